From an optimization exercise on the open Yosys and OpenROAD flow, aimed at small area and a short achievable clock period; shortcuts taken in it are not production practice.
RTL that was checked went through simulation tests only; none was proved equivalent to the original.
The runs stand in the order in which they began. Some may have run side by side, so a run need not build on the results above it, and the first need not be the original design.
The series may have gaps, and a smaller design here may also do less where the tests do not look.
The RTL of runs 5 to 11, 14, 16 to 19, 21, 22, 24, 25, 27, 28 and 31 to 34 was laid out without a check of its function.
The clock cells of runs 15 to 35 come from the design's own scripts or RTL, not from TritonCTS.
The clock port is modelled as an ideal driver, which makes a skipped or thinned clock tree look cheaper than it is; a real chip needs a root buffer or a tree.

$ cat flow/run.sh
#!/bin/bash
# synth_recipe.tcl (not shown) runs the flow's synth.tcl, then flattens the netlist and writes it again
# the make line also repeats each setting of config.mk as NAME=value (left out here)
make -C /OpenROAD-flow-scripts/flow DESIGN_CONFIG=/design/flow/config.mk WORK_HOME=/design/flow/orfs CLKGATE_MAP_FILE= SYNTH_SCRIPT=/design/flow/synth_recipe.tcl finish
$ cat flow/design.v
module contador (iCLK, iRST_n, iENABLE, iUP_DOWN, oCOUNT, oTC, oTCMedios);
	parameter fin_cuenta = 20;  
	parameter n = $clog2(fin_cuenta-1);  
	input iCLK, iRST_n, iENABLE, iUP_DOWN;
	output reg [n-1:0] oCOUNT;
	output oTC,oTCMedios;
	always @(posedge iCLK)
	begin
		if (!iRST_n)			 
			oCOUNT <= 0;
		else if (iENABLE)		 
			begin
			if (iUP_DOWN)		 
				begin
				if(oCOUNT == fin_cuenta-1)  
					oCOUNT <= 0;
				else
					oCOUNT <= oCOUNT + 1;  
				end
			else						 
				begin
				if(oCOUNT == 0)	 
					oCOUNT <= fin_cuenta-1;
				else					 
					oCOUNT <= oCOUNT -1;
				end
			end
	end
	assign oTC = (iUP_DOWN)? ((oCOUNT == (fin_cuenta-1))? iENABLE :0) : ((oCOUNT == 0)? iENABLE : 0);
	assign oTCMedios = (iUP_DOWN)? ((oCOUNT == (fin_cuenta/2))? iENABLE :0) : ((oCOUNT == 0)? iENABLE : 0);
endmodule 
module ram_dp #(parameter mem_depth=32, parameter size=8)
(
input [size-1:0] data_in,
input wren,clock,rden,
input [$clog2(mem_depth-1)-1:0] wraddress, 
input [$clog2(mem_depth-1)-1:0] rdaddress,
output logic [size-1:0] data_out
);
logic [size-1:0] mem [mem_depth-1 :0];
always_ff @(posedge clock)
begin
  if (wren==1'b1)
        mem[wraddress]<=data_in;
  if (rden==1'b1)
        data_out<=mem[rdaddress];   
end     
endmodule 
module DataPath_FIFO (
    input  CLK, RST_n, 
    input  e_countr, e_countw, e_USE_DW, UD_USE_DW, control,
    input WREN, RDEN,
    input [7:0] data_in,
    output [4:0] USE_DW,
    output reg [7:0] data_out
);
wire [$clog2(31)-1:0] wraddress; 
wire [$clog2(31)-1:0] rdaddress;
wire [7:0] DATA;
contador Countw
(
	.iCLK(CLK) ,	 
	.iRST_n(RST_n) ,	 
	.iENABLE(e_countw) ,	 
	.oCOUNT(wraddress) ,	 
	.iUP_DOWN(1'b1)
);
defparam Countw.fin_cuenta = 32; 
contador Countr
(
	.iCLK(CLK) ,	 
	.iRST_n(RST_n) ,	 
	.iENABLE(e_countr) ,	 
	.oCOUNT(rdaddress) ,	 
	.iUP_DOWN(1'b1)
);
defparam Countr.fin_cuenta = 32; 
contador Use_DW
(
	.iCLK(CLK) ,	 
	.iRST_n(RST_n) ,	 
	.iENABLE(e_USE_DW) ,	 
	.oCOUNT(USE_DW) ,	 
	.iUP_DOWN(UD_USE_DW)
);
defparam Use_DW.fin_cuenta = 32;  
ram_dp  Ram_dp (
    .clock(CLK),
    .rden(RDEN),
    .wren(WREN),
    .data_in(data_in), 
    .wraddress(wraddress), 
    .rdaddress(rdaddress),
    .data_out(DATA)
);
always@(posedge CLK)
begin
	if(control)
		data_out <= data_in;
	else
		data_out <= DATA;
end
endmodule
module FSM_FIFO (
	input CLK, RESET_N,
	input CLEAR_N, READ, WRITE, 
	input [4:0] USE_DW,
	output reg F_FULL_N, F_EMPTY_N, UD_USE_DW,
	output reg e_countw,e_countr, e_USE_DW, WREN, RDEN, control
);
reg [1:0] state, next_state;
localparam [1:0] vacio = 2'b00, otros = 2'b01, lleno = 2'b10;
always @(posedge CLK)
	begin
		if(!RESET_N)
			state <= vacio;
		else if (!CLEAR_N)
			state <= vacio;
		else
			state <= next_state;
	end
always @(WRITE, READ, USE_DW, state)
begin
		case (state)
			vacio:
				begin
					if(WRITE == 1 && READ == 0)
						next_state = otros;
					else
						next_state = vacio;
				end
			otros:
				begin
					if (WRITE)
						if(READ)
							next_state = otros;
						else
							begin
								if(USE_DW == 31)
									next_state = lleno;
								else
									next_state = otros;
							end
					else
						if(!READ)
							next_state = otros;
						else
							begin
								if(USE_DW == 1)
									next_state = vacio;
								else
									next_state = otros;
							end
				end
			lleno:
				begin
					if (WRITE)
						next_state = lleno; 
					else
						if (READ)
							next_state = otros;
						else
							next_state = lleno;
				end
			default: next_state = vacio;
		endcase 
	end
always @(state, READ, WRITE)
	begin
		case (state)
			vacio:
				begin
					F_EMPTY_N = 0;
					F_FULL_N = 1;
					if (WRITE && READ)
						begin
							WREN = 1;
							RDEN = 1;
							e_countw = 0;
							e_countr = 0;
							e_USE_DW = 0;
							UD_USE_DW = 1;
							control = 1;
						end
					else if (WRITE == 1 && READ == 0)
						begin
							WREN = 1;
							RDEN = 0;
							e_countw = 1;
							e_countr = 0;
							e_USE_DW = 1;
							UD_USE_DW = 1;
							control = 0;
						end
					else
						begin
							WREN = 0;
							RDEN = 0;
							e_countw = 0;
							e_countr = 0;
							e_USE_DW = 0;
							UD_USE_DW = 1;
							control = 0;
						end
				end
			otros:
				begin
					F_EMPTY_N = 1;
					F_FULL_N = 1;
					control = 0;
					if (WRITE)
						if (READ)
							begin
								WREN = 1;  
								RDEN = 1;  
								e_countw = 1;
								e_countr = 1;
								e_USE_DW = 0;
								UD_USE_DW = 1;
							end
						else
							begin
								WREN = 1;  
								RDEN = 0;  
								e_countw = 1;
								e_countr = 0;
								e_USE_DW = 1;
								UD_USE_DW = 1;
							end
					else if (!WRITE && READ)
						begin
							WREN = 0;  
							RDEN = 1;  
							e_countw = 0;
							e_countr = 1;
							e_USE_DW = 1;
							UD_USE_DW = 0;
						end
					else
						begin
							WREN = 0;  
							RDEN = 0;  
							e_countw = 0;
							e_countr = 0;
							e_USE_DW = 0;
							UD_USE_DW = 1;
						end
				end
			lleno:
				begin
					F_EMPTY_N = 1;
					F_FULL_N = 0;
					control = 0;
					if (WRITE && READ)
						begin
							WREN = 1;  
							RDEN = 1;  
							e_countw = 1;
							e_countr = 1;
							e_USE_DW = 0;
							UD_USE_DW = 1;
						end
					else if (!WRITE && READ)
						begin
							WREN = 0;  
							RDEN = 1;  
							e_countw = 0;
							e_countr = 1;
							e_USE_DW = 1;
							UD_USE_DW = 0;
						end
					else
						begin
							WREN = 0;  
							RDEN = 0;  
							e_countw = 0;
							e_countr = 0;
							e_USE_DW = 0;
							UD_USE_DW = 1;
						end
				end
			default:
				begin
					F_EMPTY_N = 1;
					F_FULL_N = 1;
					control = 0;
					WREN = 0;  
					RDEN = 0;  
					e_countw = 0;
					e_countr = 0;
					e_USE_DW = 0;
					UD_USE_DW = 1;
				end
		endcase
	end
endmodule 
module FIFO(
	input [7:0] DATA_IN,
	input READ, WRITE, CLEAR_N, RESET_N, CLOCK,
	output[7:0] DATA_OUT,
	output [4:0] USE_DW,
	output F_FULL_N, F_EMPTY_N
);
wire e_countr, e_countw,e_USE_DW, UD_USE_DW;
wire WREN, RDEN, control;
wire RESET;
and(RESET, RESET_N, CLEAR_N);
DataPath_FIFO DataPath_FIFO
(
	.CLK(CLOCK) ,	
	.RST_n(RESET) ,	
	.e_countr(e_countr) ,	
	.e_countw(e_countw) ,
	.e_USE_DW(e_USE_DW) ,
	.UD_USE_DW(UD_USE_DW) ,
	.WREN(WREN) ,
	.RDEN(RDEN) ,
	.data_in(DATA_IN) ,
	.USE_DW(USE_DW) ,
	.control(control),
	.data_out(DATA_OUT) 
);
FSM_FIFO FSM_FIFO
(
	.CLK(CLOCK) ,	
	.RESET_N(RESET) ,
	.CLEAR_N(RESET) ,
	.READ(READ) ,	
	.control(control),
	.WRITE(WRITE) ,	
	.USE_DW(USE_DW) ,
	.F_FULL_N(F_FULL_N) ,
	.F_EMPTY_N(F_EMPTY_N) ,
	.UD_USE_DW(UD_USE_DW) ,	
	.e_countw(e_countw) ,	
	.e_countr(e_countr) ,	
	.e_USE_DW(e_USE_DW) ,	
	.WREN(WREN) ,	
	.RDEN(RDEN) 	
);
endmodule 
$ cat flow/constraint.sdc
create_clock -name core_clock -period 2.5 [get_ports {CLOCK}]
set_input_delay 0.5000 -clock core_clock [delete_from_list [all_inputs] [get_ports {CLOCK}]]
set_output_delay 0.5000 -clock core_clock [all_outputs]
set_load 0.01 [all_outputs]
$ cat flow/config.mk
export PLATFORM = sky130hd
export DESIGN_NAME = FIFO
export DESIGN_NICKNAME = FIFO
export VERILOG_FILES = /design/flow/design.v
export SDC_FILE = /design/flow/constraint.sdc
export NUM_CORES = 4
export LEC_CHECK = 0
export CAP_MARGIN = 20
export CORE_MARGIN = 2
export CORE_UTILIZATION = 40
export SLEW_MARGIN = 20
==> results of run 1 <==
worst paths after layout:
check	startpoint	end	slack [ns]	cells after the start
max	FSM_FIFO.state[0]	F_FULL_N	0.15	4
min	DataPath_FIFO.Ram_dp.data_out[3]	DataPath_FIFO.data_out[3]	0.48	1
max reg2reg	DataPath_FIFO.Countr.oCOUNT[1]	DataPath_FIFO.Ram_dp.data_out[5]	0.16	6
min reg2reg	DataPath_FIFO.Ram_dp.data_out[3]	DataPath_FIFO.data_out[3]	0.48	1
synth_stat cells (3+ instances only):
library cell,instances
sky130_fd_sc_hd__mux2i_1,36
sky130_fd_sc_hd__nor2b_1,4
sky130_fd_sc_hd__a22o_1,7
sky130_fd_sc_hd__and2_1,3
sky130_fd_sc_hd__nand2_1,18
sky130_fd_sc_hd__edfxtp_1,264
sky130_fd_sc_hd__nand3b_1,8
sky130_fd_sc_hd__buf_4,4
sky130_fd_sc_hd__mux4_2,45
sky130_fd_sc_hd__clkbuf_1,17
sky130_fd_sc_hd__nand3_1,7
sky130_fd_sc_hd__nor4_1,3
sky130_fd_sc_hd__o221ai_1,9
sky130_fd_sc_hd__a2111oi_1,3
sky130_fd_sc_hd__o21ai_0,6
sky130_fd_sc_hd__buf_6,4
sky130_fd_sc_hd__dfxtp_1,25
sky130_fd_sc_hd__inv_1,11
sky130_fd_sc_hd__ha_1,21
sky130_fd_sc_hd__mux2_2,8
sky130_fd_sc_hd__o22ai_1,7
sky130_fd_sc_hd__nor2_1,44
sky130_fd_sc_hd__nor3_1,3
sky130_fd_sc_hd__a21oi_1,28
sky130_fd_sc_hd__a22oi_1,10
sky130_fd_sc_hd__buf_2,8
sky130_fd_sc_hd__and3_1,3
sky130_fd_sc_hd__a31oi_1,6
sky130_fd_sc_hd__or3b_1,3
sky130_fd_sc_hd__o21ai_1,8
flip-flops by register name, summed over array words and instances, names as in the netlist:
name / count
DataPath_FIFO.Countr.oCOUNT: 5
DataPath_FIFO.Countw.oCOUNT: 5
DataPath_FIFO.Ram_dp.data_out: 8
DataPath_FIFO.Ram_dp.mem: 256
DataPath_FIFO.Use_DW.oCOUNT: 5
DataPath_FIFO.data_out: 8
FSM_FIFO.state: 2
layer usage:
layer	routed length, µm	global-route usage (%)
met1	11300	23.9
met2	12000	27.2
met3	1500	2.72
met4	466	3.99
met5	0	0
placed cells by master (no fill, tap or decap), types with 7 or more instances in the layout:
master and count:
sky130_fd_sc_hd__dfxtp_1 23, sky130_fd_sc_hd__nor2_1 44, sky130_fd_sc_hd__mux2_2 8, sky130_fd_sc_hd__nand3_1 7, sky130_fd_sc_hd__clkdlybuf4s50_1 27, sky130_fd_sc_hd__a22o_1 7
sky130_fd_sc_hd__a21oi_1 28, sky130_fd_sc_hd__nand3b_1 8, sky130_fd_sc_hd__clkinv_2 9, sky130_fd_sc_hd__edfxtp_1 264, sky130_fd_sc_hd__o22ai_1 7, sky130_fd_sc_hd__ha_1 21
sky130_fd_sc_hd__o221ai_1 9, sky130_fd_sc_hd__nand2_1 18, sky130_fd_sc_hd__o21ai_1 8, sky130_fd_sc_hd__a22oi_1 10, sky130_fd_sc_hd__buf_4 83, sky130_fd_sc_hd__mux2i_1 36
sky130_fd_sc_hd__inv_1 11, sky130_fd_sc_hd__clkbuf_16 31, sky130_fd_sc_hd__mux4_2 45
layout make-up:
type                    instances  area [µm²]  area share (%)
flip-flops and latches        289        8430            60.6
multi-input cells             323        3030            21.8
repair buffers                112         933            6.70
clock buffers                  36         795            5.71
well taps                     384         480            3.45
clock inverters                20         208            1.49
inverters                      11        41.3           0.297
what timing repair did:
item	4_1_cts	5_1_grt
hold buffers	0	0
setup endpoints to repair	0	3
resized for setup	0	1
setup buffers	0	7
worst register-to-register path, cell delays in order (launching register included):
cell and delay (ns):
sky130_fd_sc_hd__dfxtp_1 0.77, sky130_fd_sc_hd__buf_4 0.27, sky130_fd_sc_hd__nor2b_1 0.43, sky130_fd_sc_hd__buf_4 0.27, sky130_fd_sc_hd__a22o_1 0.17, sky130_fd_sc_hd__a2111oi_2 0.07
sky130_fd_sc_hd__a21oi_1 0.21
per-stage QoR:
step	worst slack [ns]	cell area [µm²]	utilization [%]	setup TNS (ns)
floorplan	0.452	11700	-	0
global placement	-0.101	12900	44.7	-17.16
detailed placement	-0.198	12900	44.7	-30.59
CTS	0.0590	13900	48.2	0
global route	0.0158	13900	48.4	0
finish	0.152	13900	48.4	0
logic make-up after synthesis:
family / share of synthesized area (%)
and+or+nand+nor: 4.74
buffers and inverters: 2.09
DFF: 72.0
adders and majority gates: 2.25
muxes: 13.0
xor gates and xnor gates: 0.0749
AOI/OAI and AO/OA: 5.87
==> impl_metrics.env, run 1 <==
export IMPL_outcome="timing/DRC/antenna clean"
export IMPL_synth_lib_cells_used_distinct=56
export IMPL_h_tree_depth=1
export IMPL_route_detailed_drc=0
export IMPL_cell_chosen_for_the_clock_root="sky130_fd_sc_hd__clkbuf_16"
export IMPL_final_hold_violation_count=0
export IMPL_placement_io_buffers=27
export IMPL_placement_rows=62
export IMPL_hpwl_um=16600
export IMPL_report_final_slew_viol_count=0
export IMPL_die_area_mm2=0.0306
export IMPL_clock_skew_final_ns=0.00804
export IMPL_critPathArrivalTime_ns=1.85
export IMPL_area_of_the_core_region_mm2=0.0288
export IMPL_first_pass_grt_wire_length_um=39200
export IMPL_antenna_diode_count=0
export IMPL_worst_slew_margin_rel_pct=46.9
export IMPL_hold_class="register to register"
export IMPL_max_cap_violations=0
export IMPL_post_synth_instance_area_mm2=0.0117
export IMPL_post_place_cells=1112
export IMPL_globalRoute_totalOverflow=0
export IMPL_crit_path_max_fanout=6
export IMPL_synth_largest_area_cell="sky130_fd_sc_hd__edfxtp_1"
export IMPL_wl_per_cell_um=21.5
export IMPL_floorplan_initialDensity_pct=40.7
export IMPL_number_of_buffers_on_the_longest_clock_path=3
export IMPL_instances_no_fill=1175
export IMPL_synth_edff_count=264
export IMPL_totalWireLength_um=25300
export IMPL_critical_path_required_ns=2.00
export IMPL_gp_routability_congestion=0.850
export IMPL_synth_ff_type="sky130_fd_sc_hd__edfxtp_1"
export IMPL_worst_path_top_cell_family_by_delay="buffers and inverters"
export IMPL_first_global_vias=6630
export IMPL_fraction_of_final_layout_cells_with_drive_strength_greater_than_1_pct=24.1
export IMPL_layout_worst_path_cycle_share_pct=93.9
export IMPL_numCtsBuffers=30
export IMPL_syn_nets=692
export IMPL_layout_min_cycle_time_ns=2.35
export IMPL_synth_top_cell_area_share_pct=67.8
export IMPL_maxClockFrequency_mhz=426
export IMPL_unrepaired_setup_endpoints_after_global_routing="false"
export IMPL_signed_area_change_from_the_synthesized_netlist_to_the_final_layout_pct=19.0
export IMPL_cp_common_cell="sky130_fd_sc_hd__inv_1"
export IMPL_synth_async_reset_ratio_pct=0
export IMPL_vias_per_cell=5.38
export IMPL_finish_net_count=801
export IMPL_layout_filler_cells=2383
export IMPL_slew_of_the_pin_with_the_lowest_slew_margin_ns=0.795
export IMPL_nature_of_the_critical_path_startpoint="register"
export IMPL_number_of_cells_produced_by_synthesis=658
export IMPL_tritoncts_num_sinks=289
export IMPL_timing_critical_path_slowest_cell_delay_ns=0.53
export IMPL_critical_path_slowest_cell="sky130_fd_sc_hd__clkdlybuf4s50_1"
export IMPL_grt_max_degree=34
export IMPL_groute_usage_overall_pct=16.8
export IMPL_clkTransAtPathRegs_ns=0.06
export IMPL_drt_pass1_iter_count=5
export IMPL_grt_antenna_before_repair=0
export IMPL_end_kind="primary output"
export IMPL_path_buf_inv=3
export IMPL_synth_seq_area_share_pct=72.0
export IMPL_hold_ws_ns=0.483
export IMPL_path_cells="inv_1 -> ha_1 -> inv_1 -> clkdlybuf4s50_1"
export IMPL_height_of_the_chip_um=175
export IMPL_detail_route_antenna_nets=0
export IMPL_tritoncts="yes"
export IMPL_setup_worst_path_class="register to primary output"
export IMPL_synth_seq_cells=289
export IMPL_drt_iter0_drc=578
export IMPL_yosys_warnings=4
export IMPL_finalSetupViolCount=0
export IMPL_die_width_um=175
export IMPL_clkLatencyLatePin_ns=0.54
export IMPL_boundaryPins=28
export IMPL_num_vias=6325
export IMPL_post_synth_cell_area_avg_um2=17.8
export IMPL_synth_top_cells_by_area="sky130_fd_sc_hd__edfxtp_1, sky130_fd_sc_hd__mux4_2, sky130_fd_sc_hd__dfxtp_1, sky130_fd_sc_hd__mux2i_1, sky130_fd_sc_hd__ha_1"
Power of run 1 is not shown: the default activity estimate is doubtful for this run.
==> run 2, diff against run 1 <==
==> flow/design.v (replaced) <==
module FIFO(
	input [7:0] DATA_IN,
	input READ, WRITE, CLEAR_N, RESET_N, CLOCK,
	output reg [7:0] DATA_OUT,
	output reg [4:0] USE_DW,
	output reg F_FULL_N, F_EMPTY_N
);
reg [255:0] sr;       
reg [7:0]   rd;       
wire rst = ~(RESET_N & CLEAR_N);
wire shift = WRITE & (READ | F_FULL_N);
always @(posedge CLOCK)
	if (shift)
		sr <= {sr[247:0], DATA_IN};
wire [7:0] oldest [0:31];
genvar s;
generate
	for (s = 0; s < 32; s = s + 1) begin : g_rot
		assign oldest[s] = sr[8*((s+31)%32) +: 8];
	end
endgenerate
always @(posedge CLOCK)
	rd <= oldest[USE_DW];
always @(posedge CLOCK)
	if (~F_EMPTY_N & WRITE & READ)
		DATA_OUT <= DATA_IN;
	else
		DATA_OUT <= rd;
wire inc = WRITE & ~READ & F_FULL_N;
wire dec = READ & ~WRITE & F_EMPTY_N;
always @(posedge CLOCK)
	if (rst) begin
		USE_DW    <= 5'd0;
		F_FULL_N  <= 1'b1;
		F_EMPTY_N <= 1'b0;
	end else if (inc) begin
		USE_DW    <= USE_DW + 5'd1;
		F_FULL_N  <= ~(USE_DW == 5'd31);
		F_EMPTY_N <= 1'b1;
	end else if (dec) begin
		USE_DW    <= USE_DW - 5'd1;
		F_FULL_N  <= 1'b1;
		F_EMPTY_N <= ~(USE_DW == 5'd1 && F_FULL_N);
	end
endmodule
==> run 2 against run 1 <==
Synthesized area fell by 6.0%; register-to-register slack lost 0.05 ns; critical endpoint is now USE_DW[4]; sequential share of layout area rose by 2.2 points; setup slack got worse by 0.10 ns; highest routed layer unchanged; critical path type unchanged; global-route usage rose by 3.3 points; utilization shrank 0.13 points.
==> impl_metrics.env, run 2 <==
export IMPL_nature_of_the_critical_path_startpoint="register"
export IMPL_layout_top_registers="sr: 256 flops, DATA_OUT: 8 flops, rd: 8 flops"
export IMPL_area_of_the_core_region_mm2=0.0270
export IMPL_syn_nets=709
export IMPL_antenna_diode_count=0
export IMPL_finish_net_count=787
export IMPL_synth_largest_area_cell="sky130_fd_sc_hd__edfxtp_1"
export IMPL_die_width_um=170
export IMPL_crit_path_max_fanout=18
export IMPL_hold_ws_ns=0.442
export IMPL_finalSetupViolCount=0
export IMPL_largest_register_ff_count=256
export IMPL_synth_edff_count=256
export IMPL_layout_worst_path_cycle_share_pct=98.1
export IMPL_critical_path_required_ns=2.00
export IMPL_maxClockFrequency_mhz=408
export IMPL_placement_rows=60
export IMPL_critPathArrivalTime_ns=1.95
export IMPL_grt_max_degree=41
export IMPL_worst_slew_margin_rel_pct=24.4
export IMPL_post_synth_cell_area_avg_um2=16.0
export IMPL_grt_antenna_before_repair=0
export IMPL_first_global_vias=6834
export IMPL_groute_usage_overall_pct=20.1
export IMPL_synth_ff_type="sky130_fd_sc_hd__edfxtp_1"
export IMPL_cell_chosen_for_the_clock_root="sky130_fd_sc_hd__clkbuf_16"
export IMPL_post_place_cells=1078
export IMPL_layout_min_cycle_time_ns=2.45
export IMPL_totalWireLength_um=29100
export IMPL_post_cts_buffers=0
export IMPL_floorplan_initialDensity_pct=40.8
export IMPL_synth_top_cell_area_share_pct=69.9
export IMPL_number_of_buffers_on_the_longest_clock_path=3
export IMPL_post_synth_instance_area_mm2=0.0110
export IMPL_end_kind="primary output"
export IMPL_largest_register="sr"
export IMPL_yosys_cell_count_top_type="sky130_fd_sc_hd__edfxtp_1"
export IMPL_first_pass_grt_wire_length_um=43100
export IMPL_most_common_layout_cells="sky130_fd_sc_hd__edfxtp_1, sky130_fd_sc_hd__buf_4, sky130_fd_sc_hd__nand3_1, sky130_fd_sc_hd__a22oi_1, sky130_fd_sc_hd__nand2_1"
export IMPL_signed_area_change_from_the_synthesized_netlist_to_the_final_layout_pct=18.2
export IMPL_drt_iter0_drc=1018
export IMPL_clkLatencyLatePin_ns=0.55
export IMPL_boundaryPins=28
export IMPL_route_detailed_drc=0
export IMPL_unrepaired_setup_endpoints_after_global_routing="false"
export IMPL_instances_no_fill=1130
export IMPL_synth_seq_cells=279
export IMPL_utilization_of_the_core_after_routing_pct=48.2
export IMPL_outcome="timing/DRC/antenna clean"
export IMPL_synth_async_reset_ratio_pct=0
export IMPL_detail_route_antenna_nets=0
export IMPL_height_of_the_chip_um=170
export IMPL_globalRoute_totalOverflow=0
export IMPL_slew_of_the_pin_with_the_lowest_slew_margin_ns=1.13
export IMPL_tritoncts_num_sinks=279
export IMPL_gp_routability_congestion=0.937
export IMPL_wl_per_cell_um=25.8
export IMPL_max_cap_violations=0
export IMPL_h_tree_depth=1
export IMPL_synth_top_cells_by_area="sky130_fd_sc_hd__edfxtp_1, sky130_fd_sc_hd__dfxtp_1, sky130_fd_sc_hd__a22oi_1, sky130_fd_sc_hd__mux2_2, sky130_fd_sc_hd__nand3_1"
export IMPL_layout_cells_most_common="sky130_fd_sc_hd__edfxtp_1"
export IMPL_final_hold_violation_count=0
export IMPL_placement_io_buffers=27
export IMPL_synth_top_cells_by_count="sky130_fd_sc_hd__edfxtp_1, sky130_fd_sc_hd__nand3_1, sky130_fd_sc_hd__a22oi_1"
export IMPL_number_of_cells_produced_by_synthesis=689
export IMPL_num_vias=6915
export IMPL_hpwl_um=19700
export IMPL_clkTransAtPathRegs_ns=0.06
export IMPL_setup_worst_path_class="register to primary output"
export IMPL_fraction_of_final_layout_cells_with_drive_strength_greater_than_1_pct=19.8
export IMPL_yosys_warnings=1
export IMPL_hold_class="register to register"
export IMPL_vias_per_cell=6.12
export IMPL_tritoncts="yes"
export IMPL_numCtsBuffers=28
export IMPL_synth_lib_cells_used_distinct=65
export IMPL_synth_seq_area_share_pct=74.1
export IMPL_report_final_slew_viol_count=0
export IMPL_die_area_mm2=0.0288
export IMPL_clock_skew_final_ns=0.0177
export IMPL_drt_pass1_iter_count=6
## run 2: changes by cell type after synthesis, sizes merged, moves of 16 or more
| cell | change |
|---|---|
| mux4 | -42 |
| mux2 | +16 |
| a22oi | +28 |
| nor2 | -30 |
| nand3 | +40 |
| a21oi | -21 |
| mux2i | -18 |
## run 2: worst max-delay path, stage by stage, from the launching register on
cell	delay, ns
sky130_fd_sc_hd__dfxtp_2	0.46
sky130_fd_sc_hd__buf_4	0.34
sky130_fd_sc_hd__clkdlybuf4s50_1	0.60
## run 2: cell families (layout without fill, tap and decap cells)
group / after synthesis / after routing / share of synthesized area [%]
adders and majority gates: 7 / 7 / 0.796
and+or+nand+nor: 157 / 157 / 7.48
AOI/OAI and AO/OA: 142 / 142 / 9.96
xor gates and xnor gates: 3 / 3 / 0.239
muxes: 47 / 47 / 5.12
buffers and inverters: 54 / 154 / 2.32
DFF: 279 / 279 / 74.1
## run 2: metal layers
metal | track usage [%] | up-vias | share of wire (%)
met4 | 6.69 | 0 | 3.1
met2 | 29.9 | 442 | 44
met1 | 29.5 | 3468 | 44
met3 | 4.13 | 66 | 9.2
met5 | 0 | - | 0
li1 | - | 2939 | -
## run 2: per-stage QoR
step	area, µm²	setup slack (ns)	TNS, ns
finish	13000	0.0484	0
detailed placement	12100	0.101	0
global route	13000	0.0128	0
CTS	13000	0.0531	0
floorplan	11100	-0.311	-79.56
global placement	12100	0.178	0
## run 2: path summary, 6_finish.rpt
kind / from / end / slack (ns) / depth (start not counted)
setup / recovery: USE_DW[4] / USE_DW[4] / 0.05 / 2
hold / removal: sr[68] / sr[76] / 0.44 / 0
setup reg to reg: USE_DW[0] / rd[0] / 0.11 / 8
hold reg to reg: sr[68] / sr[76] / 0.44 / 0
## run 2: layout make-up
cell class              instances  area [µm²]
clock inverters                18         111
inverters                       8        30.0
clock buffers                  34         764
flip-flops and latches        279        8160
well taps                     341         427
multi-input cells             356        2640
fillers                      2257       13900
repair buffers                 94         873
## run 2: repair_timing
| item | 4_1_cts | 5_1_grt |
|---|---|---|
| gates resized for setup | 0 | 4 |
| hold buffers | 0 | 0 |
| endpoints found under the setup margin | 0 | 8 |
Power of run 2 is not shown: the default activity estimate is doubtful for this run.
==> run 3, diff against run 2 <==
--- a/flow/config.mk
+++ b/flow/config.mk
@@ -9,3 +9,4 @@
 export CORE_MARGIN = 2
 export CORE_UTILIZATION = 40
+export SETUP_SLACK_MARGIN = 0.8
 export SLEW_MARGIN = 20
==> run 3 against run 2 <==
Final area up 4.3%; utilization increased by 2.1 points; fmax rose by 15%; die area unchanged; wire length increased by 2.6%; register-to-register slack better by 0.25 ns; highest routed layer unchanged.
==> impl_metrics.env, run 3 <==
export IMPL_number_of_buffers_on_the_longest_clock_path=3
export IMPL_largest_register_ff_count=256
export IMPL_groute_layer_met3_usage_pct=5.20
export IMPL_end_point_of_the_critical_path="rd[6]"
export IMPL_clkLatencyLatePin_ns=0.56
export IMPL_slew_of_the_pin_with_the_lowest_slew_margin_ns=0.615
export IMPL_tritoncts="yes"
export IMPL_utilization_of_the_core_after_routing_pct=50.3
export IMPL_syn_nets=709
export IMPL_crit_path_start="USE_DW[3]"
export IMPL_launch_instance_of_the_worst_register_to_register_path="USE_DW[3]"
export IMPL_drt_iter0_drc=959
export IMPL_outcome="timing/DRC/antenna clean"
export IMPL_final_area_mm2=0.0136
export IMPL_crit_path_max_fanout=12
export IMPL_synth_seq_area_share_pct=74.1
export IMPL_layout_min_cycle_time_ns=2.14
export IMPL_unrepaired_setup_endpoints_after_global_routing="true"
export IMPL_holdCritStartpoint="sr[186]"
export IMPL_hpwl_um=19800
export IMPL_groute_layer_met2_usage_pct=31.7
export IMPL_rr_worst_depth=8
export IMPL_post_synth_instance_area_mm2=0.0110
export IMPL_fraction_of_final_layout_cells_with_drive_strength_greater_than_1_pct=25.9
export IMPL_critPathArrivalTime_ns=2.61
export IMPL_max_cap_violations=0
export IMPL_yosys_cell_count_top_type="sky130_fd_sc_hd__edfxtp_1"
export IMPL_worst_slew_margin_rel_pct=58.8
export IMPL_clkTransAtPathRegs_ns=0.07
export IMPL_maxClockFrequency_mhz=468
export IMPL_synth_top_cell_area_share_pct=69.9
export IMPL_synth_largest_area_cell="sky130_fd_sc_hd__edfxtp_1"
export IMPL_globalRouteMet1Util_pct=29.5
export IMPL_end_kind="register"
export IMPL_clock_skew_final_ns=0.0178
export IMPL_placement_rows=60
export IMPL_pre_cts_slack_ns=0.120
export IMPL_detail_route_antenna_nets=0
export IMPL_grt_max_degree=62
export IMPL_synth_top_cells_by_count="sky130_fd_sc_hd__edfxtp_1, sky130_fd_sc_hd__nand3_1, sky130_fd_sc_hd__a22oi_1"
export IMPL_synth_async_reset_ratio_pct=0
export IMPL_setup_worst_path_class="register to register"
export IMPL_layout_worst_path_cycle_share_pct=85.5
export IMPL_synth_ff_type="sky130_fd_sc_hd__edfxtp_1"
export IMPL_grt_antenna_before_repair=0
export IMPL_report_final_slew_viol_count=0
export IMPL_numCtsBuffers=29
export IMPL_synth_seq_cells=279
export IMPL_groute_usage_overall_pct=20.8
export IMPL_cell_chosen_for_the_clock_root="sky130_fd_sc_hd__clkbuf_16"
export IMPL_grt_most_used_layer="met2"
export IMPL_gp_routability_congestion=0.924
export IMPL_setup_total_negative_slack_ns=0
export IMPL_tritoncts_num_sinks=279
export IMPL_wl_per_cell_um=26.0
export IMPL_height_of_the_chip_um=170
export IMPL_worst_slack_ns=0.363
export IMPL_totalWireLength_um=29900
export IMPL_placement_io_buffers=27
export IMPL_number_of_cells_produced_by_synthesis=689
export IMPL_boundaryPins=28
export IMPL_drt_pass1_iter_count=8
export IMPL_layout_cells_most_common="sky130_fd_sc_hd__edfxtp_1"
export IMPL_most_common_layout_cells="sky130_fd_sc_hd__edfxtp_1, sky130_fd_sc_hd__buf_4, sky130_fd_sc_hd__nand3_1, sky130_fd_sc_hd__a22oi_1, sky130_fd_sc_hd__nand2_1"
export IMPL_nature_of_the_critical_path_startpoint="register"
export IMPL_die_width_um=170
export IMPL_largest_register="sr"
export IMPL_signed_area_change_from_the_synthesized_netlist_to_the_final_layout_pct=23.3
export IMPL_cts_hold_repair_buffers=0
export IMPL_regToRegEndpoint="rd[6]"
export IMPL_antenna_diode_count=0
export IMPL_die_area_mm2=0.0288
export IMPL_num_vias=7088
export IMPL_finish_net_count=807
export IMPL_post_synth_cell_area_avg_um2=16.0
export IMPL_synth_lib_cells_used_distinct=65
export IMPL_final_hold_violation_count=0
export IMPL_synth_edff_count=256
export IMPL_hold_class="register to register"
export IMPL_globalRoute_totalOverflow=0
export IMPL_floorplan_initialDensity_pct=40.8
export IMPL_finalSetupViolCount=0
export IMPL_layout_top_registers="sr: 256 flops, DATA_OUT: 8 flops, rd: 8 flops"
export IMPL_h_tree_depth=1
export IMPL_area_of_the_core_region_mm2=0.0270
export IMPL_dpl_instance_area_mm2=0.0121
export IMPL_layout_filler_cells=2208
export IMPL_vias_per_cell=6.16
export IMPL_reg2reg_slack_ns=0.36
export IMPL_critical_path_required_ns=2.97
export IMPL_route_detailed_drc=0
export IMPL_synth_top_cells_by_area="sky130_fd_sc_hd__edfxtp_1, sky130_fd_sc_hd__dfxtp_1, sky130_fd_sc_hd__a22oi_1, sky130_fd_sc_hd__mux2_2, sky130_fd_sc_hd__nand3_1"
export IMPL_first_pass_grt_wire_length_um=44700
export IMPL_yosys_warnings=1
export IMPL_first_global_vias=6976
[run 3: kinds of logic (layout without fill, tap and decap cells)]
group | Yosys count | in the layout | synth area share [%]
AOI/OAI and AO/OA | 142 | 142 | 9.96
DFF | 279 | 279 | 74.1
buffers and inverters | 54 | 175 | 2.32
adders and majority gates | 7 | 7 | 0.796
and+or+nand+nor | 157 | 157 | 7.48
xor gates and xnor gates | 3 | 3 | 0.239
muxes | 47 | 47 | 5.12
[run 3: repair_timing]
item / in CTS / in global routing
gates resized for setup: 79 / 18
setup endpoints to repair: 24 / 14
pin swaps: 8 / 7
buffers inserted: 16 / 6
cloned: 1 / 1
endpoints found under the hold margin: 0 / 0
[run 3: routing by layer]
layer	share of wire, %	vias to the layer above
met2	46	475
met1	40	3548
met5	0	-
met4	2.9	0
met3	11	73
li1	-	2992
[run 3: final cells by class]
class,count,area [µm²],share of cell area [%]
sequential,279,8170,60.2
multi-input combinational,356,2790,20.6
clock inverter,16,223,1.64
tap,341,427,3.15
inverter,8,32.5,0.240
timing repair buffer,113,1120,8.23
clock buffer,38,800,5.90
[run 3: worst min path at each step]
stage | slack [ns] | endpoint | depth (start not counted)
final | 0.43 | sr[194] | 0
after global routing | 0.45 | sr[60] | 0
after CTS | 0.43 | sr[194] | 0
after detailed placement | 0.43 | sr[239] | 0
after global placement | 0.42 | sr[74] | 0
after floorplan | 0.42 | sr[144] | 0
[run 3: critical path: stages, from the launching register on]
cell and delay (ns):
sky130_fd_sc_hd__dfxtp_4 0.34, sky130_fd_sc_hd__buf_4 0.18, sky130_fd_sc_hd__buf_6 0.17, sky130_fd_sc_hd__nor2_2 0.34, sky130_fd_sc_hd__buf_4 0.24, sky130_fd_sc_hd__a21oi_1 0.09, sky130_fd_sc_hd__o32ai_1 0.45, sky130_fd_sc_hd__nor4_4 0.07
sky130_fd_sc_hd__a41oi_2 0.18
[run 3: through the flow]
step | hold WS [ns] | instances
floorplan | 0.418 | 689
global placement | 0.424 | 1073
detailed placement | 0.428 | 1073
CTS | 0.434 | 1144
global route | 0.454 | 1151
finish | 0.432 | 1151
Power of run 3 is not shown: the default activity estimate is doubtful for this run.
==> run 4, diff against run 3 <==
--- a/flow/config.mk
+++ b/flow/config.mk
@@ -9,4 +9,4 @@
 export CORE_MARGIN = 2
 export CORE_UTILIZATION = 40
-export SETUP_SLACK_MARGIN = 0.8
+export SETUP_SLACK_MARGIN = 1.2
 export SLEW_MARGIN = 20
==> run 4 against run 3 <==
Sequential share of layout area is 6.7 points lower; count of clock-buffer cells in the layout rose by 2; cell count increased by 7.7%; die area stayed put; first-iteration DRC count rose by 16%; largest cell class unchanged.
==> impl_metrics.env, run 4 <==
export IMPL_end_kind="register"
export IMPL_hold_end="sr[195]"
export IMPL_globalRoute_totalOverflow=0
export IMPL_height_of_the_chip_um=170
export IMPL_clkLatencyLatePin_ns=0.55
export IMPL_finalSetupViolCount=0
export IMPL_nature_of_the_critical_path_startpoint="register"
export IMPL_finish_net_count=898
export IMPL_yosys_warnings=1
export IMPL_placement_rows=60
export IMPL_crit_path_max_fanout=8
export IMPL_drt_pass1_iter_count=8
export IMPL_die_area_mm2=0.0288
export IMPL_layout_cells_most_common="sky130_fd_sc_hd__edfxtp_1"
export IMPL_post_synth_cell_area_avg_um2=16.0
export IMPL_synth_top_cell_area_share_pct=69.9
export IMPL_number_of_buffers_on_the_longest_clock_path=3
export IMPL_synth_lib_cells_used_distinct=65
export IMPL_slew_of_the_pin_with_the_lowest_slew_margin_ns=0.787
export IMPL_final_hold_violation_count=0
export IMPL_rr_worst_depth=7
export IMPL_worst_hold_path_num_cells=0
export IMPL_max_cap_violations=0
export IMPL_number_of_cells_produced_by_synthesis=689
export IMPL_synth_edff_count=256
export IMPL_worst_slew_margin_rel_pct=47.3
export IMPL_launch_instance_of_the_worst_register_to_register_path="USE_DW[2]"
export IMPL_post_synth_instance_area_mm2=0.0110
export IMPL_reg2reg_slack_ns=0.31
export IMPL_setup_worst_path_class="register to register"
export IMPL_num_vias=7665
export IMPL_antenna_diode_count=0
export IMPL_synth_seq_cells=279
export IMPL_tritoncts="yes"
export IMPL_syn_nets=709
export IMPL_yosys_cell_count_top_type="sky130_fd_sc_hd__edfxtp_1"
export IMPL_detail_route_antenna_nets=0
export IMPL_setup_total_negative_slack_ns=0
export IMPL_floorplan_initialDensity_pct=40.8
export IMPL_synth_largest_area_cell="sky130_fd_sc_hd__edfxtp_1"
export IMPL_first_pass_grt_wire_length_um=47800
export IMPL_unrepaired_setup_endpoints_after_global_routing="true"
export IMPL_hpwl_um=20000
export IMPL_first_global_vias=7475
export IMPL_layout_worst_path_cycle_share_pct=87.7
export IMPL_vias_per_cell=6.18
export IMPL_hold_ws_ns=0.448
export IMPL_signed_area_change_from_the_synthesized_netlist_to_the_final_layout_pct=38.8
export IMPL_synth_async_reset_ratio_pct=0
export IMPL_outcome="timing/DRC/antenna clean"
export IMPL_area_of_the_core_region_mm2=0.0270
export IMPL_dpl_instance_area_mm2=0.0122
export IMPL_hold_class="register to register"
export IMPL_die_width_um=170
export IMPL_placement_io_buffers=27
export IMPL_pre_cts_slack_ns=0.0849
export IMPL_tritoncts_num_sinks=279
export IMPL_wl_per_cell_um=26.4
export IMPL_numCtsBuffers=28
export IMPL_most_common_layout_cells="sky130_fd_sc_hd__edfxtp_1, sky130_fd_sc_hd__buf_4, sky130_fd_sc_hd__buf_6, sky130_fd_sc_hd__nand3_1, sky130_fd_sc_hd__a22oi_1"
export IMPL_clock_skew_final_ns=0.0118
export IMPL_largest_register="sr"
export IMPL_drt_iter0_drc=1114
export IMPL_boundaryPins=28
export IMPL_route_detailed_drc=0
export IMPL_totalWireLength_um=32700
export IMPL_clkTransAtPathRegs_ns=0.06
export IMPL_grt_antenna_before_repair=1
export IMPL_synth_ff_type="sky130_fd_sc_hd__edfxtp_1"
export IMPL_holdCritStartpoint="sr[187]"
export IMPL_cell_chosen_for_the_clock_root="sky130_fd_sc_hd__clkbuf_16"
export IMPL_gp_routability_congestion=0.949
export IMPL_worst_slack_ns=0.308
export IMPL_synth_top_cells_by_count="sky130_fd_sc_hd__edfxtp_1, sky130_fd_sc_hd__nand3_1, sky130_fd_sc_hd__a22oi_1"
export IMPL_layout_min_cycle_time_ns=2.19
export IMPL_grt_max_degree=16
export IMPL_critical_path_required_ns=2.96
export IMPL_synth_seq_area_share_pct=74.1
export IMPL_groute_usage_overall_pct=22.4
export IMPL_layout_top_registers="sr: 256 flops, DATA_OUT: 8 flops, rd: 8 flops"
export IMPL_largest_register_ff_count=256
export IMPL_fraction_of_final_layout_cells_with_drive_strength_greater_than_1_pct=36.9
export IMPL_final_area_mm2=0.0153
export IMPL_maxClockFrequency_mhz=456
export IMPL_regToRegEndpoint="rd[4]"
export IMPL_cts_hold_repair_buffers=0
export IMPL_h_tree_depth=1
export IMPL_critPathArrivalTime_ns=2.65
export IMPL_synth_top_cells_by_area="sky130_fd_sc_hd__edfxtp_1, sky130_fd_sc_hd__dfxtp_1, sky130_fd_sc_hd__a22oi_1, sky130_fd_sc_hd__mux2_2, sky130_fd_sc_hd__nand3_1"
export IMPL_report_final_slew_viol_count=0
run 4: through the flow:
stage	cells	util [%]
after global routing	1240	56.6
after global placement	1075	45.2
after detailed placement	1075	45.2
final	1240	56.6
after CTS	1218	54.6
after floorplan	689	-
run 4: metal layers:
metal / vias up / part of all wire (%) / global-route usage, %
met5: - / 0.040 / 0
met4: 2 / 4.0 / 7.95
met3: 118 / 11 / 5.55
met2: 569 / 45 / 34.1
met1: 3794 / 40 / 31.4
li1: 3182 / - / -
run 4: area by class of cell:
| cell class | count | area, µm² |
|---|---|---|
| flip-flops and latches | 279 | 8170 |
| clock inverters | 11 | 104 |
| inverters | 8 | 37.5 |
| clock buffers | 40 | 787 |
| multi-input cells | 356 | 2970 |
| repair buffers | 205 | 2770 |
| well taps | 341 | 427 |
| fillers | 2003 | 11700 |
run 4: timing repair:
item / CTS / global route
endpoints found under the setup margin: 284 / 289
gates resized for setup: 173 / 77
gates cloned: 23 / 5
setup buffers: 69 / 17
pin swaps: 11 / 36
run 4: cells by family after synthesis:
kind of cell    count (synthesis)  synth area share (%)
compound gates                142                  9.96
xor+xnor                        3                 0.239
fa+ha+maj                       7                 0.796
buf+inv                        54                  2.32
flops                         279                  74.1
mux                            47                  5.12
simple gates                  157                  7.48
run 4: worst max path at each step:
stage	start	to	slack [ns]	depth (start not counted)
3_5_place_dp	USE_DW[0]	rd[1]	0.08	7
5_1_grt	USE_DW[0]	rd[3]	0.25	10
6_report	USE_DW[2]	rd[4]	0.31	7
4_1_cts	USE_DW[0]	rd[4]	0.33	7
2_1_floorplan	READ	sr[0]	-0.31	1
3_3_place_gp	USE_DW[0]	rd[2]	0.22	7
run 4: critical path, cell delays in order, from the launching register on:
cell and delay (ns):
sky130_fd_sc_hd__dfxtp_4 0.37, sky130_fd_sc_hd__buf_6 0.14, sky130_fd_sc_hd__and3_4 0.20, sky130_fd_sc_hd__ha_4 0.17, sky130_fd_sc_hd__buf_6 0.13, sky130_fd_sc_hd__or4_4 0.54, sky130_fd_sc_hd__or2_4 0.33, sky130_fd_sc_hd__a41oi_2 0.23
Power of run 4 is not shown: the default activity estimate is doubtful for this run.
==> run 5, diff against run 4 <==
==> flow/design.v (replaced) <==
module FIFO(
	input [7:0] DATA_IN,
	input READ, WRITE, CLEAR_N, RESET_N, CLOCK,
	output reg [7:0] DATA_OUT,
	output reg [4:0] USE_DW,
	output reg F_FULL_N, F_EMPTY_N
);
reg [255:0] sr;       
reg [7:0]   rd;       
reg [3:0]   lo;       
reg [7:0]   hi;       
wire rst = ~(RESET_N & CLEAR_N);
wire shift = WRITE & (READ | F_FULL_N);
always @(posedge CLOCK)
	if (shift)
		sr <= {sr[247:0], DATA_IN};
reg [7:0] oldest;
integer s;
always @* begin
	oldest = 8'd0;
	for (s = 0; s < 32; s = s + 1)
		oldest = oldest | ({8{lo[s%4] & hi[s/4]}} & sr[8*((s+31)%32) +: 8]);
end
always @(posedge CLOCK)
	rd <= oldest;
always @(posedge CLOCK)
	if (~F_EMPTY_N & WRITE & READ)
		DATA_OUT <= DATA_IN;
	else
		DATA_OUT <= rd;
wire inc = WRITE & ~READ & F_FULL_N;
wire dec = READ & ~WRITE & F_EMPTY_N;
reg [4:0] cnt_n;
reg       full_n_n, empty_n_n;
always @* begin
	cnt_n     = USE_DW;
	full_n_n  = F_FULL_N;
	empty_n_n = F_EMPTY_N;
	if (rst) begin
		cnt_n     = 5'd0;
		full_n_n  = 1'b1;
		empty_n_n = 1'b0;
	end else if (inc) begin
		cnt_n     = USE_DW + 5'd1;
		full_n_n  = ~(USE_DW == 5'd31);
		empty_n_n = 1'b1;
	end else if (dec) begin
		cnt_n     = USE_DW - 5'd1;
		full_n_n  = 1'b1;
		empty_n_n = ~(USE_DW == 5'd1 && F_FULL_N);
	end
end
always @(posedge CLOCK) begin
	USE_DW    <= cnt_n;
	F_FULL_N  <= full_n_n;
	F_EMPTY_N <= empty_n_n;
	lo        <= 4'd1 << cnt_n[1:0];
	hi        <= 8'd1 << cnt_n[4:2];
end
endmodule
--- a/flow/config.mk
+++ b/flow/config.mk
@@ -9,4 +9,3 @@
 export CORE_MARGIN = 2
 export CORE_UTILIZATION = 40
-export SETUP_SLACK_MARGIN = 1.2
 export SLEW_MARGIN = 20
==> run 5 against run 4 <==
Global-route usage shrank 6.5 points; utilization down 8.6 points; synthesized cell count decreased by 12%; first-iteration DRC count down 22%; still clean on timing, DRC and antenna; sequential share of layout area rose by 14 points; flip-flop and latch count rose by 12; setup slack improved by 0.075 ns; critical path type is now register to primary output; clock skew increased by 0.0060 ns; wire length is 31% lower; count of clock-buffer cells in the layout fell by 7.
==> impl_metrics.env, run 5 <==
export IMPL_outcome="timing/DRC/antenna clean"
export IMPL_slew_of_the_pin_with_the_lowest_slew_margin_ns=1.09
export IMPL_placement_io_buffers=27
export IMPL_height_of_the_chip_um=166
export IMPL_clkLatencyLatePin_ns=0.55
export IMPL_synth_lib_cells_used_distinct=45
export IMPL_post_cts_resized_instances=0
export IMPL_placement_rows=59
export IMPL_number_of_cells_produced_by_synthesis=608
export IMPL_dpl_instance_area_mm2=0.0114
export IMPL_detail_route_antenna_nets=0
export IMPL_fraction_of_final_layout_cells_with_drive_strength_greater_than_1_pct=13.5
export IMPL_final_hold_violation_count=0
export IMPL_gp_routability_congestion=0.862
export IMPL_groute_usage_overall_pct=15.9
export IMPL_numCtsBuffers=30
export IMPL_wl_per_cell_um=22.2
export IMPL_clock_skew_final_ns=0.0178
export IMPL_synth_async_reset_ratio_pct=0
export IMPL_worst_slack_ns=0.383
export IMPL_largest_register="sr"
export IMPL_setup_total_negative_slack_ns=0
export IMPL_cell_chosen_for_the_clock_root="sky130_fd_sc_hd__clkbuf_16"
export IMPL_totalWireLength_um=22400
export IMPL_report_final_slew_viol_count=0
export IMPL_die_area_mm2=0.0277
export IMPL_route_detailed_drc=0
export IMPL_synth_edff_count=256
export IMPL_die_width_um=166
export IMPL_area_of_the_core_region_mm2=0.0260
export IMPL_h_tree_depth=1
export IMPL_boundaryPins=28
export IMPL_antenna_diode_count=0
export IMPL_most_common_layout_cells="sky130_fd_sc_hd__edfxtp_1, sky130_fd_sc_hd__a22oi_1, sky130_fd_sc_hd__a22o_1, sky130_fd_sc_hd__clkbuf_16"
export IMPL_timing_critical_path_slowest_cell_delay_ns=0.60
export IMPL_hold_class="register to register"
export IMPL_maxClockFrequency_mhz=472
export IMPL_synth_top_cells_by_count="sky130_fd_sc_hd__edfxtp_1, sky130_fd_sc_hd__a22oi_1, sky130_fd_sc_hd__a22o_1"
export IMPL_post_cts_buffers=0
export IMPL_seqCellArea_mm2=0.00839
export IMPL_synth_seq_area_share_pct=79.4
export IMPL_layout_min_cycle_time_ns=2.12
export IMPL_max_cap_violations=0
export IMPL_critPathArrivalTime_ns=1.62
export IMPL_synth_top_cells_by_area="sky130_fd_sc_hd__edfxtp_1, sky130_fd_sc_hd__dfxtp_1, sky130_fd_sc_hd__a22oi_1, sky130_fd_sc_hd__a22o_1, sky130_fd_sc_hd__a222oi_1"
export IMPL_finalSetupViolCount=0
export IMPL_num_vias=5980
export IMPL_first_global_vias=6131
export IMPL_vias_per_cell=5.91
export IMPL_syn_nets=625
export IMPL_tritoncts="yes"
export IMPL_drt_iter0_drc=870
export IMPL_yosys_cell_count_top_type="sky130_fd_sc_hd__edfxtp_1"
export IMPL_path_buf_inv=1
export IMPL_multi_input_area_mm2=0.00201
export IMPL_setup_worst_path_class="register to primary output"
export IMPL_number_of_buffers_on_the_longest_clock_path=3
export IMPL_layout_cells_most_common="sky130_fd_sc_hd__edfxtp_1"
export IMPL_crit_path_max_fanout=7
export IMPL_worst_path_top_cell_family_by_delay="buffers and inverters"
export IMPL_critical_path_slowest_cell="sky130_fd_sc_hd__clkdlybuf4s50_1"
export IMPL_layout_filler_cells=2154
export IMPL_clkTransAtPathRegs_ns=0.06
export IMPL_post_synth_cell_area_avg_um2=17.4
export IMPL_finish_net_count=670
export IMPL_largest_register_ff_count=256
export IMPL_floorplan_initialDensity_pct=40.6
export IMPL_layout_worst_path_cycle_share_pct=84.7
export IMPL_drt_pass1_iter_count=5
export IMPL_hold_ws_ns=0.448
export IMPL_synth_largest_area_cell="sky130_fd_sc_hd__edfxtp_1"
export IMPL_first_pass_grt_wire_length_um=35200
export IMPL_synth_ff_type="sky130_fd_sc_hd__edfxtp_1"
export IMPL_worst_slew_margin_rel_pct=27.1
export IMPL_nature_of_the_critical_path_startpoint="register"
export IMPL_post_synth_instance_area_mm2=0.0106
export IMPL_synth_seq_cells=291
export IMPL_yosys_warnings=1
export IMPL_path_cells="clkdlybuf4s50_1"
export IMPL_final_area_mm2=0.0125
export IMPL_grt_max_degree=66
export IMPL_synth_top_cell_area_share_pct=72.8
export IMPL_tritoncts_num_sinks=291
export IMPL_hpwl_um=13000
export IMPL_pre_cts_slack_ns=0.116
export IMPL_critical_path_required_ns=2.00
export IMPL_grt_antenna_before_repair=0
export IMPL_end_kind="primary output"
export IMPL_cts_hold_repair_buffers=0
export IMPL_globalRoute_totalOverflow=0
export IMPL_signed_area_change_from_the_synthesized_netlist_to_the_final_layout_pct=18.1
export IMPL_unrepaired_setup_endpoints_after_global_routing="false"
[run 5: cell count changes in the layout (fill, tap and decap cells not counted), moves of 21 or more]
cell / change
sky130_fd_sc_hd__buf_4: -51
sky130_fd_sc_hd__buf_6: -47
sky130_fd_sc_hd__a22oi_1: +35
sky130_fd_sc_hd__a22o_1: +32
sky130_fd_sc_hd__buf_16: -25
sky130_fd_sc_hd__nand3_1: -21
[run 5: worst paths after layout]
path / startpoint / to / slack [ns] / cells after the start
worst min register to register: sr[117] / sr[125] / 0.45 / 0
worst max register to register: USE_DW[0] / hi[2] / 0.66 / 6
worst max-delay path: USE_DW[2] / USE_DW[2] / 0.38 / 1
worst min-delay path: sr[117] / sr[125] / 0.45 / 0
[run 5: layout make-up]
class                           count  share of cell area [%]
Timing Repair Buffer               51                    4.31
Clock inverter                     22                    2.47
Sequential cell                   291                    67.3
Inverter                            8                   0.241
Multi-Input combinational cell    271                    16.1
Tap cell                          335                    3.36
Clock buffer                       33                    6.28
[run 5: kinds of logic after synthesis]
logic type	synth area share [%]
buf+inv	1.66
flops	79.4
fa+ha+maj	0.474
simple gates	4.63
compound gates	12.7
mux	1.16
[run 5: per-stage QoR]
step	cells	util, %
after global routing	1011	48.0
after CTS	1011	48.0
final	1011	48.0
after floorplan	608	-
after global placement	956	43.8
after detailed placement	956	43.8
[run 5: routing by layer]
metal	GRT usage [%]	vias up	part of all wire (%)
li1	-	2613	-
met1	23.5	3039	44
met5	0	-	0
met2	24.2	289	45
met3	2.59	39	8.1
met4	5.43	0	2.5
[run 5: worst register-to-register path, cell delays in order (launching register included)]
cell	delay, ns
sky130_fd_sc_hd__dfxtp_1	0.37
sky130_fd_sc_hd__ha_1	0.24
sky130_fd_sc_hd__and3_1	0.19
sky130_fd_sc_hd__ha_1	0.28
sky130_fd_sc_hd__nand2b_1	0.18
sky130_fd_sc_hd__o31a_1	0.17
sky130_fd_sc_hd__a211oi_1	0.30
Power of run 5 is not shown: the default activity estimate is doubtful for this run.
==> run 6, diff against run 5 <==
--- a/flow/config.mk
+++ b/flow/config.mk
@@ -9,3 +9,4 @@
 export CORE_MARGIN = 2
 export CORE_UTILIZATION = 40
+export SETUP_SLACK_MARGIN = 1.0
 export SLEW_MARGIN = 20
==> run 6 against run 5 <==
Via count is 5.3% higher; die area did not move; fmax up 31%; flip-flop and latch count unchanged; hold slack lost 0.0014 ns; setup slack improved by 0.50 ns; global-route usage up 0.52 points; wire length grew 7.9%; critical path depth up 6; first-iteration DRC count decreased by 20%; critical path type is now register to register; critical endpoint is now hi[4].
==> impl_metrics.env, run 6 <==
export IMPL_setup_worst_path_class="register to register"
export IMPL_yosys_cell_count_top_type="sky130_fd_sc_hd__edfxtp_1"
export IMPL_nature_of_the_critical_path_startpoint="register"
export IMPL_hold_class="register to register"
export IMPL_final_area_mm2=0.0134
export IMPL_clock_skew_final_ns=0.00952
export IMPL_synth_top_cells_by_count="sky130_fd_sc_hd__edfxtp_1, sky130_fd_sc_hd__a22oi_1, sky130_fd_sc_hd__a22o_1"
export IMPL_critical_path_required_ns=2.94
export IMPL_globalRoute_totalOverflow=0
export IMPL_largest_register="sr"
export IMPL_report_final_slew_viol_count=0
export IMPL_boundaryPins=28
export IMPL_layout_cells_most_common="sky130_fd_sc_hd__edfxtp_1"
export IMPL_groute_layer_met2_usage_pct=25.3
export IMPL_dpl_instance_area_mm2=0.0116
export IMPL_area_of_the_core_region_mm2=0.0260
export IMPL_worst_slew_margin_rel_pct=74.0
export IMPL_seqCellArea_mm2=0.00846
export IMPL_drt_iter0_drc=697
export IMPL_synth_largest_area_cell="sky130_fd_sc_hd__edfxtp_1"
export IMPL_number_of_buffers_on_the_longest_clock_path=3
export IMPL_post_place_cells=966
export IMPL_cts_hold_repair_buffers=0
export IMPL_antenna_diode_count=0
export IMPL_crit_path_max_fanout=5
export IMPL_hpwl_um=13600
export IMPL_max_cap_violations=0
export IMPL_multi_input_area_mm2=0.00226
export IMPL_fraction_of_final_layout_cells_with_drive_strength_greater_than_1_pct=29.7
export IMPL_wl_per_cell_um=22.7
export IMPL_clkLatencyLatePin_ns=0.54
export IMPL_yosys_warnings=1
export IMPL_largest_register_ff_count=256
export IMPL_syn_nets=625
export IMPL_synth_ff_type="sky130_fd_sc_hd__edfxtp_1"
export IMPL_vias_per_cell=5.91
export IMPL_layout_min_cycle_time_ns=1.62
export IMPL_drt_pass1_iter_count=5
export IMPL_groute_layer_met3_usage_pct=3.16
export IMPL_grt_antenna_before_repair=0
export IMPL_numCtsBuffers=29
export IMPL_synth_top_cell_area_share_pct=72.8
export IMPL_globalRouteMet1Util_pct=24.2
export IMPL_height_of_the_chip_um=166
export IMPL_die_area_mm2=0.0277
export IMPL_route_detailed_drc=0
export IMPL_synth_edff_count=256
export IMPL_first_global_vias=6208
export IMPL_h_tree_depth=1
export IMPL_grt_most_used_layer="met2"
export IMPL_number_of_cells_produced_by_synthesis=608
export IMPL_post_synth_instance_area_mm2=0.0106
export IMPL_finalSetupViolCount=0
export IMPL_end_kind="register"
export IMPL_layout_filler_cells=2103
export IMPL_post_synth_cell_area_avg_um2=17.4
export IMPL_groute_usage_overall_pct=16.5
export IMPL_synth_lib_cells_used_distinct=45
export IMPL_gp_routability_congestion=0.860
export IMPL_maxClockFrequency_mhz=618
export IMPL_synth_top_cells_by_area="sky130_fd_sc_hd__edfxtp_1, sky130_fd_sc_hd__dfxtp_1, sky130_fd_sc_hd__a22oi_1, sky130_fd_sc_hd__a22o_1, sky130_fd_sc_hd__a222oi_1"
export IMPL_totalWireLength_um=24200
export IMPL_cell_chosen_for_the_clock_root="sky130_fd_sc_hd__clkbuf_16"
export IMPL_placement_io_buffers=27
export IMPL_grt_max_degree=28
export IMPL_clkTransAtPathRegs_ns=0.06
export IMPL_tritoncts="yes"
export IMPL_tritoncts_num_sinks=291
export IMPL_slew_of_the_pin_with_the_lowest_slew_margin_ns=0.387
export IMPL_detail_route_antenna_nets=0
export IMPL_placement_rows=59
export IMPL_synth_seq_area_share_pct=79.4
export IMPL_finish_net_count=725
export IMPL_first_pass_grt_wire_length_um=36000
export IMPL_outcome="timing/DRC/antenna clean"
export IMPL_most_common_layout_cells="sky130_fd_sc_hd__edfxtp_1, sky130_fd_sc_hd__a22oi_1, sky130_fd_sc_hd__buf_4, sky130_fd_sc_hd__a22o_1, sky130_fd_sc_hd__clkbuf_16"
export IMPL_reg2reg_slack_ns=0.88
export IMPL_floorplan_initialDensity_pct=40.6
export IMPL_layout_worst_path_cycle_share_pct=64.8
export IMPL_utilization_of_the_core_after_routing_pct=51.7
export IMPL_signed_area_change_from_the_synthesized_netlist_to_the_final_layout_pct=27.1
export IMPL_instances_no_fill=1066
export IMPL_die_width_um=166
export IMPL_final_hold_violation_count=0
export IMPL_synth_async_reset_ratio_pct=0
export IMPL_critPathArrivalTime_ns=2.06
export IMPL_synth_seq_cells=291
export IMPL_num_vias=6297
export IMPL_unrepaired_setup_endpoints_after_global_routing="true"
[run 6: cell counts after synthesis]
Identical to the previous run, type by type.
[run 6: final cells by class]
cell class	count	area share (%)
clock buffers	38	5.96
well taps	335	3.12
repair buffers	107	8.94
inverters	8	0.242
clock inverters	16	1.90
flip-flops and latches	291	63.0
multi-input cells	271	16.8
[run 6: worst max-delay path: stages (launching register included)]
cell                       delay (ns)
sky130_fd_sc_hd__dfxtp_4         0.38
sky130_fd_sc_hd__inv_4           0.07
sky130_fd_sc_hd__ha_4            0.14
sky130_fd_sc_hd__nand4b_1        0.16
sky130_fd_sc_hd__and4_1          0.23
sky130_fd_sc_hd__nor2_4          0.18
sky130_fd_sc_hd__inv_2           0.10
sky130_fd_sc_hd__nor4_1          0.25
[run 6: final timing paths]
path             to  depth (start not counted)       from
min reg2reg  sr[37]                          0     sr[29]
min          sr[37]                          0     sr[29]
max reg2reg   hi[4]                          7  USE_DW[1]
max           hi[4]                          7  USE_DW[1]
[run 6: metrics by stage]
step	hold WS, ns	TNS (ns)	setup slack (ns)
finish	0.447	0	0.881
global route	0.456	0	0.834
CTS	0.448	0	0.876
detailed placement	0.435	0	0.185
global placement	0.429	0	0.217
floorplan	0.426	-79.56	-0.311
[run 6: logic make-up (layout without fill, tap and decap cells)]
family                   after synthesis  count (layout)  share of synthesized area [%]
flip-flops                           291             291                           79.4
AO/OA/AOI/OAI                        163             163                           12.7
AND/OR/NAND/NOR                       94              94                           4.63
buffers and inverters                 46             169                           1.66
multiplexers                          10              10                           1.16
adder cells (fa/ha/maj)                4               4                          0.474
[run 6: timing repair]
item / in CTS / in global routing
endpoints found under the setup margin: 235 / 164
pin swaps: 21 / 24
gates resized for setup: 131 / 28
cloned: 0 / 2
setup buffers: 28 / 16
hold endpoints to repair: 0 / 0
[run 6: metal layers]
layer	wire length (µm)	share of wire (%)
met1	11000	45
met2	11000	45
met3	1780	7.4
met4	455	1.9
met5	0	0
Power of run 6 is not shown: the default activity estimate is doubtful for this run.
==> run 7, diff against run 6 <==
--- a/flow/config.mk
+++ b/flow/config.mk
@@ -9,4 +9,6 @@
 export CORE_MARGIN = 2
 export CORE_UTILIZATION = 40
-export SETUP_SLACK_MARGIN = 1.0
+export CTS_BUF_LIST = sky130_fd_sc_hd__clkbuf_8
+export CTS_CLUSTER_DIAMETER = 60
+export CTS_CLUSTER_SIZE = 18
 export SLEW_MARGIN = 20
==> run 7 against run 6 <==
Flip-flop and latch count unchanged; hold slack better by 0.0043 ns; count of clock-buffer cells in the layout down 15; via count down 5.9%; critical path depth down 6; die area unchanged; fmax down 23%; global-route usage down 0.80 points; utilization down 6.3 points; critical path type is now register to primary output; critical endpoint is now USE_DW[0].
==> impl_metrics.env, run 7 <==
export IMPL_yosys_cell_count_top_type="sky130_fd_sc_hd__edfxtp_1"
export IMPL_instances_no_fill=993
export IMPL_numCtsBuffers=21
export IMPL_tritoncts_num_sinks=291
export IMPL_drt_iter0_drc=760
export IMPL_timing_critical_path_slowest_cell_delay_ns=0.60
export IMPL_gp_routability_congestion=0.862
export IMPL_height_of_the_chip_um=166
export IMPL_final_hold_violation_count=0
export IMPL_groute_usage_overall_pct=15.7
export IMPL_post_place_cells=956
export IMPL_yosys_warnings=1
export IMPL_hold_ws_ns=0.451
export IMPL_first_pass_grt_wire_length_um=34600
export IMPL_layout_worst_path_cycle_share_pct=84.5
export IMPL_path_cells="clkdlybuf4s50_1"
export IMPL_largest_register="sr"
export IMPL_finalSetupViolCount=0
export IMPL_report_final_slew_viol_count=0
export IMPL_hold_class="register to register"
export IMPL_end_kind="primary output"
export IMPL_detail_route_antenna_nets=0
export IMPL_h_tree_depth=1
export IMPL_grt_antenna_before_repair=0
export IMPL_worst_path_top_cell_family_by_delay="buffers and inverters"
export IMPL_synth_top_cells_by_count="sky130_fd_sc_hd__edfxtp_1, sky130_fd_sc_hd__a22oi_1, sky130_fd_sc_hd__a22o_1"
export IMPL_critPathArrivalTime_ns=1.61
export IMPL_hold_end="sr[131]"
export IMPL_floorplan_initialDensity_pct=40.6
export IMPL_layout_filler_cells=2232
export IMPL_number_of_cells_produced_by_synthesis=608
export IMPL_fraction_of_final_layout_cells_with_drive_strength_greater_than_1_pct=10.6
export IMPL_placement_io_buffers=27
export IMPL_pre_cts_slack_ns=0.116
export IMPL_cell_chosen_for_the_clock_root="sky130_fd_sc_hd__clkbuf_8"
export IMPL_finish_net_count=661
export IMPL_wl_per_cell_um=22.2
export IMPL_synth_top_cell_area_share_pct=72.8
export IMPL_slew_of_the_pin_with_the_lowest_slew_margin_ns=1.10
export IMPL_post_synth_cell_area_avg_um2=17.4
export IMPL_path_buf_inv=1
export IMPL_area_of_the_core_region_mm2=0.0260
export IMPL_globalRoute_totalOverflow=0
export IMPL_post_cts_buffers=0
export IMPL_rr_worst_depth=5
export IMPL_worst_slack_ns=0.388
export IMPL_layout_min_cycle_time_ns=2.11
export IMPL_first_global_vias=6006
export IMPL_synth_seq_cells=291
export IMPL_worst_hold_path_num_cells=0
export IMPL_boundaryPins=28
export IMPL_most_common_layout_cells="sky130_fd_sc_hd__edfxtp_1, sky130_fd_sc_hd__a22oi_1, sky130_fd_sc_hd__a22o_1, sky130_fd_sc_hd__dfxtp_1, sky130_fd_sc_hd__nand2_1"
export IMPL_synth_top_cells_by_area="sky130_fd_sc_hd__edfxtp_1, sky130_fd_sc_hd__dfxtp_1, sky130_fd_sc_hd__a22oi_1, sky130_fd_sc_hd__a22o_1, sky130_fd_sc_hd__a222oi_1"
export IMPL_reg2reg_slack_ns=0.64
export IMPL_die_width_um=166
export IMPL_largest_register_ff_count=256
export IMPL_clock_skew_final_ns=0.0317
export IMPL_maxClockFrequency_mhz=474
export IMPL_route_detailed_drc=0
export IMPL_synth_largest_area_cell="sky130_fd_sc_hd__edfxtp_1"
export IMPL_nature_of_the_critical_path_startpoint="register"
export IMPL_grt_max_degree=66
export IMPL_post_synth_instance_area_mm2=0.0106
export IMPL_clkLatencyLatePin_ns=0.54
export IMPL_outcome="timing/DRC/antenna clean"
export IMPL_launch_instance_of_the_worst_register_to_register_path="hi[0]"
export IMPL_die_area_mm2=0.0277
export IMPL_tritoncts="yes"
export IMPL_num_vias=5924
export IMPL_crit_path_max_fanout=7
export IMPL_vias_per_cell=5.97
export IMPL_max_cap_violations=0
export IMPL_holdCritStartpoint="sr[123]"
export IMPL_synth_async_reset_ratio_pct=0
export IMPL_setup_worst_path_class="register to primary output"
export IMPL_totalWireLength_um=22000
export IMPL_layout_cells_most_common="sky130_fd_sc_hd__edfxtp_1"
export IMPL_critical_path_slowest_cell="sky130_fd_sc_hd__clkdlybuf4s50_1"
export IMPL_cts_hold_repair_buffers=0
export IMPL_critical_path_required_ns=2.00
export IMPL_syn_nets=625
export IMPL_antenna_diode_count=0
export IMPL_post_cts_resized_instances=0
export IMPL_worst_slew_margin_rel_pct=26.4
export IMPL_synth_seq_area_share_pct=79.4
export IMPL_unrepaired_setup_endpoints_after_global_routing="false"
export IMPL_drt_pass1_iter_count=8
export IMPL_synth_edff_count=256
export IMPL_placement_rows=59
export IMPL_signed_area_change_from_the_synthesized_netlist_to_the_final_layout_pct=11.5
export IMPL_number_of_buffers_on_the_longest_clock_path=3
export IMPL_regToRegEndpoint="rd[1]"
export IMPL_synth_lib_cells_used_distinct=45
export IMPL_hpwl_um=13000
export IMPL_synth_ff_type="sky130_fd_sc_hd__edfxtp_1"
export IMPL_clkTransAtPathRegs_ns=0.11
[run 7: worst register-to-register path, cell delays in order, from the launching register on]
cell                       delay, ns
sky130_fd_sc_hd__dfxtp_1        0.69
sky130_fd_sc_hd__buf_4          0.35
sky130_fd_sc_hd__a22oi_1        0.19
sky130_fd_sc_hd__nand2_1        0.08
sky130_fd_sc_hd__a221oi_1       0.29
sky130_fd_sc_hd__nand4_1        0.13
[run 7: metal layers]
layer | GRT usage (%) | part of all wire, %
met5 | 0 | 0
met4 | 4.31 | 2.2
met3 | 2.71 | 8.1
met2 | 24.1 | 45
met1 | 23.2 | 45
[run 7: logic make-up after synthesis]
logic type,synth area share [%]
buffers and inverters,1.66
AO/OA/AOI/OAI,12.7
multiplexers,1.16
AND/OR/NAND/NOR,4.63
adder cells (fa/ha/maj),0.474
flip-flops,79.4
[run 7: metrics by stage]
| stage | util (%) | cell area [µm²] | TNS [ns] |
|---|---|---|---|
| after floorplan | - | 10600 | -79.56 |
| after global placement | 43.8 | 11400 | 0 |
| after detailed placement | 43.8 | 11400 | 0 |
| after CTS | 45.3 | 11800 | 0 |
| after global routing | 45.3 | 11800 | 0 |
| final | 45.3 | 11800 | 0 |
[run 7: area by class of cell]
| class | instances | area [µm²] | area share, % |
|---|---|---|---|
| inverter | 8 | 30.0 | 0.255 |
| timing repair buffer | 51 | 538 | 4.57 |
| clock inverter | 14 | 75.1 | 0.637 |
| sequential | 291 | 8390 | 71.3 |
| tap | 335 | 419 | 3.56 |
| clock buffer | 23 | 317 | 2.69 |
| multi-input combinational | 271 | 2010 | 17.0 |
[run 7: worst max-delay path by stage]
stage / start / to / slack, ns / cells past startpoint
final: USE_DW[0] / USE_DW[0] / 0.39 / 1
after global routing: USE_DW[2] / USE_DW[2] / 0.25 / 1
after CTS: USE_DW[2] / USE_DW[2] / 0.35 / 1
after detailed placement: WRITE / hi[4] / 0.12 / 6
after global placement: WRITE / hi[4] / 0.24 / 6
after floorplan: READ / sr[0] / -0.31 / 1
Power of run 7 is not shown: the default activity estimate is doubtful for this run.
==> run 8, diff against run 7 <==
--- a/flow/design.v
+++ b/flow/design.v
@@ -55,6 +55,17 @@
 	F_FULL_N  <= full_n_n;
 	F_EMPTY_N <= empty_n_n;
-	lo        <= 4'd1 << cnt_n[1:0];
-	hi        <= 8'd1 << cnt_n[4:2];
 end
+always @(posedge CLOCK)
+	if (rst) begin
+		lo <= 4'b0001;
+		hi <= 8'b00000001;
+	end else if (inc) begin
+		lo <= {lo[2:0], lo[3]};
+		if (lo[3])
+			hi <= {hi[6:0], hi[7]};
+	end else if (dec) begin
+		lo <= {lo[0], lo[3:1]};
+		if (lo[0])
+			hi <= {hi[0], hi[7:1]};
+	end
 endmodule
--- a/flow/config.mk
+++ b/flow/config.mk
@@ -12,3 +12,4 @@
 export CTS_CLUSTER_DIAMETER = 60
 export CTS_CLUSTER_SIZE = 18
+export SETUP_SLACK_MARGIN = 1.0
 export SLEW_MARGIN = 20
==> run 8 against run 7 <==
Still clean; synthesized area up 2.0%; first-iteration DRC count down 3.0%; fmax up 27%; register-to-register slack better by 0.20 ns; critical endpoint is now rd[2].
==> impl_metrics.env, run 8 <==
export IMPL_vias_per_cell=5.96
export IMPL_hpwl_um=13100
export IMPL_synth_top_cell_area_share_pct=71.4
export IMPL_post_synth_and_or_nand_nor_area_fraction_pct=4.51
export IMPL_drt_pass1_iter_count=5
export IMPL_height_of_the_chip_um=168
export IMPL_slew_of_the_pin_with_the_lowest_slew_margin_ns=0.408
export IMPL_number_of_cells_produced_by_synthesis=640
export IMPL_route_detailed_drc=0
export IMPL_layout_cells_most_common="sky130_fd_sc_hd__edfxtp_1"
export IMPL_totalWireLength_um=26000
export IMPL_wl_per_cell_um=24.0
export IMPL_tritoncts_num_sinks=291
export IMPL_numCtsBuffers=22
export IMPL_crit_path_max_fanout=2
export IMPL_finalSetupViolCount=0
export IMPL_nature_of_the_critical_path_startpoint="register"
export IMPL_unrepaired_setup_endpoints_after_global_routing="true"
export IMPL_gp_routability_congestion=0.830
export IMPL_yosys_area_share_xor_xnor_pct=0.244
export IMPL_synth_top_cells_by_count="sky130_fd_sc_hd__edfxtp_1, sky130_fd_sc_hd__a22oi_1, sky130_fd_sc_hd__nand2_1"
export IMPL_max_cap_violations=0
export IMPL_critPathArrivalTime_ns=2.07
export IMPL_maxClockFrequency_mhz=603
export IMPL_layout_min_cycle_time_ns=1.66
export IMPL_outcome="timing/DRC/antenna clean"
export IMPL_pre_cts_slack_ns=0.204
export IMPL_layout_worst_path_cycle_share_pct=66.3
export IMPL_largest_register="sr"
export IMPL_floorplan_initialDensity_pct=40.3
export IMPL_cts_hold_repair_buffers=0
export IMPL_rr_worst_depth=4
export IMPL_num_vias=6438
export IMPL_globalRoute_totalOverflow=0
export IMPL_holdCritStartpoint="sr[18]"
export IMPL_critical_path_slowest_cell="sky130_fd_sc_hd__edfxtp_1"
export IMPL_yosys_cell_count_top_type="sky130_fd_sc_hd__edfxtp_1"
export IMPL_timing_critical_path_slowest_cell_delay_ns=0.45
export IMPL_clkLatencyLatePin_ns=0.56
export IMPL_setup_total_negative_slack_ns=0
export IMPL_detail_route_antenna_nets=0
export IMPL_clock_skew_final_ns=0.0259
export IMPL_clkTransAtPathRegs_ns=0.12
export IMPL_setup_worst_path_class="register to register"
export IMPL_synth_async_reset_ratio_pct=0
export IMPL_die_area_mm2=0.0283
export IMPL_tritoncts="yes"
export IMPL_launch_instance_of_the_worst_register_to_register_path="sr[90]"
export IMPL_placement_rows=60
export IMPL_synth_ff_type="sky130_fd_sc_hd__edfxtp_1"
export IMPL_end_kind="register"
export IMPL_hold_end="sr[26]"
export IMPL_final_area_mm2=0.0128
export IMPL_worst_hold_path_num_cells=0
export IMPL_post_synth_mux_area_share_pct=1.23
export IMPL_fraction_of_final_layout_cells_with_drive_strength_greater_than_1_pct=25.2
export IMPL_synthAdderAreaFrac_pct=0.465
export IMPL_antenna_diode_count=0
export IMPL_final_hold_violation_count=0
export IMPL_placement_io_buffers=27
export IMPL_first_global_vias=6429
export IMPL_path_cells="a222oi_1 -> nand3_1 -> a222oi_1 -> nand3_1"
export IMPL_synth_compound_area_share_pct=13.6
export IMPL_drt_iter0_drc=737
export IMPL_critical_path_required_ns=2.91
export IMPL_synth_lib_cells_used_distinct=41
export IMPL_synth_edff_count=256
export IMPL_signed_area_change_from_the_synthesized_netlist_to_the_final_layout_pct=19.3
export IMPL_grt_max_degree=97
export IMPL_worst_slack_ns=0.842
export IMPL_number_of_buffers_on_the_longest_clock_path=3
export IMPL_post_synth_cell_area_avg_um2=16.8
export IMPL_largest_register_ff_count=256
export IMPL_first_pass_grt_wire_length_um=38400
export IMPL_synth_top_cells_by_area="sky130_fd_sc_hd__edfxtp_1, sky130_fd_sc_hd__dfxtp_1, sky130_fd_sc_hd__a22oi_1, sky130_fd_sc_hd__a22o_1, sky130_fd_sc_hd__a222oi_1"
export IMPL_most_common_layout_cells="sky130_fd_sc_hd__edfxtp_1, sky130_fd_sc_hd__a22oi_1, sky130_fd_sc_hd__nand2_1, sky130_fd_sc_hd__buf_4, sky130_fd_sc_hd__a22o_1"
export IMPL_hold_class="register to register"
export IMPL_grt_antenna_before_repair=0
export IMPL_post_synth_instance_area_mm2=0.0108
export IMPL_synth_largest_area_cell="sky130_fd_sc_hd__edfxtp_1"
export IMPL_groute_usage_overall_pct=17.7
export IMPL_report_final_slew_viol_count=0
export IMPL_yosys_warnings=1
export IMPL_h_tree_depth=1
export IMPL_area_of_the_core_region_mm2=0.0267
export IMPL_synth_seq_cells=291
export IMPL_reg2reg_slack_ns=0.84
export IMPL_dpl_instance_area_mm2=0.0116
export IMPL_syn_nets=657
export IMPL_cell_chosen_for_the_clock_root="sky130_fd_sc_hd__clkbuf_8"
export IMPL_finish_net_count=740
export IMPL_main_combinational_cell_family_by_area_after_synthesis="compound AO/OA/AOI/OAI gates"
export IMPL_synth_seq_area_share_pct=77.9
export IMPL_worst_slew_margin_rel_pct=72.8
export IMPL_regToRegEndpoint="rd[2]"
export IMPL_boundaryPins=28
export IMPL_die_width_um=168
-- run 8: changes by cell type in the layout (fill, tap and decap cells not counted), sizes merged, moves of 3 or more --
| cell | previous run | this run |
|---|---|---|
| buf | 24 | 85 |
| nand3 | 25 | 20 |
| clkdlybuf4s50 | 27 | 10 |
| a21boi | 5 | 2 |
| bufbuf | 0 | 3 |
| nor2 | 5 | 18 |
| nor4 | 8 | 0 |
| a22oi | 72 | 76 |
| a311oi | 0 | 10 |
| nand2 | 30 | 49 |
| a211oi | 5 | 2 |
| inv | 21 | 18 |
-- run 8: how the worst max path moves through the flow --
stage | start | end | slack, ns
after global routing | sr[90] | rd[2] | 0.73
after CTS | F_EMPTY_N | F_EMPTY_N | 0.93
after global placement | READ | hi[0] | 0.32
final | sr[90] | rd[2] | 0.84
after floorplan | READ | sr[0] | -0.31
after detailed placement | WRITE | hi[2] | 0.20
-- run 8: logic make-up (layout without fill, tap and decap cells) --
kind of cell	Yosys count	count (layout)
flip-flops	291	291
AO/OA/AOI/OAI	173	174
AND/OR/NAND/NOR	107	108
buffers and inverters	50	147
multiplexers	12	12
adder cells (fa/ha/maj)	4	4
XOR/XNOR	3	3
-- run 8: per-stage QoR --
step	hold WS, ns	util (%)	std cells
floorplan	0.426	-	640
global placement	0.434	43.2	989
CTS	0.438	46.9	1069
detailed placement	0.433	43.2	989
finish	0.447	48.1	1080
global route	0.442	48.1	1080
-- run 8: critical path, delay by kind of cell (launching register included) --
kind	cells	cell delay, ns
AOI/OAI and AO/OA	2	0.80
DFF	1	0.45
and+or+nand+nor	2	0.27
-- run 8: timing repair --
| item | in CTS | in global routing |
|---|---|---|
| endpoints found under the setup margin | 226 | 125 |
| pin swaps | 20 | 28 |
| gates resized for setup | 110 | 39 |
| gates cloned | 4 | 2 |
| buffers inserted | 36 | 9 |
-- run 8: area by class of cell --
class | instances | area [µm²]
Clock buffer | 23 | 317
Clock inverter | 17 | 125
Fill cell | 2293 | 13900
Inverter | 6 | 22.5
Multi-Input combinational cell | 301 | 2340
Sequential cell | 291 | 8450
Tap cell | 341 | 427
Timing Repair Buffer | 101 | 1170
-- run 8: routing by layer --
layer  track usage [%]  part of all wire, %
met1              25.5                   45
met2              26.9                   45
met3              3.29                  7.0
met4              6.45                  2.7
met5                 0                    0
Power of run 8 is not shown: the default activity estimate is doubtful for this run.
==> run 9, diff against run 8 <==
--- a/flow/config.mk
+++ b/flow/config.mk
@@ -8,5 +8,5 @@
 export CAP_MARGIN = 20
 export CORE_MARGIN = 2
-export CORE_UTILIZATION = 40
+export CORE_UTILIZATION = 60
 export CTS_BUF_LIST = sky130_fd_sc_hd__clkbuf_8
 export CTS_CLUSTER_DIAMETER = 60
==> run 9 against run 8 <==
Final area decreased by 3.6%; critical path depth unchanged; sequential share of layout area increased by 2.4 points; setup slack improved by 0.043 ns.
==> impl_metrics.env, run 9 <==
export IMPL_layout_min_cycle_time_ns=1.62
export IMPL_critPathArrivalTime_ns=2.03
export IMPL_crit_path_start="sr[86]"
export IMPL_synth_seq_area_share_pct=77.9
export IMPL_max_cap_violations=0
export IMPL_critical_path_required_ns=2.91
export IMPL_grt_antenna_before_repair=0
export IMPL_worst_slack_ns=0.885
export IMPL_instances_no_fill=952
export IMPL_hold_class="register to register"
export IMPL_pre_cts_slack_ns=0.253
export IMPL_synth_edff_count=256
export IMPL_tritoncts="yes"
export IMPL_clkTransAtPathRegs_ns=0.11
export IMPL_synth_ff_type="sky130_fd_sc_hd__edfxtp_1"
export IMPL_wl_per_cell_um=24.8
export IMPL_layout_worst_path_cycle_share_pct=64.6
export IMPL_gp_routability_congestion=0.786
export IMPL_outcome="timing/DRC/antenna clean"
export IMPL_rr_worst_depth=4
export IMPL_number_of_buffers_on_the_longest_clock_path=3
export IMPL_drt_pass1_iter_count=7
export IMPL_synth_async_reset_ratio_pct=0
export IMPL_post_synth_instance_area_mm2=0.0108
export IMPL_post_synth_mux_area_share_pct=1.23
export IMPL_first_pass_grt_wire_length_um=36400
export IMPL_post_synth_and_or_nand_nor_area_fraction_pct=4.51
export IMPL_placement_io_buffers=27
export IMPL_layout_cells_most_common="sky130_fd_sc_hd__edfxtp_1"
export IMPL_synth_compound_area_share_pct=13.6
export IMPL_tritoncts_num_sinks=291
export IMPL_hpwl_um=13200
export IMPL_signed_area_change_from_the_synthesized_netlist_to_the_final_layout_pct=15.0
export IMPL_height_of_the_chip_um=138
export IMPL_slew_of_the_pin_with_the_lowest_slew_margin_ns=0.456
export IMPL_detail_route_antenna_nets=0
export IMPL_finalSetupViolCount=0
export IMPL_area_of_the_core_region_mm2=0.0174
export IMPL_drt_iter0_drc=842
export IMPL_final_hold_violation_count=0
export IMPL_synth_largest_area_cell="sky130_fd_sc_hd__edfxtp_1"
export IMPL_end_kind="register"
export IMPL_nature_of_the_critical_path_startpoint="register"
export IMPL_yosys_warnings=1
export IMPL_worst_slew_margin_rel_pct=69.5
export IMPL_synth_seq_cells=291
export IMPL_setup_worst_path_class="register to register"
export IMPL_synth_lib_cells_used_distinct=41
export IMPL_main_combinational_cell_family_by_area_after_synthesis="compound AO/OA/AOI/OAI gates"
export IMPL_antenna_diode_count=0
export IMPL_finish_net_count=730
export IMPL_vias_per_cell=6.74
export IMPL_syn_nets=657
export IMPL_yosys_cell_count_top_type="sky130_fd_sc_hd__edfxtp_1"
export IMPL_post_place_cells=880
export IMPL_holdCritStartpoint="sr[245]"
export IMPL_synth_top_cells_by_count="sky130_fd_sc_hd__edfxtp_1, sky130_fd_sc_hd__a22oi_1, sky130_fd_sc_hd__nand2_1"
export IMPL_fraction_of_final_layout_cells_with_drive_strength_greater_than_1_pct=22.8
export IMPL_largest_register="sr"
export IMPL_totalWireLength_um=23600
export IMPL_synth_top_cells_by_area="sky130_fd_sc_hd__edfxtp_1, sky130_fd_sc_hd__dfxtp_1, sky130_fd_sc_hd__a22oi_1, sky130_fd_sc_hd__a22o_1, sky130_fd_sc_hd__a222oi_1"
export IMPL_unrepaired_setup_endpoints_after_global_routing="true"
export IMPL_floorplan_initialDensity_pct=61.9
export IMPL_cell_chosen_for_the_clock_root="sky130_fd_sc_hd__clkbuf_8"
export IMPL_synth_top_cell_area_share_pct=71.4
export IMPL_largest_register_ff_count=256
export IMPL_route_detailed_drc=0
export IMPL_groute_usage_overall_pct=25.6
export IMPL_globalRoute_totalOverflow=0
export IMPL_die_area_mm2=0.0190
export IMPL_post_synth_cell_area_avg_um2=16.8
export IMPL_numCtsBuffers=20
export IMPL_launch_instance_of_the_worst_register_to_register_path="sr[86]"
export IMPL_first_global_vias=6314
export IMPL_clkLatencyLatePin_ns=0.54
export IMPL_setup_total_negative_slack_ns=0
export IMPL_num_vias=6414
export IMPL_crit_path_max_fanout=2
export IMPL_maxClockFrequency_mhz=619
export IMPL_most_common_layout_cells="sky130_fd_sc_hd__edfxtp_1, sky130_fd_sc_hd__a22oi_1, sky130_fd_sc_hd__nand2_1, sky130_fd_sc_hd__buf_4, sky130_fd_sc_hd__a22o_1"
export IMPL_yosys_area_share_xor_xnor_pct=0.244
export IMPL_die_width_um=138
export IMPL_clock_skew_final_ns=0.0157
export IMPL_worst_hold_path_num_cells=0
export IMPL_synthAdderAreaFrac_pct=0.465
export IMPL_report_final_slew_viol_count=0
export IMPL_placement_rows=48
export IMPL_boundaryPins=28
export IMPL_h_tree_depth=1
export IMPL_grt_max_degree=63
export IMPL_number_of_cells_produced_by_synthesis=640
-- run 9: cell types whose count changed in the layout (fill, tap and decap cells not counted), sizes merged --
| cell | previous run | this run |
|---|---|---|
| clkinvlp | 1 | 0 |
| bufinv | 1 | 0 |
| clkinv | 3 | 1 |
| clkbuf | 24 | 21 |
| buf | 85 | 82 |
| and3b | 3 | 2 |
| inv | 18 | 20 |
| bufbuf | 3 | 0 |
-- run 9: logic make-up after synthesis --
logic type	count (synthesis)
xor gates and xnor gates	3
buffers and inverters	50
AOI/OAI and AO/OA	173
DFF	291
and+or+nand+nor	107
muxes	12
adders and majority gates	4
-- run 9: area by class of cell --
cell class | count | area [µm²]
Multi-Input combinational cell | 300 | 2300
Inverter | 6 | 22.5
Tap cell | 225 | 282
Sequential cell | 291 | 8440
Clock buffer | 21 | 289
Fill cell | 1159 | 5030
Timing Repair Buffer | 94 | 991
Clock inverter | 15 | 65.1
-- run 9: repair_timing --
item                                   in CTS  in global routing
setup endpoints to repair                 207                 27
pin swaps                                  16                 16
hold buffers                                0                  0
gates cloned                                1                  0
setup buffers                              33                  2
gates resized for setup                   109                 22
endpoints found under the hold margin       0                  0
-- run 9: metrics by stage --
| stage | hold slack [ns] | area, µm² | util (%) |
|---|---|---|---|
| after global routing | 0.458 | 12400 | 71.1 |
| after detailed placement | 0.435 | 11500 | 66.0 |
| final | 0.453 | 12400 | 71.1 |
| after global placement | 0.429 | 11500 | 66.0 |
| after floorplan | 0.426 | 10800 | - |
| after CTS | 0.454 | 12300 | 70.4 |
-- run 9: final timing paths --
kind                                end  slack (ns)
worst max-delay path              rd[6]        0.88
worst min-delay path            sr[253]        0.45
worst max register to register    rd[6]        0.88
worst min register to register  sr[253]        0.45
-- run 9: per-layer routing --
layer / share of wire, % / up-vias / routed length [µm] / global-route usage (%)
met5: 0 / - / 0 / 0
met1: 43 / 3298 / 10100 / 37.3
met3: 8.1 / 30 / 1900 / 4.13
li1: - / 2762 / - / -
met2: 48 / 324 / 11200 / 40.6
met4: 1.5 / 0 / 355 / 7.31
-- run 9: worst max-delay path, stage by stage (launching register included) --
cell,delay [ns]
sky130_fd_sc_hd__edfxtp_1,0.42
sky130_fd_sc_hd__a222oi_1,0.42
sky130_fd_sc_hd__nand3_1,0.13
sky130_fd_sc_hd__a222oi_1,0.39
sky130_fd_sc_hd__nand3_1,0.14
Power of run 9 is not shown: the default activity estimate is doubtful for this run.
==> run 10, diff against run 9 <==
--- a/flow/config.mk
+++ b/flow/config.mk
@@ -6,7 +6,8 @@
 export NUM_CORES = 4
 export LEC_CHECK = 0
+export ABC_CLOCK_PERIOD_IN_PS = 1000
 export CAP_MARGIN = 20
 export CORE_MARGIN = 2
-export CORE_UTILIZATION = 60
+export CORE_UTILIZATION = 40
 export CTS_BUF_LIST = sky130_fd_sc_hd__clkbuf_8
 export CTS_CLUSTER_DIAMETER = 60
==> run 10 against run 9 <==
Critical endpoint is now rd[2]; clock skew up 0.010 ns; wire length grew 10%; die area rose by 48%.
==> impl_metrics.env, run 10 <==
export IMPL_outcome="timing/DRC/antenna clean"
export IMPL_post_synth_mux_area_share_pct=1.23
export IMPL_regToRegEndpoint="rd[2]"
export IMPL_synth_largest_area_cell="sky130_fd_sc_hd__edfxtp_1"
export IMPL_worst_hold_path_num_cells=0
export IMPL_die_area_mm2=0.0283
export IMPL_h_tree_depth=1
export IMPL_maxClockFrequency_mhz=603
export IMPL_clock_skew_final_ns=0.0259
export IMPL_globalRoute_totalOverflow=0
export IMPL_reg2reg_slack_ns=0.84
export IMPL_main_combinational_cell_family_by_area_after_synthesis="compound AO/OA/AOI/OAI gates"
export IMPL_rr_worst_depth=4
export IMPL_boundaryPins=28
export IMPL_post_synth_cell_area_avg_um2=16.8
export IMPL_end_kind="register"
export IMPL_yosys_warnings=1
export IMPL_clkLatencyLatePin_ns=0.56
export IMPL_layout_min_cycle_time_ns=1.66
export IMPL_synth_edff_count=256
export IMPL_worst_slack_ns=0.842
export IMPL_max_cap_violations=0
export IMPL_vias_per_cell=5.96
export IMPL_hpwl_um=13100
export IMPL_post_synth_instance_area_mm2=0.0108
export IMPL_cts_hold_repair_buffers=0
export IMPL_pre_cts_slack_ns=0.204
export IMPL_synth_ff_type="sky130_fd_sc_hd__edfxtp_1"
export IMPL_finish_net_count=740
export IMPL_most_common_layout_cells="sky130_fd_sc_hd__edfxtp_1, sky130_fd_sc_hd__a22oi_1, sky130_fd_sc_hd__nand2_1, sky130_fd_sc_hd__buf_4, sky130_fd_sc_hd__a22o_1"
export IMPL_worst_slew_margin_rel_pct=72.8
export IMPL_holdCritStartpoint="sr[18]"
export IMPL_groute_usage_overall_pct=17.7
export IMPL_height_of_the_chip_um=168
export IMPL_totalWireLength_um=26000
export IMPL_finalSetupViolCount=0
export IMPL_unrepaired_setup_endpoints_after_global_routing="true"
export IMPL_dpl_instance_area_mm2=0.0116
export IMPL_layout_worst_path_cycle_share_pct=66.3
export IMPL_floorplan_initialDensity_pct=40.3
export IMPL_synth_async_reset_ratio_pct=0
export IMPL_clkTransAtPathRegs_ns=0.12
export IMPL_drt_iter0_drc=737
export IMPL_tritoncts="yes"
export IMPL_die_width_um=168
export IMPL_hold_end="sr[26]"
export IMPL_drt_pass1_iter_count=5
export IMPL_fraction_of_final_layout_cells_with_drive_strength_greater_than_1_pct=25.2
export IMPL_gp_routability_congestion=0.830
export IMPL_slew_of_the_pin_with_the_lowest_slew_margin_ns=0.408
export IMPL_launch_instance_of_the_worst_register_to_register_path="sr[90]"
export IMPL_crit_path_max_fanout=2
export IMPL_synth_lib_cells_used_distinct=41
export IMPL_number_of_cells_produced_by_synthesis=640
export IMPL_first_pass_grt_wire_length_um=38400
export IMPL_wl_per_cell_um=24.0
export IMPL_signed_area_change_from_the_synthesized_netlist_to_the_final_layout_pct=19.3
export IMPL_num_vias=6438
export IMPL_largest_register="sr"
export IMPL_synth_seq_cells=291
export IMPL_hold_class="register to register"
export IMPL_post_synth_and_or_nand_nor_area_fraction_pct=4.51
export IMPL_grt_antenna_before_repair=0
export IMPL_nature_of_the_critical_path_startpoint="register"
export IMPL_synthAdderAreaFrac_pct=0.465
export IMPL_grt_max_degree=97
export IMPL_syn_nets=657
export IMPL_final_area_mm2=0.0128
export IMPL_synth_compound_area_share_pct=13.6
export IMPL_synth_top_cell_area_share_pct=71.4
export IMPL_synth_top_cells_by_count="sky130_fd_sc_hd__edfxtp_1, sky130_fd_sc_hd__a22oi_1, sky130_fd_sc_hd__nand2_1"
export IMPL_yosys_cell_count_top_type="sky130_fd_sc_hd__edfxtp_1"
export IMPL_critical_path_required_ns=2.91
export IMPL_largest_register_ff_count=256
export IMPL_report_final_slew_viol_count=0
export IMPL_placement_io_buffers=27
export IMPL_cell_chosen_for_the_clock_root="sky130_fd_sc_hd__clkbuf_8"
export IMPL_setup_worst_path_class="register to register"
export IMPL_critPathArrivalTime_ns=2.07
export IMPL_antenna_diode_count=0
export IMPL_placement_rows=60
export IMPL_number_of_buffers_on_the_longest_clock_path=3
export IMPL_layout_cells_most_common="sky130_fd_sc_hd__edfxtp_1"
export IMPL_tritoncts_num_sinks=291
export IMPL_synth_seq_area_share_pct=77.9
export IMPL_detail_route_antenna_nets=0
export IMPL_area_of_the_core_region_mm2=0.0267
export IMPL_numCtsBuffers=22
export IMPL_yosys_area_share_xor_xnor_pct=0.244
export IMPL_route_detailed_drc=0
export IMPL_first_global_vias=6429
export IMPL_final_hold_violation_count=0
export IMPL_synth_top_cells_by_area="sky130_fd_sc_hd__edfxtp_1, sky130_fd_sc_hd__dfxtp_1, sky130_fd_sc_hd__a22oi_1, sky130_fd_sc_hd__a22o_1, sky130_fd_sc_hd__a222oi_1"
[run 10: per-stage QoR]
| stage | setup TNS, ns | std cells | util, % | hold WS, ns |
|---|---|---|---|---|
| 6_report | 0 | 1080 | 48.1 | 0.447 |
| 5_1_grt | 0 | 1080 | 48.1 | 0.442 |
| 4_1_cts | 0 | 1069 | 46.9 | 0.438 |
| 3_5_place_dp | 0 | 989 | 43.2 | 0.433 |
| 3_3_place_gp | 0 | 989 | 43.2 | 0.434 |
| 2_1_floorplan | -79.56 | 640 | - | 0.426 |
[run 10: area by class of cell]
| cell class | count | area (µm²) |
|---|---|---|
| inverter | 6 | 22.5 |
| tap | 341 | 427 |
| sequential | 291 | 8450 |
| fill | 2293 | 13900 |
| clock buffer | 23 | 317 |
| clock inverter | 17 | 125 |
| timing repair buffer | 101 | 1170 |
| multi-input combinational | 301 | 2340 |
[run 10: worst max-delay path by stage]
stage / to / from
detailed placement: hi[2] / WRITE
CTS: F_EMPTY_N / F_EMPTY_N
global route: rd[2] / sr[90]
floorplan: sr[0] / READ
finish: rd[2] / sr[90]
global placement: hi[0] / READ
[run 10: critical path, stage by stage, from the launching register on]
cell and delay [ns]:
sky130_fd_sc_hd__edfxtp_1 0.45, sky130_fd_sc_hd__a222oi_1 0.45, sky130_fd_sc_hd__nand3_1 0.14, sky130_fd_sc_hd__a222oi_1 0.35, sky130_fd_sc_hd__nand3_1 0.13
[run 10: cells by family after synthesis]
family | after synthesis
xor gates and xnor gates | 3
muxes | 12
buffers and inverters | 50
DFF | 291
AOI/OAI and AO/OA | 173
adders and majority gates | 4
and+or+nand+nor | 107
[run 10: what timing repair did]
item,CTS,global route
resized for setup,110,39
pin swaps,20,28
setup buffers,36,9
endpoints found under the setup margin,226,125
gates cloned,4,2
[run 10: per-layer routing]
metal / routed length [µm] / GRT usage, % / vias up
met2: 11700 / 26.9 / 299
met5: 0 / 0 / -
met3: 1810 / 3.29 / 45
met4: 712 / 6.45 / 0
li1: - / - / 2793
met1: 11700 / 25.5 / 3301
Power of run 10 is not shown: the default activity estimate is doubtful for this run.
==> run 11, diff against run 10 <==
--- a/flow/config.mk
+++ b/flow/config.mk
@@ -9,5 +9,5 @@
 export CAP_MARGIN = 20
 export CORE_MARGIN = 2
-export CORE_UTILIZATION = 40
+export CORE_UTILIZATION = 70
 export CTS_BUF_LIST = sky130_fd_sc_hd__clkbuf_8
 export CTS_CLUSTER_DIAMETER = 60
==> run 11 against run 10 <==
Fmax is 1.3% higher; die area down 42%; non-clock buffer count up 2; count of clock-buffer cells in the layout fell by 1; critical path depth stayed put; synthesized area unchanged; global-route usage up 11 points; register-to-register slack improved by 0.02 ns; wire length decreased by 4.6%; final area fell by 3.0%; highest routed layer unchanged.
==> impl_metrics.env, run 11 <==
export IMPL_synth_lib_cells_used_distinct=41
export IMPL_detail_route_antenna_nets=0
export IMPL_cell_chosen_for_the_clock_root="sky130_fd_sc_hd__clkbuf_8"
export IMPL_numCtsBuffers=20
export IMPL_post_place_cells=842
export IMPL_grt_max_degree=59
export IMPL_number_of_cells_produced_by_synthesis=640
export IMPL_synth_edff_count=256
export IMPL_cts_hold_repair_buffers=0
export IMPL_drt_iter0_drc=926
export IMPL_synth_largest_area_cell="sky130_fd_sc_hd__edfxtp_1"
export IMPL_rr_worst_depth=4
export IMPL_finish_net_count=740
export IMPL_clock_skew_final_ns=0.0284
export IMPL_finalSetupViolCount=0
export IMPL_hold_class="register to register"
export IMPL_synth_top_cell_area_share_pct=71.4
export IMPL_instances_no_fill=925
export IMPL_clkLatencyLatePin_ns=0.55
export IMPL_outcome="timing/DRC/antenna clean"
export IMPL_reg2reg_slack_ns=0.86
export IMPL_first_global_vias=6214
export IMPL_placement_io_buffers=27
export IMPL_floorplan_initialDensity_pct=71.1
export IMPL_die_area_mm2=0.0164
export IMPL_slew_of_the_pin_with_the_lowest_slew_margin_ns=0.473
export IMPL_largest_register_ff_count=256
export IMPL_synth_top_cells_by_count="sky130_fd_sc_hd__edfxtp_1, sky130_fd_sc_hd__a22oi_1, sky130_fd_sc_hd__nand2_1"
export IMPL_hold_end="sr[50]"
export IMPL_groute_layer_met2_usage_pct=44.1
export IMPL_pre_cts_slack_ns=0.285
export IMPL_area_of_the_core_region_mm2=0.0151
export IMPL_layout_cells_most_common="sky130_fd_sc_hd__edfxtp_1"
export IMPL_wl_per_cell_um=26.8
export IMPL_number_of_buffers_on_the_longest_clock_path=3
export IMPL_first_pass_grt_wire_length_um=35200
export IMPL_gp_routability_congestion=0.826
export IMPL_route_detailed_drc=0
export IMPL_critPathArrivalTime_ns=2.04
export IMPL_report_final_slew_viol_count=0
export IMPL_globalRouteMet1Util_pct=42.7
export IMPL_holdCritStartpoint="sr[42]"
export IMPL_regToRegEndpoint="rd[5]"
export IMPL_max_cap_violations=0
export IMPL_maxClockFrequency_mhz=611
export IMPL_globalRoute_totalOverflow=0
export IMPL_h_tree_depth=1
export IMPL_clkTransAtPathRegs_ns=0.11
export IMPL_post_synth_cell_area_avg_um2=16.8
export IMPL_launch_instance_of_the_worst_register_to_register_path="sr[117]"
export IMPL_setup_worst_path_class="register to register"
export IMPL_end_kind="register"
export IMPL_placement_rows=45
export IMPL_most_common_layout_cells="sky130_fd_sc_hd__edfxtp_1, sky130_fd_sc_hd__a22oi_1, sky130_fd_sc_hd__nand2_1, sky130_fd_sc_hd__buf_4, sky130_fd_sc_hd__a22o_1"
export IMPL_tritoncts="yes"
export IMPL_unrepaired_setup_endpoints_after_global_routing="true"
export IMPL_num_vias=6628
export IMPL_layout_min_cycle_time_ns=1.64
export IMPL_fraction_of_final_layout_cells_with_drive_strength_greater_than_1_pct=23.6
export IMPL_groute_layer_met3_usage_pct=4.63
export IMPL_layout_worst_path_cycle_share_pct=65.5
export IMPL_drt_pass1_iter_count=6
export IMPL_worst_slack_ns=0.863
export IMPL_yosys_warnings=1
export IMPL_final_hold_violation_count=0
export IMPL_syn_nets=657
export IMPL_largest_register="sr"
export IMPL_tritoncts_num_sinks=291
export IMPL_nature_of_the_critical_path_startpoint="register"
export IMPL_synth_async_reset_ratio_pct=0
export IMPL_grt_most_used_layer="met2"
export IMPL_grt_antenna_before_repair=0
export IMPL_synth_seq_area_share_pct=77.9
export IMPL_crit_path_max_fanout=2
export IMPL_critical_path_required_ns=2.90
export IMPL_totalWireLength_um=24800
export IMPL_post_synth_instance_area_mm2=0.0108
export IMPL_die_width_um=128
export IMPL_worst_hold_path_num_cells=0
export IMPL_signed_area_change_from_the_synthesized_netlist_to_the_final_layout_pct=15.7
export IMPL_synth_ff_type="sky130_fd_sc_hd__edfxtp_1"
export IMPL_groute_usage_overall_pct=28.7
export IMPL_synth_seq_cells=291
export IMPL_boundaryPins=28
export IMPL_height_of_the_chip_um=128
export IMPL_yosys_cell_count_top_type="sky130_fd_sc_hd__edfxtp_1"
export IMPL_hpwl_um=13100
export IMPL_antenna_diode_count=0
export IMPL_worst_slew_margin_rel_pct=68.4
export IMPL_vias_per_cell=7.17
export IMPL_synth_top_cells_by_area="sky130_fd_sc_hd__edfxtp_1, sky130_fd_sc_hd__dfxtp_1, sky130_fd_sc_hd__a22oi_1, sky130_fd_sc_hd__a22o_1, sky130_fd_sc_hd__a222oi_1"
## run 11: cell counts after synthesis
No cell type changed its count.
## run 11: critical path: stages, from the launching register on
cell                       delay [ns]
sky130_fd_sc_hd__edfxtp_1        0.44
sky130_fd_sc_hd__a222oi_1        0.39
sky130_fd_sc_hd__inv_1           0.09
sky130_fd_sc_hd__a222oi_1        0.37
sky130_fd_sc_hd__nand4b_1        0.20
## run 11: cell type report
cell class | count | area (µm²)
clock buffers | 22 | 303
clock inverters | 14 | 65.1
fillers | 774 | 2690
inverters | 6 | 22.5
multi-input cells | 301 | 2300
flip-flops and latches | 291 | 8450
well taps | 188 | 235
repair buffers | 103 | 1080
## run 11: through the flow
| step | util (%) | setup TNS (ns) | hold WS [ns] | cell area [µm²] |
|---|---|---|---|---|
| floorplan | - | -79.56 | 0.426 | 10800 |
| global placement | 75.5 | 0 | 0.431 | 11400 |
| detailed placement | 75.5 | 0 | 0.435 | 11400 |
| CTS | 79.9 | 0 | 0.433 | 12100 |
| global route | 82.3 | 0 | 0.435 | 12500 |
| finish | 82.3 | 0 | 0.442 | 12500 |
## run 11: how the worst max path moves through the flow
stage / from / to / slack, ns / depth (start not counted)
5_1_grt: sr[117] / rd[5] / 0.80 / 4
3_3_place_gp: READ / hi[0] / 0.35 / 5
2_1_floorplan: READ / sr[0] / -0.31 / 1
6_report: sr[117] / rd[5] / 0.86 / 4
4_1_cts: sr[117] / rd[5] / 0.89 / 4
3_5_place_dp: WRITE / hi[7] / 0.28 / 5
## run 11: cells by family (layout without fill, tap and decap cells)
group / count (synthesis) / count (layout) / synth area share (%)
simple gates: 107 / 108 / 4.51
mux: 12 / 12 / 1.23
xor+xnor: 3 / 3 / 0.244
fa+ha+maj: 4 / 4 / 0.465
buf+inv: 50 / 145 / 2.09
compound gates: 173 / 174 / 13.6
flops: 291 / 291 / 77.9
## run 11: timing repair
item                                    in CTS  in global routing
endpoints found under the setup margin      32                166
setup buffers                               26                 17
resized for setup                          108                 39
gates cloned                                 2                  2
pin swaps                                   16                 27
endpoints found under the hold margin        0                  0
## run 11: layer usage
metal	wire length (µm)	vias to the layer above
met1	9870	3314
met5	0	-
met3	2540	64
met2	11600	466
li1	-	2784
met4	723	0
Power of run 11 is not shown: the default activity estimate is doubtful for this run.
==> run 12, diff against run 11 <==
--- a/flow/design.v
+++ b/flow/design.v
@@ -7,5 +7,7 @@
 );
 reg [255:0] sr;       
-reg [7:0]   rd;       
+reg [7:0]   rd0;      
+reg [7:0]   rd1;      
+reg         rdh;      
 reg [3:0]   lo;       
 reg [7:0]   hi;       
@@ -15,18 +17,24 @@
 	if (shift)
 		sr <= {sr[247:0], DATA_IN};
-reg [7:0] oldest;
+reg [7:0] oldest0, oldest1;
 integer s;
 always @* begin
-	oldest = 8'd0;
-	for (s = 0; s < 32; s = s + 1)
-		oldest = oldest | ({8{lo[s%4] & hi[s/4]}} & sr[8*((s+31)%32) +: 8]);
+	oldest0 = 8'd0;
+	oldest1 = 8'd0;
+	for (s = 0; s < 16; s = s + 1)
+		oldest0 = oldest0 | ({8{lo[s%4] & hi[s/4]}} & sr[8*((s+31)%32) +: 8]);
+	for (s = 16; s < 32; s = s + 1)
+		oldest1 = oldest1 | ({8{lo[s%4] & hi[s/4]}} & sr[8*((s+31)%32) +: 8]);
 end
-always @(posedge CLOCK)
-	rd <= oldest;
+always @(posedge CLOCK) begin
+	rd0 <= oldest0;
+	rd1 <= oldest1;
+	rdh <= |hi[7:4];
+end
 always @(posedge CLOCK)
 	if (~F_EMPTY_N & WRITE & READ)
 		DATA_OUT <= DATA_IN;
 	else
-		DATA_OUT <= rd;
+		DATA_OUT <= rdh ? rd1 : rd0;
 wire inc = WRITE & ~READ & F_FULL_N;
 wire dec = READ & ~WRITE & F_EMPTY_N;
--- a/flow/config.mk
+++ b/flow/config.mk
@@ -6,8 +6,8 @@
 export NUM_CORES = 4
 export LEC_CHECK = 0
-export ABC_CLOCK_PERIOD_IN_PS = 1000
+export ABC_AREA = 1
 export CAP_MARGIN = 20
 export CORE_MARGIN = 2
-export CORE_UTILIZATION = 70
+export CORE_UTILIZATION = 60
 export CTS_BUF_LIST = sky130_fd_sc_hd__clkbuf_8
 export CTS_CLUSTER_DIAMETER = 60
==> run 12 against run 11 <==
Setup slack improved by 0.091 ns; register-to-register slack improved by 0.097 ns; cell count up 46%; critical path type is now register to primary output; global-route usage down 3.5 points; die area up 24%; critical path depth fell by 3; hold slack better by 0.0022 ns; first-iteration DRC count decreased by 24%; non-clock buffer count down 34.
==> impl_metrics.env, run 12 <==
export IMPL_instances_no_fill=1355
export IMPL_cts_hold_repair_buffers=0
export IMPL_num_vias=7325
export IMPL_finalSetupViolCount=0
export IMPL_clkTransAtPathRegs_ns=0.11
export IMPL_synth_seq_cells=300
export IMPL_layout_worst_path_cycle_share_pct=61.8
export IMPL_end_point_of_the_critical_path="F_FULL_N"
export IMPL_first_global_vias=6816
export IMPL_end_kind="primary output"
export IMPL_synth_lib_cells_used_distinct=20
export IMPL_pre_cts_slack_ns=0.247
export IMPL_worst_slew_margin_rel_pct=51.0
export IMPL_gp_routability_congestion=0.810
export IMPL_launch_instance_of_the_worst_register_to_register_path="F_FULL_N"
export IMPL_largest_register_ff_count=256
export IMPL_synth_async_reset_ratio_pct=0
export IMPL_reg2reg_slack_ns=0.96
export IMPL_post_synth_cell_area_avg_um2=11.3
export IMPL_vias_per_cell=5.41
export IMPL_hold_class="register to register"
export IMPL_final_hold_violation_count=0
export IMPL_groute_usage_overall_pct=25.2
export IMPL_drt_iter0_drc=708
export IMPL_worst_path_top_cell_family_by_delay="flip-flops"
export IMPL_most_common_layout_cells="sky130_fd_sc_hd__nand2_1, sky130_fd_sc_hd__edfxtp_1, sky130_fd_sc_hd__inv_1, sky130_fd_sc_hd__nor2_1, sky130_fd_sc_hd__nand4_1"
export IMPL_clkLatencyLatePin_ns=0.56
export IMPL_post_place_cells=1286
export IMPL_globalRoute_totalOverflow=0
export IMPL_hold_ws_ns=0.445
export IMPL_crit_path_start="F_FULL_N"
export IMPL_die_width_um=143
export IMPL_area_of_the_core_region_mm2=0.0188
export IMPL_placement_io_buffers=27
export IMPL_worst_path_stages=1
export IMPL_critPathArrivalTime_ns=1.05
export IMPL_outcome="timing/DRC/antenna clean"
export IMPL_signed_area_change_from_the_synthesized_netlist_to_the_final_layout_pct=14.3
export IMPL_route_detailed_drc=0
export IMPL_hpwl_um=16100
export IMPL_worst_hold_path_num_cells=0
export IMPL_synth_largest_area_cell="sky130_fd_sc_hd__edfxtp_1"
export IMPL_worst_slack_ns=0.955
export IMPL_setup_worst_path_class="register to primary output"
export IMPL_critical_path_slowest_cell="sky130_fd_sc_hd__dfxtp_4"
export IMPL_largest_register="sr"
export IMPL_layout_min_cycle_time_ns=1.55
export IMPL_number_of_cells_produced_by_synthesis=1021
export IMPL_synth_seq_area_share_pct=74.2
export IMPL_yosys_warnings=1
export IMPL_boundaryPins=28
export IMPL_layout_filler_cells=1361
export IMPL_height_of_the_chip_um=143
export IMPL_slew_of_the_pin_with_the_lowest_slew_margin_ns=0.733
export IMPL_fraction_of_final_layout_cells_with_drive_strength_greater_than_1_pct=10.6
export IMPL_synth_top_cell_area_share_pct=66.6
export IMPL_die_area_mm2=0.0204
export IMPL_regToRegEndpoint="sr[193]"
export IMPL_grt_antenna_before_repair=0
export IMPL_crit_path_max_fanout=2
export IMPL_number_of_buffers_on_the_longest_clock_path=3
export IMPL_yosys_cell_count_top_type="sky130_fd_sc_hd__nand2_1"
export IMPL_drt_pass1_iter_count=5
export IMPL_layout_cells_most_common="sky130_fd_sc_hd__nand2_1"
export IMPL_report_final_slew_viol_count=0
export IMPL_syn_nets=1038
export IMPL_numCtsBuffers=22
export IMPL_totalWireLength_um=25800
export IMPL_first_pass_grt_wire_length_um=38100
export IMPL_timing_critical_path_slowest_cell_delay_ns=0.37
export IMPL_maxClockFrequency_mhz=647
export IMPL_synth_top_cells_by_area="sky130_fd_sc_hd__edfxtp_1, sky130_fd_sc_hd__nand2_1, sky130_fd_sc_hd__dfxtp_1, sky130_fd_sc_hd__inv_1, sky130_fd_sc_hd__nor2_1"
export IMPL_synth_top_cells_by_count="sky130_fd_sc_hd__nand2_1, sky130_fd_sc_hd__edfxtp_1, sky130_fd_sc_hd__inv_1"
export IMPL_tritoncts_num_sinks=300
export IMPL_h_tree_depth=1
export IMPL_path_cells="buf_6"
export IMPL_wl_per_cell_um=19.0
export IMPL_synth_ff_type="sky130_fd_sc_hd__edfxtp_1"
export IMPL_cell_chosen_for_the_clock_root="sky130_fd_sc_hd__clkbuf_8"
export IMPL_unrepaired_setup_endpoints_after_global_routing="true"
export IMPL_nature_of_the_critical_path_startpoint="register"
export IMPL_critical_path_required_ns=2.00
export IMPL_synth_edff_count=256
export IMPL_finish_net_count=1121
export IMPL_floorplan_initialDensity_pct=61.5
export IMPL_detail_route_antenna_nets=0
export IMPL_grt_max_degree=67
export IMPL_post_synth_instance_area_mm2=0.0115
export IMPL_clock_skew_final_ns=0.0290
export IMPL_path_buf_inv=1
export IMPL_rr_worst_depth=7
export IMPL_tritoncts="yes"
export IMPL_placement_rows=50
export IMPL_max_cap_violations=0
## run 12: cell types whose count changed after synthesis, sizes merged, moves of 13 or more
cell / before / now
o21ai: 2 / 15
inv: 6 / 109
a21oi: 6 / 19
nand4: 6 / 35
clkbuf: 20 / 2
a222oi: 22 / 0
a22oi: 76 / 0
a22o: 41 / 0
nor2: 18 / 60
buf: 24 / 8
nand2: 49 / 441
## run 12: stage by stage
| step | instance area [µm²] | utilization, % | setup TNS [ns] |
|---|---|---|---|
| floorplan | 11600 | - | -692.02 |
| global placement | 12300 | 65.4 | 0 |
| detailed placement | 12300 | 65.4 | 0 |
| CTS | 12900 | 68.9 | 0 |
| global route | 13200 | 70.3 | 0 |
| finish | 13200 | 70.3 | 0 |
## run 12: cells by family (layout without fill, tap and decap cells)
group,Yosys count,count (layout),synth area share [%]
AO/OA/AOI/OAI,34,34,1.47
adder cells (fa/ha/maj),4,4,0.433
buffers and inverters,119,218,4.00
flip-flops,300,300,74.2
multiplexers,8,8,0.694
other,0,1,0
AND/OR/NAND/NOR,556,556,19.2
## run 12: worst reg2reg max path, cell delays in order (launching register included)
cell and delay (ns):
sky130_fd_sc_hd__dfxtp_4 0.38, sky130_fd_sc_hd__buf_4 0.16, sky130_fd_sc_hd__nand2_4 0.08, sky130_fd_sc_hd__o21ai_4 0.09, sky130_fd_sc_hd__buf_12 0.15, sky130_fd_sc_hd__buf_12 0.14
sky130_fd_sc_hd__buf_12 0.12, sky130_fd_sc_hd__buf_16 0.13
## run 12: what timing repair did
action	CTS	global route
gates cloned	3	4
pin swaps	1	1
buffers inserted	13	8
setup endpoints to repair	262	201
gates resized for setup	97	21
## run 12: layout make-up
class	instances	area [µm²]	share of cell area, %
clock buffer	24	330	2.50
antenna	1	2.50	0.0190
inverter	109	444	3.36
multi-input combinational	602	2550	19.3
timing repair buffer	69	888	6.73
clock inverter	16	91.3	0.692
sequential	300	8610	65.2
tap	234	293	2.22
## run 12: per-layer routing
metal / vias up / wire (µm) / global-route usage (%)
li1: 3538 / - / -
met1: 3516 / 11900 / 37.7
met2: 229 / 11800 / 39.2
met3: 42 / 1510 / 3.86
met4: 0 / 610 / 6.83
met5: - / 0 / 0
## run 12: how the worst min path moves through the flow
stage               endpoint     from  slack (ns)
floorplan            sr[100]   sr[92]        0.43
global placement     sr[150]  sr[142]        0.43
detailed placement    sr[85]   sr[77]        0.43
CTS                  sr[172]  sr[164]        0.44
global route         sr[188]  sr[180]        0.44
finish               sr[188]  sr[180]        0.44
Power of run 12 is not shown: the default activity estimate is doubtful for this run.
==> run 13, diff against run 12 <==
--- a/flow/config.mk
+++ b/flow/config.mk
@@ -6,5 +6,4 @@
 export NUM_CORES = 4
 export LEC_CHECK = 0
-export ABC_AREA = 1
 export CAP_MARGIN = 20
 export CORE_MARGIN = 2
==> run 13 against run 12 <==
Synthesized area is 4.5% lower; via count is 9.4% lower; utilization is 0.17 points higher; global-route usage is 1.2 points lower; die area is 4.4% lower; setup slack better by 0.011 ns; sequential share of layout area is 2.7 points higher; critical path depth stayed put; synthesized cell count is 33% lower; highest routed layer unchanged; non-clock buffer count is 27 higher; wire length is 3.2% lower; critical endpoint is now USE_DW[1].
==> impl_metrics.env, run 13 <==
export IMPL_synth_edff_count=256
export IMPL_post_synth_instance_area_mm2=0.0110
export IMPL_signed_area_change_from_the_synthesized_netlist_to_the_final_layout_pct=15.3
export IMPL_vias_per_cell=6.66
export IMPL_floorplan_initialDensity_pct=61.2
export IMPL_layout_filler_cells=1198
export IMPL_detail_route_antenna_nets=0
export IMPL_largest_register_ff_count=256
export IMPL_area_of_the_core_region_mm2=0.0180
export IMPL_synth_lib_cells_used_distinct=38
export IMPL_synth_ff_type="sky130_fd_sc_hd__edfxtp_1"
export IMPL_nature_of_the_critical_path_startpoint="register"
export IMPL_synth_async_reset_ratio_pct=0
export IMPL_route_detailed_drc=0
export IMPL_cell_chosen_for_the_clock_root="sky130_fd_sc_hd__clkbuf_8"
export IMPL_h_tree_depth=1
export IMPL_seqCellArea_mm2=0.00863
export IMPL_globalRoute_totalOverflow=0
export IMPL_yosys_cell_count_top_type="sky130_fd_sc_hd__edfxtp_1"
export IMPL_syn_nets=697
export IMPL_post_synth_cell_area_avg_um2=16.2
export IMPL_drt_pass1_iter_count=7
export IMPL_max_cap_violations=0
export IMPL_grt_antenna_before_repair=0
export IMPL_setup_total_negative_slack_ns=0
export IMPL_layout_worst_path_cycle_share_pct=61.4
export IMPL_groute_usage_overall_pct=24.0
export IMPL_clock_skew_final_ns=0.0232
export IMPL_wl_per_cell_um=25.1
export IMPL_number_of_cells_produced_by_synthesis=680
export IMPL_tritoncts="yes"
export IMPL_synth_top_cells_by_area="sky130_fd_sc_hd__edfxtp_1, sky130_fd_sc_hd__dfxtp_1, sky130_fd_sc_hd__a222oi_1, sky130_fd_sc_hd__a22oi_1, sky130_fd_sc_hd__a22o_1"
export IMPL_largest_register="sr"
export IMPL_routedLengthMet1_um=10300
export IMPL_critPathArrivalTime_ns=1.03
export IMPL_finish_net_count=768
export IMPL_fraction_of_final_layout_cells_with_drive_strength_greater_than_1_pct=19.8
export IMPL_hold_class="register to register"
export IMPL_synth_largest_area_cell="sky130_fd_sc_hd__edfxtp_1"
export IMPL_worst_path_top_cell_family_by_delay="flip-flops"
export IMPL_grt_max_degree=80
export IMPL_path_buf_inv=1
export IMPL_first_global_vias=6326
export IMPL_clkLatencyLatePin_ns=0.57
export IMPL_unrepaired_setup_endpoints_after_global_routing="true"
export IMPL_critical_path_required_ns=2.00
export IMPL_final_hold_violation_count=0
export IMPL_setup_worst_path_class="register to primary output"
export IMPL_tritoncts_num_sinks=300
export IMPL_most_common_layout_cells="sky130_fd_sc_hd__edfxtp_1, sky130_fd_sc_hd__nand2_1, sky130_fd_sc_hd__a22oi_1, sky130_fd_sc_hd__a222oi_1, sky130_fd_sc_hd__buf_4"
export IMPL_num_vias=6634
export IMPL_first_pass_grt_wire_length_um=36400
export IMPL_wl_met2_um=12400
export IMPL_slew_of_the_pin_with_the_lowest_slew_margin_ns=0.747
export IMPL_synth_top_cell_area_share_pct=69.7
export IMPL_synth_seq_cells=300
export IMPL_placement_io_buffers=27
export IMPL_hpwl_um=12500
export IMPL_maxClockFrequency_mhz=652
export IMPL_layout_min_cycle_time_ns=1.53
export IMPL_gp_routability_congestion=0.783
export IMPL_clkTransAtPathRegs_ns=0.11
export IMPL_totalWireLength_um=25000
export IMPL_crit_path_max_fanout=2
export IMPL_finalSetupViolCount=0
export IMPL_timing_critical_path_slowest_cell_delay_ns=0.37
export IMPL_multi_input_area_mm2=0.00224
export IMPL_number_of_buffers_on_the_longest_clock_path=3
export IMPL_cts_hold_repair_buffers=0
export IMPL_worst_slew_margin_rel_pct=50.1
export IMPL_outcome="timing/DRC/antenna clean"
export IMPL_numCtsBuffers=22
export IMPL_highest_signal_layer="met4"
export IMPL_boundaryPins=28
export IMPL_placement_rows=49
export IMPL_path_cells="buf_6"
export IMPL_end_kind="primary output"
export IMPL_die_area_mm2=0.0195
export IMPL_met3RoutedLength_um=1910
export IMPL_synth_seq_area_share_pct=77.7
export IMPL_yosys_warnings=1
export IMPL_height_of_the_chip_um=140
export IMPL_die_width_um=140
export IMPL_critical_path_slowest_cell="sky130_fd_sc_hd__dfxtp_4"
export IMPL_antenna_diode_count=0
export IMPL_drt_iter0_drc=1036
export IMPL_synth_top_cells_by_count="sky130_fd_sc_hd__edfxtp_1, sky130_fd_sc_hd__a22oi_1, sky130_fd_sc_hd__nand2_1"
export IMPL_report_final_slew_viol_count=0
export IMPL_layout_cells_most_common="sky130_fd_sc_hd__edfxtp_1"
run 13: worst paths after layout:
kind / endpoint / depth (start not counted) / from / slack (ns)
setup reg to reg: rd0[3] / 5 / lo[0] / 0.98
setup / recovery: USE_DW[1] / 1 / USE_DW[1] / 0.97
hold reg to reg: sr[67] / 0 / sr[59] / 0.45
hold / removal: sr[67] / 0 / sr[59] / 0.45
run 13: what timing repair did:
item	in CTS	in global routing
resized for setup	108	24
pin swaps	14	18
gates cloned	1	3
endpoints found under the setup margin	243	246
setup buffers	23	20
run 13: cells by family after synthesis:
kind of cell	count (synthesis)	synth area share [%]
flip-flops	300	77.7
XOR/XNOR	3	0.238
AO/OA/AOI/OAI	171	12.9
multiplexers	14	1.29
AND/OR/NAND/NOR	114	4.56
buffers and inverters	74	2.81
adder cells (fa/ha/maj)	4	0.454
run 13: area by class of cell:
cell class	instances	area share, %
flip-flops and latches	300	67.9
multi-input cells	307	17.6
repair buffers	96	8.23
clock buffers	23	2.49
well taps	229	2.25
clock inverters	17	0.807
inverters	24	0.709
run 13: through the flow:
step	setup slack, ns	hold WS (ns)	utilization, %	area (µm²)	instances
2_1_floorplan	-0.311	0.419	-	11000	680
3_3_place_gp	0.353	0.427	64.6	11600	909
3_5_place_dp	0.284	0.434	64.6	11600	909
4_1_cts	0.938	0.453	68.7	12400	973
5_1_grt	0.874	0.461	70.5	12700	996
6_report	0.966	0.446	70.5	12700	996
run 13: metal layers:
| metal | global-route usage, % | vias up |
|---|---|---|
| li1 | - | 2884 |
| met1 | 34.8 | 3360 |
| met2 | 39.6 | 360 |
| met3 | 3.34 | 30 |
| met4 | 5.58 | 0 |
| met5 | 0 | - |
Power of run 13 is not shown: the default activity estimate is doubtful for this run.
==> run 14, diff against run 13 <==
==> flow/design.v (replaced) <==
module FIFO(
	input [7:0] DATA_IN,
	input READ, WRITE, CLEAR_N, RESET_N, CLOCK,
	output reg [7:0] DATA_OUT,
	output reg [4:0] USE_DW,
	output reg F_FULL_N, F_EMPTY_N
);
reg [255:0] sr;       
reg [7:0]   pd;       
reg         pv;       
reg [3:0]   lo;       
reg [7:0]   hi;       
reg [7:0]   rd0;      
reg [7:0]   rd1;      
reg         rdh;      
reg         rdp;      
wire rst = ~(RESET_N & CLEAR_N);
wire wa = WRITE & (READ ? F_EMPTY_N : F_FULL_N);
wire rr = READ & F_EMPTY_N;
always @(posedge CLOCK) begin
	pd <= DATA_IN;
	pv <= wa & ~rst;
end
always @(posedge CLOCK)
	if (pv)
		sr <= {sr[247:0], pd};
always @(posedge CLOCK)
	if (rst) begin
		lo <= 4'b1000;
		hi <= 8'b10000000;
	end else if (pv & ~rr) begin
		lo <= {lo[2:0], lo[3]};
		if (lo[3])
			hi <= {hi[6:0], hi[7]};
	end else if (~pv & rr) begin
		lo <= {lo[0], lo[3:1]};
		if (lo[0])
			hi <= {hi[0], hi[7:1]};
	end
reg [7:0] oldest0, oldest1;
integer s;
always @* begin
	oldest0 = 8'd0;
	oldest1 = 8'd0;
	for (s = 0; s < 16; s = s + 1)
		oldest0 = oldest0 | ({8{lo[s%4] & hi[s/4]}} & sr[8*s +: 8]);
	for (s = 16; s < 32; s = s + 1)
		oldest1 = oldest1 | ({8{lo[s%4] & hi[s/4]}} & sr[8*s +: 8]);
end
always @(posedge CLOCK) begin
	rd0 <= oldest0;
	rd1 <= oldest1;
	rdh <= |hi[7:4];
	rdp <= pv & lo[3] & hi[7];
end
always @(posedge CLOCK)
	if (~F_EMPTY_N & WRITE & READ)
		DATA_OUT <= DATA_IN;
	else if (rdp)
		DATA_OUT <= sr[7:0];
	else
		DATA_OUT <= rdh ? rd1 : rd0;
wire inc = WRITE & ~READ & F_FULL_N;
wire dec = READ & ~WRITE & F_EMPTY_N;
always @(posedge CLOCK)
	if (rst) begin
		USE_DW    <= 5'd0;
		F_FULL_N  <= 1'b1;
		F_EMPTY_N <= 1'b0;
	end else if (inc) begin
		USE_DW    <= USE_DW + 5'd1;
		F_FULL_N  <= ~(USE_DW == 5'd31);
		F_EMPTY_N <= 1'b1;
	end else if (dec) begin
		USE_DW    <= USE_DW - 5'd1;
		F_FULL_N  <= 1'b1;
		F_EMPTY_N <= ~(USE_DW == 5'd1 && F_FULL_N);
	end
endmodule
==> run 14 against run 13 <==
Hold slack lost 0.040 ns; utilization grew 0.45 points; register-to-register slack worse by 0.18 ns; die area up 1.6%; final area is 1.3% higher; critical path depth rose by 3; non-clock buffer count did not move; fmax is 9.6% lower.
==> impl_metrics.env, run 14 <==
export IMPL_report_final_slew_viol_count=0
export IMPL_layout_cells_most_common="sky130_fd_sc_hd__edfxtp_1"
export IMPL_hold_class="input port to register"
export IMPL_finalSetupViolCount=0
export IMPL_path_cells="buf_12 -> a222oi_1 -> o22ai_1 -> or4_1"
export IMPL_num_vias=6731
export IMPL_timing_critical_path_slowest_cell_delay_ns=0.46
export IMPL_unrepaired_setup_endpoints_after_global_routing="true"
export IMPL_numCtsBuffers=22
export IMPL_critical_path_required_ns=2.95
export IMPL_worst_slew_margin_rel_pct=54.6
export IMPL_reg2reg_slack_ns=0.80
export IMPL_drt_pass1_iter_count=8
export IMPL_first_pass_grt_wire_length_um=37600
export IMPL_syn_nets=689
export IMPL_synth_seq_area_share_pct=78.2
export IMPL_placement_io_buffers=27
export IMPL_synthAdderAreaFrac_pct=0.670
export IMPL_area_of_the_core_region_mm2=0.0181
export IMPL_max_cap_violations=0
export IMPL_die_width_um=141
export IMPL_setup_worst_path_class="register to register"
export IMPL_clock_skew_final_ns=0.0253
export IMPL_wl_per_cell_um=25.1
export IMPL_placement_rows=49
export IMPL_drt_iter0_drc=1179
export IMPL_dpl_instance_area_mm2=0.0118
export IMPL_final_hold_violation_count=0
export IMPL_floorplan_initialDensity_pct=61.8
export IMPL_h_tree_depth=1
export IMPL_synth_async_reset_ratio_pct=0
export IMPL_die_area_mm2=0.0198
export IMPL_synth_top_cell_area_share_pct=68.6
export IMPL_synth_lib_cells_used_distinct=43
export IMPL_layout_filler_cells=1198
export IMPL_post_synth_mux_area_share_pct=2.41
export IMPL_grt_max_degree=116
export IMPL_final_area_mm2=0.0129
export IMPL_slew_of_the_pin_with_the_lowest_slew_margin_ns=0.679
export IMPL_synth_largest_area_cell="sky130_fd_sc_hd__edfxtp_1"
export IMPL_utilization_of_the_core_after_routing_pct=71.0
export IMPL_height_of_the_chip_um=141
export IMPL_nature_of_the_critical_path_startpoint="register"
export IMPL_post_synth_and_or_nand_nor_area_fraction_pct=3.44
export IMPL_most_common_layout_cells="sky130_fd_sc_hd__edfxtp_1, sky130_fd_sc_hd__buf_4, sky130_fd_sc_hd__a222oi_1, sky130_fd_sc_hd__a22oi_1, sky130_fd_sc_hd__dfxtp_1"
export IMPL_first_global_vias=6292
export IMPL_gp_routability_congestion=0.820
export IMPL_grt_antenna_before_repair=0
export IMPL_boundaryPins=28
export IMPL_detail_route_antenna_nets=0
export IMPL_globalRoute_totalOverflow=0
export IMPL_largest_register_ff_count=256
export IMPL_yosys_area_share_xor_xnor_pct=0.234
export IMPL_post_synth_cell_area_avg_um2=16.7
export IMPL_synth_seq_cells=310
export IMPL_antenna_diode_count=0
export IMPL_layout_worst_path_cycle_share_pct=67.9
export IMPL_synth_top_cells_by_area="sky130_fd_sc_hd__edfxtp_1, sky130_fd_sc_hd__dfxtp_1, sky130_fd_sc_hd__a222oi_1, sky130_fd_sc_hd__a22oi_1, sky130_fd_sc_hd__mux2i_1"
export IMPL_layout_min_cycle_time_ns=1.70
export IMPL_tritoncts="yes"
export IMPL_synth_top_cells_by_count="sky130_fd_sc_hd__edfxtp_1, sky130_fd_sc_hd__dfxtp_1, sky130_fd_sc_hd__a22oi_1"
export IMPL_tritoncts_num_sinks=310
export IMPL_cell_chosen_for_the_clock_root="sky130_fd_sc_hd__clkbuf_8"
export IMPL_hpwl_um=14000
export IMPL_cts_hold_repair_buffers=0
export IMPL_yosys_cell_count_top_type="sky130_fd_sc_hd__edfxtp_1"
export IMPL_end_kind="register"
export IMPL_outcome="timing/DRC/antenna clean"
export IMPL_post_synth_instance_area_mm2=0.0112
export IMPL_groute_usage_overall_pct=24.9
export IMPL_synth_ff_type="sky130_fd_sc_hd__edfxtp_1"
export IMPL_finish_net_count=768
export IMPL_main_combinational_cell_family_by_area_after_synthesis="compound AO/OA/AOI/OAI gates"
export IMPL_synth_compound_area_share_pct=12.6
export IMPL_yosys_warnings=1
export IMPL_critPathArrivalTime_ns=2.14
export IMPL_totalWireLength_um=25000
export IMPL_clkLatencyLatePin_ns=0.56
export IMPL_crit_path_max_fanout=24
export IMPL_largest_register="sr"
export IMPL_fraction_of_final_layout_cells_with_drive_strength_greater_than_1_pct=22.6
export IMPL_number_of_cells_produced_by_synthesis=670
export IMPL_critical_path_slowest_cell="sky130_fd_sc_hd__a222oi_1"
export IMPL_number_of_buffers_on_the_longest_clock_path=3
export IMPL_maxClockFrequency_mhz=589
export IMPL_signed_area_change_from_the_synthesized_netlist_to_the_final_layout_pct=14.9
export IMPL_vias_per_cell=6.77
export IMPL_route_detailed_drc=0
export IMPL_synth_edff_count=256
export IMPL_clkTransAtPathRegs_ns=0.12
## run 14: changes by cell type after synthesis, moves of 8 or more
cell	before	now
sky130_fd_sc_hd__a211oi_1	3	14
sky130_fd_sc_hd__a21oi_1	12	21
sky130_fd_sc_hd__a22o_1	34	4
sky130_fd_sc_hd__dfxtp_1	44	54
sky130_fd_sc_hd__inv_1	24	16
sky130_fd_sc_hd__nand2_1	57	16
sky130_fd_sc_hd__o21ai_0	2	16
sky130_fd_sc_hd__o22ai_1	1	26
## run 14: worst max-delay path, delay by kind of cell (launching register included)
family	cells	cell delay [ns]
buffers and inverters	1	0.17
and+or+nand+nor	1	0.40
AOI/OAI and AO/OA	2	0.58
DFF	1	0.41
## run 14: metrics by stage
stage                     setup TNS [ns]  setup WS [ns]  hold WS (ns)  instances
after CTS                              0          0.849         0.382        982
after floorplan                    -8.21         -0.769         0.386        670
after global routing                   0          0.779         0.392        994
final                                  0          0.802         0.406        994
after global placement                 0          0.362         0.387        910
after detailed placement               0          0.267         0.390        910
## run 14: layout make-up
class,count,area (µm²),share of cell area (%)
timing repair buffer,96,923,7.17
clock inverter,17,114,0.884
tap,229,287,2.22
inverter,18,77.6,0.602
sequential,310,8830,68.6
multi-input combinational,301,2330,18.1
clock buffer,23,317,2.46
## run 14: what timing repair did
| action | 4_1_cts | 5_1_grt |
|---|---|---|
| setup buffers | 32 | 11 |
| setup endpoints to repair | 212 | 48 |
| cloned | 0 | 1 |
| resized for setup | 117 | 36 |
| pin swaps | 23 | 19 |
## run 14: final timing paths
check	startpoint	to	depth (start not counted)
setup / recovery	lo[2]	rd0[6]	4
hold / removal	READ	pv	3
setup reg to reg	lo[2]	rd0[6]	4
hold reg to reg	pd[6]	sr[6]	0
## run 14: metal layers
layer	share of wire (%)	vias up	track usage [%]	wire length [µm]
li1	-	2902	-	-
met5	0	-	0	0
met2	46	380	38.2	11500
met3	8.6	46	3.77	2160
met4	2.7	0	7.37	686
met1	43	3403	37.8	10600
## run 14: cell families (layout without fill, tap and decap cells)
group                    count (synthesis)  after routing
buffers and inverters                   60            154
AND/OR/NAND/NOR                         77             77
AO/OA/AOI/OAI                          188            189
adder cells (fa/ha/maj)                  6              6
flip-flops                             310            310
XOR/XNOR                                 3              3
multiplexers                            26             26
Power of run 14 is not shown: the default activity estimate is doubtful for this run.
==> run 15, diff against run 14 <==
--- a/flow/design.v
+++ b/flow/design.v
@@ -11,7 +11,6 @@
 reg [3:0]   lo;       
 reg [7:0]   hi;       
-reg [7:0]   rd0;      
-reg [7:0]   rd1;      
-reg         rdh;      
+reg [31:0]  rd;        
+reg [3:0]   rdq;       
 reg         rdp;      
 wire rst = ~(RESET_N & CLEAR_N);
@@ -38,19 +37,22 @@
 			hi <= {hi[0], hi[7:1]};
 	end
-reg [7:0] oldest0, oldest1;
-integer s;
+reg [31:0] oldest;
+integer s, q;
 always @* begin
-	oldest0 = 8'd0;
-	oldest1 = 8'd0;
-	for (s = 0; s < 16; s = s + 1)
-		oldest0 = oldest0 | ({8{lo[s%4] & hi[s/4]}} & sr[8*s +: 8]);
-	for (s = 16; s < 32; s = s + 1)
-		oldest1 = oldest1 | ({8{lo[s%4] & hi[s/4]}} & sr[8*s +: 8]);
+	oldest = 32'd0;
+	for (s = 0; s < 32; s = s + 1)
+		oldest[8*(s/8) +: 8] = oldest[8*(s/8) +: 8] | ({8{lo[s%4] & hi[s/4]}} & sr[8*s +: 8]);
 end
 always @(posedge CLOCK) begin
-	rd0 <= oldest0;
-	rd1 <= oldest1;
-	rdh <= |hi[7:4];
+	rd <= oldest;
+	for (q = 0; q < 4; q = q + 1)
+		rdq[q] <= hi[2*q] | hi[2*q+1];
 	rdp <= pv & lo[3] & hi[7];
+end
+reg [7:0] rdsel;
+always @* begin
+	rdsel = 8'd0;
+	for (q = 0; q < 4; q = q + 1)
+		rdsel = rdsel | ({8{rdq[q]}} & rd[8*q +: 8]);
 end
 always @(posedge CLOCK)
@@ -60,5 +62,5 @@
 		DATA_OUT <= sr[7:0];
 	else
-		DATA_OUT <= rdh ? rd1 : rd0;
+		DATA_OUT <= rdsel;
 wire inc = WRITE & ~READ & F_FULL_N;
 wire dec = READ & ~WRITE & F_EMPTY_N;
==> flow/flow/run.sh (new file) <==
#!/bin/bash
# Standard ORFS layout, except that the clock tree is built by manual_cts.tcl:
# a two-level inverter tree (one root inverter, one leaf inverter per cluster
# of flip-flops) in place of TritonCTS's buffer tree.
set -euo pipefail
here=$(cd "$(dirname "$0")" && pwd)
export PRE_CTS_TCL="$here/manual_cts.tcl"
bash standard.sh > standard.log 2>&1
==> flow/flow/manual_cts.tcl (new file) <==
# Sourced by ORFS's cts.tcl (PRE_CTS_TCL hook). Replaces clock_tree_synthesis
# with a two-level inverter tree: the clock port drives a few root inverters,
# which drive one leaf inverter per k-means cluster of flip-flops.

proc mcts_outpin {inst} {
  foreach it [$inst getITerms] {
    if {[$it isOutputSignal]} { return $it }
  }
}

# k-means of points (xs, ys) into K clusters of at most capf * n / K points,
# seeded along x. Returns {assign cx cy cnt}.
proc mcts_kmeans {xs ys K capf} {
  set n [llength $xs]
  set order [lsort -real -indices $xs]
  set cx {}
  set cy {}
  for {set k 0} {$k < $K} {incr k} {
    set i [lindex $order [expr {int(($k + 0.5) * $n / $K)}]]
    lappend cx [lindex $xs $i]
    lappend cy [lindex $ys $i]
  }
  set cap [expr {int(ceil($capf * $n / $K))}]
  for {set iter 0} {$iter < 40} {incr iter} {
    set pairs {}
    for {set i 0} {$i < $n} {incr i} {
      for {set k 0} {$k < $K} {incr k} {
        set d [expr {abs([lindex $xs $i] - [lindex $cx $k]) + abs([lindex $ys $i] - [lindex $cy $k])}]
        lappend pairs [list $d $i $k]
      }
    }
    set pairs [lsort -real -index 0 $pairs]
    set assign [lrepeat $n -1]
    set cnt [lrepeat $K 0]
    foreach p $pairs {
      lassign $p d i k
      if {[lindex $assign $i] >= 0} continue
      if {[lindex $cnt $k] >= $cap} continue
      lset assign $i $k
      lset cnt $k [expr {[lindex $cnt $k] + 1}]
    }
    set sx [lrepeat $K 0.0]
    set sy [lrepeat $K 0.0]
    for {set i 0} {$i < $n} {incr i} {
      set k [lindex $assign $i]
      lset sx $k [expr {[lindex $sx $k] + [lindex $xs $i]}]
      lset sy $k [expr {[lindex $sy $k] + [lindex $ys $i]}]
    }
    for {set k 0} {$k < $K} {incr k} {
      if {[lindex $cnt $k] > 0} {
        lset cx $k [expr {[lindex $sx $k] / [lindex $cnt $k]}]
        lset cy $k [expr {[lindex $sy $k] / [lindex $cnt $k]}]
      }
    }
  }
  return [list $assign $cx $cy $cnt]
}

# The clock port drives R root inverters; each drives a group of leaf
# inverters; each leaf inverter drives one cluster of about S flip-flops.
proc mcts_build {S R root_cell leaf_cell} {
  set block [ord::get_db_block]
  set db [ord::get_db]
  set clk_net [$block findNet CLOCK]
  set sinks {}
  set xs {}
  set ys {}
  foreach it [$clk_net getITerms] {
    set inst [$it getInst]
    set bb [$inst getBBox]
    lappend sinks $it
    lappend xs [expr {([$bb xMin] + [$bb xMax]) / 2.0}]
    lappend ys [expr {([$bb yMin] + [$bb yMax]) / 2.0}]
  }
  set n [llength $sinks]
  set K [expr {max($R, int(round(double($n) / $S)))}]
  lassign [mcts_kmeans $xs $ys $K 1.1] assign cx cy cnt
  puts "manual CTS: $n sinks in $K clusters of $cnt"
  lassign [mcts_kmeans $cx $cy $R 1.0] rassign rx ry rcnt
  puts "manual CTS: $R roots driving $rcnt leaves"
  set rootm [$db findMaster $root_cell]
  set leafm [$db findMaster $leaf_cell]
  set rnets {}
  for {set r 0} {$r < $R} {incr r} {
    set root [odb::dbInst_create $block $rootm clkinv_root_$r]
    $root setLocation [expr {int([lindex $rx $r])}] [expr {int([lindex $ry $r])}]
    $root setPlacementStatus PLACED
    set rnet [odb::dbNet_create $block clknet_root_$r]
    $rnet setSigType CLOCK
    [$root findITerm A] connect $clk_net
    [mcts_outpin $root] connect $rnet
    lappend rnets $rnet
  }
  for {set k 0} {$k < $K} {incr k} {
    set b [odb::dbInst_create $block $leafm clkinv_leaf_$k]
    $b setLocation [expr {int([lindex $cx $k])}] [expr {int([lindex $cy $k])}]
    $b setPlacementStatus PLACED
    set net [odb::dbNet_create $block clknet_leaf_$k]
    $net setSigType CLOCK
    [$b findITerm A] connect [lindex $rnets [lindex $rassign $k]]
    [mcts_outpin $b] connect $net
    for {set i 0} {$i < $n} {incr i} {
      if {[lindex $assign $i] == $k} {
        set it [lindex $sinks $i]
        $it disconnect
        $it connect $net
      }
    }
  }
  global_connect
}

set ::mcts_S 20
set ::mcts_R 3
set ::mcts_root sky130_fd_sc_hd__inv_16
set ::mcts_leaf sky130_fd_sc_hd__clkinv_8

# cts.tcl calls repair_clock_inverters and then clock_tree_synthesis after
# this hook; build the tree in place of the latter.
proc clock_tree_synthesis {args} {
  mcts_build $::mcts_S $::mcts_R $::mcts_root $::mcts_leaf
  set_propagated_clock [all_clocks]
}
==> flow/standard.sh (new file) <==
#!/bin/bash
# synth_recipe.tcl (not shown) runs the flow's synth.tcl, then flattens the netlist and writes it again
# the make line also repeats each setting of config.mk as NAME=value (left out here)
make -C /OpenROAD-flow-scripts/flow DESIGN_CONFIG=/design/flow/config.mk WORK_HOME=/design/flow/orfs CLKGATE_MAP_FILE= SYNTH_SCRIPT=/design/flow/synth_recipe.tcl "${@:-finish}"
--- a/flow/config.mk
+++ b/flow/config.mk
@@ -12,4 +12,4 @@
 export CTS_CLUSTER_DIAMETER = 60
 export CTS_CLUSTER_SIZE = 18
-export SETUP_SLACK_MARGIN = 1.0
+export SETUP_SLACK_MARGIN = 1.3
 export SLEW_MARGIN = 20
removed: flow/run.sh
==> run 15 against run 14 <==
Flip-flop and latch count increased by 19; fmax up 11%; wire length is 14% higher; critical path depth grew 3; global-route usage increased by 1.3 points; final area rose by 12%.
==> impl_metrics.env, run 15 <==
export IMPL_clkTransAtPathRegs_ns=0.07
export IMPL_post_synth_cell_area_avg_um2=16.6
export IMPL_num_vias=7201
export IMPL_hold_class="register to register"
export IMPL_synth_lib_cells_used_distinct=48
export IMPL_first_global_vias=6926
export IMPL_critical_path_slowest_cell="sky130_fd_sc_hd__mux2_4"
export IMPL_detail_route_antenna_nets=0
export IMPL_groute_layer_met2_usage_pct=43.6
export IMPL_synth_largest_area_cell="sky130_fd_sc_hd__edfxtp_1"
export IMPL_finalSetupViolCount=0
export IMPL_final_hold_violation_count=0
export IMPL_synth_seq_cells=329
export IMPL_clkLatencyLatePin_ns=0.14
export IMPL_die_width_um=145
export IMPL_critical_path_required_ns=2.52
export IMPL_cts_hold_repair_buffers=0
export IMPL_clock_skew_final_ns=0.0247
export IMPL_worst_slew_margin_rel_pct=56.0
export IMPL_first_pass_grt_wire_length_um=41100
export IMPL_nature_of_the_critical_path_startpoint="input port"
export IMPL_end_kind="register"
export IMPL_setup_worst_path_class="input port to register"
export IMPL_grt_max_degree=69
export IMPL_grt_most_used_layer="met2"
export IMPL_synth_seq_area_share_pct=76.9
export IMPL_unrepaired_setup_endpoints_after_global_routing="true"
export IMPL_wl_per_cell_um=26.4
export IMPL_hpwl_um=14000
export IMPL_timing_critical_path_slowest_cell_delay_ns=0.31
export IMPL_crit_path_max_fanout=6
export IMPL_outcome="timing/DRC/antenna clean"
export IMPL_largest_register_ff_count=256
export IMPL_post_synth_instance_area_mm2=0.0119
export IMPL_fraction_of_final_layout_cells_with_drive_strength_greater_than_1_pct=29.8
export IMPL_drt_pass1_iter_count=7
export IMPL_number_of_cells_produced_by_synthesis=718
export IMPL_largest_register="sr"
export IMPL_instances_no_fill=1074
export IMPL_route_detailed_drc=0
export IMPL_grt_antenna_before_repair=1
export IMPL_finish_net_count=829
export IMPL_synth_top_cell_area_share_pct=64.6
export IMPL_layout_cells_most_common="sky130_fd_sc_hd__edfxtp_1"
export IMPL_report_final_slew_viol_count=0
export IMPL_synth_async_reset_ratio_pct=0
export IMPL_yosys_warnings=1
export IMPL_synth_ff_type="sky130_fd_sc_hd__edfxtp_1"
export IMPL_placement_rows=51
export IMPL_layout_worst_path_cycle_share_pct=61.0
export IMPL_placement_io_buffers=27
export IMPL_synth_top_cells_by_area="sky130_fd_sc_hd__edfxtp_1, sky130_fd_sc_hd__dfxtp_1, sky130_fd_sc_hd__a22o_1, sky130_fd_sc_hd__a22oi_1, sky130_fd_sc_hd__a222oi_1"
export IMPL_height_of_the_chip_um=145
export IMPL_layout_top_registers="sr: 256 flops, rd: 32 flops"
export IMPL_die_area_mm2=0.0210
export IMPL_boundaryPins=28
export IMPL_most_common_layout_cells="sky130_fd_sc_hd__edfxtp_1, sky130_fd_sc_hd__dfxtp_1, sky130_fd_sc_hd__a22o_1, sky130_fd_sc_hd__a22oi_1, sky130_fd_sc_hd__buf_4"
export IMPL_totalWireLength_um=28400
export IMPL_slew_of_the_pin_with_the_lowest_slew_margin_ns=0.659
export IMPL_post_place_cells=976
export IMPL_max_cap_violations=0
export IMPL_globalRouteMet1Util_pct=36.5
export IMPL_gp_routability_congestion=0.804
export IMPL_drt_iter0_drc=841
export IMPL_syn_nets=737
export IMPL_synth_edff_count=256
export IMPL_layout_min_cycle_time_ns=1.53
export IMPL_signed_area_change_from_the_synthesized_netlist_to_the_final_layout_pct=21.2
export IMPL_path_cells="buf_8 -> nand2_8 -> ha_4 -> buf_6 -> mux2_4 -> mux2i_2 -> nand2_1"
export IMPL_floorplan_initialDensity_pct=61.1
export IMPL_area_of_the_core_region_mm2=0.0195
export IMPL_vias_per_cell=6.70
export IMPL_groute_usage_overall_pct=26.2
export IMPL_globalRoute_totalOverflow=0
export IMPL_critPathArrivalTime_ns=1.54
export IMPL_synth_top_cells_by_count="sky130_fd_sc_hd__edfxtp_1, sky130_fd_sc_hd__dfxtp_1, sky130_fd_sc_hd__a22oi_1"
export IMPL_groute_layer_met3_usage_pct=4.54
export IMPL_maxClockFrequency_mhz=656
export IMPL_yosys_cell_count_top_type="sky130_fd_sc_hd__edfxtp_1"
-- run 15: cell count changes after synthesis, moves of 16 or more --
cell / change
sky130_fd_sc_hd__a21oi_1: -18
sky130_fd_sc_hd__a222oi_1: -20
sky130_fd_sc_hd__nor2_1: -17
sky130_fd_sc_hd__dfxtp_1: +19
sky130_fd_sc_hd__a22o_1: +48
sky130_fd_sc_hd__o22ai_1: -19
sky130_fd_sc_hd__nand2_1: +16
-- run 15: repair_timing --
| action | in CTS | in global routing |
|---|---|---|
| pin swaps | 51 | 29 |
| buffers inserted | 44 | 11 |
| gates resized for setup | 187 | 69 |
| gates cloned | 16 | 7 |
| setup endpoints to repair | 322 | 283 |
-- run 15: final timing paths --
| kind | start | to | slack, ns | depth (start not counted) |
|---|---|---|---|---|
| max | READ | lo[3] | 0.97 | 7 |
| min | pd[5] | sr[5] | 0.41 | 0 |
| min reg2reg | pd[5] | sr[5] | 0.41 | 0 |
| max reg2reg | F_EMPTY_N | lo[3] | 1.03 | 6 |
-- run 15: routing by layer --
metal	vias to the layer above	share of wire [%]
li1	3117	-
met1	3700	41
met2	335	49
met3	49	8.1
met4	0	2.7
met5	-	0
-- run 15: cell families after synthesis --
family,Yosys count,synth area share [%]
DFF,329,76.9
AOI/OAI and AO/OA,216,15.0
and+or+nand+nor,82,3.59
buffers and inverters,69,2.47
muxes,16,1.38
adders and majority gates,6,0.631
-- run 15: critical path, delay by kind of cell --
kind                     cells  cell delay [ns]
adder cells (fa/ha/maj)      1             0.14
buffers and inverters        2             0.25
AND/OR/NAND/NOR              2             0.17
multiplexers                 2             0.49
-- run 15: final cells by class --
type                       count  area (µm²)
inverter                      34         395
tap                          265         332
timing repair buffer         124        1620
fill                        1190        5040
antenna                        1        2.50
sequential                   329        9210
multi-input combinational    321        2870
-- run 15: metrics by stage --
step	cell area, µm²	hold slack (ns)	util (%)	setup TNS (ns)	worst slack [ns]
floorplan	11900	0.386	-	-9.42	-0.893
global placement	12500	0.387	64.3	0	0.254
detailed placement	12500	0.389	64.3	0	0.189
CTS	14000	0.407	71.9	0	1.00
global route	14400	0.416	74.1	0	0.945
finish	14400	0.406	74.1	0	0.975
Power of run 15 is not shown: the default activity estimate is doubtful for this run.
==> run 16, diff against run 15 <==
--- a/flow/design.v
+++ b/flow/design.v
@@ -24,16 +24,15 @@
 	if (pv)
 		sr <= {sr[247:0], pd};
+wire [3:0] lo_r0 = pv ? {lo[2:0], lo[3]} : lo;           
+wire [3:0] lo_r1 = pv ? lo : {lo[0], lo[3:1]};           
+wire [7:0] hi_r0 = (pv & lo[3]) ? {hi[6:0], hi[7]} : hi;
+wire [7:0] hi_r1 = (~pv & lo[0]) ? {hi[0], hi[7:1]} : hi;
 always @(posedge CLOCK)
 	if (rst) begin
 		lo <= 4'b1000;
 		hi <= 8'b10000000;
-	end else if (pv & ~rr) begin
-		lo <= {lo[2:0], lo[3]};
-		if (lo[3])
-			hi <= {hi[6:0], hi[7]};
-	end else if (~pv & rr) begin
-		lo <= {lo[0], lo[3:1]};
-		if (lo[0])
-			hi <= {hi[0], hi[7:1]};
+	end else begin
+		lo <= rr ? lo_r1 : lo_r0;
+		hi <= rr ? hi_r1 : hi_r0;
 	end
 reg [31:0] oldest;
@@ -56,26 +55,27 @@
 		rdsel = rdsel | ({8{rdq[q]}} & rd[8*q +: 8]);
 end
+wire [7:0] rdout = rdp ? sr[7:0] : rdsel;
 always @(posedge CLOCK)
 	if (~F_EMPTY_N & WRITE & READ)
 		DATA_OUT <= DATA_IN;
-	else if (rdp)
-		DATA_OUT <= sr[7:0];
 	else
-		DATA_OUT <= rdsel;
-wire inc = WRITE & ~READ & F_FULL_N;
-wire dec = READ & ~WRITE & F_EMPTY_N;
-always @(posedge CLOCK)
-	if (rst) begin
-		USE_DW    <= 5'd0;
-		F_FULL_N  <= 1'b1;
-		F_EMPTY_N <= 1'b0;
-	end else if (inc) begin
-		USE_DW    <= USE_DW + 5'd1;
-		F_FULL_N  <= ~(USE_DW == 5'd31);
-		F_EMPTY_N <= 1'b1;
-	end else if (dec) begin
-		USE_DW    <= USE_DW - 5'd1;
-		F_FULL_N  <= 1'b1;
-		F_EMPTY_N <= ~(USE_DW == 5'd1 && F_FULL_N);
-	end
+		DATA_OUT <= rdout;
+wire [4:0] cnt_up = F_FULL_N  ? USE_DW + 5'd1 : USE_DW;    
+wire [4:0] cnt_dn = F_EMPTY_N ? USE_DW - 5'd1 : USE_DW;    
+wire       full_up  = ~F_FULL_N | (USE_DW == 5'd31);      
+wire       empty_dn = ~F_EMPTY_N | (USE_DW == 5'd1 && F_FULL_N);  
+reg [4:0] cnt_n;
+reg       full_n, empty_n;
+always @* begin
+	case ({WRITE, READ})
+		2'b10: begin cnt_n = cnt_up; full_n = full_up;   empty_n = 1'b0;       end
+		2'b01: begin cnt_n = cnt_dn; full_n = 1'b0;      empty_n = empty_dn;   end
+		default: begin cnt_n = USE_DW; full_n = ~F_FULL_N; empty_n = ~F_EMPTY_N; end
+	endcase
+end
+always @(posedge CLOCK) begin
+	USE_DW    <= rst ? 5'd0 : cnt_n;
+	F_FULL_N  <= rst | ~full_n;
+	F_EMPTY_N <= ~rst & ~empty_n;
+end
 endmodule
--- a/flow/config.mk
+++ b/flow/config.mk
@@ -12,4 +12,4 @@
 export CTS_CLUSTER_DIAMETER = 60
 export CTS_CLUSTER_SIZE = 18
-export SETUP_SLACK_MARGIN = 1.3
+export SETUP_SLACK_MARGIN = 1.0
 export SLEW_MARGIN = 20
==> run 16 against run 15 <==
Still clean on timing, DRC and antenna; final area shrank 9.7%; die area shrank 0.47%; clock skew shrank 0.0072 ns.
==> impl_metrics.env, run 16 <==
export IMPL_unrepaired_setup_endpoints_after_global_routing="true"
export IMPL_largest_register_ff_count=256
export IMPL_layout_min_cycle_time_ns=1.63
export IMPL_vias_per_cell=6.61
export IMPL_finalSetupViolCount=0
export IMPL_floorplan_initialDensity_pct=61.0
export IMPL_layout_filler_cells=1395
export IMPL_clkLatencyLatePin_ns=0.14
export IMPL_outcome="timing/DRC/antenna clean"
export IMPL_critPathArrivalTime_ns=1.66
export IMPL_cts_hold_repair_buffers=0
export IMPL_worst_slew_margin_rel_pct=62.0
export IMPL_clock_skew_final_ns=0.0176
export IMPL_critical_path_required_ns=2.53
export IMPL_die_width_um=144
export IMPL_synth_seq_area_share_pct=77.3
export IMPL_wl_per_cell_um=23.4
export IMPL_path_buf_inv=2
export IMPL_worst_hold_path_num_cells=0
export IMPL_grt_antenna_before_repair=0
export IMPL_highest_signal_layer="met4"
export IMPL_first_pass_grt_wire_length_um=36700
export IMPL_timing_critical_path_slowest_cell_delay_ns=0.46
export IMPL_report_final_slew_viol_count=0
export IMPL_boundaryPins=28
export IMPL_layout_worst_path_cycle_share_pct=65.2
export IMPL_yosys_cell_count_top_type="sky130_fd_sc_hd__edfxtp_1"
export IMPL_layout_cells_most_common="sky130_fd_sc_hd__edfxtp_1"
export IMPL_layout_top_registers="sr: 256 flops, rd: 32 flops"
export IMPL_post_synth_cell_area_avg_um2=16.0
export IMPL_synth_top_cells_by_count="sky130_fd_sc_hd__edfxtp_1, sky130_fd_sc_hd__dfxtp_1, sky130_fd_sc_hd__a22o_1"
export IMPL_synth_seq_cells=329
export IMPL_met3RoutedLength_um=1530
export IMPL_synth_lib_cells_used_distinct=43
export IMPL_post_place_cells=996
export IMPL_placement_io_buffers=27
export IMPL_globalRoute_totalOverflow=0
export IMPL_synth_async_reset_ratio_pct=0
export IMPL_multi_input_area_mm2=0.00256
export IMPL_synth_largest_area_cell="sky130_fd_sc_hd__edfxtp_1"
export IMPL_fraction_of_final_layout_cells_with_drive_strength_greater_than_1_pct=12.2
export IMPL_number_of_cells_produced_by_synthesis=738
export IMPL_crit_path_max_fanout=3
export IMPL_die_area_mm2=0.0209
export IMPL_totalWireLength_um=24000
export IMPL_hold_class="register to register"
export IMPL_most_common_layout_cells="sky130_fd_sc_hd__edfxtp_1, sky130_fd_sc_hd__a22o_1, sky130_fd_sc_hd__dfxtp_1, sky130_fd_sc_hd__a22oi_1, sky130_fd_sc_hd__nand2_1"
export IMPL_gp_routability_congestion=0.831
export IMPL_routedLengthMet1_um=10400
export IMPL_dpl_instance_area_mm2=0.0124
export IMPL_antenna_diode_count=0
export IMPL_drt_iter0_drc=818
export IMPL_finish_net_count=781
export IMPL_worst_path_stages=7
export IMPL_area_of_the_core_region_mm2=0.0194
export IMPL_signed_area_change_from_the_synthesized_netlist_to_the_final_layout_pct=10.0
export IMPL_worst_path_top_cell_family_by_delay="simple AND/OR/NAND/NOR gates"
export IMPL_route_detailed_drc=0
export IMPL_instances_no_fill=1025
export IMPL_grt_max_degree=105
export IMPL_post_synth_instance_area_mm2=0.0118
export IMPL_placement_rows=51
export IMPL_detail_route_antenna_nets=0
export IMPL_wl_met2_um=11500
export IMPL_path_cells="buf_12 -> inv_12 -> ha_4 -> or4b_4 -> a211oi_2 -> xnor2_1 -> nor2_1"
export IMPL_final_hold_violation_count=0
export IMPL_end_kind="register"
export IMPL_syn_nets=757
export IMPL_nature_of_the_critical_path_startpoint="input port"
export IMPL_height_of_the_chip_um=144
export IMPL_synth_edff_count=256
export IMPL_setup_worst_path_class="input port to register"
export IMPL_critical_path_slowest_cell="sky130_fd_sc_hd__or4b_4"
export IMPL_seqCellArea_mm2=0.00919
export IMPL_synth_ff_type="sky130_fd_sc_hd__edfxtp_1"
export IMPL_largest_register="sr"
export IMPL_maxClockFrequency_mhz=613
export IMPL_num_vias=6774
export IMPL_drt_pass1_iter_count=5
export IMPL_final_area_mm2=0.0130
export IMPL_synth_top_cells_by_area="sky130_fd_sc_hd__edfxtp_1, sky130_fd_sc_hd__dfxtp_1, sky130_fd_sc_hd__a22o_1, sky130_fd_sc_hd__a22oi_1, sky130_fd_sc_hd__a222oi_1"
export IMPL_first_global_vias=6626
export IMPL_hpwl_um=14400
export IMPL_slew_of_the_pin_with_the_lowest_slew_margin_ns=0.571
export IMPL_rr_worst_depth=6
export IMPL_yosys_warnings=1
export IMPL_max_cap_violations=0
export IMPL_clkTransAtPathRegs_ns=0.08
export IMPL_synth_top_cell_area_share_pct=64.9
export IMPL_groute_usage_overall_pct=22.6
==> run 16: cell types whose count changed in the layout (fill, tap and decap cells not counted), moves of 9 or more <==
cell	change
sky130_fd_sc_hd__mux2i_1	-11
sky130_fd_sc_hd__buf_2	-14
sky130_fd_sc_hd__a22o_1	+9
sky130_fd_sc_hd__buf_6	-20
sky130_fd_sc_hd__nand3_1	+16
sky130_fd_sc_hd__nor2_1	+22
sky130_fd_sc_hd__buf_4	-17
sky130_fd_sc_hd__buf_16	-16
sky130_fd_sc_hd__nand2_1	+10
sky130_fd_sc_hd__a21oi_1	+16
sky130_fd_sc_hd__a22oi_1	+12
sky130_fd_sc_hd__a22oi_2	-19
sky130_fd_sc_hd__o21ai_0	+12
==> run 16: metrics by stage <==
stage,hold WS [ns],setup slack (ns),utilization (%),TNS (ns)
6_report,0.403,0.869,67.2,0
5_1_grt,0.418,0.813,67.2,0
4_1_cts,0.404,0.807,66.7,0
3_5_place_dp,0.391,0.159,64.2,0
3_3_place_gp,0.387,0.200,64.2,0
2_1_floorplan,0.386,-0.639,-,-6.50
==> run 16: path summary, 6_finish.rpt <==
path                            slack (ns)      start   endpoint
worst max register to register        0.97  USE_DW[0]  USE_DW[4]
worst min register to register        0.40      pd[0]      sr[0]
worst max-delay path                  0.87      WRITE  USE_DW[3]
worst min-delay path                  0.40      pd[0]      sr[0]
==> run 16: kinds of logic after synthesis <==
kind of cell | after synthesis | synth area share, %
DFF | 329 | 77.3
AOI/OAI and AO/OA | 222 | 15.0
and+or+nand+nor | 108 | 4.19
buffers and inverters | 67 | 2.39
adders and majority gates | 6 | 0.634
xor gates and xnor gates | 4 | 0.296
muxes | 2 | 0.169
==> run 16: repair_timing <==
| action | 4_1_cts | 5_1_grt |
|---|---|---|
| gates cloned | 1 | 0 |
| gates resized for setup | 53 | 19 |
| endpoints found under the hold margin | 0 | 0 |
| pin swaps | 11 | 10 |
| setup endpoints to repair | 107 | 31 |
| setup buffers | 7 | 2 |
==> run 16: cell type report <==
| type | count | area share, % |
|---|---|---|
| flip-flops and latches | 329 | 70.5 |
| multi-input cells | 343 | 19.7 |
| repair buffers | 55 | 4.28 |
| inverters | 33 | 2.98 |
| well taps | 265 | 2.55 |
==> run 16: layer usage <==
metal / up-vias / GRT usage [%]
met2: 251 / 36.9
met5: - / 0
met3: 47 / 1.92
met4: 0 / 4.96
met1: 3456 / 33.8
li1: 3020 / -
Power of run 16 is not shown: the default activity estimate is doubtful for this run.
==> run 17, diff against run 16 <==
--- a/flow/config.mk
+++ b/flow/config.mk
@@ -12,4 +12,4 @@
 export CTS_CLUSTER_DIAMETER = 60
 export CTS_CLUSTER_SIZE = 18
-export SETUP_SLACK_MARGIN = 1.0
+export SETUP_SLACK_MARGIN = 1.2
 export SLEW_MARGIN = 20
==> run 17 against run 16 <==
Clock skew rose by 0.026 ns; cell count rose by 4.4%; sequential share of layout area fell by 4.1 points; setup slack barely moved; flip-flop and latch count did not move; via count rose by 3.3%; largest cell class unchanged; hold slack improved by 0.0063 ns; die area did not move; first-iteration DRC count fell by 7.3%; critical path type unchanged.
==> impl_metrics.env, run 17 <==
export IMPL_antenna_diode_count=0
export IMPL_placement_io_buffers=27
export IMPL_num_vias=6995
export IMPL_synth_async_reset_ratio_pct=0
export IMPL_globalRoute_totalOverflow=0
export IMPL_vias_per_cell=6.54
export IMPL_synth_edff_count=256
export IMPL_max_cap_violations=0
export IMPL_synth_top_cell_area_share_pct=64.9
export IMPL_post_synth_cell_area_avg_um2=16.0
export IMPL_detail_route_antenna_nets=0
export IMPL_layout_min_cycle_time_ns=1.63
export IMPL_number_of_cells_produced_by_synthesis=738
export IMPL_boundaryPins=28
export IMPL_setup_worst_path_class="input port to register"
export IMPL_crit_path_max_fanout=2
export IMPL_synth_largest_area_cell="sky130_fd_sc_hd__edfxtp_1"
export IMPL_outcome="timing/DRC/antenna clean"
export IMPL_slew_of_the_pin_with_the_lowest_slew_margin_ns=0.513
export IMPL_yosys_warnings=1
export IMPL_first_pass_grt_wire_length_um=38800
export IMPL_report_final_slew_viol_count=0
export IMPL_synth_top_cells_by_count="sky130_fd_sc_hd__edfxtp_1, sky130_fd_sc_hd__dfxtp_1, sky130_fd_sc_hd__a22o_1"
export IMPL_signed_area_change_from_the_synthesized_netlist_to_the_final_layout_pct=16.9
export IMPL_synth_top_cells_by_area="sky130_fd_sc_hd__edfxtp_1, sky130_fd_sc_hd__dfxtp_1, sky130_fd_sc_hd__a22o_1, sky130_fd_sc_hd__a22oi_1, sky130_fd_sc_hd__a222oi_1"
export IMPL_synth_lib_cells_used_distinct=43
export IMPL_hpwl_um=14300
export IMPL_clkTransAtPathRegs_ns=0.08
export IMPL_clock_skew_final_ns=0.0440
export IMPL_fraction_of_final_layout_cells_with_drive_strength_greater_than_1_pct=23.2
export IMPL_post_synth_instance_area_mm2=0.0118
export IMPL_most_common_layout_cells="sky130_fd_sc_hd__edfxtp_1, sky130_fd_sc_hd__a22o_1, sky130_fd_sc_hd__dfxtp_1, sky130_fd_sc_hd__a22oi_1"
export IMPL_critical_path_required_ns=2.54
export IMPL_layout_top_registers="sr: 256 flops, rd: 32 flops"
export IMPL_layout_filler_cells=1278
export IMPL_groute_layer_met3_usage_pct=1.72
export IMPL_height_of_the_chip_um=144
export IMPL_synth_seq_cells=329
export IMPL_nature_of_the_critical_path_startpoint="input port"
export IMPL_hold_class="register to register"
export IMPL_globalRouteMet1Util_pct=35.4
export IMPL_multi_input_area_mm2=0.00277
export IMPL_area_of_the_core_region_mm2=0.0194
export IMPL_final_hold_violation_count=0
export IMPL_layout_worst_path_cycle_share_pct=65.2
export IMPL_totalWireLength_um=26300
export IMPL_end_kind="register"
export IMPL_die_width_um=144
export IMPL_seqCellArea_mm2=0.00920
export IMPL_hold_ws_ns=0.410
export IMPL_yosys_cell_count_top_type="sky130_fd_sc_hd__edfxtp_1"
export IMPL_drt_iter0_drc=758
export IMPL_route_detailed_drc=0
export IMPL_groute_usage_overall_pct=24.2
export IMPL_finalSetupViolCount=0
export IMPL_clkLatencyLatePin_ns=0.15
export IMPL_grt_most_used_layer="met2"
export IMPL_gp_routability_congestion=0.844
export IMPL_unrepaired_setup_endpoints_after_global_routing="true"
export IMPL_syn_nets=757
export IMPL_drt_pass1_iter_count=6
export IMPL_groute_layer_met2_usage_pct=40.9
export IMPL_critPathArrivalTime_ns=1.67
export IMPL_layout_cells_most_common="sky130_fd_sc_hd__edfxtp_1"
export IMPL_grt_antenna_before_repair=0
export IMPL_placement_rows=51
export IMPL_cts_hold_repair_buffers=0
export IMPL_finish_net_count=826
export IMPL_synth_ff_type="sky130_fd_sc_hd__edfxtp_1"
export IMPL_wl_per_cell_um=24.6
export IMPL_synth_seq_area_share_pct=77.3
export IMPL_largest_register_ff_count=256
export IMPL_largest_register="sr"
export IMPL_floorplan_initialDensity_pct=61.0
export IMPL_worst_slew_margin_rel_pct=65.8
export IMPL_die_area_mm2=0.0209
export IMPL_maxClockFrequency_mhz=613
export IMPL_grt_max_degree=88
export IMPL_first_global_vias=6752
run 17: cell types whose count changed in the layout (fill, tap and decap cells not counted), moves of 4 or more:
cell and change:
sky130_fd_sc_hd__buf_16 +6, sky130_fd_sc_hd__a311oi_1 -5, sky130_fd_sc_hd__nor2_1 -10, sky130_fd_sc_hd__a22oi_1 -11, sky130_fd_sc_hd__clkdlybuf4s50_1 -6, sky130_fd_sc_hd__dfxtp_1 -4
sky130_fd_sc_hd__a22oi_2 +11, sky130_fd_sc_hd__a311oi_2 +5, sky130_fd_sc_hd__buf_4 +18, sky130_fd_sc_hd__nor2_2 +10, sky130_fd_sc_hd__buf_8 +8, sky130_fd_sc_hd__buf_6 +8
run 17: area by class of cell:
class | instances | share of cell area, %
Tap cell | 265 | 2.40
Multi-Input combinational cell | 345 | 20.0
Timing Repair Buffer | 98 | 8.25
Inverter | 33 | 2.87
Sequential cell | 329 | 66.4
run 17: per-stage QoR:
| step | std cells | instance area (µm²) | TNS [ns] | setup slack (ns) | util (%) |
|---|---|---|---|---|---|
| final | 1070 | 13800 | 0 | 0.869 | 71.3 |
| after global routing | 1070 | 13800 | 0 | 0.837 | 71.3 |
| after CTS | 1052 | 13400 | 0 | 0.842 | 69.3 |
| after detailed placement | 997 | 12500 | 0 | 0.0646 | 64.5 |
| after global placement | 997 | 12500 | 0 | 0.127 | 64.5 |
| after floorplan | 738 | 12000 | -6.50 | -0.639 | - |
run 17: layer usage:
layer  part of all wire (%)  vias up  routed length [µm]
li1                       -     3120                   -
met2                     50      284               13100
met1                     43     3556               11200
met3                    5.4       35                1430
met5                      0        -                   0
met4                    2.0        0                 524
run 17: logic make-up (layout without fill, tap and decap cells):
group | after synthesis | after routing | share of synthesized area (%)
buffers and inverters | 67 | 131 | 2.39
flip-flops | 329 | 329 | 77.3
AND/OR/NAND/NOR | 108 | 110 | 4.19
AO/OA/AOI/OAI | 222 | 223 | 15.0
multiplexers | 2 | 2 | 0.169
adder cells (fa/ha/maj) | 6 | 6 | 0.634
XOR/XNOR | 4 | 4 | 0.296
run 17: worst paths after layout:
check                           cells past startpoint  slack (ns)      start        end
worst max register to register                      6        1.04  USE_DW[1]  USE_DW[4]
worst max-delay path                                7        0.87      WRITE  USE_DW[3]
worst min register to register                      0        0.41      pd[0]      sr[0]
worst min-delay path                                0        0.41      pd[0]      sr[0]
run 17: critical path, stage by stage:
cell	delay, ns
sky130_fd_sc_hd__buf_8	0.11
sky130_fd_sc_hd__inv_12	0.04
sky130_fd_sc_hd__ha_4	0.12
sky130_fd_sc_hd__or4b_4	0.46
sky130_fd_sc_hd__a211oi_2	0.24
sky130_fd_sc_hd__xnor2_1	0.15
sky130_fd_sc_hd__nor2_1	0.05
run 17: timing repair:
| action | in CTS | in global routing |
|---|---|---|
| endpoints found under the hold margin | 0 | 0 |
| setup buffers | 30 | 15 |
| pin swaps | 30 | 46 |
| gates resized for setup | 107 | 62 |
| cloned | 6 | 3 |
| setup endpoints to repair | 334 | 77 |
Power of run 17 is not shown: the default activity estimate is doubtful for this run.
==> run 18, diff against run 17 <==
--- a/flow/design.v
+++ b/flow/design.v
@@ -61,18 +61,48 @@
 	else
 		DATA_OUT <= rdout;
-wire [4:0] cnt_up = F_FULL_N  ? USE_DW + 5'd1 : USE_DW;    
-wire [4:0] cnt_dn = F_EMPTY_N ? USE_DW - 5'd1 : USE_DW;    
-wire       full_up  = ~F_FULL_N | (USE_DW == 5'd31);      
-wire       empty_dn = ~F_EMPTY_N | (USE_DW == 5'd1 && F_FULL_N);  
+reg [3:0] nlo;
+reg [7:0] nhi;
+function [4:0] enc;
+	input [3:0] l;
+	input [7:0] h;
+	begin
+		enc[0] = l[1] | l[3];
+		enc[1] = l[2] | l[3];
+		enc[2] = h[1] | h[3] | h[5] | h[7];
+		enc[3] = h[2] | h[3] | h[6] | h[7];
+		enc[4] = h[4] | h[5] | h[6] | h[7];
+	end
+endfunction
+wire [3:0] nlo_up = F_FULL_N ? {nlo[2:0], nlo[3]} : nlo;
+wire [7:0] nhi_up = (F_FULL_N & nlo[3]) ? {nhi[6:0], nhi[7]} : nhi;
+wire [3:0] nlo_dn = F_EMPTY_N ? {nlo[0], nlo[3:1]} : nlo;
+wire [7:0] nhi_dn = (F_EMPTY_N & nlo[0]) ? {nhi[0], nhi[7:1]} : nhi;
+wire [4:0] cnt_up = enc(nlo_up, nhi_up);
+wire [4:0] cnt_dn = enc(nlo_dn, nhi_dn);
+wire       full_up  = ~F_FULL_N | (nlo[3] & nhi[7]);             
+wire       empty_dn = ~F_EMPTY_N | (nlo[1] & nhi[0] & F_FULL_N);  
+reg [3:0] nlo_n;
+reg [7:0] nhi_n;
 reg [4:0] cnt_n;
 reg       full_n, empty_n;
 always @* begin
 	case ({WRITE, READ})
-		2'b10: begin cnt_n = cnt_up; full_n = full_up;   empty_n = 1'b0;       end
-		2'b01: begin cnt_n = cnt_dn; full_n = 1'b0;      empty_n = empty_dn;   end
-		default: begin cnt_n = USE_DW; full_n = ~F_FULL_N; empty_n = ~F_EMPTY_N; end
+		2'b10: begin
+			nlo_n = nlo_up; nhi_n = nhi_up; cnt_n = cnt_up;
+			full_n = full_up; empty_n = 1'b0;
+		end
+		2'b01: begin
+			nlo_n = nlo_dn; nhi_n = nhi_dn; cnt_n = cnt_dn;
+			full_n = 1'b0; empty_n = empty_dn;
+		end
+		default: begin
+			nlo_n = nlo; nhi_n = nhi; cnt_n = USE_DW;
+			full_n = ~F_FULL_N; empty_n = ~F_EMPTY_N;
+		end
 	endcase
 end
 always @(posedge CLOCK) begin
+	nlo       <= rst ? 4'b0001 : nlo_n;
+	nhi       <= rst ? 8'b00000001 : nhi_n;
 	USE_DW    <= rst ? 5'd0 : cnt_n;
 	F_FULL_N  <= rst | ~full_n;
--- a/flow/flow/run.sh
+++ b/flow/flow/run.sh
@@ -6,3 +6,4 @@
 here=$(cd "$(dirname "$0")" && pwd)
 export PRE_CTS_TCL="$here/manual_cts.tcl"
+export BUFFER_PORTS_ARGS="-buffer_cell sky130_fd_sc_hd__buf_2"
 bash standard.sh > standard.log 2>&1
==> run 18 against run 17 <==
Synthesized area grew 6.6%; critical path depth grew 1; wire length grew 13%; largest cell class unchanged; cell count grew 10%; final area grew 5.4%; sequential share of layout area shrank 1.8 points; hold slack lost 0.0036 ns; flip-flop and latch count grew 12; still clean; first-iteration DRC count grew 30%; via count grew 15%; synthesized cell count grew 13%.
==> impl_metrics.env, run 18 <==
export IMPL_route_detailed_drc=0
export IMPL_height_of_the_chip_um=149
export IMPL_pre_cts_slack_ns=0.562
export IMPL_first_global_vias=7587
export IMPL_area_of_the_core_region_mm2=0.0208
export IMPL_fraction_of_final_layout_cells_with_drive_strength_greater_than_1_pct=25.6
export IMPL_worst_slew_margin_rel_pct=58.6
export IMPL_post_synth_cell_area_avg_um2=15.1
export IMPL_end_kind="register"
export IMPL_finish_net_count=923
export IMPL_critPathArrivalTime_ns=1.60
export IMPL_detail_route_antenna_nets=0
export IMPL_hold_class="register to register"
export IMPL_grt_max_degree=90
export IMPL_post_synth_instance_area_mm2=0.0126
export IMPL_num_vias=8039
export IMPL_synth_lib_cells_used_distinct=59
export IMPL_wl_per_cell_um=25.2
export IMPL_setup_total_negative_slack_ns=0
export IMPL_unrepaired_setup_endpoints_after_global_routing="true"
export IMPL_clock_skew_final_ns=0.0313
export IMPL_clkLatencyLatePin_ns=0.15
export IMPL_critical_path_slowest_cell="sky130_fd_sc_hd__a222oi_1"
export IMPL_synth_largest_area_cell="sky130_fd_sc_hd__edfxtp_1"
export IMPL_first_pass_grt_wire_length_um=44400
export IMPL_maxClockFrequency_mhz=632
export IMPL_cts_hold_repair_buffers=0
export IMPL_layout_worst_path_cycle_share_pct=63.3
export IMPL_slew_of_the_pin_with_the_lowest_slew_margin_ns=0.621
export IMPL_layout_cells_most_common="sky130_fd_sc_hd__edfxtp_1"
export IMPL_synth_seq_cells=341
export IMPL_syn_nets=851
export IMPL_signed_area_change_from_the_synthesized_netlist_to_the_final_layout_pct=15.6
export IMPL_drt_iter0_drc=983
export IMPL_placement_rows=53
export IMPL_yosys_warnings=1
export IMPL_layout_min_cycle_time_ns=1.58
export IMPL_gp_routability_congestion=0.827
export IMPL_regToRegEndpoint="nhi[2]"
export IMPL_final_hold_violation_count=0
export IMPL_hpwl_um=17000
export IMPL_synth_top_cell_area_share_pct=60.9
export IMPL_synth_edff_count=256
export IMPL_path_buf_inv=3
export IMPL_report_final_slew_viol_count=0
export IMPL_drt_pass1_iter_count=5
export IMPL_finalSetupViolCount=0
export IMPL_synth_top_cells_by_count="sky130_fd_sc_hd__edfxtp_1, sky130_fd_sc_hd__dfxtp_1, sky130_fd_sc_hd__clkbuf_1"
export IMPL_antenna_diode_count=0
export IMPL_hold_end="sr[3]"
export IMPL_holdCritStartpoint="pd[3]"
export IMPL_largest_register="sr"
export IMPL_max_cap_violations=0
export IMPL_cp_common_cell="sky130_fd_sc_hd__nor2b_4"
export IMPL_nature_of_the_critical_path_startpoint="input port"
export IMPL_synth_top_cells_by_area="sky130_fd_sc_hd__edfxtp_1, sky130_fd_sc_hd__dfxtp_1, sky130_fd_sc_hd__a22o_1, sky130_fd_sc_hd__a22oi_1, sky130_fd_sc_hd__a32oi_1"
export IMPL_synth_async_reset_ratio_pct=0
export IMPL_worst_path_top_cell_family_by_delay="simple AND/OR/NAND/NOR gates"
export IMPL_yosys_cell_count_top_type="sky130_fd_sc_hd__edfxtp_1"
export IMPL_floorplan_initialDensity_pct=60.6
export IMPL_layout_top_registers="sr: 256 flops, rd: 32 flops"
export IMPL_clkTransAtPathRegs_ns=0.07
export IMPL_outcome="timing/DRC/antenna clean"
export IMPL_placement_io_buffers=27
export IMPL_timing_critical_path_slowest_cell_delay_ns=0.33
export IMPL_vias_per_cell=6.81
export IMPL_number_of_cells_produced_by_synthesis=836
export IMPL_worst_hold_path_num_cells=0
export IMPL_most_common_layout_cells="sky130_fd_sc_hd__edfxtp_1, sky130_fd_sc_hd__dfxtp_1, sky130_fd_sc_hd__buf_4, sky130_fd_sc_hd__nand3_1, sky130_fd_sc_hd__nand2_1"
export IMPL_totalWireLength_um=29800
export IMPL_path_cells="buf_12 -> inv_12 -> ha_4 -> buf_6 -> nor2b_4 -> nor2b_4 -> a222oi_1 -> nor2_1"
export IMPL_worst_slack_ns=0.918
export IMPL_crit_path_max_fanout=6
export IMPL_setup_worst_path_class="input port to register"
export IMPL_reg2reg_slack_ns=0.95
export IMPL_rr_worst_depth=5
export IMPL_globalRoute_totalOverflow=0
export IMPL_die_area_mm2=0.0222
export IMPL_die_width_um=149
export IMPL_grt_antenna_before_repair=0
export IMPL_launch_instance_of_the_worst_register_to_register_path="nlo[3]"
export IMPL_groute_usage_overall_pct=25.5
export IMPL_synth_seq_area_share_pct=74.4
export IMPL_largest_register_ff_count=256
export IMPL_critical_path_required_ns=2.52
export IMPL_boundaryPins=28
export IMPL_synth_ff_type="sky130_fd_sc_hd__edfxtp_1"
-- run 18: cell types whose count changed after synthesis, moves of 9 or more --
cell	previous run	this run
sky130_fd_sc_hd__nand3_1	21	42
sky130_fd_sc_hd__a22oi_1	53	38
sky130_fd_sc_hd__a311oi_1	9	0
sky130_fd_sc_hd__and2_1	1	11
sky130_fd_sc_hd__dfxtp_1	73	85
sky130_fd_sc_hd__clkbuf_1	36	46
sky130_fd_sc_hd__a22o_1	61	33
sky130_fd_sc_hd__nand4_1	0	10
sky130_fd_sc_hd__a32oi_1	0	30
-- run 18: cells by family after synthesis --
| group | Yosys count | synth area share [%] |
|---|---|---|
| AO/OA/AOI/OAI | 239 | 15.4 |
| flip-flops | 341 | 74.4 |
| adder cells (fa/ha/maj) | 2 | 0.198 |
| AND/OR/NAND/NOR | 164 | 6.40 |
| buffers and inverters | 81 | 2.84 |
| multiplexers | 9 | 0.734 |
-- run 18: routing by layer --
metal  global-route usage (%)  share of wire, %  vias up
li1                         -                 -     3504
met1                     38.8                42     4073
met2                     39.5                47      399
met3                     2.87               7.7       63
met4                     7.38               2.9        0
met5                        0                 0        -
-- run 18: area by class of cell --
| cell class | instances | area [µm²] |
|---|---|---|
| inverter | 35 | 410 |
| fill | 1398 | 6240 |
| tap | 275 | 344 |
| multi-input combinational | 415 | 3240 |
| timing repair buffer | 115 | 1160 |
| sequential | 341 | 9430 |
-- run 18: what timing repair did --
| action | in CTS | in global routing |
|---|---|---|
| gates resized for setup | 85 | 57 |
| setup buffers | 40 | 23 |
| gates cloned | 3 | 2 |
| pin swaps | 31 | 38 |
| endpoints found under the setup margin | 331 | 143 |
| hold endpoints to repair | 0 | 0 |
-- run 18: worst reg2reg max path, cell delays in order, from the launching register on --
cell                       delay, ns
sky130_fd_sc_hd__dfxtp_1        0.30
sky130_fd_sc_hd__buf_4          0.17
sky130_fd_sc_hd__nand2_2        0.23
sky130_fd_sc_hd__mux2_2         0.37
sky130_fd_sc_hd__a222oi_1       0.29
sky130_fd_sc_hd__nor2_1         0.07
-- run 18: worst max-delay path by stage --
stage / startpoint / to / slack (ns) / depth (start not counted)
CTS: WRITE / nhi[2] / 0.95 / 8
global route: WRITE / USE_DW[4] / 0.88 / 8
global placement: READ / nhi[2] / 0.61 / 7
floorplan: pv / hi[7] / -0.61 / 6
detailed placement: READ / nhi[2] / 0.56 / 7
finish: WRITE / nhi[2] / 0.92 / 8
-- run 18: per-stage QoR --
| step | area, µm² | instances | utilization [%] | hold slack, ns |
|---|---|---|---|---|
| after global placement | 13100 | 1093 | 63.1 | 0.386 |
| after CTS | 14200 | 1156 | 68.0 | 0.408 |
| after floorplan | 12900 | 836 | - | 0.386 |
| after global routing | 14600 | 1181 | 70.1 | 0.420 |
| final | 14600 | 1181 | 70.1 | 0.406 |
| after detailed placement | 13100 | 1093 | 63.1 | 0.389 |
Power of run 18 is not shown: the default activity estimate is doubtful for this run.
==> run 19, diff against run 18 <==
--- a/flow/config.mk
+++ b/flow/config.mk
@@ -12,4 +12,4 @@
 export CTS_CLUSTER_DIAMETER = 60
 export CTS_CLUSTER_SIZE = 18
-export SETUP_SLACK_MARGIN = 1.2
+export SETUP_SLACK_MARGIN = 1.0
 export SLEW_MARGIN = 20
==> run 19 against run 18 <==
First-iteration DRC count decreased by 13%; highest routed layer unchanged; via count down 5.1%; wire length decreased by 6.6%; synthesized area unchanged; final area shrank 5.5%; register-to-register slack better by 0.04 ns; flip-flop and latch count unchanged; sequential share of layout area up 3.7 points; fmax rose by 0.62%; critical path type unchanged; critical path depth stayed put; synthesized cell count is the same; global-route usage down 1.2 points.
==> impl_metrics.env, run 19 <==
export IMPL_outcome="timing/DRC/antenna clean"
export IMPL_synth_seq_cells=341
export IMPL_path_cells="buf_12 -> inv_12 -> ha_4 -> buf_4 -> nor2_1 -> o21a_1 -> a21oi_1 -> a31oi_1"
export IMPL_yosys_area_share_xor_xnor_pct=0
export IMPL_drt_iter0_drc=853
export IMPL_final_area_mm2=0.0138
export IMPL_totalWireLength_um=27800
export IMPL_slew_of_the_pin_with_the_lowest_slew_margin_ns=0.798
export IMPL_main_combinational_cell_family_by_area_after_synthesis="compound AO/OA/AOI/OAI gates"
export IMPL_post_synth_mux_area_share_pct=0.734
export IMPL_layout_min_cycle_time_ns=1.57
export IMPL_largest_register_ff_count=256
export IMPL_gp_routability_congestion=0.885
export IMPL_report_final_slew_viol_count=0
export IMPL_regToRegEndpoint="nhi[2]"
export IMPL_antenna_diode_count=0
export IMPL_clkTransAtPathRegs_ns=0.07
export IMPL_post_synth_cell_area_avg_um2=15.1
export IMPL_synth_largest_area_cell="sky130_fd_sc_hd__edfxtp_1"
export IMPL_number_of_cells_produced_by_synthesis=836
export IMPL_floorplan_initialDensity_pct=60.6
export IMPL_synth_lib_cells_used_distinct=59
export IMPL_globalRoute_totalOverflow=0
export IMPL_die_width_um=149
export IMPL_critical_path_required_ns=2.55
export IMPL_rr_worst_depth=4
export IMPL_final_hold_violation_count=0
export IMPL_num_vias=7627
export IMPL_height_of_the_chip_um=149
export IMPL_grt_max_degree=160
export IMPL_syn_nets=851
export IMPL_placement_rows=53
export IMPL_yosys_cell_count_top_type="sky130_fd_sc_hd__edfxtp_1"
export IMPL_hold_class="register to register"
export IMPL_synth_edff_count=256
export IMPL_critPathArrivalTime_ns=1.62
export IMPL_detail_route_antenna_nets=0
export IMPL_placement_io_buffers=27
export IMPL_clock_skew_final_ns=0.0262
export IMPL_wl_per_cell_um=24.5
export IMPL_layout_filler_cells=1512
export IMPL_unrepaired_setup_endpoints_after_global_routing="true"
export IMPL_instances_no_fill=1137
export IMPL_vias_per_cell=6.71
export IMPL_first_pass_grt_wire_length_um=42600
export IMPL_post_place_cells=1096
export IMPL_critical_path_slowest_cell="sky130_fd_sc_hd__nor2_1"
export IMPL_clkLatencyLatePin_ns=0.15
export IMPL_reg2reg_slack_ns=0.99
export IMPL_grt_antenna_before_repair=0
export IMPL_setup_worst_path_class="input port to register"
export IMPL_largest_register="sr"
export IMPL_layout_cells_most_common="sky130_fd_sc_hd__edfxtp_1"
export IMPL_cts_hold_repair_buffers=0
export IMPL_finalSetupViolCount=0
export IMPL_synthAdderAreaFrac_pct=0.198
export IMPL_most_common_layout_cells="sky130_fd_sc_hd__edfxtp_1, sky130_fd_sc_hd__dfxtp_1, sky130_fd_sc_hd__nand3_1, sky130_fd_sc_hd__nand2_1, sky130_fd_sc_hd__a22oi_1"
export IMPL_end_point_of_the_critical_path="USE_DW[2]"
export IMPL_area_of_the_core_region_mm2=0.0208
export IMPL_finish_net_count=879
export IMPL_fraction_of_final_layout_cells_with_drive_strength_greater_than_1_pct=16.8
export IMPL_drt_pass1_iter_count=8
export IMPL_path_buf_inv=3
export IMPL_end_kind="register"
export IMPL_dpl_instance_area_mm2=0.0131
export IMPL_synth_compound_area_share_pct=15.4
export IMPL_layout_worst_path_cycle_share_pct=62.9
export IMPL_synth_top_cells_by_area="sky130_fd_sc_hd__edfxtp_1, sky130_fd_sc_hd__dfxtp_1, sky130_fd_sc_hd__a22o_1, sky130_fd_sc_hd__a22oi_1, sky130_fd_sc_hd__a32oi_1"
export IMPL_groute_usage_overall_pct=24.4
export IMPL_worst_path_top_cell_family_by_delay="compound AO/OA/AOI/OAI gates"
export IMPL_synth_ff_type="sky130_fd_sc_hd__edfxtp_1"
export IMPL_synth_seq_area_share_pct=74.4
export IMPL_signed_area_change_from_the_synthesized_netlist_to_the_final_layout_pct=9.17
export IMPL_launch_instance_of_the_worst_register_to_register_path="nlo[3]"
export IMPL_route_detailed_drc=0
export IMPL_max_cap_violations=0
export IMPL_synth_top_cells_by_count="sky130_fd_sc_hd__edfxtp_1, sky130_fd_sc_hd__dfxtp_1, sky130_fd_sc_hd__clkbuf_1"
export IMPL_hpwl_um=16900
export IMPL_worst_slew_margin_rel_pct=46.8
export IMPL_synth_async_reset_ratio_pct=0
export IMPL_crit_path_start="WRITE"
export IMPL_layout_top_registers="sr: 256 flops, rd: 32 flops"
export IMPL_boundaryPins=28
export IMPL_post_synth_and_or_nand_nor_area_fraction_pct=6.40
export IMPL_die_area_mm2=0.0222
export IMPL_crit_path_max_fanout=6
export IMPL_worst_path_stages=8
export IMPL_post_synth_instance_area_mm2=0.0126
export IMPL_timing_critical_path_slowest_cell_delay_ns=0.25
export IMPL_synth_top_cell_area_share_pct=60.9
export IMPL_maxClockFrequency_mhz=636
export IMPL_nature_of_the_critical_path_startpoint="input port"
export IMPL_first_global_vias=7419
export IMPL_yosys_warnings=1
==> run 19: cell count changes in the layout (fill, tap and decap cells not counted), sizes merged <==
cell    before  now
buf        113   71
clkbuf       2    0
==> run 19: what timing repair did <==
action / 4_1_cts / 5_1_grt
buffers inserted: 13 / 7
endpoints found under the setup margin: 69 / 76
pin swaps: 9 / 8
resized for setup: 40 / 16
cloned: 1 / 0
==> run 19: layout make-up <==
| class | count | area [µm²] | share of cell area (%) |
|---|---|---|---|
| inverters | 35 | 410 | 2.98 |
| multi-input cells | 415 | 3010 | 21.9 |
| flip-flops and latches | 341 | 9420 | 68.4 |
| well taps | 275 | 344 | 2.50 |
| repair buffers | 71 | 588 | 4.27 |
==> run 19: per-layer routing <==
layer,global-route usage (%),vias to the layer above,routed length (µm)
met5,0,-,0
met4,6.14,0,794
met3,1.77,51,1590
met2,39.1,332,13100
met1,36.9,3841,12300
li1,-,3403,-
==> run 19: stage by stage <==
step	util (%)	hold WS, ns	TNS, ns	worst slack, ns
2_1_floorplan	-	0.386	-6.28	-0.611
3_5_place_dp	62.9	0.393	0	0.419
4_1_cts	65.6	0.397	0	0.935
6_report	66.2	0.396	0	0.928
5_1_grt	66.2	0.392	0	0.878
3_3_place_gp	62.9	0.389	0	0.475
==> run 19: logic make-up (layout without fill, tap and decap cells) <==
logic type               Yosys count  count (layout)
AO/OA/AOI/OAI                    239             240
adder cells (fa/ha/maj)            2               2
AND/OR/NAND/NOR                  164             164
flip-flops                       341             341
multiplexers                       9               9
buffers and inverters             81             106
==> run 19: worst min path at each step <==
| stage | start | endpoint | slack, ns | cells after the start |
|---|---|---|---|---|
| 2_1_floorplan | pd[0] | sr[0] | 0.39 | 0 |
| 3_3_place_gp | pd[7] | sr[7] | 0.39 | 0 |
| 3_5_place_dp | pd[7] | sr[7] | 0.39 | 0 |
| 4_1_cts | pd[1] | sr[1] | 0.40 | 0 |
| 5_1_grt | pd[1] | sr[1] | 0.39 | 0 |
| 6_report | pd[1] | sr[1] | 0.40 | 0 |
Power of run 19 is not shown: the default activity estimate is doubtful for this run.
==> run 20, diff against run 19 <==
==> flow/design.v (replaced) <==
module FIFO(
	input [7:0] DATA_IN,
	input READ, WRITE, CLEAR_N, RESET_N, CLOCK,
	output reg [7:0] DATA_OUT,
	output reg [4:0] USE_DW,
	output reg F_FULL_N, F_EMPTY_N
);
reg [255:0] sr;       
reg [7:0]   pd;       
reg         pv;       
reg [3:0]   lo;       
reg [7:0]   hi;       
reg [31:0]  rd;        
reg [3:0]   rdq;       
reg         rdp;      
wire rst = ~(RESET_N & CLEAR_N);
wire wa = WRITE & (READ ? F_EMPTY_N : F_FULL_N);
wire rr = READ & F_EMPTY_N;
always @(posedge CLOCK) begin
	pd <= DATA_IN;
	pv <= wa & ~rst;
end
always @(posedge CLOCK)
	if (pv)
		sr <= {sr[247:0], pd};
always @(posedge CLOCK)
	if (rst) begin
		lo <= 4'b1000;
		hi <= 8'b10000000;
	end else if (pv & ~rr) begin
		lo <= {lo[2:0], lo[3]};
		if (lo[3])
			hi <= {hi[6:0], hi[7]};
	end else if (~pv & rr) begin
		lo <= {lo[0], lo[3:1]};
		if (lo[0])
			hi <= {hi[0], hi[7:1]};
	end
reg [31:0] oldest;
integer s, q;
always @* begin
	oldest = 32'd0;
	for (s = 0; s < 32; s = s + 1)
		oldest[8*(s/8) +: 8] = oldest[8*(s/8) +: 8] | ({8{lo[s%4] & hi[s/4]}} & sr[8*s +: 8]);
end
always @(posedge CLOCK) begin
	rd <= oldest;
	for (q = 0; q < 4; q = q + 1)
		rdq[q] <= hi[2*q] | hi[2*q+1];
	rdp <= pv & lo[3] & hi[7];
end
reg [7:0] rdsel;
always @* begin
	rdsel = 8'd0;
	for (q = 0; q < 4; q = q + 1)
		rdsel = rdsel | ({8{rdq[q]}} & rd[8*q +: 8]);
end
always @(posedge CLOCK)
	if (~F_EMPTY_N & WRITE & READ)
		DATA_OUT <= DATA_IN;
	else if (rdp)
		DATA_OUT <= sr[7:0];
	else
		DATA_OUT <= rdsel;
wire inc = WRITE & ~READ & F_FULL_N;
wire dec = READ & ~WRITE & F_EMPTY_N;
always @(posedge CLOCK)
	if (rst) begin
		USE_DW    <= 5'd0;
		F_FULL_N  <= 1'b1;
		F_EMPTY_N <= 1'b0;
	end else if (inc) begin
		USE_DW    <= USE_DW + 5'd1;
		F_FULL_N  <= ~(USE_DW == 5'd31);
		F_EMPTY_N <= 1'b1;
	end else if (dec) begin
		USE_DW    <= USE_DW - 5'd1;
		F_FULL_N  <= 1'b1;
		F_EMPTY_N <= ~(USE_DW == 5'd1 && F_FULL_N);
	end
endmodule
--- a/flow/flow/run.sh
+++ b/flow/flow/run.sh
@@ -6,4 +6,3 @@
 here=$(cd "$(dirname "$0")" && pwd)
 export PRE_CTS_TCL="$here/manual_cts.tcl"
-export BUFFER_PORTS_ARGS="-buffer_cell sky130_fd_sc_hd__buf_2"
 bash standard.sh > standard.log 2>&1
==> run 20 against run 19 <==
Cell count shrank 12%; synthesized area shrank 5.7%; global-route usage shrank 2.3 points; largest cell class unchanged; setup slack gained 0.10 ns; still clean on timing, DRC and antenna; critical path depth grew 2; via count shrank 14%; register-to-register slack gained 0.08 ns; final area shrank 6.0%; wire length shrank 16%.
==> impl_metrics.env, run 20 <==
export IMPL_finish_net_count=757
export IMPL_layout_worst_path_cycle_share_pct=58.7
export IMPL_floorplan_initialDensity_pct=61.1
export IMPL_totalWireLength_um=23200
export IMPL_globalRouteMet1Util_pct=33.7
export IMPL_most_common_layout_cells="sky130_fd_sc_hd__edfxtp_1, sky130_fd_sc_hd__a22oi_1, sky130_fd_sc_hd__dfxtp_1, sky130_fd_sc_hd__a22o_1, sky130_fd_sc_hd__nand2_1"
export IMPL_layout_min_cycle_time_ns=1.47
export IMPL_unrepaired_setup_endpoints_after_global_routing="true"
export IMPL_number_of_cells_produced_by_synthesis=718
export IMPL_grt_max_degree=141
export IMPL_largest_register="sr"
export IMPL_groute_layer_met2_usage_pct=35.9
export IMPL_groute_layer_met3_usage_pct=1.55
export IMPL_fraction_of_final_layout_cells_with_drive_strength_greater_than_1_pct=11.5
export IMPL_utilization_of_the_core_after_routing_pct=66.5
export IMPL_clkTransAtPathRegs_ns=0.06
export IMPL_setup_worst_path_class="input port to register"
export IMPL_cts_hold_repair_buffers=0
export IMPL_crit_path_max_fanout=9
export IMPL_synth_top_cell_area_share_pct=64.6
export IMPL_synth_seq_area_share_pct=76.9
export IMPL_wl_per_cell_um=23.2
export IMPL_area_of_the_core_region_mm2=0.0195
export IMPL_synth_ff_type="sky130_fd_sc_hd__edfxtp_1"
export IMPL_end_kind="register"
export IMPL_layout_cells_most_common="sky130_fd_sc_hd__edfxtp_1"
export IMPL_clkLatencyLatePin_ns=0.15
export IMPL_clock_skew_final_ns=0.0278
export IMPL_post_synth_cell_area_avg_um2=16.6
export IMPL_groute_usage_overall_pct=22.0
export IMPL_synth_lib_cells_used_distinct=48
export IMPL_max_cap_violations=0
export IMPL_synth_largest_area_cell="sky130_fd_sc_hd__edfxtp_1"
export IMPL_globalRoute_totalOverflow=0
export IMPL_grt_antenna_before_repair=0
export IMPL_final_hold_violation_count=0
export IMPL_yosys_cell_count_top_type="sky130_fd_sc_hd__edfxtp_1"
export IMPL_critPathArrivalTime_ns=1.47
export IMPL_dpl_instance_area_mm2=0.0125
export IMPL_first_global_vias=6360
export IMPL_die_area_mm2=0.0210
export IMPL_signed_area_change_from_the_synthesized_netlist_to_the_final_layout_pct=8.81
export IMPL_gp_routability_congestion=0.791
export IMPL_detail_route_antenna_nets=0
export IMPL_placement_io_buffers=27
export IMPL_num_vias=6559
export IMPL_finalSetupViolCount=0
export IMPL_layout_top_registers="sr: 256 flops, rd: 32 flops"
export IMPL_outcome="timing/DRC/antenna clean"
export IMPL_drt_pass1_iter_count=5
export IMPL_critical_path_required_ns=2.50
export IMPL_final_area_mm2=0.0129
export IMPL_route_detailed_drc=0
export IMPL_slew_of_the_pin_with_the_lowest_slew_margin_ns=0.724
export IMPL_first_pass_grt_wire_length_um=36100
export IMPL_post_synth_instance_area_mm2=0.0119
export IMPL_height_of_the_chip_um=145
export IMPL_worst_slew_margin_rel_pct=51.7
export IMPL_vias_per_cell=6.55
export IMPL_antenna_diode_count=0
export IMPL_setup_total_negative_slack_ns=0
export IMPL_largest_register_ff_count=256
export IMPL_synth_top_cells_by_count="sky130_fd_sc_hd__edfxtp_1, sky130_fd_sc_hd__dfxtp_1, sky130_fd_sc_hd__a22oi_1"
export IMPL_nature_of_the_critical_path_startpoint="input port"
export IMPL_die_width_um=145
export IMPL_hpwl_um=13900
export IMPL_synth_seq_cells=329
export IMPL_yosys_warnings=1
export IMPL_grt_most_used_layer="met2"
export IMPL_synth_edff_count=256
export IMPL_reg2reg_slack_ns=1.07
export IMPL_layout_filler_cells=1383
export IMPL_report_final_slew_viol_count=0
export IMPL_placement_rows=51
export IMPL_drt_iter0_drc=843
export IMPL_synth_top_cells_by_area="sky130_fd_sc_hd__edfxtp_1, sky130_fd_sc_hd__dfxtp_1, sky130_fd_sc_hd__a22o_1, sky130_fd_sc_hd__a22oi_1, sky130_fd_sc_hd__a222oi_1"
export IMPL_boundaryPins=28
export IMPL_maxClockFrequency_mhz=681
export IMPL_synth_async_reset_ratio_pct=0
export IMPL_syn_nets=737
export IMPL_hold_class="register to register"
-- run 20: kinds of logic (layout without fill, tap and decap cells) --
logic type / count (synthesis) / count (layout) / synth area share, %
DFF: 329 / 329 / 76.9
AOI/OAI and AO/OA: 216 / 216 / 15.0
and+or+nand+nor: 82 / 82 / 3.59
buffers and inverters: 69 / 87 / 2.47
muxes: 16 / 16 / 1.38
adders and majority gates: 6 / 6 / 0.631
-- run 20: worst paths after layout --
kind,startpoint,end,cells past startpoint
worst min-delay path,pd[2],sr[2],0
worst max-delay path,READ,pv,10
worst min register to register,pd[2],sr[2],0
worst max register to register,F_EMPTY_N,hi[1],6
-- run 20: critical path, cell delays in order --
cell	delay, ns
sky130_fd_sc_hd__buf_12	0.11
sky130_fd_sc_hd__nand2_4	0.07
sky130_fd_sc_hd__inv_2	0.05
sky130_fd_sc_hd__buf_4	0.13
sky130_fd_sc_hd__buf_4	0.12
sky130_fd_sc_hd__buf_4	0.12
sky130_fd_sc_hd__buf_4	0.12
sky130_fd_sc_hd__buf_4	0.12
sky130_fd_sc_hd__nand2_1	0.06
sky130_fd_sc_hd__a21oi_1	0.06
-- run 20: per-layer routing --
layer	wire length [µm]	part of all wire [%]	vias to the layer above
met5	0	0	-
met4	392	1.7	0
met3	1330	5.7	26
met2	11100	48	225
met1	10400	45	3354
li1	-	-	2954
-- run 20: layout make-up --
class                   count  area, µm²  area share [%]
repair buffers             53        544            4.20
flip-flops and latches    329       9180            70.9
well taps                 265        332            2.56
multi-input cells         320       2520            19.4
inverters                  34        377            2.91
-- run 20: repair_timing --
action	in CTS	in global routing
resized for setup	42	14
gates cloned	0	0
pin swaps	3	3
buffers inserted	5	4
setup endpoints to repair	62	33
-- run 20: through the flow --
stage               setup slack (ns)  hold slack (ns)  cells
finish                          1.03            0.404   1001
global route                   0.963            0.416   1001
detailed placement           -0.0289            0.390    973
floorplan                     -0.893            0.386    718
CTS                            0.889            0.405    997
global placement              0.0740            0.387    973
Power of run 20 is not shown: the default activity estimate is doubtful for this run.
==> run 21, diff against run 20 <==
--- a/flow/design.v
+++ b/flow/design.v
@@ -24,16 +24,15 @@
 	if (pv)
 		sr <= {sr[247:0], pd};
+wire [3:0] lo_r0 = pv ? {lo[2:0], lo[3]} : lo;           
+wire [3:0] lo_r1 = pv ? lo : {lo[0], lo[3:1]};           
+wire [7:0] hi_r0 = (pv & lo[3]) ? {hi[6:0], hi[7]} : hi;
+wire [7:0] hi_r1 = (~pv & lo[0]) ? {hi[0], hi[7:1]} : hi;
 always @(posedge CLOCK)
 	if (rst) begin
 		lo <= 4'b1000;
 		hi <= 8'b10000000;
-	end else if (pv & ~rr) begin
-		lo <= {lo[2:0], lo[3]};
-		if (lo[3])
-			hi <= {hi[6:0], hi[7]};
-	end else if (~pv & rr) begin
-		lo <= {lo[0], lo[3:1]};
-		if (lo[0])
-			hi <= {hi[0], hi[7:1]};
+	end else begin
+		lo <= rr ? lo_r1 : lo_r0;
+		hi <= rr ? hi_r1 : hi_r0;
 	end
 reg [31:0] oldest;
@@ -56,26 +55,55 @@
 		rdsel = rdsel | ({8{rdq[q]}} & rd[8*q +: 8]);
 end
+wire [7:0] rdout = rdp ? sr[7:0] : rdsel;
 always @(posedge CLOCK)
 	if (~F_EMPTY_N & WRITE & READ)
 		DATA_OUT <= DATA_IN;
-	else if (rdp)
-		DATA_OUT <= sr[7:0];
 	else
-		DATA_OUT <= rdsel;
-wire inc = WRITE & ~READ & F_FULL_N;
-wire dec = READ & ~WRITE & F_EMPTY_N;
-always @(posedge CLOCK)
-	if (rst) begin
-		USE_DW    <= 5'd0;
-		F_FULL_N  <= 1'b1;
-		F_EMPTY_N <= 1'b0;
-	end else if (inc) begin
-		USE_DW    <= USE_DW + 5'd1;
-		F_FULL_N  <= ~(USE_DW == 5'd31);
-		F_EMPTY_N <= 1'b1;
-	end else if (dec) begin
-		USE_DW    <= USE_DW - 5'd1;
-		F_FULL_N  <= 1'b1;
-		F_EMPTY_N <= ~(USE_DW == 5'd1 && F_FULL_N);
+		DATA_OUT <= rdout;
+reg [3:0] nlo;
+reg [7:0] nhi;
+function [4:0] enc;
+	input [3:0] l;
+	input [7:0] h;
+	begin
+		enc[0] = l[1] | l[3];
+		enc[1] = l[2] | l[3];
+		enc[2] = h[1] | h[3] | h[5] | h[7];
+		enc[3] = h[2] | h[3] | h[6] | h[7];
+		enc[4] = h[4] | h[5] | h[6] | h[7];
 	end
+endfunction
+wire [3:0] nlo_up = F_FULL_N ? {nlo[2:0], nlo[3]} : nlo;
+wire [7:0] nhi_up = (F_FULL_N & nlo[3]) ? {nhi[6:0], nhi[7]} : nhi;
+wire [3:0] nlo_dn = F_EMPTY_N ? {nlo[0], nlo[3:1]} : nlo;
+wire [7:0] nhi_dn = (F_EMPTY_N & nlo[0]) ? {nhi[0], nhi[7:1]} : nhi;
+wire [4:0] cnt_up = enc(nlo_up, nhi_up);
+wire [4:0] cnt_dn = enc(nlo_dn, nhi_dn);
+wire       full_up  = ~F_FULL_N | (nlo[3] & nhi[7]);             
+wire       empty_dn = ~F_EMPTY_N | (nlo[1] & nhi[0] & F_FULL_N);  
+reg [3:0] nlo_n;
+reg [7:0] nhi_n;
+reg [4:0] cnt_n;
+reg       full_n, empty_n;
+wire wr_only = WRITE & ~READ;
+wire rd_only = READ & ~WRITE;
+always @* begin
+	nlo_n = nlo; nhi_n = nhi; cnt_n = USE_DW;
+	full_n = ~F_FULL_N; empty_n = ~F_EMPTY_N;
+	if (rd_only) begin
+		nlo_n = nlo_dn; nhi_n = nhi_dn; cnt_n = cnt_dn;
+		full_n = 1'b0; empty_n = empty_dn;
+	end
+	if (wr_only) begin
+		nlo_n = nlo_up; nhi_n = nhi_up; cnt_n = cnt_up;
+		full_n = full_up; empty_n = 1'b0;
+	end
+end
+always @(posedge CLOCK) begin
+	nlo       <= rst ? 4'b0001 : nlo_n;
+	nhi       <= rst ? 8'b00000001 : nhi_n;
+	USE_DW    <= rst ? 5'd0 : cnt_n;
+	F_FULL_N  <= rst | ~full_n;
+	F_EMPTY_N <= ~rst & ~empty_n;
+end
 endmodule
--- a/flow/flow/run.sh
+++ b/flow/flow/run.sh
@@ -6,3 +6,4 @@
 here=$(cd "$(dirname "$0")" && pwd)
 export PRE_CTS_TCL="$here/manual_cts.tcl"
+export BUFFER_PORTS_ARGS="-buffer_cell sky130_fd_sc_hd__buf_2"
 bash standard.sh > standard.log 2>&1
==> run 21 against run 20 <==
Critical path depth is 2 lower; fmax is 9.4% lower; global-route usage is 1.7 points higher; hold slack better by 0.0046 ns; setup slack worse by 0.15 ns; highest routed layer unchanged; via count is 15% higher; synthesized cell count is 15% higher; still clean on timing, DRC and antenna; synthesized area is 5.9% higher; utilization is 0.97 points lower; register-to-register slack worse by 0.13 ns; critical path type unchanged; first-iteration DRC count is 14% higher.
==> impl_metrics.env, run 21 <==
export IMPL_finish_net_count=863
export IMPL_utilization_of_the_core_after_routing_pct=65.5
export IMPL_clkLatencyLatePin_ns=0.15
export IMPL_wl_per_cell_um=23.9
export IMPL_layout_top_registers="sr: 256 flops, rd: 32 flops"
export IMPL_setup_worst_path_class="input port to register"
export IMPL_critPathArrivalTime_ns=1.62
export IMPL_nature_of_the_critical_path_startpoint="input port"
export IMPL_synth_edff_count=256
export IMPL_route_detailed_drc=0
export IMPL_antenna_diode_count=0
export IMPL_yosys_area_share_xor_xnor_pct=0
export IMPL_critical_path_required_ns=2.50
export IMPL_unrepaired_setup_endpoints_after_global_routing="true"
export IMPL_largest_register_ff_count=256
export IMPL_synth_top_cells_by_count="sky130_fd_sc_hd__edfxtp_1, sky130_fd_sc_hd__dfxtp_1, sky130_fd_sc_hd__a22oi_1"
export IMPL_die_width_um=149
export IMPL_yosys_warnings=1
export IMPL_drt_pass1_iter_count=8
export IMPL_synth_compound_area_share_pct=16.0
export IMPL_groute_usage_overall_pct=23.7
export IMPL_cts_hold_repair_buffers=0
export IMPL_synth_seq_area_share_pct=74.5
export IMPL_final_hold_violation_count=0
export IMPL_worst_slew_margin_rel_pct=52.1
export IMPL_post_synth_mux_area_share_pct=0
export IMPL_max_cap_violations=0
export IMPL_slew_of_the_pin_with_the_lowest_slew_margin_ns=0.718
export IMPL_num_vias=7519
export IMPL_end_kind="register"
export IMPL_synth_largest_area_cell="sky130_fd_sc_hd__edfxtp_1"
export IMPL_pre_cts_slack_ns=0.404
export IMPL_post_synth_and_or_nand_nor_area_fraction_pct=5.84
export IMPL_fraction_of_final_layout_cells_with_drive_strength_greater_than_1_pct=16.5
export IMPL_placement_io_buffers=27
export IMPL_maxClockFrequency_mhz=617
export IMPL_clock_skew_final_ns=0.0263
export IMPL_largest_register="sr"
export IMPL_number_of_cells_produced_by_synthesis=829
export IMPL_first_global_vias=7298
export IMPL_grt_antenna_before_repair=0
export IMPL_grt_max_degree=131
export IMPL_detail_route_antenna_nets=0
export IMPL_outcome="timing/DRC/antenna clean"
export IMPL_signed_area_change_from_the_synthesized_netlist_to_the_final_layout_pct=8.34
export IMPL_placement_rows=53
export IMPL_finalSetupViolCount=0
export IMPL_floorplan_initialDensity_pct=60.5
export IMPL_hold_class="register to register"
export IMPL_synth_top_cells_by_area="sky130_fd_sc_hd__edfxtp_1, sky130_fd_sc_hd__dfxtp_1, sky130_fd_sc_hd__a22oi_1, sky130_fd_sc_hd__a22o_1, sky130_fd_sc_hd__nand3_1"
export IMPL_height_of_the_chip_um=149
export IMPL_synth_async_reset_ratio_pct=0
export IMPL_synth_top_cell_area_share_pct=61.0
export IMPL_area_of_the_core_region_mm2=0.0208
export IMPL_boundaryPins=28
export IMPL_most_common_layout_cells="sky130_fd_sc_hd__edfxtp_1, sky130_fd_sc_hd__dfxtp_1, sky130_fd_sc_hd__a22oi_1, sky130_fd_sc_hd__a22o_1, sky130_fd_sc_hd__nand2_1"
export IMPL_globalRoute_totalOverflow=0
export IMPL_vias_per_cell=6.71
export IMPL_synth_ff_type="sky130_fd_sc_hd__edfxtp_1"
export IMPL_layout_worst_path_cycle_share_pct=64.8
export IMPL_post_synth_instance_area_mm2=0.0126
export IMPL_drt_iter0_drc=962
export IMPL_layout_min_cycle_time_ns=1.62
export IMPL_main_combinational_cell_family_by_area_after_synthesis="compound AO/OA/AOI/OAI gates"
export IMPL_crit_path_max_fanout=7
export IMPL_first_pass_grt_wire_length_um=41600
export IMPL_clkTransAtPathRegs_ns=0.08
export IMPL_syn_nets=844
export IMPL_yosys_cell_count_top_type="sky130_fd_sc_hd__edfxtp_1"
export IMPL_setup_total_negative_slack_ns=0
export IMPL_worst_slack_ns=0.880
export IMPL_totalWireLength_um=26800
export IMPL_die_area_mm2=0.0222
export IMPL_synthAdderAreaFrac_pct=0.199
export IMPL_report_final_slew_viol_count=0
export IMPL_gp_routability_congestion=0.801
export IMPL_synth_seq_cells=341
export IMPL_post_synth_cell_area_avg_um2=15.2
export IMPL_hpwl_um=16300
export IMPL_synth_lib_cells_used_distinct=60
export IMPL_layout_cells_most_common="sky130_fd_sc_hd__edfxtp_1"
-- run 21: worst max-delay path: stages --
cell and delay, ns:
sky130_fd_sc_hd__buf_12 0.09, sky130_fd_sc_hd__inv_12 0.03, sky130_fd_sc_hd__ha_4 0.17, sky130_fd_sc_hd__buf_6 0.13, sky130_fd_sc_hd__buf_4 0.14, sky130_fd_sc_hd__a2111oi_4 0.31, sky130_fd_sc_hd__a221o_1 0.19, sky130_fd_sc_hd__a21oi_1 0.06
-- run 21: cell families after synthesis --
logic type	after synthesis
AOI/OAI and AO/OA	253
adders and majority gates	2
buffers and inverters	84
DFF	341
and+or+nand+nor	149
-- run 21: final timing paths --
check / from / endpoint / slack (ns) / cells past startpoint
worst max-delay path: READ / USE_DW[4] / 0.88 / 8
worst min-delay path: pd[1] / sr[1] / 0.41 / 0
worst max register to register: lo[3] / rd[5] / 0.94 / 4
worst min register to register: pd[1] / sr[1] / 0.41 / 0
-- run 21: metal layers --
layer  part of all wire [%]  vias to the layer above  GRT usage, %
met5                      0                        -             0
met4                    1.9                        0          5.00
met3                    5.7                       33          2.32
met2                     47                      278          37.7
met1                     45                     3859          36.3
li1                       -                     3349             -
-- run 21: repair_timing --
action / in CTS / in global routing
gates cloned: 1 / 0
endpoints found under the setup margin: 58 / 49
pin swaps: 6 / 7
gates resized for setup: 37 / 22
setup buffers: 16 / 6
-- run 21: cell type report --
class / instances / area (µm²)
Tap cell: 275 / 344
Sequential cell: 341 / 9420
Timing Repair Buffer: 65 / 514
Inverter: 35 / 408
Multi-Input combinational cell: 405 / 2970
Fill cell: 1542 / 7170
-- run 21: through the flow --
stage | cell area, µm² | hold slack (ns) | instances
floorplan | 12700 | 0.386 | 829
global placement | 12900 | 0.388 | 1078
detailed placement | 12900 | 0.390 | 1078
CTS | 13500 | 0.405 | 1115
global route | 13600 | 0.419 | 1121
finish | 13600 | 0.408 | 1121
Power of run 21 is not shown: the default activity estimate is doubtful for this run.
==> run 22, diff against run 21 <==
==> flow/design.v (replaced) <==
module FIFO(
	input [7:0] DATA_IN,
	input READ, WRITE, CLEAR_N, RESET_N, CLOCK,
	output reg [7:0] DATA_OUT,
	output reg [4:0] USE_DW,
	output reg F_FULL_N, F_EMPTY_N
);
reg [255:0] sr;       
reg [7:0]   pd;       
reg         pv;       
reg [3:0]   lo;       
reg [7:0]   hi;       
reg [31:0]  rd;        
reg [3:0]   rdq;       
reg         rdp;      
wire rst_n = RESET_N & CLEAR_N;
wire rst   = ~rst_n;
wire rr = READ & F_EMPTY_N;
always @(posedge CLOCK) begin
	pd <= DATA_IN;
	pv <= rst_n & WRITE & ((READ & F_EMPTY_N) | (~READ & F_FULL_N));
end
always @(posedge CLOCK)
	if (pv)
		sr <= {sr[247:0], pd};
wire [3:0] lo_r0, lo_r1;    
wire [7:0] hi_r0, hi_r1;
wire       hi_up = pv & lo[3];
wire       hi_dn = ~pv & lo[0];
genvar g;
generate
	for (g = 0; g < 4; g = g + 1) begin : g_lo
		assign lo_r0[g] = (pv & lo[(g+3)%4]) | (~pv & lo[g]);
		assign lo_r1[g] = (pv & lo[g]) | (~pv & lo[(g+1)%4]);
	end
	for (g = 0; g < 8; g = g + 1) begin : g_hi
		assign hi_r0[g] = (hi_up & hi[(g+7)%8]) | (~hi_up & hi[g]);
		assign hi_r1[g] = (hi_dn & hi[(g+1)%8]) | (~hi_dn & hi[g]);
	end
endgenerate
always @(posedge CLOCK) begin
	lo <= {4{rst_n}} & ((lo_r1 & {4{rr}}) | (lo_r0 & {4{~rr}})) | {rst, 3'b000};
	hi <= {8{rst_n}} & ((hi_r1 & {8{rr}}) | (hi_r0 & {8{~rr}})) | {rst, 7'b0};
end
reg [31:0] oldest;
integer s, q;
always @* begin
	oldest = 32'd0;
	for (s = 0; s < 32; s = s + 1)
		oldest[8*(s/8) +: 8] = oldest[8*(s/8) +: 8] | ({8{lo[s%4] & hi[s/4]}} & sr[8*s +: 8]);
end
always @(posedge CLOCK) begin
	rd <= oldest;
	for (q = 0; q < 4; q = q + 1)
		rdq[q] <= hi[2*q] | hi[2*q+1];
	rdp <= pv & lo[3] & hi[7];
end
reg [7:0] rdsel;
always @* begin
	rdsel = 8'd0;
	for (q = 0; q < 4; q = q + 1)
		rdsel = rdsel | ({8{rdq[q]}} & rd[8*q +: 8]);
end
wire [7:0] rdout = rdp ? sr[7:0] : rdsel;
always @(posedge CLOCK)
	if (~F_EMPTY_N & WRITE & READ)
		DATA_OUT <= DATA_IN;
	else
		DATA_OUT <= rdout;
reg [3:0] nlo;
reg [7:0] nhi;
function [4:0] enc;
	input [3:0] l;
	input [7:0] h;
	begin
		enc[0] = l[1] | l[3];
		enc[1] = l[2] | l[3];
		enc[2] = h[1] | h[3] | h[5] | h[7];
		enc[3] = h[2] | h[3] | h[6] | h[7];
		enc[4] = h[4] | h[5] | h[6] | h[7];
	end
endfunction
wire inc  = WRITE & ~READ & F_FULL_N;
wire dec  = READ & ~WRITE & F_EMPTY_N;
wire hold = ~inc & ~dec;
wire [3:0] nlo_up = {nlo[2:0], nlo[3]};
wire [7:0] nhi_up = nlo[3] ? {nhi[6:0], nhi[7]} : nhi;
wire [3:0] nlo_dn = {nlo[0], nlo[3:1]};
wire [7:0] nhi_dn = nlo[0] ? {nhi[0], nhi[7:1]} : nhi;
wire [4:0] cnt_up = enc(nlo_up, nhi_up);
wire [4:0] cnt_dn = enc(nlo_dn, nhi_dn);
wire       c31 = nlo[3] & nhi[7];    
wire       c1  = nlo[1] & nhi[0];    
always @(posedge CLOCK) begin
	nlo       <= {3'b000, rst} | ({4{rst_n}} & (({4{inc}} & nlo_up) | ({4{dec}} & nlo_dn) | ({4{hold}} & nlo)));
	nhi       <= {7'b0, rst} | ({8{rst_n}} & (({8{inc}} & nhi_up) | ({8{dec}} & nhi_dn) | ({8{hold}} & nhi)));
	USE_DW    <= {5{rst_n}} & (({5{inc}} & cnt_up) | ({5{dec}} & cnt_dn) | ({5{hold}} & USE_DW));
	F_FULL_N  <= ~(rst_n & ((inc & c31) | (hold & ~F_FULL_N)));
	F_EMPTY_N <= rst_n & ~((dec & c1) | (hold & ~F_EMPTY_N));
end
endmodule
==> run 22 against run 21 <==
Sequential share of layout area is 2.0 points higher; utilization is 0.16 points higher; cell count is 4.4% lower; die area is 2.2% lower; synthesized cell count is 4.9% lower; synthesized area is 2.2% lower; critical path type is now register to register; clock skew is 0.0083 ns higher; first-iteration DRC count is 15% lower; register-to-register slack better by 0.08 ns; critical endpoint is now USE_DW[4]; hold slack worse by 0.0044 ns.
==> impl_metrics.env, run 22 <==
export IMPL_synth_async_reset_ratio_pct=0
export IMPL_final_area_mm2=0.0133
export IMPL_hpwl_um=16200
export IMPL_final_hold_violation_count=0
export IMPL_layout_min_cycle_time_ns=1.48
export IMPL_groute_usage_overall_pct=23.3
export IMPL_unrepaired_setup_endpoints_after_global_routing="true"
export IMPL_setup_total_negative_slack_ns=0
export IMPL_synth_top_cell_area_share_pct=62.4
export IMPL_crit_path_max_fanout=11
export IMPL_clkLatencyLatePin_ns=0.15
export IMPL_max_cap_violations=0
export IMPL_synth_seq_cells=341
export IMPL_grt_max_degree=87
export IMPL_holdCritStartpoint="pd[3]"
export IMPL_area_of_the_core_region_mm2=0.0202
export IMPL_nature_of_the_critical_path_startpoint="register"
export IMPL_report_final_slew_viol_count=0
export IMPL_layout_top_registers="sr: 256 flops, rd: 32 flops"
export IMPL_finalSetupViolCount=0
export IMPL_largest_register="sr"
export IMPL_clkTransAtPathRegs_ns=0.07
export IMPL_regToRegEndpoint="USE_DW[4]"
export IMPL_totalWireLength_um=25900
export IMPL_critical_path_slowest_cell="sky130_fd_sc_hd__dfxtp_1"
export IMPL_launch_instance_of_the_worst_register_to_register_path="nlo[3]"
export IMPL_route_detailed_drc=0
export IMPL_drt_iter0_drc=815
export IMPL_die_width_um=147
export IMPL_grt_antenna_before_repair=0
export IMPL_boundaryPins=28
export IMPL_yosys_cell_count_top_type="sky130_fd_sc_hd__edfxtp_1"
export IMPL_post_synth_cell_area_avg_um2=15.6
export IMPL_synth_largest_area_cell="sky130_fd_sc_hd__edfxtp_1"
export IMPL_utilization_of_the_core_after_routing_pct=65.7
export IMPL_worst_hold_path_num_cells=0
export IMPL_maxClockFrequency_mhz=674
export IMPL_slew_of_the_pin_with_the_lowest_slew_margin_ns=0.710
export IMPL_syn_nets=801
export IMPL_end_kind="register"
export IMPL_synth_seq_area_share_pct=76.2
export IMPL_placement_io_buffers=27
export IMPL_antenna_diode_count=0
export IMPL_synth_lib_cells_used_distinct=53
export IMPL_setup_worst_path_class="register to register"
export IMPL_outcome="timing/DRC/antenna clean"
export IMPL_drt_pass1_iter_count=5
export IMPL_floorplan_initialDensity_pct=61.1
export IMPL_path_cells="mux2_2 -> o41ai_1 -> a21oi_1"
export IMPL_layout_worst_path_cycle_share_pct=59.3
export IMPL_dpl_instance_area_mm2=0.0127
export IMPL_globalRoute_totalOverflow=0
export IMPL_rr_worst_depth=3
export IMPL_synth_top_cells_by_area="sky130_fd_sc_hd__edfxtp_1, sky130_fd_sc_hd__dfxtp_1, sky130_fd_sc_hd__a22oi_1, sky130_fd_sc_hd__a22o_1, sky130_fd_sc_hd__a222oi_1"
export IMPL_gp_routability_congestion=0.840
export IMPL_synth_ff_type="sky130_fd_sc_hd__edfxtp_1"
export IMPL_most_common_layout_cells="sky130_fd_sc_hd__edfxtp_1, sky130_fd_sc_hd__dfxtp_1, sky130_fd_sc_hd__a22oi_1, sky130_fd_sc_hd__nand2_1, sky130_fd_sc_hd__a21oi_1"
export IMPL_height_of_the_chip_um=147
export IMPL_clock_skew_final_ns=0.0346
export IMPL_largest_register_ff_count=256
export IMPL_yosys_warnings=1
export IMPL_wl_per_cell_um=24.2
export IMPL_layout_cells_most_common="sky130_fd_sc_hd__edfxtp_1"
export IMPL_reg2reg_slack_ns=1.02
export IMPL_die_area_mm2=0.0217
export IMPL_first_pass_grt_wire_length_um=39900
export IMPL_first_global_vias=6804
export IMPL_critical_path_required_ns=2.48
export IMPL_finish_net_count=817
export IMPL_vias_per_cell=6.76
export IMPL_fraction_of_final_layout_cells_with_drive_strength_greater_than_1_pct=14.7
export IMPL_number_of_cells_produced_by_synthesis=788
export IMPL_detail_route_antenna_nets=0
export IMPL_worst_slew_margin_rel_pct=52.5
export IMPL_hold_class="register to register"
export IMPL_signed_area_change_from_the_synthesized_netlist_to_the_final_layout_pct=7.60
export IMPL_num_vias=7243
export IMPL_synth_edff_count=256
export IMPL_timing_critical_path_slowest_cell_delay_ns=0.56
export IMPL_placement_rows=52
export IMPL_synth_top_cells_by_count="sky130_fd_sc_hd__edfxtp_1, sky130_fd_sc_hd__dfxtp_1, sky130_fd_sc_hd__a22oi_1"
export IMPL_critPathArrivalTime_ns=1.46
export IMPL_post_synth_instance_area_mm2=0.0123
export IMPL_hold_end="sr[3]"
run 22: cell type report:
class                      count  area (µm²)
tap                          270         338
inverter                      31         392
multi-input combinational    377        2720
fill                        1476        6920
sequential                   341        9410
timing repair buffer          53         398
run 22: worst max path at each step:
stage	start	endpoint	slack, ns	depth (start not counted)
floorplan	pv	hi[6]	-0.54	5
global placement	READ	nlo[0]	0.59	5
detailed placement	READ	nhi[3]	0.50	5
CTS	READ	USE_DW[1]	1.00	5
global route	lo[0]	rd[31]	0.96	4
finish	nlo[3]	USE_DW[4]	1.02	3
run 22: per-stage QoR:
| stage | setup slack (ns) | instances | hold WS (ns) |
|---|---|---|---|
| 6_report | 1.02 | 1072 | 0.404 |
| 3_5_place_dp | 0.504 | 1042 | 0.389 |
| 5_1_grt | 0.962 | 1072 | 0.419 |
| 4_1_cts | 1.00 | 1068 | 0.406 |
| 2_1_floorplan | -0.542 | 788 | 0.386 |
| 3_3_place_gp | 0.593 | 1042 | 0.389 |
run 22: repair_timing:
| action | CTS | global route |
|---|---|---|
| hold buffers | 0 | 0 |
| pin swaps | 2 | 4 |
| resized for setup | 14 | 25 |
| buffers inserted | 6 | 4 |
| endpoints found under the setup margin | 156 | 28 |
run 22: logic make-up (layout without fill, tap and decap cells):
| family | Yosys count | after routing | share of synthesized area, % |
|---|---|---|---|
| compound gates | 241 | 241 | 15.1 |
| simple gates | 127 | 127 | 5.28 |
| buf+inv | 70 | 84 | 2.64 |
| mux | 9 | 9 | 0.762 |
| flops | 341 | 341 | 76.2 |
run 22: layer usage:
layer	up-vias	global-route usage (%)	part of all wire [%]
met4	0	3.80	2.1
met2	310	37.4	47
met5	-	0	0
met1	3677	36.1	45
li1	3220	-	-
met3	36	2.08	6.4
run 22: critical path, delay by kind of cell (launching register included):
kind / cells / cell delay (ns)
muxes: 1 / 0.38
DFF: 1 / 0.56
AOI/OAI and AO/OA: 2 / 0.40
Power of run 22 is not shown: the default activity estimate is doubtful for this run.
==> run 23, diff against run 22 <==
==> flow/design.v (replaced) <==
module FIFO(
	input [7:0] DATA_IN,
	input READ, WRITE, CLEAR_N, RESET_N, CLOCK,
	output reg [7:0] DATA_OUT,
	output reg [4:0] USE_DW,
	output reg F_FULL_N, F_EMPTY_N
);
reg [255:0] sr;       
reg [7:0]   pd;       
reg         pv;       
reg [3:0]   lo;       
reg [7:0]   hi;       
reg [31:0]  rd;        
reg [3:0]   rdq;       
reg         rdp;      
wire rst = ~(RESET_N & CLEAR_N);
wire wa = WRITE & (READ ? F_EMPTY_N : F_FULL_N);
wire rr = READ & F_EMPTY_N;
always @(posedge CLOCK) begin
	pd <= DATA_IN;
	pv <= wa & ~rst;
end
always @(posedge CLOCK)
	if (pv)
		sr <= {sr[247:0], pd};
always @(posedge CLOCK)
	if (rst) begin
		lo <= 4'b1000;
		hi <= 8'b10000000;
	end else if (pv & ~rr) begin
		lo <= {lo[2:0], lo[3]};
		if (lo[3])
			hi <= {hi[6:0], hi[7]};
	end else if (~pv & rr) begin
		lo <= {lo[0], lo[3:1]};
		if (lo[0])
			hi <= {hi[0], hi[7:1]};
	end
reg [31:0] oldest;
integer s, q;
always @* begin
	oldest = 32'd0;
	for (s = 0; s < 32; s = s + 1)
		oldest[8*(s/8) +: 8] = oldest[8*(s/8) +: 8] | ({8{lo[s%4] & hi[s/4]}} & sr[8*s +: 8]);
end
always @(posedge CLOCK) begin
	rd <= oldest;
	for (q = 0; q < 4; q = q + 1)
		rdq[q] <= hi[2*q] | hi[2*q+1];
	rdp <= pv & lo[3] & hi[7];
end
reg [7:0] rdsel;
always @* begin
	rdsel = 8'd0;
	for (q = 0; q < 4; q = q + 1)
		rdsel = rdsel | ({8{rdq[q]}} & rd[8*q +: 8]);
end
always @(posedge CLOCK)
	if (~F_EMPTY_N & WRITE & READ)
		DATA_OUT <= DATA_IN;
	else if (rdp)
		DATA_OUT <= sr[7:0];
	else
		DATA_OUT <= rdsel;
wire inc = WRITE & ~READ & F_FULL_N;
wire dec = READ & ~WRITE & F_EMPTY_N;
always @(posedge CLOCK)
	if (rst) begin
		USE_DW    <= 5'd0;
		F_FULL_N  <= 1'b1;
		F_EMPTY_N <= 1'b0;
	end else if (inc) begin
		USE_DW    <= USE_DW + 5'd1;
		F_FULL_N  <= ~(USE_DW == 5'd31);
		F_EMPTY_N <= 1'b1;
	end else if (dec) begin
		USE_DW    <= USE_DW - 5'd1;
		F_FULL_N  <= 1'b1;
		F_EMPTY_N <= ~(USE_DW == 5'd1 && F_FULL_N);
	end
endmodule
==> run 23 against run 22 <==
Setup slack lost 0.067 ns; clock skew shrank 0.0013 ns; first-iteration DRC count shrank 17%; synthesized cell count shrank 8.9%; still clean; fmax shrank 4.3%; global-route usage shrank 1.1 points; final area shrank 3.3%; wire length shrank 9.1%; register-to-register slack lost 0.02 ns; via count shrank 9.6%; sequential share of layout area grew 0.54 points.
==> impl_metrics.env, run 23 <==
export IMPL_first_global_vias=6346
export IMPL_synth_seq_cells=329
export IMPL_final_hold_violation_count=0
export IMPL_timing_critical_path_slowest_cell_delay_ns=0.30
export IMPL_report_final_slew_viol_count=0
export IMPL_nature_of_the_critical_path_startpoint="input port"
export IMPL_outcome="timing/DRC/antenna clean"
export IMPL_number_of_cells_produced_by_synthesis=718
export IMPL_synth_async_reset_ratio_pct=0
export IMPL_max_cap_violations=0
export IMPL_vias_per_cell=6.53
export IMPL_worst_path_top_cell_family_by_delay="simple AND/OR/NAND/NOR gates"
export IMPL_num_vias=6547
export IMPL_worst_slew_margin_rel_pct=56.0
export IMPL_layout_worst_path_cycle_share_pct=62.0
export IMPL_synth_lib_cells_used_distinct=48
export IMPL_synth_top_cells_by_area="sky130_fd_sc_hd__edfxtp_1, sky130_fd_sc_hd__dfxtp_1, sky130_fd_sc_hd__a22o_1, sky130_fd_sc_hd__a22oi_1, sky130_fd_sc_hd__a222oi_1"
export IMPL_path_buf_inv=2
export IMPL_hold_ws_ns=0.406
export IMPL_gp_routability_congestion=0.786
export IMPL_groute_usage_overall_pct=22.2
export IMPL_layout_min_cycle_time_ns=1.55
export IMPL_placement_rows=51
export IMPL_end_kind="register"
export IMPL_first_pass_grt_wire_length_um=35900
export IMPL_maxClockFrequency_mhz=645
export IMPL_totalWireLength_um=23600
export IMPL_synth_top_cell_area_share_pct=64.6
export IMPL_syn_nets=737
export IMPL_fraction_of_final_layout_cells_with_drive_strength_greater_than_1_pct=14.7
export IMPL_largest_register="sr"
export IMPL_placement_io_buffers=27
export IMPL_finalSetupViolCount=0
export IMPL_critPathArrivalTime_ns=1.59
export IMPL_slew_of_the_pin_with_the_lowest_slew_margin_ns=0.660
export IMPL_grt_max_degree=106
export IMPL_wl_per_cell_um=23.5
export IMPL_synth_largest_area_cell="sky130_fd_sc_hd__edfxtp_1"
export IMPL_area_of_the_core_region_mm2=0.0195
export IMPL_most_common_layout_cells="sky130_fd_sc_hd__edfxtp_1, sky130_fd_sc_hd__dfxtp_1, sky130_fd_sc_hd__a22oi_1, sky130_fd_sc_hd__a22o_1, sky130_fd_sc_hd__nand2_1"
export IMPL_height_of_the_chip_um=145
export IMPL_clock_skew_final_ns=0.0333
export IMPL_drt_pass1_iter_count=5
export IMPL_synth_ff_type="sky130_fd_sc_hd__edfxtp_1"
export IMPL_layout_filler_cells=1394
export IMPL_signed_area_change_from_the_synthesized_netlist_to_the_final_layout_pct=7.74
export IMPL_floorplan_initialDensity_pct=61.1
export IMPL_finish_net_count=758
export IMPL_critical_path_slowest_cell="sky130_fd_sc_hd__or2_4"
export IMPL_layout_cells_most_common="sky130_fd_sc_hd__edfxtp_1"
export IMPL_largest_register_ff_count=256
export IMPL_synth_top_cells_by_count="sky130_fd_sc_hd__edfxtp_1, sky130_fd_sc_hd__dfxtp_1, sky130_fd_sc_hd__a22oi_1"
export IMPL_antenna_diode_count=0
export IMPL_die_width_um=145
export IMPL_post_synth_cell_area_avg_um2=16.6
export IMPL_detail_route_antenna_nets=0
export IMPL_clkLatencyLatePin_ns=0.15
export IMPL_layout_top_registers="sr: 256 flops, rd: 32 flops"
export IMPL_synth_seq_area_share_pct=76.9
export IMPL_path_cells="buf_8 -> nand2_8 -> inv_4 -> ha_4 -> and3b_2 -> or2_4 -> a211oi_2"
export IMPL_unrepaired_setup_endpoints_after_global_routing="true"
export IMPL_hold_class="register to register"
export IMPL_crit_path_max_fanout=7
export IMPL_globalRoute_totalOverflow=0
export IMPL_post_synth_instance_area_mm2=0.0119
export IMPL_clkTransAtPathRegs_ns=0.08
export IMPL_yosys_cell_count_top_type="sky130_fd_sc_hd__edfxtp_1"
export IMPL_route_detailed_drc=0
export IMPL_drt_iter0_drc=679
export IMPL_die_area_mm2=0.0210
export IMPL_boundaryPins=28
export IMPL_synth_edff_count=256
export IMPL_critical_path_required_ns=2.54
export IMPL_hpwl_um=13900
export IMPL_yosys_warnings=1
export IMPL_grt_antenna_before_repair=0
export IMPL_setup_worst_path_class="input port to register"
-- run 23: cell types whose count changed after synthesis, moves of 8 or more --
cell / change
sky130_fd_sc_hd__dfxtp_1: -12
sky130_fd_sc_hd__a31oi_1: -10
sky130_fd_sc_hd__a22oi_1: +14
sky130_fd_sc_hd__a22o_1: +24
sky130_fd_sc_hd__o2bb2ai_1: +8
sky130_fd_sc_hd__a21oi_1: -32
sky130_fd_sc_hd__a32oi_1: -19
sky130_fd_sc_hd__nand3_1: -19
sky130_fd_sc_hd__a221oi_1: -14
sky130_fd_sc_hd__and3_1: +8
sky130_fd_sc_hd__nor2_1: -17
-- run 23: final cells by class --
type	instances	area, µm²	share of cell area (%)
Sequential cell	329	9170	71.5
Multi-Input combinational cell	320	2520	19.7
Timing Repair Buffer	54	417	3.25
Inverter	34	379	2.96
Tap cell	265	332	2.59
-- run 23: metrics by stage --
stage,instance area (µm²),setup WS [ns],cells,TNS (ns),util (%)
2_1_floorplan,11900,-0.893,718,-9.42,-
3_3_place_gp,12300,0.436,971,0,63.1
3_5_place_dp,12300,0.330,971,0,63.1
4_1_cts,12800,0.909,1001,0,65.6
5_1_grt,12800,0.910,1002,0,65.9
6_report,12800,0.950,1002,0,65.9
-- run 23: kinds of logic (layout without fill, tap and decap cells) --
logic type	count (synthesis)	count (layout)	synth area share (%)
buf+inv	69	88	2.47
fa+ha+maj	6	6	0.631
mux	16	16	1.38
compound gates	216	216	15.0
simple gates	82	82	3.59
flops	329	329	76.9
-- run 23: worst reg2reg max path, cell delays in order, from the launching register on --
cell	delay, ns
sky130_fd_sc_hd__dfxtp_2	0.45
sky130_fd_sc_hd__nand2_8	0.08
sky130_fd_sc_hd__ha_4	0.18
sky130_fd_sc_hd__and3b_2	0.30
sky130_fd_sc_hd__buf_4	0.15
sky130_fd_sc_hd__nor3_1	0.05
sky130_fd_sc_hd__a211oi_2	0.22
-- run 23: final timing paths --
check        startpoint     to  slack (ns)  cells after the start
max                READ  hi[4]        0.95                      7
min               pd[7]  sr[7]        0.41                      0
min reg2reg       pd[7]  sr[7]        0.41                      0
max reg2reg   F_EMPTY_N  hi[4]        1.00                      6
-- run 23: what timing repair did --
action | CTS | global route
hold buffers | 0 | 0
gates resized for setup | 19 | 13
buffers inserted | 10 | 1
gates cloned | 1 | 0
setup endpoints to repair | 254 | 60
pin swaps | 4 | 9
-- run 23: layer usage --
layer  track usage (%)  vias up  wire length, µm  share of wire (%)
met5                 0        -                0                  0
met4              5.11        0              442                1.9
met3              2.24       39             1400                5.9
met2              35.8      230            11300                 48
met1              33.2     3326            10500                 44
li1                  -     2952                -                  -
Power of run 23 is not shown: the default activity estimate is doubtful for this run.
==> run 24, diff against run 23 <==
==> flow/design.v (replaced) <==
module FIFO(
	input [7:0] DATA_IN,
	input READ, WRITE, CLEAR_N, RESET_N, CLOCK,
	output reg [7:0] DATA_OUT,
	output reg [4:0] USE_DW,
	output reg F_FULL_N, F_EMPTY_N
);
reg [255:0] sr;       
reg [31:0]  rd;       
reg [3:0]   rdq;      
reg [3:0]   lo;       
reg [7:0]   hi;       
wire rst = ~(RESET_N & CLEAR_N);
wire shift = WRITE & (READ | F_FULL_N);
always @(posedge CLOCK)
	if (shift)
		sr <= {sr[247:0], DATA_IN};
reg [31:0] oldest;
integer s, q;
always @* begin
	oldest = 32'd0;
	for (s = 0; s < 32; s = s + 1)
		oldest[8*(s/8) +: 8] = oldest[8*(s/8) +: 8] | ({8{lo[s%4] & hi[s/4]}} & sr[8*((s+31)%32) +: 8]);
end
always @(posedge CLOCK) begin
	rd <= oldest;
	for (q = 0; q < 4; q = q + 1)
		rdq[q] <= hi[2*q] | hi[2*q+1];
end
reg [7:0] rdsel;
always @* begin
	rdsel = 8'd0;
	for (q = 0; q < 4; q = q + 1)
		rdsel = rdsel | ({8{rdq[q]}} & rd[8*q +: 8]);
end
always @(posedge CLOCK)
	if (~F_EMPTY_N & WRITE & READ)
		DATA_OUT <= DATA_IN;
	else
		DATA_OUT <= rdsel;
wire inc = WRITE & ~READ & F_FULL_N;
wire dec = READ & ~WRITE & F_EMPTY_N;
reg [4:0] cnt_n;
reg       full_n_n, empty_n_n;
always @* begin
	cnt_n     = USE_DW;
	full_n_n  = F_FULL_N;
	empty_n_n = F_EMPTY_N;
	if (rst) begin
		cnt_n     = 5'd0;
		full_n_n  = 1'b1;
		empty_n_n = 1'b0;
	end else if (inc) begin
		cnt_n     = USE_DW + 5'd1;
		full_n_n  = ~(USE_DW == 5'd31);
		empty_n_n = 1'b1;
	end else if (dec) begin
		cnt_n     = USE_DW - 5'd1;
		full_n_n  = 1'b1;
		empty_n_n = ~(USE_DW == 5'd1 && F_FULL_N);
	end
end
always @(posedge CLOCK) begin
	USE_DW    <= cnt_n;
	F_FULL_N  <= full_n_n;
	F_EMPTY_N <= empty_n_n;
end
always @(posedge CLOCK)
	if (rst) begin
		lo <= 4'b0001;
		hi <= 8'b00000001;
	end else if (inc) begin
		lo <= {lo[2:0], lo[3]};
		if (lo[3])
			hi <= {hi[6:0], hi[7]};
	end else if (dec) begin
		lo <= {lo[0], lo[3:1]};
		if (lo[0])
			hi <= {hi[0], hi[7:1]};
	end
endmodule
==> run 24 against run 23 <==
Wire length grew 7.1%; setup slack lost 0.077 ns; critical path depth shrank 4; fmax shrank 4.7%; flip-flop and latch count shrank 10; utilization grew 0.22 points; register-to-register slack lost 0.06 ns; global-route usage grew 2.5 points; critical path type unchanged; largest cell class unchanged.
==> impl_metrics.env, run 24 <==
export IMPL_outcome="timing/DRC/antenna clean"
export IMPL_cts_hold_repair_buffers=0
export IMPL_finalSetupViolCount=0
export IMPL_crit_path_max_fanout=120
export IMPL_layout_min_cycle_time_ns=1.63
export IMPL_globalRoute_totalOverflow=0
export IMPL_post_synth_instance_area_mm2=0.0115
export IMPL_die_width_um=142
export IMPL_floorplan_initialDensity_pct=61.2
export IMPL_hold_ws_ns=0.434
export IMPL_critical_path_required_ns=2.29
export IMPL_unrepaired_setup_endpoints_after_global_routing="true"
export IMPL_nature_of_the_critical_path_startpoint="input port"
export IMPL_clock_skew_final_ns=0.0322
export IMPL_syn_nets=715
export IMPL_first_global_vias=6434
export IMPL_largest_register="sr"
export IMPL_detail_route_antenna_nets=0
export IMPL_number_of_cells_produced_by_synthesis=698
export IMPL_end_kind="register"
export IMPL_largest_register_ff_count=256
export IMPL_synth_top_cells_by_area="sky130_fd_sc_hd__edfxtp_1, sky130_fd_sc_hd__dfxtp_1, sky130_fd_sc_hd__a22o_1, sky130_fd_sc_hd__a22oi_1, sky130_fd_sc_hd__a222oi_1"
export IMPL_first_pass_grt_wire_length_um=38500
export IMPL_layout_top_registers="sr: 256 flops, rd: 32 flops"
export IMPL_hold_end="sr[165]"
export IMPL_holdCritStartpoint="sr[157]"
export IMPL_placement_rows=50
export IMPL_rr_worst_depth=2
export IMPL_yosys_cell_count_top_type="sky130_fd_sc_hd__edfxtp_1"
export IMPL_launch_instance_of_the_worst_register_to_register_path="F_FULL_N"
export IMPL_vias_per_cell=6.95
export IMPL_synth_largest_area_cell="sky130_fd_sc_hd__edfxtp_1"
export IMPL_fraction_of_final_layout_cells_with_drive_strength_greater_than_1_pct=14.0
export IMPL_maxClockFrequency_mhz=615
export IMPL_route_detailed_drc=0
export IMPL_drt_iter0_drc=807
export IMPL_clkTransAtPathRegs_ns=0.08
export IMPL_layout_worst_path_cycle_share_pct=65.1
export IMPL_grt_antenna_before_repair=1
export IMPL_clkLatencyLatePin_ns=0.15
export IMPL_post_synth_cell_area_avg_um2=16.5
export IMPL_die_area_mm2=0.0203
export IMPL_reg2reg_slack_ns=0.94
export IMPL_gp_routability_congestion=0.813
export IMPL_layout_filler_cells=1310
export IMPL_area_of_the_core_region_mm2=0.0188
export IMPL_synth_lib_cells_used_distinct=49
export IMPL_placement_io_buffers=27
export IMPL_regToRegEndpoint="sr[154]"
export IMPL_synth_edff_count=256
export IMPL_hold_class="register to register"
export IMPL_yosys_warnings=1
export IMPL_height_of_the_chip_um=142
export IMPL_worst_hold_path_num_cells=0
export IMPL_totalWireLength_um=25300
export IMPL_worst_slew_margin_rel_pct=59.8
export IMPL_synth_seq_cells=319
export IMPL_max_cap_violations=0
export IMPL_critPathArrivalTime_ns=1.42
export IMPL_groute_usage_overall_pct=24.7
export IMPL_utilization_of_the_core_after_routing_pct=66.1
export IMPL_slew_of_the_pin_with_the_lowest_slew_margin_ns=0.602
export IMPL_final_hold_violation_count=0
export IMPL_boundaryPins=28
export IMPL_num_vias=6663
export IMPL_layout_cells_most_common="sky130_fd_sc_hd__edfxtp_1"
export IMPL_synth_seq_area_share_pct=77.9
export IMPL_synth_async_reset_ratio_pct=0
export IMPL_synth_top_cell_area_share_pct=66.9
export IMPL_grt_max_degree=121
export IMPL_most_common_layout_cells="sky130_fd_sc_hd__edfxtp_1, sky130_fd_sc_hd__dfxtp_1, sky130_fd_sc_hd__a22o_1, sky130_fd_sc_hd__nand2_1, sky130_fd_sc_hd__a22oi_1"
export IMPL_wl_per_cell_um=26.3
export IMPL_setup_worst_path_class="input port to register"
export IMPL_finish_net_count=743
export IMPL_signed_area_change_from_the_synthesized_netlist_to_the_final_layout_pct=7.94
export IMPL_synth_ff_type="sky130_fd_sc_hd__edfxtp_1"
export IMPL_synth_top_cells_by_count="sky130_fd_sc_hd__edfxtp_1, sky130_fd_sc_hd__dfxtp_1, sky130_fd_sc_hd__a22o_1, sky130_fd_sc_hd__nand2_1, sky130_fd_sc_hd__a22oi_1"
export IMPL_drt_pass1_iter_count=5
export IMPL_hpwl_um=15600
export IMPL_report_final_slew_viol_count=0
[run 24: what timing repair did]
| action | 4_1_cts | 5_1_grt |
|---|---|---|
| endpoints found under the hold margin | 0 | 0 |
| buffers inserted | 2 | 6 |
| setup endpoints to repair | 238 | 239 |
| cloned | 0 | 0 |
| pin swaps | 0 | 2 |
| resized for setup | 15 | 13 |
[run 24: how the worst max path moves through the flow]
stage           from       to  slack, ns  depth (start not counted)
4_1_cts        WRITE  sr[157]       0.89                          3
3_3_place_gp    READ    lo[3]       0.74                          5
5_1_grt        WRITE  sr[178]       0.82                          3
6_report       WRITE  sr[154]       0.87                          3
2_1_floorplan   READ    sr[0]      -0.40                          2
3_5_place_dp   WRITE   sr[82]       0.68                          4
[run 24: final cells by class]
cell class / count / area (µm²) / area share [%]
Antenna cell: 1 / 2.50 / 0.0202
Inverter: 29 / 358 / 2.89
Multi-Input combinational cell: 317 / 2290 / 18.5
Sequential cell: 319 / 8970 / 72.3
Tap cell: 234 / 293 / 2.36
Timing Repair Buffer: 59 / 488 / 3.94
[run 24: per-stage QoR]
step | instances | setup WS [ns] | TNS, ns | area [µm²]
floorplan | 698 | -0.402 | -102.94 | 11500
global placement | 931 | 0.740 | 0 | 11900
detailed placement | 931 | 0.682 | 0 | 11900
CTS | 952 | 0.890 | 0 | 12300
global route | 958 | 0.821 | 0 | 12400
finish | 959 | 0.873 | 0 | 12400
[run 24: routing by layer]
layer | vias up | wire length (µm) | GRT usage [%]
met5 | - | 0 | 0
met4 | 0 | 635 | 6.04
met3 | 44 | 1540 | 1.88
met2 | 276 | 12200 | 39.9
met1 | 3434 | 10900 | 37.3
li1 | 2909 | - | -
[run 24: cell families (layout without fill, tap and decap cells)]
family,count (synthesis),count (layout),synth area share [%]
flops,319,319,77.9
compound gates,200,200,13.9
simple gates,110,110,4.94
buf+inv,62,88,2.53
fa+ha+maj,4,4,0.436
mux,3,3,0.261
other cells,0,1,0
[run 24: critical path, cell delays in order]
cell	delay [ns]
sky130_fd_sc_hd__buf_2	0.18
sky130_fd_sc_hd__o21a_4	0.20
sky130_fd_sc_hd__buf_16	0.43
Power of run 24 is not shown: the default activity estimate is doubtful for this run.
==> run 25, diff against run 24 <==
--- a/flow/flow/run.sh
+++ b/flow/flow/run.sh
@@ -6,4 +6,5 @@
 here=$(cd "$(dirname "$0")" && pwd)
 export PRE_CTS_TCL="$here/manual_cts.tcl"
+export PRE_RESIZE_TCL="$here/max_fanout.tcl"
 export BUFFER_PORTS_ARGS="-buffer_cell sky130_fd_sc_hd__buf_2"
 bash standard.sh > standard.log 2>&1
==> flow/flow/max_fanout.tcl (new file) <==
# Sourced by ORFS's resize.tcl (PRE_RESIZE_TCL hook) before repair_design:
# a fanout limit makes repair_design build buffer trees for the wide nets
# (the shift enable of the storage, the read selects).
set_max_fanout 20 [current_design]
==> run 25 against run 24 <==
Fmax up 9.4%; first-iteration DRC count up 11%; via count up 2.5%; global-route usage up 1.3 points; synthesized area unchanged; clock skew up 0.0029 ns; final area up 4.7%; register-to-register slack better by 0.11 ns; largest cell class unchanged; highest routed layer unchanged.
==> impl_metrics.env, run 25 <==
export IMPL_outcome="timing/DRC/antenna clean"
export IMPL_yosys_warnings=1
export IMPL_unrepaired_setup_endpoints_after_global_routing="false"
export IMPL_seqCellArea_mm2=0.00897
export IMPL_slew_of_the_pin_with_the_lowest_slew_margin_ns=0.753
export IMPL_dpl_instance_area_mm2=0.0121
export IMPL_detail_route_antenna_nets=0
export IMPL_worst_path_top_cell_family_by_delay="buffers and inverters"
export IMPL_finalSetupViolCount=0
export IMPL_groute_layer_met3_usage_pct=2.83
export IMPL_largest_register="sr"
export IMPL_floorplan_initialDensity_pct=61.2
export IMPL_timing_critical_path_slowest_cell_delay_ns=0.21
export IMPL_area_of_the_core_region_mm2=0.0188
export IMPL_signed_area_change_from_the_synthesized_netlist_to_the_final_layout_pct=13.0
export IMPL_vias_per_cell=6.89
export IMPL_critPathArrivalTime_ns=1.38
export IMPL_clkLatencyLatePin_ns=0.15
export IMPL_synth_edff_count=256
export IMPL_synth_ff_type="sky130_fd_sc_hd__edfxtp_1"
export IMPL_setup_worst_path_class="input port to register"
export IMPL_final_hold_violation_count=0
export IMPL_max_cap_violations=0
export IMPL_report_final_slew_viol_count=0
export IMPL_synth_lib_cells_used_distinct=49
export IMPL_first_pass_grt_wire_length_um=40100
export IMPL_multi_input_area_mm2=0.00233
export IMPL_synth_largest_area_cell="sky130_fd_sc_hd__edfxtp_1"
export IMPL_syn_nets=715
export IMPL_end_kind="register"
export IMPL_synth_top_cells_by_count="sky130_fd_sc_hd__edfxtp_1, sky130_fd_sc_hd__dfxtp_1, sky130_fd_sc_hd__a22o_1, sky130_fd_sc_hd__nand2_1, sky130_fd_sc_hd__a22oi_1"
export IMPL_first_global_vias=6647
export IMPL_globalRoute_totalOverflow=0
export IMPL_grt_max_degree=23
export IMPL_layout_filler_cells=1261
export IMPL_route_detailed_drc=0
export IMPL_globalRouteMet1Util_pct=38.6
export IMPL_path_cells="buf_12 -> o21a_4 -> buf_12 -> buf_16 -> buf_12 -> clkbuf_16"
export IMPL_hold_class="register to register"
export IMPL_synth_async_reset_ratio_pct=0
export IMPL_layout_top_registers="sr: 256 flops, rd: 32 flops"
export IMPL_cp_common_cell="sky130_fd_sc_hd__buf_12"
export IMPL_fraction_of_final_layout_cells_with_drive_strength_greater_than_1_pct=18.4
export IMPL_drt_pass1_iter_count=7
export IMPL_worst_slew_margin_rel_pct=49.7
export IMPL_yosys_cell_count_top_type="sky130_fd_sc_hd__edfxtp_1"
export IMPL_number_of_cells_produced_by_synthesis=698
export IMPL_layout_worst_path_cycle_share_pct=59.5
export IMPL_post_synth_instance_area_mm2=0.0115
export IMPL_finish_net_count=775
export IMPL_final_area_mm2=0.0130
export IMPL_post_synth_cell_area_avg_um2=16.5
export IMPL_cts_hold_repair_buffers=0
export IMPL_synth_top_cell_area_share_pct=66.9
export IMPL_grt_most_used_layer="met2"
export IMPL_layout_cells_most_common="sky130_fd_sc_hd__edfxtp_1"
export IMPL_height_of_the_chip_um=142
export IMPL_crit_path_max_fanout=7
export IMPL_layout_min_cycle_time_ns=1.49
export IMPL_nature_of_the_critical_path_startpoint="input port"
export IMPL_num_vias=6832
export IMPL_largest_register_ff_count=256
export IMPL_hpwl_um=17000
export IMPL_grt_antenna_before_repair=1
export IMPL_wl_per_cell_um=26.7
export IMPL_synth_seq_area_share_pct=77.9
export IMPL_most_common_layout_cells="sky130_fd_sc_hd__edfxtp_1, sky130_fd_sc_hd__dfxtp_1, sky130_fd_sc_hd__a22o_1, sky130_fd_sc_hd__nand2_1, sky130_fd_sc_hd__a22oi_1"
export IMPL_path_buf_inv=5
export IMPL_utilization_of_the_core_after_routing_pct=69.2
export IMPL_critical_path_required_ns=2.39
export IMPL_gp_routability_congestion=0.813
export IMPL_clkTransAtPathRegs_ns=0.08
export IMPL_totalWireLength_um=26500
export IMPL_placement_rows=50
export IMPL_groute_usage_overall_pct=26.0
export IMPL_synth_seq_cells=319
export IMPL_clock_skew_final_ns=0.0351
export IMPL_critical_path_slowest_cell="sky130_fd_sc_hd__o21a_4"
export IMPL_die_width_um=142
export IMPL_drt_iter0_drc=899
export IMPL_hold_ws_ns=0.425
export IMPL_groute_layer_met2_usage_pct=42.1
export IMPL_boundaryPins=28
export IMPL_die_area_mm2=0.0203
export IMPL_placement_io_buffers=27
export IMPL_synth_top_cells_by_area="sky130_fd_sc_hd__edfxtp_1, sky130_fd_sc_hd__dfxtp_1, sky130_fd_sc_hd__a22o_1, sky130_fd_sc_hd__a22oi_1, sky130_fd_sc_hd__a222oi_1"
export IMPL_maxClockFrequency_mhz=673
==> run 25: final timing paths <==
kind	slack [ns]	to	from	cells after the start
worst max-delay path	1.01	sr[36]	READ	6
worst min-delay path	0.43	sr[39]	sr[31]	0
worst max register to register	1.05	rd[6]	lo[0]	5
worst min register to register	0.43	sr[39]	sr[31]	0
==> run 25: through the flow <==
step	setup TNS (ns)	worst slack, ns	cells
floorplan	-102.94	-0.402	698
global placement	0	0.740	931
detailed placement	-115.75	-1.44	949
CTS	0	0.912	982
global route	0	1.00	990
finish	0	1.01	991
==> run 25: final cells by class <==
cell class                 count  share of cell area, %
tap                          234                   2.26
multi-input combinational    317                   18.0
timing repair buffer          91                   7.91
inverter                      29                   2.76
sequential                   319                   69.1
antenna                        1                 0.0193
==> run 25: layer usage <==
layer / vias to the layer above / part of all wire (%)
li1: 2984 / -
met1: 3501 / 44
met2: 305 / 48
met3: 42 / 6.4
met4: 0 / 2.1
met5: - / 0
==> run 25: logic make-up (layout without fill, tap and decap cells) <==
| family | count (synthesis) | count (layout) | share of synthesized area, % |
|---|---|---|---|
| mux | 3 | 3 | 0.261 |
| other cells | 0 | 1 | 0 |
| compound gates | 200 | 200 | 13.9 |
| buf+inv | 62 | 120 | 2.53 |
| flops | 319 | 319 | 77.9 |
| fa+ha+maj | 4 | 4 | 0.436 |
| simple gates | 110 | 110 | 4.94 |
==> run 25: what timing repair did <==
item | 4_1_cts | 5_1_grt
gates cloned | 3 | 3
pin swaps | 3 | 7
setup endpoints to repair | 249 | 93
hold endpoints to repair | 0 | 0
buffers inserted | 11 | 5
gates resized for setup | 156 | 26
Power of run 25 is not shown: the default activity estimate is doubtful for this run.
==> run 26, diff against run 25 <==
==> flow/design.v (replaced) <==
module FIFO(
	input [7:0] DATA_IN,
	input READ, WRITE, CLEAR_N, RESET_N, CLOCK,
	output reg [7:0] DATA_OUT,
	output reg [4:0] USE_DW,
	output reg F_FULL_N, F_EMPTY_N
);
reg [255:0] sr;       
reg [7:0]   pd;       
reg         pv;       
reg [3:0]   lo;       
reg [7:0]   hi;       
reg [31:0]  rd;        
reg [3:0]   rdq;       
reg         rdp;      
wire rst = ~(RESET_N & CLEAR_N);
wire wa = WRITE & (READ ? F_EMPTY_N : F_FULL_N);
wire rr = READ & F_EMPTY_N;
always @(posedge CLOCK) begin
	pd <= DATA_IN;
	pv <= wa & ~rst;
end
always @(posedge CLOCK)
	if (pv)
		sr <= {sr[247:0], pd};
always @(posedge CLOCK)
	if (rst) begin
		lo <= 4'b1000;
		hi <= 8'b10000000;
	end else if (pv & ~rr) begin
		lo <= {lo[2:0], lo[3]};
		if (lo[3])
			hi <= {hi[6:0], hi[7]};
	end else if (~pv & rr) begin
		lo <= {lo[0], lo[3:1]};
		if (lo[0])
			hi <= {hi[0], hi[7:1]};
	end
reg [31:0] oldest;
integer s, q;
always @* begin
	oldest = 32'd0;
	for (s = 0; s < 32; s = s + 1)
		oldest[8*(s/8) +: 8] = oldest[8*(s/8) +: 8] | ({8{lo[s%4] & hi[s/4]}} & sr[8*s +: 8]);
end
always @(posedge CLOCK) begin
	rd <= oldest;
	for (q = 0; q < 4; q = q + 1)
		rdq[q] <= hi[2*q] | hi[2*q+1];
	rdp <= pv & lo[3] & hi[7];
end
reg [7:0] rdsel;
always @* begin
	rdsel = 8'd0;
	for (q = 0; q < 4; q = q + 1)
		rdsel = rdsel | ({8{rdq[q]}} & rd[8*q +: 8]);
end
always @(posedge CLOCK)
	if (~F_EMPTY_N & WRITE & READ)
		DATA_OUT <= DATA_IN;
	else if (rdp)
		DATA_OUT <= sr[7:0];
	else
		DATA_OUT <= rdsel;
wire inc = WRITE & ~READ & F_FULL_N;
wire dec = READ & ~WRITE & F_EMPTY_N;
always @(posedge CLOCK)
	if (rst) begin
		USE_DW    <= 5'd0;
		F_FULL_N  <= 1'b1;
		F_EMPTY_N <= 1'b0;
	end else if (inc) begin
		USE_DW    <= USE_DW + 5'd1;
		F_FULL_N  <= ~(USE_DW == 5'd31);
		F_EMPTY_N <= 1'b1;
	end else if (dec) begin
		USE_DW    <= USE_DW - 5'd1;
		F_FULL_N  <= 1'b1;
		F_EMPTY_N <= ~(USE_DW == 5'd1 && F_FULL_N);
	end
endmodule
==> run 26 against run 25 <==
Hold slack worse by 0.017 ns; critical path type unchanged; sequential share of layout area grew 1.4 points; cell count is 2.9% higher; setup slack got worse by 0.047 ns; critical path depth increased by 1; clock skew down 0.017 ns.
==> impl_metrics.env, run 26 <==
export IMPL_outcome="timing/DRC/antenna clean"
export IMPL_hold_end="sr[6]"
export IMPL_post_synth_instance_area_mm2=0.0119
export IMPL_post_synth_mux_area_share_pct=1.38
export IMPL_grt_antenna_before_repair=0
export IMPL_most_common_layout_cells="sky130_fd_sc_hd__edfxtp_1, sky130_fd_sc_hd__dfxtp_1, sky130_fd_sc_hd__a22oi_1, sky130_fd_sc_hd__a22o_1, sky130_fd_sc_hd__nand2_1"
export IMPL_critPathArrivalTime_ns=1.58
export IMPL_fraction_of_final_layout_cells_with_drive_strength_greater_than_1_pct=17.0
export IMPL_worst_slew_margin_rel_pct=55.0
export IMPL_placement_io_buffers=27
export IMPL_antenna_diode_count=0
export IMPL_height_of_the_chip_um=145
export IMPL_synth_top_cells_by_count="sky130_fd_sc_hd__edfxtp_1, sky130_fd_sc_hd__dfxtp_1, sky130_fd_sc_hd__a22oi_1"
export IMPL_synth_top_cell_area_share_pct=64.6
export IMPL_hpwl_um=15800
export IMPL_number_of_cells_produced_by_synthesis=718
export IMPL_synth_compound_area_share_pct=15.0
export IMPL_layout_cells_most_common="sky130_fd_sc_hd__edfxtp_1"
export IMPL_finish_net_count=776
export IMPL_critical_path_required_ns=2.54
export IMPL_detail_route_antenna_nets=0
export IMPL_synth_ff_type="sky130_fd_sc_hd__edfxtp_1"
export IMPL_groute_usage_overall_pct=23.4
export IMPL_final_hold_violation_count=0
export IMPL_hold_class="register to register"
export IMPL_setup_worst_path_class="input port to register"
export IMPL_dpl_instance_area_mm2=0.0125
export IMPL_slew_of_the_pin_with_the_lowest_slew_margin_ns=0.674
export IMPL_layout_top_registers="sr: 256 flops, rd: 32 flops"
export IMPL_largest_register_ff_count=256
export IMPL_synth_edff_count=256
export IMPL_syn_nets=737
export IMPL_crit_path_max_fanout=7
export IMPL_yosys_warnings=1
export IMPL_synthAdderAreaFrac_pct=0.631
export IMPL_synth_largest_area_cell="sky130_fd_sc_hd__edfxtp_1"
export IMPL_die_area_mm2=0.0210
export IMPL_worst_hold_path_num_cells=0
export IMPL_launch_instance_of_the_worst_register_to_register_path="pv"
export IMPL_first_pass_grt_wire_length_um=37600
export IMPL_signed_area_change_from_the_synthesized_netlist_to_the_final_layout_pct=9.27
export IMPL_final_area_mm2=0.0130
export IMPL_grt_max_degree=24
export IMPL_finalSetupViolCount=0
export IMPL_holdCritStartpoint="pd[6]"
export IMPL_num_vias=6691
export IMPL_utilization_of_the_core_after_routing_pct=66.8
export IMPL_die_width_um=145
export IMPL_post_synth_and_or_nand_nor_area_fraction_pct=3.59
export IMPL_vias_per_cell=6.56
export IMPL_synth_seq_area_share_pct=76.9
export IMPL_post_synth_cell_area_avg_um2=16.6
export IMPL_globalRoute_totalOverflow=0
export IMPL_reg2reg_slack_ns=1.01
export IMPL_gp_routability_congestion=0.786
export IMPL_maxClockFrequency_mhz=652
export IMPL_boundaryPins=28
export IMPL_synth_seq_cells=329
export IMPL_yosys_area_share_xor_xnor_pct=0
export IMPL_drt_pass1_iter_count=7
export IMPL_synth_top_cells_by_area="sky130_fd_sc_hd__edfxtp_1, sky130_fd_sc_hd__dfxtp_1, sky130_fd_sc_hd__a22o_1, sky130_fd_sc_hd__a22oi_1, sky130_fd_sc_hd__a222oi_1"
export IMPL_placement_rows=51
export IMPL_layout_min_cycle_time_ns=1.53
export IMPL_report_final_slew_viol_count=0
export IMPL_synth_lib_cells_used_distinct=48
export IMPL_wl_per_cell_um=24.1
export IMPL_clkLatencyLatePin_ns=0.15
export IMPL_yosys_cell_count_top_type="sky130_fd_sc_hd__edfxtp_1"
export IMPL_totalWireLength_um=24600
export IMPL_end_kind="register"
export IMPL_max_cap_violations=0
export IMPL_clkTransAtPathRegs_ns=0.08
export IMPL_unrepaired_setup_endpoints_after_global_routing="true"
export IMPL_route_detailed_drc=0
export IMPL_nature_of_the_critical_path_startpoint="input port"
export IMPL_main_combinational_cell_family_by_area_after_synthesis="compound AO/OA/AOI/OAI gates"
export IMPL_rr_worst_depth=5
export IMPL_first_global_vias=6527
export IMPL_regToRegEndpoint="hi[4]"
export IMPL_clock_skew_final_ns=0.0178
export IMPL_cts_hold_repair_buffers=0
export IMPL_drt_iter0_drc=564
export IMPL_synth_async_reset_ratio_pct=0
export IMPL_area_of_the_core_region_mm2=0.0195
export IMPL_layout_worst_path_cycle_share_pct=61.3
export IMPL_floorplan_initialDensity_pct=61.1
export IMPL_largest_register="sr"
## run 26: layout make-up
class	count	area, µm²
sequential	329	9170
timing repair buffer	72	572
fill	1383	6460
multi-input combinational	320	2550
tap	265	332
inverter	34	382
## run 26: stage by stage
stage               cells  hold WS (ns)  setup TNS [ns]  setup slack (ns)
floorplan             718         0.386           -9.42            -0.893
global placement      971         0.388               0             0.436
detailed placement    995         0.389         -118.37             -1.12
CTS                  1018         0.408               0             0.929
global route         1020         0.415               0             0.937
finish               1020         0.408               0             0.967
## run 26: layer usage
layer	share of wire, %	wire length (µm)	vias up	GRT usage (%)
li1	-	-	2994	-
met1	43	10500	3411	33.7
met2	49	12000	256	38.7
met3	6.6	1610	30	3.03
met4	1.9	470	0	5.01
met5	0	0	-	0
## run 26: logic make-up (layout without fill, tap and decap cells)
kind of cell             count (synthesis)  count (layout)
flip-flops                             329             329
AO/OA/AOI/OAI                          216             216
AND/OR/NAND/NOR                         82              82
buffers and inverters                   69             106
multiplexers                            16              16
adder cells (fa/ha/maj)                  6               6
## run 26: timing repair
| item | in CTS | in global routing |
|---|---|---|
| resized for setup | 144 | 20 |
| gates cloned | 0 | 0 |
| setup endpoints to repair | 293 | 50 |
| setup buffers | 7 | 2 |
| pin swaps | 4 | 8 |
## run 26: worst max-delay path by stage
stage          startpoint  endpoint  slack (ns)  depth (start not counted)
6_report             READ     hi[4]        0.97                          7
2_1_floorplan          pv     hi[2]       -0.89                          6
5_1_grt              READ     hi[4]        0.94                          7
3_5_place_dp        lo[1]     rd[9]       -1.12                          6
4_1_cts              READ     hi[4]        0.93                          7
3_3_place_gp         READ     hi[6]        0.44                          6
## run 26: critical path, cell delays in order
cell and delay [ns]:
sky130_fd_sc_hd__buf_8 0.11, sky130_fd_sc_hd__nand2_8 0.08, sky130_fd_sc_hd__inv_6 0.04, sky130_fd_sc_hd__ha_4 0.14
sky130_fd_sc_hd__and3b_2 0.22, sky130_fd_sc_hd__or2_4 0.29, sky130_fd_sc_hd__a211oi_2 0.21
Power of run 26 is not shown: the default activity estimate is doubtful for this run.
==> run 27, diff against run 26 <==
==> flow/design.v (replaced) <==
module FIFO(
	input [7:0] DATA_IN,
	input READ, WRITE, CLEAR_N, RESET_N, CLOCK,
	output reg [7:0] DATA_OUT,
	output reg [4:0] USE_DW,
	output reg F_FULL_N, F_EMPTY_N
);
reg [255:0] sr;       
reg [31:0]  rd;       
reg [3:0]   rdq;      
reg [3:0]   lo;       
reg [7:0]   hi;       
wire rst = ~(RESET_N & CLEAR_N);
wire shift = WRITE & (READ | F_FULL_N);
always @(posedge CLOCK)
	if (shift)
		sr <= {sr[247:0], DATA_IN};
reg [31:0] oldest;
integer s, q;
always @* begin
	oldest = 32'd0;
	for (s = 0; s < 32; s = s + 1)
		oldest[8*(s/8) +: 8] = oldest[8*(s/8) +: 8] | ({8{lo[s%4] & hi[s/4]}} & sr[8*((s+31)%32) +: 8]);
end
always @(posedge CLOCK) begin
	rd <= oldest;
	for (q = 0; q < 4; q = q + 1)
		rdq[q] <= hi[2*q] | hi[2*q+1];
end
reg [7:0] rdsel;
always @* begin
	rdsel = 8'd0;
	for (q = 0; q < 4; q = q + 1)
		rdsel = rdsel | ({8{rdq[q]}} & rd[8*q +: 8]);
end
always @(posedge CLOCK)
	if (~F_EMPTY_N & WRITE & READ)
		DATA_OUT <= DATA_IN;
	else
		DATA_OUT <= rdsel;
wire inc = WRITE & ~READ & F_FULL_N;
wire dec = READ & ~WRITE & F_EMPTY_N;
reg [4:0] cnt_n;
reg       full_n_n, empty_n_n;
always @* begin
	cnt_n     = USE_DW;
	full_n_n  = F_FULL_N;
	empty_n_n = F_EMPTY_N;
	if (rst) begin
		cnt_n     = 5'd0;
		full_n_n  = 1'b1;
		empty_n_n = 1'b0;
	end else if (inc) begin
		cnt_n     = USE_DW + 5'd1;
		full_n_n  = ~(USE_DW == 5'd31);
		empty_n_n = 1'b1;
	end else if (dec) begin
		cnt_n     = USE_DW - 5'd1;
		full_n_n  = 1'b1;
		empty_n_n = ~(USE_DW == 5'd1 && F_FULL_N);
	end
end
always @(posedge CLOCK) begin
	USE_DW    <= cnt_n;
	F_FULL_N  <= full_n_n;
	F_EMPTY_N <= empty_n_n;
end
always @(posedge CLOCK)
	if (rst) begin
		lo <= 4'b0001;
		hi <= 8'b00000001;
	end else if (inc) begin
		lo <= {lo[2:0], lo[3]};
		if (lo[3])
			hi <= {hi[6:0], hi[7]};
	end else if (dec) begin
		lo <= {lo[0], lo[3:1]};
		if (lo[0])
			hi <= {hi[0], hi[7:1]};
	end
endmodule
--- a/flow/config.mk
+++ b/flow/config.mk
@@ -12,4 +12,4 @@
 export CTS_CLUSTER_DIAMETER = 60
 export CTS_CLUSTER_SIZE = 18
-export SETUP_SLACK_MARGIN = 1.0
+export SETUP_SLACK_MARGIN = 1.1
 export SLEW_MARGIN = 20
==> run 27 against run 26 <==
Largest cell class unchanged; synthesized cell count is 2.8% lower; die area is 3.3% lower; cell count is 3.1% higher; sequential share of layout area is 8.2 points lower; register-to-register slack worse by 0.03 ns; global-route usage is 3.7 points higher; wire length is 19% higher; first-iteration DRC count is 65% higher; hold slack better by 0.041 ns; utilization is 10 points higher.
==> impl_metrics.env, run 27 <==
export IMPL_outcome="timing/DRC/antenna clean"
export IMPL_maxClockFrequency_mhz=654
export IMPL_highest_signal_layer="met4"
export IMPL_post_synth_and_or_nand_nor_area_fraction_pct=4.94
export IMPL_post_synth_mux_area_share_pct=0.261
export IMPL_met3RoutedLength_um=2390
export IMPL_layout_worst_path_cycle_share_pct=61.1
export IMPL_hold_class="register to register"
export IMPL_synth_compound_area_share_pct=13.9
export IMPL_syn_nets=715
export IMPL_placement_io_buffers=27
export IMPL_synth_seq_cells=319
export IMPL_fraction_of_final_layout_cells_with_drive_strength_greater_than_1_pct=29.2
export IMPL_hpwl_um=16500
export IMPL_boundaryPins=28
export IMPL_regToRegEndpoint="rd[19]"
export IMPL_worst_slew_margin_rel_pct=65.8
export IMPL_grt_antenna_before_repair=0
export IMPL_largest_register="sr"
export IMPL_synth_edff_count=256
export IMPL_synth_ff_type="sky130_fd_sc_hd__edfxtp_1"
export IMPL_layout_cells_most_common="sky130_fd_sc_hd__edfxtp_1"
export IMPL_synth_top_cell_area_share_pct=66.9
export IMPL_synth_seq_area_share_pct=77.9
export IMPL_first_pass_grt_wire_length_um=41600
export IMPL_groute_usage_overall_pct=27.1
export IMPL_layout_min_cycle_time_ns=1.53
export IMPL_synth_async_reset_ratio_pct=0
export IMPL_rr_worst_depth=4
export IMPL_globalRoute_totalOverflow=0
export IMPL_detail_route_antenna_nets=0
export IMPL_signed_area_change_from_the_synthesized_netlist_to_the_final_layout_pct=25.4
export IMPL_height_of_the_chip_um=142
export IMPL_launch_instance_of_the_worst_register_to_register_path="lo[1]"
export IMPL_placement_rows=50
export IMPL_utilization_of_the_core_after_routing_pct=76.8
export IMPL_setup_worst_path_class="input port to register"
export IMPL_die_width_um=142
export IMPL_first_global_vias=6846
export IMPL_num_vias=7398
export IMPL_worst_slack_ns=0.971
export IMPL_clkLatencyLatePin_ns=0.14
export IMPL_hold_end="sr[134]"
export IMPL_finalSetupViolCount=0
export IMPL_worst_hold_path_num_cells=0
export IMPL_unrepaired_setup_endpoints_after_global_routing="true"
export IMPL_area_of_the_core_region_mm2=0.0188
export IMPL_nature_of_the_critical_path_startpoint="input port"
export IMPL_most_common_layout_cells="sky130_fd_sc_hd__edfxtp_1, sky130_fd_sc_hd__dfxtp_1, sky130_fd_sc_hd__buf_4, sky130_fd_sc_hd__a22o_1, sky130_fd_sc_hd__nand2_1"
export IMPL_drt_pass1_iter_count=7
export IMPL_totalWireLength_um=29300
export IMPL_wl_per_cell_um=27.9
export IMPL_synth_top_cells_by_area="sky130_fd_sc_hd__edfxtp_1, sky130_fd_sc_hd__dfxtp_1, sky130_fd_sc_hd__a22o_1, sky130_fd_sc_hd__a22oi_1, sky130_fd_sc_hd__a222oi_1"
export IMPL_antenna_diode_count=0
export IMPL_yosys_warnings=1
export IMPL_floorplan_initialDensity_pct=61.2
export IMPL_max_cap_violations=0
export IMPL_synth_lib_cells_used_distinct=49
export IMPL_post_synth_instance_area_mm2=0.0115
export IMPL_reg2reg_slack_ns=0.98
export IMPL_number_of_cells_produced_by_synthesis=698
export IMPL_routedLengthMet1_um=12300
export IMPL_grt_max_degree=23
export IMPL_main_combinational_cell_family_by_area_after_synthesis="compound AO/OA/AOI/OAI gates"
export IMPL_yosys_area_share_xor_xnor_pct=0
export IMPL_clkTransAtPathRegs_ns=0.07
export IMPL_wl_met2_um=14000
export IMPL_finish_net_count=837
export IMPL_yosys_cell_count_top_type="sky130_fd_sc_hd__edfxtp_1"
export IMPL_final_hold_violation_count=0
export IMPL_hold_ws_ns=0.450
export IMPL_critPathArrivalTime_ns=1.42
export IMPL_critical_path_required_ns=2.40
export IMPL_report_final_slew_viol_count=0
export IMPL_pre_cts_slack_ns=-2.14
export IMPL_die_area_mm2=0.0203
export IMPL_synthAdderAreaFrac_pct=0.436
export IMPL_layout_top_registers="sr: 256 flops, rd: 32 flops"
export IMPL_slew_of_the_pin_with_the_lowest_slew_margin_ns=0.512
export IMPL_route_detailed_drc=0
export IMPL_vias_per_cell=7.03
export IMPL_layout_filler_cells=1061
export IMPL_gp_routability_congestion=0.807
export IMPL_crit_path_max_fanout=5
export IMPL_largest_register_ff_count=256
export IMPL_clock_skew_final_ns=0.0236
export IMPL_synth_largest_area_cell="sky130_fd_sc_hd__edfxtp_1"
export IMPL_end_kind="register"
export IMPL_drt_iter0_drc=933
export IMPL_post_synth_cell_area_avg_um2=16.5
export IMPL_holdCritStartpoint="sr[126]"
export IMPL_synth_top_cells_by_count="sky130_fd_sc_hd__edfxtp_1, sky130_fd_sc_hd__dfxtp_1, sky130_fd_sc_hd__a22o_1, sky130_fd_sc_hd__nand2_1, sky130_fd_sc_hd__a22oi_1"
-- run 27: worst max-delay path by stage --
stage,startpoint,end,slack (ns),cells past startpoint
CTS,WRITE,sr[224],0.94,6
finish,READ,sr[247],0.97,6
floorplan,READ,sr[0],-0.40,2
global placement,lo[0],hi[0],0.70,3
detailed placement,WRITE,sr[109],-2.14,6
global route,lo[1],rd[19],0.94,5
-- run 27: logic make-up after synthesis --
kind of cell	after synthesis
buf+inv	62
flops	319
mux	3
simple gates	110
fa+ha+maj	4
compound gates	200
-- run 27: metal layers --
layer,track usage (%),up-vias
met1,42.2,3808
li1,-,3121
met3,1.95,52
met2,43.7,417
met4,4.43,0
met5,0,-
-- run 27: metrics by stage --
step                      area [µm²]  std cells  setup TNS [ns]
after floorplan                11500        698         -102.94
after global placement         11900        928               0
after detailed placement       12100        948         -213.67
after CTS                      13700       1023               0
after global routing           14400       1052               0
final                          14400       1052               0
-- run 27: layout make-up --
cell class / count / area, µm² / share of cell area [%]
Inverter: 29 / 363 / 2.52
Sequential cell: 319 / 8980 / 62.3
Multi-Input combinational cell: 319 / 2580 / 17.9
Tap cell: 234 / 293 / 2.03
Timing Repair Buffer: 151 / 2200 / 15.3
-- run 27: critical path: stages --
cell,delay (ns)
sky130_fd_sc_hd__buf_12,0.10
sky130_fd_sc_hd__o21a_4,0.24
sky130_fd_sc_hd__buf_12,0.14
sky130_fd_sc_hd__buf_12,0.13
sky130_fd_sc_hd__buf_16,0.15
sky130_fd_sc_hd__clkbuf_16,0.16
-- run 27: what timing repair did --
action / CTS / global route
cloned: 19 / 15
hold buffers: 0 / 0
endpoints found under the setup margin: 295 / 228
pin swaps: 17 / 27
gates resized for setup: 256 / 57
buffers inserted: 37 / 14
Power of run 27 is not shown: the default activity estimate is doubtful for this run.
==> run 28, diff against run 27 <==
--- a/flow/config.mk
+++ b/flow/config.mk
@@ -12,4 +12,4 @@
 export CTS_CLUSTER_DIAMETER = 60
 export CTS_CLUSTER_SIZE = 18
-export SETUP_SLACK_MARGIN = 1.1
+export SETUP_SLACK_MARGIN = 1.2
 export SLEW_MARGIN = 20
==> run 28 against run 27 <==
Fmax is 1.6% lower; utilization is 2.4 points higher; register-to-register slack worse by 0.03 ns; hold slack better by 0.0014 ns; clock skew increased by 0.0034 ns; sequential share of layout area is 1.9 points lower; wire length grew 4.5%; still clean on timing, DRC and antenna; critical path depth unchanged.
==> impl_metrics.env, run 28 <==
export IMPL_largest_register_ff_count=256
export IMPL_hpwl_um=16300
export IMPL_area_of_the_core_region_mm2=0.0188
export IMPL_end_kind="register"
export IMPL_rr_worst_depth=6
export IMPL_groute_usage_overall_pct=26.9
export IMPL_grt_antenna_before_repair=0
export IMPL_first_pass_grt_wire_length_um=41300
export IMPL_final_hold_violation_count=0
export IMPL_holdCritStartpoint="sr[124]"
export IMPL_layout_min_cycle_time_ns=1.55
export IMPL_synth_edff_count=256
export IMPL_layout_top_registers="sr: 256 flops, rd: 32 flops"
export IMPL_signed_area_change_from_the_synthesized_netlist_to_the_final_layout_pct=29.4
export IMPL_post_synth_cell_area_avg_um2=16.5
export IMPL_synth_async_reset_ratio_pct=0
export IMPL_gp_routability_congestion=0.834
export IMPL_syn_nets=715
export IMPL_hold_class="register to register"
export IMPL_yosys_cell_count_top_type="sky130_fd_sc_hd__edfxtp_1"
export IMPL_route_detailed_drc=0
export IMPL_worst_slack_ns=0.946
export IMPL_wl_per_cell_um=28.6
export IMPL_critPathArrivalTime_ns=1.56
export IMPL_report_final_slew_viol_count=0
export IMPL_globalRoute_totalOverflow=0
export IMPL_setup_total_negative_slack_ns=0
export IMPL_pre_cts_slack_ns=-1.92
export IMPL_detail_route_antenna_nets=0
export IMPL_antenna_diode_count=0
export IMPL_vias_per_cell=6.98
export IMPL_hold_end="sr[132]"
export IMPL_clock_skew_final_ns=0.0270
export IMPL_reg2reg_slack_ns=0.95
export IMPL_slew_of_the_pin_with_the_lowest_slew_margin_ns=0.533
export IMPL_layout_cells_most_common="sky130_fd_sc_hd__edfxtp_1"
export IMPL_cts_hold_repair_buffers=0
export IMPL_finish_net_count=858
export IMPL_crit_path_max_fanout=5
export IMPL_worst_hold_path_num_cells=0
export IMPL_synth_lib_cells_used_distinct=49
export IMPL_first_global_vias=6894
export IMPL_maxClockFrequency_mhz=644
export IMPL_clkTransAtPathRegs_ns=0.08
export IMPL_boundaryPins=28
export IMPL_num_vias=7488
export IMPL_nature_of_the_critical_path_startpoint="register"
export IMPL_clkLatencyLatePin_ns=0.15
export IMPL_synth_top_cell_area_share_pct=66.9
export IMPL_critical_path_required_ns=2.51
export IMPL_drt_iter0_drc=1016
export IMPL_yosys_warnings=1
export IMPL_synth_largest_area_cell="sky130_fd_sc_hd__edfxtp_1"
export IMPL_drt_pass1_iter_count=6
export IMPL_placement_io_buffers=27
export IMPL_max_cap_violations=0
export IMPL_unrepaired_setup_endpoints_after_global_routing="true"
export IMPL_placement_rows=50
export IMPL_die_width_um=142
export IMPL_fraction_of_final_layout_cells_with_drive_strength_greater_than_1_pct=33.4
export IMPL_totalWireLength_um=30700
export IMPL_layout_worst_path_cycle_share_pct=62.1
export IMPL_regToRegEndpoint="rd[5]"
export IMPL_post_synth_instance_area_mm2=0.0115
export IMPL_largest_register="sr"
export IMPL_die_area_mm2=0.0203
export IMPL_synth_top_cells_by_area="sky130_fd_sc_hd__edfxtp_1, sky130_fd_sc_hd__dfxtp_1, sky130_fd_sc_hd__a22o_1, sky130_fd_sc_hd__a22oi_1, sky130_fd_sc_hd__a222oi_1"
export IMPL_synth_top_cells_by_count="sky130_fd_sc_hd__edfxtp_1, sky130_fd_sc_hd__dfxtp_1, sky130_fd_sc_hd__a22o_1, sky130_fd_sc_hd__nand2_1, sky130_fd_sc_hd__a22oi_1"
export IMPL_synth_ff_type="sky130_fd_sc_hd__edfxtp_1"
export IMPL_launch_instance_of_the_worst_register_to_register_path="lo[0]"
export IMPL_synth_seq_area_share_pct=77.9
export IMPL_worst_slew_margin_rel_pct=64.4
export IMPL_finalSetupViolCount=0
export IMPL_synth_seq_cells=319
export IMPL_outcome="timing/DRC/antenna clean"
export IMPL_grt_max_degree=23
export IMPL_floorplan_initialDensity_pct=61.2
export IMPL_number_of_cells_produced_by_synthesis=698
export IMPL_most_common_layout_cells="sky130_fd_sc_hd__edfxtp_1, sky130_fd_sc_hd__dfxtp_1, sky130_fd_sc_hd__a22o_1, sky130_fd_sc_hd__nand2_1, sky130_fd_sc_hd__buf_4"
export IMPL_height_of_the_chip_um=142
export IMPL_setup_worst_path_class="register to register"
## run 28: cell counts after synthesis
No cell type changed its count.
## run 28: area by class of cell
cell class | instances | area, µm²
Sequential cell | 319 | 8980
Timing Repair Buffer | 171 | 2530
Inverter | 29 | 378
Multi-Input combinational cell | 320 | 2690
Fill cell | 982 | 3900
Tap cell | 234 | 293
## run 28: layer usage
metal  vias to the layer above  global-route usage (%)  wire length, µm
met3                        61                    2.96             2430
li1                       3173                       -                -
met2                       424                    42.0            14700
met5                         -                       0                0
met4                         0                    7.66              758
met1                      3830                    41.0            12700
## run 28: metrics by stage
step | cell area (µm²) | hold WS [ns] | instances | utilization (%)
after detailed placement | 12100 | 0.432 | 948 | 64.6
final | 14900 | 0.451 | 1073 | 79.2
after global routing | 14900 | 0.461 | 1073 | 79.2
after floorplan | 11500 | 0.419 | 698 | -
after global placement | 12000 | 0.423 | 932 | 63.8
after CTS | 13600 | 0.448 | 1018 | 72.2
## run 28: how the worst max path moves through the flow
stage	start	end	cells past startpoint
after floorplan	READ	sr[0]	2
after global placement	READ	lo[2]	5
after detailed placement	WRITE	sr[26]	6
after CTS	lo[0]	rd[3]	5
after global routing	lo[0]	rd[5]	6
final	lo[0]	rd[5]	6
## run 28: cells by family after synthesis
kind of cell / Yosys count / share of synthesized area [%]
compound gates: 200 / 13.9
mux: 3 / 0.261
simple gates: 110 / 4.94
buf+inv: 62 / 2.53
flops: 319 / 77.9
fa+ha+maj: 4 / 0.436
## run 28: critical path, stage by stage, from the launching register on
cell and delay (ns):
sky130_fd_sc_hd__dfxtp_4 0.36, sky130_fd_sc_hd__buf_12 0.12, sky130_fd_sc_hd__buf_12 0.14, sky130_fd_sc_hd__buf_12 0.14, sky130_fd_sc_hd__a22o_1 0.23, sky130_fd_sc_hd__a221oi_2 0.25, sky130_fd_sc_hd__o22ai_1 0.15
## run 28: timing repair
action                     4_1_cts  5_1_grt
pin swaps                       10       40
setup buffers                   31       34
setup endpoints to repair      307      307
gates resized for setup        190      135
gates cloned                    20       21
Power of run 28 is not shown: the default activity estimate is doubtful for this run.
==> run 29, diff against run 28 <==
==> flow/design.v (replaced) <==
module FIFO(
	input [7:0] DATA_IN,
	input READ, WRITE, CLEAR_N, RESET_N, CLOCK,
	output reg [7:0] DATA_OUT,
	output reg [4:0] USE_DW,
	output reg F_FULL_N, F_EMPTY_N
);
reg [255:0] sr;       
reg [7:0]   pd;       
reg         pv;       
reg [31:0]  sel;      
reg [31:0]  rd;        
reg [3:0]   rdq;       
reg         rdp;      
wire rst_n = RESET_N & CLEAR_N;
wire rst   = ~rst_n;
wire wa = WRITE & (READ ? F_EMPTY_N : F_FULL_N);
wire rr = READ & F_EMPTY_N;
always @(posedge CLOCK) begin
	pd <= DATA_IN;
	pv <= wa & ~rst;
end
always @(posedge CLOCK)
	if (pv)
		sr <= {sr[247:0], pd};
wire [31:0] sel_r1 = ({32{pv}} & sel) | ({32{~pv}} & {sel[0], sel[31:1]});    
wire [31:0] sel_r0 = ({32{pv}} & {sel[30:0], sel[31]}) | ({32{~pv}} & sel);   
always @(posedge CLOCK)
	sel <= ({32{rst_n}} & (({32{rr}} & sel_r1) | ({32{~rr}} & sel_r0))) | {rst, 31'd0};
reg [31:0] oldest;
integer s, q;
always @* begin
	oldest = 32'd0;
	for (s = 0; s < 32; s = s + 1)
		oldest[8*(s/8) +: 8] = oldest[8*(s/8) +: 8] | ({8{sel[s]}} & sr[8*s +: 8]);
end
always @(posedge CLOCK) begin
	rd <= oldest;
	for (q = 0; q < 4; q = q + 1)
		rdq[q] <= |sel[8*q +: 8];
	rdp <= pv & sel[31];
end
reg [7:0] rdsel;
always @* begin
	rdsel = 8'd0;
	for (q = 0; q < 4; q = q + 1)
		rdsel = rdsel | ({8{rdq[q]}} & rd[8*q +: 8]);
end
always @(posedge CLOCK)
	if (~F_EMPTY_N & WRITE & READ)
		DATA_OUT <= DATA_IN;
	else if (rdp)
		DATA_OUT <= sr[7:0];
	else
		DATA_OUT <= rdsel;
wire inc = WRITE & ~READ & F_FULL_N;
wire dec = READ & ~WRITE & F_EMPTY_N;
always @(posedge CLOCK)
	if (rst) begin
		USE_DW    <= 5'd0;
		F_FULL_N  <= 1'b1;
		F_EMPTY_N <= 1'b0;
	end else if (inc) begin
		USE_DW    <= USE_DW + 5'd1;
		F_FULL_N  <= ~(USE_DW == 5'd31);
		F_EMPTY_N <= 1'b1;
	end else if (dec) begin
		USE_DW    <= USE_DW - 5'd1;
		F_FULL_N  <= 1'b1;
		F_EMPTY_N <= ~(USE_DW == 5'd1 && F_FULL_N);
	end
endmodule
--- a/flow/config.mk
+++ b/flow/config.mk
@@ -12,4 +12,4 @@
 export CTS_CLUSTER_DIAMETER = 60
 export CTS_CLUSTER_SIZE = 18
-export SETUP_SLACK_MARGIN = 1.2
+export SETUP_SLACK_MARGIN = 1.0
 export SLEW_MARGIN = 20
==> run 29 against run 28 <==
Critical path type is now input port to register; flip-flop and latch count up 30; die area up 6.7%; wire length down 16%; setup slack better by 0.094 ns; register-to-register slack better by 0.10 ns; utilization down 14 points; fmax up 6.4%; clock skew down 0.014 ns.
==> impl_metrics.env, run 29 <==
export IMPL_setup_worst_path_class="input port to register"
export IMPL_synth_top_cell_area_share_pct=62.6
export IMPL_route_detailed_drc=0
export IMPL_yosys_cell_count_top_type="sky130_fd_sc_hd__edfxtp_1"
export IMPL_max_cap_violations=0
export IMPL_layout_cells_most_common="sky130_fd_sc_hd__edfxtp_1"
export IMPL_globalRoute_totalOverflow=0
export IMPL_final_hold_violation_count=0
export IMPL_synth_async_reset_ratio_pct=0
export IMPL_grt_max_degree=24
export IMPL_largest_register_ff_count=256
export IMPL_hold_ws_ns=0.407
export IMPL_synth_seq_cells=349
export IMPL_outcome="timing/DRC/antenna clean"
export IMPL_largest_register="sr"
export IMPL_floorplan_initialDensity_pct=60.9
export IMPL_critical_path_required_ns=2.55
export IMPL_num_vias=6966
export IMPL_synth_edff_count=256
export IMPL_boundaryPins=28
export IMPL_number_of_cells_produced_by_synthesis=779
export IMPL_clkTransAtPathRegs_ns=0.07
export IMPL_synth_top_cells_by_count="sky130_fd_sc_hd__edfxtp_1, sky130_fd_sc_hd__a22oi_1, sky130_fd_sc_hd__dfxtp_1"
export IMPL_pre_cts_slack_ns=-2.67
export IMPL_rr_worst_depth=4
export IMPL_first_pass_grt_wire_length_um=40300
export IMPL_synth_top_cells_by_area="sky130_fd_sc_hd__edfxtp_1, sky130_fd_sc_hd__dfxtp_1, sky130_fd_sc_hd__a22oi_1, sky130_fd_sc_hd__nand4_1, sky130_fd_sc_hd__buf_2"
export IMPL_layout_top_registers="sr: 256 flops, rd: 32 flops, sel: 32 flops"
export IMPL_syn_nets=796
export IMPL_layout_filler_cells=1407
export IMPL_grt_antenna_before_repair=0
export IMPL_crit_path_max_fanout=13
export IMPL_first_global_vias=6890
export IMPL_signed_area_change_from_the_synthesized_netlist_to_the_final_layout_pct=7.16
export IMPL_critPathArrivalTime_ns=1.51
export IMPL_yosys_warnings=1
export IMPL_detail_route_antenna_nets=0
export IMPL_placement_io_buffers=27
export IMPL_layout_min_cycle_time_ns=1.46
export IMPL_post_synth_cell_area_avg_um2=15.8
export IMPL_die_area_mm2=0.0216
export IMPL_area_of_the_core_region_mm2=0.0202
export IMPL_hpwl_um=16600
export IMPL_die_width_um=147
export IMPL_launch_instance_of_the_worst_register_to_register_path="pv"
export IMPL_synth_ff_type="sky130_fd_sc_hd__edfxtp_1"
export IMPL_worst_hold_path_num_cells=0
export IMPL_totalWireLength_um=25800
export IMPL_worst_slack_ns=1.04
export IMPL_gp_routability_congestion=0.846
export IMPL_synth_lib_cells_used_distinct=38
export IMPL_report_final_slew_viol_count=0
export IMPL_clock_skew_final_ns=0.0134
export IMPL_clkLatencyLatePin_ns=0.14
export IMPL_worst_slew_margin_rel_pct=55.9
export IMPL_finalSetupViolCount=0
export IMPL_nature_of_the_critical_path_startpoint="input port"
export IMPL_fraction_of_final_layout_cells_with_drive_strength_greater_than_1_pct=11.9
export IMPL_height_of_the_chip_um=147
export IMPL_groute_usage_overall_pct=23.8
export IMPL_layout_worst_path_cycle_share_pct=58.4
export IMPL_cts_hold_repair_buffers=0
export IMPL_drt_iter0_drc=875
export IMPL_wl_per_cell_um=24.2
export IMPL_most_common_layout_cells="sky130_fd_sc_hd__edfxtp_1, sky130_fd_sc_hd__a22oi_1, sky130_fd_sc_hd__dfxtp_1, sky130_fd_sc_hd__nand2_1"
export IMPL_synth_seq_area_share_pct=77.7
export IMPL_post_synth_instance_area_mm2=0.0123
export IMPL_utilization_of_the_core_after_routing_pct=65.3
export IMPL_slew_of_the_pin_with_the_lowest_slew_margin_ns=0.660
export IMPL_finish_net_count=816
export IMPL_synth_largest_area_cell="sky130_fd_sc_hd__edfxtp_1"
export IMPL_holdCritStartpoint="pd[0]"
export IMPL_placement_rows=52
export IMPL_maxClockFrequency_mhz=685
export IMPL_hold_class="register to register"
export IMPL_vias_per_cell=6.52
export IMPL_unrepaired_setup_endpoints_after_global_routing="true"
export IMPL_end_kind="register"
export IMPL_drt_pass1_iter_count=5
export IMPL_crit_path_start="READ"
-- run 29: cell count changes after synthesis, moves of 10 or more --
cell	previous run	this run
sky130_fd_sc_hd__nand4_1	5	33
sky130_fd_sc_hd__dfxtp_1	63	93
sky130_fd_sc_hd__a22o_1	42	0
sky130_fd_sc_hd__o21ai_0	4	19
sky130_fd_sc_hd__o22ai_1	11	0
sky130_fd_sc_hd__clkbuf_1	27	11
sky130_fd_sc_hd__a22oi_1	35	175
sky130_fd_sc_hd__buf_2	13	37
sky130_fd_sc_hd__a221oi_1	16	0
sky130_fd_sc_hd__a21oi_1	7	33
sky130_fd_sc_hd__a31oi_1	22	0
sky130_fd_sc_hd__a222oi_1	20	0
sky130_fd_sc_hd__a32oi_1	11	0
sky130_fd_sc_hd__nand3_1	20	10
-- run 29: critical path, stage by stage --
cell and delay (ns):
sky130_fd_sc_hd__buf_6 0.13, sky130_fd_sc_hd__and3b_2 0.25, sky130_fd_sc_hd__buf_6 0.13, sky130_fd_sc_hd__buf_8 0.13, sky130_fd_sc_hd__nor2b_1 0.13, sky130_fd_sc_hd__o31ai_1 0.23
-- run 29: cells by family after synthesis --
group,Yosys count,share of synthesized area (%)
AND/OR/NAND/NOR,124,5.41
buffers and inverters,61,2.64
adder cells (fa/ha/maj),4,0.407
flip-flops,349,77.7
XOR/XNOR,3,0.214
AO/OA/AOI/OAI,238,13.6
-- run 29: final timing paths --
| path | end | slack [ns] |
|---|---|---|
| min reg2reg | sr[0] | 0.41 |
| max reg2reg | sr[67] | 1.05 |
| min | sr[0] | 0.41 |
| max | sel[31] | 1.04 |
-- run 29: stage by stage --
| stage | cells | setup TNS (ns) | cell area (µm²) |
|---|---|---|---|
| floorplan | 779 | -15.52 | 12300 |
| global placement | 1027 | 0 | 12600 |
| detailed placement | 1046 | -181.63 | 12700 |
| CTS | 1067 | 0 | 13100 |
| global route | 1067 | 0 | 13200 |
| finish | 1068 | 0 | 13200 |
-- run 29: per-layer routing --
| metal | GRT usage, % | share of wire (%) |
|---|---|---|
| met3 | 2.14 | 5.9 |
| met2 | 36.8 | 46 |
| met4 | 7.26 | 3.5 |
| met1 | 36.6 | 44 |
| met5 | 0 | 0 |
-- run 29: final cells by class --
type / instances / area [µm²] / share of cell area (%)
diodes: 1 / 2.50 / 0.0190
inverters: 26 / 359 / 2.73
multi-input cells: 369 / 2440 / 18.5
flip-flops and latches: 349 / 9560 / 72.6
well taps: 270 / 338 / 2.57
repair buffers: 53 / 463 / 3.52
-- run 29: what timing repair did --
item	4_1_cts	5_1_grt
pin swaps	2	1
buffers inserted	2	0
endpoints found under the setup margin	287	69
resized for setup	109	15
Power of run 29 is not shown: the default activity estimate is doubtful for this run.
==> run 30, diff against run 29 <==
--- a/flow/config.mk
+++ b/flow/config.mk
@@ -12,4 +12,4 @@
 export CTS_CLUSTER_DIAMETER = 60
 export CTS_CLUSTER_SIZE = 18
-export SETUP_SLACK_MARGIN = 1.0
+export SETUP_SLACK_MARGIN = 1.1
 export SLEW_MARGIN = 20
==> run 30 against run 29 <==
Sequential share of layout area is 1.5 points lower; largest cell class unchanged; global-route usage rose by 0.055 points; critical path depth is the same; fmax is 3.7% higher; flip-flop and latch count unchanged; setup slack better by 0.052 ns; wire length rose by 2.1%; final area up 2.2%; cell count increased by 1.5%; die area stayed put.
==> impl_metrics.env, run 30 <==
export IMPL_fraction_of_final_layout_cells_with_drive_strength_greater_than_1_pct=14.9
export IMPL_utilization_of_the_core_after_routing_pct=66.7
export IMPL_synth_top_cells_by_count="sky130_fd_sc_hd__edfxtp_1, sky130_fd_sc_hd__a22oi_1, sky130_fd_sc_hd__dfxtp_1"
export IMPL_layout_cells_most_common="sky130_fd_sc_hd__edfxtp_1"
export IMPL_first_pass_grt_wire_length_um=40400
export IMPL_yosys_cell_count_top_type="sky130_fd_sc_hd__edfxtp_1"
export IMPL_gp_routability_congestion=0.846
export IMPL_routedLengthMet1_um=11600
export IMPL_nature_of_the_critical_path_startpoint="input port"
export IMPL_max_cap_violations=0
export IMPL_syn_nets=796
export IMPL_grt_antenna_before_repair=0
export IMPL_outcome="timing/DRC/antenna clean"
export IMPL_highest_signal_layer="met4"
export IMPL_post_synth_cell_area_avg_um2=15.8
export IMPL_height_of_the_chip_um=147
export IMPL_boundaryPins=28
export IMPL_crit_path_max_fanout=8
export IMPL_placement_rows=52
export IMPL_yosys_warnings=1
export IMPL_largest_register_ff_count=256
export IMPL_wl_met2_um=12200
export IMPL_area_of_the_core_region_mm2=0.0202
export IMPL_largest_register="sr"
export IMPL_synth_edff_count=256
export IMPL_setup_worst_path_class="input port to register"
export IMPL_slew_of_the_pin_with_the_lowest_slew_margin_ns=0.690
export IMPL_hpwl_um=16600
export IMPL_synth_top_cells_by_area="sky130_fd_sc_hd__edfxtp_1, sky130_fd_sc_hd__dfxtp_1, sky130_fd_sc_hd__a22oi_1, sky130_fd_sc_hd__nand4_1, sky130_fd_sc_hd__buf_2"
export IMPL_final_hold_violation_count=0
export IMPL_maxClockFrequency_mhz=710
export IMPL_most_common_layout_cells="sky130_fd_sc_hd__edfxtp_1, sky130_fd_sc_hd__a22oi_1, sky130_fd_sc_hd__dfxtp_1, sky130_fd_sc_hd__nand2_1, sky130_fd_sc_hd__nand4_1"
export IMPL_drt_pass1_iter_count=5
export IMPL_num_vias=7030
export IMPL_synth_largest_area_cell="sky130_fd_sc_hd__edfxtp_1"
export IMPL_end_kind="register"
export IMPL_first_global_vias=6895
export IMPL_number_of_cells_produced_by_synthesis=779
export IMPL_layout_min_cycle_time_ns=1.41
export IMPL_placement_io_buffers=27
export IMPL_critical_path_required_ns=2.52
export IMPL_globalRoute_totalOverflow=0
export IMPL_clkLatencyLatePin_ns=0.14
export IMPL_floorplan_initialDensity_pct=60.9
export IMPL_layout_top_registers="sr: 256 flops, rd: 32 flops, sel: 32 flops"
export IMPL_report_final_slew_viol_count=0
export IMPL_synth_seq_area_share_pct=77.7
export IMPL_layout_worst_path_cycle_share_pct=56.3
export IMPL_groute_usage_overall_pct=23.8
export IMPL_wl_per_cell_um=24.3
export IMPL_finalSetupViolCount=0
export IMPL_clkTransAtPathRegs_ns=0.08
export IMPL_met3RoutedLength_um=1680
export IMPL_route_detailed_drc=0
export IMPL_synth_async_reset_ratio_pct=0
export IMPL_worst_slew_margin_rel_pct=54.0
export IMPL_grt_max_degree=24
export IMPL_drt_iter0_drc=993
export IMPL_die_area_mm2=0.0216
export IMPL_vias_per_cell=6.49
export IMPL_synth_top_cell_area_share_pct=62.6
export IMPL_clock_skew_final_ns=0.0133
export IMPL_synth_seq_cells=349
export IMPL_hold_ws_ns=0.408
export IMPL_synth_ff_type="sky130_fd_sc_hd__edfxtp_1"
export IMPL_finish_net_count=833
export IMPL_die_width_um=147
export IMPL_antenna_diode_count=0
export IMPL_signed_area_change_from_the_synthesized_netlist_to_the_final_layout_pct=9.49
export IMPL_synth_lib_cells_used_distinct=38
export IMPL_detail_route_antenna_nets=0
export IMPL_layout_filler_cells=1377
export IMPL_cts_hold_repair_buffers=0
export IMPL_post_synth_instance_area_mm2=0.0123
export IMPL_hold_class="register to register"
export IMPL_totalWireLength_um=26400
export IMPL_critPathArrivalTime_ns=1.43
export IMPL_unrepaired_setup_endpoints_after_global_routing="true"
run 30: repair_timing:
item | in CTS | in global routing
cloned | 1 | 3
gates resized for setup | 150 | 17
pin swaps | 2 | 0
setup buffers | 2 | 12
endpoints found under the setup margin | 292 | 71
run 30: cell type report:
type | count | area [µm²] | area share [%]
flip-flops and latches | 349 | 9570 | 71.1
inverters | 26 | 359 | 2.67
multi-input cells | 369 | 2470 | 18.3
well taps | 270 | 338 | 2.51
repair buffers | 70 | 719 | 5.35
run 30: logic make-up (layout without fill, tap and decap cells):
family,after synthesis,count (layout),synth area share [%]
AOI/OAI and AO/OA,238,238,13.6
xor gates and xnor gates,3,3,0.214
adders and majority gates,4,4,0.407
buffers and inverters,61,96,2.64
DFF,349,349,77.7
and+or+nand+nor,124,124,5.41
run 30: path summary, 6_finish.rpt:
kind | start | endpoint | depth (start not counted) | slack (ns)
max | READ | sel[25] | 6 | 1.09
min | pd[0] | sr[0] | 0 | 0.41
max reg2reg | USE_DW[0] | F_FULL_N | 6 | 1.13
min reg2reg | pd[0] | sr[0] | 0 | 0.41
run 30: critical path: stages:
cell	delay, ns
sky130_fd_sc_hd__buf_12	0.11
sky130_fd_sc_hd__and3b_2	0.24
sky130_fd_sc_hd__buf_6	0.15
sky130_fd_sc_hd__buf_8	0.12
sky130_fd_sc_hd__a22oi_1	0.21
sky130_fd_sc_hd__a21oi_2	0.09
run 30: per-layer routing:
| metal | global-route usage [%] | vias up |
|---|---|---|
| met4 | 7.36 | 0 |
| met3 | 2.39 | 53 |
| met1 | 36.5 | 3553 |
| met2 | 36.9 | 274 |
| li1 | - | 3150 |
| met5 | 0 | - |
run 30: metrics by stage:
step	area, µm²	std cells	setup TNS, ns	worst slack, ns
2_1_floorplan	12300	779	-15.52	-0.497
3_3_place_gp	12600	1027	0	0.602
3_5_place_dp	12700	1046	-181.63	-2.67
4_1_cts	13200	1069	0	1.08
5_1_grt	13400	1084	0	1.06
6_report	13400	1084	0	1.09
Power of run 30 is not shown: the default activity estimate is doubtful for this run.
==> run 31, diff against run 30 <==
--- a/flow/design.v
+++ b/flow/design.v
@@ -54,4 +54,6 @@
 	else
 		DATA_OUT <= rdsel;
+wire n31 = pv ? sel[29] : sel[30];
+wire n1  = pv ? sel[31] : sel[0];
 wire inc = WRITE & ~READ & F_FULL_N;
 wire dec = READ & ~WRITE & F_EMPTY_N;
@@ -63,10 +65,10 @@
 	end else if (inc) begin
 		USE_DW    <= USE_DW + 5'd1;
-		F_FULL_N  <= ~(USE_DW == 5'd31);
+		F_FULL_N  <= ~n31;
 		F_EMPTY_N <= 1'b1;
 	end else if (dec) begin
 		USE_DW    <= USE_DW - 5'd1;
 		F_FULL_N  <= 1'b1;
-		F_EMPTY_N <= ~(USE_DW == 5'd1 && F_FULL_N);
+		F_EMPTY_N <= ~n1;
 	end
 endmodule
==> run 31 against run 30 <==
Via count grew 2.6%; critical path depth grew 1; register-to-register slack lost 0.25 ns; global-route usage grew 0.37 points; still clean; die area grew 0.48%; hold slack lost 0.0026 ns; clock skew grew 0.016 ns; utilization grew 2.5 points; flip-flop and latch count is the same; wire length grew 4.5%; fmax shrank 18%; setup slack lost 0.32 ns.
==> impl_metrics.env, run 31 <==
export IMPL_outcome="timing/DRC/antenna clean"
export IMPL_post_place_cells=1040
export IMPL_finalSetupViolCount=0
export IMPL_regToRegEndpoint="USE_DW[4]"
export IMPL_max_cap_violations=0
export IMPL_utilization_of_the_core_after_routing_pct=69.1
export IMPL_post_synth_instance_area_mm2=0.0123
export IMPL_holdCritStartpoint="pd[6]"
export IMPL_layout_min_cycle_time_ns=1.73
export IMPL_final_hold_violation_count=0
export IMPL_slew_of_the_pin_with_the_lowest_slew_margin_ns=0.659
export IMPL_route_detailed_drc=0
export IMPL_launch_instance_of_the_worst_register_to_register_path="F_FULL_N"
export IMPL_detail_route_antenna_nets=0
export IMPL_die_area_mm2=0.0217
export IMPL_area_of_the_core_region_mm2=0.0202
export IMPL_synth_async_reset_ratio_pct=0
export IMPL_synth_lib_cells_used_distinct=40
export IMPL_synth_ff_type="sky130_fd_sc_hd__edfxtp_1"
export IMPL_globalRoute_totalOverflow=0
export IMPL_most_common_layout_cells="sky130_fd_sc_hd__edfxtp_1, sky130_fd_sc_hd__a22oi_1, sky130_fd_sc_hd__dfxtp_1, sky130_fd_sc_hd__nand4_1, sky130_fd_sc_hd__nand2_1"
export IMPL_yosys_warnings=1
export IMPL_cts_hold_repair_buffers=0
export IMPL_crit_path_max_fanout=4
export IMPL_hpwl_um=16900
export IMPL_layout_cells_most_common="sky130_fd_sc_hd__edfxtp_1"
export IMPL_placement_rows=52
export IMPL_synth_top_cells_by_area="sky130_fd_sc_hd__edfxtp_1, sky130_fd_sc_hd__dfxtp_1, sky130_fd_sc_hd__a22oi_1, sky130_fd_sc_hd__buf_4, sky130_fd_sc_hd__a21oi_1"
export IMPL_drt_pass1_iter_count=5
export IMPL_largest_register_ff_count=256
export IMPL_worst_slew_margin_rel_pct=56.0
export IMPL_largest_register="sr"
export IMPL_path_cells="buf_12 -> nand3b_4 -> fa_2 -> a21o_1 -> a21oi_2 -> a21oi_1 -> nand3b_1"
export IMPL_rr_worst_depth=6
export IMPL_setup_worst_path_class="input port to register"
export IMPL_totalWireLength_um=27600
export IMPL_grt_antenna_before_repair=2
export IMPL_end_kind="register"
export IMPL_boundaryPins=28
export IMPL_num_vias=7214
export IMPL_nature_of_the_critical_path_startpoint="input port"
export IMPL_syn_nets=788
export IMPL_critical_path_required_ns=2.50
export IMPL_critPathArrivalTime_ns=1.73
export IMPL_fraction_of_final_layout_cells_with_drive_strength_greater_than_1_pct=21.9
export IMPL_finish_net_count=844
export IMPL_crit_path_start="READ"
export IMPL_instances_no_fill=1095
export IMPL_signed_area_change_from_the_synthesized_netlist_to_the_final_layout_pct=13.3
export IMPL_layout_worst_path_cycle_share_pct=69.1
export IMPL_synth_largest_area_cell="sky130_fd_sc_hd__edfxtp_1"
export IMPL_die_width_um=147
export IMPL_post_synth_cell_area_avg_um2=16.0
export IMPL_hold_class="register to register"
export IMPL_reg2reg_slack_ns=0.88
export IMPL_wl_per_cell_um=25.2
export IMPL_synth_seq_area_share_pct=77.4
export IMPL_height_of_the_chip_um=147
export IMPL_yosys_cell_count_top_type="sky130_fd_sc_hd__edfxtp_1"
export IMPL_timing_critical_path_slowest_cell_delay_ns=0.37
export IMPL_report_final_slew_viol_count=0
export IMPL_grt_max_degree=24
export IMPL_unrepaired_setup_endpoints_after_global_routing="true"
export IMPL_synth_edff_count=256
export IMPL_gp_routability_congestion=0.762
export IMPL_setup_total_negative_slack_ns=0
export IMPL_first_pass_grt_wire_length_um=41100
export IMPL_critical_path_slowest_cell="sky130_fd_sc_hd__fa_2"
export IMPL_layout_top_registers="sr: 256 flops, rd: 32 flops, sel: 32 flops"
export IMPL_floorplan_initialDensity_pct=61.0
export IMPL_number_of_cells_produced_by_synthesis=771
export IMPL_synth_seq_cells=349
export IMPL_antenna_diode_count=0
export IMPL_clkLatencyLatePin_ns=0.15
export IMPL_clkTransAtPathRegs_ns=0.06
export IMPL_maxClockFrequency_mhz=579
export IMPL_synth_top_cells_by_count="sky130_fd_sc_hd__edfxtp_1, sky130_fd_sc_hd__a22oi_1, sky130_fd_sc_hd__dfxtp_1"
export IMPL_end_point_of_the_critical_path="USE_DW[4]"
export IMPL_groute_usage_overall_pct=24.2
export IMPL_first_global_vias=7014
export IMPL_vias_per_cell=6.59
export IMPL_placement_io_buffers=27
export IMPL_clock_skew_final_ns=0.0291
export IMPL_synth_top_cell_area_share_pct=62.3
export IMPL_drt_iter0_drc=749
-- run 31: cell types whose count changed after synthesis, sizes merged, moves of 2 or more --
cell	delta
o21ai	-10
a21oi	+8
inv	-5
clkbuf	-3
nand2	-3
nand2b	+3
nor2	+3
a21o	+2
and3	-2
nand3b	+2
nor2b	-2
-- run 31: repair_timing --
action                     in CTS  in global routing
gates cloned                    5                  6
pin swaps                      18                 28
setup endpoints to repair     301                 86
gates resized for setup       148                 64
buffers inserted               12                 12
-- run 31: logic make-up (layout without fill, tap and decap cells) --
group | after synthesis | after routing | share of synthesized area [%]
fa+ha+maj | 4 | 4 | 0.466
simple gates | 123 | 123 | 5.29
mux | 1 | 1 | 0.0811
buf+inv | 54 | 108 | 3.14
compound gates | 237 | 237 | 13.5
flops | 349 | 349 | 77.4
xor+xnor | 3 | 3 | 0.213
-- run 31: cell type report --
| cell class | count | area, µm² |
|---|---|---|
| fill | 1341 | 6240 |
| inverter | 21 | 340 |
| timing repair buffer | 87 | 1080 |
| multi-input combinational | 368 | 2680 |
| sequential | 349 | 9560 |
| tap | 270 | 338 |
-- run 31: worst max-delay path: cells and delay by family --
kind            cells  cell delay, ns
buf+inv             1            0.10
simple gates        2            0.34
fa+ha+maj           1            0.37
compound gates      3            0.42
-- run 31: worst min path at each step --
stage | slack [ns] | depth (start not counted) | endpoint
floorplan | 0.39 | 0 | sr[0]
global placement | 0.39 | 0 | sr[1]
finish | 0.41 | 0 | sr[6]
global route | 0.42 | 0 | sr[2]
CTS | 0.41 | 0 | sr[6]
detailed placement | 0.39 | 0 | sr[5]
-- run 31: layer usage --
layer	global-route usage, %	routed length (µm)	vias up
met5	0	0	-
li1	-	-	3184
met3	3.21	1870	35
met1	36.4	11700	3689
met4	5.53	626	0
met2	38.5	13400	306
-- run 31: stage by stage --
stage	hold WS, ns	setup slack [ns]	area [µm²]
after detailed placement	0.390	-2.07	12700
after CTS	0.408	0.781	13500
final	0.405	0.774	14000
after global placement	0.387	0.565	12600
after global routing	0.421	0.740	14000
after floorplan	0.386	-0.522	12400
Power of run 31 is not shown: the default activity estimate is doubtful for this run.
==> run 32, diff against run 31 <==
--- a/flow/config.mk
+++ b/flow/config.mk
@@ -12,4 +12,4 @@
 export CTS_CLUSTER_DIAMETER = 60
 export CTS_CLUSTER_SIZE = 18
-export SETUP_SLACK_MARGIN = 1.1
+export SETUP_SLACK_MARGIN = 1.2
 export SLEW_MARGIN = 20
==> run 32 against run 31 <==
First-iteration DRC count shrank 11%; via count grew 2.1%; clock skew is essentially flat; critical path type unchanged; highest routed layer unchanged.
==> impl_metrics.env, run 32 <==
export IMPL_yosys_warnings=1
export IMPL_placement_rows=52
export IMPL_worst_slew_margin_rel_pct=51.8
export IMPL_post_synth_cell_area_avg_um2=16.0
export IMPL_max_cap_violations=0
export IMPL_critPathArrivalTime_ns=1.78
export IMPL_layout_min_cycle_time_ns=1.73
export IMPL_drt_pass1_iter_count=5
export IMPL_crit_path_max_fanout=5
export IMPL_die_area_mm2=0.0217
export IMPL_height_of_the_chip_um=147
export IMPL_maxClockFrequency_mhz=577
export IMPL_signed_area_change_from_the_synthesized_netlist_to_the_final_layout_pct=16.8
export IMPL_placement_io_buffers=27
export IMPL_end_kind="register"
export IMPL_route_detailed_drc=0
export IMPL_vias_per_cell=6.61
export IMPL_synth_top_cells_by_count="sky130_fd_sc_hd__edfxtp_1, sky130_fd_sc_hd__a22oi_1, sky130_fd_sc_hd__dfxtp_1"
export IMPL_synth_ff_type="sky130_fd_sc_hd__edfxtp_1"
export IMPL_report_final_slew_viol_count=0
export IMPL_outcome="timing/DRC/antenna clean"
export IMPL_slew_of_the_pin_with_the_lowest_slew_margin_ns=0.722
export IMPL_yosys_cell_count_top_type="sky130_fd_sc_hd__edfxtp_1"
export IMPL_globalRoute_totalOverflow=0
export IMPL_worst_slack_ns=0.767
export IMPL_first_global_vias=7137
export IMPL_synth_seq_cells=349
export IMPL_antenna_diode_count=0
export IMPL_boundaryPins=28
export IMPL_layout_worst_path_cycle_share_pct=69.3
export IMPL_groute_usage_overall_pct=25.1
export IMPL_first_pass_grt_wire_length_um=42300
export IMPL_nature_of_the_critical_path_startpoint="input port"
export IMPL_number_of_cells_produced_by_synthesis=771
export IMPL_synth_async_reset_ratio_pct=0
export IMPL_setup_worst_path_class="input port to register"
export IMPL_most_common_layout_cells="sky130_fd_sc_hd__edfxtp_1, sky130_fd_sc_hd__a22oi_1, sky130_fd_sc_hd__dfxtp_1, sky130_fd_sc_hd__nand4_1, sky130_fd_sc_hd__buf_2"
export IMPL_drt_iter0_drc=667
export IMPL_fraction_of_final_layout_cells_with_drive_strength_greater_than_1_pct=25.3
export IMPL_layout_cells_most_common="sky130_fd_sc_hd__edfxtp_1"
export IMPL_synth_lib_cells_used_distinct=40
export IMPL_largest_register_ff_count=256
export IMPL_syn_nets=788
export IMPL_totalWireLength_um=28300
export IMPL_critical_path_required_ns=2.55
export IMPL_synth_top_cells_by_area="sky130_fd_sc_hd__edfxtp_1, sky130_fd_sc_hd__dfxtp_1, sky130_fd_sc_hd__a22oi_1, sky130_fd_sc_hd__buf_4, sky130_fd_sc_hd__a21oi_1"
export IMPL_wl_per_cell_um=25.3
export IMPL_largest_register="sr"
export IMPL_floorplan_initialDensity_pct=61.0
export IMPL_finish_net_count=864
export IMPL_cts_hold_repair_buffers=0
export IMPL_area_of_the_core_region_mm2=0.0202
export IMPL_synth_edff_count=256
export IMPL_hold_class="register to register"
export IMPL_layout_top_registers="sr: 256 flops, rd: 32 flops, sel: 32 flops"
export IMPL_grt_antenna_before_repair=2
export IMPL_synth_top_cell_area_share_pct=62.3
export IMPL_num_vias=7368
export IMPL_grt_max_degree=24
export IMPL_pre_cts_slack_ns=-2.07
export IMPL_gp_routability_congestion=0.762
export IMPL_post_synth_instance_area_mm2=0.0123
export IMPL_unrepaired_setup_endpoints_after_global_routing="true"
export IMPL_detail_route_antenna_nets=0
export IMPL_clkTransAtPathRegs_ns=0.06
export IMPL_final_hold_violation_count=0
export IMPL_die_width_um=147
export IMPL_hpwl_um=16900
export IMPL_synth_largest_area_cell="sky130_fd_sc_hd__edfxtp_1"
export IMPL_clkLatencyLatePin_ns=0.15
export IMPL_synth_seq_area_share_pct=77.4
export IMPL_reg2reg_slack_ns=0.88
export IMPL_clock_skew_final_ns=0.0286
export IMPL_finalSetupViolCount=0
-- run 32: cell count changes in the layout (fill, tap and decap cells not counted), sizes merged --
| cell | delta |
|---|---|
| buf | +23 |
| clkbuf | -3 |
| clkinvlp | +1 |
| inv | -1 |
-- run 32: area by class of cell --
| class | instances | area (µm²) |
|---|---|---|
| flip-flops and latches | 349 | 9560 |
| fillers | 1300 | 5810 |
| repair buffers | 107 | 1400 |
| multi-input cells | 368 | 2790 |
| inverters | 21 | 344 |
| well taps | 270 | 338 |
-- run 32: metrics by stage --
stage	setup TNS (ns)	utilization (%)	area, µm²	std cells	hold WS [ns]
after global routing	0	71.3	14400	1115	0.421
after CTS	0	68.5	13900	1096	0.408
after global placement	0	62.1	12600	1022	0.387
final	0	71.3	14400	1115	0.406
after detailed placement	-137.81	63.0	12700	1040	0.390
after floorplan	-16.77	-	12400	771	0.386
-- run 32: metal layers --
metal  share of wire [%]  global-route usage, %  vias up
met5                   0                      0        -
met4                 2.0                   5.67        0
met3                 6.8                   2.96       32
met2                  49                   40.7      309
met1                  42                   37.3     3795
li1                    -                      -     3232
-- run 32: cells by family after synthesis --
group | after synthesis | synth area share (%)
DFF | 349 | 77.4
buffers and inverters | 54 | 3.14
adders and majority gates | 4 | 0.466
xor gates and xnor gates | 3 | 0.213
AOI/OAI and AO/OA | 237 | 13.5
muxes | 1 | 0.0811
and+or+nand+nor | 123 | 5.29
-- run 32: worst paths after layout --
check,start,end,cells past startpoint
min,pd[6],sr[6],0
max,READ,sel[0],10
max reg2reg,F_FULL_N,USE_DW[4],6
min reg2reg,pd[6],sr[6],0
-- run 32: what timing repair did --
item / in CTS / in global routing
gates cloned: 11 / 4
setup endpoints to repair: 302 / 168
resized for setup: 182 / 82
buffers inserted: 25 / 15
pin swaps: 29 / 35
-- run 32: critical path, cell delays in order --
cell and delay, ns:
sky130_fd_sc_hd__buf_12 0.10, sky130_fd_sc_hd__buf_4 0.12, sky130_fd_sc_hd__buf_6 0.11, sky130_fd_sc_hd__and3b_2 0.25, sky130_fd_sc_hd__nor2_8 0.11, sky130_fd_sc_hd__buf_6 0.13
sky130_fd_sc_hd__buf_6 0.10, sky130_fd_sc_hd__buf_12 0.12, sky130_fd_sc_hd__nand2_4 0.05, sky130_fd_sc_hd__a21oi_2 0.17
Power of run 32 is not shown: the default activity estimate is doubtful for this run.
==> run 33, diff against run 32 <==
--- a/flow/design.v
+++ b/flow/design.v
@@ -54,21 +54,34 @@
 	else
 		DATA_OUT <= rdsel;
-wire n31 = pv ? sel[29] : sel[30];
-wire n1  = pv ? sel[31] : sel[0];
-wire inc = WRITE & ~READ & F_FULL_N;
-wire dec = READ & ~WRITE & F_EMPTY_N;
-always @(posedge CLOCK)
-	if (rst) begin
-		USE_DW    <= 5'd0;
-		F_FULL_N  <= 1'b1;
-		F_EMPTY_N <= 1'b0;
-	end else if (inc) begin
-		USE_DW    <= USE_DW + 5'd1;
-		F_FULL_N  <= ~n31;
-		F_EMPTY_N <= 1'b1;
-	end else if (dec) begin
-		USE_DW    <= USE_DW - 5'd1;
-		F_FULL_N  <= 1'b1;
-		F_EMPTY_N <= ~n1;
+reg [3:0] nlo;
+reg [7:0] nhi;
+function [4:0] enc;
+	input [3:0] l;
+	input [7:0] h;
+	begin
+		enc[0] = l[1] | l[3];
+		enc[1] = l[2] | l[3];
+		enc[2] = h[1] | h[3] | h[5] | h[7];
+		enc[3] = h[2] | h[3] | h[6] | h[7];
+		enc[4] = h[4] | h[5] | h[6] | h[7];
 	end
+endfunction
+wire inc  = WRITE & ~READ & F_FULL_N;
+wire dec  = READ & ~WRITE & F_EMPTY_N;
+wire hold = ~inc & ~dec;
+wire [3:0] nlo_up = {nlo[2:0], nlo[3]};
+wire [7:0] nhi_up = nlo[3] ? {nhi[6:0], nhi[7]} : nhi;
+wire [3:0] nlo_dn = {nlo[0], nlo[3:1]};
+wire [7:0] nhi_dn = nlo[0] ? {nhi[0], nhi[7:1]} : nhi;
+wire [4:0] cnt_up = enc(nlo_up, nhi_up);
+wire [4:0] cnt_dn = enc(nlo_dn, nhi_dn);
+wire       c31 = nlo[3] & nhi[7];    
+wire       c1  = nlo[1] & nhi[0];    
+always @(posedge CLOCK) begin
+	nlo       <= {3'b000, rst} | ({4{rst_n}} & (({4{inc}} & nlo_up) | ({4{dec}} & nlo_dn) | ({4{hold}} & nlo)));
+	nhi       <= {7'b0, rst} | ({8{rst_n}} & (({8{inc}} & nhi_up) | ({8{dec}} & nhi_dn) | ({8{hold}} & nhi)));
+	USE_DW    <= {5{rst_n}} & (({5{inc}} & cnt_up) | ({5{dec}} & cnt_dn) | ({5{hold}} & USE_DW));
+	F_FULL_N  <= ~(rst_n & ((inc & c31) | (hold & ~F_FULL_N)));
+	F_EMPTY_N <= rst_n & ~((dec & c1) | (hold & ~F_EMPTY_N));
+end
 endmodule
==> run 33 against run 32 <==
Fmax grew 18%; clock skew fell by 0.010 ns; flip-flop and latch count grew 12; first-iteration DRC count increased by 14%; still clean on timing, DRC and antenna; sequential share of layout area is 1.3 points higher; wire length grew 1.6%; largest cell class unchanged; synthesized area up 3.5%; hold slack gained 0.0011 ns; cell count increased by 4.6%; die area increased by 3.4%; setup slack better by 0.27 ns; utilization is 2.0 points lower.
==> impl_metrics.env, run 33 <==
export IMPL_final_hold_violation_count=0
export IMPL_first_global_vias=7465
export IMPL_drt_pass1_iter_count=5
export IMPL_fraction_of_final_layout_cells_with_drive_strength_greater_than_1_pct=24.2
export IMPL_setup_worst_path_class="input port to register"
export IMPL_path_cells="buf_12 -> and3b_2 -> nor2_4 -> buf_12 -> buf_12 -> buf_16 -> nand2_1 -> a21oi_2"
export IMPL_post_synth_instance_area_mm2=0.0128
export IMPL_clkTransAtPathRegs_ns=0.08
export IMPL_clock_skew_final_ns=0.0182
export IMPL_report_final_slew_viol_count=0
export IMPL_placement_rows=53
export IMPL_unrepaired_setup_endpoints_after_global_routing="true"
export IMPL_drt_iter0_drc=763
export IMPL_max_cap_violations=0
export IMPL_first_pass_grt_wire_length_um=44100
export IMPL_vias_per_cell=6.67
export IMPL_syn_nets=862
export IMPL_maxClockFrequency_mhz=683
export IMPL_end_kind="register"
export IMPL_synth_top_cell_area_share_pct=60.1
export IMPL_largest_register="sr"
export IMPL_timing_critical_path_slowest_cell_delay_ns=0.22
export IMPL_hpwl_um=17600
export IMPL_critical_path_slowest_cell="sky130_fd_sc_hd__and3b_2"
export IMPL_signed_area_change_from_the_synthesized_netlist_to_the_final_layout_pct=13.5
export IMPL_nature_of_the_critical_path_startpoint="input port"
export IMPL_setup_total_negative_slack_ns=0
export IMPL_detail_route_antenna_nets=0
export IMPL_gp_routability_congestion=0.821
export IMPL_hold_class="register to register"
export IMPL_synth_largest_area_cell="sky130_fd_sc_hd__edfxtp_1"
export IMPL_utilization_of_the_core_after_routing_pct=69.3
export IMPL_grt_antenna_before_repair=0
export IMPL_critPathArrivalTime_ns=1.54
export IMPL_route_detailed_drc=0
export IMPL_num_vias=7778
export IMPL_yosys_cell_count_top_type="sky130_fd_sc_hd__edfxtp_1"
export IMPL_largest_register_ff_count=256
export IMPL_worst_path_top_cell_family_by_delay="buffers and inverters"
export IMPL_area_of_the_core_region_mm2=0.0210
export IMPL_boundaryPins=28
export IMPL_yosys_warnings=1
export IMPL_floorplan_initialDensity_pct=61.0
export IMPL_grt_max_degree=24
export IMPL_synth_top_cells_by_area="sky130_fd_sc_hd__edfxtp_1, sky130_fd_sc_hd__dfxtp_1, sky130_fd_sc_hd__a22oi_1, sky130_fd_sc_hd__a21oi_1, sky130_fd_sc_hd__nand4_1"
export IMPL_slew_of_the_pin_with_the_lowest_slew_margin_ns=0.719
export IMPL_layout_min_cycle_time_ns=1.46
export IMPL_number_of_cells_produced_by_synthesis=849
export IMPL_synth_edff_count=256
export IMPL_cp_common_cell="sky130_fd_sc_hd__buf_12"
export IMPL_placement_io_buffers=27
export IMPL_path_buf_inv=4
export IMPL_synth_top_cells_by_count="sky130_fd_sc_hd__edfxtp_1, sky130_fd_sc_hd__a22oi_1, sky130_fd_sc_hd__dfxtp_1"
export IMPL_outcome="timing/DRC/antenna clean"
export IMPL_layout_worst_path_cycle_share_pct=58.6
export IMPL_hold_ws_ns=0.407
export IMPL_layout_top_registers="sr: 256 flops, rd: 32 flops, sel: 32 flops"
export IMPL_height_of_the_chip_um=150
export IMPL_clkLatencyLatePin_ns=0.15
export IMPL_critical_path_required_ns=2.58
export IMPL_layout_filler_cells=1442
export IMPL_synth_async_reset_ratio_pct=0
export IMPL_die_width_um=150
export IMPL_wl_per_cell_um=24.6
export IMPL_synth_seq_area_share_pct=76.6
export IMPL_die_area_mm2=0.0225
export IMPL_groute_usage_overall_pct=25.5
export IMPL_cts_hold_repair_buffers=0
export IMPL_antenna_diode_count=0
export IMPL_most_common_layout_cells="sky130_fd_sc_hd__edfxtp_1, sky130_fd_sc_hd__a22oi_1, sky130_fd_sc_hd__dfxtp_1, sky130_fd_sc_hd__nand2_1, sky130_fd_sc_hd__nand4_1"
export IMPL_layout_cells_most_common="sky130_fd_sc_hd__edfxtp_1"
export IMPL_totalWireLength_um=28700
export IMPL_globalRoute_totalOverflow=0
export IMPL_synth_ff_type="sky130_fd_sc_hd__edfxtp_1"
export IMPL_synth_lib_cells_used_distinct=36
export IMPL_finalSetupViolCount=0
export IMPL_post_synth_cell_area_avg_um2=15.1
export IMPL_synth_seq_cells=361
export IMPL_worst_slew_margin_rel_pct=52.0
export IMPL_finish_net_count=906
export IMPL_crit_path_max_fanout=8
## run 33: what timing repair did
action,in CTS,in global routing
pin swaps,33,18
resized for setup,239,58
endpoints found under the setup margin,317,165
cloned,6,0
endpoints found under the hold margin,0,0
setup buffers,14,7
## run 33: cells by family (layout without fill, tap and decap cells)
kind of cell           count (synthesis)  count (layout)  share of synthesized area [%]
and+or+nand+nor                      146             147                           5.76
buffers and inverters                 67             108                           2.49
DFF                                  361             361                           76.6
muxes                                 12              12                          0.979
AOI/OAI and AO/OA                    263             263                           14.2
## run 33: final cells by class
class,instances,area [µm²],area share [%]
Inverter,24,368,2.53
Multi-Input combinational cell,422,3080,21.2
Sequential cell,361,9810,67.6
Tap cell,275,344,2.37
Timing Repair Buffer,84,906,6.24
## run 33: path summary, 6_finish.rpt
path         startpoint  endpoint  slack [ns]  cells after the start
max                READ    sel[6]        1.04                      8
min               pd[0]     sr[0]        0.41                      0
max reg2reg   F_EMPTY_N    sel[6]        1.10                      7
min reg2reg       pd[0]     sr[0]        0.41                      0
## run 33: worst reg2reg max path, stage by stage, from the launching register on
cell                      delay, ns
sky130_fd_sc_hd__dfxtp_4       0.38
sky130_fd_sc_hd__and3b_2       0.25
sky130_fd_sc_hd__nor2_4        0.14
sky130_fd_sc_hd__buf_12        0.14
sky130_fd_sc_hd__buf_12        0.10
sky130_fd_sc_hd__buf_16        0.11
sky130_fd_sc_hd__nand2_1       0.06
sky130_fd_sc_hd__a21oi_2       0.16
## run 33: metrics by stage
step                area, µm²  setup slack, ns  cells
floorplan               12900           -0.509    849
global placement        13100            0.689   1094
detailed placement      13300           -0.709   1118
CTS                     14200             1.05   1159
global route            14500             1.03   1166
finish                  14500             1.04   1166
## run 33: metal layers
layer | vias up | global-route usage [%] | share of wire [%]
li1 | 3447 | - | -
met1 | 3930 | 38.3 | 43
met2 | 350 | 39.4 | 47
met3 | 51 | 3.11 | 7.3
met4 | 0 | 8.07 | 3.3
met5 | - | 0 | 0
Power of run 33 is not shown: the default activity estimate is doubtful for this run.
==> run 34, diff against run 33 <==
--- a/flow/config.mk
+++ b/flow/config.mk
@@ -12,4 +12,4 @@
 export CTS_CLUSTER_DIAMETER = 60
 export CTS_CLUSTER_SIZE = 18
-export SETUP_SLACK_MARGIN = 1.2
+export SETUP_SLACK_MARGIN = 1.1
 export SLEW_MARGIN = 20
==> run 34 against run 33 <==
Wire length fell by 3.6%; synthesized cell count is the same; flip-flop and latch count stayed put; via count fell by 0.90%; critical endpoint is now sel[26].
==> impl_metrics.env, run 34 <==
export IMPL_outcome="timing/DRC/antenna clean"
export IMPL_drt_iter0_drc=715
export IMPL_critical_path_slowest_cell="sky130_fd_sc_hd__and3b_2"
export IMPL_worst_slew_margin_rel_pct=54.2
export IMPL_worst_slack_ns=1.04
export IMPL_vias_per_cell=6.66
export IMPL_pre_cts_slack_ns=-1.26
export IMPL_globalRoute_totalOverflow=0
export IMPL_finish_net_count=897
export IMPL_area_of_the_core_region_mm2=0.0210
export IMPL_final_hold_violation_count=0
export IMPL_first_global_vias=7490
export IMPL_hold_class="register to register"
export IMPL_max_cap_violations=0
export IMPL_wl_per_cell_um=23.9
export IMPL_rr_worst_depth=4
export IMPL_largest_register="sr"
export IMPL_synth_top_cells_by_count="sky130_fd_sc_hd__edfxtp_1, sky130_fd_sc_hd__a22oi_1, sky130_fd_sc_hd__dfxtp_1"
export IMPL_critical_path_required_ns=2.59
export IMPL_height_of_the_chip_um=150
export IMPL_drt_pass1_iter_count=5
export IMPL_die_area_mm2=0.0225
export IMPL_nature_of_the_critical_path_startpoint="input port"
export IMPL_layout_min_cycle_time_ns=1.46
export IMPL_totalWireLength_um=27700
export IMPL_synth_lib_cells_used_distinct=36
export IMPL_fraction_of_final_layout_cells_with_drive_strength_greater_than_1_pct=16.3
export IMPL_maxClockFrequency_mhz=685
export IMPL_route_detailed_drc=0
export IMPL_synth_largest_area_cell="sky130_fd_sc_hd__edfxtp_1"
export IMPL_synth_seq_cells=361
export IMPL_end_point_of_the_critical_path="sel[26]"
export IMPL_gp_routability_congestion=0.803
export IMPL_slew_of_the_pin_with_the_lowest_slew_margin_ns=0.685
export IMPL_path_cells="buf_12 -> and3b_2 -> nor2_4 -> buf_6 -> clkbuf_16 -> nand2_1 -> a21oi_1"
export IMPL_synth_top_cell_area_share_pct=60.1
export IMPL_synth_async_reset_ratio_pct=0
export IMPL_report_final_slew_viol_count=0
export IMPL_clock_skew_final_ns=0.0344
export IMPL_grt_max_degree=24
export IMPL_grt_antenna_before_repair=0
export IMPL_post_synth_instance_area_mm2=0.0128
export IMPL_synth_ff_type="sky130_fd_sc_hd__edfxtp_1"
export IMPL_synth_seq_area_share_pct=76.6
export IMPL_most_common_layout_cells="sky130_fd_sc_hd__edfxtp_1, sky130_fd_sc_hd__a22oi_1, sky130_fd_sc_hd__dfxtp_1, sky130_fd_sc_hd__nand2_1, sky130_fd_sc_hd__a21oi_1"
export IMPL_clkTransAtPathRegs_ns=0.08
export IMPL_detail_route_antenna_nets=0
export IMPL_layout_cells_most_common="sky130_fd_sc_hd__edfxtp_1"
export IMPL_placement_rows=53
export IMPL_post_synth_cell_area_avg_um2=15.1
export IMPL_regToRegEndpoint="USE_DW[2]"
export IMPL_synth_edff_count=256
export IMPL_num_vias=7708
export IMPL_yosys_warnings=1
export IMPL_end_kind="register"
export IMPL_floorplan_initialDensity_pct=61.0
export IMPL_signed_area_change_from_the_synthesized_netlist_to_the_final_layout_pct=9.99
export IMPL_syn_nets=862
export IMPL_setup_worst_path_class="input port to register"
export IMPL_clkLatencyLatePin_ns=0.16
export IMPL_groute_usage_overall_pct=24.7
export IMPL_reg2reg_slack_ns=1.07
export IMPL_layout_worst_path_cycle_share_pct=58.4
export IMPL_hpwl_um=17500
export IMPL_number_of_cells_produced_by_synthesis=849
export IMPL_layout_top_registers="sr: 256 flops, rd: 32 flops, sel: 32 flops"
export IMPL_critPathArrivalTime_ns=1.55
export IMPL_antenna_diode_count=0
export IMPL_first_pass_grt_wire_length_um=43100
export IMPL_crit_path_max_fanout=8
export IMPL_crit_path_start="READ"
export IMPL_finalSetupViolCount=0
export IMPL_boundaryPins=28
export IMPL_placement_io_buffers=27
export IMPL_largest_register_ff_count=256
export IMPL_die_width_um=150
export IMPL_synth_top_cells_by_area="sky130_fd_sc_hd__edfxtp_1, sky130_fd_sc_hd__dfxtp_1, sky130_fd_sc_hd__a22oi_1, sky130_fd_sc_hd__a21oi_1, sky130_fd_sc_hd__nand4_1"
export IMPL_launch_instance_of_the_worst_register_to_register_path="F_EMPTY_N"
export IMPL_yosys_cell_count_top_type="sky130_fd_sc_hd__edfxtp_1"
export IMPL_timing_critical_path_slowest_cell_delay_ns=0.25
export IMPL_unrepaired_setup_endpoints_after_global_routing="true"
run 34: cell counts after synthesis:
Identical to the previous run, type by type.
run 34: final cells by class:
cell class                      count  area, µm²
Sequential cell                   361       9800
Fill cell                        1532       6900
Multi-Input combinational cell    422       2830
Timing Repair Buffer               75        712
Inverter                           24        368
Tap cell                          275        344
run 34: cell families after synthesis:
kind of cell | after synthesis | share of synthesized area [%]
mux | 12 | 0.979
buf+inv | 67 | 2.49
compound gates | 263 | 14.2
simple gates | 146 | 5.76
flops | 361 | 76.6
run 34: how the worst min path moves through the flow:
stage               start     to  depth (start not counted)
finish              pd[4]  sr[4]                          0
global route        pd[0]  sr[0]                          0
CTS                 pd[0]  sr[0]                          0
detailed placement  pd[4]  sr[4]                          0
global placement    pd[4]  sr[4]                          0
floorplan           pd[0]  sr[0]                          0
run 34: worst max-delay path: cells and delay by family:
family | cells | cell delay (ns)
AO/OA/AOI/OAI | 1 | 0.15
buffers and inverters | 3 | 0.40
AND/OR/NAND/NOR | 3 | 0.50
run 34: through the flow:
stage                     TNS (ns)  hold WS, ns  std cells  utilization, %  area, µm²
final                            0        0.406       1157            67.1      14100
after global routing             0        0.421       1157            67.1      14100
after CTS                        0        0.406       1150            66.1      13900
after detailed placement   -147.36        0.391       1116            63.4      13300
after global placement           0        0.389       1094            62.4      13100
after floorplan             -15.94        0.386        849               -      12900
run 34: per-layer routing:
| metal | part of all wire, % | vias up | global-route usage, % |
|---|---|---|---|
| li1 | - | 3427 | - |
| met1 | 43 | 3879 | 36.9 |
| met2 | 47 | 346 | 38.4 |
| met3 | 7.1 | 56 | 3.35 |
| met4 | 3.4 | 0 | 7.55 |
| met5 | 0 | - | 0 |
run 34: timing repair:
item                       CTS  global route
setup endpoints to repair  312           121
gates resized for setup    167            39
hold buffers                 0             0
setup buffers               11             5
gates cloned                 2             2
pin swaps                    8            17
Power of run 34 is not shown: the default activity estimate is doubtful for this run.
==> run 35, diff against run 34 <==
--- a/flow/design.v
+++ b/flow/design.v
@@ -54,34 +54,19 @@
 	else
 		DATA_OUT <= rdsel;
-reg [3:0] nlo;
-reg [7:0] nhi;
-function [4:0] enc;
-	input [3:0] l;
-	input [7:0] h;
-	begin
-		enc[0] = l[1] | l[3];
-		enc[1] = l[2] | l[3];
-		enc[2] = h[1] | h[3] | h[5] | h[7];
-		enc[3] = h[2] | h[3] | h[6] | h[7];
-		enc[4] = h[4] | h[5] | h[6] | h[7];
+wire inc = WRITE & ~READ & F_FULL_N;
+wire dec = READ & ~WRITE & F_EMPTY_N;
+always @(posedge CLOCK)
+	if (rst) begin
+		USE_DW    <= 5'd0;
+		F_FULL_N  <= 1'b1;
+		F_EMPTY_N <= 1'b0;
+	end else if (inc) begin
+		USE_DW    <= USE_DW + 5'd1;
+		F_FULL_N  <= ~(USE_DW == 5'd31);
+		F_EMPTY_N <= 1'b1;
+	end else if (dec) begin
+		USE_DW    <= USE_DW - 5'd1;
+		F_FULL_N  <= 1'b1;
+		F_EMPTY_N <= ~(USE_DW == 5'd1 && F_FULL_N);
 	end
-endfunction
-wire inc  = WRITE & ~READ & F_FULL_N;
-wire dec  = READ & ~WRITE & F_EMPTY_N;
-wire hold = ~inc & ~dec;
-wire [3:0] nlo_up = {nlo[2:0], nlo[3]};
-wire [7:0] nhi_up = nlo[3] ? {nhi[6:0], nhi[7]} : nhi;
-wire [3:0] nlo_dn = {nlo[0], nlo[3:1]};
-wire [7:0] nhi_dn = nlo[0] ? {nhi[0], nhi[7:1]} : nhi;
-wire [4:0] cnt_up = enc(nlo_up, nhi_up);
-wire [4:0] cnt_dn = enc(nlo_dn, nhi_dn);
-wire       c31 = nlo[3] & nhi[7];    
-wire       c1  = nlo[1] & nhi[0];    
-always @(posedge CLOCK) begin
-	nlo       <= {3'b000, rst} | ({4{rst_n}} & (({4{inc}} & nlo_up) | ({4{dec}} & nlo_dn) | ({4{hold}} & nlo)));
-	nhi       <= {7'b0, rst} | ({8{rst_n}} & (({8{inc}} & nhi_up) | ({8{dec}} & nhi_dn) | ({8{hold}} & nhi)));
-	USE_DW    <= {5{rst_n}} & (({5{inc}} & cnt_up) | ({5{dec}} & cnt_dn) | ({5{hold}} & USE_DW));
-	F_FULL_N  <= ~(rst_n & ((inc & c31) | (hold & ~F_FULL_N)));
-	F_EMPTY_N <= rst_n & ~((dec & c1) | (hold & ~F_EMPTY_N));
-end
 endmodule
--- a/flow/flow/manual_cts.tcl
+++ b/flow/flow/manual_cts.tcl
@@ -112,5 +112,5 @@
 
 set ::mcts_S 20
-set ::mcts_R 3
+set ::mcts_R 2
 set ::mcts_root sky130_fd_sc_hd__inv_16
 set ::mcts_leaf sky130_fd_sc_hd__clkinv_8
==> run 35 against run 34 <==
Clock skew fell by 0.010 ns; register-to-register slack gained 0.06 ns; synthesized area fell by 3.9%; synthesized cell count is 8.2% lower; utilization is 1.1 points lower; final area shrank 5.3%; critical path type unchanged; critical endpoint is now sel[18].
==> impl_metrics.env, run 35 <==
export IMPL_outcome="timing/DRC/antenna clean"
export IMPL_critPathArrivalTime_ns=1.48
export IMPL_most_common_layout_cells="sky130_fd_sc_hd__edfxtp_1, sky130_fd_sc_hd__a22oi_1, sky130_fd_sc_hd__dfxtp_1, sky130_fd_sc_hd__nand2_1, sky130_fd_sc_hd__nand4_1"
export IMPL_clkTransAtPathRegs_ns=0.08
export IMPL_totalWireLength_um=26100
export IMPL_layout_worst_path_cycle_share_pct=57.6
export IMPL_yosys_cell_count_top_type="sky130_fd_sc_hd__edfxtp_1"
export IMPL_grt_antenna_before_repair=0
export IMPL_synth_largest_area_cell="sky130_fd_sc_hd__edfxtp_1"
export IMPL_first_global_vias=6909
export IMPL_cp_common_cell="sky130_fd_sc_hd__buf_6"
export IMPL_hold_class="register to register"
export IMPL_rr_worst_depth=5
export IMPL_regToRegEndpoint="sel[26]"
export IMPL_synth_seq_cells=349
export IMPL_synth_seq_area_share_pct=77.7
export IMPL_synth_ff_type="sky130_fd_sc_hd__edfxtp_1"
export IMPL_worst_slack_ns=1.06
export IMPL_worst_path_top_cell_family_by_delay="buffers and inverters"
export IMPL_setup_total_negative_slack_ns=0
export IMPL_layout_cells_most_common="sky130_fd_sc_hd__edfxtp_1"
export IMPL_setup_worst_path_class="input port to register"
export IMPL_first_pass_grt_wire_length_um=40200
export IMPL_globalRouteMet1Util_pct=36.7
export IMPL_die_area_mm2=0.0216
export IMPL_synth_edff_count=256
export IMPL_floorplan_initialDensity_pct=60.9
export IMPL_layout_top_registers="sr: 256 flops, rd: 32 flops, sel: 32 flops"
export IMPL_route_detailed_drc=0
export IMPL_unrepaired_setup_endpoints_after_global_routing="true"
export IMPL_critical_path_slowest_cell="sky130_fd_sc_hd__and3b_2"
export IMPL_crit_path_max_fanout=13
export IMPL_syn_nets=796
export IMPL_groute_layer_met3_usage_pct=1.93
export IMPL_crit_path_start="READ"
export IMPL_synth_top_cells_by_area="sky130_fd_sc_hd__edfxtp_1, sky130_fd_sc_hd__dfxtp_1, sky130_fd_sc_hd__a22oi_1, sky130_fd_sc_hd__nand4_1, sky130_fd_sc_hd__buf_2"
export IMPL_post_synth_cell_area_avg_um2=15.8
export IMPL_layout_min_cycle_time_ns=1.44
export IMPL_worst_slew_margin_rel_pct=55.2
export IMPL_path_buf_inv=3
export IMPL_groute_layer_met2_usage_pct=36.6
export IMPL_end_point_of_the_critical_path="sel[18]"
export IMPL_synth_top_cell_area_share_pct=62.6
export IMPL_num_vias=6976
export IMPL_area_of_the_core_region_mm2=0.0202
export IMPL_launch_instance_of_the_worst_register_to_register_path="F_EMPTY_N"
export IMPL_drt_pass1_iter_count=5
export IMPL_timing_critical_path_slowest_cell_delay_ns=0.26
export IMPL_reg2reg_slack_ns=1.13
export IMPL_nature_of_the_critical_path_startpoint="input port"
export IMPL_clkLatencyLatePin_ns=0.18
export IMPL_path_cells="buf_6 -> and3b_2 -> buf_6 -> buf_8 -> a22oi_1 -> a21oi_2"
export IMPL_finalSetupViolCount=0
export IMPL_die_width_um=147
export IMPL_groute_usage_overall_pct=23.8
export IMPL_synth_top_cells_by_count="sky130_fd_sc_hd__edfxtp_1, sky130_fd_sc_hd__a22oi_1, sky130_fd_sc_hd__dfxtp_1"
export IMPL_maxClockFrequency_mhz=695
export IMPL_signed_area_change_from_the_synthesized_netlist_to_the_final_layout_pct=8.37
export IMPL_fraction_of_final_layout_cells_with_drive_strength_greater_than_1_pct=14.0
export IMPL_placement_io_buffers=27
export IMPL_yosys_warnings=1
export IMPL_report_final_slew_viol_count=0
export IMPL_wl_per_cell_um=24.3
export IMPL_max_cap_violations=0
export IMPL_clock_skew_final_ns=0.0242
export IMPL_largest_register_ff_count=256
export IMPL_vias_per_cell=6.49
export IMPL_slew_of_the_pin_with_the_lowest_slew_margin_ns=0.671
export IMPL_largest_register="sr"
export IMPL_gp_routability_congestion=0.846
export IMPL_post_synth_instance_area_mm2=0.0123
export IMPL_final_hold_violation_count=0
export IMPL_placement_rows=52
export IMPL_grt_max_degree=24
export IMPL_globalRoute_totalOverflow=0
export IMPL_synth_async_reset_ratio_pct=0
export IMPL_critical_path_required_ns=2.54
export IMPL_number_of_cells_produced_by_synthesis=779
export IMPL_end_kind="register"
export IMPL_finish_net_count=824
export IMPL_pre_cts_slack_ns=-2.67
export IMPL_boundaryPins=28
export IMPL_grt_most_used_layer="met1"
export IMPL_synth_lib_cells_used_distinct=38
export IMPL_antenna_diode_count=0
export IMPL_drt_iter0_drc=898
export IMPL_hpwl_um=16600
export IMPL_height_of_the_chip_um=147
export IMPL_detail_route_antenna_nets=0
export IMPL_worst_path_stages=6
[run 35: per-layer routing]
layer  vias up  part of all wire, %  wire length [µm]
li1       3135                    -                 -
met4         0                  3.5               915
met1      3515                   44             11500
met2       271                   46             12100
met5         -                    0                 0
met3        55                  5.9              1530
[run 35: kinds of logic (layout without fill, tap and decap cells)]
group                      Yosys count  in the layout  share of synthesized area, %
DFF                                349            349                          77.7
AOI/OAI and AO/OA                  238            238                          13.6
and+or+nand+nor                    124            124                          5.41
buffers and inverters               61             87                          2.64
adders and majority gates            4              4                         0.407
xor gates and xnor gates             3              3                         0.214
[run 35: area by class of cell]
cell class	count	area (µm²)
flip-flops and latches	349	9570
fillers	1388	6860
multi-input cells	369	2480
repair buffers	62	592
inverters	25	339
well taps	270	338
[run 35: how the worst min path moves through the flow]
stage	cells after the start	endpoint	start	slack [ns]
2_1_floorplan	0	sr[0]	pd[0]	0.39
3_3_place_gp	0	sr[5]	pd[5]	0.39
3_5_place_dp	0	sr[0]	pd[0]	0.39
4_1_cts	0	sr[0]	pd[0]	0.41
5_1_grt	0	sr[4]	pd[4]	0.42
6_report	0	sr[0]	pd[0]	0.41
[run 35: per-stage QoR]
stage          cell area, µm²  util, %  hold WS (ns)  cells
4_1_cts                 13100     65.2         0.408   1067
6_report                13300     66.0         0.409   1075
3_3_place_gp            12600     62.3         0.388   1027
2_1_floorplan           12300        -         0.386    779
3_5_place_dp            12700     63.2         0.389   1046
5_1_grt                 13300     66.0         0.416   1075
[run 35: repair_timing]
item	4_1_cts	5_1_grt
cloned	1	1
setup endpoints to repair	290	111
hold buffers	0	0
resized for setup	140	23
pin swaps	2	2
hold endpoints to repair	0	0
buffers inserted	1	7
Power of run 35 is not shown: the default activity estimate is doubtful for this run.

separate check: timing with driven ports:
No port has a modelled driver above. Below, the same layouts with a new extraction and two added sets of constraints. Step 1, drivers: a clkbuf_16 drives CLOCK and a buf_2 each remaining input, both assumed. Step 2 adds t to the input delays and takes it off the output delays; t is the mean of the earliest and latest rising clock arrival at the registers after step 1. Input paths then give back, and output paths get back, about the clock's delay inside the block. a / b / c = ideal ports / drivers / drivers and shift; a / b = the first two.
| run | t (ns) | setup slack, ns | worst hold slack (ns) | latest minus earliest clock arrival (ns) | worst register clock-pin slew, ns |
|---|---|---|---|---|---|
| run 1 | 0.583 | 0.152 / 0.106 / -0.223 | 0.483 / 0.483 / 0.483 | 0.008 / 0.009 | 0.06 / 0.06 |
| run 2 | 0.593 | 0.048 / -0.001 / 0.107 | 0.442 / 0.442 / 0.442 | 0.023 / 0.023 | 0.07 / 0.07 |
| run 3 | 0.599 | 0.363 / 0.363 / 0.313 | 0.432 / 0.432 / 0.432 | 0.023 / 0.023 | 0.07 / 0.07 |
| run 4 | 0.587 | 0.308 / 0.308 / 0.308 | 0.448 / 0.448 / 0.448 | 0.015 / 0.015 | 0.06 / 0.06 |
| run 5 | 0.591 | 0.383 / 0.336 / 0.063 | 0.448 / 0.448 / 0.448 | 0.020 / 0.020 | 0.07 / 0.07 |
| run 6 | 0.585 | 0.881 / 0.881 / 0.360 | 0.447 / 0.447 / 0.447 | 0.010 / 0.009 | 0.06 / 0.06 |
| run 7 | 0.573 | 0.388 / 0.345 / 0.102 | 0.451 / 0.451 / 0.451 | 0.036 / 0.035 | 0.12 / 0.12 |
| run 8 | 0.588 | 0.842 / 0.842 / 0.564 | 0.447 / 0.447 / 0.447 | 0.027 / 0.028 | 0.12 / 0.12 |
| run 9 | 0.573 | 0.885 / 0.885 / 0.589 | 0.453 / 0.453 / 0.453 | 0.020 / 0.020 | 0.11 / 0.11 |
| run 10 | 0.588 | 0.842 / 0.842 / 0.564 | 0.447 / 0.447 / 0.447 | 0.027 / 0.028 | 0.12 / 0.12 |
| run 11 | 0.584 | 0.863 / 0.863 / 0.479 | 0.442 / 0.442 / 0.442 | 0.045 / 0.044 | 0.12 / 0.12 |
| run 12 | 0.587 | 0.955 / 0.913 / 0.435 | 0.445 / 0.445 / 0.445 | 0.034 / 0.033 | 0.12 / 0.12 |
| run 13 | 0.595 | 0.966 / 0.926 / 0.525 | 0.446 / 0.446 / 0.446 | 0.025 / 0.025 | 0.12 / 0.12 |
| run 14 | 0.591 | 0.802 / 0.802 / 0.608 | 0.406 / 0.391 / 0.414 | 0.031 / 0.031 | 0.12 / 0.12 |
| run 15 | 0.299 | 0.975 / 1.034 / 0.800 | 0.406 / 0.406 / 0.406 | 0.025 / 0.026 | 0.09 / 0.09 |
| run 16 | 0.294 | 0.869 / 0.727 / 0.688 | 0.403 / 0.404 / 0.404 | 0.019 / 0.018 | 0.08 / 0.08 |
| run 17 | 0.286 | 0.869 / 0.989 / 0.703 | 0.410 / 0.410 / 0.410 | 0.047 / 0.049 | 0.09 / 0.09 |
| run 18 | 0.293 | 0.918 / 0.949 / 0.722 | 0.406 / 0.324 / 0.407 | 0.040 / 0.041 | 0.09 / 0.09 |
| run 19 | 0.295 | 0.928 / 0.990 / 0.726 | 0.396 / 0.329 / 0.397 | 0.031 / 0.031 | 0.09 / 0.09 |
| run 20 | 0.297 | 1.032 / 0.991 / 0.848 | 0.404 / 0.404 / 0.404 | 0.028 / 0.028 | 0.09 / 0.09 |
| run 21 | 0.297 | 0.880 / 0.942 / 0.675 | 0.408 / 0.323 / 0.409 | 0.027 / 0.027 | 0.09 / 0.09 |
| run 22 | 0.305 | 1.017 / 1.017 / 0.879 | 0.404 / 0.333 / 0.405 | 0.035 / 0.036 | 0.09 / 0.09 |
| run 23 | 0.300 | 0.950 / 0.996 / 0.770 | 0.406 / 0.330 / 0.407 | 0.033 / 0.033 | 0.09 / 0.09 |
| run 24 | 0.288 | 0.873 / 0.940 / 0.715 | 0.434 / 0.422 / 0.434 | 0.033 / 0.032 | 0.09 / 0.09 |
| run 25 | 0.293 | 1.013 / 1.048 / 0.813 | 0.425 / 0.419 / 0.425 | 0.037 / 0.037 | 0.09 / 0.09 |
| run 26 | 0.294 | 0.967 / 1.012 / 0.791 | 0.408 / 0.335 / 0.409 | 0.017 / 0.018 | 0.08 / 0.08 |
| run 27 | 0.299 | 0.971 / 0.978 / 0.793 | 0.450 / 0.415 / 0.450 | 0.026 / 0.026 | 0.08 / 0.08 |
| run 28 | 0.308 | 0.946 / 0.946 / 0.782 | 0.451 / 0.406 / 0.451 | 0.027 / 0.028 | 0.09 / 0.09 |
| run 29 | 0.303 | 1.040 / 0.982 / 0.870 | 0.407 / 0.335 / 0.408 | 0.015 / 0.015 | 0.09 / 0.09 |
| run 30 | 0.301 | 1.092 / 1.004 / 0.902 | 0.408 / 0.340 / 0.408 | 0.015 / 0.015 | 0.08 / 0.08 |
| run 31 | 0.299 | 0.774 / 0.876 / 0.577 | 0.405 / 0.335 / 0.406 | 0.030 / 0.030 | 0.09 / 0.09 |
| run 32 | 0.299 | 0.767 / 0.867 / 0.568 | 0.406 / 0.337 / 0.406 | 0.031 / 0.032 | 0.09 / 0.09 |
| run 33 | 0.306 | 1.036 / 1.097 / 0.851 | 0.407 / 0.318 / 0.407 | 0.020 / 0.020 | 0.09 / 0.09 |
| run 34 | 0.304 | 1.040 / 1.074 / 0.848 | 0.406 / 0.306 / 0.406 | 0.035 / 0.035 | 0.09 / 0.09 |
| run 35 | 0.287 | 1.060 / 1.016 / 0.863 | 0.409 / 0.341 / 0.409 | 0.029 / 0.029 | 0.10 / 0.10 |
Met with ideal ports but missed after step 2: setup timing in run 1. For run 6, which loses most, drivers alone change the setup slack by 0.000 ns; drivers and shift together by -0.521 ns.
